Context: an optimization exercise on an open-source flow, tuned for small area and a short achievable clock period. The choices shown serve that exercise and are no tape-out recipe.
RTL that was checked went through simulation tests only; none was proved equivalent to the original.
Runs are listed by start time; runs that overlapped did not see each other's results, and the first one shown may already differ from the original design.
The series may have gaps, and a smaller design here may also do less where the tests do not look.
No functional check of the RTL was part of runs 2 to 5, 8, 11, 14, 16 to 18, 21, 24, 27 to 29 and 34.
Power and IR drop assume default switching activity.

$ cat flow/design.v
module writebackmultiplexer (vsel, datapath_in, datapath_out, data_in);   
  input vsel;
  input [15:0] datapath_in;
  input[15:0] datapath_out;
  output reg [15:0] data_in;
  always @(*) begin
    case(vsel)
      1'b1: data_in=datapath_in;
      1'b0: data_in=datapath_out; 
    endcase
  end
endmodule
module vDFF1(clk,D,Q);
  input clk;
  input  D;
  output Q;
  reg Q;
  always @(posedge clk)
    Q <= D;
endmodule
module regfile(data_in,writenum,write,readnum,clk,data_out);
input [15:0] data_in;
input [2:0] writenum, readnum;
input write, clk;
output [15:0] data_out;
wire[15:0] R0,R1,R2,R3,R4,R5,R6,R7;
wire [7:0] read_decoder_out;
wire [7:0] write_decoder_out;
wire [7:0] and_gate;
assign and_gate[0]=write_decoder_out[0] & write;
assign and_gate[1]=write_decoder_out[1] & write;
assign and_gate[2]=write_decoder_out[2] & write;
assign and_gate[3]=write_decoder_out[3] & write;
assign and_gate[4]=write_decoder_out[4] & write;
assign and_gate[5]=write_decoder_out[5] & write;
assign and_gate[6]=write_decoder_out[6] & write;
assign and_gate[7]=write_decoder_out[7] & write;
decoder dec1(writenum,write_decoder_out);
decoder dec2(readnum,read_decoder_out);
LoadEnableCircuit r0(clk,data_in,and_gate[0],R0);
LoadEnableCircuit r1(clk,data_in,and_gate[1],R1);
LoadEnableCircuit r2(clk,data_in,and_gate[2],R2);
LoadEnableCircuit r3(clk,data_in,and_gate[3],R3);
LoadEnableCircuit r4(clk,data_in,and_gate[4],R4);
LoadEnableCircuit r5(clk,data_in,and_gate[5],R5);
LoadEnableCircuit r6(clk,data_in,and_gate[6],R6);
LoadEnableCircuit r7(clk,data_in,and_gate[7],R7);
MUX16to8 mu(R0,R1,R2,R3,R4,R5,R6,R7,read_decoder_out,data_out);
endmodule
module LoadEnableCircuit(clk,in_data,and_output,LEC_out);
input clk,and_output;
input [15:0] in_data;
output reg [15:0] LEC_out;
reg [15:0] mux_out;
wire [15:0] df_out;
always @(*) begin
  case(and_output)
    1'b1:begin  mux_out = in_data;
                LEC_out=df_out;
    end
    1'b0:begin mux_out = df_out;
               LEC_out=df_out;
    end
  endcase
end
vDFF16 dq(clk,mux_out,df_out);
endmodule
module vDFF16(clk,D,Q);
  input clk;
  input [15:0] D;
  output [15:0] Q;
  reg [15:0] Q;
  always @(posedge clk)
    Q <= D;
endmodule
module decoder(in,out);
input [2:0] in;
output [7:0] out;
wire [7:0] out= 1 << in;
endmodule
module MUX16to8 (AG0,AG1,AG2,AG3,AG4,AG5,AG6,AG7,num_sel,out_data);
input[15:0] AG0,AG1,AG2,AG3,AG4,AG5,AG6,AG7;
input [7:0] num_sel;
output [15:0] out_data;
reg [15:0] out_data;
always @(*)
begin
case(num_sel)
    8'b00000001:out_data=AG0;
    8'b00000010:out_data=AG1;
    8'b00000100:out_data=AG2;
    8'b00001000:out_data=AG3;
    8'b00010000:out_data=AG4;
    8'b00100000:out_data=AG5;
    8'b01000000:out_data=AG6;
    8'b10000000:out_data=AG7;
	 default:out_data=16'bx;
endcase
end
endmodule
module pipeline_reg(in_data, clk, load, pipeline_out);   
input clk,load;
input [15:0] in_data;
output [15:0] pipeline_out;
reg [15:0] pipeline_out;
reg [15:0] MUX_out;
wire [15:0] DF_out;
vDFF16  DQ(clk,MUX_out,DF_out);
always @(*) begin
  case(load)
    1'b1:begin  MUX_out = in_data;
                pipeline_out=DF_out;
    end
    1'b0:begin MUX_out = DF_out;
             pipeline_out=DF_out;
    end
  endcase
end
endmodule
module shifter(in,shift,sout);
   input [15:0] in;
   input [1:0] shift;
   output reg [15:0] sout;
   always @(*) begin
      case(shift)
         2'b00: sout = in;
         2'b01: sout = in << 1;
         2'b10: sout = in >> 1;
         2'b11: begin
                   sout = in >> 1;
                   sout[15] = in[15];  
                end
      endcase
end
endmodule
module Multiplexer_A (asel, pipeline_out,A_inp,Ain);     
  input asel;
  input [15:0] pipeline_out;
  input [15:0] A_inp;
  output reg [15:0] Ain;
  always @(*) begin
    case(asel)
    1'b1:Ain=A_inp;
    1'b0:Ain=pipeline_out;
    endcase
  end
endmodule
module Multiplexer_B (bsel, sout, B_inp,Bin);
  input bsel;
  input [15:0] sout,B_inp;
  output reg [15:0] Bin;  
  always @(*) begin
    case(bsel)
    1'b0:Bin=sout; 
    1'b1:Bin=B_inp; 
    endcase
  end
endmodule
module ALU(Ain,Bin,ALUop,out,Z);
input [15:0] Ain, Bin;
input [1:0] ALUop;
output reg [15:0] out;
output Z;
reg Z;
always @(*) begin
    case(ALUop) 
        2'b00:
        begin 
            out=Ain+Bin;
                if(out==16'b0000000000000000)
                  Z=1'b1;
                else
                  Z=1'b0;
        end
        2'b01:begin 
            out=Ain-Bin;
                if(out==16'b0000000000000000)begin
                  Z=1'b1;
                end
                else
                  Z=1'b0;
        end 
        2'b10: begin
        out=Ain & Bin;
                if(out==16'b0000000000000000)begin
                  Z=1'b1;
                end
                else
                  Z=1'b0;
        end
        2'b11: begin
        out=~Bin;
                if(out==16'b0000000000000000)begin
                  Z=1'b1;
                end
                else
                  Z=1'b0;
        end
        default:Z=1'b0;
    endcase
end 
endmodule
module status( Z, clk, loads, Z_out); 
  input loads,clk;
  input Z;
  output reg Z_out;
  reg mux_out;
  wire df_out;
  vDFF1 DQ(clk,mux_out,df_out);
always @(*) begin
  case(loads)
    1'b1:begin  mux_out = Z;
                Z_out=df_out;
    end
    1'b0:begin mux_out = df_out;
               Z_out=df_out;
    end
  endcase     
  end
endmodule
module datapath(datapath_in, vsel, writenum, write, readnum, clk, loada, loadb, shift, asel, bsel, ALUop, loadc, loads, datapath_out, Z_out);
  input write, clk, loada, loadb, vsel, asel, bsel, loadc, loads;
  input [1:0] shift, ALUop;
  input [2:0] writenum, readnum;
  input [15:0] datapath_in;
  output [15:0] datapath_out;
  output Z_out;
  wire [15:0] out,data_in, data_out, A_out, in, sout, Ain, Bin;
  wire Z;
  writebackmultiplexer beg(vsel, datapath_in, datapath_out, data_in);
  regfile REGFILE(data_in, writenum, write,readnum, clk, data_out);  
  pipeline_reg A(data_out, clk, loada, A_out);  
  pipeline_reg B(data_out, clk, loadb, in);  
  shifter SHIFT(in,shift,sout);  
  Multiplexer_A mux_A(asel,A_out,16'b0, Ain);
  Multiplexer_B mux_B(bsel, sout,{11'b0,datapath_in[4:0]}, Bin);
  ALU ALU(Ain,Bin,ALUop,out,Z);  
  pipeline_reg C(out, clk, loadc, datapath_out);
  status STATUS(Z, clk, loads, Z_out);  
endmodule
$ cat flow/run.sh
#!/bin/bash
# synth_recipe.tcl (not shown) runs the flow's synth.tcl, then flattens the netlist and writes it again
# the make line also repeats each setting of config.mk as NAME=value (left out here)
make -C /OpenROAD-flow-scripts/flow DESIGN_CONFIG=/design/flow/config.mk WORK_HOME=/design/flow/orfs CLKGATE_MAP_FILE= SYNTH_SCRIPT=/design/flow/synth_recipe.tcl finish
$ cat flow/config.mk
export PLATFORM = sky130hd
export DESIGN_NAME = datapath
export DESIGN_NICKNAME = datapath
export VERILOG_FILES = /design/flow/design.v
export SDC_FILE = /design/flow/constraint.sdc
export NUM_CORES = 4
export LEC_CHECK = 0
export CAP_MARGIN = 20
export CORE_MARGIN = 2
export CORE_UTILIZATION = 40
export SLEW_MARGIN = 20
$ cat flow/constraint.sdc
create_clock -name core_clock -period 5.0 [get_ports {clk}]
set_input_delay 1.0000 -clock core_clock [delete_from_list [all_inputs] [get_ports {clk}]]
set_output_delay 1.0000 -clock core_clock [all_outputs]
set_load 0.01 [all_outputs]
==> results of run 1 <==
-- power by group --
| group | internal (mW) | switching [mW] | total, mW |
|---|---|---|---|
| sequential | 1.74 | 0.0324 | 1.77 |
| combinational | 0.395 | 0.436 | 0.831 |
| clock | 0.895 | 0.559 | 1.45 |
-- metrics by stage --
step	setup TNS, ps	util [%]	hold WS [ps]	power, mW
CTS	0	50.69	604.2	4.051
finish	0	51.53	589.4	4.056
global placement	-3170	47.71	545.8	2.588
global route	0	51.53	638.3	4.212
floorplan	0	-	528.8	2.207
detailed placement	-3369	47.71	581.6	2.596
-- cell type report --
cell class              count  area [um2]  share of cell area (%)
flip-flops and latches    177        5315                   45.70
multi-input cells         475        3745                   32.20
clock inverters            15       230.2                   1.979
well taps                 285       356.6                   3.066
repair buffers            169        1398                   12.02
clock buffers              17       425.4                   3.657
inverters                  43       161.4                   1.388
-- worst max-delay path, stage by stage --
cell and delay (ps):
dlygate4sd2_1 290, inv_2 130, ha_4 180, nor2_1 60, a21oi_1 160, o21ai_2 80, buf_4 150, ha_1 220
fa_2 430, xnor2_2 160, or4_4 500, nor3_4 170, or4b_4 480, or4_4 420, or4_1 400, o311ai_1 260
-- per-layer routing --
metal / routed length, um / global-route usage, % / up-vias
met1: 10520 / 26.88 / 3219
met5: 0 / 0 / -
met4: 484 / 6.684 / 0
met2: 12090 / 35.39 / 178
met3: 972 / 2.702 / 35
li1: - / - / 3077
-- path summary, 6_finish.rpt --
check | from | endpoint | depth (start not counted) | slack (ps)
worst max-delay path | shift[1] | STATUS.DQ.Q$_DFFE_PP_ | 16 | 160
worst min-delay path | REGFILE.r0.dq.Q[4]$_DFFE_PP_ | A.DQ.Q[4]$_DFFE_PP_ | 1 | 590
worst max register to register | B.DQ.Q[1]$_DFFE_PP_ | STATUS.DQ.Q$_DFFE_PP_ | 14 | 870
worst min register to register | REGFILE.r0.dq.Q[4]$_DFFE_PP_ | A.DQ.Q[4]$_DFFE_PP_ | 1 | 590
-- what timing repair did --
action | in CTS | in global routing
setup endpoints to repair | 3 | 3
resized for setup | 6 | 35
pin swaps | 0 | 10
setup buffers | 1 | 2
cloned | 0 | 0
-- logic make-up after synthesis --
| kind of cell | Yosys count | share of synthesized area (%) |
|---|---|---|
| AND/OR/NAND/NOR | 183 | 9.907 |
| flip-flops | 177 | 58.13 |
| AO/OA/AOI/OAI | 175 | 12.75 |
| buffers and inverters | 77 | 3.270 |
| multiplexers | 49 | 7.663 |
| adder cells (fa/ha/maj) | 39 | 5.501 |
| XOR/XNOR | 29 | 2.778 |
-- layout by cell type (no fill, tap or decap), drive strengths merged, types with 3 or more instances in the layout --
| master | n |
|---|---|
| nor3 | 11 |
| o21bai | 8 |
| a22oi | 18 |
| o21ai | 25 |
| clkbuf | 17 |
| mux2i | 16 |
| mux4 | 15 |
| nand2b | 11 |
| a22o | 8 |
| xnor2 | 24 |
| clkdlybuf4s50 | 49 |
| and3 | 3 |
| a221oi | 16 |
| nor4 | 7 |
| nor2b | 25 |
| or3b | 3 |
| a211oi | 4 |
| o21a | 4 |
| xor2 | 5 |
| a31oi | 5 |
| buf | 118 |
| a21oi | 53 |
| inv | 47 |
| clkinv | 6 |
| edfxtp | 177 |
| mux2 | 18 |
| a21o | 4 |
| ha | 37 |
| or4 | 3 |
| or4b | 4 |
| nor2 | 73 |
| nand3 | 8 |
| o211ai | 5 |
| nand2 | 27 |
| o22a | 6 |
| nand4 | 3 |
| bufinv | 5 |
==> impl_results.md, run 1 <==
* Syn. warnings at 11
* Routed Antenna Nets at 0
* Hold Crit Class: flip-flop to flip-flop
* Slack of the critical path at 162.1 ps
* Worst-Skew Late Latency at 430 ps
* Layout Nets at 957
* Die footprint at 24090 um2
* Finished Cell Area at 11630 um2
* WP data required at 5250 ps
* Vias in the first global route at 6729
* Crit path launch type: input pin
* Ranking of synthesized cells by area: edfxtp_1 (58%), ha_1 (5.1%), mux4_2 (3.7%), nor2_1 (3.0%), a21oi_1 (2.9%)
* EDFF count, synth at 177
* DIE WIDTH at 155.2 um
* Post-Syn Nets at 803
* Average wire per standard cell at 20.38 um
* Hold buffer count at cts at 0
* Synth top cells by count: edfxtp_1 (177), nor2_1 (73), a21oi_1 (53)
* Peak supply drop at 0.3087 mV
* Ant diodes at 0
* Maxcap violations at 0
* Vias/cell at 5.511
* Clock buffer depth at 2
* First-pass GRT wire length at 37180 um
* CTS clk-pin slew, worst paths at 70 ps
* Number of remaining DRC errors at 0
* Outcome: timing/DRC/antenna clean
* GRT overflow at 0
* Top_reg_cell synth: edfxtp_1
* CTS tree: done
* Hpwl dp at 17870 um
* Post-synthesis cell area at 9144 um2
* Die height at 155.2 um
* CTS sink cnt at 177
* Cell taking the most area after synthesis: edfxtp_1
* FF+latch count, synth at 177
* Syn Inst Count at 729
* DR vias at 6509
* Total GRT Usage at 20.48%
* Final Max Tran Viols at 0
* Relative slew slack at 29.89%
* Post-synth cell types at 59
* Pwr Density at 348.7 nW/um2
* Critical path type: input pin to flip-flop
* Register area share after synthesis at 58.13%
* Least-Margin Pin Slew at 1048 ps
* Dpl ws at -763.6 ps
* Root Driver: clkbuf_16
* DP Area at 10770 um2
* Synth top area share at 58.13%
* H-tree levels at 4
* Ratio of cells with drive above 1 in the final layout at 25.00%
* Area grow syn2layout at 27.20%
* Num CTS Buffers at 17
* Post-synth ARST share at 0%
* Finished Layout Cells at 1181
* Final setup violation count at 0
* Post-Place Cells at 1147
* Count leader, synth: edfxtp_1
* Core ar. at 22570 um2
* Initial antenna violation count at 0
* Critical Path End Type: flip-flop
* Largest net degree at the start of global routing at 35
* Final number of hold-violating endpoints at 0
* Fin crit share at 96.76%
* WL final at 24070 um
* Clk_skew at 17.06 ps
* I/O Pins at 52
* Pre-Repair DR Iteration Count at 5
* Max Freq at 206.7 MHz
* Initial core utilization at 40.51%
* GP Congestion at 0.9074
* Filler cells at 1960
* Critical Path AT at 5090 ps
* Syn_area_per_cell at 12.54 um2
* Final min period at 4838 ps
* RSZ-0062 raised after global routing: no
* Initial detailed-routing violation count at 382
* Pleak at 4.321 nW
* IO Port Bufs at 51
* Core Rows at 55
* Crit-path max FO at 5
==> inputs of run 2 (changes only) <==
==> flow/design.v (replaced) <==
module datapath(datapath_in, vsel, writenum, write, readnum, clk, loada, loadb, shift, asel, bsel, ALUop, loadc, loads, datapath_out, Z_out);
  input write, clk, loada, loadb, vsel, asel, bsel, loadc, loads;
  input [1:0] shift, ALUop;
  input [2:0] writenum, readnum;
  input [15:0] datapath_in;
  output [15:0] datapath_out;
  output Z_out;
  reg [15:0] R0, R1, R2, R3, R4, R5, R6, R7;
  reg [15:0] A, B, C;
  reg S;
  wire [15:0] wdata = vsel ? datapath_in : C;
  always @(posedge clk) begin
    if (write && writenum == 3'd0) R0 <= wdata;
    if (write && writenum == 3'd1) R1 <= wdata;
    if (write && writenum == 3'd2) R2 <= wdata;
    if (write && writenum == 3'd3) R3 <= wdata;
    if (write && writenum == 3'd4) R4 <= wdata;
    if (write && writenum == 3'd5) R5 <= wdata;
    if (write && writenum == 3'd6) R6 <= wdata;
    if (write && writenum == 3'd7) R7 <= wdata;
  end
  wire [7:0] rsel = 8'b1 << readnum;
  wire [15:0] rdata = ({16{rsel[0]}} & R0) | ({16{rsel[1]}} & R1) |
                      ({16{rsel[2]}} & R2) | ({16{rsel[3]}} & R3) |
                      ({16{rsel[4]}} & R4) | ({16{rsel[5]}} & R5) |
                      ({16{rsel[6]}} & R6) | ({16{rsel[7]}} & R7);
  always @(posedge clk) begin
    if (loada) A <= rdata;
    if (loadb) B <= rdata;
  end
  wire selB = ~bsel & (shift == 2'b00);
  wire selL = ~bsel & (shift == 2'b01);
  wire selR = ~bsel & shift[1];
  wire msb  = shift[0] & B[15];
  wire [15:0] Bin = ({16{selB}} & B) | ({16{selL}} & {B[14:0], 1'b0}) |
                    ({16{selR}} & {msb, B[15:1]}) | ({16{bsel}} & {11'b0, datapath_in[4:0]});
  wire [15:0] Ain = {16{~asel}} & A;
  wire sub = ALUop[0];
  wire [15:0] bx = Bin ^ {16{sub}};
  wire [15:0] p = Ain ^ bx;
  wire [15:0] g = Ain & bx;
  wire [15:0] y = Ain | bx;
  wire [15:0] g1, p1, g2, p2, g3, p3, g4, p4;
  wire [15:0] g0 = {g[15:1], g[0] | (p[0] & sub)};
  wire [15:0] p0 = p;
  genvar i;
  generate
    for (i = 0; i < 16; i = i + 1) begin : pfx
      if (i % 2 == 1) begin : l1
        assign g1[i] = g0[i] | (p0[i] & g0[i-1]);
        assign p1[i] = p0[i] & p0[i-1];
      end else begin : l1n
        assign g1[i] = g0[i];
        assign p1[i] = p0[i];
      end
      if (i % 4 >= 2) begin : l2
        assign g2[i] = g1[i] | (p1[i] & g1[(i/4)*4+1]);
        assign p2[i] = p1[i] & p1[(i/4)*4+1];
      end else begin : l2n
        assign g2[i] = g1[i];
        assign p2[i] = p1[i];
      end
      if (i % 8 >= 4) begin : l3
        assign g3[i] = g2[i] | (p2[i] & g2[(i/8)*8+3]);
        assign p3[i] = p2[i] & p2[(i/8)*8+3];
      end else begin : l3n
        assign g3[i] = g2[i];
        assign p3[i] = p2[i];
      end
      if (i >= 8) begin : l4
        assign g4[i] = g3[i] | (p3[i] & g3[7]);
        assign p4[i] = p3[i] & p3[7];
      end else begin : l4n
        assign g4[i] = g3[i];
        assign p4[i] = p3[i];
      end
    end
  endgenerate
  wire [15:0] carry = {g4[14:0], sub};
  wire [15:0] sum = p ^ carry;
  wire [15:0] alu_out = ALUop[1] ? (ALUop[0] ? ~Bin : (Ain & Bin)) : sum;
  wire [15:0] cz = {y[14:0], sub};
  wire z_arith = &(p ~^ cz);
  wire z_and = ~|(Ain & Bin);
  wire z_not = &Bin;
  wire Z = ALUop[1] ? (ALUop[0] ? z_not : z_and) : z_arith;
  always @(posedge clk) begin
    if (loadc) C <= alu_out;
    if (loads) S <= Z;
  end
  assign datapath_out = C;
  assign Z_out = S;
endmodule
--- a/flow/config.mk
+++ b/flow/config.mk
@@ -7,5 +7,5 @@
 export LEC_CHECK = 0
 export CAP_MARGIN = 20
 export CORE_MARGIN = 2
-export CORE_UTILIZATION = 40
+export CORE_UTILIZATION = 65
 export SLEW_MARGIN = 20
==> run 2 against run 1 <==
  * Still clean
  * Global-route usage up 11 points
  * Clock-buffer cell count is the same
  * Final cell count fell by 21%
  * Clock power fell by 6%
  * Largest power group unchanged
  * Highest routed layer unchanged
==> impl_results.md, run 2 <==
* Syn_area_per_cell at 13.10 um2 (+4.4%)
* Final Max Tran Viols at 0 (unchanged)
* FF+latch count, synth at 177 (unchanged)
* Critical Path End Type: flip-flop
* Root Driver: clkbuf_16
* Clock power frac at 36.3% (+0.4 points)
* Synth top area share at 59.40% (+1.3 points)
* Initial core utilization at 67.03% (+27 points)
* Worst r2r dst: C[15]$_DFFE_PP_
* Slack of the worst reg-to-reg path at 1290 ps (+420 ps)
* Least-Margin Pin Slew at 956.2 ps (-92.11 ps)
* Ratio of cells with drive above 1 in the final layout at 15.74% (-9.3 points)
* Most frequent cells in the layout: edfxtp_1 (177), clkdlybuf4s50_1 (51), nand2_1 (47), mux2_2 (44)
* RSZ-0062 raised after global routing: no
* CTS clk-pin slew, worst paths at 70 ps (about the same)
* DIE WIDTH at 121.3 um (-22%)
* Final number of hold-violating endpoints at 0 (unchanged)
* Switching fraction of total power at 26.81% (+1.5 points)
* Ant diodes at 0 (unchanged)
* Post-synthesis cell area at 8947 um2 (-2.1%)
* GRT overflow at 0 (unchanged)
* Register-to-Register Path Depth at 12 (-2)
* Vias/cell at 6.441 (+17%)
* TNS Setup at 0 ps (unchanged)
* Combinational share of power at 16.8% (-3.7 points)
* Crit path launch type: input pin
* Final min period at 4419 ps (-418.9 ps)
* WL final at 22000 um (-8.6%)
* Max Freq at 226.3 MHz (+9.5%)
* Count leader, synth: edfxtp_1
* Clk_skew at 7.796 ps (-9.264 ps)
* Pwr Density at 365.1 nW/um2 (+4.7%)
* Routed Antenna Nets at 0 (unchanged)
* Core ar. at 13350 um2 (-41%)
* Hold Path Depth at 2 (+1)
* Hold buffer count at cts at 0 (unchanged)
* Internal power at 2.760 mW (-8.9%)
* Post-synth cell types at 55 (-6.8%)
* Vias in the first global route at 5879 (-13%)
* Most common cell after layout, fill and taps aside: edfxtp_1
* Die height at 121.3 um (-22%)
* I/O Pins at 52 (unchanged)
* Hold Crit Class: flip-flop to flip-flop
* Synth top cells by count: edfxtp_1 (177), nand2_1 (47), mux2_2 (44)
* Post-Route Utilization at 77.37% (+26 points)
* Initial antenna violation count at 0 (unchanged)
* Syn. warnings at 1 (-10)
* Core Rows at 42 (-24%)
* WP data required at 5160 ps (-90 ps)
* CTS sink cnt at 177 (unchanged)
* Layout Nets at 811 (-15%)
* H-tree levels at 4 (unchanged)
* Worst-Skew Late Latency at 430 ps (about the same)
* EDFF count, synth at 177 (unchanged)
* Average wire per standard cell at 23.61 um (+16%)
* Crit-path max FO at 17 (+12)
* Critical path type: input pin to flip-flop
* Total power at 3.771 mW (-7.0%)
* Hpwl dp at 15260 um (-15%)
* Pleak at 3.671 nW (-15%)
* Total GRT Usage at 31.71% (+11 points)
* Post-Syn Nets at 751 (-6.5%)
* Critical Path AT at 4580 ps (-510 ps)
* Fin crit share at 88.38% (-8.4 points)
* Sequential Power Share at 47.0% (+3.4 points)
* IO Port Bufs at 51 (unchanged)
* Post-CTS Repair Setup Buffers at 0 (-1)
* Relative slew slack at 36.02% (+6.1 points)
* Register area share after synthesis at 59.40% (+1.3 points)
* Num CTS Buffers at 17 (unchanged)
* Peak supply drop at 0.3584 mV (+16%)
* Maxcap violations at 0 (unchanged)
* Die footprint at 14720 um2 (-39%)
* Number of remaining DRC errors at 0 (unchanged)
* Hold endpoint: A[15]$_DFFE_PP_
* Largest net degree at the start of global routing at 31 (-11%)
* Sw Pwr at 1.011 mW (-1.6%)
* Post-synth ARST share at 0% (unchanged)
* Cell taking the most area after synthesis: edfxtp_1
* GP Congestion at 0.9936 (+9.5%)
* Syn Inst Count at 683 (-6.3%)
* Outcome: timing/DRC/antenna clean
* DR vias at 6003 (-7.8%)
* Ranking of synthesized cells by area: edfxtp_1 (59%), mux2_2 (5.5%), ha_1 (4.1%), xnor2_1 (3.7%), a221oi_1 (2.5%)
* Area grow syn2layout at 15.42%
* Pre-Repair DR Iteration Count at 5 (unchanged)
* Top_reg_cell synth: edfxtp_1
* First-pass GRT wire length at 33400 um (-10%)
* Final setup violation count at 0 (unchanged)
* CTS tree: done
* Post-cts resize count at 0 (-6)
* Hold path start: R6[15]$_DFFE_PP_
* Reg2reg start: B[1]$_DFFE_PP_
* Clock buffer depth at 2 (unchanged)
* Initial detailed-routing violation count at 762 (+99%)
[run 2: worst max-delay path, stage by stage]
cell,delay (ps)
clkdlybuf4s50_1,540
buf_4,280
a211oi_1,250
nor3_1,80
a21oi_1,280
xnor2_1,140
ha_1,370
a211oi_1,360
o211ai_1,230
and4_1,240
o22ai_1,280
xnor2_1,170
a22oi_1,200
o221ai_1,160
[run 2: per-stage QoR]
stage	hold WS, ps	area, um2	worst slack [ps]	std cells
after floorplan	612.8	8947	1178	683
after global placement	676.0	9713	393.7	900
after detailed placement	693.2	9713	208.0	900
after CTS	736.1	10330	651.1	932
after global routing	777.4	10330	417.1	932
final	742.3	10330	581.1	932
[run 2: worst max-delay path by stage]
stage / from / to / depth (start not counted)
after global routing: shift[0] / C[15]$_DFFE_PP_ / 14
final: shift[0] / C[15]$_DFFE_PP_ / 14
after floorplan: shift[0] / C[9]$_DFFE_PP_ / 15
after detailed placement: shift[1] / C[15]$_DFFE_PP_ / 13
after global placement: shift[0] / C[9]$_DFFE_PP_ / 15
after CTS: shift[1] / C[15]$_DFFE_PP_ / 13
[run 2: cells by family after synthesis]
family,Yosys count,synth area share (%)
AO/OA/AOI/OAI,140,10.77
XOR/XNOR,44,4.307
AND/OR/NAND/NOR,155,8.628
adder cells (fa/ha/maj),33,4.950
buffers and inverters,70,3.314
flip-flops,177,59.40
multiplexers,64,8.628
[run 2: power by group through the flow]
stage          clock network [mW]  logic, mW  registers (mW)
2_1_floorplan                   0      0.398            1.80
3_3_place_gp                    0      0.604            1.80
3_5_place_dp                    0      0.618            1.80
4_1_cts                      1.38      0.624            1.77
5_1_grt                      1.43      0.679            1.78
6_report                     1.37      0.632            1.77
[run 2: cell type report]
type / count / area (um2)
Clock buffer: 17 / 425.4
Clock inverter: 15 / 188.9
Fill cell: 824 / 3020
Inverter: 36 / 135.1
Multi-Input combinational cell: 436 / 3352
Tap cell: 176 / 220.2
Timing Repair Buffer: 75 / 690.7
Sequential cell: 177 / 5315
[run 2: metal layers]
metal  up-vias  track usage [%]  part of all wire (%)
li1       2706                -                     -
met1      2911            40.67                    39
met2       324            52.46                    50
met3        62            6.109                   7.3
met4         0            14.87                   3.4
met5         -                0                     0
==> inputs of run 3 (changes only) <==
--- a/flow/config.mk
+++ b/flow/config.mk
@@ -7,5 +7,5 @@
 export LEC_CHECK = 0
 export CAP_MARGIN = 20
 export CORE_MARGIN = 2
-export CORE_UTILIZATION = 65
+export CORE_UTILIZATION = 40
 export SLEW_MARGIN = 20
==> run 3 against run 2 <==
  * Critical path depth fell by 1
  * Sequential share of layout area decreased by 0.63 points
  * Final cell count rose by 11%
  * Critical path type unchanged
  * Highest routed layer unchanged
  * Clock power decreased by 3%
  * Still clean
  * Sequential cell count unchanged
  * Clock-buffer cell count is 1 higher
  * Total power decreased by 1.0%
  * Register-to-register slack improved by 120 ps
  * Largest power group unchanged
  * Sequential power barely moved
  * Largest cell class unchanged
==> impl_results.md, run 3 <==
* Initial core utilization at 40.87% (-26 points)
* Critical path type: input pin to flip-flop
* EDFF count, synth at 177 (unchanged)
* Final min period at 4363 ps (-56.12 ps)
* Post-synthesis cell area at 8947 um2 (unchanged)
* Post-cts resize count at 0 (unchanged)
* Synth top cells by count: edfxtp_1 (177), nand2_1 (47), mux2_2 (44)
* Die height at 153.6 um (+27%)
* Hold Crit Class: flip-flop to flip-flop
* Initial detailed-routing violation count at 624 (-18%)
* DIE WIDTH at 153.6 um (+27%)
* Outcome: timing/DRC/antenna clean
* CTS clk-pin slew, worst paths at 70 ps (about the same)
* Root Driver: clkbuf_16
* GRT overflow at 0 (unchanged)
* Post-synth ARST share at 0% (unchanged)
* IO Port Bufs at 51 (unchanged)
* Post-Route Utilization at 47.77% (-30 points)
* RSZ-0062 raised after global routing: no
* Vias/cell at 5.536 (-14%)
* Number of remaining DRC errors at 0 (unchanged)
* Final setup violation count at 0 (unchanged)
* Pre-Repair DR Iteration Count at 5 (unchanged)
* Max Freq at 229.2 MHz (+1.3%)
* Total GRT Usage at 19.53% (-12 points)
* Average wire per standard cell at 21.79 um (-7.7%)
* WL final at 22640 um (+2.9%)
* Post-Syn Nets at 751 (unchanged)
* Pleak at 3.672 nW (about the same)
* Slack of the critical path at 637.2 ps (+56.12 ps)
* First-pass GRT wire length at 34410 um (+3.0%)
* FF+latch count, synth at 177 (unchanged)
* Syn. warnings at 1 (unchanged)
* Largest net degree at the start of global routing at 30 (-3.2%)
* Core Rows at 54 (+29%)
* Least-Margin Pin Slew at 974.0 ps (+17.82 ps)
* Synth top area share at 59.40% (unchanged)
* Worst-Skew Late Latency at 430 ps (about the same)
* Register area share after synthesis at 59.40% (unchanged)
* Clk_skew at 13.92 ps (+6.121 ps)
* Clock buffer depth at 2 (unchanged)
* Crit-path max FO at 8 (-9)
* GP Congestion at 0.8678 (-13%)
* TNS Setup at 0 ps (unchanged)
* Maxcap violations at 0 (unchanged)
* Ant diodes at 0 (unchanged)
* Critical Path End Type: flip-flop
* Syn_area_per_cell at 13.10 um2 (unchanged)
* Count leader, synth: edfxtp_1
* Layout Nets at 814 (+0.37%)
* Syn Inst Count at 683 (unchanged)
* Pwr Density at 356.9 nW/um2 (-2.3%)
* Post-synth cell types at 55 (unchanged)
* Cell taking the most area after synthesis: edfxtp_1
* Initial antenna violation count at 0 (unchanged)
* Most common cell after layout, fill and taps aside: edfxtp_1
* Critical Path AT at 4510 ps (-70 ps)
* Area grow syn2layout at 16.87%
* Final number of hold-violating endpoints at 0 (unchanged)
* Top_reg_cell synth: edfxtp_1
* Fin crit share at 87.26% (-1.1 points)
* H-tree levels at 4 (unchanged)
* Core ar. at 21890 um2 (+64%)
* CTS sink cnt at 177 (unchanged)
* Num CTS Buffers at 17 (unchanged)
* DR vias at 5752 (-4.2%)
* Dpl ws at 248.4 ps (+40.42 ps)
* WP data required at 5150 ps (about the same)
* Hold WS at 706.4 ps (-35.84 ps)
* Hpwl dp at 16280 um (+6.7%)
* Ranking of synthesized cells by area: edfxtp_1 (59%), mux2_2 (5.5%), ha_1 (4.1%), xnor2_1 (3.7%), a221oi_1 (2.5%)
* Routed Antenna Nets at 0 (unchanged)
* Vias in the first global route at 5771 (-1.8%)
* Most frequent cells in the layout: edfxtp_1 (177), clkdlybuf4s50_1 (51), nand2_1 (47), mux2_2 (44)
* Peak supply drop at 0.3086 mV (-14%)
* I/O Pins at 52 (unchanged)
* Die footprint at 23580 um2 (+60%)
* Crit path launch type: input pin
* Relative slew slack at 34.86% (-1.2 points)
* Post-CTS Repair Setup Buffers at 0 (unchanged)
* Final Max Tran Viols at 0 (unchanged)
* CTS tree: done
* Ratio of cells with drive above 1 in the final layout at 15.81% (+0.070 points)
* Hold buffer count at cts at 0 (unchanged)
run 3: cell counts after synthesis:
Identical to the previous run, type by type.
run 3: cell type report:
type / count / area (um2)
Tap cell: 280 / 350.3
Clock inverter: 14 / 167.7
Sequential cell: 177 / 5315
Timing Repair Buffer: 78 / 713.2
Fill cell: 1959 / 11430
Inverter: 36 / 135.1
Multi-Input combinational cell: 436 / 3346
Clock buffer: 18 / 429.2
run 3: final timing paths:
| check | slack (ps) | endpoint | depth (start not counted) | from |
|---|---|---|---|---|
| worst max-delay path | 640 | C[15]$_DFFE_PP_ | 13 | shift[0] |
| worst min-delay path | 710 | B[4]$_DFFE_PP_ | 2 | R3[4]$_DFFE_PP_ |
| worst max register to register | 1410 | C[15]$_DFFE_PP_ | 13 | B[2]$_DFFE_PP_ |
| worst min register to register | 710 | B[4]$_DFFE_PP_ | 2 | R3[4]$_DFFE_PP_ |
run 3: cell families (layout without fill, tap and decap cells):
family                     Yosys count  in the layout  share of synthesized area (%)
buffers and inverters               70            146                          3.314
adders and majority gates           33             33                          4.950
AOI/OAI and AO/OA                  140            140                          10.77
muxes                               64             64                          8.628
DFF                                177            177                          59.40
and+or+nand+nor                    155            155                          8.628
xor gates and xnor gates            44             44                          4.307
run 3: critical path, stage by stage:
cell,delay [ps]
clkdlybuf4s50_1,680
mux2i_1,230
o21ai_1,70
mux2i_1,280
xnor2_1,190
fa_1,480
a211oi_1,360
o211ai_1,220
and4_1,240
o22ai_1,290
xnor2_1,140
a22oi_1,170
o221ai_1,150
run 3: metrics by stage:
stage / area [um2] / instances / total power, mW
global placement: 9859 / 1007 / 2.427
finish: 10460 / 1039 / 3.732
global route: 10460 / 1039 / 3.881
floorplan: 8947 / 683 / 2.195
CTS: 10460 / 1039 / 3.755
detailed placement: 9859 / 1007 / 2.433
run 3: report_power, final:
group	total, mW	internal (mW)	switching [mW]
registers	1.77	1.74	0.0347
clock network	1.33	0.714	0.616
logic	0.630	0.264	0.366
run 3: routing by layer:
metal,global-route usage [%],vias up,share of wire [%]
li1,-,2695,-
met1,27.05,2865,45
met2,32.28,168,49
met3,2.959,24,4.1
met4,5.374,0,1.4
met5,0,-,0
==> inputs of run 4 (changes only) <==
--- a/flow/config.mk
+++ b/flow/config.mk
@@ -7,5 +7,6 @@
 export LEC_CHECK = 0
 export CAP_MARGIN = 20
 export CORE_MARGIN = 2
-export CORE_UTILIZATION = 40
+export CORE_UTILIZATION = 65
+export SETUP_SLACK_MARGIN = 2.0
 export SLEW_MARGIN = 20
==> run 4 against run 3 <==
  * Cell area rose by 6.4%
  * Critical path type unchanged
  * Die area shrank 38%
  * Wire length grew 3.9%
  * Critical path depth is 1 higher
  * Maximum frequency is 29% higher
  * Total power grew 7.9%
  * Utilization is 36 points higher
==> impl_results.md, run 4 <==
* Reg2reg start: B[2]$_DFFE_PP_
* RSZ-0062 raised after global routing: yes
* Peak supply drop at 0.3589 mV (+16%)
* Critical Path AT at 3560 ps (-950 ps)
* Clk_skew at 13.56 ps (-0.3570 ps)
* Crit-path max FO at 5 (-3)
* Ranking of synthesized cells by area: edfxtp_1 (59%), mux2_2 (5.5%), ha_1 (4.1%), xnor2_1 (3.7%), a221oi_1 (2.5%)
* Initial antenna violation count at 0 (unchanged)
* WP data required at 5180 ps (+30 ps)
* Ratio of cells with drive above 1 in the final layout at 27.47% (+12 points)
* Core Rows at 42 (-22%)
* Register-to-Register Path Depth at 13 (unchanged)
* Crit path depth at 14 (+1)
* Relative slew slack at 33.81% (-1.0 points)
* Final min period at 3386 ps (-976.8 ps)
* I/O Pins at 52 (unchanged)
* Outcome: timing/DRC/antenna clean
* Crit path buffers/inverters at 3 (+2)
* Register area share after synthesis at 59.40% (unchanged)
* FF+latch count, synth at 177 (unchanged)
* Post-synth ARST share at 0% (unchanged)
* Most used cell, CP: a21oi_2
* GP Congestion at 0.9394 (+8.3%)
* Die footprint at 14720 um2 (-38%)
* Post-synth cell types at 55 (unchanged)
* Number of remaining DRC errors at 0 (unchanged)
* Critical Path End Type: flip-flop
* Cell taking the most area after synthesis: edfxtp_1
* GRT overflow at 0 (unchanged)
* Hold path start: R3[4]$_DFFE_PP_
* Slowest-stage cell, CP: fa_2
* Top_reg_cell synth: edfxtp_1
* CTS clk-pin slew, worst paths at 70 ps (about the same)
* Hold Path Depth at 2 (unchanged)
* Crit path launch type: input pin
* Post-Syn Nets at 751 (unchanged)
* Synth top cells by count: edfxtp_1 (177), nand2_1 (47), mux2_2 (44)
* Vias in the first global route at 6251 (+8.3%)
* EDFF count, synth at 177 (unchanged)
* Initial detailed-routing violation count at 761 (+22%)
* Average wire per standard cell at 24.35 um (+12%)
* Count leader, synth: edfxtp_1
* First-pass GRT wire length at 34420 um (about the same)
* Final Max Tran Viols at 0 (unchanged)
* Syn. warnings at 1 (unchanged)
* Slack of the worst reg-to-reg path at 1770 ps (+360 ps)
* H-tree levels at 4 (unchanged)
* IO Port Bufs at 51 (unchanged)
* Most frequent cells in the layout: edfxtp_1 (177), buf_4 (47), nand2_1 (45), mux2_2 (43), clkdlybuf4s50_1 (42)
* Hpwl dp at 15070 um (-7.4%)
* Layout Nets at 845 (+3.8%)
* Clock buffer depth at 2 (unchanged)
* Routed Antenna Nets at 0 (unchanged)
* Root Driver: clkbuf_16
* DR vias at 6300 (+9.5%)
* Num CTS Buffers at 17 (unchanged)
* CP top delay family: adder cells
* Final number of hold-violating endpoints at 0 (unchanged)
* Critical path type: input pin to flip-flop
* Syn_area_per_cell at 13.10 um2 (unchanged)
* Die height at 121.3 um (-21%)
* DIE WIDTH at 121.3 um (-21%)
* Pre-Repair DR Iteration Count at 6 (+1)
* Peak per-stage delay on the critical path at 530 ps (-150 ps)
* Pleak at 4.002 nW (+9.0%)
* Most common cell after layout, fill and taps aside: edfxtp_1
* Total GRT Usage at 32.29% (+13 points)
* Worst path cell trace: buf_12 -> buf_6 -> mux2i_4 -> a21oi_2 -> mux2_4 -> xnor2_4 -> ha_4 -> o211ai_1 -> buf_4 -> o21ai_4 -> a21o_1 -> a21oi_2 -> fa_2 -> mux2i_1
* Post-synthesis cell area at 8947 um2 (unchanged)
* Vias/cell at 6.522 (+18%)
* Worst r2r dst: C[8]$_DFFE_PP_
* Least-Margin Pin Slew at 989.6 ps (+15.57 ps)
* Final setup violation count at 0 (unchanged)
* Core ar. at 13350 um2 (-39%)
* Area grow syn2layout at 24.32%
* Hold endpoint: B[4]$_DFFE_PP_
* TNS Setup at 0 ps (unchanged)
* CTS tree: done
* Worst-Skew Late Latency at 430 ps (about the same)
* Synth top area share at 59.40% (unchanged)
* Max Freq at 295.3 MHz (+29%)
* Fin crit share at 67.72% (-20 points)
* Total power at 4.026 mW (+7.9%)
* Ant diodes at 0 (unchanged)
* Largest net degree at the start of global routing at 31 (+3.3%)
* Hold Crit Class: flip-flop to flip-flop
* Maxcap violations at 0 (unchanged)
* Pwr Density at 362.0 nW/um2 (+1.4%)
* Initial core utilization at 67.03% (+26 points)
* WL final at 23520 um (+3.9%)
* Syn Inst Count at 683 (unchanged)
* CTS sink cnt at 177 (unchanged)
[run 4: final cells by class]
| type | count | area [um2] |
|---|---|---|
| clock inverters | 15 | 227.7 |
| inverters | 36 | 138.9 |
| repair inverters | 1 | 5.005 |
| flip-flops and latches | 177 | 5315 |
| repair buffers | 108 | 1021 |
| well taps | 176 | 220.2 |
| fillers | 687 | 2225 |
| clock buffers | 17 | 425.4 |
| multi-input cells | 436 | 3770 |
[run 4: cells by family (layout without fill, tap and decap cells)]
| logic type | after synthesis | count (layout) | share of synthesized area, % |
|---|---|---|---|
| buffers and inverters | 70 | 177 | 3.314 |
| flip-flops | 177 | 177 | 59.40 |
| XOR/XNOR | 44 | 44 | 4.307 |
| adder cells (fa/ha/maj) | 33 | 33 | 4.950 |
| AND/OR/NAND/NOR | 155 | 155 | 8.628 |
| AO/OA/AOI/OAI | 140 | 140 | 10.77 |
| multiplexers | 64 | 64 | 8.628 |
[run 4: worst max path at each step]
| stage | startpoint | end | slack [ps] |
|---|---|---|---|
| final | shift[0] | C[8]$_DFFE_PP_ | 1610 |
| after global routing | shift[0] | C[15]$_DFFE_PP_ | 1510 |
| after CTS | shift[0] | C[15]$_DFFE_PP_ | 1720 |
| after detailed placement | shift[1] | C[15]$_DFFE_PP_ | 340 |
| after global placement | shift[0] | C[15]$_DFFE_PP_ | 500 |
| after floorplan | shift[0] | C[8]$_DFFE_PP_ | 1420 |
[run 4: metal layers]
metal	track usage [%]	up-vias	share of wire (%)
met5	0	-	0
met4	16.02	0	4.5
met3	4.746	75	6.4
met2	54.07	320	50
met1	41.42	3141	39
li1	-	2764	-
[run 4: worst register-to-register path: stages (launching register included)]
cell and delay (ps):
edfxtp_1 450, nor2b_1 180, a211oi_1 230, nor3_1 80
a21oi_2 210, xnor2_2 180, ha_4 250, a211oi_4 290
buf_4 180, o21ai_4 60, a21o_1 220, a21oi_2 160
fa_2 460, mux2i_1 130
[run 4: report_power, final]
| group | switching [mW] | internal (mW) |
|---|---|---|
| combinational | 0.437 | 0.368 |
| clock | 0.594 | 0.855 |
| sequential | 0.0350 | 1.74 |
| total | 1.07 | 2.96 |
[run 4: timing repair]
action	CTS	global route
gates cloned	2	0
pin swaps	27	26
setup buffers	28	4
endpoints found under the setup margin	30	19
gates resized for setup	65	50
hold buffers	0	0
[run 4: stage by stage]
step	setup slack [ps]	instance area [um2]	std cells	hold WS [ps]	utilization, %
after floorplan	1418	9026	683	612.8	-
after global placement	503.7	9766	900	671.2	73.16
after detailed placement	343.3	9766	900	687.9	73.16
after CTS	1718	10800	962	700.7	80.94
after global routing	1509	11120	966	742.0	83.33
final	1614	11120	966	696.5	83.33
==> inputs of run 5 (changes only) <==
--- a/flow/config.mk
+++ b/flow/config.mk
@@ -8,5 +8,5 @@
 export CAP_MARGIN = 20
 export CORE_MARGIN = 2
 export CORE_UTILIZATION = 65
-export SETUP_SLACK_MARGIN = 2.0
+export SETUP_SLACK_MARGIN = 2.6
 export SLEW_MARGIN = 20
==> run 5 against run 4 <==
  * Still clean on timing, DRC and antenna
  * Hold slack gained 76 ps
  * Largest cell class unchanged
  * Sequential share of layout area shrank 1.6 points
  * Global-route usage grew 5.5 points
  * Critical path type unchanged
  * Critical endpoint is now C[15]$_DFFE_PP_
==> impl_results.md, run 5 <==
* Outcome: timing/DRC/antenna clean
* Crit-path max FO at 5 (unchanged)
* Syn Inst Count at 683 (unchanged)
* Reg2reg start: B[1]$_DFFE_PP_
* Ant diodes at 0 (unchanged)
* Multiplexer area fraction after synthesis at 8.628% (unchanged)
* Vias in the first global route at 6617 (+5.9%)
* CP endpoint: C[15]$_DFFE_PP_
* Hold Crit Class: flip-flop to flip-flop
* Final Max Tran Viols at 0 (unchanged)
* FF+latch count, synth at 177 (unchanged)
* Relative slew slack at 38.29% (+4.5 points)
* DR vias at 6847 (+8.7%)
* CTS tree: done
* Count leader, synth: edfxtp_1
* Core Rows at 42 (unchanged)
* IO Port Bufs at 51 (unchanged)
* Crit path launch type: input pin
* Worst r2r dst: C[15]$_DFFE_PP_
* Post-Syn Nets at 751 (unchanged)
* TNS Setup at 0 ps (unchanged)
* Xor/xnor share of the synthesized area at 4.307% (unchanged)
* Largest net degree at the start of global routing at 30 (-3.2%)
* Synth Area in Compound Gates at 10.77% (unchanged)
* Routed Antenna Nets at 0 (unchanged)
* CTS clk-pin slew, worst paths at 80 ps (about the same)
* Most frequent cells in the layout: edfxtp_1 (177), buf_4 (55), nand2_1 (44), mux2_2 (43), clkdlybuf4s50_1 (33)
* Average wire per standard cell at 29.09 um (+19%)
* Post-synthesis cell area at 8947 um2 (unchanged)
* DIE WIDTH at 121.3 um (unchanged)
* Synth top cells by count: edfxtp_1 (177), nand2_1 (47), mux2_2 (44)
* Number of remaining DRC errors at 0 (unchanged)
* Ranking of synthesized cells by area: edfxtp_1 (59%), mux2_2 (5.5%), ha_1 (4.1%), xnor2_1 (3.7%), a221oi_1 (2.5%)
* Least-Margin Pin Slew at 925.6 ps (-64.01 ps)
* Hold Path Depth at 1 (-1)
* CTS sink cnt at 177 (unchanged)
* Area grow syn2layout at 28.72%
* Register area share after synthesis at 59.40% (unchanged)
* Layout Nets at 862 (+2.0%)
* Top_reg_cell synth: edfxtp_1
* WP data required at 5170 ps (about the same)
* RSZ-0062 raised after global routing: yes
* Peak supply drop at 0.3347 mV (-6.8%)
* Total GRT Usage at 37.80% (+5.5 points)
* WL final at 28600 um (+22%)
* Fin crit share at 65.36% (-2.4 points)
* Final setup violation count at 0 (unchanged)
* I/O Pins at 52 (unchanged)
* Initial core utilization at 67.03% (unchanged)
* Worst-Skew Late Latency at 440 ps (about the same)
* Clk_skew at 12.52 ps (-1.045 ps)
* Core ar. at 13350 um2 (unchanged)
* GP Congestion at 0.9019 (-4.0%)
* Pleak at 4.253 nW (+6.3%)
* Die footprint at 14720 um2 (unchanged)
* Die height at 121.3 um (unchanged)
* Pwr Density at 351.6 nW/um2 (-2.9%)
* Maxcap violations at 0 (unchanged)
* H-tree levels at 4 (unchanged)
* Post-synthesis simple-gate area fraction at 8.628% (unchanged)
* Root Driver: clkbuf_16
* Initial antenna violation count at 0 (unchanged)
* Initial detailed-routing violation count at 1069 (+40%)
* Main combinational cell family by area after synthesis: compound AO/OA/AOI/OAI gates
* Cell taking the most area after synthesis: edfxtp_1
* Post-synth cell types at 55 (unchanged)
* Pre-Repair DR Iteration Count at 8 (+2)
* Hpwl dp at 15440 um (+2.5%)
* GRT overflow at 0 (unchanged)
* Num CTS Buffers at 17 (unchanged)
* Final min period at 3268 ps (-117.8 ps)
* Most common cell after layout, fill and taps aside: edfxtp_1
* Vias/cell at 6.965 (+6.8%)
* Clock buffer depth at 2 (unchanged)
* Register-to-Register Path Depth at 12 (-1)
* Total power at 4.049 mW (+0.57%)
* Syn_area_per_cell at 13.10 um2 (unchanged)
* Syn. warnings at 1 (unchanged)
* Critical Path AT at 3440 ps (-120 ps)
* EDFF count, synth at 177 (unchanged)
* Post-synth ARST share at 0% (unchanged)
* First-pass GRT wire length at 39880 um (+16%)
* Ratio of cells with drive above 1 in the final layout at 31.10% (+3.6 points)
* Synth top area share at 59.40% (unchanged)
* Max Freq at 306.0 MHz (+3.6%)
* Critical Path Source: shift[0]
* Critical path type: input pin to flip-flop
* Slack of the worst reg-to-reg path at 1870 ps (+100 ps)
* Final number of hold-violating endpoints at 0 (unchanged)
* Synth Area in Adders at 4.950% (unchanged)
* Hold buffer count at cts at 0 (unchanged)
* Critical Path End Type: flip-flop
==> run 5: cell count changes in the layout (fill, tap and decap cells not counted), moves of 3 or more <==
cell	before	now
bufbuf_16	0	4
nor2_4	1	4
xnor2_2	13	16
a221oi_2	0	5
buf_12	3	10
clkdlybuf4s50_1	42	33
a221oi_1	26	20
buf_4	47	55
dlygate4sd2_1	3	9
buf_6	8	5
nor2_1	31	27
dlymetal6s2s_1	0	4
==> run 5: cells by family after synthesis <==
family,Yosys count
AOI/OAI and AO/OA,140
buffers and inverters,70
DFF,177
and+or+nand+nor,155
adders and majority gates,33
muxes,64
xor gates and xnor gates,44
==> run 5: power by group <==
part	leakage (nW)	internal (mW)	switching, mW
Clock	0.295	0.723	0.689
Sequential	1.65	1.74	0.0393
Combinational	2.31	0.393	0.469
Total	4.25	2.85	1.20
==> run 5: worst max-delay path: stages <==
cell,delay [ps]
buf_12,100
mux2i_1,220
o21ai_2,80
mux2i_4,210
xnor2_2,110
fa_2,420
a211oi_4,280
o211ai_1,180
and4_1,220
o22ai_2,220
xnor2_2,100
a22oi_1,160
o221ai_1,120
==> run 5: worst min-delay path by stage <==
| stage | from | endpoint |
|---|---|---|
| CTS | R6[15]$_DFFE_PP_ | A[15]$_DFFE_PP_ |
| finish | C[6]$_DFFE_PP_ | R5[6]$_DFFE_PP_ |
| global route | C[7]$_DFFE_PP_ | R6[7]$_DFFE_PP_ |
| global placement | R3[7]$_DFFE_PP_ | A[7]$_DFFE_PP_ |
| detailed placement | R6[15]$_DFFE_PP_ | A[15]$_DFFE_PP_ |
| floorplan | R4[13]$_DFFE_PP_ | A[13]$_DFFE_PP_ |
==> run 5: metrics by stage <==
step	setup slack (ps)	area (um2)	std cells	hold WS (ps)	utilization [%]
global placement	506.6	9744	898	680.7	73.00
global route	1645	11520	983	785.1	86.29
detailed placement	381.5	9744	898	689.9	73.00
floorplan	1418	9046	683	612.8	-
finish	1732	11520	983	772.4	86.29
CTS	1756	11110	963	710.2	83.23
==> run 5: routing by layer <==
metal	routed length (um)	up-vias	global-route usage (%)
met5	0	-	0
met4	1370	0	15.37
met3	2904	113	7.895
met2	14240	587	63.80
met1	10080	3346	47.97
li1	-	2801	-
==> run 5: cell type report <==
class / count / area [um2]
clock buffer: 17 / 425.4
clock inverter: 15 / 183.9
fill: 591 / 1831
inverter: 36 / 166.4
multi-input combinational: 436 / 3855
sequential: 177 / 5315
tap: 176 / 220.2
timing repair buffer: 125 / 1344
timing repair inverter: 1 / 7.507
==> run 5: timing repair <==
item	CTS	global route
gates resized for setup	115	44
pin swaps	31	22
gates cloned	7	0
endpoints found under the setup margin	161	41
buffers inserted	26	20
==> inputs of run 6 (changes only) <==
==> flow/design.v (replaced) <==
module datapath(datapath_in, vsel, writenum, write, readnum, clk, loada, loadb, shift, asel, bsel, ALUop, loadc, loads, datapath_out, Z_out);
  input write, clk, loada, loadb, vsel, asel, bsel, loadc, loads;
  input [1:0] shift, ALUop;
  input [2:0] writenum, readnum;
  input [15:0] datapath_in;
  output [15:0] datapath_out;
  output Z_out;
  reg [15:0] R0, R1, R2, R3, R4, R5, R6, R7;
  reg [15:0] A, B, C;
  reg S;
  wire [15:0] wdata = vsel ? datapath_in : C;
  always @(posedge clk) begin
    if (write && writenum == 3'd0) R0 <= wdata;
    if (write && writenum == 3'd1) R1 <= wdata;
    if (write && writenum == 3'd2) R2 <= wdata;
    if (write && writenum == 3'd3) R3 <= wdata;
    if (write && writenum == 3'd4) R4 <= wdata;
    if (write && writenum == 3'd5) R5 <= wdata;
    if (write && writenum == 3'd6) R6 <= wdata;
    if (write && writenum == 3'd7) R7 <= wdata;
  end
  wire [7:0] rsel = 8'b1 << readnum;
  wire [15:0] rdata;
  genvar i;
  generate
    for (i = 0; i < 16; i = i + 1) begin : rd
      read_bit u(.r({R7[i], R6[i], R5[i], R4[i], R3[i], R2[i], R1[i], R0[i]}), .s(rsel), .q(rdata[i]));
    end
  endgenerate
  always @(posedge clk) begin
    if (loada) A <= rdata;
    if (loadb) B <= rdata;
  end
  wire sel_b = ~bsel & ~shift[1] & ~shift[0];    
  wire sel_l = ~bsel & ~shift[1] & shift[0];     
  wire sel_r = ~bsel & shift[1];                 
  wire sel_s = ~bsel & shift[1] & shift[0];      
  wire sub = ALUop[0];
  wire [15:0] bx;
  operand_bit3 ob0(.s0(sel_b), .d0(B[0]), .s1(sel_r), .d1(B[1]), .s2(bsel), .d2(datapath_in[0]), .inv(sub), .bx(bx[0]));
  generate
    for (i = 1; i < 5; i = i + 1) begin : ob_imm
      operand_bit4 u(.s0(sel_b), .d0(B[i]), .s1(sel_l), .d1(B[i-1]), .s2(sel_r), .d2(B[i+1]),
                     .s3(bsel), .d3(datapath_in[i]), .inv(sub), .bx(bx[i]));
    end
    for (i = 5; i < 15; i = i + 1) begin : ob
      operand_bit3 u(.s0(sel_b), .d0(B[i]), .s1(sel_l), .d1(B[i-1]), .s2(sel_r), .d2(B[i+1]), .inv(sub), .bx(bx[i]));
    end
  endgenerate
  operand_bit3 ob15(.s0(sel_b), .d0(B[15]), .s1(sel_l), .d1(B[14]), .s2(sel_s), .d2(B[15]), .inv(sub), .bx(bx[15]));
  wire [15:0] ain = A & {16{~asel}};
  wire [15:0] p, g, y;
  generate
    for (i = 0; i < 16; i = i + 1) begin : pg
      xor_bit ux(.a(ain[i]), .b(bx[i]), .y(p[i]));
      and_or_bit ua(.a(ain[i]), .b(bx[i]), .g(g[i]), .y(y[i]));
    end
  endgenerate
  wire [15:0] carry;
  prefix16 u_pfx(.p(p), .g(g), .cin(sub), .c(carry));
  wire arith = ~ALUop[1];
  wire pick_not = ALUop[1] & ALUop[0];
  wire pick_and = ALUop[1] & ~ALUop[0];
  wire [15:0] alu_out;
  generate
    for (i = 0; i < 16; i = i + 1) begin : res
      result_bit u(.p(p[i]), .c(carry[i]), .arith(arith), .pick_not(pick_not), .bx(bx[i]),
                   .pick_and(pick_and), .g(g[i]), .out(alu_out[i]));
    end
  endgenerate
  wire Z;
  zero_flag u_z(.op(ALUop), .p(p), .y(y), .g(g), .bx(bx), .z(Z));
  always @(posedge clk) begin
    if (loadc) C <= alu_out;
    if (loads) S <= Z;
  end
  assign datapath_out = C;
  assign Z_out = S;
endmodule
module read_bit(r, s, q);
  input [7:0] r, s;
  output q;
  assign q = |(r & s);
endmodule
module operand_bit3(s0, d0, s1, d1, s2, d2, inv, bx);
  input s0, d0, s1, d1, s2, d2, inv;
  output bx;
  assign bx = ((s0 & d0) | (s1 & d1) | (s2 & d2)) ^ inv;
endmodule
module operand_bit4(s0, d0, s1, d1, s2, d2, s3, d3, inv, bx);
  input s0, d0, s1, d1, s2, d2, s3, d3, inv;
  output bx;
  assign bx = ((s0 & d0) | (s1 & d1) | (s2 & d2) | (s3 & d3)) ^ inv;
endmodule
module xor_bit(a, b, y);
  input a, b;
  output y;
  assign y = a ^ b;
endmodule
module and_or_bit(a, b, g, y);
  input a, b;
  output g, y;
  assign g = a & b;
  assign y = a | b;
endmodule
module prefix16(p, g, cin, c);
  input [15:0] p, g;
  input cin;
  output [15:0] c;
  wire [15:0] g0 = {g[15:1], g[0] | (p[0] & cin)};
  wire [15:0] g1, p1, g2, p2, g3, p3, g4;
  genvar i;
  generate
    for (i = 0; i < 16; i = i + 1) begin : lvl
      if (i % 2 == 1) begin : l1
        assign g1[i] = g0[i] | (p[i] & g0[i-1]);
        assign p1[i] = p[i] & p[i-1];
      end else begin : l1n
        assign g1[i] = g0[i];
        assign p1[i] = p[i];
      end
      if (i % 4 >= 2) begin : l2
        assign g2[i] = g1[i] | (p1[i] & g1[(i/4)*4+1]);
        assign p2[i] = p1[i] & p1[(i/4)*4+1];
      end else begin : l2n
        assign g2[i] = g1[i];
        assign p2[i] = p1[i];
      end
      if (i % 8 >= 4) begin : l3
        assign g3[i] = g2[i] | (p2[i] & g2[(i/8)*8+3]);
        assign p3[i] = p2[i] & p2[(i/8)*8+3];
      end else begin : l3n
        assign g3[i] = g2[i];
        assign p3[i] = p2[i];
      end
      if (i >= 8) begin : l4
        assign g4[i] = g3[i] | (p3[i] & g3[7]);
      end else begin : l4n
        assign g4[i] = g3[i];
      end
    end
  endgenerate
  assign c = {g4[14:0], cin};
endmodule
module result_bit(p, c, arith, pick_not, bx, pick_and, g, out);
  input p, c, arith, pick_not, bx, pick_and, g;
  output out;
  assign out = (arith & (p ^ c)) | (pick_not & bx) | (pick_and & g);
endmodule
module zero_flag(op, p, y, g, bx, z);
  input [1:0] op;
  input [15:0] p, y, g, bx;
  output z;
  wire z_arith = &(p ~^ {y[14:0], op[0]});
  wire z_and = ~|g;
  wire z_not = ~|bx;
  assign z = op[1] ? (op[0] ? z_not : z_and) : z_arith;
endmodule
--- a/flow/config.mk
+++ b/flow/config.mk
@@ -8,5 +8,7 @@
 export CAP_MARGIN = 20
 export CORE_MARGIN = 2
 export CORE_UTILIZATION = 65
-export SETUP_SLACK_MARGIN = 2.6
+export SETUP_SLACK_MARGIN = 2.0
 export SLEW_MARGIN = 20
+export SYNTH_HIERARCHICAL = 1
+export SYNTH_MINIMUM_KEEP_SIZE = 0
==> run 6 against run 5 <==
  * Sequential cell count unchanged
  * Setup slack got worse by 170 ps
  * Global-route usage decreased by 4.6 points
  * Critical path depth decreased by 1
  * Sequential power about the same
  * Hold slack got worse by 180 ps
  * Clock skew decreased by 1.4 ps
  * Register-to-register slack improved by 70 ps
  * Non-clock buffer count increased by 3
  * Via count decreased by 16%
  * Clock-buffer cell count unchanged
  * Cell area decreased by 9.1%
  * Critical endpoint is now C[13]$_DFFE_PP_
  * Largest cell class unchanged
==> impl_results.md, run 6 <==
* Clock buffer depth at 2 (unchanged)
* DR vias at 5759 (-16%)
* Hold buffer count at cts at 0 (unchanged)
* Filler cells at 491 (-17%)
* Syn Inst Count at 541 (-21%)
* Maxcap violations at 0 (unchanged)
* Pwr Density at 371.6 nW/um2 (+5.7%)
* GP Congestion at 0.8884 (-1.5%)
* Most frequent cells in the layout: edfxtp_1 (177), a22oi_1 (80), buf_4 (65), clkdlybuf4s50_1 (44), nand4_1 (22)
* Ant diodes at 0 (unchanged)
* Max Freq at 290.6 MHz (-5.0%)
* Most used cell, CP: xnor2_1
* Core Rows at 40 (-4.8%)
* Hold Path Depth at 2 (+1)
* Worst-Skew Late Latency at 430 ps (about the same)
* WP data required at 5180 ps (about the same)
* Fin crit share at 68.83% (+3.5 points)
* Initial antenna violation count at 0 (unchanged)
* Syn. warnings at 7 (+6)
* Reg2reg start: B[0]$_DFFE_PP_
* CP top delay family: compound AO/OA/AOI/OAI gates
* Layout Nets at 719 (-17%)
* TNS Setup at 0 ps (unchanged)
* Final Max Tran Viols at 0 (unchanged)
* Routed Antenna Nets at 0 (unchanged)
* WL final at 21890 um (-23%)
* Hpwl dp at 12580 um (-19%)
* Pre-Repair DR Iteration Count at 6 (-2)
* RSZ-0062 raised after global routing: yes
* First-pass GRT wire length at 32120 um (-19%)
* Root Driver: clkbuf_16
* Die height at 115.6 um (-4.7%)
* Total GRT Usage at 33.21% (-4.6 points)
* Crit path buffers/inverters at 2 (+1)
* Final min period at 3441 ps (+173.2 ps)
* CTS clk-pin slew, worst paths at 70 ps (about the same)
* CTS sink cnt at 177 (unchanged)
* Critical path type: input pin to flip-flop
* Register-to-Register Path Depth at 10 (-2)
* Final setup violation count at 0 (unchanged)
* Peak per-stage delay on the critical path at 480 ps (+60 ps)
* Reg area at 5315 um2 (unchanged)
* Post-synthesis cell area at 8095 um2 (-9.5%)
* GRT overflow at 0 (unchanged)
* Crit-path max FO at 5 (unchanged)
* Initial detailed-routing violation count at 781 (-27%)
* Crit path depth at 12 (-1)
* CP endpoint: C[13]$_DFFE_PP_
* Pleak at 3.761 nW (-12%)
* Worst path cell trace: buf_12 -> buf_4 -> a222oi_1 -> xnor2_1 -> xor2_1 -> a21o_4 -> nand4_1 -> a21oi_2 -> o2111ai_4 -> a32oi_2 -> xnor2_1 -> o21ai_1
* CTS tree: done
* Average wire per standard cell at 25.31 um (-13%)
* Peak supply drop at 0.3213 mV (-4.0%)
* Critical Path AT at 3620 ps (+180 ps)
* Area of the multi-input gates at 3127 um2 (-19%)
* Outcome: timing/DRC/antenna clean
* Post-Syn Nets at 576 (-23%)
* IO Port Bufs at 51 (unchanged)
* Syn_area_per_cell at 14.96 um2 (+14%)
* DIE WIDTH at 115.6 um (-4.7%)
* Ratio of cells with drive above 1 in the final layout at 29.84% (-1.3 points)
* Area grow syn2layout at 29.26%
* Vias in the first global route at 5752 (-13%)
* Crit path launch type: input pin
* Finished Layout Cells at 865 (-12%)
* Slowest-stage cell, CP: a222oi_1
* I/O Pins at 52 (unchanged)
* Num CTS Buffers at 17 (unchanged)
* Least-Margin Pin Slew at 1013 ps (+87.90 ps)
* Vias/cell at 6.658 (-4.4%)
* Largest net degree at the start of global routing at 18 (-40%)
* Number of remaining DRC errors at 0 (unchanged)
* Hold Crit Class: flip-flop to flip-flop
* Most common cell after layout, fill and taps aside: edfxtp_1
* H-tree levels at 4 (unchanged)
* Critical Path End Type: flip-flop
* Total power at 3.889 mW (-4.0%)
* Initial core utilization at 67.12% (+0.084 points)
* Post-Place Cells at 770 (-14%)
* Critical Path Source: bsel
* Core ar. at 12060 um2 (-9.6%)
* Clk_skew at 11.16 ps (-1.359 ps)
* Worst r2r dst: C[13]$_DFFE_PP_
* Relative slew slack at 32.22% (-6.1 points)
* Post-Route Utilization at 86.75% (+0.47 points)
* Slack of the worst reg-to-reg path at 1940 ps (+70 ps)
* Final number of hold-violating endpoints at 0 (unchanged)
* Die footprint at 13360 um2 (-9.2%)
==> run 6: worst register-to-register path: stages (launching register included) <==
cell,delay [ps]
edfxtp_1,410
a222oi_1,530
xnor2_1,250
xor2_1,330
a21o_4,180
nand4_1,180
a21oi_2,270
o2111ai_4,180
a32oi_2,280
xnor2_1,150
o21ai_1,70
==> run 6: layout make-up <==
cell class / count / share of cell area, %
Timing Repair Buffer: 128 / 11.08
Inverter: 21 / 0.7533
Multi-Input combinational cell: 339 / 29.88
Sequential cell: 177 / 50.80
Clock inverter: 15 / 1.411
Tap cell: 168 / 2.009
Clock buffer: 17 / 4.066
==> run 6: worst min path at each step <==
stage | endpoint | slack, ps | start
after CTS | B[7]$_DFFE_PP_ | 590 | R6[7]$_DFFE_PP_
after global placement | A[4]$_DFFE_PP_ | 560 | R6[4]$_DFFE_PP_
final | B[0]$_DFFE_PP_ | 590 | R6[0]$_DFFE_PP_
after floorplan | A[0]$_DFFE_PP_ | 540 | R6[0]$_DFFE_PP_
after global routing | A[7]$_DFFE_PP_ | 620 | R6[7]$_DFFE_PP_
after detailed placement | B[4]$_DFFE_PP_ | 570 | R6[4]$_DFFE_PP_
==> run 6: per-layer routing <==
metal,global-route usage [%],vias to the layer above,part of all wire [%]
li1,-,2470,-
met1,41.38,2868,37
met2,57.78,355,52
met3,6.538,66,8.3
met4,12.93,0,3.2
met5,0,-,0
==> run 6: stage by stage <==
step | cell area [um2] | hold WS, ps | setup slack, ps
after floorplan | 8207 | 539.3 | 1309
after global placement | 9036 | 559.8 | 375.9
after detailed placement | 9036 | 567.3 | 246.3
after CTS | 10270 | 593.4 | 1834
after global routing | 10460 | 623.9 | 1428
final | 10460 | 592.5 | 1559
==> run 6: where the power goes <==
part           leakage [nW]  internal (mW)  total (mW)  switching [mW]
logic                  1.83          0.378       0.811           0.433
clock network         0.279          0.699        1.29           0.586
registers              1.66           1.75        1.79          0.0427
total                  3.76           2.83        3.89            1.06
==> run 6: timing repair <==
item	in CTS	in global routing
setup endpoints to repair	17	14
setup buffers	48	15
gates resized for setup	73	17
hold endpoints to repair	0	0
pin swaps	61	40
==> inputs of run 7 (changes only) <==
--- a/flow/config.mk
+++ b/flow/config.mk
@@ -8,7 +8,7 @@
 export CAP_MARGIN = 20
 export CORE_MARGIN = 2
 export CORE_UTILIZATION = 65
-export SETUP_SLACK_MARGIN = 2.0
+export SETUP_SLACK_MARGIN = 2.6
 export SLEW_MARGIN = 20
 export SYNTH_HIERARCHICAL = 1
 export SYNTH_MINIMUM_KEEP_SIZE = 0
==> run 7 against run 6 <==
  * Utilization increased by 0.37 points
  * Critical path depth up 3
  * Critical endpoint is now C[10]$_DFFE_PP_
  * Non-clock buffer count decreased by 2
  * Still clean
  * Clock skew decreased by 0.54 ps
  * Synthesized cell count is the same
  * Final cell count shrank 0.23%
  * Global-route usage grew 0.46 points
  * Sequential power about the same
  * Wire length rose by 12%
==> impl_results.md, run 7 <==
* Outcome: timing/DRC/antenna clean
* Layout Nets at 717 (-0.28%)
* H-tree levels at 4 (unchanged)
* Clock power frac at 35.1% (+2.0 points)
* Sw Pwr at 1.129 mW (+6.4%)
* Largest net degree at the start of global routing at 19 (+1)
* Slack of the worst reg-to-reg path at 2100 ps (+160 ps)
* Crit path buffers/inverters at 4 (+2)
* Core ar. at 12060 um2 (unchanged)
* CTS sink cnt at 177 (unchanged)
* WP data required at 5170 ps (about the same)
* Hpwl dp at 12850 um (+2.1%)
* Most frequent cells in the layout: edfxtp_1 (177), a22oi_1 (80), buf_4 (64), clkdlybuf4s50_1 (33), nand4_1 (22)
* Total GRT Usage at 33.68% (+0.46 points)
* WL final at 24430 um (+12%)
* Initial detailed-routing violation count at 955 (+22%)
* Hold buffer count at cts at 0 (unchanged)
* Ratio of cells with drive above 1 in the final layout at 30.94% (+1.1 points)
* Critical Path Source: shift[1]
* Slowest-stage cell, CP: a221oi_2
* Routed Antenna Nets at 0 (unchanged)
* Post-synthesis cell area at 8095 um2 (unchanged)
* Finished Cell Area at 10510 um2 (+0.43%)
* Final number of hold-violating endpoints at 0 (unchanged)
* Pre-Repair DR Iteration Count at 6 (unchanged)
* CTS clk-pin slew, worst paths at 70 ps (about the same)
* Worst r2r dst: C[10]$_DFFE_PP_
* Num CTS Buffers at 17 (unchanged)
* Max Freq at 295.0 MHz (+1.5%)
* Switching fraction of total power at 28.14% (+0.84 points)
* Worst path cell trace: buf_6 -> nor2b_4 -> buf_6 -> a22o_1 -> a221oi_2 -> xnor2_2 -> xor2_1 -> buf_4 -> nand4_1 -> buf_4 -> a21o_1 -> a21oi_2 -> a21o_1 -> xnor2_1 -> o21ai_1
* Core Rows at 40 (unchanged)
* Die height at 115.6 um (unchanged)
* CTS tree: done
* Clk_skew at 10.62 ps (-0.5412 ps)
* Average wire per standard cell at 28.31 um (+12%)
* CP top delay family: compound AO/OA/AOI/OAI gates
* Crit path depth at 15 (+3)
* Hold WS at 595.0 ps (+2.521 ps)
* Final Max Tran Viols at 0 (unchanged)
* Least-Margin Pin Slew at 1072 ps (+58.82 ps)
* First-pass GRT wire length at 32450 um (+1.0%)
* Area grow syn2layout at 29.81%
* Peak per-stage delay on the critical path at 290 ps (-190 ps)
* Worst-Skew Late Latency at 430 ps (about the same)
* Internal power at 2.883 mW (+2.0%)
* GRT overflow at 0 (unchanged)
* Initial core utilization at 67.12% (unchanged)
* Syn Inst Count at 541 (unchanged)
* Final min period at 3390 ps (-51.59 ps)
* Crit path launch type: input pin
* Critical path type: input pin to flip-flop
* Final setup violation count at 0 (unchanged)
* Combinational share of power at 20.2% (-0.6 points)
* Reg2reg start: B[2]$_DFFE_PP_
* Slack of the critical path at 1610 ps (+51.59 ps)
* Critical Path End Type: flip-flop
* Crit-path max FO at 5 (unchanged)
* Die footprint at 13360 um2 (unchanged)
* Maxcap violations at 0 (unchanged)
* DR vias at 5944 (+3.2%)
* Root Driver: clkbuf_16
* Syn. warnings at 7 (unchanged)
* IO Port Bufs at 51 (unchanged)
* Critical Path AT at 3560 ps (-60 ps)
* Ant diodes at 0 (unchanged)
* Vias in the first global route at 5760 (+0.14%)
* Vias/cell at 6.888 (+3.5%)
* Relative slew slack at 28.51% (-3.7 points)
* Register-to-Register Path Depth at 11 (+1)
* Fin crit share at 67.80% (-1.0 points)
* Syn_area_per_cell at 14.96 um2 (unchanged)
* TNS Setup at 0 ps (unchanged)
* GP Congestion at 0.8777 (-1.2%)
* Hold Crit Class: flip-flop to flip-flop
* DP Area at 9074 um2 (+0.42%)
* RSZ-0062 raised after global routing: yes
* Number of remaining DRC errors at 0 (unchanged)
* Clock buffer depth at 2 (unchanged)
* Sequential Power Share at 44.7% (-1.4 points)
* Initial antenna violation count at 0 (unchanged)
* Dpl ws at 332.4 ps (+86.09 ps)
* Pleak at 3.852 nW (+2.4%)
* Most common cell after layout, fill and taps aside: edfxtp_1
* I/O Pins at 52 (unchanged)
* Post-Syn Nets at 576 (unchanged)
* Peak supply drop at 0.3414 mV (+6.3%)
* CP endpoint: C[10]$_DFFE_PP_
* Pwr Density at 381.8 nW/um2 (+2.7%)
* DIE WIDTH at 115.6 um (unchanged)
-- run 7: power by group through the flow --
stage               clock network (mW)  logic (mW)  registers (mW)
floorplan                            0       0.368            1.81
global placement                     0       0.582            1.82
detailed placement                   0       0.594            1.82
CTS                               1.38       0.693            1.79
global route                      1.45       0.851            1.80
finish                            1.41       0.812            1.79
-- run 7: stage by stage --
step                      util, %  instances  power, mW
after floorplan                 -        541      2.180
after global placement      75.23        775      2.397
after detailed placement    75.23        775      2.412
after CTS                   84.35        843      3.859
after global routing        87.13        863      4.103
final                       87.13        863      4.012
-- run 7: cell type report --
class | count | area [um2]
well taps | 168 | 210.2
clock buffers | 17 | 425.4
repair buffers | 126 | 1146
inverters | 21 | 78.83
multi-input cells | 339 | 3143
clock inverters | 15 | 190.2
flip-flops and latches | 177 | 5315
fillers | 461 | 1553
-- run 7: per-layer routing --
layer  routed length, um  up-vias  GRT usage [%]
met2               12240      512          58.25
met4                 706        0          13.33
met5                   0        -              0
li1                    -     2474              -
met3                2720       71          5.596
met1                8761     2887          42.87
-- run 7: worst min path at each step --
stage	from	to	slack, ps	cells past startpoint
2_1_floorplan	R6[0]$_DFFE_PP_	A[0]$_DFFE_PP_	540	2
3_5_place_dp	R6[6]$_DFFE_PP_	A[6]$_DFFE_PP_	580	2
5_1_grt	R6[6]$_DFFE_PP_	B[6]$_DFFE_PP_	620	2
3_3_place_gp	R6[2]$_DFFE_PP_	A[2]$_DFFE_PP_	550	2
4_1_cts	R6[6]$_DFFE_PP_	B[6]$_DFFE_PP_	600	2
6_report	R6[6]$_DFFE_PP_	B[6]$_DFFE_PP_	600	2
-- run 7: timing repair --
| action | CTS | global route |
|---|---|---|
| cloned | 0 | 1 |
| pin swaps | 39 | 46 |
| gates resized for setup | 73 | 37 |
| endpoints found under the setup margin | 244 | 50 |
| setup buffers | 36 | 19 |
-- run 7: worst min-delay path: stages (launching register included) --
cell      delay, ps
edfxtp_1        330
a22oi_1          60
nand4_1          90
==> inputs of run 8 (changes only) <==
--- a/flow/design.v
+++ b/flow/design.v
@@ -36,24 +36,27 @@
   wire sel_r = ~bsel & shift[1];                 
   wire sel_s = ~bsel & shift[1] & shift[0];      
   wire sub = ALUop[0];
-  wire [15:0] bx;
-  operand_bit3 ob0(.s0(sel_b), .d0(B[0]), .s1(sel_r), .d1(B[1]), .s2(bsel), .d2(datapath_in[0]), .inv(sub), .bx(bx[0]));
+  wire [15:0] bn;
+  aoi222 ob0(.a1(sel_b), .a2(B[0]), .b1(sel_r), .b2(B[1]), .c1(bsel), .c2(datapath_in[0]), .y(bn[0]));
   generate
     for (i = 1; i < 5; i = i + 1) begin : ob_imm
-      operand_bit4 u(.s0(sel_b), .d0(B[i]), .s1(sel_l), .d1(B[i-1]), .s2(sel_r), .d2(B[i+1]),
-                     .s3(bsel), .d3(datapath_in[i]), .inv(sub), .bx(bx[i]));
+      wire lo_n, hi_n;
+      aoi22 u0(.a1(sel_b), .a2(B[i]), .b1(sel_l), .b2(B[i-1]), .y(lo_n));
+      aoi22 u1(.a1(sel_r), .a2(B[i+1]), .b1(bsel), .b2(datapath_in[i]), .y(hi_n));
+      and2 u2(.a(lo_n), .b(hi_n), .y(bn[i]));
     end
     for (i = 5; i < 15; i = i + 1) begin : ob
-      operand_bit3 u(.s0(sel_b), .d0(B[i]), .s1(sel_l), .d1(B[i-1]), .s2(sel_r), .d2(B[i+1]), .inv(sub), .bx(bx[i]));
+      aoi222 u(.a1(sel_b), .a2(B[i]), .b1(sel_l), .b2(B[i-1]), .c1(sel_r), .c2(B[i+1]), .y(bn[i]));
     end
   endgenerate
-  operand_bit3 ob15(.s0(sel_b), .d0(B[15]), .s1(sel_l), .d1(B[14]), .s2(sel_s), .d2(B[15]), .inv(sub), .bx(bx[15]));
+  aoi222 ob15(.a1(sel_b), .a2(B[15]), .b1(sel_l), .b2(B[14]), .c1(sel_s), .c2(B[15]), .y(bn[15]));
   wire [15:0] ain = A & {16{~asel}};
+  wire [15:0] ainx = ain ^ {16{sub}};
   wire [15:0] p, g, y;
   generate
     for (i = 0; i < 16; i = i + 1) begin : pg
-      xor_bit ux(.a(ain[i]), .b(bx[i]), .y(p[i]));
-      and_or_bit ua(.a(ain[i]), .b(bx[i]), .g(g[i]), .y(y[i]));
+      xnor2 ux(.a(ainx[i]), .b(bn[i]), .y(p[i]));
+      gen_or_bit ua(.a(ain[i]), .p(p[i]), .g(g[i]), .y(y[i]));
     end
   endgenerate
   wire [15:0] carry;
@@ -64,12 +67,12 @@
   wire [15:0] alu_out;
   generate
     for (i = 0; i < 16; i = i + 1) begin : res
-      result_bit u(.p(p[i]), .c(carry[i]), .arith(arith), .pick_not(pick_not), .bx(bx[i]),
+      result_bit u(.p(p[i]), .c(carry[i]), .arith(arith), .pick_not(pick_not), .bn(bn[i]),
                    .pick_and(pick_and), .g(g[i]), .out(alu_out[i]));
     end
   endgenerate
   wire Z;
-  zero_flag u_z(.op(ALUop), .p(p), .y(y), .g(g), .bx(bx), .z(Z));
+  zero_flag u_z(.op(ALUop), .p(p), .y(y), .g(g), .bn(bn), .z(Z));
   always @(posedge clk) begin
     if (loadc) C <= alu_out;
     if (loads) S <= Z;
@@ -82,26 +85,31 @@
   output q;
   assign q = |(r & s);
 endmodule
-module operand_bit3(s0, d0, s1, d1, s2, d2, inv, bx);
-  input s0, d0, s1, d1, s2, d2, inv;
-  output bx;
-  assign bx = ((s0 & d0) | (s1 & d1) | (s2 & d2)) ^ inv;
+module aoi222(a1, a2, b1, b2, c1, c2, y);
+  input a1, a2, b1, b2, c1, c2;
+  output y;
+  assign y = ~((a1 & a2) | (b1 & b2) | (c1 & c2));
 endmodule
-module operand_bit4(s0, d0, s1, d1, s2, d2, s3, d3, inv, bx);
-  input s0, d0, s1, d1, s2, d2, s3, d3, inv;
-  output bx;
-  assign bx = ((s0 & d0) | (s1 & d1) | (s2 & d2) | (s3 & d3)) ^ inv;
+module aoi22(a1, a2, b1, b2, y);
+  input a1, a2, b1, b2;
+  output y;
+  assign y = ~((a1 & a2) | (b1 & b2));
 endmodule
-module xor_bit(a, b, y);
+module and2(a, b, y);
   input a, b;
   output y;
-  assign y = a ^ b;
+  assign y = a & b;
 endmodule
-module and_or_bit(a, b, g, y);
+module xnor2(a, b, y);
   input a, b;
+  output y;
+  assign y = ~(a ^ b);
+endmodule
+module gen_or_bit(a, p, g, y);
+  input a, p;
   output g, y;
-  assign g = a & b;
-  assign y = a | b;
+  assign g = a & ~p;
+  assign y = a | p;
 endmodule
 module prefix16(p, g, cin, c);
   input [15:0] p, g;
@@ -142,17 +150,17 @@
   endgenerate
   assign c = {g4[14:0], cin};
 endmodule
-module result_bit(p, c, arith, pick_not, bx, pick_and, g, out);
-  input p, c, arith, pick_not, bx, pick_and, g;
+module result_bit(p, c, arith, pick_not, bn, pick_and, g, out);
+  input p, c, arith, pick_not, bn, pick_and, g;
   output out;
-  assign out = (arith & (p ^ c)) | (pick_not & bx) | (pick_and & g);
+  assign out = (arith & (p ^ c)) | (pick_not & bn) | (pick_and & g);
 endmodule
-module zero_flag(op, p, y, g, bx, z);
+module zero_flag(op, p, y, g, bn, z);
   input [1:0] op;
-  input [15:0] p, y, g, bx;
+  input [15:0] p, y, g, bn;
   output z;
   wire z_arith = &(p ~^ {y[14:0], op[0]});
   wire z_and = ~|g;
-  wire z_not = ~|bx;
+  wire z_not = ~|bn;
   assign z = op[1] ? (op[0] ? z_not : z_and) : z_arith;
 endmodule
==> run 8 against run 7 <==
  * Clock power shrank 5%
  * Highest routed layer unchanged
  * Setup slack lost 330 ps
  * Clock skew shrank 0.56 ps
  * Critical path type unchanged
  * Synthesized cell count grew 2.2%
  * Hold slack gained 9.9 ps
  * Maximum frequency shrank 8.9%
  * Die area grew 0.91%
  * Wire length is essentially flat
  * Sequential cell count is the same
==> impl_results.md, run 8 <==
* RSZ-0062 raised after global routing: yes
* Register-to-Register Path Depth at 11 (unchanged)
* DR vias at 6113 (+2.8%)
* Ant diodes at 0 (unchanged)
* Maxcap violations at 0 (unchanged)
* IO Port Bufs at 51 (unchanged)
* Initial detailed-routing violation count at 930 (-2.6%)
* First-pass GRT wire length at 34340 um (+5.8%)
* Slack of the worst reg-to-reg path at 1690 ps (-410 ps)
* Number of remaining DRC errors at 0 (unchanged)
* Crit-path max FO at 5 (unchanged)
* I/O Pins at 52 (unchanged)
* Root Driver: clkbuf_16
* WP data required at 5170 ps (about the same)
* Num CTS Buffers at 17 (unchanged)
* Syn_area_per_cell at 14.78 um2 (-1.2%)
* Largest net degree at the start of global routing at 19 (unchanged)
* Most frequent cells in the layout: edfxtp_1 (177), buf_4 (87), a22oi_1 (80), clkdlybuf4s50_1 (30), xor2_1 (26)
* Syn. warnings at 7 (unchanged)
* Outcome: timing/DRC/antenna clean
* Slowest-stage cell, CP: a222oi_1
* Worst-Skew Late Latency at 440 ps (about the same)
* Initial antenna violation count at 0 (unchanged)
* Average wire per standard cell at 27.34 um (-3.4%)
* Relative slew slack at 33.89% (+5.4 points)
* CP top delay family: compound AO/OA/AOI/OAI gates
* Die footprint at 13490 um2 (+0.91%)
* Post-Syn Nets at 588 (+2.1%)
* Syn Inst Count at 553 (+2.2%)
* Worst r2r dst: C[9]$_DFFE_PP_
* CTS sink cnt at 177 (unchanged)
* Peak supply drop at 0.3565 mV (+4.4%)
* Most common cell after layout, fill and taps aside: edfxtp_1
* DP Area at 9124 um2 (+0.55%)
* Finished Layout Cells at 894 (+3.6%)
* Critical Path End Type: flip-flop
* GRT overflow at 0 (unchanged)
* Crit path buffers/inverters at 4 (unchanged)
* TNS Setup at 0 ps (unchanged)
* Core ar. at 12160 um2 (+0.83%)
* Core Rows at 40 (unchanged)
* CTS tree: done
* Area grow syn2layout at 31.82%
* Crit path launch type: input pin
* Post-synthesis cell area at 8172 um2 (+0.94%)
* Least-Margin Pin Slew at 991.6 ps (-80.67 ps)
* Hold endpoint: B[15]$_DFFE_PP_
* Die height at 116.1 um (+0.45%)
* Final number of hold-violating endpoints at 0 (unchanged)
* Finished Cell Area at 10770 um2 (+2.5%)
* Final min period at 3722 ps (+332.3 ps)
* Hold Path Depth at 2 (unchanged)
* Hold WS at 604.9 ps (+9.902 ps)
* Slack of the critical path at 1278 ps (-332.2 ps)
* Max Freq at 268.7 MHz (-8.9%)
* DIE WIDTH at 116.1 um (+0.45%)
* H-tree levels at 4 (unchanged)
* Final Max Tran Viols at 0 (unchanged)
* Post-Place Cells at 784 (+1.2%)
* Pre-Repair DR Iteration Count at 8 (+2)
* Critical path type: input pin to flip-flop
* Reg2reg start: B[0]$_DFFE_PP_
* Pleak at 3.958 nW (+2.8%)
* Clk_skew at 10.05 ps (-0.5638 ps)
* Pwr Density at 375.1 nW/um2 (-1.8%)
* Total GRT Usage at 35.69% (+2.0 points)
* Layout Nets at 749 (+4.5%)
* Vias/cell at 6.838 (-0.72%)
* WL final at 24440 um (about the same)
* GP Congestion at 0.9125 (+4.0%)
* Routed Antenna Nets at 0 (unchanged)
* Hold Crit Class: flip-flop to flip-flop
* Peak per-stage delay on the critical path at 460 ps (+170 ps)
* Dpl ws at 359.5 ps (+27.04 ps)
* Ratio of cells with drive above 1 in the final layout at 32.64% (+1.7 points)
* CTS clk-pin slew, worst paths at 70 ps (about the same)
* Worst path cell trace: buf_12 -> nor2b_4 -> buf_12 -> a222oi_1 -> xnor2_1 -> nor2b_1 -> a21o_2 -> nand4_1 -> buf_4 -> a21o_1 -> a21oi_2 -> buf_4 -> xnor2_1 -> o21ai_1
* Initial core utilization at 67.19% (+0.075 points)
* Clock buffer depth at 2 (unchanged)
* Hold path start: R6[15]$_DFFE_PP_
* Hpwl dp at 12590 um (-2.0%)
* Critical Path Source: shift[1]
* Critical Path AT at 3890 ps (+330 ps)
* Fin crit share at 74.44% (+6.6 points)
* Vias in the first global route at 6100 (+5.9%)
* Final setup violation count at 0 (unchanged)
## run 8: cell type report
type	instances	area [um2]
sequential	177	5315
multi-input combinational	349	3233
fill	482	1390
timing repair buffer	148	1351
clock buffer	19	432.9
tap	168	210.2
clock inverter	12	150.1
inverter	21	78.83
## run 8: power by group
part	internal, mW	total (mW)	switching (mW)
registers	1.75	1.79	0.0441
logic	0.412	0.912	0.500
clock network	0.747	1.34	0.589
## run 8: routing by layer
| layer | vias to the layer above | part of all wire, % | track usage, % |
|---|---|---|---|
| met5 | - | 0 | 0 |
| met4 | 0 | 5.1 | 17.22 |
| met3 | 127 | 10 | 7.421 |
| met1 | 3000 | 35 | 44.75 |
| li1 | 2538 | - | - |
| met2 | 448 | 49 | 60.04 |
## run 8: how the worst max path moves through the flow
stage / end / depth (start not counted)
2_1_floorplan: C[15]$_DFFE_PP_ / 11
6_report: C[9]$_DFFE_PP_ / 14
3_3_place_gp: C[13]$_DFFE_PP_ / 12
4_1_cts: C[13]$_DFFE_PP_ / 12
5_1_grt: C[10]$_DFFE_PP_ / 14
3_5_place_dp: C[13]$_DFFE_PP_ / 12
## run 8: timing repair
action / in CTS / in global routing
gates cloned: 1 / 0
endpoints found under the setup margin: 104 / 67
buffers inserted: 72 / 6
hold buffers: 0 / 0
pin swaps: 52 / 26
resized for setup: 97 / 27
## run 8: through the flow
step           util, %  total power, mW
6_report         88.57            4.041
5_1_grt          88.57            4.143
4_1_cts          86.99            3.907
3_5_place_dp     75.02            2.438
3_3_place_gp     75.02            2.419
2_1_floorplan        -            2.219
## run 8: worst reg2reg max path: stages (launching register included)
cell and delay (ps):
edfxtp_1 420, a222oi_1 580, xnor2_1 220, nor2b_1 230, a21o_2 150, nand4_1 200
buf_4 220, a21o_1 210, a21oi_2 350, buf_4 230, xnor2_1 130, o21ai_1 100
==> inputs of run 9 (changes only) <==
==> flow/design.v: back to that of run 6 <==
==> flow/flow/run.sh (new file) <==
#!/bin/bash
# Layout flow: the standard flow (standard.sh, unchanged synthesis) with
# smaller port buffers and no dummy clock loads. Each tool's full output
# stays in orfs/logs/; make's own output goes to flow_make.log here.
set -euo pipefail
bash standard.sh \
  "BUFFER_PORTS_ARGS=-buffer_cell sky130_fd_sc_hd__buf_2" \
  "CTS_ARGS=-sink_clustering_enable -repair_clock_nets -dont_use_dummy_load" \
  finish > flow_make.log 2>&1
==> flow/standard.sh (new file) <==
#!/bin/bash
# synth_recipe.tcl (not shown) runs the flow's synth.tcl, then flattens the netlist and writes it again
# the make line also repeats each setting of config.mk as NAME=value (left out here)
make -C /OpenROAD-flow-scripts/flow DESIGN_CONFIG=/design/flow/config.mk WORK_HOME=/design/flow/orfs CLKGATE_MAP_FILE= SYNTH_SCRIPT=/design/flow/synth_recipe.tcl "${@:-finish}"
removed: flow/run.sh
==> run 9 against run 8 <==
  * Global-route usage shrank 2.9 points
  * Synthesized area fell by 0.93%
  * Cell area is 6.5% lower
  * Maximum frequency grew 14%
  * Final cell count down 5.1%
  * Critical path depth fell by 2
  * Clock skew increased by 8.2 ps
  * Largest power group unchanged
==> impl_results.md, run 9 <==
* Outcome: timing/DRC/antenna clean
* Die footprint at 13360 um2 (-0.90%)
* Peak supply drop at 0.3069 mV (-14%)
* Critical Path Source: shift[1]
* Sequential Power Share at 49.2% (+4.8 points)
* Syn. warnings at 7 (unchanged)
* Crit path launch type: input pin
* Final setup violation count at 0 (unchanged)
* Post-Place Cells at 763 (-2.7%)
* RSZ-0062 raised after global routing: yes
* CP endpoint: C[13]$_DFFE_PP_
* Area grow syn2layout at 24.44%
* DR vias at 5670 (-7.2%)
* Internal power at 2.694 mW (-7.4%)
* Sw Pwr at 941.5 uW (-17%)
* Die height at 115.6 um (-0.45%)
* Critical Path End Type: flip-flop
* Least-Margin Pin Slew at 938.5 ps (-53.14 ps)
* Post-synthesis cell area at 8095 um2 (-0.93%)
* Average wire per standard cell at 24.88 um (-9.0%)
* CTS sink cnt at 177 (unchanged)
* Ratio of cells with drive above 1 in the final layout at 35.88% (+3.2 points)
* Relative slew slack at 37.39% (+3.5 points)
* Clock buffer depth at 2 (unchanged)
* Core ar. at 12060 um2 (-0.82%)
* Critical path type: input pin to flip-flop
* IO Port Bufs at 51 (unchanged)
* Clk_skew at 18.25 ps (+8.204 ps)
* Hold WS at 598.1 ps (-6.820 ps)
* Pre-Repair DR Iteration Count at 8 (unchanged)
* H-tree levels at 4 (unchanged)
* GRT overflow at 0 (unchanged)
* Dpl ws at 695.9 ps (+336.4 ps)
* Combinational share of power at 21.7% (-0.9 points)
* TNS Setup at 0 ps (unchanged)
* Register-to-Register Path Depth at 10 (-1)
* Critical Path AT at 3430 ps (-460 ps)
* WL final at 21100 um (-14%)
* Num CTS Buffers at 17 (unchanged)
* Clock power frac at 29.1% (-4.0 points)
* Slack of the critical path at 1741 ps (+463.2 ps)
* Post-Syn Nets at 576 (-2.0%)
* Crit-path max FO at 5 (unchanged)
* Most common cell after layout, fill and taps aside: edfxtp_1
* Finished Layout Cells at 848 (-5.1%)
* Root Driver: clkbuf_16
* Max Freq at 306.9 MHz (+14%)
* Initial detailed-routing violation count at 785 (-16%)
* Slack of the worst reg-to-reg path at 2090 ps (+400 ps)
* Syn Inst Count at 541 (-2.2%)
* Vias in the first global route at 5631 (-7.7%)
* Pleak at 3.685 nW (-6.9%)
* Worst r2r dst: C[13]$_DFFE_PP_
* Routed Antenna Nets at 0 (unchanged)
* Initial antenna violation count at 0 (unchanged)
* Reg2reg start: B[0]$_DFFE_PP_
* Switching fraction of total power at 25.90% (-2.1 points)
* Pwr Density at 360.9 nW/um2 (-3.8%)
* CTS clk-pin slew, worst paths at 60 ps (about the same)
* Filler cells at 569 (+18%)
* Final Max Tran Viols at 0 (unchanged)
* Core Rows at 40 (unchanged)
* Hold Crit Class: flip-flop to flip-flop
* WP data required at 5170 ps (about the same)
* Total GRT Usage at 32.81% (-2.9 points)
* Fin crit share at 65.18% (-9.3 points)
* Vias/cell at 6.686 (-2.2%)
* Worst-Skew Late Latency at 420 ps (-20 ps)
* Largest net degree at the start of global routing at 24 (+5)
* Final min period at 3259 ps (-463.2 ps)
* Ant diodes at 0 (unchanged)
* Final number of hold-violating endpoints at 0 (unchanged)
* Hpwl dp at 12180 um (-3.3%)
* GP Congestion at 0.9201 (+0.83%)
* Initial core utilization at 67.12% (-0.075 points)
* Number of remaining DRC errors at 0 (unchanged)
* Layout Nets at 717 (-4.3%)
* First-pass GRT wire length at 31150 um (-9.3%)
* CTS tree: done
* Maxcap violations at 0 (unchanged)
* DIE WIDTH at 115.6 um (-0.45%)
* I/O Pins at 52 (unchanged)
* Syn_area_per_cell at 14.96 um2 (+1.3%)
* Most frequent cells in the layout: edfxtp_1 (177), a22oi_1 (80), buf_4 (70), buf_2 (47), nand4_1 (22)
run 9: worst min-delay path by stage:
stage | cells past startpoint | end | start
6_report | 2 | B[0]$_DFFE_PP_ | R6[0]$_DFFE_PP_
5_1_grt | 2 | A[4]$_DFFE_PP_ | R2[4]$_DFFE_PP_
4_1_cts | 2 | B[0]$_DFFE_PP_ | R6[0]$_DFFE_PP_
3_5_place_dp | 2 | B[4]$_DFFE_PP_ | R6[4]$_DFFE_PP_
3_3_place_gp | 2 | A[0]$_DFFE_PP_ | R6[0]$_DFFE_PP_
2_1_floorplan | 2 | A[0]$_DFFE_PP_ | R6[0]$_DFFE_PP_
run 9: repair_timing:
action / CTS / global route
pin swaps: 71 / 41
setup endpoints to repair: 17 / 16
gates resized for setup: 52 / 14
hold buffers: 0 / 0
setup buffers: 53 / 15
run 9: routing by layer:
metal	wire [um]	up-vias	part of all wire, %	track usage, %
li1	-	2455	-	-
met4	735	0	3.5	14.38
met2	10820	295	51	55.71
met1	8165	2849	39	40.55
met3	1386	71	6.6	7.741
met5	0	-	0	0
run 9: final cells by class:
class / count / area [um2] / area share, %
Clock buffer: 17 / 425.4 / 4.223
Inverter: 21 / 78.83 / 0.7825
Multi-Input combinational cell: 339 / 3143 / 31.20
Sequential cell: 177 / 5315 / 52.76
Tap cell: 168 / 210.2 / 2.087
Timing Repair Buffer: 126 / 900.9 / 8.943
run 9: metrics by stage:
step | total power [mW] | instance area (um2) | utilization (%)
after detailed placement | 2.358 | 8731 | 72.39
final | 3.635 | 10070 | 83.52
after CTS | 3.558 | 9878 | 81.90
after global placement | 2.342 | 8728 | 72.37
after floorplan | 2.180 | 8238 | -
after global routing | 3.748 | 10070 | 83.52
run 9: worst max-delay path, stage by stage:
cell       delay, ps
buf_6            110
nor2b_4          140
a222oi_1         350
xnor2_1          210
xor2_1           300
a21o_4           190
nand4_1          180
a21oi_2          250
o2111ai_4        190
a32oi_2          290
xnor2_1          140
o21ai_1           70
run 9: power groups by stage:
stage	logic (mW)	clock network, mW	registers (mW)
floorplan	0.368	0	1.81
global placement	0.528	0	1.81
detailed placement	0.542	0	1.82
CTS	0.705	1.07	1.79
global route	0.832	1.12	1.79
finish	0.788	1.06	1.79
==> inputs of run 10 (changes only) <==
==> flow/design.v (replaced) <==
module alu16(a, b, imm, asel, bsel, shift, op, out, z);
  input [15:0] a, b;
  input [4:0] imm;
  input asel, bsel;
  input [1:0] shift, op;
  output [15:0] out;
  output z;
  wire sel_b = ~bsel & ~shift[1] & ~shift[0];    
  wire sel_l = ~bsel & ~shift[1] & shift[0];     
  wire sel_r = ~bsel & shift[1];                 
  wire sel_bs = ~bsel & (shift == 2'b00 || shift == 2'b11);   
  wire sub = op[0];
  wire sub_n = ~op[0];
  wire asel_n = ~asel;
  wire arith_n = op[1];
  wire pick_not_n = ~(op[1] & op[0]);
  wire pick_and_n = ~(op[1] & ~op[0]);
  wire [15:0] bin, ainx, pn, gn;
  wire bt0_0;
  wire bt0_1;
  wire bt0_2;
  wire bt1_0;
  wire bt1_1;
  wire bt1_2;
  wire bt1_3;
  wire bt2_0;
  wire bt2_1;
  wire bt2_2;
  wire bt2_3;
  wire bt3_0;
  wire bt3_1;
  wire bt3_2;
  wire bt3_3;
  wire bt4_0;
  wire bt4_1;
  wire bt4_2;
  wire bt4_3;
  wire bt5_0;
  wire bt5_1;
  wire bt5_2;
  wire bt6_0;
  wire bt6_1;
  wire bt6_2;
  wire bt7_0;
  wire bt7_1;
  wire bt7_2;
  wire bt8_0;
  wire bt8_1;
  wire bt8_2;
  wire bt9_0;
  wire bt9_1;
  wire bt9_2;
  wire bt10_0;
  wire bt10_1;
  wire bt10_2;
  wire bt11_0;
  wire bt11_1;
  wire bt11_2;
  wire bt12_0;
  wire bt12_1;
  wire bt12_2;
  wire bt13_0;
  wire bt13_1;
  wire bt13_2;
  wire bt14_0;
  wire bt14_1;
  wire bt14_2;
  wire bt15_0;
  wire bt15_1;
  wire an_0;
  wire an_1;
  wire an_2;
  wire an_3;
  wire an_4;
  wire an_5;
  wire an_6;
  wire an_7;
  wire an_8;
  wire an_9;
  wire an_10;
  wire an_11;
  wire an_12;
  wire an_13;
  wire an_14;
  wire an_15;
  wire g0n_0;
  wire p0n_0;
  wire g0n_1;
  wire p0n_1;
  wire g0n_2;
  wire p0n_2;
  wire g0n_3;
  wire p0n_3;
  wire g0n_4;
  wire p0n_4;
  wire g0n_5;
  wire p0n_5;
  wire g0n_6;
  wire p0n_6;
  wire g0n_7;
  wire p0n_7;
  wire g0n_8;
  wire p0n_8;
  wire g0n_9;
  wire p0n_9;
  wire g0n_10;
  wire p0n_10;
  wire g0n_11;
  wire p0n_11;
  wire g0n_12;
  wire p0n_12;
  wire g0n_13;
  wire p0n_13;
  wire g0n_14;
  wire p0n_14;
  wire g0n_15;
  wire p0n_15;
  wire g1_1;
  wire g1_3;
  wire pp1_3;
  wire g1_5;
  wire pp1_5;
  wire g1_7;
  wire pp1_7;
  wire g1_9;
  wire pp1_9;
  wire g1_11;
  wire pp1_11;
  wire g1_13;
  wire pp1_13;
  wire g1_15;
  wire pp1_15;
  wire g0n_2_i;
  wire p0n_2_i;
  wire g2_2;
  wire g2_3;
  wire g0n_6_i;
  wire p0n_6_i;
  wire g2_6;
  wire pp2_6;
  wire g2_7;
  wire pp2_7;
  wire g0n_10_i;
  wire p0n_10_i;
  wire g2_10;
  wire pp2_10;
  wire g2_11;
  wire pp2_11;
  wire g0n_14_i;
  wire p0n_14_i;
  wire g2_14;
  wire pp2_14;
  wire g2_15;
  wire pp2_15;
  wire g3_4;
  wire g1_5_i;
  wire pp1_5_i;
  wire g3_5;
  wire g3_6;
  wire g3_7;
  wire g3_12;
  wire pp3_12;
  wire g1_13_i;
  wire pp1_13_i;
  wire g3_13;
  wire pp3_13;
  wire g3_14;
  wire pp3_14;
  wire g3_15;
  wire pp3_15;
  wire g0n_8_i;
  wire p0n_8_i;
  wire g4_8;
  wire g4_9;
  wire g2_10_i;
  wire pp2_10_i;
  wire g4_10;
  wire g2_11_i;
  wire pp2_11_i;
  wire g4_11;
  wire g4_12;
  wire g4_13;
  wire g4_14;
  wire g4_15;
  wire q_0;
  wire sn_0;
  wire tn_0;
  wire q_1;
  wire sn_1;
  wire tn_1;
  wire q_2;
  wire sn_2;
  wire tn_2;
  wire q_3;
  wire sn_3;
  wire tn_3;
  wire q_4;
  wire sn_4;
  wire tn_4;
  wire q_5;
  wire sn_5;
  wire tn_5;
  wire q_6;
  wire sn_6;
  wire tn_6;
  wire q_7;
  wire sn_7;
  wire tn_7;
  wire q_8;
  wire sn_8;
  wire tn_8;
  wire q_9;
  wire sn_9;
  wire tn_9;
  wire q_10;
  wire sn_10;
  wire tn_10;
  wire q_11;
  wire sn_11;
  wire tn_11;
  wire q_12;
  wire sn_12;
  wire tn_12;
  wire q_13;
  wire sn_13;
  wire tn_13;
  wire q_14;
  wire sn_14;
  wire tn_14;
  wire q_15;
  wire sn_15;
  wire tn_15;
  wire k_0;
  wire e_0;
  wire k_1;
  wire e_1;
  wire k_2;
  wire e_2;
  wire k_3;
  wire e_3;
  wire k_4;
  wire e_4;
  wire k_5;
  wire e_5;
  wire k_6;
  wire e_6;
  wire k_7;
  wire e_7;
  wire k_8;
  wire e_8;
  wire k_9;
  wire e_9;
  wire k_10;
  wire e_10;
  wire k_11;
  wire e_11;
  wire k_12;
  wire e_12;
  wire k_13;
  wire e_13;
  wire k_14;
  wire e_14;
  wire k_15;
  wire e_15;
  wire z_arith_n0;
  wire z_arith_n1;
  wire z_arith_n2;
  wire z_arith_n3;
  wire z_arith;
  wire z_logic_n0;
  wire z_logic_n1;
  wire z_logic_n2;
  wire z_logic_n3;
  wire z_logic;
  c_nand2 u1(.a(sel_b), .b(b[0]), .y(bt0_0));
  c_nand2 u2(.a(sel_r), .b(b[1]), .y(bt0_1));
  c_nand2 u3(.a(bsel), .b(imm[0]), .y(bt0_2));
  c_nand3 u4(.a(bt0_0), .b(bt0_1), .c(bt0_2), .y(bin[0]));
  c_nand2 u5(.a(sel_b), .b(b[1]), .y(bt1_0));
  c_nand2 u6(.a(sel_l), .b(b[0]), .y(bt1_1));
  c_nand2 u7(.a(sel_r), .b(b[2]), .y(bt1_2));
  c_nand2 u8(.a(bsel), .b(imm[1]), .y(bt1_3));
  c_nand4 u9(.a(bt1_0), .b(bt1_1), .c(bt1_2), .d(bt1_3), .y(bin[1]));
  c_nand2 u10(.a(sel_b), .b(b[2]), .y(bt2_0));
  c_nand2 u11(.a(sel_l), .b(b[1]), .y(bt2_1));
  c_nand2 u12(.a(sel_r), .b(b[3]), .y(bt2_2));
  c_nand2 u13(.a(bsel), .b(imm[2]), .y(bt2_3));
  c_nand4 u14(.a(bt2_0), .b(bt2_1), .c(bt2_2), .d(bt2_3), .y(bin[2]));
  c_nand2 u15(.a(sel_b), .b(b[3]), .y(bt3_0));
  c_nand2 u16(.a(sel_l), .b(b[2]), .y(bt3_1));
  c_nand2 u17(.a(sel_r), .b(b[4]), .y(bt3_2));
  c_nand2 u18(.a(bsel), .b(imm[3]), .y(bt3_3));
  c_nand4 u19(.a(bt3_0), .b(bt3_1), .c(bt3_2), .d(bt3_3), .y(bin[3]));
  c_nand2 u20(.a(sel_b), .b(b[4]), .y(bt4_0));
  c_nand2 u21(.a(sel_l), .b(b[3]), .y(bt4_1));
  c_nand2 u22(.a(sel_r), .b(b[5]), .y(bt4_2));
  c_nand2 u23(.a(bsel), .b(imm[4]), .y(bt4_3));
  c_nand4 u24(.a(bt4_0), .b(bt4_1), .c(bt4_2), .d(bt4_3), .y(bin[4]));
  c_nand2 u25(.a(sel_b), .b(b[5]), .y(bt5_0));
  c_nand2 u26(.a(sel_l), .b(b[4]), .y(bt5_1));
  c_nand2 u27(.a(sel_r), .b(b[6]), .y(bt5_2));
  c_nand3 u28(.a(bt5_0), .b(bt5_1), .c(bt5_2), .y(bin[5]));
  c_nand2 u29(.a(sel_b), .b(b[6]), .y(bt6_0));
  c_nand2 u30(.a(sel_l), .b(b[5]), .y(bt6_1));
  c_nand2 u31(.a(sel_r), .b(b[7]), .y(bt6_2));
  c_nand3 u32(.a(bt6_0), .b(bt6_1), .c(bt6_2), .y(bin[6]));
  c_nand2 u33(.a(sel_b), .b(b[7]), .y(bt7_0));
  c_nand2 u34(.a(sel_l), .b(b[6]), .y(bt7_1));
  c_nand2 u35(.a(sel_r), .b(b[8]), .y(bt7_2));
  c_nand3 u36(.a(bt7_0), .b(bt7_1), .c(bt7_2), .y(bin[7]));
  c_nand2 u37(.a(sel_b), .b(b[8]), .y(bt8_0));
  c_nand2 u38(.a(sel_l), .b(b[7]), .y(bt8_1));
  c_nand2 u39(.a(sel_r), .b(b[9]), .y(bt8_2));
  c_nand3 u40(.a(bt8_0), .b(bt8_1), .c(bt8_2), .y(bin[8]));
  c_nand2 u41(.a(sel_b), .b(b[9]), .y(bt9_0));
  c_nand2 u42(.a(sel_l), .b(b[8]), .y(bt9_1));
  c_nand2 u43(.a(sel_r), .b(b[10]), .y(bt9_2));
  c_nand3 u44(.a(bt9_0), .b(bt9_1), .c(bt9_2), .y(bin[9]));
  c_nand2 u45(.a(sel_b), .b(b[10]), .y(bt10_0));
  c_nand2 u46(.a(sel_l), .b(b[9]), .y(bt10_1));
  c_nand2 u47(.a(sel_r), .b(b[11]), .y(bt10_2));
  c_nand3 u48(.a(bt10_0), .b(bt10_1), .c(bt10_2), .y(bin[10]));
  c_nand2 u49(.a(sel_b), .b(b[11]), .y(bt11_0));
  c_nand2 u50(.a(sel_l), .b(b[10]), .y(bt11_1));
  c_nand2 u51(.a(sel_r), .b(b[12]), .y(bt11_2));
  c_nand3 u52(.a(bt11_0), .b(bt11_1), .c(bt11_2), .y(bin[11]));
  c_nand2 u53(.a(sel_b), .b(b[12]), .y(bt12_0));
  c_nand2 u54(.a(sel_l), .b(b[11]), .y(bt12_1));
  c_nand2 u55(.a(sel_r), .b(b[13]), .y(bt12_2));
  c_nand3 u56(.a(bt12_0), .b(bt12_1), .c(bt12_2), .y(bin[12]));
  c_nand2 u57(.a(sel_b), .b(b[13]), .y(bt13_0));
  c_nand2 u58(.a(sel_l), .b(b[12]), .y(bt13_1));
  c_nand2 u59(.a(sel_r), .b(b[14]), .y(bt13_2));
  c_nand3 u60(.a(bt13_0), .b(bt13_1), .c(bt13_2), .y(bin[13]));
  c_nand2 u61(.a(sel_b), .b(b[14]), .y(bt14_0));
  c_nand2 u62(.a(sel_l), .b(b[13]), .y(bt14_1));
  c_nand2 u63(.a(sel_r), .b(b[15]), .y(bt14_2));
  c_nand3 u64(.a(bt14_0), .b(bt14_1), .c(bt14_2), .y(bin[14]));
  c_nand2 u65(.a(sel_bs), .b(b[15]), .y(bt15_0));
  c_nand2 u66(.a(sel_l), .b(b[14]), .y(bt15_1));
  c_nand2 u67(.a(bt15_0), .b(bt15_1), .y(bin[15]));
  c_nand2 u68(.a(a[0]), .b(asel_n), .y(an_0));
  c_xnor2 u69(.a(an_0), .b(sub), .y(ainx[0]));
  c_nand2 u70(.a(a[1]), .b(asel_n), .y(an_1));
  c_xnor2 u71(.a(an_1), .b(sub), .y(ainx[1]));
  c_nand2 u72(.a(a[2]), .b(asel_n), .y(an_2));
  c_xnor2 u73(.a(an_2), .b(sub), .y(ainx[2]));
  c_nand2 u74(.a(a[3]), .b(asel_n), .y(an_3));
  c_xnor2 u75(.a(an_3), .b(sub), .y(ainx[3]));
  c_nand2 u76(.a(a[4]), .b(asel_n), .y(an_4));
  c_xnor2 u77(.a(an_4), .b(sub), .y(ainx[4]));
  c_nand2 u78(.a(a[5]), .b(asel_n), .y(an_5));
  c_xnor2 u79(.a(an_5), .b(sub), .y(ainx[5]));
  c_nand2 u80(.a(a[6]), .b(asel_n), .y(an_6));
  c_xnor2 u81(.a(an_6), .b(sub), .y(ainx[6]));
  c_nand2 u82(.a(a[7]), .b(asel_n), .y(an_7));
  c_xnor2 u83(.a(an_7), .b(sub), .y(ainx[7]));
  c_nand2 u84(.a(a[8]), .b(asel_n), .y(an_8));
  c_xnor2 u85(.a(an_8), .b(sub), .y(ainx[8]));
  c_nand2 u86(.a(a[9]), .b(asel_n), .y(an_9));
  c_xnor2 u87(.a(an_9), .b(sub), .y(ainx[9]));
  c_nand2 u88(.a(a[10]), .b(asel_n), .y(an_10));
  c_xnor2 u89(.a(an_10), .b(sub), .y(ainx[10]));
  c_nand2 u90(.a(a[11]), .b(asel_n), .y(an_11));
  c_xnor2 u91(.a(an_11), .b(sub), .y(ainx[11]));
  c_nand2 u92(.a(a[12]), .b(asel_n), .y(an_12));
  c_xnor2 u93(.a(an_12), .b(sub), .y(ainx[12]));
  c_nand2 u94(.a(a[13]), .b(asel_n), .y(an_13));
  c_xnor2 u95(.a(an_13), .b(sub), .y(ainx[13]));
  c_nand2 u96(.a(a[14]), .b(asel_n), .y(an_14));
  c_xnor2 u97(.a(an_14), .b(sub), .y(ainx[14]));
  c_nand2 u98(.a(a[15]), .b(asel_n), .y(an_15));
  c_xnor2 u99(.a(an_15), .b(sub), .y(ainx[15]));
  c_nand2 u100(.a(ainx[0]), .b(bin[0]), .y(g0n_0));
  c_xnor2 u101(.a(ainx[0]), .b(bin[0]), .y(p0n_0));
  assign pn[0] = p0n_0;
  assign gn[0] = g0n_0;
  c_nand2 u102(.a(ainx[1]), .b(bin[1]), .y(g0n_1));
  c_xnor2 u103(.a(ainx[1]), .b(bin[1]), .y(p0n_1));
  assign pn[1] = p0n_1;
  assign gn[1] = g0n_1;
  c_nand2 u104(.a(ainx[2]), .b(bin[2]), .y(g0n_2));
  c_xnor2 u105(.a(ainx[2]), .b(bin[2]), .y(p0n_2));
  assign pn[2] = p0n_2;
  assign gn[2] = g0n_2;
  c_nand2 u106(.a(ainx[3]), .b(bin[3]), .y(g0n_3));
  c_xnor2 u107(.a(ainx[3]), .b(bin[3]), .y(p0n_3));
  assign pn[3] = p0n_3;
  assign gn[3] = g0n_3;
  c_nand2 u108(.a(ainx[4]), .b(bin[4]), .y(g0n_4));
  c_xnor2 u109(.a(ainx[4]), .b(bin[4]), .y(p0n_4));
  assign pn[4] = p0n_4;
  assign gn[4] = g0n_4;
  c_nand2 u110(.a(ainx[5]), .b(bin[5]), .y(g0n_5));
  c_xnor2 u111(.a(ainx[5]), .b(bin[5]), .y(p0n_5));
  assign pn[5] = p0n_5;
  assign gn[5] = g0n_5;
  c_nand2 u112(.a(ainx[6]), .b(bin[6]), .y(g0n_6));
  c_xnor2 u113(.a(ainx[6]), .b(bin[6]), .y(p0n_6));
  assign pn[6] = p0n_6;
  assign gn[6] = g0n_6;
  c_nand2 u114(.a(ainx[7]), .b(bin[7]), .y(g0n_7));
  c_xnor2 u115(.a(ainx[7]), .b(bin[7]), .y(p0n_7));
  assign pn[7] = p0n_7;
  assign gn[7] = g0n_7;
  c_nand2 u116(.a(ainx[8]), .b(bin[8]), .y(g0n_8));
  c_xnor2 u117(.a(ainx[8]), .b(bin[8]), .y(p0n_8));
  assign pn[8] = p0n_8;
  assign gn[8] = g0n_8;
  c_nand2 u118(.a(ainx[9]), .b(bin[9]), .y(g0n_9));
  c_xnor2 u119(.a(ainx[9]), .b(bin[9]), .y(p0n_9));
  assign pn[9] = p0n_9;
  assign gn[9] = g0n_9;
  c_nand2 u120(.a(ainx[10]), .b(bin[10]), .y(g0n_10));
  c_xnor2 u121(.a(ainx[10]), .b(bin[10]), .y(p0n_10));
  assign pn[10] = p0n_10;
  assign gn[10] = g0n_10;
  c_nand2 u122(.a(ainx[11]), .b(bin[11]), .y(g0n_11));
  c_xnor2 u123(.a(ainx[11]), .b(bin[11]), .y(p0n_11));
  assign pn[11] = p0n_11;
  assign gn[11] = g0n_11;
  c_nand2 u124(.a(ainx[12]), .b(bin[12]), .y(g0n_12));
  c_xnor2 u125(.a(ainx[12]), .b(bin[12]), .y(p0n_12));
  assign pn[12] = p0n_12;
  assign gn[12] = g0n_12;
  c_nand2 u126(.a(ainx[13]), .b(bin[13]), .y(g0n_13));
  c_xnor2 u127(.a(ainx[13]), .b(bin[13]), .y(p0n_13));
  assign pn[13] = p0n_13;
  assign gn[13] = g0n_13;
  c_nand2 u128(.a(ainx[14]), .b(bin[14]), .y(g0n_14));
  c_xnor2 u129(.a(ainx[14]), .b(bin[14]), .y(p0n_14));
  assign pn[14] = p0n_14;
  assign gn[14] = g0n_14;
  c_nand2 u130(.a(ainx[15]), .b(bin[15]), .y(g0n_15));
  c_xnor2 u131(.a(ainx[15]), .b(bin[15]), .y(p0n_15));
  assign pn[15] = p0n_15;
  assign gn[15] = g0n_15;
  c_oai21 u132(.a1(p0n_1), .a2(g0n_0), .b1(g0n_1), .y(g1_1));
  c_oai21 u133(.a1(p0n_3), .a2(g0n_2), .b1(g0n_3), .y(g1_3));
  c_nor2 u134(.a(p0n_3), .b(p0n_2), .y(pp1_3));
  c_oai21 u135(.a1(p0n_5), .a2(g0n_4), .b1(g0n_5), .y(g1_5));
  c_nor2 u136(.a(p0n_5), .b(p0n_4), .y(pp1_5));
  c_oai21 u137(.a1(p0n_7), .a2(g0n_6), .b1(g0n_7), .y(g1_7));
  c_nor2 u138(.a(p0n_7), .b(p0n_6), .y(pp1_7));
  c_oai21 u139(.a1(p0n_9), .a2(g0n_8), .b1(g0n_9), .y(g1_9));
  c_nor2 u140(.a(p0n_9), .b(p0n_8), .y(pp1_9));
  c_oai21 u141(.a1(p0n_11), .a2(g0n_10), .b1(g0n_11), .y(g1_11));
  c_nor2 u142(.a(p0n_11), .b(p0n_10), .y(pp1_11));
  c_oai21 u143(.a1(p0n_13), .a2(g0n_12), .b1(g0n_13), .y(g1_13));
  c_nor2 u144(.a(p0n_13), .b(p0n_12), .y(pp1_13));
  c_oai21 u145(.a1(p0n_15), .a2(g0n_14), .b1(g0n_15), .y(g1_15));
  c_nor2 u146(.a(p0n_15), .b(p0n_14), .y(pp1_15));
  c_inv u147(.a(g0n_2), .y(g0n_2_i));
  c_inv u148(.a(p0n_2), .y(p0n_2_i));
  c_aoi21 u149(.a1(p0n_2_i), .a2(g1_1), .b1(g0n_2_i), .y(g2_2));
  c_aoi21 u150(.a1(pp1_3), .a2(g1_1), .b1(g1_3), .y(g2_3));
  c_inv u151(.a(g0n_6), .y(g0n_6_i));
  c_inv u152(.a(p0n_6), .y(p0n_6_i));
  c_aoi21 u153(.a1(p0n_6_i), .a2(g1_5), .b1(g0n_6_i), .y(g2_6));
  c_nand2 u154(.a(p0n_6_i), .b(pp1_5), .y(pp2_6));
  c_aoi21 u155(.a1(pp1_7), .a2(g1_5), .b1(g1_7), .y(g2_7));
  c_nand2 u156(.a(pp1_7), .b(pp1_5), .y(pp2_7));
  c_inv u157(.a(g0n_10), .y(g0n_10_i));
  c_inv u158(.a(p0n_10), .y(p0n_10_i));
  c_aoi21 u159(.a1(p0n_10_i), .a2(g1_9), .b1(g0n_10_i), .y(g2_10));
  c_nand2 u160(.a(p0n_10_i), .b(pp1_9), .y(pp2_10));
  c_aoi21 u161(.a1(pp1_11), .a2(g1_9), .b1(g1_11), .y(g2_11));
  c_nand2 u162(.a(pp1_11), .b(pp1_9), .y(pp2_11));
  c_inv u163(.a(g0n_14), .y(g0n_14_i));
  c_inv u164(.a(p0n_14), .y(p0n_14_i));
  c_aoi21 u165(.a1(p0n_14_i), .a2(g1_13), .b1(g0n_14_i), .y(g2_14));
  c_nand2 u166(.a(p0n_14_i), .b(pp1_13), .y(pp2_14));
  c_aoi21 u167(.a1(pp1_15), .a2(g1_13), .b1(g1_15), .y(g2_15));
  c_nand2 u168(.a(pp1_15), .b(pp1_13), .y(pp2_15));
  c_oai21 u169(.a1(p0n_4), .a2(g2_3), .b1(g0n_4), .y(g3_4));
  c_inv u170(.a(g1_5), .y(g1_5_i));
  c_inv u171(.a(pp1_5), .y(pp1_5_i));
  c_oai21 u172(.a1(pp1_5_i), .a2(g2_3), .b1(g1_5_i), .y(g3_5));
  c_oai21 u173(.a1(pp2_6), .a2(g2_3), .b1(g2_6), .y(g3_6));
  c_oai21 u174(.a1(pp2_7), .a2(g2_3), .b1(g2_7), .y(g3_7));
  c_oai21 u175(.a1(p0n_12), .a2(g2_11), .b1(g0n_12), .y(g3_12));
  c_nor2 u176(.a(p0n_12), .b(pp2_11), .y(pp3_12));
  c_inv u177(.a(g1_13), .y(g1_13_i));
  c_inv u178(.a(pp1_13), .y(pp1_13_i));
  c_oai21 u179(.a1(pp1_13_i), .a2(g2_11), .b1(g1_13_i), .y(g3_13));
  c_nor2 u180(.a(pp1_13_i), .b(pp2_11), .y(pp3_13));
  c_oai21 u181(.a1(pp2_14), .a2(g2_11), .b1(g2_14), .y(g3_14));
  c_nor2 u182(.a(pp2_14), .b(pp2_11), .y(pp3_14));
  c_oai21 u183(.a1(pp2_15), .a2(g2_11), .b1(g2_15), .y(g3_15));
  c_nor2 u184(.a(pp2_15), .b(pp2_11), .y(pp3_15));
  c_inv u185(.a(g0n_8), .y(g0n_8_i));
  c_inv u186(.a(p0n_8), .y(p0n_8_i));
  c_aoi21 u187(.a1(p0n_8_i), .a2(g3_7), .b1(g0n_8_i), .y(g4_8));
  c_aoi21 u188(.a1(pp1_9), .a2(g3_7), .b1(g1_9), .y(g4_9));
  c_inv u189(.a(g2_10), .y(g2_10_i));
  c_inv u190(.a(pp2_10), .y(pp2_10_i));
  c_aoi21 u191(.a1(pp2_10_i), .a2(g3_7), .b1(g2_10_i), .y(g4_10));
  c_inv u192(.a(g2_11), .y(g2_11_i));
  c_inv u193(.a(pp2_11), .y(pp2_11_i));
  c_aoi21 u194(.a1(pp2_11_i), .a2(g3_7), .b1(g2_11_i), .y(g4_11));
  c_aoi21 u195(.a1(pp3_12), .a2(g3_7), .b1(g3_12), .y(g4_12));
  c_aoi21 u196(.a1(pp3_13), .a2(g3_7), .b1(g3_13), .y(g4_13));
  c_aoi21 u197(.a1(pp3_14), .a2(g3_7), .b1(g3_14), .y(g4_14));
  c_aoi21 u198(.a1(pp3_15), .a2(g3_7), .b1(g3_15), .y(g4_15));
  c_xnor2 u199(.a(pn[0]), .b(sub), .y(q_0));
  c_inv u200(.a(q_0), .y(sn_0));
  c_o22a u201(.a1(pick_not_n), .a2(bin[0]), .b1(pick_and_n), .b2(gn[0]), .y(tn_0));
  c_oai21 u202(.a1(sn_0), .a2(arith_n), .b1(tn_0), .y(out[0]));
  c_xnor2 u203(.a(pn[1]), .b(sub), .y(q_1));
  c_xor2 u204(.a(q_1), .b(g0n_0), .y(sn_1));
  c_o22a u205(.a1(pick_not_n), .a2(bin[1]), .b1(pick_and_n), .b2(gn[1]), .y(tn_1));
  c_oai21 u206(.a1(sn_1), .a2(arith_n), .b1(tn_1), .y(out[1]));
  c_xnor2 u207(.a(pn[2]), .b(sub), .y(q_2));
  c_xnor2 u208(.a(q_2), .b(g1_1), .y(sn_2));
  c_o22a u209(.a1(pick_not_n), .a2(bin[2]), .b1(pick_and_n), .b2(gn[2]), .y(tn_2));
  c_oai21 u210(.a1(sn_2), .a2(arith_n), .b1(tn_2), .y(out[2]));
  c_xnor2 u211(.a(pn[3]), .b(sub), .y(q_3));
  c_xor2 u212(.a(q_3), .b(g2_2), .y(sn_3));
  c_o22a u213(.a1(pick_not_n), .a2(bin[3]), .b1(pick_and_n), .b2(gn[3]), .y(tn_3));
  c_oai21 u214(.a1(sn_3), .a2(arith_n), .b1(tn_3), .y(out[3]));
  c_xnor2 u215(.a(pn[4]), .b(sub), .y(q_4));
  c_xor2 u216(.a(q_4), .b(g2_3), .y(sn_4));
  c_o22a u217(.a1(pick_not_n), .a2(bin[4]), .b1(pick_and_n), .b2(gn[4]), .y(tn_4));
  c_oai21 u218(.a1(sn_4), .a2(arith_n), .b1(tn_4), .y(out[4]));
  c_xnor2 u219(.a(pn[5]), .b(sub), .y(q_5));
  c_xnor2 u220(.a(q_5), .b(g3_4), .y(sn_5));
  c_o22a u221(.a1(pick_not_n), .a2(bin[5]), .b1(pick_and_n), .b2(gn[5]), .y(tn_5));
  c_oai21 u222(.a1(sn_5), .a2(arith_n), .b1(tn_5), .y(out[5]));
  c_xnor2 u223(.a(pn[6]), .b(sub), .y(q_6));
  c_xnor2 u224(.a(q_6), .b(g3_5), .y(sn_6));
  c_o22a u225(.a1(pick_not_n), .a2(bin[6]), .b1(pick_and_n), .b2(gn[6]), .y(tn_6));
  c_oai21 u226(.a1(sn_6), .a2(arith_n), .b1(tn_6), .y(out[6]));
  c_xnor2 u227(.a(pn[7]), .b(sub), .y(q_7));
  c_xnor2 u228(.a(q_7), .b(g3_6), .y(sn_7));
  c_o22a u229(.a1(pick_not_n), .a2(bin[7]), .b1(pick_and_n), .b2(gn[7]), .y(tn_7));
  c_oai21 u230(.a1(sn_7), .a2(arith_n), .b1(tn_7), .y(out[7]));
  c_xnor2 u231(.a(pn[8]), .b(sub), .y(q_8));
  c_xnor2 u232(.a(q_8), .b(g3_7), .y(sn_8));
  c_o22a u233(.a1(pick_not_n), .a2(bin[8]), .b1(pick_and_n), .b2(gn[8]), .y(tn_8));
  c_oai21 u234(.a1(sn_8), .a2(arith_n), .b1(tn_8), .y(out[8]));
  c_xnor2 u235(.a(pn[9]), .b(sub), .y(q_9));
  c_xor2 u236(.a(q_9), .b(g4_8), .y(sn_9));
  c_o22a u237(.a1(pick_not_n), .a2(bin[9]), .b1(pick_and_n), .b2(gn[9]), .y(tn_9));
  c_oai21 u238(.a1(sn_9), .a2(arith_n), .b1(tn_9), .y(out[9]));
  c_xnor2 u239(.a(pn[10]), .b(sub), .y(q_10));
  c_xor2 u240(.a(q_10), .b(g4_9), .y(sn_10));
  c_o22a u241(.a1(pick_not_n), .a2(bin[10]), .b1(pick_and_n), .b2(gn[10]), .y(tn_10));
  c_oai21 u242(.a1(sn_10), .a2(arith_n), .b1(tn_10), .y(out[10]));
  c_xnor2 u243(.a(pn[11]), .b(sub), .y(q_11));
  c_xor2 u244(.a(q_11), .b(g4_10), .y(sn_11));
  c_o22a u245(.a1(pick_not_n), .a2(bin[11]), .b1(pick_and_n), .b2(gn[11]), .y(tn_11));
  c_oai21 u246(.a1(sn_11), .a2(arith_n), .b1(tn_11), .y(out[11]));
  c_xnor2 u247(.a(pn[12]), .b(sub), .y(q_12));
  c_xor2 u248(.a(q_12), .b(g4_11), .y(sn_12));
  c_o22a u249(.a1(pick_not_n), .a2(bin[12]), .b1(pick_and_n), .b2(gn[12]), .y(tn_12));
  c_oai21 u250(.a1(sn_12), .a2(arith_n), .b1(tn_12), .y(out[12]));
  c_xnor2 u251(.a(pn[13]), .b(sub), .y(q_13));
  c_xor2 u252(.a(q_13), .b(g4_12), .y(sn_13));
  c_o22a u253(.a1(pick_not_n), .a2(bin[13]), .b1(pick_and_n), .b2(gn[13]), .y(tn_13));
  c_oai21 u254(.a1(sn_13), .a2(arith_n), .b1(tn_13), .y(out[13]));
  c_xnor2 u255(.a(pn[14]), .b(sub), .y(q_14));
  c_xor2 u256(.a(q_14), .b(g4_13), .y(sn_14));
  c_o22a u257(.a1(pick_not_n), .a2(bin[14]), .b1(pick_and_n), .b2(gn[14]), .y(tn_14));
  c_oai21 u258(.a1(sn_14), .a2(arith_n), .b1(tn_14), .y(out[14]));
  c_xnor2 u259(.a(pn[15]), .b(sub), .y(q_15));
  c_xor2 u260(.a(q_15), .b(g4_14), .y(sn_15));
  c_o22a u261(.a1(pick_not_n), .a2(bin[15]), .b1(pick_and_n), .b2(gn[15]), .y(tn_15));
  c_oai21 u262(.a1(sn_15), .a2(arith_n), .b1(tn_15), .y(out[15]));
  assign k_0 = sub;
  c_xor2 u263(.a(pn[0]), .b(k_0), .y(e_0));
  c_nand3 u264(.a(gn[0]), .b(pn[0]), .c(sub_n), .y(k_1));
  c_xor2 u265(.a(pn[1]), .b(k_1), .y(e_1));
  c_nand3 u266(.a(gn[1]), .b(pn[1]), .c(sub_n), .y(k_2));
  c_xor2 u267(.a(pn[2]), .b(k_2), .y(e_2));
  c_nand3 u268(.a(gn[2]), .b(pn[2]), .c(sub_n), .y(k_3));
  c_xor2 u269(.a(pn[3]), .b(k_3), .y(e_3));
  c_nand3 u270(.a(gn[3]), .b(pn[3]), .c(sub_n), .y(k_4));
  c_xor2 u271(.a(pn[4]), .b(k_4), .y(e_4));
  c_nand3 u272(.a(gn[4]), .b(pn[4]), .c(sub_n), .y(k_5));
  c_xor2 u273(.a(pn[5]), .b(k_5), .y(e_5));
  c_nand3 u274(.a(gn[5]), .b(pn[5]), .c(sub_n), .y(k_6));
  c_xor2 u275(.a(pn[6]), .b(k_6), .y(e_6));
  c_nand3 u276(.a(gn[6]), .b(pn[6]), .c(sub_n), .y(k_7));
  c_xor2 u277(.a(pn[7]), .b(k_7), .y(e_7));
  c_nand3 u278(.a(gn[7]), .b(pn[7]), .c(sub_n), .y(k_8));
  c_xor2 u279(.a(pn[8]), .b(k_8), .y(e_8));
  c_nand3 u280(.a(gn[8]), .b(pn[8]), .c(sub_n), .y(k_9));
  c_xor2 u281(.a(pn[9]), .b(k_9), .y(e_9));
  c_nand3 u282(.a(gn[9]), .b(pn[9]), .c(sub_n), .y(k_10));
  c_xor2 u283(.a(pn[10]), .b(k_10), .y(e_10));
  c_nand3 u284(.a(gn[10]), .b(pn[10]), .c(sub_n), .y(k_11));
  c_xor2 u285(.a(pn[11]), .b(k_11), .y(e_11));
  c_nand3 u286(.a(gn[11]), .b(pn[11]), .c(sub_n), .y(k_12));
  c_xor2 u287(.a(pn[12]), .b(k_12), .y(e_12));
  c_nand3 u288(.a(gn[12]), .b(pn[12]), .c(sub_n), .y(k_13));
  c_xor2 u289(.a(pn[13]), .b(k_13), .y(e_13));
  c_nand3 u290(.a(gn[13]), .b(pn[13]), .c(sub_n), .y(k_14));
  c_xor2 u291(.a(pn[14]), .b(k_14), .y(e_14));
  c_nand3 u292(.a(gn[14]), .b(pn[14]), .c(sub_n), .y(k_15));
  c_xor2 u293(.a(pn[15]), .b(k_15), .y(e_15));
  c_nand4 u294(.a(e_0), .b(e_1), .c(e_2), .d(e_3), .y(z_arith_n0));
  c_nand4 u295(.a(e_4), .b(e_5), .c(e_6), .d(e_7), .y(z_arith_n1));
  c_nand4 u296(.a(e_8), .b(e_9), .c(e_10), .d(e_11), .y(z_arith_n2));
  c_nand4 u297(.a(e_12), .b(e_13), .c(e_14), .d(e_15), .y(z_arith_n3));
  c_nor4 u298(.a(z_arith_n0), .b(z_arith_n1), .c(z_arith_n2), .d(z_arith_n3), .y(z_arith));
  c_nand4 u299(.a(tn_0), .b(tn_1), .c(tn_2), .d(tn_3), .y(z_logic_n0));
  c_nand4 u300(.a(tn_4), .b(tn_5), .c(tn_6), .d(tn_7), .y(z_logic_n1));
  c_nand4 u301(.a(tn_8), .b(tn_9), .c(tn_10), .d(tn_11), .y(z_logic_n2));
  c_nand4 u302(.a(tn_12), .b(tn_13), .c(tn_14), .d(tn_15), .y(z_logic_n3));
  c_nor4 u303(.a(z_logic_n0), .b(z_logic_n1), .c(z_logic_n2), .d(z_logic_n3), .y(z_logic));
  c_mux2 u304(.s(op[1]), .a(z_arith), .b(z_logic), .y(z));
endmodule
module datapath(datapath_in, vsel, writenum, write, readnum, clk, loada, loadb, shift, asel, bsel, ALUop, loadc, loads, datapath_out, Z_out);
  input write, clk, loada, loadb, vsel, asel, bsel, loadc, loads;
  input [1:0] shift, ALUop;
  input [2:0] writenum, readnum;
  input [15:0] datapath_in;
  output [15:0] datapath_out;
  output Z_out;
  reg [15:0] R0, R1, R2, R3, R4, R5, R6, R7;
  reg [15:0] A, B, C;
  reg S;
  wire [15:0] wdata = vsel ? datapath_in : C;
  always @(posedge clk) begin
    if (write && writenum == 3'd0) R0 <= wdata;
    if (write && writenum == 3'd1) R1 <= wdata;
    if (write && writenum == 3'd2) R2 <= wdata;
    if (write && writenum == 3'd3) R3 <= wdata;
    if (write && writenum == 3'd4) R4 <= wdata;
    if (write && writenum == 3'd5) R5 <= wdata;
    if (write && writenum == 3'd6) R6 <= wdata;
    if (write && writenum == 3'd7) R7 <= wdata;
  end
  wire [7:0] rsel = 8'b1 << readnum;
  wire [15:0] rdata;
  genvar i;
  generate
    for (i = 0; i < 16; i = i + 1) begin : rd
      read_bit u(.r({R7[i], R6[i], R5[i], R4[i], R3[i], R2[i], R1[i], R0[i]}), .s(rsel), .q(rdata[i]));
    end
  endgenerate
  always @(posedge clk) begin
    if (loada) A <= rdata;
    if (loadb) B <= rdata;
  end
  wire [15:0] alu_out;
  wire Z;
  alu16 u_alu(.a(A), .b(B), .imm(datapath_in[4:0]), .asel(asel), .bsel(bsel), .shift(shift),
              .op(ALUop), .out(alu_out), .z(Z));
  always @(posedge clk) begin
    if (loadc) C <= alu_out;
    if (loads) S <= Z;
  end
  assign datapath_out = C;
  assign Z_out = S;
endmodule
module read_bit(r, s, q);
  input [7:0] r, s;
  output q;
  assign q = |(r & s);
endmodule
module c_inv(a, y);
  input a;
  output y;
  assign y = ~a;
endmodule
module c_nand2(a, b, y);
  input a, b;
  output y;
  assign y = ~(a & b);
endmodule
module c_nand3(a, b, c, y);
  input a, b, c;
  output y;
  assign y = ~(a & b & c);
endmodule
module c_nand4(a, b, c, d, y);
  input a, b, c, d;
  output y;
  assign y = ~(a & b & c & d);
endmodule
module c_nor2(a, b, y);
  input a, b;
  output y;
  assign y = ~(a | b);
endmodule
module c_xor2(a, b, y);
  input a, b;
  output y;
  assign y = a ^ b;
endmodule
module c_xnor2(a, b, y);
  input a, b;
  output y;
  assign y = ~(a ^ b);
endmodule
module c_aoi21(a1, a2, b1, y);
  input a1, a2, b1;
  output y;
  assign y = ~((a1 & a2) | b1);
endmodule
module c_oai21(a1, a2, b1, y);
  input a1, a2, b1;
  output y;
  assign y = ~((a1 | a2) & b1);
endmodule
module c_o22a(a1, a2, b1, b2, y);
  input a1, a2, b1, b2;
  output y;
  assign y = (a1 | a2) & (b1 | b2);
endmodule
module c_nor4(a, b, c, d, y);
  input a, b, c, d;
  output y;
  assign y = ~(a | b | c | d);
endmodule
module c_mux2(s, a, b, y);
  input s, a, b;
  output y;
  assign y = s ? b : a;
endmodule
--- a/flow/config.mk
+++ b/flow/config.mk
@@ -8,7 +8,7 @@
 export CAP_MARGIN = 20
 export CORE_MARGIN = 2
 export CORE_UTILIZATION = 65
-export SETUP_SLACK_MARGIN = 2.6
+export SETUP_SLACK_MARGIN = 3.0
 export SLEW_MARGIN = 20
 export SYNTH_HIERARCHICAL = 1
 export SYNTH_MINIMUM_KEEP_SIZE = 0
==> run 10 against run 9 <==
  * Synthesized area grew 0.31%
  * Sequential share of layout area shrank 1.1 points
  * Clock skew is 1.7 ps higher
  * Critical path depth increased by 1
  * Utilization is 1.4 points higher
  * Maximum frequency increased by 17%
  * Sequential cell count is the same
  * Critical endpoint is now C[8]$_DFFE_PP_
==> impl_results.md, run 10 <==
* Die height at 115.8 um (+0.15%)
* Hold buffer count at cts at 0 (unchanged)
* Vias/cell at 6.469 (-3.3%)
* Clock buffer depth at 2 (unchanged)
* Sequential Power Share at 48.5% (-0.7 points)
* Ant diodes at 0 (unchanged)
* Initial detailed-routing violation count at 571 (-27%)
* Routed Antenna Nets at 0 (unchanged)
* Crit-path max FO at 8 (+3)
* Total power at 3.687 mW (+1.4%)
* GRT overflow at 0 (unchanged)
* Final number of hold-violating endpoints at 0 (unchanged)
* Synth top cells by count: edfxtp_1 (177), nand2_1 (91), a22oi_1 (64)
* Count leader, synth: edfxtp_1
* FF+latch count, synth at 177
* Post-Route Utilization at 84.88% (+1.4 points)
* Switching fraction of total power at 26.42% (+0.52 points)
* Layout Nets at 765 (+6.7%)
* Vias in the first global route at 5656 (+0.44%)
* I/O Pins at 52 (unchanged)
* Sw Pwr at 973.9 uW (+3.4%)
* Post-synth ARST share at 0%
* DP Area at 8931 um2 (+2.3%)
* IO Port Bufs at 51 (unchanged)
* Syn Inst Count at 597 (+10%)
* Clock power frac at 28.7% (-0.4 points)
* Internal power at 2.713 mW (+0.71%)
* Filler cells at 571 (+0.35%)
* First-pass GRT wire length at 29880 um (-4.1%)
* Cell taking the most area after synthesis: edfxtp_1
* Ratio of cells with drive above 1 in the final layout at 35.30% (-0.58 points)
* Final Max Tran Viols at 0 (unchanged)
* Max Freq at 359.3 MHz (+17%)
* Post-synthesis cell area at 8120 um2 (+0.31%)
* Hold Crit Class: flip-flop to flip-flop
* WP data required at 5150 ps (-20 ps)
* Combinational share of power at 22.8% (+1.1 points)
* CTS sink cnt at 177 (unchanged)
* CTS clk-pin slew, worst paths at 60 ps (about the same)
* Crit path launch type: input pin
* Most common cell after layout, fill and taps aside: edfxtp_1
* Outcome: timing/DRC/antenna clean
* Final setup violation count at 0 (unchanged)
* Fin crit share at 55.67% (-9.5 points)
* Average wire per standard cell at 22.96 um (-7.7%)
* DIE WIDTH at 115.8 um (+0.15%)
* Most frequent cells in the layout: edfxtp_1 (177), nand2_1 (81), a22oi_1 (64), buf_4 (57), buf_2 (47)
* Ranking of synthesized cells by area: edfxtp_1 (65%), a22oi_1 (5.9%), xnor2_1 (5.7%), nand2_1 (4.2%), xor2_1 (2.9%)
* GP Congestion at 0.9008 (-2.1%)
* CTS tree: done
* Pwr Density at 358.6 nW/um2 (-0.62%)
* Register area share after synthesis at 65.45%
* Critical Path AT at 2930 ps (-500 ps)
* Finished Layout Cells at 896 (+5.7%)
* Hold path start: R6[0]$_DFFE_PP_
* Root Driver: clkbuf_16
* WL final at 20570 um (-2.5%)
* Core Rows at 40 (unchanged)
* Pre-Repair DR Iteration Count at 7 (-1)
* Worst-Skew Late Latency at 430 ps (about the same)
* TNS Setup at 0 ps (unchanged)
* Num CTS Buffers at 17 (unchanged)
* Initial core utilization at 67.05% (-0.071 points)
* Syn_area_per_cell at 13.60 um2 (-9.1%)
* Die footprint at 13400 um2 (+0.29%)
* Maxcap violations at 0 (unchanged)
* Finished Cell Area at 10280 um2 (+2.0%)
* Reg2reg start: B[4]$_DFFE_PP_
* H-tree levels at 4 (unchanged)
* Core ar. at 12110 um2 (+0.41%)
* Largest net degree at the start of global routing at 28 (+17%)
* Total GRT Usage at 30.78% (-2.0 points)
* Number of remaining DRC errors at 0 (unchanged)
* RSZ-0062 raised after global routing: yes
* Clk_skew at 20.00 ps (+1.747 ps)
* Critical Path Source: shift[1]
* Critical Path End Type: flip-flop
* Peak supply drop at 0.2882 mV (-6.1%)
* Post-Place Cells at 822 (+7.7%)
* Post-Syn Nets at 632 (+9.7%)
* Pleak at 3.711 nW (+0.72%)
* Final min period at 2783 ps (-475.6 ps)
* Area grow syn2layout at 26.60%
* Initial antenna violation count at 0 (unchanged)
* Hpwl dp at 11910 um (-2.2%)
* Top_reg_cell synth: edfxtp_1
* Relative slew slack at 57.81% (+20 points)
* Least-Margin Pin Slew at 631.3 ps (-307.2 ps)
* Synth top area share at 65.45%
* DR vias at 5796 (+2.2%)
* EDFF count, synth at 177
* Post-synth cell types at 27
* Syn. warnings at 7 (unchanged)
* Critical path type: input pin to flip-flop
## run 10: final cells by class
| type | count | area (um2) | area share (%) |
|---|---|---|---|
| Timing Repair inverter | 1 | 7.507 | 0.07303 |
| Inverter | 21 | 86.33 | 0.8398 |
| Clock buffer | 17 | 425.4 | 4.138 |
| Tap cell | 168 | 210.2 | 2.045 |
| Multi-Input combinational cell | 397 | 3418 | 33.25 |
| Timing Repair Buffer | 115 | 817.0 | 7.948 |
| Sequential cell | 177 | 5315 | 51.70 |
## run 10: worst max-delay path, stage by stage
cell and delay, ps:
buf_6 110, nor3b_4 260, buf_6 170, nand2_1 90
nand4_1 230, xnor2_2 160, nor2_2 190, nand2_2 80
o21ai_4 150, buf_12 160, buf_4 120, xnor2_2 100
o21ai_1 80
## run 10: logic make-up after synthesis
logic type             after synthesis  synth area share (%)
multiplexers                        17                 2.866
AND/OR/NAND/NOR                    176                 10.69
AO/OA/AOI/OAI                      124                 11.00
flip-flops                         177                 65.45
XOR/XNOR                            80                 8.629
buffers and inverters               23                 1.356
## run 10: power groups by stage
stage                     combinational, mW  sequential, mW  clock (mW)
after floorplan                       0.434            1.81           0
after global placement                0.591            1.82           0
after detailed placement              0.608            1.82           0
after CTS                             0.736            1.78        1.06
after global routing                  0.890            1.79        1.11
final                                 0.839            1.79        1.06
## run 10: routing by layer
| metal | global-route usage [%] | part of all wire, % |
|---|---|---|
| met1 | 38.47 | 38 |
| met2 | 52.48 | 52 |
| met3 | 5.021 | 6.6 |
| met4 | 15.63 | 3.9 |
| met5 | 0 | 0 |
## run 10: timing repair
action                                 in CTS  in global routing
setup buffers                              32                 24
setup endpoints to repair                  83                 43
endpoints found under the hold margin       0                  0
gates cloned                                1                  0
pin swaps                                  24                 19
gates resized for setup                    68                 24
## run 10: worst paths after layout
check,slack (ps),cells past startpoint,endpoint
worst min register to register,580,2,B[0]$_DFFE_PP_
worst min-delay path,580,2,B[0]$_DFFE_PP_
worst max register to register,2700,10,C[14]$_DFFE_PP_
worst max-delay path,2220,13,C[8]$_DFFE_PP_
## run 10: modules after synthesis, one instance, submodules excluded, a selection
module / copies in the design / flops+latches / cells inside
c_mux2: 1 / 0 / 1
read_bit: 16 / 0 / 5
c_nand4: 12 / 0 / 1
c_nand2: 89 / 0 / 1
c_inv: 19 / 0 / 1
c_oai21: 30 / 0 / 1
## run 10: metrics by stage
step	hold WS (ps)	setup WS [ps]
6_report	583.0	2217
5_1_grt	646.7	2112
4_1_cts	582.4	2355
3_5_place_dp	564.6	1387
3_3_place_gp	560.5	1476
2_1_floorplan	539.3	2035
==> inputs of run 11 (changes only) <==
==> flow/design.v (replaced) <==
module alu16(a, b, imm, asel, bsel, shift, op, out, z);
  input [15:0] a, b;
  input [4:0] imm;
  input asel, bsel;
  input [1:0] shift, op;
  output [15:0] out;
  output z;
  wire sub = op[0];
  wire sub_n = ~op[0];
  wire arith_n = op[1];
  wire arith = ~op[1];
  wire pick_not_n = ~(op[1] & op[0]);
  wire pick_and_n = ~(op[1] & ~op[0]);
  wire [15:0] bin, ainx, pn, gn;
  wire s0_n;
  wire s1_n;
  wire sel_b0;
  wire sel_l0;
  wire sel_r0;
  wire sel_b1;
  wire sel_l1;
  wire sel_r1;
  wire sel_b2;
  wire sel_l2;
  wire sel_r2;
  wire sel_b3;
  wire sel_l3;
  wire sel_r3;
  wire s_x;
  wire sel_bs;
  wire bt0_0;
  wire bt0_1;
  wire bt0_2;
  wire bt1_0;
  wire bt1_1;
  wire bt1_2;
  wire bt1_3;
  wire bt2_0;
  wire bt2_1;
  wire bt2_2;
  wire bt2_3;
  wire bt3_0;
  wire bt3_1;
  wire bt3_2;
  wire bt3_3;
  wire bt4_0;
  wire bt4_1;
  wire bt4_2;
  wire bt4_3;
  wire bt5_0;
  wire bt5_1;
  wire bt5_2;
  wire bt6_0;
  wire bt6_1;
  wire bt6_2;
  wire bt7_0;
  wire bt7_1;
  wire bt7_2;
  wire bt8_0;
  wire bt8_1;
  wire bt8_2;
  wire bt9_0;
  wire bt9_1;
  wire bt9_2;
  wire bt10_0;
  wire bt10_1;
  wire bt10_2;
  wire bt11_0;
  wire bt11_1;
  wire bt11_2;
  wire bt12_0;
  wire bt12_1;
  wire bt12_2;
  wire bt13_0;
  wire bt13_1;
  wire bt13_2;
  wire bt14_0;
  wire bt14_1;
  wire bt14_2;
  wire bt15_0;
  wire bt15_1;
  wire asel_n0;
  wire asel_n1;
  wire an_0;
  wire an_1;
  wire an_2;
  wire an_3;
  wire an_4;
  wire an_5;
  wire an_6;
  wire an_7;
  wire an_8;
  wire an_9;
  wire an_10;
  wire an_11;
  wire an_12;
  wire an_13;
  wire an_14;
  wire an_15;
  wire g0n_0;
  wire p0n_0;
  wire g0n_1;
  wire p0n_1;
  wire g0n_2;
  wire p0n_2;
  wire g0n_3;
  wire p0n_3;
  wire g0n_4;
  wire p0n_4;
  wire g0n_5;
  wire p0n_5;
  wire g0n_6;
  wire p0n_6;
  wire g0n_7;
  wire p0n_7;
  wire g0n_8;
  wire p0n_8;
  wire g0n_9;
  wire p0n_9;
  wire g0n_10;
  wire p0n_10;
  wire g0n_11;
  wire p0n_11;
  wire g0n_12;
  wire p0n_12;
  wire g0n_13;
  wire p0n_13;
  wire g0n_14;
  wire p0n_14;
  wire g0n_15;
  wire p0n_15;
  wire g1_1;
  wire g1_3;
  wire pp1_3;
  wire g1_5;
  wire pp1_5;
  wire g1_7;
  wire pp1_7;
  wire g1_9;
  wire pp1_9;
  wire g1_11;
  wire pp1_11;
  wire g1_13;
  wire pp1_13;
  wire g1_15;
  wire pp1_15;
  wire g0n_2_i;
  wire p0n_2_i;
  wire g2_2;
  wire g2_3;
  wire g0n_6_i;
  wire p0n_6_i;
  wire g2_6;
  wire pp2_6;
  wire g2_7;
  wire pp2_7;
  wire g0n_10_i;
  wire p0n_10_i;
  wire g2_10;
  wire pp2_10;
  wire g2_11;
  wire pp2_11;
  wire g0n_14_i;
  wire p0n_14_i;
  wire g2_14;
  wire pp2_14;
  wire g2_15;
  wire pp2_15;
  wire g3_4;
  wire g1_5_i;
  wire pp1_5_i;
  wire g3_5;
  wire g3_6;
  wire g3_7;
  wire g3_12;
  wire pp3_12;
  wire g1_13_i;
  wire pp1_13_i;
  wire g3_13;
  wire pp3_13;
  wire g3_14;
  wire pp3_14;
  wire g3_15;
  wire pp3_15;
  wire g0n_8_i;
  wire p0n_8_i;
  wire g4_8;
  wire g4_9;
  wire g2_10_i;
  wire pp2_10_i;
  wire g4_10;
  wire g2_11_i;
  wire pp2_11_i;
  wire g4_11;
  wire g4_12;
  wire g4_13;
  wire g4_14;
  wire g4_15;
  wire q_0;
  wire sn_0;
  wire tn_0;
  wire q_1;
  wire sn_1;
  wire tn_1;
  wire q_2;
  wire sn_2;
  wire tn_2;
  wire q_3;
  wire sn_3;
  wire tn_3;
  wire q_4;
  wire sn_4;
  wire tn_4;
  wire q_5;
  wire sn_5;
  wire tn_5;
  wire q_6;
  wire sn_6;
  wire tn_6;
  wire q_7;
  wire sn_7;
  wire tn_7;
  wire q_8;
  wire sn_8;
  wire tn_8;
  wire q_9;
  wire sn_9;
  wire tn_9;
  wire q_10;
  wire sn_10;
  wire tn_10;
  wire q_11;
  wire sn_11;
  wire tn_11;
  wire q_12;
  wire sn_12;
  wire tn_12;
  wire q_13;
  wire sn_13;
  wire tn_13;
  wire q_14;
  wire sn_14;
  wire tn_14;
  wire q_15;
  wire sn_15;
  wire tn_15;
  wire kn_0;
  wire e_0;
  wire kn_1;
  wire e_1;
  wire kn_2;
  wire e_2;
  wire kn_3;
  wire e_3;
  wire kn_4;
  wire e_4;
  wire kn_5;
  wire e_5;
  wire kn_6;
  wire e_6;
  wire kn_7;
  wire e_7;
  wire kn_8;
  wire e_8;
  wire kn_9;
  wire e_9;
  wire kn_10;
  wire e_10;
  wire kn_11;
  wire e_11;
  wire kn_12;
  wire e_12;
  wire kn_13;
  wire e_13;
  wire kn_14;
  wire e_14;
  wire kn_15;
  wire e_15;
  wire za_q0;
  wire za_q1;
  wire za_q2;
  wire za_q3;
  wire za_h0;
  wire za_h1;
  wire za_n;
  wire zl_q0;
  wire zl_q1;
  wire zl_q2;
  wire zl_q3;
  wire zl_h0;
  wire zl_h1;
  wire zl_n;
  c_inv u1(.a(shift[0]), .y(s0_n));
  c_inv u2(.a(shift[1]), .y(s1_n));
  c_nor3 u3(.a(bsel), .b(shift[1]), .c(shift[0]), .y(sel_b0));
  c_nor3 u4(.a(bsel), .b(shift[1]), .c(s0_n), .y(sel_l0));
  c_nor2 u5(.a(bsel), .b(s1_n), .y(sel_r0));
  c_nor3 u6(.a(bsel), .b(shift[1]), .c(shift[0]), .y(sel_b1));
  c_nor3 u7(.a(bsel), .b(shift[1]), .c(s0_n), .y(sel_l1));
  c_nor2 u8(.a(bsel), .b(s1_n), .y(sel_r1));
  c_nor3 u9(.a(bsel), .b(shift[1]), .c(shift[0]), .y(sel_b2));
  c_nor3 u10(.a(bsel), .b(shift[1]), .c(s0_n), .y(sel_l2));
  c_nor2 u11(.a(bsel), .b(s1_n), .y(sel_r2));
  c_nor3 u12(.a(bsel), .b(shift[1]), .c(shift[0]), .y(sel_b3));
  c_nor3 u13(.a(bsel), .b(shift[1]), .c(s0_n), .y(sel_l3));
  c_nor2 u14(.a(bsel), .b(s1_n), .y(sel_r3));
  c_xor2 u15(.a(shift[1]), .b(shift[0]), .y(s_x));
  c_nor2 u16(.a(bsel), .b(s_x), .y(sel_bs));
  c_nand2 u17(.a(sel_b0), .b(b[0]), .y(bt0_0));
  c_nand2 u18(.a(sel_r0), .b(b[1]), .y(bt0_1));
  c_nand2 u19(.a(bsel), .b(imm[0]), .y(bt0_2));
  c_nand3 u20(.a(bt0_0), .b(bt0_1), .c(bt0_2), .y(bin[0]));
  c_nand2 u21(.a(sel_b0), .b(b[1]), .y(bt1_0));
  c_nand2 u22(.a(sel_l0), .b(b[0]), .y(bt1_1));
  c_nand2 u23(.a(sel_r0), .b(b[2]), .y(bt1_2));
  c_nand2 u24(.a(bsel), .b(imm[1]), .y(bt1_3));
  c_nand4 u25(.a(bt1_0), .b(bt1_1), .c(bt1_2), .d(bt1_3), .y(bin[1]));
  c_nand2 u26(.a(sel_b0), .b(b[2]), .y(bt2_0));
  c_nand2 u27(.a(sel_l0), .b(b[1]), .y(bt2_1));
  c_nand2 u28(.a(sel_r0), .b(b[3]), .y(bt2_2));
  c_nand2 u29(.a(bsel), .b(imm[2]), .y(bt2_3));
  c_nand4 u30(.a(bt2_0), .b(bt2_1), .c(bt2_2), .d(bt2_3), .y(bin[2]));
  c_nand2 u31(.a(sel_b0), .b(b[3]), .y(bt3_0));
  c_nand2 u32(.a(sel_l0), .b(b[2]), .y(bt3_1));
  c_nand2 u33(.a(sel_r0), .b(b[4]), .y(bt3_2));
  c_nand2 u34(.a(bsel), .b(imm[3]), .y(bt3_3));
  c_nand4 u35(.a(bt3_0), .b(bt3_1), .c(bt3_2), .d(bt3_3), .y(bin[3]));
  c_nand2 u36(.a(sel_b1), .b(b[4]), .y(bt4_0));
  c_nand2 u37(.a(sel_l1), .b(b[3]), .y(bt4_1));
  c_nand2 u38(.a(sel_r1), .b(b[5]), .y(bt4_2));
  c_nand2 u39(.a(bsel), .b(imm[4]), .y(bt4_3));
  c_nand4 u40(.a(bt4_0), .b(bt4_1), .c(bt4_2), .d(bt4_3), .y(bin[4]));
  c_nand2 u41(.a(sel_b1), .b(b[5]), .y(bt5_0));
  c_nand2 u42(.a(sel_l1), .b(b[4]), .y(bt5_1));
  c_nand2 u43(.a(sel_r1), .b(b[6]), .y(bt5_2));
  c_nand3 u44(.a(bt5_0), .b(bt5_1), .c(bt5_2), .y(bin[5]));
  c_nand2 u45(.a(sel_b1), .b(b[6]), .y(bt6_0));
  c_nand2 u46(.a(sel_l1), .b(b[5]), .y(bt6_1));
  c_nand2 u47(.a(sel_r1), .b(b[7]), .y(bt6_2));
  c_nand3 u48(.a(bt6_0), .b(bt6_1), .c(bt6_2), .y(bin[6]));
  c_nand2 u49(.a(sel_b1), .b(b[7]), .y(bt7_0));
  c_nand2 u50(.a(sel_l1), .b(b[6]), .y(bt7_1));
  c_nand2 u51(.a(sel_r1), .b(b[8]), .y(bt7_2));
  c_nand3 u52(.a(bt7_0), .b(bt7_1), .c(bt7_2), .y(bin[7]));
  c_nand2 u53(.a(sel_b2), .b(b[8]), .y(bt8_0));
  c_nand2 u54(.a(sel_l2), .b(b[7]), .y(bt8_1));
  c_nand2 u55(.a(sel_r2), .b(b[9]), .y(bt8_2));
  c_nand3 u56(.a(bt8_0), .b(bt8_1), .c(bt8_2), .y(bin[8]));
  c_nand2 u57(.a(sel_b2), .b(b[9]), .y(bt9_0));
  c_nand2 u58(.a(sel_l2), .b(b[8]), .y(bt9_1));
  c_nand2 u59(.a(sel_r2), .b(b[10]), .y(bt9_2));
  c_nand3 u60(.a(bt9_0), .b(bt9_1), .c(bt9_2), .y(bin[9]));
  c_nand2 u61(.a(sel_b2), .b(b[10]), .y(bt10_0));
  c_nand2 u62(.a(sel_l2), .b(b[9]), .y(bt10_1));
  c_nand2 u63(.a(sel_r2), .b(b[11]), .y(bt10_2));
  c_nand3 u64(.a(bt10_0), .b(bt10_1), .c(bt10_2), .y(bin[10]));
  c_nand2 u65(.a(sel_b2), .b(b[11]), .y(bt11_0));
  c_nand2 u66(.a(sel_l2), .b(b[10]), .y(bt11_1));
  c_nand2 u67(.a(sel_r2), .b(b[12]), .y(bt11_2));
  c_nand3 u68(.a(bt11_0), .b(bt11_1), .c(bt11_2), .y(bin[11]));
  c_nand2 u69(.a(sel_b3), .b(b[12]), .y(bt12_0));
  c_nand2 u70(.a(sel_l3), .b(b[11]), .y(bt12_1));
  c_nand2 u71(.a(sel_r3), .b(b[13]), .y(bt12_2));
  c_nand3 u72(.a(bt12_0), .b(bt12_1), .c(bt12_2), .y(bin[12]));
  c_nand2 u73(.a(sel_b3), .b(b[13]), .y(bt13_0));
  c_nand2 u74(.a(sel_l3), .b(b[12]), .y(bt13_1));
  c_nand2 u75(.a(sel_r3), .b(b[14]), .y(bt13_2));
  c_nand3 u76(.a(bt13_0), .b(bt13_1), .c(bt13_2), .y(bin[13]));
  c_nand2 u77(.a(sel_b3), .b(b[14]), .y(bt14_0));
  c_nand2 u78(.a(sel_l3), .b(b[13]), .y(bt14_1));
  c_nand2 u79(.a(sel_r3), .b(b[15]), .y(bt14_2));
  c_nand3 u80(.a(bt14_0), .b(bt14_1), .c(bt14_2), .y(bin[14]));
  c_nand2 u81(.a(sel_bs), .b(b[15]), .y(bt15_0));
  c_nand2 u82(.a(sel_l3), .b(b[14]), .y(bt15_1));
  c_nand2 u83(.a(bt15_0), .b(bt15_1), .y(bin[15]));
  c_inv u84(.a(asel), .y(asel_n0));
  c_inv u85(.a(asel), .y(asel_n1));
  c_nand2 u86(.a(a[0]), .b(asel_n0), .y(an_0));
  c_xnor2 u87(.a(an_0), .b(sub), .y(ainx[0]));
  c_nand2 u88(.a(a[1]), .b(asel_n0), .y(an_1));
  c_xnor2 u89(.a(an_1), .b(sub), .y(ainx[1]));
  c_nand2 u90(.a(a[2]), .b(asel_n0), .y(an_2));
  c_xnor2 u91(.a(an_2), .b(sub), .y(ainx[2]));
  c_nand2 u92(.a(a[3]), .b(asel_n0), .y(an_3));
  c_xnor2 u93(.a(an_3), .b(sub), .y(ainx[3]));
  c_nand2 u94(.a(a[4]), .b(asel_n0), .y(an_4));
  c_xnor2 u95(.a(an_4), .b(sub), .y(ainx[4]));
  c_nand2 u96(.a(a[5]), .b(asel_n0), .y(an_5));
  c_xnor2 u97(.a(an_5), .b(sub), .y(ainx[5]));
  c_nand2 u98(.a(a[6]), .b(asel_n0), .y(an_6));
  c_xnor2 u99(.a(an_6), .b(sub), .y(ainx[6]));
  c_nand2 u100(.a(a[7]), .b(asel_n0), .y(an_7));
  c_xnor2 u101(.a(an_7), .b(sub), .y(ainx[7]));
  c_nand2 u102(.a(a[8]), .b(asel_n1), .y(an_8));
  c_xnor2 u103(.a(an_8), .b(sub), .y(ainx[8]));
  c_nand2 u104(.a(a[9]), .b(asel_n1), .y(an_9));
  c_xnor2 u105(.a(an_9), .b(sub), .y(ainx[9]));
  c_nand2 u106(.a(a[10]), .b(asel_n1), .y(an_10));
  c_xnor2 u107(.a(an_10), .b(sub), .y(ainx[10]));
  c_nand2 u108(.a(a[11]), .b(asel_n1), .y(an_11));
  c_xnor2 u109(.a(an_11), .b(sub), .y(ainx[11]));
  c_nand2 u110(.a(a[12]), .b(asel_n1), .y(an_12));
  c_xnor2 u111(.a(an_12), .b(sub), .y(ainx[12]));
  c_nand2 u112(.a(a[13]), .b(asel_n1), .y(an_13));
  c_xnor2 u113(.a(an_13), .b(sub), .y(ainx[13]));
  c_nand2 u114(.a(a[14]), .b(asel_n1), .y(an_14));
  c_xnor2 u115(.a(an_14), .b(sub), .y(ainx[14]));
  c_nand2 u116(.a(a[15]), .b(asel_n1), .y(an_15));
  c_xnor2 u117(.a(an_15), .b(sub), .y(ainx[15]));
  c_nand2 u118(.a(ainx[0]), .b(bin[0]), .y(g0n_0));
  c_xnor2 u119(.a(ainx[0]), .b(bin[0]), .y(p0n_0));
  assign pn[0] = p0n_0;
  assign gn[0] = g0n_0;
  c_nand2 u120(.a(ainx[1]), .b(bin[1]), .y(g0n_1));
  c_xnor2 u121(.a(ainx[1]), .b(bin[1]), .y(p0n_1));
  assign pn[1] = p0n_1;
  assign gn[1] = g0n_1;
  c_nand2 u122(.a(ainx[2]), .b(bin[2]), .y(g0n_2));
  c_xnor2 u123(.a(ainx[2]), .b(bin[2]), .y(p0n_2));
  assign pn[2] = p0n_2;
  assign gn[2] = g0n_2;
  c_nand2 u124(.a(ainx[3]), .b(bin[3]), .y(g0n_3));
  c_xnor2 u125(.a(ainx[3]), .b(bin[3]), .y(p0n_3));
  assign pn[3] = p0n_3;
  assign gn[3] = g0n_3;
  c_nand2 u126(.a(ainx[4]), .b(bin[4]), .y(g0n_4));
  c_xnor2 u127(.a(ainx[4]), .b(bin[4]), .y(p0n_4));
  assign pn[4] = p0n_4;
  assign gn[4] = g0n_4;
  c_nand2 u128(.a(ainx[5]), .b(bin[5]), .y(g0n_5));
  c_xnor2 u129(.a(ainx[5]), .b(bin[5]), .y(p0n_5));
  assign pn[5] = p0n_5;
  assign gn[5] = g0n_5;
  c_nand2 u130(.a(ainx[6]), .b(bin[6]), .y(g0n_6));
  c_xnor2 u131(.a(ainx[6]), .b(bin[6]), .y(p0n_6));
  assign pn[6] = p0n_6;
  assign gn[6] = g0n_6;
  c_nand2 u132(.a(ainx[7]), .b(bin[7]), .y(g0n_7));
  c_xnor2 u133(.a(ainx[7]), .b(bin[7]), .y(p0n_7));
  assign pn[7] = p0n_7;
  assign gn[7] = g0n_7;
  c_nand2 u134(.a(ainx[8]), .b(bin[8]), .y(g0n_8));
  c_xnor2 u135(.a(ainx[8]), .b(bin[8]), .y(p0n_8));
  assign pn[8] = p0n_8;
  assign gn[8] = g0n_8;
  c_nand2 u136(.a(ainx[9]), .b(bin[9]), .y(g0n_9));
  c_xnor2 u137(.a(ainx[9]), .b(bin[9]), .y(p0n_9));
  assign pn[9] = p0n_9;
  assign gn[9] = g0n_9;
  c_nand2 u138(.a(ainx[10]), .b(bin[10]), .y(g0n_10));
  c_xnor2 u139(.a(ainx[10]), .b(bin[10]), .y(p0n_10));
  assign pn[10] = p0n_10;
  assign gn[10] = g0n_10;
  c_nand2 u140(.a(ainx[11]), .b(bin[11]), .y(g0n_11));
  c_xnor2 u141(.a(ainx[11]), .b(bin[11]), .y(p0n_11));
  assign pn[11] = p0n_11;
  assign gn[11] = g0n_11;
  c_nand2 u142(.a(ainx[12]), .b(bin[12]), .y(g0n_12));
  c_xnor2 u143(.a(ainx[12]), .b(bin[12]), .y(p0n_12));
  assign pn[12] = p0n_12;
  assign gn[12] = g0n_12;
  c_nand2 u144(.a(ainx[13]), .b(bin[13]), .y(g0n_13));
  c_xnor2 u145(.a(ainx[13]), .b(bin[13]), .y(p0n_13));
  assign pn[13] = p0n_13;
  assign gn[13] = g0n_13;
  c_nand2 u146(.a(ainx[14]), .b(bin[14]), .y(g0n_14));
  c_xnor2 u147(.a(ainx[14]), .b(bin[14]), .y(p0n_14));
  assign pn[14] = p0n_14;
  assign gn[14] = g0n_14;
  c_nand2 u148(.a(ainx[15]), .b(bin[15]), .y(g0n_15));
  c_xnor2 u149(.a(ainx[15]), .b(bin[15]), .y(p0n_15));
  assign pn[15] = p0n_15;
  assign gn[15] = g0n_15;
  c_oai21 u150(.a1(p0n_1), .a2(g0n_0), .b1(g0n_1), .y(g1_1));
  c_oai21 u151(.a1(p0n_3), .a2(g0n_2), .b1(g0n_3), .y(g1_3));
  c_nor2 u152(.a(p0n_3), .b(p0n_2), .y(pp1_3));
  c_oai21 u153(.a1(p0n_5), .a2(g0n_4), .b1(g0n_5), .y(g1_5));
  c_nor2 u154(.a(p0n_5), .b(p0n_4), .y(pp1_5));
  c_oai21 u155(.a1(p0n_7), .a2(g0n_6), .b1(g0n_7), .y(g1_7));
  c_nor2 u156(.a(p0n_7), .b(p0n_6), .y(pp1_7));
  c_oai21 u157(.a1(p0n_9), .a2(g0n_8), .b1(g0n_9), .y(g1_9));
  c_nor2 u158(.a(p0n_9), .b(p0n_8), .y(pp1_9));
  c_oai21 u159(.a1(p0n_11), .a2(g0n_10), .b1(g0n_11), .y(g1_11));
  c_nor2 u160(.a(p0n_11), .b(p0n_10), .y(pp1_11));
  c_oai21 u161(.a1(p0n_13), .a2(g0n_12), .b1(g0n_13), .y(g1_13));
  c_nor2 u162(.a(p0n_13), .b(p0n_12), .y(pp1_13));
  c_oai21 u163(.a1(p0n_15), .a2(g0n_14), .b1(g0n_15), .y(g1_15));
  c_nor2 u164(.a(p0n_15), .b(p0n_14), .y(pp1_15));
  c_inv u165(.a(g0n_2), .y(g0n_2_i));
  c_inv u166(.a(p0n_2), .y(p0n_2_i));
  c_aoi21 u167(.a1(p0n_2_i), .a2(g1_1), .b1(g0n_2_i), .y(g2_2));
  c_aoi21 u168(.a1(pp1_3), .a2(g1_1), .b1(g1_3), .y(g2_3));
  c_inv u169(.a(g0n_6), .y(g0n_6_i));
  c_inv u170(.a(p0n_6), .y(p0n_6_i));
  c_aoi21 u171(.a1(p0n_6_i), .a2(g1_5), .b1(g0n_6_i), .y(g2_6));
  c_nand2 u172(.a(p0n_6_i), .b(pp1_5), .y(pp2_6));
  c_aoi21 u173(.a1(pp1_7), .a2(g1_5), .b1(g1_7), .y(g2_7));
  c_nand2 u174(.a(pp1_7), .b(pp1_5), .y(pp2_7));
  c_inv u175(.a(g0n_10), .y(g0n_10_i));
  c_inv u176(.a(p0n_10), .y(p0n_10_i));
  c_aoi21 u177(.a1(p0n_10_i), .a2(g1_9), .b1(g0n_10_i), .y(g2_10));
  c_nand2 u178(.a(p0n_10_i), .b(pp1_9), .y(pp2_10));
  c_aoi21 u179(.a1(pp1_11), .a2(g1_9), .b1(g1_11), .y(g2_11));
  c_nand2 u180(.a(pp1_11), .b(pp1_9), .y(pp2_11));
  c_inv u181(.a(g0n_14), .y(g0n_14_i));
  c_inv u182(.a(p0n_14), .y(p0n_14_i));
  c_aoi21 u183(.a1(p0n_14_i), .a2(g1_13), .b1(g0n_14_i), .y(g2_14));
  c_nand2 u184(.a(p0n_14_i), .b(pp1_13), .y(pp2_14));
  c_aoi21 u185(.a1(pp1_15), .a2(g1_13), .b1(g1_15), .y(g2_15));
  c_nand2 u186(.a(pp1_15), .b(pp1_13), .y(pp2_15));
  c_oai21 u187(.a1(p0n_4), .a2(g2_3), .b1(g0n_4), .y(g3_4));
  c_inv u188(.a(g1_5), .y(g1_5_i));
  c_inv u189(.a(pp1_5), .y(pp1_5_i));
  c_oai21 u190(.a1(pp1_5_i), .a2(g2_3), .b1(g1_5_i), .y(g3_5));
  c_oai21 u191(.a1(pp2_6), .a2(g2_3), .b1(g2_6), .y(g3_6));
  c_oai21 u192(.a1(pp2_7), .a2(g2_3), .b1(g2_7), .y(g3_7));
  c_oai21 u193(.a1(p0n_12), .a2(g2_11), .b1(g0n_12), .y(g3_12));
  c_nor2 u194(.a(p0n_12), .b(pp2_11), .y(pp3_12));
  c_inv u195(.a(g1_13), .y(g1_13_i));
  c_inv u196(.a(pp1_13), .y(pp1_13_i));
  c_oai21 u197(.a1(pp1_13_i), .a2(g2_11), .b1(g1_13_i), .y(g3_13));
  c_nor2 u198(.a(pp1_13_i), .b(pp2_11), .y(pp3_13));
  c_oai21 u199(.a1(pp2_14), .a2(g2_11), .b1(g2_14), .y(g3_14));
  c_nor2 u200(.a(pp2_14), .b(pp2_11), .y(pp3_14));
  c_oai21 u201(.a1(pp2_15), .a2(g2_11), .b1(g2_15), .y(g3_15));
  c_nor2 u202(.a(pp2_15), .b(pp2_11), .y(pp3_15));
  c_inv u203(.a(g0n_8), .y(g0n_8_i));
  c_inv u204(.a(p0n_8), .y(p0n_8_i));
  c_aoi21 u205(.a1(p0n_8_i), .a2(g3_7), .b1(g0n_8_i), .y(g4_8));
  c_aoi21 u206(.a1(pp1_9), .a2(g3_7), .b1(g1_9), .y(g4_9));
  c_inv u207(.a(g2_10), .y(g2_10_i));
  c_inv u208(.a(pp2_10), .y(pp2_10_i));
  c_aoi21 u209(.a1(pp2_10_i), .a2(g3_7), .b1(g2_10_i), .y(g4_10));
  c_inv u210(.a(g2_11), .y(g2_11_i));
  c_inv u211(.a(pp2_11), .y(pp2_11_i));
  c_aoi21 u212(.a1(pp2_11_i), .a2(g3_7), .b1(g2_11_i), .y(g4_11));
  c_aoi21 u213(.a1(pp3_12), .a2(g3_7), .b1(g3_12), .y(g4_12));
  c_aoi21 u214(.a1(pp3_13), .a2(g3_7), .b1(g3_13), .y(g4_13));
  c_aoi21 u215(.a1(pp3_14), .a2(g3_7), .b1(g3_14), .y(g4_14));
  c_aoi21 u216(.a1(pp3_15), .a2(g3_7), .b1(g3_15), .y(g4_15));
  c_xnor2 u217(.a(pn[0]), .b(sub), .y(q_0));
  c_inv u218(.a(q_0), .y(sn_0));
  c_o22a u219(.a1(pick_not_n), .a2(bin[0]), .b1(pick_and_n), .b2(gn[0]), .y(tn_0));
  c_oai21 u220(.a1(sn_0), .a2(arith_n), .b1(tn_0), .y(out[0]));
  c_xnor2 u221(.a(pn[1]), .b(sub), .y(q_1));
  c_xor2 u222(.a(q_1), .b(g0n_0), .y(sn_1));
  c_o22a u223(.a1(pick_not_n), .a2(bin[1]), .b1(pick_and_n), .b2(gn[1]), .y(tn_1));
  c_oai21 u224(.a1(sn_1), .a2(arith_n), .b1(tn_1), .y(out[1]));
  c_xnor2 u225(.a(pn[2]), .b(sub), .y(q_2));
  c_xnor2 u226(.a(q_2), .b(g1_1), .y(sn_2));
  c_o22a u227(.a1(pick_not_n), .a2(bin[2]), .b1(pick_and_n), .b2(gn[2]), .y(tn_2));
  c_oai21 u228(.a1(sn_2), .a2(arith_n), .b1(tn_2), .y(out[2]));
  c_xnor2 u229(.a(pn[3]), .b(sub), .y(q_3));
  c_xor2 u230(.a(q_3), .b(g2_2), .y(sn_3));
  c_o22a u231(.a1(pick_not_n), .a2(bin[3]), .b1(pick_and_n), .b2(gn[3]), .y(tn_3));
  c_oai21 u232(.a1(sn_3), .a2(arith_n), .b1(tn_3), .y(out[3]));
  c_xnor2 u233(.a(pn[4]), .b(sub), .y(q_4));
  c_xor2 u234(.a(q_4), .b(g2_3), .y(sn_4));
  c_o22a u235(.a1(pick_not_n), .a2(bin[4]), .b1(pick_and_n), .b2(gn[4]), .y(tn_4));
  c_oai21 u236(.a1(sn_4), .a2(arith_n), .b1(tn_4), .y(out[4]));
  c_xnor2 u237(.a(pn[5]), .b(sub), .y(q_5));
  c_xnor2 u238(.a(q_5), .b(g3_4), .y(sn_5));
  c_o22a u239(.a1(pick_not_n), .a2(bin[5]), .b1(pick_and_n), .b2(gn[5]), .y(tn_5));
  c_oai21 u240(.a1(sn_5), .a2(arith_n), .b1(tn_5), .y(out[5]));
  c_xnor2 u241(.a(pn[6]), .b(sub), .y(q_6));
  c_xnor2 u242(.a(q_6), .b(g3_5), .y(sn_6));
  c_o22a u243(.a1(pick_not_n), .a2(bin[6]), .b1(pick_and_n), .b2(gn[6]), .y(tn_6));
  c_oai21 u244(.a1(sn_6), .a2(arith_n), .b1(tn_6), .y(out[6]));
  c_xnor2 u245(.a(pn[7]), .b(sub), .y(q_7));
  c_xnor2 u246(.a(q_7), .b(g3_6), .y(sn_7));
  c_o22a u247(.a1(pick_not_n), .a2(bin[7]), .b1(pick_and_n), .b2(gn[7]), .y(tn_7));
  c_oai21 u248(.a1(sn_7), .a2(arith_n), .b1(tn_7), .y(out[7]));
  c_xnor2 u249(.a(pn[8]), .b(sub), .y(q_8));
  c_xnor2 u250(.a(q_8), .b(g3_7), .y(sn_8));
  c_o22a u251(.a1(pick_not_n), .a2(bin[8]), .b1(pick_and_n), .b2(gn[8]), .y(tn_8));
  c_oai21 u252(.a1(sn_8), .a2(arith_n), .b1(tn_8), .y(out[8]));
  c_xnor2 u253(.a(pn[9]), .b(sub), .y(q_9));
  c_xor2 u254(.a(q_9), .b(g4_8), .y(sn_9));
  c_o22a u255(.a1(pick_not_n), .a2(bin[9]), .b1(pick_and_n), .b2(gn[9]), .y(tn_9));
  c_oai21 u256(.a1(sn_9), .a2(arith_n), .b1(tn_9), .y(out[9]));
  c_xnor2 u257(.a(pn[10]), .b(sub), .y(q_10));
  c_xor2 u258(.a(q_10), .b(g4_9), .y(sn_10));
  c_o22a u259(.a1(pick_not_n), .a2(bin[10]), .b1(pick_and_n), .b2(gn[10]), .y(tn_10));
  c_oai21 u260(.a1(sn_10), .a2(arith_n), .b1(tn_10), .y(out[10]));
  c_xnor2 u261(.a(pn[11]), .b(sub), .y(q_11));
  c_xor2 u262(.a(q_11), .b(g4_10), .y(sn_11));
  c_o22a u263(.a1(pick_not_n), .a2(bin[11]), .b1(pick_and_n), .b2(gn[11]), .y(tn_11));
  c_oai21 u264(.a1(sn_11), .a2(arith_n), .b1(tn_11), .y(out[11]));
  c_xnor2 u265(.a(pn[12]), .b(sub), .y(q_12));
  c_xor2 u266(.a(q_12), .b(g4_11), .y(sn_12));
  c_o22a u267(.a1(pick_not_n), .a2(bin[12]), .b1(pick_and_n), .b2(gn[12]), .y(tn_12));
  c_oai21 u268(.a1(sn_12), .a2(arith_n), .b1(tn_12), .y(out[12]));
  c_xnor2 u269(.a(pn[13]), .b(sub), .y(q_13));
  c_xor2 u270(.a(q_13), .b(g4_12), .y(sn_13));
  c_o22a u271(.a1(pick_not_n), .a2(bin[13]), .b1(pick_and_n), .b2(gn[13]), .y(tn_13));
  c_oai21 u272(.a1(sn_13), .a2(arith_n), .b1(tn_13), .y(out[13]));
  c_xnor2 u273(.a(pn[14]), .b(sub), .y(q_14));
  c_xor2 u274(.a(q_14), .b(g4_13), .y(sn_14));
  c_o22a u275(.a1(pick_not_n), .a2(bin[14]), .b1(pick_and_n), .b2(gn[14]), .y(tn_14));
  c_oai21 u276(.a1(sn_14), .a2(arith_n), .b1(tn_14), .y(out[14]));
  c_xnor2 u277(.a(pn[15]), .b(sub), .y(q_15));
  c_xor2 u278(.a(q_15), .b(g4_14), .y(sn_15));
  c_o22a u279(.a1(pick_not_n), .a2(bin[15]), .b1(pick_and_n), .b2(gn[15]), .y(tn_15));
  c_oai21 u280(.a1(sn_15), .a2(arith_n), .b1(tn_15), .y(out[15]));
  assign kn_0 = sub_n;
  c_xnor2 u281(.a(pn[0]), .b(kn_0), .y(e_0));
  c_nor3 u282(.a(sub), .b(ainx[0]), .c(bin[0]), .y(kn_1));
  c_xnor2 u283(.a(pn[1]), .b(kn_1), .y(e_1));
  c_nor3 u284(.a(sub), .b(ainx[1]), .c(bin[1]), .y(kn_2));
  c_xnor2 u285(.a(pn[2]), .b(kn_2), .y(e_2));
  c_nor3 u286(.a(sub), .b(ainx[2]), .c(bin[2]), .y(kn_3));
  c_xnor2 u287(.a(pn[3]), .b(kn_3), .y(e_3));
  c_nor3 u288(.a(sub), .b(ainx[3]), .c(bin[3]), .y(kn_4));
  c_xnor2 u289(.a(pn[4]), .b(kn_4), .y(e_4));
  c_nor3 u290(.a(sub), .b(ainx[4]), .c(bin[4]), .y(kn_5));
  c_xnor2 u291(.a(pn[5]), .b(kn_5), .y(e_5));
  c_nor3 u292(.a(sub), .b(ainx[5]), .c(bin[5]), .y(kn_6));
  c_xnor2 u293(.a(pn[6]), .b(kn_6), .y(e_6));
  c_nor3 u294(.a(sub), .b(ainx[6]), .c(bin[6]), .y(kn_7));
  c_xnor2 u295(.a(pn[7]), .b(kn_7), .y(e_7));
  c_nor3 u296(.a(sub), .b(ainx[7]), .c(bin[7]), .y(kn_8));
  c_xnor2 u297(.a(pn[8]), .b(kn_8), .y(e_8));
  c_nor3 u298(.a(sub), .b(ainx[8]), .c(bin[8]), .y(kn_9));
  c_xnor2 u299(.a(pn[9]), .b(kn_9), .y(e_9));
  c_nor3 u300(.a(sub), .b(ainx[9]), .c(bin[9]), .y(kn_10));
  c_xnor2 u301(.a(pn[10]), .b(kn_10), .y(e_10));
  c_nor3 u302(.a(sub), .b(ainx[10]), .c(bin[10]), .y(kn_11));
  c_xnor2 u303(.a(pn[11]), .b(kn_11), .y(e_11));
  c_nor3 u304(.a(sub), .b(ainx[11]), .c(bin[11]), .y(kn_12));
  c_xnor2 u305(.a(pn[12]), .b(kn_12), .y(e_12));
  c_nor3 u306(.a(sub), .b(ainx[12]), .c(bin[12]), .y(kn_13));
  c_xnor2 u307(.a(pn[13]), .b(kn_13), .y(e_13));
  c_nor3 u308(.a(sub), .b(ainx[13]), .c(bin[13]), .y(kn_14));
  c_xnor2 u309(.a(pn[14]), .b(kn_14), .y(e_14));
  c_nor3 u310(.a(sub), .b(ainx[14]), .c(bin[14]), .y(kn_15));
  c_xnor2 u311(.a(pn[15]), .b(kn_15), .y(e_15));
  c_nand4 u312(.a(e_0), .b(e_1), .c(e_2), .d(e_3), .y(za_q0));
  c_nand4 u313(.a(e_4), .b(e_5), .c(e_6), .d(e_7), .y(za_q1));
  c_nand4 u314(.a(e_8), .b(e_9), .c(e_10), .d(e_11), .y(za_q2));
  c_nand4 u315(.a(e_12), .b(e_13), .c(e_14), .d(e_15), .y(za_q3));
  c_nor2 u316(.a(za_q0), .b(za_q1), .y(za_h0));
  c_nor2 u317(.a(za_q2), .b(za_q3), .y(za_h1));
  c_nand3 u318(.a(za_h0), .b(za_h1), .c(arith), .y(za_n));
  c_nand4 u319(.a(tn_0), .b(tn_1), .c(tn_2), .d(tn_3), .y(zl_q0));
  c_nand4 u320(.a(tn_4), .b(tn_5), .c(tn_6), .d(tn_7), .y(zl_q1));
  c_nand4 u321(.a(tn_8), .b(tn_9), .c(tn_10), .d(tn_11), .y(zl_q2));
  c_nand4 u322(.a(tn_12), .b(tn_13), .c(tn_14), .d(tn_15), .y(zl_q3));
  c_nor2 u323(.a(zl_q0), .b(zl_q1), .y(zl_h0));
  c_nor2 u324(.a(zl_q2), .b(zl_q3), .y(zl_h1));
  c_nand3 u325(.a(zl_h0), .b(zl_h1), .c(op[1]), .y(zl_n));
  c_nand2 u326(.a(za_n), .b(zl_n), .y(z));
endmodule
module datapath(datapath_in, vsel, writenum, write, readnum, clk, loada, loadb, shift, asel, bsel, ALUop, loadc, loads, datapath_out, Z_out);
  input write, clk, loada, loadb, vsel, asel, bsel, loadc, loads;
  input [1:0] shift, ALUop;
  input [2:0] writenum, readnum;
  input [15:0] datapath_in;
  output [15:0] datapath_out;
  output Z_out;
  reg [15:0] R0, R1, R2, R3, R4, R5, R6, R7;
  reg [15:0] A, B, C;
  reg S;
  wire [15:0] wdata = vsel ? datapath_in : C;
  always @(posedge clk) begin
    if (write && writenum == 3'd0) R0 <= wdata;
    if (write && writenum == 3'd1) R1 <= wdata;
    if (write && writenum == 3'd2) R2 <= wdata;
    if (write && writenum == 3'd3) R3 <= wdata;
    if (write && writenum == 3'd4) R4 <= wdata;
    if (write && writenum == 3'd5) R5 <= wdata;
    if (write && writenum == 3'd6) R6 <= wdata;
    if (write && writenum == 3'd7) R7 <= wdata;
  end
  wire [7:0] rsel = 8'b1 << readnum;
  wire [15:0] rdata;
  genvar i;
  generate
    for (i = 0; i < 16; i = i + 1) begin : rd
      read_bit u(.r({R7[i], R6[i], R5[i], R4[i], R3[i], R2[i], R1[i], R0[i]}), .s(rsel), .q(rdata[i]));
    end
  endgenerate
  always @(posedge clk) begin
    if (loada) A <= rdata;
    if (loadb) B <= rdata;
  end
  wire [15:0] alu_out;
  wire Z;
  alu16 u_alu(.a(A), .b(B), .imm(datapath_in[4:0]), .asel(asel), .bsel(bsel), .shift(shift),
              .op(ALUop), .out(alu_out), .z(Z));
  always @(posedge clk) begin
    if (loadc) C <= alu_out;
    if (loads) S <= Z;
  end
  assign datapath_out = C;
  assign Z_out = S;
endmodule
module read_bit(r, s, q);
  input [7:0] r, s;
  output q;
  assign q = |(r & s);
endmodule
module c_inv(a, y);
  input a;
  output y;
  assign y = ~a;
endmodule
module c_nand2(a, b, y);
  input a, b;
  output y;
  assign y = ~(a & b);
endmodule
module c_nand3(a, b, c, y);
  input a, b, c;
  output y;
  assign y = ~(a & b & c);
endmodule
module c_nand4(a, b, c, d, y);
  input a, b, c, d;
  output y;
  assign y = ~(a & b & c & d);
endmodule
module c_nor2(a, b, y);
  input a, b;
  output y;
  assign y = ~(a | b);
endmodule
module c_xor2(a, b, y);
  input a, b;
  output y;
  assign y = a ^ b;
endmodule
module c_xnor2(a, b, y);
  input a, b;
  output y;
  assign y = ~(a ^ b);
endmodule
module c_aoi21(a1, a2, b1, y);
  input a1, a2, b1;
  output y;
  assign y = ~((a1 & a2) | b1);
endmodule
module c_oai21(a1, a2, b1, y);
  input a1, a2, b1;
  output y;
  assign y = ~((a1 | a2) & b1);
endmodule
module c_o22a(a1, a2, b1, b2, y);
  input a1, a2, b1, b2;
  output y;
  assign y = (a1 | a2) & (b1 | b2);
endmodule
module c_nor4(a, b, c, d, y);
  input a, b, c, d;
  output y;
  assign y = ~(a | b | c | d);
endmodule
module c_mux2(s, a, b, y);
  input s, a, b;
  output y;
  assign y = s ? b : a;
endmodule
module c_nor3(a, b, c, y);
  input a, b, c;
  output y;
  assign y = ~(a | b | c);
endmodule
--- a/flow/config.mk
+++ b/flow/config.mk
@@ -8,7 +8,7 @@
 export CAP_MARGIN = 20
 export CORE_MARGIN = 2
 export CORE_UTILIZATION = 65
-export SETUP_SLACK_MARGIN = 3.0
+export SETUP_SLACK_MARGIN = 2.6
 export SLEW_MARGIN = 20
 export SYNTH_HIERARCHICAL = 1
 export SYNTH_MINIMUM_KEEP_SIZE = 0
==> run 11 against run 10 <==
  * Sequential power about the same
  * Non-clock buffer count is 14 lower
  * Clock power is essentially flat
  * Critical path depth increased by 1
  * Highest routed layer unchanged
  * Maximum frequency rose by 2.2%
  * Total power shrank 1.0%
==> impl_results.md, run 11 <==
* Clk_skew at 27.42 ps (+7.422 ps)
* Die height at 116.9 um (+0.93%)
* First-pass GRT wire length at 30610 um (+2.4%)
* Initial core utilization at 66.13% (-0.91 points)
* Peak supply drop at 0.2621 mV (-9.0%)
* Most common cell after layout, fill and taps aside: edfxtp_1
* Final min period at 2723 ps (-60.38 ps)
* Layout Nets at 767 (+0.26%)
* Post-Syn Nets at 649 (+2.7%)
* RSZ-0062 raised after global routing: yes
* Crit path launch type: input pin
* Syn Inst Count at 614 (+2.8%)
* Total GRT Usage at 31.05% (+0.28 points)
* Synth top cells by count: edfxtp_1 (177), nand2_1 (91), xnor2_1 (69)
* Average wire per standard cell at 22.77 um (-0.84%)
* Most frequent cells in the layout: edfxtp_1 (177), nand2_1 (85), a22oi_1 (64), buf_2 (47), buf_4 (46)
* Relative slew slack at 34.62% (-23 points)
* DR vias at 5792 (-0.069%)
* DIE WIDTH at 116.9 um (+0.93%)
* Outcome: timing/DRC/antenna clean
* Ratio of cells with drive above 1 in the final layout at 34.25% (-1.1 points)
* Synth top area share at 64.21% (-1.2 points)
* Post-Place Cells at 845 (+2.8%)
* Initial detailed-routing violation count at 543 (-4.9%)
* Vias/cell at 6.421 (-0.73%)
* Least-Margin Pin Slew at 980.0 ps (+348.7 ps)
* CTS clk-pin slew, worst paths at 50 ps (about the same)
* Dpl ws at 1484 ps (+97.37 ps)
* FF+latch count, synth at 177 (unchanged)
* CTS tree: done
* H-tree levels at 4 (unchanged)
* Top_reg_cell synth: edfxtp_1
* Final setup violation count at 0 (unchanged)
* Post-synth cell types at 27 (unchanged)
* Num CTS Buffers at 17 (unchanged)
* Pleak at 3.654 nW (-1.5%)
* Final Max Tran Viols at 0 (unchanged)
* CTS sink cnt at 177 (unchanged)
* Fin crit share at 54.46% (-1.2 points)
* Cell taking the most area after synthesis: edfxtp_1
* Pwr Density at 357.2 nW/um2 (-0.41%)
* Routed Antenna Nets at 0 (unchanged)
* Ranking of synthesized cells by area: edfxtp_1 (64%), xnor2_1 (7.3%), a22oi_1 (5.8%), nand2_1 (4.1%), nor3_2 (2.8%)
* Syn_area_per_cell at 13.48 um2 (-0.88%)
* Slack of the critical path at 2277 ps (+60.38 ps)
* Die footprint at 13650 um2 (+1.9%)
* Ant diodes at 0 (unchanged)
* Root Driver: clkbuf_16
* Core ar. at 12520 um2 (+3.3%)
* Core Rows at 41 (+2.5%)
* Largest net degree at the start of global routing at 21 (-25%)
* Finished Layout Cells at 902 (+0.67%)
* Clock buffer depth at 2 (unchanged)
* Area grow syn2layout at 23.41%
* Syn. warnings at 7 (unchanged)
* Initial antenna violation count at 0 (unchanged)
* I/O Pins at 52 (unchanged)
* Register area share after synthesis at 64.21% (-1.2 points)
* Max Freq at 367.3 MHz (+2.2%)
* EDFF count, synth at 177 (unchanged)
* GP Congestion at 0.9766 (+8.4%)
* Maxcap violations at 0 (unchanged)
* GRT overflow at 0 (unchanged)
* Count leader, synth: edfxtp_1
* Crit-path max FO at 5 (-3)
* Post-synthesis cell area at 8278 um2 (+1.9%)
* Critical path type: input pin to flip-flop
* WL final at 20540 um (-0.18%)
* IO Port Bufs at 51 (unchanged)
* Final number of hold-violating endpoints at 0 (unchanged)
* Post-synth ARST share at 0% (unchanged)
* Hpwl dp at 12290 um (+3.1%)
* Number of remaining DRC errors at 0 (unchanged)
* Critical Path End Type: flip-flop
* WP data required at 5140 ps (about the same)
* Pre-Repair DR Iteration Count at 5 (-2)
* Critical Path AT at 2870 ps (-60 ps)
* Worst-Skew Late Latency at 440 ps (about the same)
* TNS Setup at 0 ps (unchanged)
* Vias in the first global route at 5655 (-0.018%)
* Hold Crit Class: flip-flop to flip-flop
## run 11: metal layers
layer / part of all wire (%) / up-vias / GRT usage, %
met1: 39 / 2872 / 40.88
li1: - / 2583 / -
met4: 2.3 / 0 / 10.51
met2: 52 / 295 / 52.45
met5: 0 / - / 0
met3: 6.9 / 42 / 6.179
## run 11: area by class of cell
cell class                      count  area (um2)
Clock buffer                       17       425.4
Fill cell                         694        2301
Inverter                           25       100.1
Multi-Input combinational cell    410        3465
Sequential cell                   177        5315
Tap cell                          172       215.2
Timing Repair Buffer              101       695.7
## run 11: modules after synthesis, one instance, submodules excluded
module | area [um2] | cells
datapath | 5704 | 211
c_inv | 3.754 | 1
read_bit | 36.28 | 5
c_nand2 | 3.754 | 1
c_nor3 | 10.01 | 1
c_nand3 | 5.005 | 1
c_nor2 | 3.754 | 1
c_nand4 | 6.256 | 1
c_xnor2 | 8.758 | 1
c_aoi21 | 8.758 | 1
alu16 | 17.52 | 4
c_o22a | 8.758 | 1
c_xor2 | 8.758 | 1
c_oai21 | 5.005 | 1
## run 11: path summary, 6_finish.rpt
check | depth (start not counted) | end | slack [ps] | from
setup / recovery | 14 | C[7]$_DFFE_PP_ | 2280 | shift[0]
hold / removal | 2 | B[15]$_DFFE_PP_ | 590 | R6[15]$_DFFE_PP_
setup reg to reg | 10 | C[7]$_DFFE_PP_ | 2770 | B[4]$_DFFE_PP_
hold reg to reg | 2 | B[15]$_DFFE_PP_ | 590 | R6[15]$_DFFE_PP_
## run 11: power breakdown
part | internal (mW) | switching, mW | leakage (nW)
clock network | 0.590 | 0.469 | 0.209
logic | 0.346 | 0.453 | 1.79
registers | 1.75 | 0.0395 | 1.65
total | 2.69 | 0.961 | 3.65
## run 11: worst max-delay path, cell delays in order
cell and delay, ps:
buf_12 110, clkinvlp_4 100, buf_6 110, nor3_4 30
nand2_1 70, nand4_1 170, xnor2_2 330, o21ai_2 130
a21oi_4 180, buf_4 140, buf_6 120, o21ai_2 70
xnor2_1 200, o21ai_1 90
## run 11: cells by family after synthesis
group | synth area share [%]
and+or+nand+nor | 12.39
DFF | 64.21
AOI/OAI and AO/OA | 10.79
xor gates and xnor gates | 8.464
buffers and inverters | 1.511
muxes | 2.630
## run 11: metrics by stage
step | utilization (%) | area [um2] | total power, mW | hold slack [ps]
6_report | 81.62 | 10220 | 3.649 | 591.5
2_1_floorplan | - | 8408 | 2.230 | 539.3
3_3_place_gp | 71.40 | 8937 | 2.396 | 559.3
3_5_place_dp | 71.40 | 8937 | 2.413 | 566.1
5_1_grt | 81.62 | 10220 | 3.766 | 632.7
4_1_cts | 80.12 | 10030 | 3.559 | 591.9
## run 11: what timing repair did
item / in CTS / in global routing
setup buffers: 27 / 13
endpoints found under the setup margin: 17 / 16
resized for setup: 83 / 16
pin swaps: 25 / 22
hold buffers: 0 / 0
==> inputs of run 12 (changes only) <==
==> flow/design.v: back to that of run 10 <==
==> run 12 against run 11 <==
  * Still clean
  * Sequential share of layout area grew 0.87 points
  * Non-clock buffer count shrank 7
  * Setup slack lost 42 ps
  * Cell area shrank 1.7%
  * Final cell count shrank 3.0%
  * Register-to-register slack lost 70 ps
  * Critical path depth shrank 2
  * Critical endpoint is now S$_DFFE_PP_
  * Highest routed layer unchanged
==> impl_results.md, run 12 <==
* WP data required at 5280 ps (+140 ps)
* Total GRT Usage at 31.94% (+0.89 points)
* Peak per-stage delay on the critical path at 310 ps (-20 ps)
* Outcome: timing/DRC/antenna clean
* Hold path start: R6[14]$_DFFE_PP_
* Worst-Skew Late Latency at 440 ps (about the same)
* CTS sink cnt at 177 (unchanged)
* Layout Nets at 744 (-3.0%)
* Critical Path AT at 3050 ps (+180 ps)
* Initial antenna violation count at 0 (unchanged)
* Slowest-stage cell, CP: nor3_4
* Maxcap violations at 0 (unchanged)
* Post-synth ARST share at 0% (unchanged)
* Relative slew slack at 37.16% (+2.5 points)
* Cell taking the most area after synthesis: edfxtp_1
* First-pass GRT wire length at 30840 um (+0.74%)
* FF+latch count, synth at 177 (unchanged)
* Least-Margin Pin Slew at 942.0 ps (-38.04 ps)
* Initial core utilization at 67.05% (+0.91 points)
* EDFF count, synth at 177 (unchanged)
* Count leader, synth: edfxtp_1
* Core Rows at 40 (-2.4%)
* Core ar. at 12110 um2 (-3.2%)
* Area grow syn2layout at 23.73%
* Final Max Tran Viols at 0 (unchanged)
* GRT overflow at 0 (unchanged)
* RSZ-0062 raised after global routing: yes
* Clk_skew at 28.07 ps (+0.6456 ps)
* Register-to-Register Path Depth at 9 (-1)
* Hpwl dp at 12140 um (-1.2%)
* Number of remaining DRC errors at 0 (unchanged)
* Largest net degree at the start of global routing at 24 (+14%)
* Pwr Density at 360.9 nW/um2 (+1.0%)
* Syn Inst Count at 597 (-2.8%)
* Die height at 115.8 um (-0.92%)
* Crit-path max FO at 7 (+2)
* Most frequent cells in the layout: edfxtp_1 (177), nand2_1 (83), a22oi_1 (64), buf_2 (47), buf_4 (38)
* Final setup violation count at 0 (unchanged)
* Crit path launch type: input pin
* Crit path buffers/inverters at 3 (-2)
* Most used cell, CP: nand4_1
* TNS Setup at 0 ps (unchanged)
* Hold endpoint: B[14]$_DFFE_PP_
* CTS tree: done
* Routed Antenna Nets at 0 (unchanged)
* Die footprint at 13400 um2 (-1.8%)
* Syn_area_per_cell at 13.60 um2 (+0.89%)
* Post-synthesis cell area at 8120 um2 (-1.9%)
* DIE WIDTH at 115.8 um (-0.92%)
* Synth top area share at 65.45% (+1.2 points)
* Final number of hold-violating endpoints at 0 (unchanged)
* Average wire per standard cell at 23.01 um (+1.1%)
* Max Freq at 361.7 MHz (-1.5%)
* Ratio of cells with drive above 1 in the final layout at 30.83% (-3.4 points)
* Register area share after synthesis at 65.45% (+1.2 points)
* Dpl ws at 1454 ps (-30.64 ps)
* CP top delay family: simple AND/OR/NAND/NOR gates
* Initial detailed-routing violation count at 487 (-10%)
* Slack of the critical path at 2235 ps (-42.05 ps)
* Post-Syn Nets at 632 (-2.6%)
* Pleak at 3.580 nW (-2.0%)
* Worst path cell trace: buf_6 -> nor3_4 -> buf_12 -> nand2_2 -> nand4_1 -> xnor2_2 -> buf_4 -> nand3_2 -> xor2_1 -> nand4_1 -> nor4_2 -> mux2_4
* Clock buffer depth at 2 (unchanged)
* Top_reg_cell synth: edfxtp_1
* Critical path type: input pin to flip-flop
* Synth top cells by count: edfxtp_1 (177), nand2_1 (91), a22oi_1 (64)
* Most common cell after layout, fill and taps aside: edfxtp_1
* GP Congestion at 0.8759 (-10%)
* Reg2reg start: B[2]$_DFFE_PP_
* CTS clk-pin slew, worst paths at 60 ps (about the same)
* Vias/cell at 6.451 (+0.47%)
* Fin crit share at 55.30% (+0.84 points)
* Critical Path End Type: flip-flop
* Num CTS Buffers at 17 (unchanged)
* Ant diodes at 0 (unchanged)
* Post-synth cell types at 27 (unchanged)
* Slack of the worst reg-to-reg path at 2700 ps (-70 ps)
* Root Driver: clkbuf_16
* I/O Pins at 52 (unchanged)
* Filler cells at 618 (-11%)
* Pre-Repair DR Iteration Count at 5 (unchanged)
* Hold Path Depth at 2 (unchanged)
* Worst r2r dst: S$_DFFE_PP_
* Hold Crit Class: flip-flop to flip-flop
* Area of the multi-input gates at 3312 um2 (-4.4%)
* Syn. warnings at 7 (unchanged)
* Vias in the first global route at 5650 (-0.088%)
* Final min period at 2765 ps (+42.05 ps)
* Reg area at 5315 um2 (unchanged)
* WL final at 20140 um (-2.0%)
* Peak supply drop at 0.3352 mV (+28%)
* Ranking of synthesized cells by area: edfxtp_1 (65%), a22oi_1 (5.9%), xnor2_1 (5.7%), nand2_1 (4.2%), xor2_1 (2.9%)
* DR vias at 5645 (-2.5%)
* IO Port Bufs at 51 (unchanged)
* H-tree levels at 4 (unchanged)
[run 12: changes by cell type after synthesis, sizes merged, moves of 2 or more]
| cell | previous run | this run |
|---|---|---|
| inv | 25 | 21 |
| nand3 | 13 | 26 |
| nor2 | 18 | 10 |
| nor3 | 24 | 2 |
| nor4 | 0 | 2 |
| xnor2 | 69 | 53 |
| xor2 | 11 | 27 |
[run 12: final cells by class]
| class | count | share of cell area, % |
|---|---|---|
| inverters | 21 | 0.8593 |
| multi-input cells | 397 | 32.96 |
| repair buffers | 94 | 6.874 |
| well taps | 168 | 2.092 |
| flip-flops and latches | 177 | 52.90 |
| repair inverters | 1 | 0.07472 |
| clock buffers | 17 | 4.234 |
[run 12: layer usage]
| metal | vias up | share of wire (%) | track usage, % |
|---|---|---|---|
| met3 | 70 | 6.9 | 7.584 |
| met4 | 0 | 4.1 | 15.08 |
| met1 | 2785 | 40 | 41.18 |
| met2 | 272 | 49 | 51.89 |
| met5 | - | 0 | 0 |
| li1 | 2518 | - | - |
[run 12: timing repair]
item	CTS	global route
setup buffers	33	1
endpoints found under the hold margin	0	0
setup endpoints to repair	17	16
hold buffers	0	0
pin swaps	33	11
gates cloned	2	0
gates resized for setup	58	6
[run 12: worst max-delay path by stage]
stage	startpoint	end	slack, ps	depth (start not counted)
floorplan	bsel	C[12]$_DFFE_PP_	2030	10
detailed placement	bsel	C[10]$_DFFE_PP_	1450	11
CTS	bsel	C[13]$_DFFE_PP_	2340	13
global route	shift[0]	S$_DFFE_PP_	2170	12
finish	shift[0]	S$_DFFE_PP_	2240	12
global placement	ALUop[0]	S$_DFFE_PP_	1490	7
[run 12: per-stage QoR]
| step | total power, mW | instance area (um2) | util (%) | instances | hold slack (ps) |
|---|---|---|---|---|---|
| 6_report | 3.626 | 10050 | 82.95 | 875 | 570.9 |
| 2_1_floorplan | 2.248 | 8417 | - | 597 | 539.3 |
| 3_3_place_gp | 2.407 | 8926 | 73.70 | 822 | 565.3 |
| 4_1_cts | 3.584 | 10010 | 82.61 | 874 | 576.6 |
| 5_1_grt | 3.730 | 10050 | 82.95 | 875 | 601.2 |
| 3_5_place_dp | 2.427 | 8926 | 73.70 | 822 | 568.4 |
[run 12: Yosys stat by module, one instance, submodules excluded, a selection]
module / times used / cell area, um2 / cells inside / flip-flops and latches
alu16: 1 / 46.29 / 9 / 0
c_aoi21: 14 / 8.758 / 1 / 0
c_inv: 19 / 3.754 / 1 / 0
c_nand2: 89 / 3.754 / 1 / 0
c_nor2: 9 / 3.754 / 1 / 0
c_nor4: 2 / 12.51 / 1 / 0
c_oai21: 30 / 5.005 / 1 / 0
c_xnor2: 53 / 8.758 / 1 / 0
datapath: 1 / 5704 / 211 / 177
[run 12: cell families (layout without fill, tap and decap cells)]
logic type                Yosys count  in the layout  synth area share (%)
AOI/OAI and AO/OA                 124            124                 11.00
DFF                               177            177                 65.45
and+or+nand+nor                   176            176                 10.69
xor gates and xnor gates           80             80                 8.629
buffers and inverters              23            133                 1.356
muxes                              17             17                 2.866
[run 12: worst reg2reg max path: cells and delay by family, from the launching register on]
| family | cells | cell delay [ps] |
|---|---|---|
| and+or+nand+nor | 5 | 910 |
| xor gates and xnor gates | 2 | 460 |
| DFF | 1 | 430 |
| buffers and inverters | 1 | 180 |
| muxes | 1 | 180 |
[run 12: power breakdown]
part | leakage [nW] | switching [mW] | total, mW | internal, mW
Clock | 0.209 | 0.474 | 1.06 | 0.590
Sequential | 1.65 | 0.0398 | 1.79 | 1.75
Combinational | 1.72 | 0.444 | 0.770 | 0.326
==> inputs of run 13 (changes only) <==
--- a/flow/config.mk
+++ b/flow/config.mk
@@ -8,6 +8,7 @@
 export CAP_MARGIN = 20
 export CORE_MARGIN = 2
 export CORE_UTILIZATION = 65
+export CTS_BUF_LIST = sky130_fd_sc_hd__clkbuf_4
 export SETUP_SLACK_MARGIN = 2.6
 export SLEW_MARGIN = 20
 export SYNTH_HIERARCHICAL = 1
==> run 13 against run 12 <==
  * Maximum frequency did not move
  * Utilization stayed put
  * Via count is the same
  * Register-to-register slack barely moved
  * Total power unchanged
  * Synthesized area unchanged
  * Sequential share of layout area stayed put
  * Setup slack is the same
  * Combinational power barely moved
  * Non-clock buffer count stayed put
  * Clock skew unchanged
  * Synthesized cell count stayed put
==> impl_results.md, run 13 <==
* CTS sink cnt at 177 (unchanged)
* Clk_skew at 28.07 ps (unchanged)
* Average wire per standard cell at 23.01 um (unchanged)
* Crit path launch type: input pin
* GP Congestion at 0.8759 (unchanged)
* CTS clk-pin slew, worst paths at 60 ps (about the same)
* Root Driver: clkbuf_16
* Layout Nets at 744 (unchanged)
* Final number of hold-violating endpoints at 0 (unchanged)
* Outcome: timing/DRC/antenna clean
* CTS tree: done
* Fin crit share at 55.30% (unchanged)
* Most frequent cells in the layout: edfxtp_1 (177), nand2_1 (83), a22oi_1 (64), buf_2 (47), buf_4 (38)
* Hold buffer count at cts at 0 (unchanged)
* Area grow syn2layout at 23.73% (unchanged)
* DIE WIDTH at 115.8 um (unchanged)
* Critical Path Source: shift[0]
* Vias in the first global route at 5650 (unchanged)
* Slack of the critical path at 2235 ps (unchanged)
* H-tree levels at 4 (unchanged)
* Hpwl dp at 12140 um (unchanged)
* Syn Inst Count at 597 (unchanged)
* RSZ-0062 raised after global routing: yes
* Slowest-stage cell, CP: nor3_4
* Post-synthesis cell area at 8120 um2 (unchanged)
* WP data required at 5280 ps (about the same)
* Die footprint at 13400 um2 (unchanged)
* Crit path buffers/inverters at 3 (unchanged)
* CP top delay family: simple AND/OR/NAND/NOR gates
* Met3 GRT Util at 7.584% (unchanged)
* Peak per-stage delay on the critical path at 310 ps (about the same)
* Reg2reg start: B[2]$_DFFE_PP_
* EDFF count, synth at 177 (unchanged)
* Maxcap violations at 0 (unchanged)
* Relative slew slack at 37.16% (unchanged)
* Total GRT Usage at 31.94% (unchanged)
* Max Freq at 361.7 MHz (unchanged)
* DR vias at 5645 (unchanged)
* Pleak at 3.580 nW (unchanged)
* Number of remaining DRC errors at 0 (unchanged)
* Top_reg_cell synth: edfxtp_1
* Initial antenna violation count at 0 (unchanged)
* Post-synth ARST share at 0% (unchanged)
* Cell taking the most area after synthesis: edfxtp_1
* GR met2 Demand/Resource at 51.89% (unchanged)
* TNS Setup at 0 ps (unchanged)
* Post-synth cell types at 27 (unchanged)
* Hold Crit Class: flip-flop to flip-flop
* Critical path type: input pin to flip-flop
* FF+latch count, synth at 177 (unchanged)
* Hold path start: R6[14]$_DFFE_PP_
* Filler cells at 618 (unchanged)
* Core ar. at 12110 um2 (unchanged)
* Die height at 115.8 um (unchanged)
* Vias/cell at 6.451 (unchanged)
* Ratio of cells with drive above 1 in the final layout at 30.83% (unchanged)
* Critical Path AT at 3050 ps (about the same)
* Most used cell, CP: nand4_1
* GRT overflow at 0 (unchanged)
* Post-Syn Nets at 632 (unchanged)
* Num CTS Buffers at 17 (unchanged)
* Total power at 3.626 mW (unchanged)
* Worst path cell trace: buf_6 -> nor3_4 -> buf_12 -> nand2_2 -> nand4_1 -> xnor2_2 -> buf_4 -> nand3_2 -> xor2_1 -> nand4_1 -> nor4_2 -> mux2_4
* Crit-path max FO at 7 (unchanged)
* Pre-Repair DR Iteration Count at 5 (unchanged)
* Final Max Tran Viols at 0 (unchanged)
* Peak supply drop at 0.3352 mV (unchanged)
* Ant diodes at 0 (unchanged)
* Final min period at 2765 ps (unchanged)
* Critical Path End Type: flip-flop
* Synth top cells by count: edfxtp_1 (177), nand2_1 (91), a22oi_1 (64)
* IO Port Bufs at 51 (unchanged)
* Worst-Skew Late Latency at 440 ps (about the same)
* Syn. warnings at 7 (unchanged)
* I/O Pins at 52 (unchanged)
* Synth top area share at 65.45% (unchanged)
* Routed Antenna Nets at 0 (unchanged)
* Dpl ws at 1454 ps (unchanged)
* GR peak layer: met2
* Least-Margin Pin Slew at 942.0 ps (unchanged)
* Final setup violation count at 0 (unchanged)
* WL final at 20140 um (unchanged)
* Initial detailed-routing violation count at 487 (unchanged)
* Count leader, synth: edfxtp_1
* Initial core utilization at 67.05% (unchanged)
* Core Rows at 40 (unchanged)
* Clock buffer depth at 2 (unchanged)
* Most common cell after layout, fill and taps aside: edfxtp_1
* Syn_area_per_cell at 13.60 um2 (unchanged)
* First-pass GRT wire length at 30840 um (unchanged)
* Met1 Usage GRT at 41.18% (unchanged)
* Pwr Density at 360.9 nW/um2 (unchanged)
* Ranking of synthesized cells by area: edfxtp_1 (65%), a22oi_1 (5.9%), xnor2_1 (5.7%), nand2_1 (4.2%), xor2_1 (2.9%)
* Register area share after synthesis at 65.45% (unchanged)
* Largest net degree at the start of global routing at 24 (unchanged)
-- run 13: stage by stage --
stage / hold WS [ps] / cell area [um2] / instances / util (%)
floorplan: 539.3 / 8417 / 597 / -
finish: 570.9 / 10050 / 875 / 82.95
global route: 601.2 / 10050 / 875 / 82.95
CTS: 576.6 / 10010 / 874 / 82.61
detailed placement: 568.4 / 8926 / 822 / 73.70
global placement: 565.3 / 8926 / 822 / 73.70
-- run 13: Yosys stat by module, one instance, submodules excluded, a selection --
module | copies in the design | cell area, um2 | flip-flops and latches | cells
c_o22a | 16 | 8.758 | 0 | 1
c_nor4 | 2 | 12.51 | 0 | 1
c_aoi21 | 14 | 8.758 | 0 | 1
alu16 | 1 | 46.29 | 0 | 9
c_mux2 | 1 | 15.01 | 0 | 1
c_nand2 | 89 | 3.754 | 0 | 1
c_nor2 | 9 | 3.754 | 0 | 1
-- run 13: area by class of cell --
class	instances	area, um2	area share (%)
timing repair buffer	94	690.7	6.874
timing repair inverter	1	7.507	0.07472
inverter	21	86.33	0.8593
tap	168	210.2	2.092
multi-input combinational	397	3312	32.96
clock buffer	17	425.4	4.234
sequential	177	5315	52.90
-- run 13: repair_timing --
| action | CTS | global route |
|---|---|---|
| endpoints found under the setup margin | 17 | 16 |
| resized for setup | 58 | 6 |
| pin swaps | 33 | 11 |
| gates cloned | 2 | 0 |
| setup buffers | 33 | 1 |
-- run 13: path summary, 6_finish.rpt --
path,end,cells after the start,slack (ps)
min reg2reg,B[14]$_DFFE_PP_,2,570
max,S$_DFFE_PP_,12,2240
max reg2reg,S$_DFFE_PP_,9,2700
min,B[14]$_DFFE_PP_,2,570
-- run 13: logic make-up after synthesis --
family | count (synthesis) | synth area share (%)
buf+inv | 23 | 1.356
compound gates | 124 | 11.00
mux | 17 | 2.866
simple gates | 176 | 10.69
xor+xnor | 80 | 8.629
flops | 177 | 65.45
-- run 13: worst min-delay path, cell delays in order (launching register included) --
cell,delay [ps]
edfxtp_1,320
a22oi_1,60
nand4_1,90
-- run 13: power by group --
part	total [mW]	internal, mW	switching [mW]	leakage (nW)
registers	1.79	1.75	0.0398	1.65
logic	0.770	0.326	0.444	1.72
clock network	1.06	0.590	0.474	0.209
total	3.63	2.67	0.958	3.58
-- run 13: layer usage --
| metal | vias up | routed length, um |
|---|---|---|
| li1 | 2518 | - |
| met4 | 0 | 817 |
| met1 | 2785 | 7963 |
| met3 | 70 | 1396 |
| met2 | 272 | 9959 |
| met5 | - | 0 |
==> inputs of run 14 (changes only) <==
--- a/flow/design.v
+++ b/flow/design.v
@@ -13,6 +13,7 @@
   wire sub_n = ~op[0];
   wire asel_n = ~asel;
   wire arith_n = op[1];
+  wire arith = ~op[1];
   wire pick_not_n = ~(op[1] & op[0]);
   wire pick_and_n = ~(op[1] & ~op[0]);
   wire [15:0] bin, ainx, pn, gn;
@@ -230,48 +231,52 @@
   wire q_15;
   wire sn_15;
   wire tn_15;
-  wire k_0;
+  wire kn_0;
   wire e_0;
-  wire k_1;
+  wire kn_1;
   wire e_1;
-  wire k_2;
+  wire kn_2;
   wire e_2;
-  wire k_3;
+  wire kn_3;
   wire e_3;
-  wire k_4;
+  wire kn_4;
   wire e_4;
-  wire k_5;
+  wire kn_5;
   wire e_5;
-  wire k_6;
+  wire kn_6;
   wire e_6;
-  wire k_7;
+  wire kn_7;
   wire e_7;
-  wire k_8;
+  wire kn_8;
   wire e_8;
-  wire k_9;
+  wire kn_9;
   wire e_9;
-  wire k_10;
+  wire kn_10;
   wire e_10;
-  wire k_11;
+  wire kn_11;
   wire e_11;
-  wire k_12;
+  wire kn_12;
   wire e_12;
-  wire k_13;
+  wire kn_13;
   wire e_13;
-  wire k_14;
+  wire kn_14;
   wire e_14;
-  wire k_15;
+  wire kn_15;
   wire e_15;
-  wire z_arith_n0;
-  wire z_arith_n1;
-  wire z_arith_n2;
-  wire z_arith_n3;
-  wire z_arith;
-  wire z_logic_n0;
-  wire z_logic_n1;
-  wire z_logic_n2;
-  wire z_logic_n3;
-  wire z_logic;
+  wire za_q0;
+  wire za_q1;
+  wire za_q2;
+  wire za_q3;
+  wire za_h0;
+  wire za_h1;
+  wire za_n;
+  wire zl_q0;
+  wire zl_q1;
+  wire zl_q2;
+  wire zl_q3;
+  wire zl_h0;
+  wire zl_h1;
+  wire zl_n;
   c_nand2 u1(.a(sel_b), .b(b[0]), .y(bt0_0));
   c_nand2 u2(.a(sel_r), .b(b[1]), .y(bt0_1));
   c_nand2 u3(.a(bsel), .b(imm[0]), .y(bt0_2));
@@ -566,49 +571,53 @@
   c_xor2 u260(.a(q_15), .b(g4_14), .y(sn_15));
   c_o22a u261(.a1(pick_not_n), .a2(bin[15]), .b1(pick_and_n), .b2(gn[15]), .y(tn_15));
   c_oai21 u262(.a1(sn_15), .a2(arith_n), .b1(tn_15), .y(out[15]));
-  assign k_0 = sub;
-  c_xor2 u263(.a(pn[0]), .b(k_0), .y(e_0));
-  c_nand3 u264(.a(gn[0]), .b(pn[0]), .c(sub_n), .y(k_1));
-  c_xor2 u265(.a(pn[1]), .b(k_1), .y(e_1));
-  c_nand3 u266(.a(gn[1]), .b(pn[1]), .c(sub_n), .y(k_2));
-  c_xor2 u267(.a(pn[2]), .b(k_2), .y(e_2));
-  c_nand3 u268(.a(gn[2]), .b(pn[2]), .c(sub_n), .y(k_3));
-  c_xor2 u269(.a(pn[3]), .b(k_3), .y(e_3));
-  c_nand3 u270(.a(gn[3]), .b(pn[3]), .c(sub_n), .y(k_4));
-  c_xor2 u271(.a(pn[4]), .b(k_4), .y(e_4));
-  c_nand3 u272(.a(gn[4]), .b(pn[4]), .c(sub_n), .y(k_5));
-  c_xor2 u273(.a(pn[5]), .b(k_5), .y(e_5));
-  c_nand3 u274(.a(gn[5]), .b(pn[5]), .c(sub_n), .y(k_6));
-  c_xor2 u275(.a(pn[6]), .b(k_6), .y(e_6));
-  c_nand3 u276(.a(gn[6]), .b(pn[6]), .c(sub_n), .y(k_7));
-  c_xor2 u277(.a(pn[7]), .b(k_7), .y(e_7));
-  c_nand3 u278(.a(gn[7]), .b(pn[7]), .c(sub_n), .y(k_8));
-  c_xor2 u279(.a(pn[8]), .b(k_8), .y(e_8));
-  c_nand3 u280(.a(gn[8]), .b(pn[8]), .c(sub_n), .y(k_9));
-  c_xor2 u281(.a(pn[9]), .b(k_9), .y(e_9));
-  c_nand3 u282(.a(gn[9]), .b(pn[9]), .c(sub_n), .y(k_10));
-  c_xor2 u283(.a(pn[10]), .b(k_10), .y(e_10));
-  c_nand3 u284(.a(gn[10]), .b(pn[10]), .c(sub_n), .y(k_11));
-  c_xor2 u285(.a(pn[11]), .b(k_11), .y(e_11));
-  c_nand3 u286(.a(gn[11]), .b(pn[11]), .c(sub_n), .y(k_12));
-  c_xor2 u287(.a(pn[12]), .b(k_12), .y(e_12));
-  c_nand3 u288(.a(gn[12]), .b(pn[12]), .c(sub_n), .y(k_13));
-  c_xor2 u289(.a(pn[13]), .b(k_13), .y(e_13));
-  c_nand3 u290(.a(gn[13]), .b(pn[13]), .c(sub_n), .y(k_14));
-  c_xor2 u291(.a(pn[14]), .b(k_14), .y(e_14));
-  c_nand3 u292(.a(gn[14]), .b(pn[14]), .c(sub_n), .y(k_15));
-  c_xor2 u293(.a(pn[15]), .b(k_15), .y(e_15));
-  c_nand4 u294(.a(e_0), .b(e_1), .c(e_2), .d(e_3), .y(z_arith_n0));
-  c_nand4 u295(.a(e_4), .b(e_5), .c(e_6), .d(e_7), .y(z_arith_n1));
-  c_nand4 u296(.a(e_8), .b(e_9), .c(e_10), .d(e_11), .y(z_arith_n2));
-  c_nand4 u297(.a(e_12), .b(e_13), .c(e_14), .d(e_15), .y(z_arith_n3));
-  c_nor4 u298(.a(z_arith_n0), .b(z_arith_n1), .c(z_arith_n2), .d(z_arith_n3), .y(z_arith));
-  c_nand4 u299(.a(tn_0), .b(tn_1), .c(tn_2), .d(tn_3), .y(z_logic_n0));
-  c_nand4 u300(.a(tn_4), .b(tn_5), .c(tn_6), .d(tn_7), .y(z_logic_n1));
-  c_nand4 u301(.a(tn_8), .b(tn_9), .c(tn_10), .d(tn_11), .y(z_logic_n2));
-  c_nand4 u302(.a(tn_12), .b(tn_13), .c(tn_14), .d(tn_15), .y(z_logic_n3));
-  c_nor4 u303(.a(z_logic_n0), .b(z_logic_n1), .c(z_logic_n2), .d(z_logic_n3), .y(z_logic));
-  c_mux2 u304(.s(op[1]), .a(z_arith), .b(z_logic), .y(z));
+  assign kn_0 = sub_n;
+  c_xnor2 u263(.a(pn[0]), .b(kn_0), .y(e_0));
+  c_nor3 u264(.a(sub), .b(ainx[0]), .c(bin[0]), .y(kn_1));
+  c_xnor2 u265(.a(pn[1]), .b(kn_1), .y(e_1));
+  c_nor3 u266(.a(sub), .b(ainx[1]), .c(bin[1]), .y(kn_2));
+  c_xnor2 u267(.a(pn[2]), .b(kn_2), .y(e_2));
+  c_nor3 u268(.a(sub), .b(ainx[2]), .c(bin[2]), .y(kn_3));
+  c_xnor2 u269(.a(pn[3]), .b(kn_3), .y(e_3));
+  c_nor3 u270(.a(sub), .b(ainx[3]), .c(bin[3]), .y(kn_4));
+  c_xnor2 u271(.a(pn[4]), .b(kn_4), .y(e_4));
+  c_nor3 u272(.a(sub), .b(ainx[4]), .c(bin[4]), .y(kn_5));
+  c_xnor2 u273(.a(pn[5]), .b(kn_5), .y(e_5));
+  c_nor3 u274(.a(sub), .b(ainx[5]), .c(bin[5]), .y(kn_6));
+  c_xnor2 u275(.a(pn[6]), .b(kn_6), .y(e_6));
+  c_nor3 u276(.a(sub), .b(ainx[6]), .c(bin[6]), .y(kn_7));
+  c_xnor2 u277(.a(pn[7]), .b(kn_7), .y(e_7));
+  c_nor3 u278(.a(sub), .b(ainx[7]), .c(bin[7]), .y(kn_8));
+  c_xnor2 u279(.a(pn[8]), .b(kn_8), .y(e_8));
+  c_nor3 u280(.a(sub), .b(ainx[8]), .c(bin[8]), .y(kn_9));
+  c_xnor2 u281(.a(pn[9]), .b(kn_9), .y(e_9));
+  c_nor3 u282(.a(sub), .b(ainx[9]), .c(bin[9]), .y(kn_10));
+  c_xnor2 u283(.a(pn[10]), .b(kn_10), .y(e_10));
+  c_nor3 u284(.a(sub), .b(ainx[10]), .c(bin[10]), .y(kn_11));
+  c_xnor2 u285(.a(pn[11]), .b(kn_11), .y(e_11));
+  c_nor3 u286(.a(sub), .b(ainx[11]), .c(bin[11]), .y(kn_12));
+  c_xnor2 u287(.a(pn[12]), .b(kn_12), .y(e_12));
+  c_nor3 u288(.a(sub), .b(ainx[12]), .c(bin[12]), .y(kn_13));
+  c_xnor2 u289(.a(pn[13]), .b(kn_13), .y(e_13));
+  c_nor3 u290(.a(sub), .b(ainx[13]), .c(bin[13]), .y(kn_14));
+  c_xnor2 u291(.a(pn[14]), .b(kn_14), .y(e_14));
+  c_nor3 u292(.a(sub), .b(ainx[14]), .c(bin[14]), .y(kn_15));
+  c_xnor2 u293(.a(pn[15]), .b(kn_15), .y(e_15));
+  c_nand4 u294(.a(e_0), .b(e_1), .c(e_2), .d(e_3), .y(za_q0));
+  c_nand4 u295(.a(e_4), .b(e_5), .c(e_6), .d(e_7), .y(za_q1));
+  c_nand4 u296(.a(e_8), .b(e_9), .c(e_10), .d(e_11), .y(za_q2));
+  c_nand4 u297(.a(e_12), .b(e_13), .c(e_14), .d(e_15), .y(za_q3));
+  c_nor2 u298(.a(za_q0), .b(za_q1), .y(za_h0));
+  c_nor2 u299(.a(za_q2), .b(za_q3), .y(za_h1));
+  c_nand3 u300(.a(za_h0), .b(za_h1), .c(arith), .y(za_n));
+  c_nand4 u301(.a(tn_0), .b(tn_1), .c(tn_2), .d(tn_3), .y(zl_q0));
+  c_nand4 u302(.a(tn_4), .b(tn_5), .c(tn_6), .d(tn_7), .y(zl_q1));
+  c_nand4 u303(.a(tn_8), .b(tn_9), .c(tn_10), .d(tn_11), .y(zl_q2));
+  c_nand4 u304(.a(tn_12), .b(tn_13), .c(tn_14), .d(tn_15), .y(zl_q3));
+  c_nor2 u305(.a(zl_q0), .b(zl_q1), .y(zl_h0));
+  c_nor2 u306(.a(zl_q2), .b(zl_q3), .y(zl_h1));
+  c_nand3 u307(.a(zl_h0), .b(zl_h1), .c(op[1]), .y(zl_n));
+  c_nand2 u308(.a(za_n), .b(zl_n), .y(z));
 endmodule
 module datapath(datapath_in, vsel, writenum, write, readnum, clk, loada, loadb, shift, asel, bsel, ALUop, loadc, loads, datapath_out, Z_out);
   input write, clk, loada, loadb, vsel, asel, bsel, loadc, loads;
@@ -714,8 +723,8 @@
   output y;
   assign y = ~(a | b | c | d);
 endmodule
-module c_mux2(s, a, b, y);
-  input s, a, b;
+module c_nor3(a, b, c, y);
+  input a, b, c;
   output y;
-  assign y = s ? b : a;
+  assign y = ~(a | b | c);
 endmodule
--- a/flow/config.mk
+++ b/flow/config.mk
@@ -8,7 +8,6 @@
 export CAP_MARGIN = 20
 export CORE_MARGIN = 2
 export CORE_UTILIZATION = 65
-export CTS_BUF_LIST = sky130_fd_sc_hd__clkbuf_4
 export SETUP_SLACK_MARGIN = 2.6
 export SLEW_MARGIN = 20
 export SYNTH_HIERARCHICAL = 1
==> run 14 against run 13 <==
  * Still clean
  * Final cell count grew 2.6%
  * Synthesized area grew 0.83%
  * Synthesized cell count grew 0.84%
  * Total power grew 0.96%
  * First-iteration DRC count grew 70%
  * Sequential power is essentially flat
  * Clock power is essentially flat
  * Sequential cell count is the same
  * Utilization grew 0.96 points
  * Hold slack gained 1.3 ps
  * Critical path type unchanged
  * Largest cell class unchanged
==> impl_results.md, run 14 <==
* Post-Route Utilization at 83.91% (+0.96 points)
* Register-to-Register Path Depth at 10 (+1)
* Critical Path End Type: flip-flop
* CTS clk-pin slew, worst paths at 60 ps (about the same)
* Total GRT Usage at 31.03% (-0.91 points)
* Most common cell after layout, fill and taps aside: edfxtp_1
* Total power at 3.661 mW (+0.96%)
* Clk_skew at 26.32 ps (-1.747 ps)
* Fin crit share at 57.39% (+2.1 points)
* CTS sink cnt at 177 (unchanged)
* Worst r2r dst: C[10]$_DFFE_PP_
* Root Driver: clkbuf_16
* Register area share after synthesis at 64.91% (-0.54 points)
* Multiplexer area fraction after synthesis at 2.659% (-0.21 points)
* EDFF count, synth at 177 (unchanged)
* Peak per-stage delay on the critical path at 340 ps (+30 ps)
* Outcome: timing/DRC/antenna clean
* DR vias at 5769 (+2.2%)
* Ratio of cells with drive above 1 in the final layout at 35.21% (+4.4 points)
* Critical Path Source: shift[0]
* Die footprint at 13510 um2 (+0.81%)
* Max Freq at 348.5 MHz (-3.6%)
* GRT overflow at 0 (unchanged)
* Post-synth cell types at 27 (unchanged)
* Vias in the first global route at 5619 (-0.55%)
* Met1 Wirelength at 8062 um (+1.2%)
* Crit path launch type: input pin
* Finished Layout Cells at 898 (+2.6%)
* Ant diodes at 0 (unchanged)
* GP Congestion at 0.8798 (+0.45%)
* TNS Setup at 0 ps (unchanged)
* Post-synthesis cell area at 8188 um2 (+0.83%)
* DIE WIDTH at 116.2 um (+0.40%)
* Xor/xnor share of the synthesized area at 8.557% (-0.071 points)
* Vias/cell at 6.424 (-0.42%)
* Pwr Density at 358.7 nW/um2 (-0.60%)
* Reg2reg start: B[2]$_DFFE_PP_
* Average wire per standard cell at 23.05 um (+0.14%)
* Layout Nets at 767 (+3.1%)
* Relative slew slack at 36.81% (-0.34 points)
* Pre-Repair DR Iteration Count at 6 (+1)
* H-tree levels at 4 (unchanged)
* Post-synthesis simple-gate area fraction at 11.57% (+0.87 points)
* Num CTS Buffers at 17 (unchanged)
* I/O Pins at 52 (unchanged)
* Hold Crit Class: flip-flop to flip-flop
* Largest net degree at the start of global routing at 30 (+25%)
* Syn. warnings at 7 (unchanged)
* Crit-path max FO at 8 (+1)
* Area grow syn2layout at 24.63%
* Final number of hold-violating endpoints at 0 (unchanged)
* Syn_area_per_cell at 13.60 um2 (about the same)
* Critical Path AT at 3010 ps (-40 ps)
* Most frequent cells in the layout: edfxtp_1 (177), nand2_1 (83), a22oi_1 (64), buf_4 (54), buf_2 (48)
* Core ar. at 12160 um2 (+0.41%)
* Slowest-stage cell, CP: xnor2_2
* Critical path type: input pin to flip-flop
* Clock buffer depth at 2 (unchanged)
* Peak supply drop at 0.3188 mV (-4.9%)
* Post-Place Cells at 830 (+0.97%)
* Met3 wire len at 1616 um (+16%)
* CTS tree: done
* Top_reg_cell synth: edfxtp_1
* Initial core utilization at 67.33% (+0.28 points)
* Maxcap violations at 0 (unchanged)
* Synth Area in Adders at 0% (unchanged)
* First-pass GRT wire length at 30300 um (-1.7%)
* Synth top area share at 64.91% (-0.54 points)
* IO Port Bufs at 51 (unchanged)
* Filler cells at 613 (-0.81%)
* Final min period at 2870 ps (+104.7 ps)
* CP endpoint: C[10]$_DFFE_PP_
* Initial detailed-routing violation count at 826 (+70%)
* Main combinational cell family by area after synthesis: simple AND/OR/NAND/NOR gates
* Synth top cells by count: edfxtp_1 (177), nand2_1 (92), xnor2_1 (69)
* WL final at 20700 um (+2.8%)
* DR WL met2 at 10470 um (+5.2%)
* Finished Cell Area at 10200 um2 (+1.6%)
* Hpwl dp at 12200 um (+0.50%)
* Synth Area in Compound Gates at 10.91% (-0.091 points)
* Initial antenna violation count at 0 (unchanged)
* Hold buffer count at cts at 0 (unchanged)
* Worst-Skew Late Latency at 430 ps (about the same)
* Count leader, synth: edfxtp_1
* Least-Margin Pin Slew at 947.1 ps (+5.159 ps)
* Final Max Tran Viols at 0 (unchanged)
* RSZ-0062 raised after global routing: yes
* Post-synth ARST share at 0% (unchanged)
* Ranking of synthesized cells by area: edfxtp_1 (65%), xnor2_1 (7.4%), a22oi_1 (5.9%), nand2_1 (4.2%), nand4_1 (2.1%)
* WP data required at 5140 ps (-140 ps)
* Pleak at 3.686 nW (+3.0%)
* DP Area at 8935 um2 (about the same)
* Die height at 116.2 um (+0.40%)
* Routed Antenna Nets at 0 (unchanged)
* FF+latch count, synth at 177 (unchanged)
* Worst path cell trace: buf_8 -> nor3b_4 -> buf_6 -> nand2_2 -> nand4_1 -> xnor2_2 -> o21ai_2 -> a21oi_4 -> o21ai_4 -> buf_12 -> a21oi_2 -> xor2_1 -> o21ai_1
* Highest metal layer with signal wires: met4
* Final setup violation count at 0 (unchanged)
* Number of remaining DRC errors at 0 (unchanged)
* Core Rows at 40 (unchanged)
* Post-Syn Nets at 637 (+0.79%)
* Cell taking the most area after synthesis: edfxtp_1
* Slack of the worst reg-to-reg path at 2640 ps (-60 ps)
* Syn Inst Count at 602 (+0.84%)
[run 14: changes by cell type after synthesis]
cell     delta
inv_1       +1
nand3_1    -13
nor2_1      +4
nand2_1     +1
nor3_2     +15
xor2_1     -16
nor4_2      -2
xnor2_1    +16
mux2_4      -1
[run 14: power by group]
group          internal [mW]  switching, mW
clock                  0.589          0.459
sequential              1.75         0.0386
combinational          0.358          0.463
total                   2.70          0.960
[run 14: worst min path at each step]
| stage | startpoint | to | slack, ps | cells after the start |
|---|---|---|---|---|
| 2_1_floorplan | R6[0]$_DFFE_PP_ | A[0]$_DFFE_PP_ | 540 | 2 |
| 3_3_place_gp | R6[7]$_DFFE_PP_ | A[7]$_DFFE_PP_ | 560 | 2 |
| 3_5_place_dp | R6[9]$_DFFE_PP_ | A[9]$_DFFE_PP_ | 580 | 2 |
| 4_1_cts | R6[7]$_DFFE_PP_ | A[7]$_DFFE_PP_ | 570 | 2 |
| 5_1_grt | R6[3]$_DFFE_PP_ | B[3]$_DFFE_PP_ | 630 | 2 |
| 6_report | R6[7]$_DFFE_PP_ | A[7]$_DFFE_PP_ | 570 | 2 |
[run 14: worst max-delay path, delay by kind of cell]
family,cells,cell delay (ps)
simple gates,3,480
compound gates,5,610
xor+xnor,2,530
buf+inv,3,390
[run 14: layout make-up]
type                            instances  area (um2)  area share, %
Clock buffer                           17       425.4          4.169
Inverter                               22       86.33         0.8460
Multi-Input combinational cell        401        3359          32.92
Sequential cell                       177        5315          52.08
Tap cell                              168       210.2          2.060
Timing Repair Buffer                  112       800.8          7.847
Timing Repair inverter                  1       7.507        0.07357
[run 14: stage by stage]
step	hold WS, ps	worst slack (ps)
global placement	556.4	1462
global route	630.5	2094
detailed placement	577.8	1376
finish	572.2	2130
CTS	574.0	2308
floorplan	539.3	2005
[run 14: modules after synthesis (local to each module, per instance), a selection]
module    area (um2)  cells inside
alu16          50.05            10
c_aoi21        8.758             1
c_inv          3.754             1
c_nand2        3.754             1
c_nor3         10.01             1
c_xnor2        8.758             1
c_xor2         8.758             1
datapath        5704           211
read_bit       36.28             5
[run 14: kinds of logic (layout without fill, tap and decap cells)]
family          Yosys count  after routing
compound gates          124            124
xor+xnor                 80             80
buf+inv                  24            152
simple gates            181            181
mux                      16             16
flops                   177            177
[run 14: routing by layer]
metal,up-vias,GRT usage [%]
met5,-,0
li1,2565,-
met1,2828,41.35
met3,51,5.916
met4,0,11.19
met2,325,51.71
[run 14: repair_timing]
action | in CTS | in global routing
setup buffers | 39 | 10
pin swaps | 29 | 15
gates resized for setup | 55 | 31
endpoints found under the setup margin | 17 | 15
cloned | 1 | 1
==> inputs of run 15 (changes only) <==
==> flow/design.v: back to that of run 10 <==
--- a/flow/flow/run.sh
+++ b/flow/flow/run.sh
@@ -5,5 +5,5 @@
 set -euo pipefail
 bash standard.sh \
   "BUFFER_PORTS_ARGS=-buffer_cell sky130_fd_sc_hd__buf_2" \
-  "CTS_ARGS=-sink_clustering_enable -repair_clock_nets -dont_use_dummy_load" \
+  "CTS_ARGS=-sink_clustering_enable -repair_clock_nets -dont_use_dummy_load -buf_list sky130_fd_sc_hd__clkbuf_8" \
   finish > flow_make.log 2>&1
==> run 15 against run 14 <==
  * Critical path depth did not move
  * Register-to-register slack improved by 50 ps
  * Die area fell by 0.80%
  * Utilization fell by 2.5 points
==> impl_results.md, run 15 <==
* Most common cell after layout, fill and taps aside: edfxtp_1
* Cell taking the most area after synthesis: edfxtp_1
* Syn Inst Count at 597 (-0.83%)
* Core Rows at 40 (unchanged)
* Die height at 115.8 um (-0.40%)
* Max Freq at 364.9 MHz (+4.7%)
* Final Max Tran Viols at 0 (unchanged)
* Post-synth cell types at 27 (unchanged)
* Pleak at 3.500 nW (-5.0%)
* Core ar. at 12110 um2 (-0.41%)
* Largest net degree at the start of global routing at 24 (-20%)
* CTS sink cnt at 177 (unchanged)
* Most frequent cells in the layout: edfxtp_1 (177), nand2_1 (82), a22oi_1 (64), buf_2 (46), buf_4 (37)
* Initial antenna violation count at 0 (unchanged)
* Hold path start: R6[14]$_DFFE_PP_
* Hold endpoint: A[14]$_DFFE_PP_
* Synth top area share at 65.45% (+0.54 points)
* Critical Path AT at 2920 ps (-90 ps)
* WP data required at 5180 ps (+40 ps)
* FF+latch count, synth at 177 (unchanged)
* DIE WIDTH at 115.8 um (-0.40%)
* Slack of the worst reg-to-reg path at 2690 ps (+50 ps)
* DR vias at 5581 (-3.3%)
* Maxcap violations at 0 (unchanged)
* Post-Syn Nets at 632 (-0.78%)
* Vias in the first global route at 5439 (-3.2%)
* Peak supply drop at 0.2933 mV (-8.0%)
* First-pass GRT wire length at 29450 um (-2.8%)
* Worst r2r dst: C[10]$_DFFE_PP_
* IO Port Bufs at 51 (unchanged)
* EDFF count, synth at 177 (unchanged)
* Outcome: timing/DRC/antenna clean
* Vias/cell at 6.386 (-0.60%)
* Count leader, synth: edfxtp_1
* CTS tree: done
* RSZ-0062 raised after global routing: yes
* Reg2reg start: B[2]$_DFFE_PP_
* I/O Pins at 52 (unchanged)
* Routed Antenna Nets at 0 (unchanged)
* Syn_area_per_cell at 13.60 um2 (about the same)
* Fin crit share at 54.81% (-2.6 points)
* Filler cells at 672 (+9.6%)
* DP Area at 8926 um2 (about the same)
* H-tree levels at 4 (unchanged)
* TNS Setup at 0 ps (unchanged)
* Clock buffer depth at 2 (unchanged)
* Least-Margin Pin Slew at 956.5 ps (+9.363 ps)
* Worst-Skew Late Latency at 470 ps (+40 ps)
* WL final at 19440 um (-6.1%)
* Total GRT Usage at 30.60% (-0.43 points)
* Root Driver: clkbuf_8
* Post-synth ARST share at 0% (unchanged)
* Hold buffer count at cts at 0 (unchanged)
* Initial detailed-routing violation count at 529 (-36%)
* CTS clk-pin slew, worst paths at 80 ps (+20 ps)
* Average wire per standard cell at 22.24 um (-3.5%)
* Number of remaining DRC errors at 0 (unchanged)
* Layout Nets at 743 (-3.1%)
* Num CTS Buffers at 17 (unchanged)
* Crit path launch type: input pin
* Initial core utilization at 67.05% (-0.28 points)
* Relative slew slack at 36.19% (-0.62 points)
* Critical Path End Type: flip-flop
* Final setup violation count at 0 (unchanged)
* Hold Path Depth at 2 (unchanged)
* Hold Crit Class: flip-flop to flip-flop
* Ratio of cells with drive above 1 in the final layout at 30.74% (-4.5 points)
* Register area share after synthesis at 65.45% (+0.54 points)
* Hpwl dp at 12140 um (-0.49%)
* Post-synthesis cell area at 8120 um2 (-0.83%)
* Area grow syn2layout at 21.45%
* Final min period at 2741 ps (-128.9 ps)
* GRT overflow at 0 (unchanged)
* Pwr Density at 331.6 nW/um2 (-7.5%)
* Ant diodes at 0 (unchanged)
* GP Congestion at 0.8759 (-0.44%)
* Crit-path max FO at 8 (unchanged)
* Synth top cells by count: edfxtp_1 (177), nand2_1 (91), a22oi_1 (64)
* Clk_skew at 43.98 ps (+17.66 ps)
* Syn. warnings at 7 (unchanged)
* Critical path type: input pin to flip-flop
* Top_reg_cell synth: edfxtp_1
* Ranking of synthesized cells by area: edfxtp_1 (65%), a22oi_1 (5.9%), xnor2_1 (5.7%), nand2_1 (4.2%), xor2_1 (2.9%)
* Die footprint at 13400 um2 (-0.80%)
* Final number of hold-violating endpoints at 0 (unchanged)
* Pre-Repair DR Iteration Count at 5 (-1)
* Register-to-Register Path Depth at 10 (unchanged)
* Finished Cell Area at 9862 um2 (-3.4%)
## run 15: worst max path at each step
stage              from               to  slack (ps)  cells past startpoint
6_report       shift[0]  C[10]$_DFFE_PP_        2260                     13
5_1_grt        shift[0]  C[14]$_DFFE_PP_        2210                     13
4_1_cts        shift[1]  C[14]$_DFFE_PP_        2390                     13
3_5_place_dp       bsel  C[10]$_DFFE_PP_        1450                     11
3_3_place_gp   ALUop[0]      S$_DFFE_PP_        1490                      7
2_1_floorplan      bsel  C[12]$_DFFE_PP_        2030                     10
## run 15: cell families after synthesis
group	after synthesis	share of synthesized area (%)
compound gates	124	11.00
xor+xnor	80	8.629
buf+inv	23	1.356
flops	177	65.45
mux	17	2.866
simple gates	176	10.69
## run 15: layout make-up
type	count	area (um2)	area share (%)
clock buffers	17	234.0	2.372
repair buffers	93	693.2	7.029
repair inverters	1	7.507	0.07612
multi-input cells	397	3316	33.62
inverters	21	86.33	0.8754
flip-flops and latches	177	5315	53.89
well taps	168	210.2	2.131
## run 15: metrics by stage
stage	total power, mW	setup slack, ps	hold WS, ps	instances	utilization [%]
floorplan	2.248	2035	539.3	597	-
global placement	2.407	1491	565.3	822	73.70
detailed placement	2.427	1454	568.4	822	73.70
CTS	3.233	2390	576.7	871	80.74
global route	3.379	2211	611.6	874	81.43
finish	3.271	2259	569.1	874	81.43
## run 15: worst max-delay path, stage by stage
cell     delay [ps]
buf_8           100
nor3_4          310
buf_12          170
nand2_4          50
nand4_1         220
xnor2_2         170
nor2_2           80
a21oi_4         190
o21ai_4          70
buf_12          150
a21oi_4         120
xor2_1          180
o21ai_1          80
## run 15: metal layers
metal / part of all wire [%] / GRT usage (%) / vias to the layer above
met1: 40 / 39.99 / 2737
li1: - / - / 2507
met2: 50 / 49.90 / 273
met3: 6.5 / 5.962 / 64
met5: 0 / 0 / -
met4: 3.7 / 14.84 / 0
## run 15: Yosys stat by module, one instance, submodules excluded, excerpt
module | copies in the design | area, um2 | cells inside
c_o22a | 16 | 8.758 | 1
c_nand2 | 89 | 3.754 | 1
c_xnor2 | 53 | 8.758 | 1
c_nor2 | 9 | 3.754 | 1
c_nand3 | 26 | 5.005 | 1
c_mux2 | 1 | 15.01 | 1
datapath | 1 | 5704 | 211
alu16 | 1 | 46.29 | 9
c_oai21 | 30 | 5.005 | 1
c_xor2 | 26 | 8.758 | 1
## run 15: what timing repair did
item / 4_1_cts / 5_1_grt
cloned: 2 / 0
setup buffers: 30 / 3
pin swaps: 33 / 15
resized for setup: 57 / 11
setup endpoints to repair: 17 / 16
## run 15: power breakdown
group	switching (mW)	internal, mW	total [mW]	leakage (nW)
sequential	0.0388	1.75	1.79	1.65
clock	0.420	0.300	0.721	0.122
combinational	0.436	0.326	0.761	1.72
total	0.895	2.38	3.27	3.50
==> inputs of run 16 (changes only) <==
--- a/flow/design.v
+++ b/flow/design.v
@@ -1,10 +1,13 @@
-module alu16(a, b, imm, asel, bsel, shift, op, out, z);
+module alu16(a, b, imm, asel, bsel, shift, op, loadc, loads, c_q, s_q, d_c, d_s);
   input [15:0] a, b;
   input [4:0] imm;
   input asel, bsel;
   input [1:0] shift, op;
-  output [15:0] out;
-  output z;
+  input loadc, loads;
+  input [15:0] c_q;   
+  input s_q;          
+  output [15:0] d_c;  
+  output d_s;         
   wire sel_b = ~bsel & ~shift[1] & ~shift[0];    
   wire sel_l = ~bsel & ~shift[1] & shift[0];     
   wire sel_r = ~bsel & shift[1];                 
@@ -12,9 +15,14 @@
   wire sub = op[0];
   wire sub_n = ~op[0];
   wire asel_n = ~asel;
-  wire arith_n = op[1];
-  wire pick_not_n = ~(op[1] & op[0]);
-  wire pick_and_n = ~(op[1] & ~op[0]);
+  wire loadc_n = ~loadc;
+  wire loads_n = ~loads;
+  wire ld_arith_n = ~(loadc & ~op[1]);
+  wire ld_not_n = ~(loadc & op[1] & op[0]);
+  wire ld_and_n = ~(loadc & op[1] & ~op[0]);
+  wire ld_arith = loads & ~op[1];
+  wire ld_not = loads & op[1] & op[0];
+  wire ld_and = loads & op[1] & ~op[0];
   wire [15:0] bin, ainx, pn, gn;
   wire bt0_0;
   wire bt0_1;
@@ -184,52 +192,68 @@
   wire g4_15;
   wire q_0;
   wire sn_0;
-  wire tn_0;
+  wire v_0;
+  wire u_0;
   wire q_1;
   wire sn_1;
-  wire tn_1;
+  wire v_1;
+  wire u_1;
   wire q_2;
   wire sn_2;
-  wire tn_2;
+  wire v_2;
+  wire u_2;
   wire q_3;
   wire sn_3;
-  wire tn_3;
+  wire v_3;
+  wire u_3;
   wire q_4;
   wire sn_4;
-  wire tn_4;
+  wire v_4;
+  wire u_4;
   wire q_5;
   wire sn_5;
-  wire tn_5;
+  wire v_5;
+  wire u_5;
   wire q_6;
   wire sn_6;
-  wire tn_6;
+  wire v_6;
+  wire u_6;
   wire q_7;
   wire sn_7;
-  wire tn_7;
+  wire v_7;
+  wire u_7;
   wire q_8;
   wire sn_8;
-  wire tn_8;
+  wire v_8;
+  wire u_8;
   wire q_9;
   wire sn_9;
-  wire tn_9;
+  wire v_9;
+  wire u_9;
   wire q_10;
   wire sn_10;
-  wire tn_10;
+  wire v_10;
+  wire u_10;
   wire q_11;
   wire sn_11;
-  wire tn_11;
+  wire v_11;
+  wire u_11;
   wire q_12;
   wire sn_12;
-  wire tn_12;
+  wire v_12;
+  wire u_12;
   wire q_13;
   wire sn_13;
-  wire tn_13;
+  wire v_13;
+  wire u_13;
   wire q_14;
   wire sn_14;
-  wire tn_14;
+  wire v_14;
+  wire u_14;
   wire q_15;
   wire sn_15;
-  wire tn_15;
+  wire v_15;
+  wire u_15;
   wire k_0;
   wire e_0;
   wire k_1;
@@ -262,16 +286,28 @@
   wire e_14;
   wire k_15;
   wire e_15;
-  wire z_arith_n0;
-  wire z_arith_n1;
-  wire z_arith_n2;
-  wire z_arith_n3;
-  wire z_arith;
-  wire z_logic_n0;
-  wire z_logic_n1;
-  wire z_logic_n2;
-  wire z_logic_n3;
-  wire z_logic;
+  wire za_q0;
+  wire za_q1;
+  wire za_q2;
+  wire za_q3;
+  wire za_h0;
+  wire za_h1;
+  wire za_n;
+  wire zand_q0;
+  wire zand_q1;
+  wire zand_q2;
+  wire zand_q3;
+  wire zand_h0;
+  wire zand_h1;
+  wire zand_n;
+  wire znot_q0;
+  wire znot_q1;
+  wire znot_q2;
+  wire znot_q3;
+  wire znot_h0;
+  wire znot_h1;
+  wire znot_n;
+  wire hold_n;
   c_nand2 u1(.a(sel_b), .b(b[0]), .y(bt0_0));
   c_nand2 u2(.a(sel_r), .b(b[1]), .y(bt0_1));
   c_nand2 u3(.a(bsel), .b(imm[0]), .y(bt0_2));
@@ -504,111 +540,139 @@
   c_aoi21 u198(.a1(pp3_15), .a2(g3_7), .b1(g3_15), .y(g4_15));
   c_xnor2 u199(.a(pn[0]), .b(sub), .y(q_0));
   c_inv u200(.a(q_0), .y(sn_0));
-  c_o22a u201(.a1(pick_not_n), .a2(bin[0]), .b1(pick_and_n), .b2(gn[0]), .y(tn_0));
-  c_oai21 u202(.a1(sn_0), .a2(arith_n), .b1(tn_0), .y(out[0]));
-  c_xnor2 u203(.a(pn[1]), .b(sub), .y(q_1));
-  c_xor2 u204(.a(q_1), .b(g0n_0), .y(sn_1));
-  c_o22a u205(.a1(pick_not_n), .a2(bin[1]), .b1(pick_and_n), .b2(gn[1]), .y(tn_1));
-  c_oai21 u206(.a1(sn_1), .a2(arith_n), .b1(tn_1), .y(out[1]));
-  c_xnor2 u207(.a(pn[2]), .b(sub), .y(q_2));
-  c_xnor2 u208(.a(q_2), .b(g1_1), .y(sn_2));
-  c_o22a u209(.a1(pick_not_n), .a2(bin[2]), .b1(pick_and_n), .b2(gn[2]), .y(tn_2));
-  c_oai21 u210(.a1(sn_2), .a2(arith_n), .b1(tn_2), .y(out[2]));
-  c_xnor2 u211(.a(pn[3]), .b(sub), .y(q_3));
-  c_xor2 u212(.a(q_3), .b(g2_2), .y(sn_3));
-  c_o22a u213(.a1(pick_not_n), .a2(bin[3]), .b1(pick_and_n), .b2(gn[3]), .y(tn_3));
-  c_oai21 u214(.a1(sn_3), .a2(arith_n), .b1(tn_3), .y(out[3]));
-  c_xnor2 u215(.a(pn[4]), .b(sub), .y(q_4));
-  c_xor2 u216(.a(q_4), .b(g2_3), .y(sn_4));
-  c_o22a u217(.a1(pick_not_n), .a2(bin[4]), .b1(pick_and_n), .b2(gn[4]), .y(tn_4));
-  c_oai21 u218(.a1(sn_4), .a2(arith_n), .b1(tn_4), .y(out[4]));
-  c_xnor2 u219(.a(pn[5]), .b(sub), .y(q_5));
-  c_xnor2 u220(.a(q_5), .b(g3_4), .y(sn_5));
-  c_o22a u221(.a1(pick_not_n), .a2(bin[5]), .b1(pick_and_n), .b2(gn[5]), .y(tn_5));
-  c_oai21 u222(.a1(sn_5), .a2(arith_n), .b1(tn_5), .y(out[5]));
-  c_xnor2 u223(.a(pn[6]), .b(sub), .y(q_6));
-  c_xnor2 u224(.a(q_6), .b(g3_5), .y(sn_6));
-  c_o22a u225(.a1(pick_not_n), .a2(bin[6]), .b1(pick_and_n), .b2(gn[6]), .y(tn_6));
-  c_oai21 u226(.a1(sn_6), .a2(arith_n), .b1(tn_6), .y(out[6]));
-  c_xnor2 u227(.a(pn[7]), .b(sub), .y(q_7));
-  c_xnor2 u228(.a(q_7), .b(g3_6), .y(sn_7));
-  c_o22a u229(.a1(pick_not_n), .a2(bin[7]), .b1(pick_and_n), .b2(gn[7]), .y(tn_7));
-  c_oai21 u230(.a1(sn_7), .a2(arith_n), .b1(tn_7), .y(out[7]));
-  c_xnor2 u231(.a(pn[8]), .b(sub), .y(q_8));
-  c_xnor2 u232(.a(q_8), .b(g3_7), .y(sn_8));
-  c_o22a u233(.a1(pick_not_n), .a2(bin[8]), .b1(pick_and_n), .b2(gn[8]), .y(tn_8));
-  c_oai21 u234(.a1(sn_8), .a2(arith_n), .b1(tn_8), .y(out[8]));
-  c_xnor2 u235(.a(pn[9]), .b(sub), .y(q_9));
-  c_xor2 u236(.a(q_9), .b(g4_8), .y(sn_9));
-  c_o22a u237(.a1(pick_not_n), .a2(bin[9]), .b1(pick_and_n), .b2(gn[9]), .y(tn_9));
-  c_oai21 u238(.a1(sn_9), .a2(arith_n), .b1(tn_9), .y(out[9]));
-  c_xnor2 u239(.a(pn[10]), .b(sub), .y(q_10));
-  c_xor2 u240(.a(q_10), .b(g4_9), .y(sn_10));
-  c_o22a u241(.a1(pick_not_n), .a2(bin[10]), .b1(pick_and_n), .b2(gn[10]), .y(tn_10));
-  c_oai21 u242(.a1(sn_10), .a2(arith_n), .b1(tn_10), .y(out[10]));
-  c_xnor2 u243(.a(pn[11]), .b(sub), .y(q_11));
-  c_xor2 u244(.a(q_11), .b(g4_10), .y(sn_11));
-  c_o22a u245(.a1(pick_not_n), .a2(bin[11]), .b1(pick_and_n), .b2(gn[11]), .y(tn_11));
-  c_oai21 u246(.a1(sn_11), .a2(arith_n), .b1(tn_11), .y(out[11]));
-  c_xnor2 u247(.a(pn[12]), .b(sub), .y(q_12));
-  c_xor2 u248(.a(q_12), .b(g4_11), .y(sn_12));
-  c_o22a u249(.a1(pick_not_n), .a2(bin[12]), .b1(pick_and_n), .b2(gn[12]), .y(tn_12));
-  c_oai21 u250(.a1(sn_12), .a2(arith_n), .b1(tn_12), .y(out[12]));
-  c_xnor2 u251(.a(pn[13]), .b(sub), .y(q_13));
-  c_xor2 u252(.a(q_13), .b(g4_12), .y(sn_13));
-  c_o22a u253(.a1(pick_not_n), .a2(bin[13]), .b1(pick_and_n), .b2(gn[13]), .y(tn_13));
-  c_oai21 u254(.a1(sn_13), .a2(arith_n), .b1(tn_13), .y(out[13]));
-  c_xnor2 u255(.a(pn[14]), .b(sub), .y(q_14));
-  c_xor2 u256(.a(q_14), .b(g4_13), .y(sn_14));
-  c_o22a u257(.a1(pick_not_n), .a2(bin[14]), .b1(pick_and_n), .b2(gn[14]), .y(tn_14));
-  c_oai21 u258(.a1(sn_14), .a2(arith_n), .b1(tn_14), .y(out[14]));
-  c_xnor2 u259(.a(pn[15]), .b(sub), .y(q_15));
-  c_xor2 u260(.a(q_15), .b(g4_14), .y(sn_15));
-  c_o22a u261(.a1(pick_not_n), .a2(bin[15]), .b1(pick_and_n), .b2(gn[15]), .y(tn_15));
-  c_oai21 u262(.a1(sn_15), .a2(arith_n), .b1(tn_15), .y(out[15]));
+  c_o22a u201(.a1(ld_not_n), .a2(bin[0]), .b1(ld_and_n), .b2(gn[0]), .y(v_0));
+  c_nand2 u202(.a(loadc_n), .b(c_q[0]), .y(u_0));
+  c_o211ai u203(.a1(sn_0), .a2(ld_arith_n), .b1(u_0), .c1(v_0), .y(d_c[0]));
+  c_xnor2 u204(.a(pn[1]), .b(sub), .y(q_1));
+  c_xor2 u205(.a(q_1), .b(g0n_0), .y(sn_1));
+  c_o22a u206(.a1(ld_not_n), .a2(bin[1]), .b1(ld_and_n), .b2(gn[1]), .y(v_1));
+  c_nand2 u207(.a(loadc_n), .b(c_q[1]), .y(u_1));
+  c_o211ai u208(.a1(sn_1), .a2(ld_arith_n), .b1(u_1), .c1(v_1), .y(d_c[1]));
+  c_xnor2 u209(.a(pn[2]), .b(sub), .y(q_2));
+  c_xnor2 u210(.a(q_2), .b(g1_1), .y(sn_2));
+  c_o22a u211(.a1(ld_not_n), .a2(bin[2]), .b1(ld_and_n), .b2(gn[2]), .y(v_2));
+  c_nand2 u212(.a(loadc_n), .b(c_q[2]), .y(u_2));
+  c_o211ai u213(.a1(sn_2), .a2(ld_arith_n), .b1(u_2), .c1(v_2), .y(d_c[2]));
+  c_xnor2 u214(.a(pn[3]), .b(sub), .y(q_3));
+  c_xor2 u215(.a(q_3), .b(g2_2), .y(sn_3));
+  c_o22a u216(.a1(ld_not_n), .a2(bin[3]), .b1(ld_and_n), .b2(gn[3]), .y(v_3));
+  c_nand2 u217(.a(loadc_n), .b(c_q[3]), .y(u_3));
+  c_o211ai u218(.a1(sn_3), .a2(ld_arith_n), .b1(u_3), .c1(v_3), .y(d_c[3]));
+  c_xnor2 u219(.a(pn[4]), .b(sub), .y(q_4));
+  c_xor2 u220(.a(q_4), .b(g2_3), .y(sn_4));
+  c_o22a u221(.a1(ld_not_n), .a2(bin[4]), .b1(ld_and_n), .b2(gn[4]), .y(v_4));
+  c_nand2 u222(.a(loadc_n), .b(c_q[4]), .y(u_4));
+  c_o211ai u223(.a1(sn_4), .a2(ld_arith_n), .b1(u_4), .c1(v_4), .y(d_c[4]));
+  c_xnor2 u224(.a(pn[5]), .b(sub), .y(q_5));
+  c_xnor2 u225(.a(q_5), .b(g3_4), .y(sn_5));
+  c_o22a u226(.a1(ld_not_n), .a2(bin[5]), .b1(ld_and_n), .b2(gn[5]), .y(v_5));
+  c_nand2 u227(.a(loadc_n), .b(c_q[5]), .y(u_5));
+  c_o211ai u228(.a1(sn_5), .a2(ld_arith_n), .b1(u_5), .c1(v_5), .y(d_c[5]));
+  c_xnor2 u229(.a(pn[6]), .b(sub), .y(q_6));
+  c_xnor2 u230(.a(q_6), .b(g3_5), .y(sn_6));
+  c_o22a u231(.a1(ld_not_n), .a2(bin[6]), .b1(ld_and_n), .b2(gn[6]), .y(v_6));
+  c_nand2 u232(.a(loadc_n), .b(c_q[6]), .y(u_6));
+  c_o211ai u233(.a1(sn_6), .a2(ld_arith_n), .b1(u_6), .c1(v_6), .y(d_c[6]));
+  c_xnor2 u234(.a(pn[7]), .b(sub), .y(q_7));
+  c_xnor2 u235(.a(q_7), .b(g3_6), .y(sn_7));
+  c_o22a u236(.a1(ld_not_n), .a2(bin[7]), .b1(ld_and_n), .b2(gn[7]), .y(v_7));
+  c_nand2 u237(.a(loadc_n), .b(c_q[7]), .y(u_7));
+  c_o211ai u238(.a1(sn_7), .a2(ld_arith_n), .b1(u_7), .c1(v_7), .y(d_c[7]));
+  c_xnor2 u239(.a(pn[8]), .b(sub), .y(q_8));
+  c_xnor2 u240(.a(q_8), .b(g3_7), .y(sn_8));
+  c_o22a u241(.a1(ld_not_n), .a2(bin[8]), .b1(ld_and_n), .b2(gn[8]), .y(v_8));
+  c_nand2 u242(.a(loadc_n), .b(c_q[8]), .y(u_8));
+  c_o211ai u243(.a1(sn_8), .a2(ld_arith_n), .b1(u_8), .c1(v_8), .y(d_c[8]));
+  c_xnor2 u244(.a(pn[9]), .b(sub), .y(q_9));
+  c_xor2 u245(.a(q_9), .b(g4_8), .y(sn_9));
+  c_o22a u246(.a1(ld_not_n), .a2(bin[9]), .b1(ld_and_n), .b2(gn[9]), .y(v_9));
+  c_nand2 u247(.a(loadc_n), .b(c_q[9]), .y(u_9));
+  c_o211ai u248(.a1(sn_9), .a2(ld_arith_n), .b1(u_9), .c1(v_9), .y(d_c[9]));
+  c_xnor2 u249(.a(pn[10]), .b(sub), .y(q_10));
+  c_xor2 u250(.a(q_10), .b(g4_9), .y(sn_10));
+  c_o22a u251(.a1(ld_not_n), .a2(bin[10]), .b1(ld_and_n), .b2(gn[10]), .y(v_10));
+  c_nand2 u252(.a(loadc_n), .b(c_q[10]), .y(u_10));
+  c_o211ai u253(.a1(sn_10), .a2(ld_arith_n), .b1(u_10), .c1(v_10), .y(d_c[10]));
+  c_xnor2 u254(.a(pn[11]), .b(sub), .y(q_11));
+  c_xor2 u255(.a(q_11), .b(g4_10), .y(sn_11));
+  c_o22a u256(.a1(ld_not_n), .a2(bin[11]), .b1(ld_and_n), .b2(gn[11]), .y(v_11));
+  c_nand2 u257(.a(loadc_n), .b(c_q[11]), .y(u_11));
+  c_o211ai u258(.a1(sn_11), .a2(ld_arith_n), .b1(u_11), .c1(v_11), .y(d_c[11]));
+  c_xnor2 u259(.a(pn[12]), .b(sub), .y(q_12));
+  c_xor2 u260(.a(q_12), .b(g4_11), .y(sn_12));
+  c_o22a u261(.a1(ld_not_n), .a2(bin[12]), .b1(ld_and_n), .b2(gn[12]), .y(v_12));
+  c_nand2 u262(.a(loadc_n), .b(c_q[12]), .y(u_12));
+  c_o211ai u263(.a1(sn_12), .a2(ld_arith_n), .b1(u_12), .c1(v_12), .y(d_c[12]));
+  c_xnor2 u264(.a(pn[13]), .b(sub), .y(q_13));
+  c_xor2 u265(.a(q_13), .b(g4_12), .y(sn_13));
+  c_o22a u266(.a1(ld_not_n), .a2(bin[13]), .b1(ld_and_n), .b2(gn[13]), .y(v_13));
+  c_nand2 u267(.a(loadc_n), .b(c_q[13]), .y(u_13));
+  c_o211ai u268(.a1(sn_13), .a2(ld_arith_n), .b1(u_13), .c1(v_13), .y(d_c[13]));
+  c_xnor2 u269(.a(pn[14]), .b(sub), .y(q_14));
+  c_xor2 u270(.a(q_14), .b(g4_13), .y(sn_14));
+  c_o22a u271(.a1(ld_not_n), .a2(bin[14]), .b1(ld_and_n), .b2(gn[14]), .y(v_14));
+  c_nand2 u272(.a(loadc_n), .b(c_q[14]), .y(u_14));
+  c_o211ai u273(.a1(sn_14), .a2(ld_arith_n), .b1(u_14), .c1(v_14), .y(d_c[14]));
+  c_xnor2 u274(.a(pn[15]), .b(sub), .y(q_15));
+  c_xor2 u275(.a(q_15), .b(g4_14), .y(sn_15));
+  c_o22a u276(.a1(ld_not_n), .a2(bin[15]), .b1(ld_and_n), .b2(gn[15]), .y(v_15));
+  c_nand2 u277(.a(loadc_n), .b(c_q[15]), .y(u_15));
+  c_o211ai u278(.a1(sn_15), .a2(ld_arith_n), .b1(u_15), .c1(v_15), .y(d_c[15]));
   assign k_0 = sub;
-  c_xor2 u263(.a(pn[0]), .b(k_0), .y(e_0));
-  c_nand3 u264(.a(gn[0]), .b(pn[0]), .c(sub_n), .y(k_1));
-  c_xor2 u265(.a(pn[1]), .b(k_1), .y(e_1));
-  c_nand3 u266(.a(gn[1]), .b(pn[1]), .c(sub_n), .y(k_2));
-  c_xor2 u267(.a(pn[2]), .b(k_2), .y(e_2));
-  c_nand3 u268(.a(gn[2]), .b(pn[2]), .c(sub_n), .y(k_3));
-  c_xor2 u269(.a(pn[3]), .b(k_3), .y(e_3));
-  c_nand3 u270(.a(gn[3]), .b(pn[3]), .c(sub_n), .y(k_4));
-  c_xor2 u271(.a(pn[4]), .b(k_4), .y(e_4));
-  c_nand3 u272(.a(gn[4]), .b(pn[4]), .c(sub_n), .y(k_5));
-  c_xor2 u273(.a(pn[5]), .b(k_5), .y(e_5));
-  c_nand3 u274(.a(gn[5]), .b(pn[5]), .c(sub_n), .y(k_6));
-  c_xor2 u275(.a(pn[6]), .b(k_6), .y(e_6));
-  c_nand3 u276(.a(gn[6]), .b(pn[6]), .c(sub_n), .y(k_7));
-  c_xor2 u277(.a(pn[7]), .b(k_7), .y(e_7));
-  c_nand3 u278(.a(gn[7]), .b(pn[7]), .c(sub_n), .y(k_8));
-  c_xor2 u279(.a(pn[8]), .b(k_8), .y(e_8));
-  c_nand3 u280(.a(gn[8]), .b(pn[8]), .c(sub_n), .y(k_9));
-  c_xor2 u281(.a(pn[9]), .b(k_9), .y(e_9));
-  c_nand3 u282(.a(gn[9]), .b(pn[9]), .c(sub_n), .y(k_10));
-  c_xor2 u283(.a(pn[10]), .b(k_10), .y(e_10));
-  c_nand3 u284(.a(gn[10]), .b(pn[10]), .c(sub_n), .y(k_11));
-  c_xor2 u285(.a(pn[11]), .b(k_11), .y(e_11));
-  c_nand3 u286(.a(gn[11]), .b(pn[11]), .c(sub_n), .y(k_12));
-  c_xor2 u287(.a(pn[12]), .b(k_12), .y(e_12));
-  c_nand3 u288(.a(gn[12]), .b(pn[12]), .c(sub_n), .y(k_13));
-  c_xor2 u289(.a(pn[13]), .b(k_13), .y(e_13));
-  c_nand3 u290(.a(gn[13]), .b(pn[13]), .c(sub_n), .y(k_14));
-  c_xor2 u291(.a(pn[14]), .b(k_14), .y(e_14));
-  c_nand3 u292(.a(gn[14]), .b(pn[14]), .c(sub_n), .y(k_15));
-  c_xor2 u293(.a(pn[15]), .b(k_15), .y(e_15));
-  c_nand4 u294(.a(e_0), .b(e_1), .c(e_2), .d(e_3), .y(z_arith_n0));
-  c_nand4 u295(.a(e_4), .b(e_5), .c(e_6), .d(e_7), .y(z_arith_n1));
-  c_nand4 u296(.a(e_8), .b(e_9), .c(e_10), .d(e_11), .y(z_arith_n2));
-  c_nand4 u297(.a(e_12), .b(e_13), .c(e_14), .d(e_15), .y(z_arith_n3));
-  c_nor4 u298(.a(z_arith_n0), .b(z_arith_n1), .c(z_arith_n2), .d(z_arith_n3), .y(z_arith));
-  c_nand4 u299(.a(tn_0), .b(tn_1), .c(tn_2), .d(tn_3), .y(z_logic_n0));
-  c_nand4 u300(.a(tn_4), .b(tn_5), .c(tn_6), .d(tn_7), .y(z_logic_n1));
-  c_nand4 u301(.a(tn_8), .b(tn_9), .c(tn_10), .d(tn_11), .y(z_logic_n2));
-  c_nand4 u302(.a(tn_12), .b(tn_13), .c(tn_14), .d(tn_15), .y(z_logic_n3));
-  c_nor4 u303(.a(z_logic_n0), .b(z_logic_n1), .c(z_logic_n2), .d(z_logic_n3), .y(z_logic));
-  c_mux2 u304(.s(op[1]), .a(z_arith), .b(z_logic), .y(z));
+  c_xor2 u279(.a(pn[0]), .b(k_0), .y(e_0));
+  c_nand3 u280(.a(gn[0]), .b(pn[0]), .c(sub_n), .y(k_1));
+  c_xor2 u281(.a(pn[1]), .b(k_1), .y(e_1));
+  c_nand3 u282(.a(gn[1]), .b(pn[1]), .c(sub_n), .y(k_2));
+  c_xor2 u283(.a(pn[2]), .b(k_2), .y(e_2));
+  c_nand3 u284(.a(gn[2]), .b(pn[2]), .c(sub_n), .y(k_3));
+  c_xor2 u285(.a(pn[3]), .b(k_3), .y(e_3));
+  c_nand3 u286(.a(gn[3]), .b(pn[3]), .c(sub_n), .y(k_4));
+  c_xor2 u287(.a(pn[4]), .b(k_4), .y(e_4));
+  c_nand3 u288(.a(gn[4]), .b(pn[4]), .c(sub_n), .y(k_5));
+  c_xor2 u289(.a(pn[5]), .b(k_5), .y(e_5));
+  c_nand3 u290(.a(gn[5]), .b(pn[5]), .c(sub_n), .y(k_6));
+  c_xor2 u291(.a(pn[6]), .b(k_6), .y(e_6));
+  c_nand3 u292(.a(gn[6]), .b(pn[6]), .c(sub_n), .y(k_7));
+  c_xor2 u293(.a(pn[7]), .b(k_7), .y(e_7));
+  c_nand3 u294(.a(gn[7]), .b(pn[7]), .c(sub_n), .y(k_8));
+  c_xor2 u295(.a(pn[8]), .b(k_8), .y(e_8));
+  c_nand3 u296(.a(gn[8]), .b(pn[8]), .c(sub_n), .y(k_9));
+  c_xor2 u297(.a(pn[9]), .b(k_9), .y(e_9));
+  c_nand3 u298(.a(gn[9]), .b(pn[9]), .c(sub_n), .y(k_10));
+  c_xor2 u299(.a(pn[10]), .b(k_10), .y(e_10));
+  c_nand3 u300(.a(gn[10]), .b(pn[10]), .c(sub_n), .y(k_11));
+  c_xor2 u301(.a(pn[11]), .b(k_11), .y(e_11));
+  c_nand3 u302(.a(gn[11]), .b(pn[11]), .c(sub_n), .y(k_12));
+  c_xor2 u303(.a(pn[12]), .b(k_12), .y(e_12));
+  c_nand3 u304(.a(gn[12]), .b(pn[12]), .c(sub_n), .y(k_13));
+  c_xor2 u305(.a(pn[13]), .b(k_13), .y(e_13));
+  c_nand3 u306(.a(gn[13]), .b(pn[13]), .c(sub_n), .y(k_14));
+  c_xor2 u307(.a(pn[14]), .b(k_14), .y(e_14));
+  c_nand3 u308(.a(gn[14]), .b(pn[14]), .c(sub_n), .y(k_15));
+  c_xor2 u309(.a(pn[15]), .b(k_15), .y(e_15));
+  c_nand4 u310(.a(e_0), .b(e_1), .c(e_2), .d(e_3), .y(za_q0));
+  c_nand4 u311(.a(e_4), .b(e_5), .c(e_6), .d(e_7), .y(za_q1));
+  c_nand4 u312(.a(e_8), .b(e_9), .c(e_10), .d(e_11), .y(za_q2));
+  c_nand4 u313(.a(e_12), .b(e_13), .c(e_14), .d(e_15), .y(za_q3));
+  c_nor2 u314(.a(za_q0), .b(za_q1), .y(za_h0));
+  c_nor2 u315(.a(za_q2), .b(za_q3), .y(za_h1));
+  c_nand3 u316(.a(za_h0), .b(za_h1), .c(ld_arith), .y(za_n));
+  c_nand4 u317(.a(gn[0]), .b(gn[1]), .c(gn[2]), .d(gn[3]), .y(zand_q0));
+  c_nand4 u318(.a(gn[4]), .b(gn[5]), .c(gn[6]), .d(gn[7]), .y(zand_q1));
+  c_nand4 u319(.a(gn[8]), .b(gn[9]), .c(gn[10]), .d(gn[11]), .y(zand_q2));
+  c_nand4 u320(.a(gn[12]), .b(gn[13]), .c(gn[14]), .d(gn[15]), .y(zand_q3));
+  c_nor2 u321(.a(zand_q0), .b(zand_q1), .y(zand_h0));
+  c_nor2 u322(.a(zand_q2), .b(zand_q3), .y(zand_h1));
+  c_nand3 u323(.a(zand_h0), .b(zand_h1), .c(ld_and), .y(zand_n));
+  c_nand4 u324(.a(bin[0]), .b(bin[1]), .c(bin[2]), .d(bin[3]), .y(znot_q0));
+  c_nand4 u325(.a(bin[4]), .b(bin[5]), .c(bin[6]), .d(bin[7]), .y(znot_q1));
+  c_nand4 u326(.a(bin[8]), .b(bin[9]), .c(bin[10]), .d(bin[11]), .y(znot_q2));
+  c_nand4 u327(.a(bin[12]), .b(bin[13]), .c(bin[14]), .d(bin[15]), .y(znot_q3));
+  c_nor2 u328(.a(znot_q0), .b(znot_q1), .y(znot_h0));
+  c_nor2 u329(.a(znot_q2), .b(znot_q3), .y(znot_h1));
+  c_nand3 u330(.a(znot_h0), .b(znot_h1), .c(ld_not), .y(znot_n));
+  c_nand2 u331(.a(loads_n), .b(s_q), .y(hold_n));
+  c_nand4 u332(.a(za_n), .b(zand_n), .c(znot_n), .d(hold_n), .y(d_s));
 endmodule
 module datapath(datapath_in, vsel, writenum, write, readnum, clk, loada, loadb, shift, asel, bsel, ALUop, loadc, loads, datapath_out, Z_out);
   input write, clk, loada, loadb, vsel, asel, bsel, loadc, loads;
@@ -643,13 +707,14 @@
     if (loada) A <= rdata;
     if (loadb) B <= rdata;
   end
-  wire [15:0] alu_out;
-  wire Z;
+  wire [15:0] c_next;
+  wire s_next;
   alu16 u_alu(.a(A), .b(B), .imm(datapath_in[4:0]), .asel(asel), .bsel(bsel), .shift(shift),
-              .op(ALUop), .out(alu_out), .z(Z));
+              .op(ALUop), .loadc(loadc), .loads(loads), .c_q(C), .s_q(S),
+              .d_c(c_next), .d_s(s_next));
   always @(posedge clk) begin
-    if (loadc) C <= alu_out;
-    if (loads) S <= Z;
+    C <= c_next;
+    S <= s_next;
   end
   assign datapath_out = C;
   assign Z_out = S;
@@ -714,8 +779,8 @@
   output y;
   assign y = ~(a | b | c | d);
 endmodule
-module c_mux2(s, a, b, y);
-  input s, a, b;
+module c_o211ai(a1, a2, b1, c1, y);
+  input a1, a2, b1, c1;
   output y;
-  assign y = s ? b : a;
+  assign y = ~((a1 | a2) & b1 & c1);
 endmodule
--- a/flow/flow/run.sh
+++ b/flow/flow/run.sh
@@ -5,5 +5,5 @@
 set -euo pipefail
 bash standard.sh \
   "BUFFER_PORTS_ARGS=-buffer_cell sky130_fd_sc_hd__buf_2" \
-  "CTS_ARGS=-sink_clustering_enable -repair_clock_nets -dont_use_dummy_load -buf_list sky130_fd_sc_hd__clkbuf_8" \
+  "CTS_ARGS=-sink_clustering_enable -repair_clock_nets -dont_use_dummy_load" \
   finish > flow_make.log 2>&1
==> run 16 against run 15 <==
  * Still clean
  * Utilization rose by 3.8 points
  * First-iteration DRC count rose by 57%
  * Clock skew fell by 29 ps
  * Sequential power barely moved
  * Register-to-register slack got worse by 40 ps
  * Non-clock buffer count rose by 31
  * Setup slack got worse by 71 ps
  * Die area rose by 0.89%
  * Combinational power rose by 31%
  * Final cell count rose by 8.0%
  * Total power rose by 18%
  * Critical path type unchanged
  * Largest power group unchanged
  * Highest routed layer unchanged
==> impl_results.md, run 16 <==
* Finished Cell Area at 10620 um2 (+7.7%)
* Pwr Density at 364.8 nW/um2 (+10%)
* Initial antenna violation count at 1 (+1)
* Outcome: timing/DRC/antenna clean
* Crit-path max FO at 8 (unchanged)
* DR vias at 6381 (+14%)
* Post-synth ARST share at 0% (unchanged)
* Hpwl dp at 11980 um (-1.3%)
* Die footprint at 13520 um2 (+0.89%)
* Crit path launch type: input pin
* Final min period at 2811 ps (+70.67 ps)
* Syn. warnings at 7 (unchanged)
* Ranking of synthesized cells by area: edfxtp_1 (59%), a22oi_1 (5.9%), xnor2_1 (5.7%), nand2_1 (4.9%), dfxtp_1 (4.2%)
* CTS clk-pin slew, worst paths at 60 ps (-20 ps)
* Syn_area_per_cell at 12.99 um2 (-4.5%)
* Hold Crit Class: flip-flop to flip-flop
* Area of the multi-input gates at 3805 um2 (+15%)
* Slack of the worst reg-to-reg path at 2650 ps (-40 ps)
* Ratio of cells with drive above 1 in the final layout at 37.82% (+7.1 points)
* Critical Path End Type: flip-flop
* Final number of hold-violating endpoints at 0 (unchanged)
* Top_reg_cell synth: edfxtp_1
* Pre-Repair DR Iteration Count at 5 (unchanged)
* Reg area at 5145 um2 (-3.2%)
* Layout Nets at 809 (+8.9%)
* Critical path type: input pin to flip-flop
* Initial core utilization at 65.74% (-1.3 points)
* CP endpoint: S$_DFF_P_
* Total GRT Usage at 31.89% (+1.3 points)
* Clock buffer depth at 2 (unchanged)
* Die height at 116.3 um (+0.44%)
* Num CTS Buffers at 17 (unchanged)
* Initial detailed-routing violation count at 833 (+57%)
* Synth top area share at 58.63% (-6.8 points)
* Core Rows at 41 (+2.5%)
* IO Port Bufs at 51 (unchanged)
* Register-to-Register Path Depth at 10 (unchanged)
* GP Congestion at 0.8922 (+1.9%)
* DIE WIDTH at 116.3 um (+0.44%)
* Final setup violation count at 0 (unchanged)
* First-pass GRT wire length at 31400 um (+6.6%)
* Synth top cells by count: edfxtp_1 (160), nand2_1 (106), a22oi_1 (64)
* FF+latch count, synth at 177 (unchanged)
* WL final at 23570 um (+21%)
* GRT overflow at 0 (unchanged)
* Ant diodes at 0 (unchanged)
* Filler cells at 558 (-17%)
* Post-synth cell types at 29 (+7.4%)
* Number of remaining DRC errors at 0 (unchanged)
* I/O Pins at 52 (unchanged)
* Final Max Tran Viols at 0 (unchanged)
* Worst-Skew Late Latency at 420 ps (-50 ps)
* Worst r2r dst: C[9]$_DFF_P_
* Cell taking the most area after synthesis: edfxtp_1
* CTS tree: done
* Root Driver: clkbuf_16
* Critical Path AT at 3160 ps (+240 ps)
* Least-Margin Pin Slew at 1134 ps (+177.9 ps)
* Maxcap violations at 0 (unchanged)
* Core ar. at 12470 um2 (+2.9%)
* Pleak at 3.940 nW (+13%)
* Peak supply drop at 0.2433 mV (-17%)
* Register area share after synthesis at 62.78% (-2.7 points)
* EDFF count, synth at 160 (-9.6%)
* Max Freq at 355.7 MHz (-2.5%)
* DP Area at 8922 um2 (about the same)
* Syn Inst Count at 631 (+5.7%)
* CTS sink cnt at 177 (unchanged)
* RSZ-0062 raised after global routing: yes
* Clk_skew at 14.54 ps (-29.44 ps)
* TNS Setup at 0 ps (unchanged)
* Count leader, synth: edfxtp_1
* Fin crit share at 56.23% (+1.4 points)
* H-tree levels at 4 (unchanged)
* WP data required at 5350 ps (+170 ps)
* Area grow syn2layout at 29.63%
* Hold WS at 524.4 ps (-44.73 ps)
* Relative slew slack at 24.37% (-12 points)
* Post-Route Utilization at 85.23% (+3.8 points)
* Most common cell after layout, fill and taps aside: edfxtp_1
* Post-synthesis cell area at 8195 um2 (+0.92%)
* Routed Antenna Nets at 0 (unchanged)
* Largest net degree at the start of global routing at 20 (-17%)
* Most frequent cells in the layout: edfxtp_1 (160), nand2_1 (82), a22oi_1 (64), buf_4 (61), buf_2 (46)
* Post-Syn Nets at 666 (+5.4%)
* Vias in the first global route at 5981 (+10%)
* Reg2reg start: B[4]$_DFFE_PP_
* Critical Path Source: asel
* Average wire per standard cell at 24.96 um (+12%)
* Hold buffer count at cts at 0 (unchanged)
* Vias/cell at 6.760 (+5.9%)
## run 16: metal layers
metal	wire, um	track usage (%)
met1	8598	40.37
met2	11570	53.22
met4	1149	16.67
met5	0	0
met3	2250	5.501
## run 16: what timing repair did
| action | 4_1_cts | 5_1_grt |
|---|---|---|
| setup endpoints to repair | 17 | 17 |
| gates cloned | 2 | 0 |
| pin swaps | 35 | 40 |
| setup buffers | 45 | 20 |
| resized for setup | 82 | 57 |
## run 16: how the worst min path moves through the flow
| stage | start | to | cells after the start |
|---|---|---|---|
| after floorplan | S$_DFF_P_ | S$_DFF_P_ | 2 |
| after global placement | S$_DFF_P_ | S$_DFF_P_ | 2 |
| after detailed placement | S$_DFF_P_ | S$_DFF_P_ | 2 |
| after CTS | S$_DFF_P_ | S$_DFF_P_ | 2 |
| after global routing | S$_DFF_P_ | S$_DFF_P_ | 2 |
| final | C[10]$_DFF_P_ | C[10]$_DFF_P_ | 2 |
## run 16: cell type report
type	instances	area share (%)
well taps	172	2.026
inverters	23	0.8833
repair buffers	124	8.774
clock buffers	17	4.004
flip-flops and latches	177	48.43
repair inverters	1	0.07066
multi-input cells	430	35.81
## run 16: logic make-up after synthesis
logic type | after synthesis | share of synthesized area [%]
DFF | 177 | 62.78
buffers and inverters | 25 | 1.435
muxes | 16 | 2.656
xor gates and xnor gates | 80 | 8.550
AOI/OAI and AO/OA | 124 | 12.37
and+or+nand+nor | 209 | 12.21
## run 16: critical path, cell delays in order
cell	delay [ps]
buf_4	140
clkinvlp_4	230
nand2_1	190
xnor2_2	110
xnor2_1	450
nand3_1	190
xor2_1	190
nand4_1	150
nor2_2	280
nand3_1	150
nand4_1	90
## run 16: per-module statistics from Yosys, one instance, submodules excluded
module | copies in the design | cells inside
c_inv | 19 | 1
c_nand3 | 29 | 1
c_o22a | 16 | 1
alu16 | 1 | 15
c_nand4 | 17 | 1
c_oai21 | 14 | 1
c_xnor2 | 53 | 1
c_nand2 | 106 | 1
c_o211ai | 16 | 1
datapath | 1 | 211
read_bit | 16 | 5
c_nor2 | 15 | 1
c_xor2 | 26 | 1
c_aoi21 | 14 | 1
## run 16: power breakdown
part / switching, mW / internal, mW / total (mW)
logic: 0.572 / 0.423 / 0.995
clock network: 0.472 / 0.591 / 1.06
registers: 0.0656 / 1.75 / 1.82
## run 16: per-stage QoR
stage	total power, mW	cells	worst slack [ps]
final	3.875	944	2189
after global routing	3.996	944	2114
after CTS	3.688	924	2413
after detailed placement	2.502	860	1445
after global placement	2.477	860	1627
after floorplan	2.303	631	2077
==> inputs of run 17 (changes only) <==
==> flow/flow/run.sh (replaced) <==
#!/bin/bash
# Layout flow: the standard flow (standard.sh, unchanged synthesis) with
# smaller port buffers, smaller clock buffers and no dummy clock loads. Each tool's full output
# stays in orfs/logs/; make's own output goes to flow_make.log here.
set -euo pipefail
bash standard.sh \
  "BUFFER_PORTS_ARGS=-buffer_cell sky130_fd_sc_hd__buf_2" \
  "CTS_ARGS=-sink_clustering_enable -repair_clock_nets -dont_use_dummy_load -buf_list sky130_fd_sc_hd__clkbuf_8" \
  finish > flow_make.log 2>&1
==> run 17 against run 16 <==
  * Die area unchanged
  * Hold slack worse by 24 ps
  * Clock power down 33%
  * Wire length down 16%
  * Critical path type unchanged
  * Critical endpoint is now C[10]$_DFF_P_
==> impl_results.md, run 17 <==
* GP Congestion at 0.8922 (unchanged)
* Combinational share of power at 25.6% (about the same)
* DIE WIDTH at 116.3 um (unchanged)
* DR WL met2 at 10130 um (-12%)
* Synth top area share at 58.63% (unchanged)
* FF+latch count, synth at 177 (unchanged)
* Average wire per standard cell at 21.17 um (-15%)
* Ratio of cells with drive above 1 in the final layout at 32.89% (-4.9 points)
* Top_reg_cell synth: edfxtp_1
* Post-synthesis cell area at 8195 um2 (unchanged)
* Max Freq at 363.3 MHz (+2.1%)
* Finished Layout Cells at 932 (-1.3%)
* Post-Syn Nets at 666 (unchanged)
* Core ar. at 12470 um2 (unchanged)
* Crit-path max FO at 8 (unchanged)
* WL final at 19730 um (-16%)
* Clock buffer depth at 2 (unchanged)
* Most common cell after layout, fill and taps aside: edfxtp_1
* CTS tree: done
* Count leader, synth: edfxtp_1
* Pleak at 3.675 nW (-6.7%)
* Syn Inst Count at 631 (unchanged)
* Root Driver: clkbuf_8
* Vias/cell at 6.265 (-7.3%)
* I/O Pins at 52 (unchanged)
* Post-synth ARST share at 0% (unchanged)
* Ranking of synthesized cells by area: edfxtp_1 (59%), a22oi_1 (5.9%), xnor2_1 (5.7%), nand2_1 (4.9%), dfxtp_1 (4.2%)
* CTS sink cnt at 177 (unchanged)
* Outcome: timing/DRC/antenna clean
* Layout Nets at 797 (-1.5%)
* Initial core utilization at 65.74% (unchanged)
* Final setup violation count at 0 (unchanged)
* Area grow syn2layout at 21.97%
* Final min period at 2753 ps (-58.63 ps)
* Total GRT Usage at 30.31% (-1.6 points)
* Die height at 116.3 um (unchanged)
* Ant diodes at 0 (unchanged)
* Clock power frac at 21.0% (-6.4 points)
* Cell taking the most area after synthesis: edfxtp_1
* Vias in the first global route at 5653 (-5.5%)
* Most frequent cells in the layout: edfxtp_1 (160), nand2_1 (96), a22oi_1 (64), buf_4 (52), buf_2 (47)
* Post-synth cell types at 29 (unchanged)
* Post-Place Cells at 860 (unchanged)
* IO Port Bufs at 51 (unchanged)
* WP data required at 5270 ps (-80 ps)
* Final Max Tran Viols at 0 (unchanged)
* Fin crit share at 55.05% (-1.2 points)
* Critical path type: input pin to flip-flop
* Critical Path AT at 3020 ps (-140 ps)
* EDFF count, synth at 160 (unchanged)
* Sequential Power Share at 53.4% (+6.5 points)
* Number of remaining DRC errors at 0 (unchanged)
* Core Rows at 41 (unchanged)
* Maxcap violations at 0 (unchanged)
* Highest metal layer with signal wires: met4
* Met3 wire len at 1360 um (-40%)
* Relative slew slack at 29.45% (+5.1 points)
* Syn_area_per_cell at 12.99 um2 (unchanged)
* Syn. warnings at 7 (unchanged)
* RSZ-0062 raised after global routing: yes
* Sw Pwr at 956.5 uW (-14%)
* Initial antenna violation count at 0 (-1)
* H-tree levels at 4 (unchanged)
* Least-Margin Pin Slew at 1058 ps (-76.17 ps)
* CTS clk-pin slew, worst paths at 60 ps (about the same)
* Initial detailed-routing violation count at 607 (-27%)
* Pwr Density at 338.7 nW/um2 (-7.2%)
* First-pass GRT wire length at 29990 um (-4.5%)
* DR vias at 5839 (-8.5%)
* Final number of hold-violating endpoints at 0 (unchanged)
* Die footprint at 13520 um2 (unchanged)
* Switching fraction of total power at 28.25% (-0.38 points)
* Worst-Skew Late Latency at 440 ps (+20 ps)
* Crit path launch type: input pin
* Pre-Repair DR Iteration Count at 5 (unchanged)
* Clk_skew at 28.51 ps (+13.97 ps)
* Internal power at 2.429 mW (-12%)
* Hpwl dp at 11980 um (unchanged)
* Peak supply drop at 0.2902 mV (+19%)
* Register area share after synthesis at 62.78% (unchanged)
* Synth top cells by count: edfxtp_1 (160), nand2_1 (106), a22oi_1 (64)
* Met1 Wirelength at 7828 um (-9.0%)
* Hold Crit Class: flip-flop to flip-flop
* Routed Antenna Nets at 0 (unchanged)
* Critical Path End Type: flip-flop
* GRT overflow at 0 (unchanged)
* TNS Setup at 0 ps (unchanged)
* Largest net degree at the start of global routing at 20 (unchanged)
* Num CTS Buffers at 17 (unchanged)
==> run 17: metrics by stage <==
stage	total power [mW]	cell area [um2]	worst slack (ps)	hold slack, ps	util (%)
after detailed placement	2.502	8922	1445	469.6	71.57
final	3.385	9996	2247	500.5	80.19
after global routing	3.523	9996	2257	527.5	80.19
after CTS	3.315	9748	2377	483.5	78.20
after floorplan	2.303	8408	2077	511.1	-
after global placement	2.477	8922	1627	461.1	71.57
==> run 17: layout make-up <==
type / count / area (um2)
Fill cell: 700 / 2470
Timing Repair Buffer: 113 / 813.3
Sequential cell: 177 / 5145
Clock buffer: 17 / 234.0
Timing Repair inverter: 1 / 7.507
Inverter: 23 / 93.84
Tap cell: 172 / 215.2
Multi-Input combinational cell: 429 / 3487
==> run 17: modules after synthesis (local to each module, per instance), excerpt <==
module / cell area (um2) / cells / times used
c_nand3: 5.005 / 1 / 29
read_bit: 36.28 / 5 / 16
c_xnor2: 8.758 / 1 / 53
c_xor2: 8.758 / 1 / 26
c_nand4: 6.256 / 1 / 17
c_o211ai: 12.51 / 1 / 16
c_aoi21: 8.758 / 1 / 14
==> run 17: path summary, 6_finish.rpt <==
check / slack [ps] / to / startpoint / depth (start not counted)
setup reg to reg: 2740 / C[10]$_DFF_P_ / B[4]$_DFFE_PP_ / 10
hold reg to reg: 500 / S$_DFF_P_ / S$_DFF_P_ / 2
setup / recovery: 2250 / C[10]$_DFF_P_ / shift[0] / 13
hold / removal: 500 / S$_DFF_P_ / S$_DFF_P_ / 2
==> run 17: kinds of logic (layout without fill, tap and decap cells) <==
group	count (synthesis)	in the layout	share of synthesized area, %
and+or+nand+nor	209	209	12.21
buffers and inverters	25	154	1.435
AOI/OAI and AO/OA	124	124	12.37
muxes	16	16	2.656
xor gates and xnor gates	80	80	8.550
DFF	177	177	62.78
==> run 17: what timing repair did <==
item / 4_1_cts / 5_1_grt
cloned: 0 / 1
resized for setup: 50 / 27
pin swaps: 37 / 15
hold buffers: 0 / 0
setup buffers: 42 / 12
setup endpoints to repair: 17 / 17
endpoints found under the hold margin: 0 / 0
==> run 17: power by group through the flow <==
stage / clock (mW) / sequential (mW) / combinational, mW
global route: 0.781 / 1.81 / 0.927
global placement: 0 / 1.83 / 0.646
CTS: 0.721 / 1.80 / 0.791
floorplan: 0 / 1.83 / 0.472
finish: 0.711 / 1.81 / 0.867
detailed placement: 0 / 1.83 / 0.668
==> run 17: worst max-delay path, stage by stage <==
cell and delay, ps:
buf_8 100, nor3b_4 140, buf_6 130, nand2_2 50
nand4_1 270, xnor2_2 360, o21ai_2 110, a21oi_4 200
o21ai_4 80, buf_12 150, a21oi_4 150, xor2_2 180
o211ai_2 90
==> run 17: routing by layer <==
layer	vias to the layer above	GRT usage [%]
met5	-	0
met4	0	11.59
met3	42	4.307
met2	277	51.16
met1	2859	40.37
li1	2661	-
==> run 18: too many edits to list; what changed since run 17 <==
flow/design.v: 786 -> 775 lines; modules unchanged: 14
  alu16: edited, 676 -> 660 lines, shown in part
  c_aoi22: new, 5 lines
==> module alu16 as of run 18, first 62 of 660 lines <==
module alu16(a, b, imm, asel, bsel, shift, op, loadc, loads, c_q, s_q, d_c, d_s);
  input [15:0] a, b;
  input [4:0] imm;
  input asel, bsel;
  input [1:0] shift, op;
  input loadc, loads;
  input [15:0] c_q;   
  input s_q;          
  output [15:0] d_c;  
  output d_s;         
  wire sel_b = ~bsel & ~shift[1] & ~shift[0];    
  wire sel_l = ~bsel & ~shift[1] & shift[0];     
  wire sel_r = ~bsel & shift[1];                 
  wire sel_bs = ~bsel & (shift == 2'b00 || shift == 2'b11);   
  wire sub = op[0];
  wire sub_n = ~op[0];
  wire asel_n = ~asel;
  wire loadc_n = ~loadc;
  wire loads_n = ~loads;
  wire ld_arith_n = ~(loadc & ~op[1]);
  wire ld_not_n = ~(loadc & op[1] & op[0]);
  wire ld_and_n = ~(loadc & op[1] & ~op[0]);
  wire ld_arith = loads & ~op[1];
  wire ld_not = loads & op[1] & op[0];
  wire ld_and = loads & op[1] & ~op[0];
  wire [15:0] bin, ainx, pn, gn;
  wire bt0_0;
  wire bt0_1;
  wire bt0_2;
  wire bt1_0;
  wire bt1_1;
  wire bt2_0;
  wire bt2_1;
  wire bt3_0;
  wire bt3_1;
  wire bt4_0;
  wire bt4_1;
  wire bt5_0;
  wire bt5_1;
  wire bt5_2;
  wire bt6_0;
  wire bt6_1;
  wire bt6_2;
  wire bt7_0;
  wire bt7_1;
  wire bt7_2;
  wire bt8_0;
  wire bt8_1;
  wire bt8_2;
  wire bt9_0;
  wire bt9_1;
  wire bt9_2;
  wire bt10_0;
  wire bt10_1;
  wire bt10_2;
  wire bt11_0;
  wire bt11_1;
  wire bt11_2;
  wire bt12_0;
  wire bt12_1;
  wire bt12_2;
  wire bt13_0;
==> module c_aoi22 as of run 18 <==
module c_aoi22(a1, a2, b1, b2, y);
  input a1, a2, b1, b2;
  output y;
  assign y = ~((a1 & a2) | (b1 & b2));
endmodule
==> run 18 against run 17 <==
  * Setup slack gained 140 ps
  * Cell area grew 1.8%
  * Clock-buffer cell count is the same
  * Die area rose by 0.35%
  * Via count up 0.21%
  * Sequential power is essentially flat
  * Sequential share of layout area down 0.89 points
  * Critical path type unchanged
==> impl_results.md, run 18 <==
* Root Driver: clkbuf_8
* Maxcap violations at 0 (unchanged)
* Hpwl dp at 12190 um (+1.8%)
* Pwr Density at 336.9 nW/um2 (-0.52%)
* Clock power frac at 21.1% (about the same)
* Critical Path Source: shift[1]
* WL final at 20560 um (+4.2%)
* CTS tree: done
* Sequential Power Share at 52.8% (-0.6 points)
* Finished Layout Cells at 916 (-1.7%)
* Reg2reg start: B[4]$_DFFE_PP_
* I/O Pins at 52 (unchanged)
* Post-synthesis cell area at 8225 um2 (+0.37%)
* Hold path start: S$_DFF_P_
* Combinational share of power at 26.1% (+0.5 points)
* Clock buffer depth at 2 (unchanged)
* Vias in the first global route at 5575 (-1.4%)
* Final min period at 2615 ps (-138.0 ps)
* Syn Inst Count at 623 (-1.3%)
* Worst path cell trace: buf_12 -> nor2b_4 -> buf_6 -> a22oi_2 -> nand2_2 -> xnor2_4 -> nor2_2 -> nand2_1 -> o21ai_4 -> buf_12 -> a21oi_4 -> xor2_2 -> o211ai_2
* Hold Crit Class: flip-flop to flip-flop
* Post-synth ARST share at 0% (unchanged)
* TNS Setup at 0 ps (unchanged)
* H-tree levels at 4 (unchanged)
* DIE WIDTH at 116.5 um (+0.18%)
* Cell taking the most area after synthesis: edfxtp_1
* Core ar. at 12470 um2 (unchanged)
* Most common cell after layout, fill and taps aside: edfxtp_1
* Worst-Skew Late Latency at 460 ps (+20 ps)
* Register area share after synthesis at 62.55% (-0.23 points)
* Die footprint at 13570 um2 (+0.35%)
* Most frequent cells in the layout: edfxtp_1 (160), nand2_1 (79), a22oi_1 (64), buf_4 (49), buf_2 (46)
* Filler cells at 687 (-1.9%)
* Max Freq at 382.4 MHz (+5.3%)
* DR vias at 5851 (+0.21%)
* CTS clk-pin slew, worst paths at 60 ps (about the same)
* Least-Margin Pin Slew at 1079 ps (+20.59 ps)
* Top_reg_cell synth: edfxtp_1
* Critical Path End Type: flip-flop
* RSZ-0062 raised after global routing: yes
* WP data required at 5280 ps (about the same)
* CTS sink cnt at 177 (unchanged)
* Initial detailed-routing violation count at 537 (-12%)
* Initial core utilization at 65.98% (+0.24 points)
* Switching fraction of total power at 29.00% (+0.75 points)
* Initial antenna violation count at 0 (unchanged)
* Layout Nets at 781 (-2.0%)
* Slowest-stage cell, CP: xnor2_4
* Outcome: timing/DRC/antenna clean
* Internal power at 2.433 mW (+0.17%)
* Pleak at 3.691 nW (+0.45%)
* Final Max Tran Viols at 0 (unchanged)
* Final setup violation count at 0 (unchanged)
* Fin crit share at 52.29% (-2.8 points)
* Die height at 116.5 um (+0.18%)
* Synth top area share at 58.41% (-0.21 points)
* GP Congestion at 0.8881 (-0.46%)
* Crit path launch type: input pin
* Synth Area in Adders at 0% (unchanged)
* Syn_area_per_cell at 13.20 um2 (+1.7%)
* Count leader, synth: edfxtp_1
* Average wire per standard cell at 22.45 um (+6.0%)
* EDFF count, synth at 160 (unchanged)
* IO Port Bufs at 51 (unchanged)
* Vias/cell at 6.388 (+2.0%)
* Ratio of cells with drive above 1 in the final layout at 34.81% (+1.9 points)
* Xor/xnor share of the synthesized area at 8.518% (-0.031 points)
* Peak per-stage delay on the critical path at 210 ps (-150 ps)
* Ranking of synthesized cells by area: edfxtp_1 (58%), a22oi_1 (5.8%), xnor2_1 (5.6%), nand2_1 (4.3%), dfxtp_1 (4.1%)
* Multiplexer area fraction after synthesis at 2.647% (-0.0097 points)
* FF+latch count, synth at 177 (unchanged)
* Routed Antenna Nets at 0 (unchanged)
* Total GRT Usage at 30.54% (+0.23 points)
* Post-Place Cells at 852 (-0.93%)
* Syn. warnings at 7 (unchanged)
* Total power at 3.427 mW (+1.2%)
* Ant diodes at 0 (unchanged)
* Relative slew slack at 28.08% (-1.4 points)
* Clk_skew at 30.84 ps (+2.330 ps)
* Core Rows at 41 (unchanged)
* Post-synthesis simple-gate area fraction at 11.32% (-0.90 points)
* Peak supply drop at 0.3389 mV (+17%)
* Largest net degree at the start of global routing at 28 (+40%)
* Number of remaining DRC errors at 0 (unchanged)
* Post-synth cell types at 30 (+3.4%)
* Critical path type: input pin to flip-flop
* Num CTS Buffers at 17 (unchanged)
* Sw Pwr at 993.8 uW (+3.9%)
* Critical Path AT at 2890 ps (-130 ps)
* GRT overflow at 0 (unchanged)
* Area grow syn2layout at 23.65%
* Main combinational cell family by area after synthesis: compound AO/OA/AOI/OAI gates
* First-pass GRT wire length at 29840 um (-0.51%)
* Pre-Repair DR Iteration Count at 8 (+3)
* Crit-path max FO at 8 (unchanged)
* Synth Area in Compound Gates at 13.54% (+1.2 points)
* Final number of hold-violating endpoints at 0 (unchanged)
* Hold WS at 496.7 ps (-3.855 ps)
* Synth top cells by count: edfxtp_1 (160), nand2_1 (94), a22oi_1 (64)
* Most used cell, CP: buf_12
* Post-Syn Nets at 658 (-1.2%)
## run 18: cell count changes in the layout (fill, tap and decap cells not counted), moves of 4 or more
cell / before / now
o21ai_1: 9 / 5
xnor2_4: 4 / 16
xnor2_2: 20 / 10
a22oi_2: 0 / 8
nand4_1: 33 / 29
nand2_1: 96 / 79
## run 18: layout make-up
cell class / instances / area [um2] / area share (%)
Clock buffer: 17 / 234.0 / 2.300
Inverter: 23 / 90.09 / 0.8857
Multi-Input combinational cell: 421 / 3747 / 36.84
Sequential cell: 177 / 5145 / 50.58
Tap cell: 172 / 215.2 / 2.116
Timing Repair Buffer: 105 / 732.0 / 7.196
Timing Repair inverter: 1 / 7.507 / 0.07381
## run 18: worst max-delay path, delay by kind of cell
family	cells	cell delay [ps]
AO/OA/AOI/OAI	4	510
buffers and inverters	3	400
AND/OR/NAND/NOR	4	570
XOR/XNOR	2	400
## run 18: kinds of logic (layout without fill, tap and decap cells)
logic type,after synthesis,count (layout)
muxes,16,16
AOI/OAI and AO/OA,132,132
DFF,177,177
xor gates and xnor gates,80,80
buffers and inverters,25,146
and+or+nand+nor,193,193
## run 18: routing by layer
metal	vias to the layer above	share of wire, %	wire length [um]	GRT usage [%]
met1	2857	39	7989	39.73
met5	-	0	0	0
li1	2636	-	-	-
met2	292	50	10310	51.71
met4	0	3.1	646	10.32
met3	66	7.9	1621	6.435
## run 18: through the flow
step,area (um2),util [%],worst slack (ps)
detailed placement,9046,72.57,1529
floorplan,8532,-,2087
CTS,9857,79.07,2475
global placement,9046,72.57,1643
finish,10170,81.59,2385
global route,10170,81.59,2347
## run 18: repair_timing
item | in CTS | in global routing
gates resized for setup | 59 | 32
setup buffers | 29 | 17
gates cloned | 1 | 0
pin swaps | 28 | 16
endpoints found under the setup margin | 17 | 17
hold buffers | 0 | 0
## run 18: power groups by stage
stage | logic (mW) | clock network, mW | registers, mW
after floorplan | 0.489 | 0 | 1.83
after global placement | 0.667 | 0 | 1.83
after detailed placement | 0.686 | 0 | 1.84
after CTS | 0.796 | 0.730 | 1.81
after global routing | 0.949 | 0.785 | 1.82
final | 0.894 | 0.723 | 1.81
## run 18: final timing paths
| kind | cells after the start | slack (ps) | endpoint |
|---|---|---|---|
| setup reg to reg | 10 | 2830 | C[10]$_DFF_P_ |
| hold reg to reg | 2 | 500 | S$_DFF_P_ |
| setup / recovery | 13 | 2390 | C[10]$_DFF_P_ |
| hold / removal | 2 | 500 | S$_DFF_P_ |
## run 18: per-module statistics from Yosys (local to each module, per instance), a selection
module,times used,cells
alu16,1,15
c_aoi21,14,1
c_inv,19,1
c_nand2,94,1
c_nand3,29,1
c_nand4,13,1
c_nor2,15,1
c_o211ai,16,1
c_o22a,16,1
c_oai21,14,1
c_xnor2,53,1
c_xor2,26,1
datapath,1,211
read_bit,16,5
==> inputs of run 19 (changes only) <==
==> flow/design.v: back to that of run 10 <==
--- a/flow/flow/run.sh
+++ b/flow/flow/run.sh
@@ -1,6 +1,6 @@
 #!/bin/bash
 # Layout flow: the standard flow (standard.sh, unchanged synthesis) with
-# smaller port buffers, smaller clock buffers and no dummy clock loads. Each tool's full output
+# smaller port buffers and no dummy clock loads. Each tool's full output
 # stays in orfs/logs/; make's own output goes to flow_make.log here.
 set -euo pipefail
 bash standard.sh \
--- a/flow/config.mk
+++ b/flow/config.mk
@@ -8,7 +8,7 @@
 export CAP_MARGIN = 20
 export CORE_MARGIN = 2
 export CORE_UTILIZATION = 65
-export SETUP_SLACK_MARGIN = 2.6
+export SETUP_SLACK_MARGIN = 2.3
 export SLEW_MARGIN = 20
 export SYNTH_HIERARCHICAL = 1
 export SYNTH_MINIMUM_KEEP_SIZE = 0
==> run 19 against run 18 <==
  * Die area shrank 1.2%
  * Highest routed layer unchanged
  * Sequential power is essentially flat
  * Combinational power shrank 16%
  * Clock skew grew 2.4 ps
  * Critical path depth is the same
  * Global-route usage shrank 1.8 points
  * Synthesized area shrank 1.3%
  * Utilization shrank 0.52 points
  * Clock-buffer cell count is the same
  * Final cell count shrank 5.0%
  * First-iteration DRC count grew 2.2%
  * Setup slack lost 110 ps
==> impl_results.md, run 19 <==
* Outcome: timing/DRC/antenna clean
* Core Rows at 40 (-2.4%)
* Final setup violation count at 0 (unchanged)
* Critical path type: input pin to flip-flop
* Relative slew slack at 37.17% (+9.1 points)
* Syn. warnings at 7 (unchanged)
* Finished Layout Cells at 870 (-5.0%)
* Synth top cells by count: edfxtp_1 (177), nand2_1 (91), a22oi_1 (64)
* Initial detailed-routing violation count at 549 (+2.2%)
* Root Driver: clkbuf_8
* Pre-Repair DR Iteration Count at 5 (-3)
* Fin crit share at 54.59% (+2.3 points)
* Pleak at 3.520 nW (-4.6%)
* Worst-Skew Late Latency at 460 ps (about the same)
* Least-Margin Pin Slew at 941.7 ps (-137.2 ps)
* FF+latch count, synth at 177 (unchanged)
* Vias in the first global route at 5190 (-6.9%)
* WL final at 18930 um (-8.0%)
* Hpwl dp at 11830 um (-3.0%)
* Combinational share of power at 23.1% (-3.0 points)
* Vias/cell at 6.267 (-1.9%)
* Sequential Power Share at 55.1% (+2.3 points)
* Register area share after synthesis at 65.45% (+2.9 points)
* Clock buffer depth at 2 (unchanged)
* Clock power frac at 21.7% (+0.6 points)
* CTS sink cnt at 177 (unchanged)
* Number of remaining DRC errors at 0 (unchanged)
* Hold Crit Class: flip-flop to flip-flop
* Largest net degree at the start of global routing at 28 (unchanged)
* Num CTS Buffers at 17 (unchanged)
* EDFF count, synth at 177 (+11%)
* Most frequent cells in the layout: edfxtp_1 (177), nand2_1 (80), a22oi_1 (64), buf_2 (46), buf_4 (33)
* Post-synth cell types at 27 (-10%)
* Die footprint at 13400 um2 (-1.2%)
* Final min period at 2730 ps (+114.8 ps)
* Post-Syn Nets at 632 (-4.0%)
* Layout Nets at 739 (-5.4%)
* Crit-path max FO at 8 (unchanged)
* Post-Place Cells at 822 (-3.5%)
* Routed Antenna Nets at 0 (unchanged)
* First-pass GRT wire length at 27720 um (-7.1%)
* Post-synthesis cell area at 8120 um2 (-1.3%)
* Area grow syn2layout at 20.92%
* Count leader, synth: edfxtp_1
* Critical Path End Type: flip-flop
* Synth top area share at 65.45% (+7.0 points)
* Met3 wire len at 1280 um (-21%)
* Ratio of cells with drive above 1 in the final layout at 31.34% (-3.5 points)
* Pwr Density at 330.0 nW/um2 (-2.0%)
* Cell taking the most area after synthesis: edfxtp_1
* CTS tree: done
* Max Freq at 366.4 MHz (-4.2%)
* Ranking of synthesized cells by area: edfxtp_1 (65%), a22oi_1 (5.9%), xnor2_1 (5.7%), nand2_1 (4.2%), xor2_1 (2.9%)
* Total GRT Usage at 28.74% (-1.8 points)
* Sw Pwr at 874.1 uW (-12%)
* Syn Inst Count at 597 (-4.2%)
* Critical Path AT at 2900 ps (about the same)
* Switching fraction of total power at 26.97% (-2.0 points)
* DR WL met2 at 9794 um (-5.0%)
* H-tree levels at 4 (unchanged)
* TNS Setup at 0 ps (unchanged)
* Peak supply drop at 0.2600 mV (-23%)
* Die height at 115.8 um (-0.62%)
* Ant diodes at 0 (unchanged)
* Final Max Tran Viols at 0 (unchanged)
* Top_reg_cell synth: edfxtp_1
* IO Port Bufs at 51 (unchanged)
* GP Congestion at 0.9373 (+5.5%)
* Internal power at 2.367 mW (-2.7%)
* CTS clk-pin slew, worst paths at 80 ps (+20 ps)
* Highest metal layer with signal wires: met4
* DIE WIDTH at 115.8 um (-0.62%)
* Most common cell after layout, fill and taps aside: edfxtp_1
* Post-synth ARST share at 0% (unchanged)
* Initial antenna violation count at 0 (unchanged)
* Final number of hold-violating endpoints at 0 (unchanged)
* DR vias at 5452 (-6.8%)
* WP data required at 5170 ps (-110 ps)
* Average wire per standard cell at 21.75 um (-3.1%)
* Core ar. at 12110 um2 (-2.8%)
* Syn_area_per_cell at 13.60 um2 (+3.0%)
* Maxcap violations at 0 (unchanged)
* Initial core utilization at 67.05% (+1.1 points)
* Clk_skew at 33.26 ps (+2.424 ps)
* RSZ-0062 raised after global routing: yes
* GRT overflow at 0 (unchanged)
* I/O Pins at 52 (unchanged)
* Met1 Wirelength at 7497 um (-6.2%)
* Crit path launch type: input pin
run 19: cell types whose count changed after synthesis, moves of 2 or more:
cell	delta
nand2_1	-3
inv_1	-2
dfxtp_1	-17
nor4_2	+2
o211ai_2	-16
nor2_1	-7
and3_1	-2
nand3_1	-5
edfxtp_1	+17
o21ai_1	+16
a22oi_2	-8
run 19: worst paths after layout:
kind / from / endpoint / slack [ps] / depth (start not counted)
min reg2reg: R4[15]$_DFFE_PP_ / B[15]$_DFFE_PP_ / 580 / 2
max reg2reg: B[4]$_DFFE_PP_ / C[15]$_DFFE_PP_ / 2680 / 10
max: bsel / C[15]$_DFFE_PP_ / 2270 / 13
min: R4[15]$_DFFE_PP_ / B[15]$_DFFE_PP_ / 580 / 2
run 19: modules after synthesis (local to each module, per instance), a selection:
module	copies in the design	cells	area [um2]
c_mux2	1	1	15.01
c_nor2	9	1	3.754
c_xor2	26	1	8.758
c_nand4	12	1	6.256
c_inv	19	1	3.754
c_aoi21	14	1	8.758
c_oai21	30	1	5.005
c_nand2	89	1	3.754
c_xnor2	53	1	8.758
c_nor4	2	1	12.51
alu16	1	9	46.29
read_bit	16	5	36.28
c_o22a	16	1	8.758
c_nand3	26	1	5.005
run 19: area by class of cell:
cell class	instances	area [um2]
Sequential cell	177	5315
Inverter	21	82.58
Tap cell	168	210.2
Timing Repair inverter	1	7.507
Clock buffer	17	234.0
Timing Repair Buffer	89	611.8
Multi-Input combinational cell	397	3358
Fill cell	682	2292
run 19: cells by family after synthesis:
kind of cell	Yosys count	synth area share, %
compound gates	124	11.00
mux	17	2.866
flops	177	65.45
xor+xnor	80	8.629
buf+inv	23	1.356
simple gates	176	10.69
run 19: critical path: stages:
cell and delay (ps):
buf_12 120, nor3b_4 300, buf_6 180, nand2_2 80, nand3_4 120, xnor2_4 160, nor2_4 70, a21oi_2 190
o21ai_4 90, buf_12 150, a21oi_2 160, xor2_1 180, o21ai_1 90
run 19: power by group through the flow:
stage                     Sequential [mW]  Clock (mW)  Combinational [mW]
after global placement               1.81           0               0.593
after CTS                            1.78       0.710               0.665
after detailed placement             1.81           0               0.607
after floorplan                      1.81           0               0.429
after global routing                 1.79       0.767               0.803
final                                1.79       0.704               0.750
run 19: per-stage QoR:
step                worst slack [ps]  power (mW)  hold WS, ps  utilization (%)  cell area [um2]
floorplan                       2001       2.243        539.3                -             8359
global placement                1500       2.407        556.9            73.48             8900
detailed placement              1444       2.422        573.2            73.48             8900
CTS                             2297       3.159        571.2            77.74             9415
global route                    2220       3.362        618.2            81.07             9819
finish                          2270       3.241        579.3            81.07             9819
run 19: routing by layer:
layer	global-route usage, %	up-vias
li1	-	2503
met1	38.61	2671
met2	47.13	250
met3	5.649	28
met4	11.19	0
met5	0	-
run 19: repair_timing:
item | in CTS | in global routing
setup buffers | 14 | 16
gates resized for setup | 25 | 58
hold buffers | 0 | 0
cloned | 0 | 1
pin swaps | 14 | 38
setup endpoints to repair | 12 | 12
==> inputs of run 20 (changes only) <==
--- a/flow/config.mk
+++ b/flow/config.mk
@@ -8,7 +8,7 @@
 export CAP_MARGIN = 20
 export CORE_MARGIN = 2
 export CORE_UTILIZATION = 65
-export SETUP_SLACK_MARGIN = 2.3
+export SETUP_SLACK_MARGIN = 2.1
 export SLEW_MARGIN = 20
 export SYNTH_HIERARCHICAL = 1
 export SYNTH_MINIMUM_KEEP_SIZE = 0
==> run 20 against run 19 <==
  * Still clean
  * Hold slack better by 21 ps
  * Register-to-register slack worse by 20 ps
  * Wire length is 2.0% lower
  * Final cell count is 0.69% lower
  * Die area stayed put
  * Critical path depth stayed put
==> impl_results.md, run 20 <==
* Relative slew slack at 39.83% (+2.7 points)
* Layout Nets at 733 (-0.81%)
* Crit path depth at 13 (unchanged)
* H-tree levels at 4 (unchanged)
* Final number of hold-violating endpoints at 0 (unchanged)
* Hold Crit Class: flip-flop to flip-flop
* Final setup violation count at 0 (unchanged)
* Worst path cell trace: buf_4 -> nor3b_4 -> buf_6 -> nand2_1 -> nand4_1 -> xnor2_2 -> nor2_2 -> a21oi_4 -> o21ai_4 -> buf_12 -> a21oi_2 -> xor2_1 -> o21ai_1
* Initial core utilization at 67.05% (unchanged)
* Critical path type: input pin to flip-flop
* Fin crit share at 57.62% (+3.0 points)
* Reg2reg start: B[3]$_DFFE_PP_
* Largest net degree at the start of global routing at 30 (+7.1%)
* Post-synth cell types at 27 (unchanged)
* Num CTS Buffers at 17 (unchanged)
* IO Port Bufs at 51 (unchanged)
* Syn Inst Count at 597 (unchanged)
* Syn_area_per_cell at 13.60 um2 (unchanged)
* Synth top cells by count: edfxtp_1 (177), nand2_1 (91), a22oi_1 (64)
* Vias in the first global route at 5308 (+2.3%)
* TNS Setup at 0 ps (unchanged)
* CTS clk-pin slew, worst paths at 90 ps (about the same)
* Most common cell after layout, fill and taps aside: edfxtp_1
* Die footprint at 13400 um2 (unchanged)
* DP Area at 8738 um2 (-1.8%)
* Critical Path End Type: flip-flop
* Ranking of synthesized cells by area: edfxtp_1 (65%), a22oi_1 (5.9%), xnor2_1 (5.7%), nand2_1 (4.2%), xor2_1 (2.9%)
* Average wire per standard cell at 21.48 um (-1.3%)
* First-pass GRT wire length at 28140 um (+1.5%)
* Post-synth ARST share at 0% (unchanged)
* Ant diodes at 0 (unchanged)
* Worst r2r dst: C[11]$_DFFE_PP_
* WP data required at 5170 ps (about the same)
* I/O Pins at 52 (unchanged)
* Top_reg_cell synth: edfxtp_1
* Ratio of cells with drive above 1 in the final layout at 25.14% (-6.2 points)
* Number of remaining DRC errors at 0 (unchanged)
* Worst-Skew Late Latency at 450 ps (about the same)
* Crit path buffers/inverters at 3 (unchanged)
* Core ar. at 12110 um2 (unchanged)
* Pre-Repair DR Iteration Count at 5 (unchanged)
* Crit-path max FO at 8 (unchanged)
* Outcome: timing/DRC/antenna clean
* Peak per-stage delay on the critical path at 390 ps (+90 ps)
* Vias/cell at 6.383 (+1.9%)
* Total GRT Usage at 28.52% (-0.22 points)
* CP endpoint: C[11]$_DFFE_PP_
* Max Freq at 347.1 MHz (-5.3%)
* Least-Margin Pin Slew at 901.9 ps (-39.74 ps)
* Cell taking the most area after synthesis: edfxtp_1
* Core Rows at 40 (unchanged)
* Finished Cell Area at 9434 um2 (-3.9%)
* DIE WIDTH at 115.8 um (unchanged)
* Die height at 115.8 um (unchanged)
* Slack of the worst reg-to-reg path at 2660 ps (-20 ps)
* WL final at 18560 um (-2.0%)
* Peak supply drop at 0.4154 mV (+60%)
* Final min period at 2881 ps (+151.3 ps)
* Hpwl dp at 11910 um (+0.65%)
* Final Max Tran Viols at 0 (unchanged)
* Root Driver: clkbuf_8
* Maxcap violations at 0 (unchanged)
* Finished Layout Cells at 864 (-0.69%)
* Syn. warnings at 7 (unchanged)
* Post-Syn Nets at 632 (unchanged)
* Register-to-Register Path Depth at 10 (unchanged)
* Post-Place Cells at 822 (unchanged)
* Initial antenna violation count at 0 (unchanged)
* Register area share after synthesis at 65.45% (unchanged)
* Synth top area share at 65.45% (unchanged)
* CP top delay family: XOR/XNOR gates
* CTS tree: done
* Post-synthesis cell area at 8120 um2 (unchanged)
* Critical Path Source: shift[0]
* Critical Path AT at 3050 ps (+150 ps)
* Area grow syn2layout at 16.18%
* GP Congestion at 0.9360 (-0.14%)
* Routed Antenna Nets at 0 (unchanged)
* Crit path launch type: input pin
* Count leader, synth: edfxtp_1
* FF+latch count, synth at 177 (unchanged)
* RSZ-0062 raised after global routing: no
* DR vias at 5515 (+1.2%)
* Clock buffer depth at 2 (unchanged)
* Most frequent cells in the layout: edfxtp_1 (177), nand2_1 (90), a22oi_1 (64), buf_2 (47), xnor2_1 (39)
* Pwr Density at 337.8 nW/um2 (+2.4%)
* EDFF count, synth at 177 (unchanged)
* Pleak at 3.314 nW (-5.9%)
* Initial detailed-routing violation count at 729 (+33%)
* CTS sink cnt at 177 (unchanged)
* Hold buffer count at cts at 0 (unchanged)
* GRT overflow at 0 (unchanged)
* Clk_skew at 29.68 ps (-3.583 ps)
* Slowest-stage cell, CP: xnor2_2
run 20: cell counts after synthesis:
No cell type changed its count.
run 20: worst min path at each step:
stage                           startpoint         endpoint  slack [ps]  depth (start not counted)
after floorplan            R6[0]$_DFFE_PP_   A[0]$_DFFE_PP_         540                          2
after global placement     R6[3]$_DFFE_PP_   A[3]$_DFFE_PP_         560                          2
after detailed placement   R6[2]$_DFFE_PP_   B[2]$_DFFE_PP_         570                          2
after CTS                  R6[7]$_DFFE_PP_   B[7]$_DFFE_PP_         600                          2
after global routing      R6[15]$_DFFE_PP_  B[15]$_DFFE_PP_         650                          2
final                      R6[7]$_DFFE_PP_   B[7]$_DFFE_PP_         600                          2
run 20: cell type report:
| type | count | area [um2] |
|---|---|---|
| Clock buffer | 17 | 234.0 |
| Inverter | 21 | 82.58 |
| Sequential cell | 177 | 5315 |
| Timing Repair Buffer | 83 | 541.8 |
| Multi-Input combinational cell | 398 | 3050 |
| Fill cell | 747 | 2678 |
| Tap cell | 168 | 210.2 |
run 20: layer usage:
layer  vias up  track usage, %  wire length (um)
met2       259           47.17              9371
met5         -               0                 0
met1      2719           38.14              7632
met3        45           6.224              1082
li1       2492               -                 -
met4         0           9.603               469
run 20: power breakdown:
part           switching, mW  total [mW]  internal (mW)
logic                  0.406       0.686          0.279
registers             0.0373        1.79           1.75
clock network          0.413       0.714          0.301
total                  0.857        3.19           2.33
run 20: Yosys stat by module, one instance, submodules excluded, excerpt:
module | flip-flops and latches | cells | area (um2)
c_o22a | 0 | 1 | 8.758
read_bit | 0 | 5 | 36.28
c_oai21 | 0 | 1 | 5.005
c_aoi21 | 0 | 1 | 8.758
c_nand2 | 0 | 1 | 3.754
c_nand3 | 0 | 1 | 5.005
c_xor2 | 0 | 1 | 8.758
c_nor4 | 0 | 1 | 12.51
c_inv | 0 | 1 | 3.754
datapath | 177 | 211 | 5704
c_nand4 | 0 | 1 | 6.256
c_mux2 | 0 | 1 | 15.01
c_nor2 | 0 | 1 | 3.754
run 20: worst register-to-register path, delay by kind of cell, from the launching register on:
kind / cells / cell delay [ps]
XOR/XNOR: 2 / 570
AND/OR/NAND/NOR: 3 / 370
AO/OA/AOI/OAI: 4 / 580
buffers and inverters: 1 / 150
flip-flops: 1 / 420
run 20: logic make-up (layout without fill, tap and decap cells):
| logic type | count (synthesis) | in the layout | share of synthesized area [%] |
|---|---|---|---|
| buffers and inverters | 23 | 121 | 1.356 |
| XOR/XNOR | 80 | 80 | 8.629 |
| flip-flops | 177 | 177 | 65.45 |
| AO/OA/AOI/OAI | 124 | 124 | 11.00 |
| AND/OR/NAND/NOR | 176 | 177 | 10.69 |
| multiplexers | 17 | 17 | 2.866 |
run 20: through the flow:
stage	hold slack [ps]	setup slack [ps]	utilization [%]	power [mW]
2_1_floorplan	539.3	2015	-	2.215
3_3_place_gp	560.8	1473	72.15	2.371
3_5_place_dp	572.0	1353	72.15	2.392
4_1_cts	597.6	2097	75.36	3.105
5_1_grt	653.0	2056	77.89	3.301
6_report	600.7	2119	77.89	3.187
run 20: what timing repair did:
item	4_1_cts	5_1_grt
endpoints found under the setup margin	12	9
setup buffers	8	16
cloned	0	1
pin swaps	5	18
resized for setup	12	33
==> inputs of run 21 (changes only) <==
==> flow/design.v: back to that of run 18 <==
--- a/flow/flow/run.sh
+++ b/flow/flow/run.sh
@@ -1,6 +1,6 @@
 #!/bin/bash
 # Layout flow: the standard flow (standard.sh, unchanged synthesis) with
-# smaller port buffers and no dummy clock loads. Each tool's full output
+# smaller port buffers, smaller clock buffers and no dummy clock loads. Each tool's full output
 # stays in orfs/logs/; make's own output goes to flow_make.log here.
 set -euo pipefail
 bash standard.sh \
--- a/flow/config.mk
+++ b/flow/config.mk
@@ -8,7 +8,7 @@
 export CAP_MARGIN = 20
 export CORE_MARGIN = 2
 export CORE_UTILIZATION = 65
-export SETUP_SLACK_MARGIN = 2.1
+export SETUP_SLACK_MARGIN = 2.3
 export SLEW_MARGIN = 20
 export SYNTH_HIERARCHICAL = 1
 export SYNTH_MINIMUM_KEEP_SIZE = 0
==> run 21 against run 20 <==
  * Still clean on timing, DRC and antenna
  * Register-to-register slack improved by 220 ps
  * Final cell count rose by 3.9%
  * Global-route usage rose by 0.075 points
  * Synthesized cell count rose by 4.4%
  * Die area rose by 1.2%
  * Via count rose by 2.9%
  * Synthesized area rose by 1.3%
  * Sequential power barely moved
  * Wire length rose by 2.4%
  * Cell area rose by 3.1%
  * Critical path type unchanged
  * Largest cell class unchanged
==> impl_results.md, run 21 <==
* Register area share after synthesis at 62.55% (-2.9 points)
* EDFF count, synth at 160 (-9.6%)
* Peak supply drop at 0.2954 mV (-29%)
* Finished Cell Area at 9731 um2 (+3.1%)
* Initial antenna violation count at 0 (unchanged)
* Synth top cells by count: edfxtp_1 (160), nand2_1 (94), a22oi_1 (64)
* Hold WS at 495.6 ps (-105.1 ps)
* Slack of the critical path at 2307 ps (+187.7 ps)
* Fin crit share at 53.86% (-3.8 points)
* Vias/cell at 6.317 (-1.0%)
* Crit path launch type: input pin
* Core Rows at 41 (+2.5%)
* Initial detailed-routing violation count at 626 (-14%)
* Crit-path max FO at 8 (unchanged)
* Final Max Tran Viols at 0 (unchanged)
* I/O Pins at 52 (unchanged)
* Register-to-Register Path Depth at 10 (unchanged)
* Hold buffer count at cts at 0 (unchanged)
* Pleak at 3.507 nW (+5.8%)
* RSZ-0062 raised after global routing: no
* Syn Inst Count at 623 (+4.4%)
* Pre-Repair DR Iteration Count at 5 (unchanged)
* DR vias at 5673 (+2.9%)
* Largest net degree at the start of global routing at 31 (+3.3%)
* Most frequent cells in the layout: edfxtp_1 (160), nand2_1 (87), a22oi_1 (64), buf_2 (48)
* Average wire per standard cell at 21.16 um (-1.5%)
* Dpl ws at 1499 ps (+146.3 ps)
* Pwr Density at 341.2 nW/um2 (+1.0%)
* Ant diodes at 0 (unchanged)
* Total power at 3.320 mW (+4.2%)
* Met1 Usage GRT at 37.87% (-0.27 points)
* Finished Layout Cells at 898 (+3.9%)
* Post-synth cell types at 30 (+11%)
* Count leader, synth: edfxtp_1
* Outcome: timing/DRC/antenna clean
* Post-synthesis cell area at 8225 um2 (+1.3%)
* First-pass GRT wire length at 28280 um (+0.52%)
* Post-Route Utilization at 78.06% (+0.17 points)
* WP data required at 5290 ps (+120 ps)
* Core ar. at 12470 um2 (+2.9%)
* WL final at 19010 um (+2.4%)
* Critical path type: input pin to flip-flop
* GR peak layer: met2
* Final setup violation count at 0 (unchanged)
* Routed Antenna Nets at 0 (unchanged)
* CTS clk-pin slew, worst paths at 80 ps (about the same)
* Clock buffer depth at 2 (unchanged)
* Total GRT Usage at 28.60% (+0.075 points)
* Filler cells at 783 (+4.8%)
* Hold Path Depth at 2 (unchanged)
* Number of remaining DRC errors at 0 (unchanged)
* Hold path start: C[15]$_DFF_P_
* Clk_skew at 31.24 ps (+1.558 ps)
* Root Driver: clkbuf_8
* Ratio of cells with drive above 1 in the final layout at 30.30% (+5.2 points)
* Max Freq at 371.3 MHz (+7.0%)
* Top_reg_cell synth: edfxtp_1
* Area grow syn2layout at 18.30%
* Maxcap violations at 0 (unchanged)
* Syn. warnings at 7 (unchanged)
* GRT overflow at 0 (unchanged)
* Met3 GRT Util at 5.189% (-1.0 points)
* Slack of the worst reg-to-reg path at 2880 ps (+220 ps)
* DP Area at 8966 um2 (+2.6%)
* Hold Crit Class: flip-flop to flip-flop
* GR met2 Demand/Resource at 48.80% (+1.6 points)
* Post-Syn Nets at 658 (+4.1%)
* Synth top area share at 58.41% (-7.0 points)
* Critical Path AT at 2980 ps (-70 ps)
* Most common cell after layout, fill and taps aside: edfxtp_1
* Critical Path End Type: flip-flop
* Hold endpoint: C[15]$_DFF_P_
* GP Congestion at 0.8674 (-7.3%)
* Die height at 116.5 um (+0.62%)
* Vias in the first global route at 5395 (+1.6%)
* Die footprint at 13570 um2 (+1.2%)
* Initial core utilization at 65.98% (-1.1 points)
* CTS sink cnt at 177 (unchanged)
* TNS Setup at 0 ps (unchanged)
* FF+latch count, synth at 177 (unchanged)
* Least-Margin Pin Slew at 1053 ps (+151.2 ps)
* Layout Nets at 763 (+4.1%)
* Post-Place Cells at 852 (+3.6%)
* Syn_area_per_cell at 13.20 um2 (-2.9%)
* Post-synth ARST share at 0% (unchanged)
* Worst r2r dst: C[11]$_DFF_P_
* Relative slew slack at 29.79% (-10 points)
* Worst-Skew Late Latency at 450 ps (about the same)
* Cell taking the most area after synthesis: edfxtp_1
* DIE WIDTH at 116.5 um (+0.62%)
* Num CTS Buffers at 17 (unchanged)
* Hpwl dp at 12310 um (+3.4%)
* H-tree levels at 4 (unchanged)
* Reg2reg start: B[3]$_DFFE_PP_
* Ranking of synthesized cells by area: edfxtp_1 (58%), a22oi_1 (5.8%), xnor2_1 (5.6%), nand2_1 (4.3%), dfxtp_1 (4.1%)
* Final min period at 2693 ps (-187.7 ps)
* IO Port Bufs at 51 (unchanged)
* Final number of hold-violating endpoints at 0 (unchanged)
* CTS tree: done
==> run 21: changes by cell type after synthesis, moves of 5 or more <==
| cell | change |
|---|---|
| dfxtp_1 | +17 |
| edfxtp_1 | -17 |
| o211ai_2 | +16 |
| o21ai_1 | -16 |
| a22oi_2 | +8 |
| nor2_1 | +7 |
| nand3_1 | +5 |
==> run 21: how the worst max path moves through the flow <==
stage,to,startpoint,depth (start not counted),slack (ps)
after floorplan,C[10]$_DFF_P_,shift[0],10,2070
after global placement,C[10]$_DFF_P_,ALUop[0],9,1550
after detailed placement,C[11]$_DFF_P_,shift[1],11,1500
after CTS,C[15]$_DFF_P_,shift[1],12,2300
after global routing,C[10]$_DFF_P_,shift[1],13,2240
final,C[15]$_DFF_P_,shift[1],13,2310
==> run 21: layout make-up <==
class | count | area (um2) | area share [%]
clock buffers | 17 | 234.0 | 2.405
inverters | 23 | 90.09 | 0.9258
multi-input cells | 421 | 3462 | 35.58
flip-flops and latches | 177 | 5145 | 52.87
well taps | 172 | 215.2 | 2.212
repair buffers | 87 | 576.8 | 5.928
repair inverters | 1 | 7.507 | 0.07715
==> run 21: modules after synthesis, one instance, submodules excluded, excerpt <==
module / cells inside / cell area (um2) / copies in the design / flops+latches
c_xnor2: 1 / 8.758 / 53 / 0
c_nand3: 1 / 5.005 / 29 / 0
c_o211ai: 1 / 12.51 / 16 / 0
c_inv: 1 / 3.754 / 19 / 0
c_nand4: 1 / 6.256 / 13 / 0
c_oai21: 1 / 5.005 / 14 / 0
c_nand2: 1 / 3.754 / 94 / 0
c_xor2: 1 / 8.758 / 26 / 0
c_o22a: 1 / 8.758 / 16 / 0
datapath: 211 / 5534 / 1 / 177
c_aoi22: 1 / 12.51 / 8 / 0
==> run 21: power breakdown <==
part	switching, mW	total, mW	internal [mW]
sequential	0.0587	1.81	1.75
combinational	0.460	0.797	0.337
clock	0.414	0.715	0.301
==> run 21: cells by family after synthesis <==
family / count (synthesis) / synth area share, %
simple gates: 193 / 11.32
flops: 177 / 62.55
compound gates: 132 / 13.54
xor+xnor: 80 / 8.519
buf+inv: 25 / 1.430
mux: 16 / 2.647
==> run 21: critical path: stages <==
cell and delay [ps]:
clkbuf_4 160, nor2b_4 150, buf_4 160, buf_4 140
nand2_1 70, nand3_1 270, xnor2_4 250, nor2_1 170
nand2_1 100, nor2_1 150, a21oi_2 80, xor2_1 180
o211ai_2 80
==> run 21: what timing repair did <==
action / 4_1_cts / 5_1_grt
setup endpoints to repair: 17 / 17
pin swaps: 7 / 15
buffers inserted: 13 / 15
gates resized for setup: 13 / 35
gates cloned: 0 / 1
==> run 21: layer usage <==
metal / vias to the layer above / share of wire (%)
li1: 2600 / -
met1: 2778 / 40
met2: 275 / 51
met3: 20 / 7.4
met4: 0 / 1.1
met5: - / 0
--- run 22: outline of the changes from run 21 ---
flow/design.v: 775 -> 800 lines; modules unchanged: 15
  alu16: edited, 660 -> 680 lines, shown in part
  c_nor3: new, 5 lines
==> module alu16, changes in run 22, first 45 of 735 lines <==
@@ -8,10 +8,6 @@
   input s_q;          
   output [15:0] d_c;  
   output d_s;         
-  wire sel_b = ~bsel & ~shift[1] & ~shift[0];    
-  wire sel_l = ~bsel & ~shift[1] & shift[0];     
-  wire sel_r = ~bsel & shift[1];                 
-  wire sel_bs = ~bsel & (shift == 2'b00 || shift == 2'b11);   
   wire sub = op[0];
   wire sub_n = ~op[0];
   wire asel_n = ~asel;
@@ -24,6 +20,16 @@
   wire ld_not = loads & op[1] & op[0];
   wire ld_and = loads & op[1] & ~op[0];
   wire [15:0] bin, ainx, pn, gn;
+  wire s0_n;
+  wire s1_n;
+  wire sel_b0;
+  wire sel_l0;
+  wire sel_r0;
+  wire sel_b1;
+  wire sel_l1;
+  wire sel_r1;
+  wire s_x;
+  wire sel_bs;
   wire bt0_0;
   wire bt0_1;
   wire bt0_2;
@@ -182,6 +188,8 @@
   wire g4_13;
   wire g4_14;
   wire g4_15;
+  wire g3_7_b;
+  wire g2_3_b;
   wire q_0;
   wire sn_0;
   wire v_0;
@@ -300,361 +308,373 @@
   wire znot_h1;
   wire znot_n;
   wire hold_n;
-  c_nand2 u1(.a(sel_b), .b(b[0]), .y(bt0_0));
-  c_nand2 u2(.a(sel_r), .b(b[1]), .y(bt0_1));
-  c_nand2 u3(.a(bsel), .b(imm[0]), .y(bt0_2));
-  c_nand3 u4(.a(bt0_0), .b(bt0_1), .c(bt0_2), .y(bin[0]));
==> module c_nor3 as of run 22 <==
module c_nor3(a, b, c, y);
  input a, b, c;
  output y;
  assign y = ~(a | b | c);
endmodule
--- a/flow/config.mk
+++ b/flow/config.mk
@@ -8,7 +8,7 @@
 export CAP_MARGIN = 20
 export CORE_MARGIN = 2
 export CORE_UTILIZATION = 65
-export SETUP_SLACK_MARGIN = 2.3
+export SETUP_SLACK_MARGIN = 2.6
 export SLEW_MARGIN = 20
 export SYNTH_HIERARCHICAL = 1
 export SYNTH_MINIMUM_KEEP_SIZE = 0
==> run 22 against run 21 <==
  * Still clean
  * Synthesized area is 0.70% higher
  * Combinational power is 15% higher
  * Die area is 0.68% higher
  * Clock-buffer cell count stayed put
  * First-iteration DRC count is 22% lower
  * Sequential power hardly changed
  * Clock skew is 13 ps higher
  * Wire length is 8.7% higher
  * Maximum frequency is 7.1% higher
  * Critical path type unchanged
==> impl_results.md, run 22 <==
* Post-synth ARST share at 0% (unchanged)
* Number of remaining DRC errors at 0 (unchanged)
* Critical Path AT at 2880 ps (-100 ps)
* Largest net degree at the start of global routing at 24 (-23%)
* Core ar. at 12520 um2 (+0.41%)
* Area grow syn2layout at 25.20%
* Worst-Skew Late Latency at 450 ps (about the same)
* Num CTS Buffers at 17 (unchanged)
* Initial core utilization at 66.17% (+0.19 points)
* DR vias at 5893 (+3.9%)
* RSZ-0062 raised after global routing: yes
* Highest metal layer with signal wires: met4
* Clk_skew at 44.48 ps (+13.24 ps)
* Relative slew slack at 26.94% (-2.8 points)
* Post-Syn Nets at 665 (+1.1%)
* First-pass GRT wire length at 30570 um (+8.1%)
* Outcome: timing/DRC/antenna clean
* CTS clk-pin slew, worst paths at 90 ps (about the same)
* Ratio of cells with drive above 1 in the final layout at 37.70% (+7.4 points)
* Critical Path End Type: flip-flop
* Met1 Wirelength at 8161 um (+7.2%)
* Vias in the first global route at 5749 (+6.6%)
* Initial antenna violation count at 0 (unchanged)
* CTS sink cnt at 177 (unchanged)
* Ant diodes at 0 (unchanged)
* Worst path cell trace: buf_12 -> nor3_4 -> buf_12 -> nand2_1 -> nand3_4 -> xnor2_2 -> buf_4 -> nand3_1 -> xor2_1 -> nand4_1 -> nor2_2 -> nand3_1 -> nand4_1
* DIE WIDTH at 116.9 um (+0.34%)
* Critical path type: input pin to flip-flop
* Pre-Repair DR Iteration Count at 5 (unchanged)
* EDFF count, synth at 160 (unchanged)
* Final min period at 2516 ps (-177.4 ps)
* Crit path buffers/inverters at 3 (unchanged)
* Crit-path max FO at 7 (-1)
* Dpl ws at 1696 ps (+197.5 ps)
* Die footprint at 13660 um2 (+0.68%)
* H-tree levels at 4 (unchanged)
* Final Max Tran Viols at 0 (unchanged)
* Peak per-stage delay on the critical path at 240 ps (-30 ps)
* WL final at 20650 um (+8.7%)
* Root Driver: clkbuf_8
* I/O Pins at 52 (unchanged)
* Pleak at 3.797 nW (+8.3%)
* Cell taking the most area after synthesis: edfxtp_1
* Register area share after synthesis at 62.11% (-0.43 points)
* Final number of hold-violating endpoints at 0 (unchanged)
* Total GRT Usage at 30.89% (+2.3 points)
* Core Rows at 41 (unchanged)
* Hpwl dp at 12680 um (+3.0%)
* Synth top area share at 58.01% (-0.41 points)
* Die height at 116.9 um (+0.34%)
* Crit path launch type: input pin
* Routed Antenna Nets at 0 (unchanged)
* GRT overflow at 0 (unchanged)
* Pwr Density at 333.3 nW/um2 (-2.3%)
* TNS Setup at 0 ps (unchanged)
* Slack of the critical path at 2484 ps (+177.4 ps)
* Syn Inst Count at 630 (+1.1%)
* Syn_area_per_cell at 13.15 um2 (-0.42%)
* Top_reg_cell synth: edfxtp_1
* Filler cells at 703 (-10%)
* Count leader, synth: edfxtp_1
* Vias/cell at 6.350 (+0.52%)
* Peak supply drop at 0.3876 mV (+31%)
* CTS tree: done
* Post-synth cell types at 32 (+6.7%)
* Slowest-stage cell, CP: nor3_4
* Met3 wire len at 1298 um (-7.5%)
* WP data required at 5360 ps (+70 ps)
* Max Freq at 397.5 MHz (+7.1%)
* Syn. warnings at 7 (unchanged)
* Most common cell after layout, fill and taps aside: edfxtp_1
* CP top delay family: simple AND/OR/NAND/NOR gates
* Clock buffer depth at 2 (unchanged)
* GP Congestion at 0.8697 (+0.27%)
* Synth top cells by count: edfxtp_1 (160), nand2_1 (94), a22oi_1 (64)
* Maxcap violations at 0 (unchanged)
* Least-Margin Pin Slew at 1096 ps (+42.71 ps)
* Most frequent cells in the layout: edfxtp_1 (160), nand2_1 (71), a22oi_1 (64), buf_4 (53), buf_2 (46)
* FF+latch count, synth at 177 (unchanged)
* Layout Nets at 793 (+3.9%)
* Final setup violation count at 0 (unchanged)
* Hold Crit Class: flip-flop to flip-flop
* Hold buffer count at cts at 0 (unchanged)
* IO Port Bufs at 51 (unchanged)
* Average wire per standard cell at 22.26 um (+5.2%)
* Fin crit share at 50.31% (-3.5 points)
* DR WL met2 at 10750 um (+10%)
* Ranking of synthesized cells by area: edfxtp_1 (58%), a22oi_1 (5.8%), xnor2_1 (5.6%), nand2_1 (4.3%), dfxtp_1 (4.1%)
* Initial detailed-routing violation count at 488 (-22%)
* Post-synthesis cell area at 8283 um2 (+0.70%)
run 22: what timing repair did:
item	4_1_cts	5_1_grt
setup endpoints to repair	17	17
pin swaps	35	45
cloned	2	0
buffers inserted	32	18
resized for setup	78	41
hold endpoints to repair	0	0
run 22: cell families (layout without fill, tap and decap cells):
kind of cell | after synthesis | count (layout) | synth area share (%)
AOI/OAI and AO/OA | 134 | 134 | 13.61
xor gates and xnor gates | 80 | 80 | 8.459
buffers and inverters | 27 | 153 | 1.511
DFF | 177 | 177 | 62.11
muxes | 16 | 16 | 2.628
and+or+nand+nor | 196 | 196 | 11.68
run 22: Yosys stat by module (local to each module, per instance), a selection:
module	times used	cells	flops+latches	area, um2
c_aoi22	8	1	0	12.51
c_inv	21	1	0	3.754
c_nand2	94	1	0	3.754
c_nand3	29	1	0	5.005
c_nand4	13	1	0	6.256
c_o22a	16	1	0	8.758
c_oai21	15	1	0	5.005
c_xor2	27	1	0	8.758
datapath	1	211	177	5534
run 22: final cells by class:
type	count	area, um2	share of cell area [%]
Sequential cell	177	5145	49.61
Multi-Input combinational cell	426	3825	36.88
Timing Repair Buffer	110	840.8	8.108
Clock buffer	17	234.0	2.256
Tap cell	172	215.2	2.075
Inverter	25	105.1	1.014
Timing Repair inverter	1	5.005	0.04826
run 22: tightest hold or removal path, cell delays in order, from the launching register on:
cell and delay, ps:
dfxtp_1 350, nand2_1 70, o211ai_2 60
run 22: path summary, 6_finish.rpt:
| path | startpoint | slack [ps] | cells past startpoint | endpoint |
|---|---|---|---|---|
| min reg2reg | C[15]$_DFF_P_ | 510 | 2 | C[15]$_DFF_P_ |
| min | C[15]$_DFF_P_ | 510 | 2 | C[15]$_DFF_P_ |
| max | shift[1] | 2480 | 13 | S$_DFF_P_ |
| max reg2reg | B[8]$_DFFE_PP_ | 2940 | 9 | S$_DFF_P_ |
run 22: through the flow:
| stage | cell area [um2] | utilization [%] | total power, mW | hold WS (ps) | std cells |
|---|---|---|---|---|---|
| 2_1_floorplan | 8538 | - | 2.317 | 510.7 | 630 |
| 3_3_place_gp | 9052 | 72.32 | 2.502 | 465.8 | 859 |
| 3_5_place_dp | 9052 | 72.32 | 2.525 | 473.7 | 859 |
| 4_1_cts | 10020 | 80.03 | 3.366 | 489.7 | 910 |
| 5_1_grt | 10370 | 82.85 | 3.578 | 524.1 | 928 |
| 6_report | 10370 | 82.85 | 3.456 | 505.4 | 928 |
run 22: metal layers:
metal | global-route usage (%) | vias to the layer above
met4 | 10.82 | 0
met5 | 0 | -
li1 | - | 2680
met3 | 6.025 | 48
met2 | 52.25 | 276
met1 | 40.45 | 2889
run 22: power breakdown:
group	leakage (nW)	total [mW]	internal, mW	switching, mW
clock	0.122	0.729	0.301	0.428
combinational	2.04	0.916	0.400	0.515
sequential	1.63	1.81	1.75	0.0620
total	3.80	3.46	2.45	1.01
==> inputs of run 23 (changes only) <==
--- a/flow/config.mk
+++ b/flow/config.mk
@@ -8,7 +8,7 @@
 export CAP_MARGIN = 20
 export CORE_MARGIN = 2
 export CORE_UTILIZATION = 65
-export SETUP_SLACK_MARGIN = 2.6
+export SETUP_SLACK_MARGIN = 2.3
 export SLEW_MARGIN = 20
 export SYNTH_HIERARCHICAL = 1
 export SYNTH_MINIMUM_KEEP_SIZE = 0
==> run 23 against run 22 <==
  * Largest cell class unchanged
  * Still clean
  * Combinational power decreased by 13%
  * Sequential share of layout area up 3.0 points
  * Final cell count down 3.1%
  * Clock-buffer cell count unchanged
  * Non-clock buffer count decreased by 29
==> impl_results.md, run 23 <==
* CTS clk-pin slew, worst paths at 60 ps (-30 ps)
* Final min period at 2674 ps (+157.8 ps)
* Initial detailed-routing violation count at 661 (+35%)
* Clock power frac at 21.5% (+0.4 points)
* Cell taking the most area after synthesis: edfxtp_1
* Internal power at 2.373 mW (-3.2%)
* Critical path type: input pin to flip-flop
* Post-synth ARST share at 0% (unchanged)
* WL final at 19090 um (-7.5%)
* Filler cells at 805 (+15%)
* DP Area at 9036 um2 (-0.18%)
* Core ar. at 12520 um2 (unchanged)
* Critical Path End Type: flip-flop
* Synth top cells by count: edfxtp_1 (160), nand2_1 (94), a22oi_1 (64)
* Peak supply drop at 0.3074 mV (-21%)
* Clk_skew at 30.81 ps (-13.67 ps)
* Pwr Density at 338.6 nW/um2 (+1.6%)
* DIE WIDTH at 116.9 um (unchanged)
* Post-synth cell types at 32 (unchanged)
* Register area share after synthesis at 62.11% (unchanged)
* Final Max Tran Viols at 0 (unchanged)
* Post-synthesis cell area at 8283 um2 (unchanged)
* Finished Cell Area at 9782 um2 (-5.7%)
* H-tree levels at 4 (unchanged)
* Fin crit share at 53.47% (+3.2 points)
* Worst r2r dst: C[8]$_DFF_P_
* Combinational share of power at 24.0% (-2.5 points)
* Num CTS Buffers at 17 (unchanged)
* Worst-Skew Late Latency at 440 ps (about the same)
* Maxcap violations at 0 (unchanged)
* Outcome: timing/DRC/antenna clean
* Area grow syn2layout at 18.10%
* Die height at 116.9 um (unchanged)
* CTS tree: done
* Total GRT Usage at 28.12% (-2.8 points)
* Pre-Repair DR Iteration Count at 5 (unchanged)
* Vias/cell at 6.394 (+0.69%)
* First-pass GRT wire length at 27920 um (-8.6%)
* Hold Path Depth at 2 (unchanged)
* Critical Path AT at 2940 ps (+60 ps)
* Number of remaining DRC errors at 0 (unchanged)
* Ratio of cells with drive above 1 in the final layout at 30.40% (-7.3 points)
* Vias in the first global route at 5314 (-7.6%)
* Root Driver: clkbuf_8
* Core Rows at 41 (unchanged)
* Layout Nets at 764 (-3.7%)
* Slack of the worst reg-to-reg path at 2810 ps (-130 ps)
* Hold endpoint: C[15]$_DFF_P_
* IO Port Bufs at 51 (unchanged)
* WP data required at 5270 ps (-90 ps)
* Sw Pwr at 939.0 uW (-6.6%)
* Most frequent cells in the layout: edfxtp_1 (160), nand2_1 (84), a22oi_1 (64), buf_2 (47), xnor2_1 (32)
* Ant diodes at 0 (unchanged)
* Finished Layout Cells at 899 (-3.1%)
* Switching fraction of total power at 28.35% (-0.74 points)
* Syn_area_per_cell at 13.15 um2 (unchanged)
* Pleak at 3.497 nW (-7.9%)
* Syn. warnings at 7 (unchanged)
* Final setup violation count at 0 (unchanged)
* Count leader, synth: edfxtp_1
* Hold Crit Class: flip-flop to flip-flop
* EDFF count, synth at 160 (unchanged)
* I/O Pins at 52 (unchanged)
* Reg2reg start: B[4]$_DFFE_PP_
* Post-Syn Nets at 665 (unchanged)
* Crit path launch type: input pin
* Post-Place Cells at 859 (unchanged)
* GRT overflow at 0 (unchanged)
* Initial core utilization at 66.17% (unchanged)
* Max Freq at 374.0 MHz (-5.9%)
* Register-to-Register Path Depth at 9 (unchanged)
* Average wire per standard cell at 21.24 um (-4.6%)
* TNS Setup at 0 ps (unchanged)
* Largest net degree at the start of global routing at 28 (+17%)
* Syn Inst Count at 630 (unchanged)
* Hpwl dp at 12200 um (-3.8%)
* Routed Antenna Nets at 0 (unchanged)
* RSZ-0062 raised after global routing: no
* Sequential Power Share at 54.5% (+2.1 points)
* CTS sink cnt at 177 (unchanged)
* Clock buffer depth at 2 (unchanged)
* Initial antenna violation count at 0 (unchanged)
* GP Congestion at 0.8678 (-0.22%)
* FF+latch count, synth at 177 (unchanged)
* Relative slew slack at 26.93% (about the same)
* Critical Path Source: shift[0]
* Hold path start: C[15]$_DFF_P_
* Ranking of synthesized cells by area: edfxtp_1 (58%), a22oi_1 (5.8%), xnor2_1 (5.6%), nand2_1 (4.3%), dfxtp_1 (4.1%)
* Final number of hold-violating endpoints at 0 (unchanged)
* Top_reg_cell synth: edfxtp_1
* DR vias at 5748 (-2.5%)
* Crit-path max FO at 7 (unchanged)
* Synth top area share at 58.01% (unchanged)
* Least-Margin Pin Slew at 1096 ps (+0.2163 ps)
* Die footprint at 13660 um2 (unchanged)
* Most common cell after layout, fill and taps aside: edfxtp_1
run 23: power by group through the flow:
stage / sequential, mW / clock (mW) / combinational [mW]
finish: 1.81 / 0.711 / 0.795
global route: 1.81 / 0.768 / 0.857
CTS: 1.80 / 0.718 / 0.708
detailed placement: 1.83 / 0 / 0.682
global placement: 1.83 / 0 / 0.661
floorplan: 1.83 / 0 / 0.482
run 23: cells by family (layout without fill, tap and decap cells):
| kind of cell | Yosys count | count (layout) | synth area share (%) |
|---|---|---|---|
| simple gates | 196 | 196 | 11.68 |
| flops | 177 | 177 | 62.11 |
| compound gates | 134 | 134 | 13.61 |
| xor+xnor | 80 | 80 | 8.459 |
| buf+inv | 27 | 124 | 1.511 |
| mux | 16 | 16 | 2.628 |
run 23: worst max-delay path by stage:
stage | end | cells after the start
floorplan | C[10]$_DFF_P_ | 10
global placement | C[15]$_DFF_P_ | 9
detailed placement | C[13]$_DFF_P_ | 9
CTS | C[12]$_DFF_P_ | 12
global route | C[9]$_DFF_P_ | 13
finish | C[8]$_DFF_P_ | 13
run 23: per-module statistics from Yosys (local to each module, per instance), excerpt:
module / cells inside / area, um2
c_xor2: 1 / 8.758
c_nand4: 1 / 6.256
c_oai21: 1 / 5.005
c_inv: 1 / 3.754
c_o22a: 1 / 8.758
read_bit: 5 / 36.28
c_nor2: 1 / 3.754
datapath: 211 / 5534
c_nand3: 1 / 5.005
c_nor3: 1 / 10.01
run 23: stage by stage:
| step | utilization [%] | hold slack (ps) | total power, mW | setup WS [ps] |
|---|---|---|---|---|
| 2_1_floorplan | - | 510.7 | 2.314 | 2267 |
| 3_3_place_gp | 72.19 | 465.3 | 2.495 | 1724 |
| 3_5_place_dp | 72.19 | 477.9 | 2.516 | 1632 |
| 4_1_cts | 75.15 | 491.0 | 3.229 | 2302 |
| 5_1_grt | 78.15 | 520.1 | 3.439 | 2254 |
| 6_report | 78.15 | 496.9 | 3.312 | 2326 |
run 23: worst max-delay path: stages:
cell,delay [ps]
buf_4,150
inv_4,80
nor3_4,50
buf_12,130
a22oi_2,150
nand2_2,140
xnor2_4,310
o21ai_4,120
a21oi_4,190
o21ai_4,120
buf_4,160
xnor2_1,220
o211ai_2,90
run 23: cell type report:
cell class	count	area, um2	area share, %
flip-flops and latches	177	5145	52.60
clock buffers	17	234.0	2.392
multi-input cells	426	3565	36.44
repair inverters	1	5.005	0.05116
inverters	25	100.1	1.023
well taps	172	215.2	2.200
repair buffers	81	518.0	5.295
run 23: layer usage:
layer	vias up	GRT usage, %	share of wire [%]
met4	0	10.12	2.2
li1	2608	-	-
met3	32	5.098	6.3
met1	2859	37.80	41
met5	-	0	0
met2	249	46.67	51
run 23: timing repair:
item / in CTS / in global routing
hold buffers: 0 / 0
setup endpoints to repair: 11 / 11
setup buffers: 7 / 15
cloned: 0 / 1
gates resized for setup: 14 / 45
pin swaps: 8 / 16
==> run 24: too many edits to list; what changed since run 23 <==
flow/design.v: 800 -> 832 lines; modules unchanged: 16
  alu16: edited, 680 -> 712 lines, not shown
--- a/flow/config.mk
+++ b/flow/config.mk
@@ -8,7 +8,7 @@
 export CAP_MARGIN = 20
 export CORE_MARGIN = 2
 export CORE_UTILIZATION = 65
-export SETUP_SLACK_MARGIN = 2.3
+export SETUP_SLACK_MARGIN = 2.6
 export SLEW_MARGIN = 20
 export SYNTH_HIERARCHICAL = 1
 export SYNTH_MINIMUM_KEEP_SIZE = 0
==> run 24 against run 23 <==
  * Still clean
  * Wire length up 8.0%
  * First-iteration DRC count up 8.6%
  * Total power up 2.4%
  * Hold slack better by 1.7 ps
  * Largest power group unchanged
==> impl_results.md, run 24 <==
* Peak supply drop at 0.3072 mV (about the same)
* Area of the multi-input gates at 3816 um2 (+7.1%)
* RSZ-0062 raised after global routing: yes
* Crit path buffers/inverters at 2 (-2)
* EDFF count, synth at 160 (unchanged)
* Register-to-Register Path Depth at 9 (unchanged)
* Critical Path End Type: flip-flop
* Num CTS Buffers at 17 (unchanged)
* Most frequent cells in the layout: edfxtp_1 (160), nand2_1 (72), a22oi_1 (64), buf_2 (46), xnor2_1 (43)
* Core ar. at 12620 um2 (+0.82%)
* Number of remaining DRC errors at 0 (unchanged)
* Syn. warnings at 7 (unchanged)
* Final number of hold-violating endpoints at 0 (unchanged)
* Post-synth cell types at 32 (unchanged)
* Top_reg_cell synth: edfxtp_1
* Ranking of synthesized cells by area: edfxtp_1 (57%), xnor2_1 (7.0%), a22oi_1 (5.7%), nand2_1 (4.2%), dfxtp_1 (4.0%)
* Area grow syn2layout at 20.62%
* Hold buffer count at cts at 0 (unchanged)
* Synth top area share at 57.16% (-0.85 points)
* Syn_area_per_cell at 13.05 um2 (-0.73%)
* Critical Path AT at 2850 ps (-90 ps)
* Critical path type: input pin to flip-flop
* Initial detailed-routing violation count at 718 (+8.6%)
* CTS tree: done
* Total GRT Usage at 29.09% (+0.96 points)
* Root Driver: clkbuf_8
* Filler cells at 714 (-11%)
* Post-Place Cells at 873 (+1.6%)
* Most used cell, CP: nand2_2
* Synth top cells by count: edfxtp_1 (160), nand2_1 (94), xnor2_1 (67)
* Pleak at 3.634 nW (+3.9%)
* WP data required at 5280 ps (about the same)
* Routed Antenna Nets at 0 (unchanged)
* Largest net degree at the start of global routing at 26 (-7.1%)
* Reg area at 5145 um2 (unchanged)
* Hold Crit Class: flip-flop to flip-flop
* IO Port Bufs at 51 (unchanged)
* Most common cell after layout, fill and taps aside: edfxtp_1
* Die footprint at 13860 um2 (+1.4%)
* Pwr Density at 334.7 nW/um2 (-1.2%)
* DP Area at 9105 um2 (+0.76%)
* FF+latch count, synth at 177 (unchanged)
* Worst r2r dst: C[12]$_DFF_P_
* Post-synth ARST share at 0% (unchanged)
* Cell taking the most area after synthesis: edfxtp_1
* Count leader, synth: edfxtp_1
* DIE WIDTH at 117.7 um (+0.71%)
* Hpwl dp at 12460 um (+2.1%)
* Final Max Tran Viols at 0 (unchanged)
* Slack of the worst reg-to-reg path at 2880 ps (+70 ps)
* Initial antenna violation count at 0 (unchanged)
* Finished Cell Area at 10140 um2 (+3.6%)
* GRT overflow at 0 (unchanged)
* Final min period at 2576 ps (-97.81 ps)
* Outcome: timing/DRC/antenna clean
* Die height at 117.7 um (+0.71%)
* H-tree levels at 4 (unchanged)
* CTS sink cnt at 177 (unchanged)
* Post-synthesis cell area at 8406 um2 (+1.5%)
* CP endpoint: C[12]$_DFF_P_
* Core Rows at 41 (unchanged)
* Average wire per standard cell at 22.53 um (+6.1%)
* DR vias at 5950 (+3.5%)
* Crit path launch type: input pin
* Pre-Repair DR Iteration Count at 5 (unchanged)
* Crit path depth at 12 (-1)
* Worst path cell trace: buf_12 -> inv_8 -> nor2_4 -> a22oi_2 -> nand2_2 -> xnor2_2 -> nor2_2 -> nand2_2 -> o21ai_4 -> a21oi_2 -> xor2_1 -> o211ai_2
* Reg2reg start: B[5]$_DFFE_PP_
* Clock buffer depth at 2 (unchanged)
* Layout Nets at 780 (+2.1%)
* I/O Pins at 52 (unchanged)
* Least-Margin Pin Slew at 1152 ps (+56.17 ps)
* Initial core utilization at 66.61% (+0.43 points)
* Maxcap violations at 0 (unchanged)
* Ant diodes at 0 (unchanged)
* TNS Setup at 0 ps (unchanged)
* Vias in the first global route at 5717 (+7.6%)
* Ratio of cells with drive above 1 in the final layout at 32.97% (+2.6 points)
* Max Freq at 388.2 MHz (+3.8%)
* Relative slew slack at 23.18% (-3.7 points)
* Syn Inst Count at 644 (+2.2%)
* First-pass GRT wire length at 30570 um (+9.5%)
* Post-Syn Nets at 679 (+2.1%)
* CTS clk-pin slew, worst paths at 70 ps (about the same)
* Peak per-stage delay on the critical path at 290 ps (-20 ps)
* Fin crit share at 51.52% (-2.0 points)
* Worst-Skew Late Latency at 450 ps (about the same)
* Final setup violation count at 0 (unchanged)
* Register area share after synthesis at 61.21% (-0.91 points)
* Critical Path Source: shift[1]
* GP Congestion at 0.9469 (+9.1%)
* Vias/cell at 6.503 (+1.7%)
* Crit-path max FO at 8 (+1)
* Slowest-stage cell, CP: o21ai_4
* WL final at 20610 um (+8.0%)
* Clk_skew at 34.20 ps (+3.392 ps)
* CP top delay family: simple AND/OR/NAND/NOR gates
* Finished Layout Cells at 915 (+1.8%)
[run 24: power by group]
part | switching (mW) | internal, mW | leakage (nW)
Clock | 0.412 | 0.301 | 0.122
Sequential | 0.0638 | 1.75 | 1.63
Combinational | 0.516 | 0.351 | 1.88
Total | 0.992 | 2.40 | 3.63
[run 24: worst min-delay path, delay by kind of cell, from the launching register on]
kind | cells | cell delay (ps)
DFF | 1 | 330
and+or+nand+nor | 2 | 140
[run 24: modules after synthesis, one instance, submodules excluded]
module	cells inside	times used	flip-flops and latches	area [um2]
c_aoi21	1	15	0	8.758
c_nand3	1	29	0	5.005
c_oai21	1	15	0	5.005
c_nand2	1	94	0	3.754
c_inv	1	21	0	3.754
read_bit	5	16	0	36.28
c_xor2	1	27	0	8.758
c_nor2	1	18	0	3.754
c_o211ai	1	16	0	12.51
c_xnor2	1	67	0	8.758
c_nor3	1	4	0	10.01
c_aoi22	1	8	0	12.51
datapath	211	1	177	5534
c_o22a	1	16	0	8.758
alu16	10	1	0	55.05
c_nand4	1	13	0	6.256
[run 24: final cells by class]
| cell class | count | area share [%] |
|---|---|---|
| clock buffer | 17 | 2.308 |
| inverter | 25 | 1.086 |
| multi-input combinational | 440 | 37.64 |
| sequential | 177 | 50.75 |
| tap | 172 | 2.123 |
| timing repair buffer | 83 | 6.022 |
| timing repair inverter | 1 | 0.07405 |
[run 24: metrics by stage]
step	setup slack [ps]	power (mW)	hold slack (ps)	utilization (%)
global route	2309	3.510	532.1	80.34
detailed placement	1683	2.535	479.4	72.15
CTS	2544	3.311	495.8	78.45
global placement	1750	2.514	456.2	72.15
floorplan	2303	2.329	510.7	-
finish	2424	3.393	498.7	80.34
[run 24: how the worst min path moves through the flow]
| stage | start | to | slack [ps] | cells after the start |
|---|---|---|---|---|
| 2_1_floorplan | S$_DFF_P_ | S$_DFF_P_ | 510 | 2 |
| 3_3_place_gp | S$_DFF_P_ | S$_DFF_P_ | 460 | 2 |
| 3_5_place_dp | S$_DFF_P_ | S$_DFF_P_ | 480 | 2 |
| 4_1_cts | S$_DFF_P_ | S$_DFF_P_ | 500 | 2 |
| 5_1_grt | S$_DFF_P_ | S$_DFF_P_ | 530 | 2 |
| 6_report | S$_DFF_P_ | S$_DFF_P_ | 500 | 2 |
[run 24: metal layers]
| layer | global-route usage (%) | wire (um) | vias to the layer above | part of all wire (%) |
|---|---|---|---|---|
| li1 | - | - | 2651 | - |
| met1 | 37.47 | 7858 | 2911 | 38 |
| met2 | 50.51 | 10490 | 323 | 51 |
| met3 | 5.039 | 1619 | 65 | 7.9 |
| met4 | 9.262 | 642 | 0 | 3.1 |
| met5 | 0 | 0 | - | 0 |
[run 24: logic make-up after synthesis]
| family | synth area share [%] |
|---|---|
| compound gates | 13.41 |
| xor+xnor | 9.795 |
| buf+inv | 1.489 |
| flops | 61.21 |
| mux | 2.590 |
| simple gates | 11.51 |
[run 24: timing repair]
item	4_1_cts	5_1_grt
resized for setup	80	27
pin swaps	29	21
setup buffers	14	10
setup endpoints to repair	17	15
gates cloned	1	0
==> inputs of run 25 (changes only) <==
==> flow/design.v: back to that of run 22 <==
--- a/flow/config.mk
+++ b/flow/config.mk
@@ -7,8 +7,8 @@
 export LEC_CHECK = 0
 export CAP_MARGIN = 20
 export CORE_MARGIN = 2
-export CORE_UTILIZATION = 65
-export SETUP_SLACK_MARGIN = 2.6
+export CORE_UTILIZATION = 75
+export SETUP_SLACK_MARGIN = 2.3
 export SLEW_MARGIN = 20
 export SYNTH_HIERARCHICAL = 1
 export SYNTH_MINIMUM_KEEP_SIZE = 0
==> run 25 against run 24 <==
  * Still clean on timing, DRC and antenna
  * Synthesized cell count shrank 2.2%
  * Wire length grew 15%
  * Utilization rose by 10 points
  * Cell area decreased by 3.9%
  * Clock skew is 1.0 ps lower
  * Critical endpoint is now C[9]$_DFF_P_
  * Largest cell class unchanged
  * Largest power group unchanged
  * Highest routed layer unchanged
==> impl_results.md, run 25 <==
* Outcome: timing/DRC/antenna clean
* Most used cell, CP: buf_4
* RSZ-0062 raised after global routing: yes
* Initial core utilization at 76.74% (+10 points)
* Worst-Skew Late Latency at 460 ps (about the same)
* Critical Path AT at 3170 ps (+320 ps)
* Syn_area_per_cell at 13.15 um2 (+0.73%)
* Least-Margin Pin Slew at 1140 ps (-11.80 ps)
* CTS tree: done
* FF+latch count, synth at 177 (unchanged)
* Critical Path End Type: flip-flop
* Crit path launch type: input pin
* Initial detailed-routing violation count at 963 (+34%)
* Worst path cell trace: buf_2 -> clkinvlp_4 -> buf_4 -> nand2_1 -> xnor2_2 -> xnor2_4 -> nor2_2 -> buf_4 -> a21oi_4 -> o21ai_4 -> a21oi_2 -> xor2_1 -> o211ai_2
* Ant diodes at 0 (unchanged)
* Max Freq at 348.0 MHz (-10%)
* Top_reg_cell synth: edfxtp_1
* Final setup violation count at 0 (unchanged)
* Die height at 109.1 um (-7.3%)
* Initial antenna violation count at 0 (unchanged)
* Register area share after synthesis at 62.11% (+0.91 points)
* Most common cell after layout, fill and taps aside: edfxtp_1
* First-pass GRT wire length at 30860 um (+0.95%)
* CTS clk-pin slew, worst paths at 70 ps (about the same)
* IO Port Bufs at 51 (unchanged)
* Maxcap violations at 0 (unchanged)
* Peak per-stage delay on the critical path at 360 ps (+70 ps)
* Post-Place Cells at 827 (-5.3%)
* Synth top cells by count: edfxtp_1 (160), nand2_1 (94), a22oi_1 (64)
* Post-synthesis cell area at 8283 um2 (-1.5%)
* Count leader, synth: edfxtp_1
* Ranking of synthesized cells by area: edfxtp_1 (58%), a22oi_1 (5.8%), xnor2_1 (5.6%), nand2_1 (4.3%), dfxtp_1 (4.1%)
* Critical path type: input pin to flip-flop
* Slowest-stage cell, CP: xnor2_2
* Ratio of cells with drive above 1 in the final layout at 30.29% (-2.7 points)
* Num CTS Buffers at 17 (unchanged)
* Slack of the critical path at 2127 ps (-297.6 ps)
* Clk_skew at 33.18 ps (-1.022 ps)
* WP data required at 5300 ps (+20 ps)
* WL final at 23720 um (+15%)
* Synth top area share at 58.01% (+0.85 points)
* DR vias at 6378 (+7.2%)
* Syn Inst Count at 630 (-2.2%)
* Total power at 3.413 mW (+0.57%)
* Largest net degree at the start of global routing at 28 (+7.7%)
* Syn. warnings at 7 (unchanged)
* CTS sink cnt at 177 (unchanged)
* Post-synth ARST share at 0% (unchanged)
* Total GRT Usage at 36.54% (+7.5 points)
* Final min period at 2873 ps (+297.6 ps)
* Crit path buffers/inverters at 4 (+2)
* Vias/cell at 7.390 (+14%)
* Most frequent cells in the layout: edfxtp_1 (160), nand2_1 (82), a22oi_1 (64), buf_2 (47), xnor2_1 (32)
* Final number of hold-violating endpoints at 0 (unchanged)
* Pre-Repair DR Iteration Count at 8 (+3)
* Number of remaining DRC errors at 0 (unchanged)
* TNS Setup at 0 ps (unchanged)
* H-tree levels at 4 (unchanged)
* Routed Antenna Nets at 0 (unchanged)
* Pwr Density at 350.1 nW/um2 (+4.6%)
* Layout Nets at 760 (-2.6%)
* Area grow syn2layout at 17.67%
* Fin crit share at 57.47% (+6.0 points)
* Hold Crit Class: flip-flop to flip-flop
* Core Rows at 38 (-7.3%)
* Finished Layout Cells at 863 (-5.7%)
* GP Congestion at 0.9336 (-1.4%)
* Root Driver: clkbuf_8
* Peak supply drop at 0.4413 mV (+44%)
* Hold buffer count at cts at 0 (unchanged)
* Relative slew slack at 23.97% (+0.79 points)
* Post-synth cell types at 32 (unchanged)
* Average wire per standard cell at 27.49 um (+22%)
* GRT overflow at 0 (unchanged)
* Die footprint at 11900 um2 (-14%)
* DIE WIDTH at 109.1 um (-7.3%)
* Dpl ws at 1652 ps (-30.84 ps)
* Cell taking the most area after synthesis: edfxtp_1
* Core ar. at 10790 um2 (-14%)
* Vias in the first global route at 5847 (+2.3%)
* EDFF count, synth at 160 (unchanged)
* Post-Route Utilization at 90.31% (+10 points)
* Post-Syn Nets at 665 (-2.1%)
* CP top delay family: XOR/XNOR gates
* Pleak at 3.487 nW (-4.0%)
* Crit-path max FO at 10 (+2)
* I/O Pins at 52 (unchanged)
* Hpwl dp at 13040 um (+4.7%)
* Final Max Tran Viols at 0 (unchanged)
* Clock buffer depth at 2 (unchanged)
run 25: cell types whose count changed in the layout (fill, tap and decap cells not counted), sizes merged:
cell,previous run,this run
clkinvlp,2,1
buf,83,77
clkbuf,17,18
xnor2,67,53
run 25: kinds of logic (layout without fill, tap and decap cells):
kind of cell | count (synthesis) | count (layout) | synth area share, %
XOR/XNOR | 80 | 80 | 8.459
AND/OR/NAND/NOR | 196 | 196 | 11.68
multiplexers | 16 | 16 | 2.628
buffers and inverters | 27 | 120 | 1.511
AO/OA/AOI/OAI | 134 | 134 | 13.61
flip-flops | 177 | 177 | 62.11
run 25: power by group:
part / switching, mW / leakage, nW / internal (mW)
clock: 0.449 / 0.122 / 0.301
combinational: 0.516 / 1.73 / 0.328
sequential: 0.0693 / 1.63 / 1.75
total: 1.03 / 3.49 / 2.38
run 25: Yosys stat by module (local to each module, per instance), a selection:
module    copies in the design  cell area (um2)  cells inside  flops+latches
c_xnor2                     53            8.758             1              0
c_aoi22                      8            12.51             1              0
c_o22a                      16            8.758             1              0
c_o211ai                    16            12.51             1              0
c_xor2                      27            8.758             1              0
alu16                        1            55.05            10              0
c_nand3                     29            5.005             1              0
c_inv                       21            3.754             1              0
c_aoi21                     15            8.758             1              0
c_nand2                     94            3.754             1              0
c_nor3                       4            10.01             1              0
c_oai21                     15            5.005             1              0
read_bit                    16            36.28             5              0
datapath                     1             5534           211            177
run 25: cell type report:
| class | count | area [um2] |
|---|---|---|
| Timing Repair Buffer | 78 | 516.7 |
| Clock buffer | 17 | 234.0 |
| Fill cell | 411 | 1046 |
| Multi-Input combinational cell | 426 | 3576 |
| Sequential cell | 177 | 5145 |
| Inverter | 25 | 100.1 |
| Tap cell | 140 | 175.2 |
run 25: per-stage QoR:
stage	hold WS (ps)	area [um2]
floorplan	510.7	8491
global placement	463.7	8996
detailed placement	475.6	8996
CTS	489.0	9360
global route	547.1	9747
finish	537.9	9747
run 25: final timing paths:
check	start	endpoint	slack, ps	depth (start not counted)
setup / recovery	asel	C[9]$_DFF_P_	2130	13
hold / removal	C[15]$_DFF_P_	C[15]$_DFF_P_	540	2
setup reg to reg	B[8]$_DFFE_PP_	C[9]$_DFF_P_	2670	10
hold reg to reg	C[15]$_DFF_P_	C[15]$_DFF_P_	540	2
run 25: timing repair:
item | in CTS | in global routing
setup endpoints to repair | 9 | 10
buffers inserted | 3 | 16
pin swaps | 8 | 21
gates cloned | 0 | 0
resized for setup | 16 | 43
run 25: worst min-delay path, delay by kind of cell (launching register included):
| kind | cells | cell delay [ps] |
|---|---|---|
| compound gates | 1 | 70 |
| simple gates | 1 | 90 |
| flops | 1 | 330 |
run 25: per-layer routing:
layer  vias to the layer above  routed length, um  global-route usage (%)
met2                       554              11720                   60.69
met5                         -                  0                       0
met4                         0               1378                   16.12
met1                      3079               7931                   46.17
met3                       143               2693                   8.488
li1                       2602                  -                       -
==> inputs of run 26 (changes only) <==
--- a/flow/flow/run.sh
+++ b/flow/flow/run.sh
@@ -5,5 +5,5 @@
 set -euo pipefail
 bash standard.sh \
   "BUFFER_PORTS_ARGS=-buffer_cell sky130_fd_sc_hd__buf_2" \
-  "CTS_ARGS=-sink_clustering_enable -repair_clock_nets -dont_use_dummy_load -buf_list sky130_fd_sc_hd__clkbuf_8" \
+  "CTS_ARGS=-sink_clustering_enable -repair_clock_nets -dont_use_dummy_load -buf_list sky130_fd_sc_hd__clkbuf_8 -sink_clustering_size 30 -sink_clustering_max_diameter 100" \
   finish > flow_make.log 2>&1
--- a/flow/config.mk
+++ b/flow/config.mk
@@ -7,7 +7,7 @@
 export LEC_CHECK = 0
 export CAP_MARGIN = 20
 export CORE_MARGIN = 2
-export CORE_UTILIZATION = 75
+export CORE_UTILIZATION = 65
 export SETUP_SLACK_MARGIN = 2.3
 export SLEW_MARGIN = 20
 export SYNTH_HIERARCHICAL = 1
==> run 26 against run 25 <==
  * Still clean on timing, DRC and antenna
  * Sequential cell count did not move
  * Die area is 15% higher
  * Sequential power about the same
  * Clock-buffer cell count unchanged
  * Critical path depth did not move
  * Sequential share of layout area shrank 0.19 points
  * Clock skew is 2.4 ps lower
  * Synthesized area stayed put
  * Clock power fell by 5.2%
  * Cell area grew 0.36%
  * Largest cell class unchanged
==> impl_results.md, run 26 <==
* H-tree levels at 4 (unchanged)
* GRT overflow at 0 (unchanged)
* Hold buffer count at cts at 0 (unchanged)
* Largest net degree at the start of global routing at 28 (unchanged)
* Synth top area share at 58.01% (unchanged)
* Worst-Skew Late Latency at 440 ps (-20 ps)
* Number of remaining DRC errors at 0 (unchanged)
* Clk_skew at 30.81 ps (-2.371 ps)
* Outcome: timing/DRC/antenna clean
* Met3 GRT Util at 5.098% (-3.4 points)
* IO Port Bufs at 51 (unchanged)
* Initial detailed-routing violation count at 661 (-31%)
* Final number of hold-violating endpoints at 0 (unchanged)
* Critical Path End Type: flip-flop
* Final Max Tran Viols at 0 (unchanged)
* Post-synth cell types at 32 (unchanged)
* EDFF count, synth at 160 (unchanged)
* FF+latch count, synth at 177 (unchanged)
* Post-synthesis simple-gate area fraction at 11.68% (unchanged)
* Post-synth ARST share at 0% (unchanged)
* Clock buffer depth at 2 (unchanged)
* Synth Area in Compound Gates at 13.61% (unchanged)
* Filler cells at 805 (+96%)
* Average wire per standard cell at 21.24 um (-23%)
* Sequential Power Share at 54.5% (+1.2 points)
* Die footprint at 13660 um2 (+15%)
* Layout Nets at 764 (+0.53%)
* Relative slew slack at 26.93% (+3.0 points)
* Pleak at 3.497 nW (+0.27%)
* GR peak layer: met2
* Cell taking the most area after synthesis: edfxtp_1
* Initial core utilization at 66.17% (-11 points)
* Pre-Repair DR Iteration Count at 5 (-3)
* Synth Area in Adders at 0% (unchanged)
* DIE WIDTH at 116.9 um (+7.1%)
* Post-Syn Nets at 665 (unchanged)
* GP Congestion at 0.8678 (-7.0%)
* Count leader, synth: edfxtp_1
* Slowest-stage cell, CP: xnor2_4
* Post-synthesis cell area at 8283 um2 (unchanged)
* Reg area at 5145 um2 (unchanged)
* Final min period at 2674 ps (-199.8 ps)
* Num CTS Buffers at 17 (unchanged)
* CTS tree: done
* Area grow syn2layout at 18.10%
* Peak supply drop at 0.3074 mV (-30%)
* CTS clk-pin slew, worst paths at 60 ps (about the same)
* Least-Margin Pin Slew at 1096 ps (-44.37 ps)
* Pwr Density at 338.6 nW/um2 (-3.3%)
* Syn_area_per_cell at 13.15 um2 (unchanged)
* Main combinational cell family by area after synthesis: compound AO/OA/AOI/OAI gates
* RSZ-0062 raised after global routing: no
* Vias/cell at 6.394 (-13%)
* Ant diodes at 0 (unchanged)
* Switching fraction of total power at 28.35% (-2.0 points)
* Max Freq at 374.0 MHz (+7.5%)
* Hpwl dp at 12200 um (-6.4%)
* Critical Path AT at 2940 ps (-230 ps)
* CP top delay family: compound AO/OA/AOI/OAI gates
* Initial antenna violation count at 0 (unchanged)
* Met1 Usage GRT at 37.80% (-8.4 points)
* Fin crit share at 53.47% (-4.0 points)
* Final setup violation count at 0 (unchanged)
* Critical path type: input pin to flip-flop
* Synth top cells by count: edfxtp_1 (160), nand2_1 (94), a22oi_1 (64)
* WL final at 19090 um (-20%)
* Internal power at 2.373 mW (-0.21%)
* Total power at 3.312 mW (-2.9%)
* Ranking of synthesized cells by area: edfxtp_1 (58%), a22oi_1 (5.8%), xnor2_1 (5.6%), nand2_1 (4.3%), dfxtp_1 (4.1%)
* Xor/xnor share of the synthesized area at 8.459% (unchanged)
* Ratio of cells with drive above 1 in the final layout at 30.40% (+0.11 points)
* Crit path buffers/inverters at 4 (unchanged)
* WP data required at 5270 ps (-30 ps)
* Crit-path max FO at 7 (-3)
* I/O Pins at 52 (unchanged)
* CTS sink cnt at 177 (unchanged)
* Most common cell after layout, fill and taps aside: edfxtp_1
* Most frequent cells in the layout: edfxtp_1 (160), nand2_1 (84), a22oi_1 (64), buf_2 (47), xnor2_1 (32)
* Clock power frac at 21.5% (-0.5 points)
* Peak per-stage delay on the critical path at 310 ps (-50 ps)
* TNS Setup at 0 ps (unchanged)
* Maxcap violations at 0 (unchanged)
* Top_reg_cell synth: edfxtp_1
* Root Driver: clkbuf_8
* Total GRT Usage at 28.12% (-8.4 points)
* First-pass GRT wire length at 27920 um (-9.5%)
* Core Rows at 41 (+7.9%)
* Worst path cell trace: buf_4 -> inv_4 -> nor3_4 -> buf_12 -> a22oi_2 -> nand2_2 -> xnor2_4 -> o21ai_4 -> a21oi_4 -> o21ai_4 -> buf_4 -> xnor2_1 -> o211ai_2
* Core ar. at 12520 um2 (+16%)
* Vias in the first global route at 5314 (-9.1%)
* Post-Route Utilization at 78.15% (-12 points)
* Die height at 116.9 um (+7.1%)
* Crit path launch type: input pin
* DR vias at 5748 (-9.9%)
* Combinational share of power at 24.0% (-0.7 points)
* Register area share after synthesis at 62.11% (unchanged)
* Hold Crit Class: flip-flop to flip-flop
* Multiplexer area fraction after synthesis at 2.628% (unchanged)
* Area of the multi-input gates at 3565 um2 (-0.31%)
* Syn. warnings at 7 (unchanged)
* Syn Inst Count at 630 (unchanged)
* Sw Pwr at 939.0 uW (-9.2%)
* GR met2 Demand/Resource at 46.67% (-14 points)
* Routed Antenna Nets at 0 (unchanged)
-- run 26: cell counts after synthesis --
Identical to the previous run, type by type.
-- run 26: area by class of cell --
type	count	area share [%]
Sequential cell	177	52.60
Timing Repair Buffer	81	5.295
Tap cell	172	2.200
Multi-Input combinational cell	426	36.44
Timing Repair inverter	1	0.05116
Inverter	25	1.023
Clock buffer	17	2.392
-- run 26: routing by layer --
layer	wire [um]	vias to the layer above
met5	0	-
met4	416	0
met3	1200	32
met2	9658	249
met1	7819	2859
li1	-	2608
-- run 26: power by group through the flow --
stage                     sequential [mW]  clock [mW]  combinational, mW
after floorplan                      1.83           0              0.482
after global placement               1.83           0              0.661
after detailed placement             1.83           0              0.682
after CTS                            1.80       0.718              0.708
after global routing                 1.81       0.768              0.857
final                                1.81       0.711              0.795
-- run 26: tightest hold or removal path: cells and delay by family, from the launching register on --
family	cells	cell delay, ps
compound gates	1	50
simple gates	1	70
flops	1	340
-- run 26: logic make-up after synthesis --
kind of cell / Yosys count
AOI/OAI and AO/OA: 134
and+or+nand+nor: 196
buffers and inverters: 27
xor gates and xnor gates: 80
DFF: 177
muxes: 16
-- run 26: metrics by stage --
stage / hold WS (ps) / std cells / worst slack, ps / area (um2)
floorplan: 510.7 / 630 / 2267 / 8491
global placement: 465.3 / 859 / 1724 / 9036
detailed placement: 477.9 / 859 / 1632 / 9036
CTS: 491.0 / 883 / 2302 / 9407
global route: 520.1 / 899 / 2254 / 9782
finish: 496.9 / 899 / 2326 / 9782
-- run 26: repair_timing --
item | CTS | global route
setup buffers | 7 | 15
pin swaps | 8 | 16
resized for setup | 14 | 45
gates cloned | 0 | 1
endpoints found under the setup margin | 11 | 11
-- run 26: final timing paths --
check                  from             to  slack (ps)  cells past startpoint
max reg2reg  B[4]$_DFFE_PP_   C[8]$_DFF_P_        2810                      9
max                shift[0]   C[8]$_DFF_P_        2330                     13
min           C[15]$_DFF_P_  C[15]$_DFF_P_         500                      2
min reg2reg   C[15]$_DFF_P_  C[15]$_DFF_P_         500                      2
-- run 26: per-module statistics from Yosys, one instance, submodules excluded, excerpt --
module | flops+latches | copies in the design | cell area [um2] | cells inside
c_nand4 | 0 | 13 | 6.256 | 1
c_o22a | 0 | 16 | 8.758 | 1
c_nand3 | 0 | 29 | 5.005 | 1
c_oai21 | 0 | 15 | 5.005 | 1
c_inv | 0 | 21 | 3.754 | 1
c_nor3 | 0 | 4 | 10.01 | 1
alu16 | 0 | 1 | 55.05 | 10
datapath | 177 | 1 | 5534 | 211
c_nand2 | 0 | 94 | 3.754 | 1
read_bit | 0 | 16 | 36.28 | 5
c_xor2 | 0 | 27 | 8.758 | 1
c_nor2 | 0 | 18 | 3.754 | 1
c_o211ai | 0 | 16 | 12.51 | 1
c_xnor2 | 0 | 53 | 8.758 | 1
==> inputs of run 27 (changes only) <==
--- a/flow/design.v
+++ b/flow/design.v
@@ -16,6 +16,7 @@
   wire ld_arith_n = ~(loadc & ~op[1]);
   wire ld_not_n = ~(loadc & op[1] & op[0]);
   wire ld_and_n = ~(loadc & op[1] & ~op[0]);
+  wire ld_arith_c = loadc & ~op[1];
   wire ld_arith = loads & ~op[1];
   wire ld_not = loads & op[1] & op[0];
   wire ld_and = loads & op[1] & ~op[0];
@@ -191,69 +192,98 @@
   wire g3_7_b;
   wire g2_3_b;
   wire q_0;
-  wire sn_0;
-  wire v_0;
-  wire u_0;
+  wire nu_0;
+  wire nv_0;
   wire q_1;
-  wire sn_1;
-  wire v_1;
-  wire u_1;
+  wire nu_1;
+  wire nv_1;
+  wire qn_1;
+  wire x0n_1;
+  wire x1n_1;
   wire q_2;
-  wire sn_2;
-  wire v_2;
-  wire u_2;
+  wire nu_2;
+  wire nv_2;
+  wire qn_2;
+  wire x0n_2;
+  wire x1n_2;
   wire q_3;
-  wire sn_3;
-  wire v_3;
-  wire u_3;
+  wire nu_3;
+  wire nv_3;
+  wire qn_3;
+  wire x0n_3;
+  wire x1n_3;
   wire q_4;
-  wire sn_4;
-  wire v_4;
-  wire u_4;
+  wire nu_4;
+  wire nv_4;
+  wire qn_4;
+  wire x0n_4;
+  wire x1n_4;
   wire q_5;
-  wire sn_5;
-  wire v_5;
-  wire u_5;
+  wire nu_5;
+  wire nv_5;
+  wire qn_5;
+  wire x0n_5;
+  wire x1n_5;
   wire q_6;
-  wire sn_6;
-  wire v_6;
-  wire u_6;
+  wire nu_6;
+  wire nv_6;
+  wire qn_6;
+  wire x0n_6;
+  wire x1n_6;
   wire q_7;
-  wire sn_7;
-  wire v_7;
-  wire u_7;
+  wire nu_7;
+  wire nv_7;
+  wire qn_7;
+  wire x0n_7;
+  wire x1n_7;
   wire q_8;
-  wire sn_8;
-  wire v_8;
-  wire u_8;
+  wire nu_8;
+  wire nv_8;
+  wire qn_8;
+  wire x0n_8;
+  wire x1n_8;
   wire q_9;
-  wire sn_9;
-  wire v_9;
-  wire u_9;
+  wire nu_9;
+  wire nv_9;
+  wire qn_9;
+  wire x0n_9;
+  wire x1n_9;
   wire q_10;
-  wire sn_10;
-  wire v_10;
-  wire u_10;
+  wire nu_10;
+  wire nv_10;
+  wire qn_10;
+  wire x0n_10;
+  wire x1n_10;
   wire q_11;
-  wire sn_11;
-  wire v_11;
-  wire u_11;
+  wire nu_11;
+  wire nv_11;
+  wire qn_11;
+  wire x0n_11;
+  wire x1n_11;
   wire q_12;
-  wire sn_12;
-  wire v_12;
-  wire u_12;
+  wire nu_12;
+  wire nv_12;
+  wire qn_12;
+  wire x0n_12;
+  wire x1n_12;
   wire q_13;
-  wire sn_13;
-  wire v_13;
-  wire u_13;
+  wire nu_13;
+  wire nv_13;
+  wire qn_13;
+  wire x0n_13;
+  wire x1n_13;
   wire q_14;
-  wire sn_14;
-  wire v_14;
-  wire u_14;
+  wire nu_14;
+  wire nv_14;
+  wire qn_14;
+  wire x0n_14;
+  wire x1n_14;
   wire q_15;
-  wire sn_15;
-  wire v_15;
-  wire u_15;
+  wire nu_15;
+  wire nv_15;
+  wire qn_15;
+  wire x0n_15;
+  wire x1n_15;
   wire k_0;
   wire e_0;
   wire k_1;
@@ -543,140 +573,169 @@
   c_oai21 u201(.a1(pp2_7), .a2(g2_3), .b1(g2_7), .y(g3_7_b));
   c_aoi21 u202(.a1(pp1_3), .a2(g1_1), .b1(g1_3), .y(g2_3_b));
   c_xnor2 u203(.a(pn[0]), .b(sub), .y(q_0));
-  c_inv u204(.a(q_0), .y(sn_0));
-  c_o22a u205(.a1(ld_not_n), .a2(bin[0]), .b1(ld_and_n), .b2(gn[0]), .y(v_0));
-  c_nand2 u206(.a(loadc_n), .b(c_q[0]), .y(u_0));
-  c_o211ai u207(.a1(sn_0), .a2(ld_arith_n), .b1(u_0), .c1(v_0), .y(d_c[0]));
-  c_xnor2 u208(.a(pn[1]), .b(sub), .y(q_1));
-  c_xor2 u209(.a(q_1), .b(g0n_0), .y(sn_1));
-  c_o22a u210(.a1(ld_not_n), .a2(bin[1]), .b1(ld_and_n), .b2(gn[1]), .y(v_1));
-  c_nand2 u211(.a(loadc_n), .b(c_q[1]), .y(u_1));
-  c_o211ai u212(.a1(sn_1), .a2(ld_arith_n), .b1(u_1), .c1(v_1), .y(d_c[1]));
-  c_xnor2 u213(.a(pn[2]), .b(sub), .y(q_2));
-  c_xnor2 u214(.a(q_2), .b(g1_1), .y(sn_2));
-  c_o22a u215(.a1(ld_not_n), .a2(bin[2]), .b1(ld_and_n), .b2(gn[2]), .y(v_2));
-  c_nand2 u216(.a(loadc_n), .b(c_q[2]), .y(u_2));
-  c_o211ai u217(.a1(sn_2), .a2(ld_arith_n), .b1(u_2), .c1(v_2), .y(d_c[2]));
-  c_xnor2 u218(.a(pn[3]), .b(sub), .y(q_3));
-  c_xor2 u219(.a(q_3), .b(g2_2), .y(sn_3));
-  c_o22a u220(.a1(ld_not_n), .a2(bin[3]), .b1(ld_and_n), .b2(gn[3]), .y(v_3));
-  c_nand2 u221(.a(loadc_n), .b(c_q[3]), .y(u_3));
-  c_o211ai u222(.a1(sn_3), .a2(ld_arith_n), .b1(u_3), .c1(v_3), .y(d_c[3]));
-  c_xnor2 u223(.a(pn[4]), .b(sub), .y(q_4));
-  c_xor2 u224(.a(q_4), .b(g2_3), .y(sn_4));
-  c_o22a u225(.a1(ld_not_n), .a2(bin[4]), .b1(ld_and_n), .b2(gn[4]), .y(v_4));
-  c_nand2 u226(.a(loadc_n), .b(c_q[4]), .y(u_4));
-  c_o211ai u227(.a1(sn_4), .a2(ld_arith_n), .b1(u_4), .c1(v_4), .y(d_c[4]));
-  c_xnor2 u228(.a(pn[5]), .b(sub), .y(q_5));
-  c_xnor2 u229(.a(q_5), .b(g3_4), .y(sn_5));
-  c_o22a u230(.a1(ld_not_n), .a2(bin[5]), .b1(ld_and_n), .b2(gn[5]), .y(v_5));
-  c_nand2 u231(.a(loadc_n), .b(c_q[5]), .y(u_5));
-  c_o211ai u232(.a1(sn_5), .a2(ld_arith_n), .b1(u_5), .c1(v_5), .y(d_c[5]));
-  c_xnor2 u233(.a(pn[6]), .b(sub), .y(q_6));
-  c_xnor2 u234(.a(q_6), .b(g3_5), .y(sn_6));
-  c_o22a u235(.a1(ld_not_n), .a2(bin[6]), .b1(ld_and_n), .b2(gn[6]), .y(v_6));
-  c_nand2 u236(.a(loadc_n), .b(c_q[6]), .y(u_6));
-  c_o211ai u237(.a1(sn_6), .a2(ld_arith_n), .b1(u_6), .c1(v_6), .y(d_c[6]));
-  c_xnor2 u238(.a(pn[7]), .b(sub), .y(q_7));
-  c_xnor2 u239(.a(q_7), .b(g3_6), .y(sn_7));
-  c_o22a u240(.a1(ld_not_n), .a2(bin[7]), .b1(ld_and_n), .b2(gn[7]), .y(v_7));
-  c_nand2 u241(.a(loadc_n), .b(c_q[7]), .y(u_7));
-  c_o211ai u242(.a1(sn_7), .a2(ld_arith_n), .b1(u_7), .c1(v_7), .y(d_c[7]));
-  c_xnor2 u243(.a(pn[8]), .b(sub), .y(q_8));
-  c_xnor2 u244(.a(q_8), .b(g3_7), .y(sn_8));
-  c_o22a u245(.a1(ld_not_n), .a2(bin[8]), .b1(ld_and_n), .b2(gn[8]), .y(v_8));
-  c_nand2 u246(.a(loadc_n), .b(c_q[8]), .y(u_8));
-  c_o211ai u247(.a1(sn_8), .a2(ld_arith_n), .b1(u_8), .c1(v_8), .y(d_c[8]));
-  c_xnor2 u248(.a(pn[9]), .b(sub), .y(q_9));
-  c_xor2 u249(.a(q_9), .b(g4_8), .y(sn_9));
-  c_o22a u250(.a1(ld_not_n), .a2(bin[9]), .b1(ld_and_n), .b2(gn[9]), .y(v_9));
-  c_nand2 u251(.a(loadc_n), .b(c_q[9]), .y(u_9));
-  c_o211ai u252(.a1(sn_9), .a2(ld_arith_n), .b1(u_9), .c1(v_9), .y(d_c[9]));
-  c_xnor2 u253(.a(pn[10]), .b(sub), .y(q_10));
-  c_xor2 u254(.a(q_10), .b(g4_9), .y(sn_10));
-  c_o22a u255(.a1(ld_not_n), .a2(bin[10]), .b1(ld_and_n), .b2(gn[10]), .y(v_10));
-  c_nand2 u256(.a(loadc_n), .b(c_q[10]), .y(u_10));
-  c_o211ai u257(.a1(sn_10), .a2(ld_arith_n), .b1(u_10), .c1(v_10), .y(d_c[10]));
-  c_xnor2 u258(.a(pn[11]), .b(sub), .y(q_11));
-  c_xor2 u259(.a(q_11), .b(g4_10), .y(sn_11));
-  c_o22a u260(.a1(ld_not_n), .a2(bin[11]), .b1(ld_and_n), .b2(gn[11]), .y(v_11));
-  c_nand2 u261(.a(loadc_n), .b(c_q[11]), .y(u_11));
-  c_o211ai u262(.a1(sn_11), .a2(ld_arith_n), .b1(u_11), .c1(v_11), .y(d_c[11]));
-  c_xnor2 u263(.a(pn[12]), .b(sub), .y(q_12));
-  c_xor2 u264(.a(q_12), .b(g4_11), .y(sn_12));
-  c_o22a u265(.a1(ld_not_n), .a2(bin[12]), .b1(ld_and_n), .b2(gn[12]), .y(v_12));
-  c_nand2 u266(.a(loadc_n), .b(c_q[12]), .y(u_12));
-  c_o211ai u267(.a1(sn_12), .a2(ld_arith_n), .b1(u_12), .c1(v_12), .y(d_c[12]));
-  c_xnor2 u268(.a(pn[13]), .b(sub), .y(q_13));
-  c_xor2 u269(.a(q_13), .b(g4_12), .y(sn_13));
-  c_o22a u270(.a1(ld_not_n), .a2(bin[13]), .b1(ld_and_n), .b2(gn[13]), .y(v_13));
-  c_nand2 u271(.a(loadc_n), .b(c_q[13]), .y(u_13));
-  c_o211ai u272(.a1(sn_13), .a2(ld_arith_n), .b1(u_13), .c1(v_13), .y(d_c[13]));
-  c_xnor2 u273(.a(pn[14]), .b(sub), .y(q_14));
-  c_xor2 u274(.a(q_14), .b(g4_13), .y(sn_14));
-  c_o22a u275(.a1(ld_not_n), .a2(bin[14]), .b1(ld_and_n), .b2(gn[14]), .y(v_14));
-  c_nand2 u276(.a(loadc_n), .b(c_q[14]), .y(u_14));
-  c_o211ai u277(.a1(sn_14), .a2(ld_arith_n), .b1(u_14), .c1(v_14), .y(d_c[14]));
-  c_xnor2 u278(.a(pn[15]), .b(sub), .y(q_15));
-  c_xor2 u279(.a(q_15), .b(g4_14), .y(sn_15));
-  c_o22a u280(.a1(ld_not_n), .a2(bin[15]), .b1(ld_and_n), .b2(gn[15]), .y(v_15));
-  c_nand2 u281(.a(loadc_n), .b(c_q[15]), .y(u_15));
-  c_o211ai u282(.a1(sn_15), .a2(ld_arith_n), .b1(u_15), .c1(v_15), .y(d_c[15]));
+  c_and2 u204(.a(loadc_n), .b(c_q[0]), .y(nu_0));
+  c_o22ai u205(.a1(ld_not_n), .a2(bin[0]), .b1(ld_and_n), .b2(gn[0]), .y(nv_0));
+  c_a211o u206(.a1(ld_arith_c), .a2(q_0), .b1(nu_0), .c1(nv_0), .y(d_c[0]));
+  c_xnor2 u207(.a(pn[1]), .b(sub), .y(q_1));
+  c_and2 u208(.a(loadc_n), .b(c_q[1]), .y(nu_1));
+  c_o22ai u209(.a1(ld_not_n), .a2(bin[1]), .b1(ld_and_n), .b2(gn[1]), .y(nv_1));
+  c_inv u210(.a(q_1), .y(qn_1));
+  c_a211oi u211(.a1(ld_arith_c), .a2(q_1), .b1(nu_1), .c1(nv_1), .y(x0n_1));
+  c_a211oi u212(.a1(ld_arith_c), .a2(qn_1), .b1(nu_1), .c1(nv_1), .y(x1n_1));
+  c_mux2i u213(.s(g0n_0), .a0(x1n_1), .a1(x0n_1), .y(d_c[1]));
+  c_xnor2 u214(.a(pn[2]), .b(sub), .y(q_2));
+  c_and2 u215(.a(loadc_n), .b(c_q[2]), .y(nu_2));
+  c_o22ai u216(.a1(ld_not_n), .a2(bin[2]), .b1(ld_and_n), .b2(gn[2]), .y(nv_2));
+  c_inv u217(.a(q_2), .y(qn_2));
+  c_a211oi u218(.a1(ld_arith_c), .a2(q_2), .b1(nu_2), .c1(nv_2), .y(x0n_2));
+  c_a211oi u219(.a1(ld_arith_c), .a2(qn_2), .b1(nu_2), .c1(nv_2), .y(x1n_2));
+  c_mux2i u220(.s(g1_1), .a0(x0n_2), .a1(x1n_2), .y(d_c[2]));
+  c_xnor2 u221(.a(pn[3]), .b(sub), .y(q_3));
+  c_and2 u222(.a(loadc_n), .b(c_q[3]), .y(nu_3));
+  c_o22ai u223(.a1(ld_not_n), .a2(bin[3]), .b1(ld_and_n), .b2(gn[3]), .y(nv_3));
+  c_inv u224(.a(q_3), .y(qn_3));
+  c_a211oi u225(.a1(ld_arith_c), .a2(q_3), .b1(nu_3), .c1(nv_3), .y(x0n_3));
+  c_a211oi u226(.a1(ld_arith_c), .a2(qn_3), .b1(nu_3), .c1(nv_3), .y(x1n_3));
+  c_mux2i u227(.s(g2_2), .a0(x1n_3), .a1(x0n_3), .y(d_c[3]));
+  c_xnor2 u228(.a(pn[4]), .b(sub), .y(q_4));
+  c_and2 u229(.a(loadc_n), .b(c_q[4]), .y(nu_4));
+  c_o22ai u230(.a1(ld_not_n), .a2(bin[4]), .b1(ld_and_n), .b2(gn[4]), .y(nv_4));
+  c_inv u231(.a(q_4), .y(qn_4));
+  c_a211oi u232(.a1(ld_arith_c), .a2(q_4), .b1(nu_4), .c1(nv_4), .y(x0n_4));
+  c_a211oi u233(.a1(ld_arith_c), .a2(qn_4), .b1(nu_4), .c1(nv_4), .y(x1n_4));
+  c_mux2i u234(.s(g2_3), .a0(x1n_4), .a1(x0n_4), .y(d_c[4]));
+  c_xnor2 u235(.a(pn[5]), .b(sub), .y(q_5));
+  c_and2 u236(.a(loadc_n), .b(c_q[5]), .y(nu_5));
+  c_o22ai u237(.a1(ld_not_n), .a2(bin[5]), .b1(ld_and_n), .b2(gn[5]), .y(nv_5));
+  c_inv u238(.a(q_5), .y(qn_5));
+  c_a211oi u239(.a1(ld_arith_c), .a2(q_5), .b1(nu_5), .c1(nv_5), .y(x0n_5));
+  c_a211oi u240(.a1(ld_arith_c), .a2(qn_5), .b1(nu_5), .c1(nv_5), .y(x1n_5));
+  c_mux2i u241(.s(g3_4), .a0(x0n_5), .a1(x1n_5), .y(d_c[5]));
+  c_xnor2 u242(.a(pn[6]), .b(sub), .y(q_6));
+  c_and2 u243(.a(loadc_n), .b(c_q[6]), .y(nu_6));
+  c_o22ai u244(.a1(ld_not_n), .a2(bin[6]), .b1(ld_and_n), .b2(gn[6]), .y(nv_6));
+  c_inv u245(.a(q_6), .y(qn_6));
+  c_a211oi u246(.a1(ld_arith_c), .a2(q_6), .b1(nu_6), .c1(nv_6), .y(x0n_6));
+  c_a211oi u247(.a1(ld_arith_c), .a2(qn_6), .b1(nu_6), .c1(nv_6), .y(x1n_6));
+  c_mux2i u248(.s(g3_5), .a0(x0n_6), .a1(x1n_6), .y(d_c[6]));
+  c_xnor2 u249(.a(pn[7]), .b(sub), .y(q_7));
+  c_and2 u250(.a(loadc_n), .b(c_q[7]), .y(nu_7));
+  c_o22ai u251(.a1(ld_not_n), .a2(bin[7]), .b1(ld_and_n), .b2(gn[7]), .y(nv_7));
+  c_inv u252(.a(q_7), .y(qn_7));
+  c_a211oi u253(.a1(ld_arith_c), .a2(q_7), .b1(nu_7), .c1(nv_7), .y(x0n_7));
+  c_a211oi u254(.a1(ld_arith_c), .a2(qn_7), .b1(nu_7), .c1(nv_7), .y(x1n_7));
+  c_mux2i u255(.s(g3_6), .a0(x0n_7), .a1(x1n_7), .y(d_c[7]));
+  c_xnor2 u256(.a(pn[8]), .b(sub), .y(q_8));
+  c_and2 u257(.a(loadc_n), .b(c_q[8]), .y(nu_8));
+  c_o22ai u258(.a1(ld_not_n), .a2(bin[8]), .b1(ld_and_n), .b2(gn[8]), .y(nv_8));
+  c_inv u259(.a(q_8), .y(qn_8));
+  c_a211oi u260(.a1(ld_arith_c), .a2(q_8), .b1(nu_8), .c1(nv_8), .y(x0n_8));
+  c_a211oi u261(.a1(ld_arith_c), .a2(qn_8), .b1(nu_8), .c1(nv_8), .y(x1n_8));
+  c_mux2i u262(.s(g3_7), .a0(x0n_8), .a1(x1n_8), .y(d_c[8]));
+  c_xnor2 u263(.a(pn[9]), .b(sub), .y(q_9));
+  c_and2 u264(.a(loadc_n), .b(c_q[9]), .y(nu_9));
+  c_o22ai u265(.a1(ld_not_n), .a2(bin[9]), .b1(ld_and_n), .b2(gn[9]), .y(nv_9));
+  c_inv u266(.a(q_9), .y(qn_9));
+  c_a211oi u267(.a1(ld_arith_c), .a2(q_9), .b1(nu_9), .c1(nv_9), .y(x0n_9));
+  c_a211oi u268(.a1(ld_arith_c), .a2(qn_9), .b1(nu_9), .c1(nv_9), .y(x1n_9));
+  c_mux2i u269(.s(g4_8), .a0(x1n_9), .a1(x0n_9), .y(d_c[9]));
+  c_xnor2 u270(.a(pn[10]), .b(sub), .y(q_10));
+  c_and2 u271(.a(loadc_n), .b(c_q[10]), .y(nu_10));
+  c_o22ai u272(.a1(ld_not_n), .a2(bin[10]), .b1(ld_and_n), .b2(gn[10]), .y(nv_10));
+  c_inv u273(.a(q_10), .y(qn_10));
+  c_a211oi u274(.a1(ld_arith_c), .a2(q_10), .b1(nu_10), .c1(nv_10), .y(x0n_10));
+  c_a211oi u275(.a1(ld_arith_c), .a2(qn_10), .b1(nu_10), .c1(nv_10), .y(x1n_10));
+  c_mux2i u276(.s(g4_9), .a0(x1n_10), .a1(x0n_10), .y(d_c[10]));
+  c_xnor2 u277(.a(pn[11]), .b(sub), .y(q_11));
+  c_and2 u278(.a(loadc_n), .b(c_q[11]), .y(nu_11));
+  c_o22ai u279(.a1(ld_not_n), .a2(bin[11]), .b1(ld_and_n), .b2(gn[11]), .y(nv_11));
+  c_inv u280(.a(q_11), .y(qn_11));
+  c_a211oi u281(.a1(ld_arith_c), .a2(q_11), .b1(nu_11), .c1(nv_11), .y(x0n_11));
+  c_a211oi u282(.a1(ld_arith_c), .a2(qn_11), .b1(nu_11), .c1(nv_11), .y(x1n_11));
+  c_mux2i u283(.s(g4_10), .a0(x1n_11), .a1(x0n_11), .y(d_c[11]));
+  c_xnor2 u284(.a(pn[12]), .b(sub), .y(q_12));
+  c_and2 u285(.a(loadc_n), .b(c_q[12]), .y(nu_12));
+  c_o22ai u286(.a1(ld_not_n), .a2(bin[12]), .b1(ld_and_n), .b2(gn[12]), .y(nv_12));
+  c_inv u287(.a(q_12), .y(qn_12));
+  c_a211oi u288(.a1(ld_arith_c), .a2(q_12), .b1(nu_12), .c1(nv_12), .y(x0n_12));
+  c_a211oi u289(.a1(ld_arith_c), .a2(qn_12), .b1(nu_12), .c1(nv_12), .y(x1n_12));
+  c_mux2i u290(.s(g4_11), .a0(x1n_12), .a1(x0n_12), .y(d_c[12]));
+  c_xnor2 u291(.a(pn[13]), .b(sub), .y(q_13));
+  c_and2 u292(.a(loadc_n), .b(c_q[13]), .y(nu_13));
+  c_o22ai u293(.a1(ld_not_n), .a2(bin[13]), .b1(ld_and_n), .b2(gn[13]), .y(nv_13));
+  c_inv u294(.a(q_13), .y(qn_13));
+  c_a211oi u295(.a1(ld_arith_c), .a2(q_13), .b1(nu_13), .c1(nv_13), .y(x0n_13));
+  c_a211oi u296(.a1(ld_arith_c), .a2(qn_13), .b1(nu_13), .c1(nv_13), .y(x1n_13));
+  c_mux2i u297(.s(g4_12), .a0(x1n_13), .a1(x0n_13), .y(d_c[13]));
+  c_xnor2 u298(.a(pn[14]), .b(sub), .y(q_14));
+  c_and2 u299(.a(loadc_n), .b(c_q[14]), .y(nu_14));
+  c_o22ai u300(.a1(ld_not_n), .a2(bin[14]), .b1(ld_and_n), .b2(gn[14]), .y(nv_14));
+  c_inv u301(.a(q_14), .y(qn_14));
+  c_a211oi u302(.a1(ld_arith_c), .a2(q_14), .b1(nu_14), .c1(nv_14), .y(x0n_14));
+  c_a211oi u303(.a1(ld_arith_c), .a2(qn_14), .b1(nu_14), .c1(nv_14), .y(x1n_14));
+  c_mux2i u304(.s(g4_13), .a0(x1n_14), .a1(x0n_14), .y(d_c[14]));
+  c_xnor2 u305(.a(pn[15]), .b(sub), .y(q_15));
+  c_and2 u306(.a(loadc_n), .b(c_q[15]), .y(nu_15));
+  c_o22ai u307(.a1(ld_not_n), .a2(bin[15]), .b1(ld_and_n), .b2(gn[15]), .y(nv_15));
+  c_inv u308(.a(q_15), .y(qn_15));
+  c_a211oi u309(.a1(ld_arith_c), .a2(q_15), .b1(nu_15), .c1(nv_15), .y(x0n_15));
+  c_a211oi u310(.a1(ld_arith_c), .a2(qn_15), .b1(nu_15), .c1(nv_15), .y(x1n_15));
+  c_mux2i u311(.s(g4_14), .a0(x1n_15), .a1(x0n_15), .y(d_c[15]));
   assign k_0 = sub;
-  c_xor2 u283(.a(pn[0]), .b(k_0), .y(e_0));
-  c_nand3 u284(.a(gn[0]), .b(pn[0]), .c(sub_n), .y(k_1));
-  c_xor2 u285(.a(pn[1]), .b(k_1), .y(e_1));
-  c_nand3 u286(.a(gn[1]), .b(pn[1]), .c(sub_n), .y(k_2));
-  c_xor2 u287(.a(pn[2]), .b(k_2), .y(e_2));
-  c_nand3 u288(.a(gn[2]), .b(pn[2]), .c(sub_n), .y(k_3));
-  c_xor2 u289(.a(pn[3]), .b(k_3), .y(e_3));
-  c_nand3 u290(.a(gn[3]), .b(pn[3]), .c(sub_n), .y(k_4));
-  c_xor2 u291(.a(pn[4]), .b(k_4), .y(e_4));
-  c_nand3 u292(.a(gn[4]), .b(pn[4]), .c(sub_n), .y(k_5));
-  c_xor2 u293(.a(pn[5]), .b(k_5), .y(e_5));
-  c_nand3 u294(.a(gn[5]), .b(pn[5]), .c(sub_n), .y(k_6));
-  c_xor2 u295(.a(pn[6]), .b(k_6), .y(e_6));
-  c_nand3 u296(.a(gn[6]), .b(pn[6]), .c(sub_n), .y(k_7));
-  c_xor2 u297(.a(pn[7]), .b(k_7), .y(e_7));
-  c_nand3 u298(.a(gn[7]), .b(pn[7]), .c(sub_n), .y(k_8));
-  c_xor2 u299(.a(pn[8]), .b(k_8), .y(e_8));
-  c_nand3 u300(.a(gn[8]), .b(pn[8]), .c(sub_n), .y(k_9));
-  c_xor2 u301(.a(pn[9]), .b(k_9), .y(e_9));
-  c_nand3 u302(.a(gn[9]), .b(pn[9]), .c(sub_n), .y(k_10));
-  c_xor2 u303(.a(pn[10]), .b(k_10), .y(e_10));
-  c_nand3 u304(.a(gn[10]), .b(pn[10]), .c(sub_n), .y(k_11));
-  c_xor2 u305(.a(pn[11]), .b(k_11), .y(e_11));
-  c_nand3 u306(.a(gn[11]), .b(pn[11]), .c(sub_n), .y(k_12));
-  c_xor2 u307(.a(pn[12]), .b(k_12), .y(e_12));
-  c_nand3 u308(.a(gn[12]), .b(pn[12]), .c(sub_n), .y(k_13));
-  c_xor2 u309(.a(pn[13]), .b(k_13), .y(e_13));
-  c_nand3 u310(.a(gn[13]), .b(pn[13]), .c(sub_n), .y(k_14));
-  c_xor2 u311(.a(pn[14]), .b(k_14), .y(e_14));
-  c_nand3 u312(.a(gn[14]), .b(pn[14]), .c(sub_n), .y(k_15));
-  c_xor2 u313(.a(pn[15]), .b(k_15), .y(e_15));
-  c_nand4 u314(.a(e_0), .b(e_1), .c(e_2), .d(e_3), .y(za_q0));
-  c_nand4 u315(.a(e_4), .b(e_5), .c(e_6), .d(e_7), .y(za_q1));
-  c_nand4 u316(.a(e_8), .b(e_9), .c(e_10), .d(e_11), .y(za_q2));
-  c_nand4 u317(.a(e_12), .b(e_13), .c(e_14), .d(e_15), .y(za_q3));
-  c_nor2 u318(.a(za_q0), .b(za_q1), .y(za_h0));
-  c_nor2 u319(.a(za_q2), .b(za_q3), .y(za_h1));
-  c_nand3 u320(.a(za_h0), .b(za_h1), .c(ld_arith), .y(za_n));
-  c_nand4 u321(.a(gn[0]), .b(gn[1]), .c(gn[2]), .d(gn[3]), .y(zand_q0));
-  c_nand4 u322(.a(gn[4]), .b(gn[5]), .c(gn[6]), .d(gn[7]), .y(zand_q1));
-  c_nand4 u323(.a(gn[8]), .b(gn[9]), .c(gn[10]), .d(gn[11]), .y(zand_q2));
-  c_nand4 u324(.a(gn[12]), .b(gn[13]), .c(gn[14]), .d(gn[15]), .y(zand_q3));
-  c_nor2 u325(.a(zand_q0), .b(zand_q1), .y(zand_h0));
-  c_nor2 u326(.a(zand_q2), .b(zand_q3), .y(zand_h1));
-  c_nand3 u327(.a(zand_h0), .b(zand_h1), .c(ld_and), .y(zand_n));
-  c_nand4 u328(.a(bin[0]), .b(bin[1]), .c(bin[2]), .d(bin[3]), .y(znot_q0));
-  c_nand4 u329(.a(bin[4]), .b(bin[5]), .c(bin[6]), .d(bin[7]), .y(znot_q1));
-  c_nand4 u330(.a(bin[8]), .b(bin[9]), .c(bin[10]), .d(bin[11]), .y(znot_q2));
-  c_nand4 u331(.a(bin[12]), .b(bin[13]), .c(bin[14]), .d(bin[15]), .y(znot_q3));
-  c_nor2 u332(.a(znot_q0), .b(znot_q1), .y(znot_h0));
-  c_nor2 u333(.a(znot_q2), .b(znot_q3), .y(znot_h1));
-  c_nand3 u334(.a(znot_h0), .b(znot_h1), .c(ld_not), .y(znot_n));
-  c_nand2 u335(.a(loads_n), .b(s_q), .y(hold_n));
-  c_nand4 u336(.a(za_n), .b(zand_n), .c(znot_n), .d(hold_n), .y(d_s));
+  c_xor2 u312(.a(pn[0]), .b(k_0), .y(e_0));
+  c_nand3 u313(.a(gn[0]), .b(pn[0]), .c(sub_n), .y(k_1));
+  c_xor2 u314(.a(pn[1]), .b(k_1), .y(e_1));
+  c_nand3 u315(.a(gn[1]), .b(pn[1]), .c(sub_n), .y(k_2));
+  c_xor2 u316(.a(pn[2]), .b(k_2), .y(e_2));
+  c_nand3 u317(.a(gn[2]), .b(pn[2]), .c(sub_n), .y(k_3));
+  c_xor2 u318(.a(pn[3]), .b(k_3), .y(e_3));
+  c_nand3 u319(.a(gn[3]), .b(pn[3]), .c(sub_n), .y(k_4));
+  c_xor2 u320(.a(pn[4]), .b(k_4), .y(e_4));
+  c_nand3 u321(.a(gn[4]), .b(pn[4]), .c(sub_n), .y(k_5));
+  c_xor2 u322(.a(pn[5]), .b(k_5), .y(e_5));
+  c_nand3 u323(.a(gn[5]), .b(pn[5]), .c(sub_n), .y(k_6));
+  c_xor2 u324(.a(pn[6]), .b(k_6), .y(e_6));
+  c_nand3 u325(.a(gn[6]), .b(pn[6]), .c(sub_n), .y(k_7));
+  c_xor2 u326(.a(pn[7]), .b(k_7), .y(e_7));
+  c_nand3 u327(.a(gn[7]), .b(pn[7]), .c(sub_n), .y(k_8));
+  c_xor2 u328(.a(pn[8]), .b(k_8), .y(e_8));
+  c_nand3 u329(.a(gn[8]), .b(pn[8]), .c(sub_n), .y(k_9));
+  c_xor2 u330(.a(pn[9]), .b(k_9), .y(e_9));
+  c_nand3 u331(.a(gn[9]), .b(pn[9]), .c(sub_n), .y(k_10));
+  c_xor2 u332(.a(pn[10]), .b(k_10), .y(e_10));
+  c_nand3 u333(.a(gn[10]), .b(pn[10]), .c(sub_n), .y(k_11));
+  c_xor2 u334(.a(pn[11]), .b(k_11), .y(e_11));
+  c_nand3 u335(.a(gn[11]), .b(pn[11]), .c(sub_n), .y(k_12));
+  c_xor2 u336(.a(pn[12]), .b(k_12), .y(e_12));
+  c_nand3 u337(.a(gn[12]), .b(pn[12]), .c(sub_n), .y(k_13));
+  c_xor2 u338(.a(pn[13]), .b(k_13), .y(e_13));
+  c_nand3 u339(.a(gn[13]), .b(pn[13]), .c(sub_n), .y(k_14));
+  c_xor2 u340(.a(pn[14]), .b(k_14), .y(e_14));
+  c_nand3 u341(.a(gn[14]), .b(pn[14]), .c(sub_n), .y(k_15));
+  c_xor2 u342(.a(pn[15]), .b(k_15), .y(e_15));
+  c_nand4 u343(.a(e_0), .b(e_1), .c(e_2), .d(e_3), .y(za_q0));
+  c_nand4 u344(.a(e_4), .b(e_5), .c(e_6), .d(e_7), .y(za_q1));
+  c_nand4 u345(.a(e_8), .b(e_9), .c(e_10), .d(e_11), .y(za_q2));
+  c_nand4 u346(.a(e_12), .b(e_13), .c(e_14), .d(e_15), .y(za_q3));
+  c_nor2 u347(.a(za_q0), .b(za_q1), .y(za_h0));
+  c_nor2 u348(.a(za_q2), .b(za_q3), .y(za_h1));
+  c_nand3 u349(.a(za_h0), .b(za_h1), .c(ld_arith), .y(za_n));
+  c_nand4 u350(.a(gn[0]), .b(gn[1]), .c(gn[2]), .d(gn[3]), .y(zand_q0));
+  c_nand4 u351(.a(gn[4]), .b(gn[5]), .c(gn[6]), .d(gn[7]), .y(zand_q1));
+  c_nand4 u352(.a(gn[8]), .b(gn[9]), .c(gn[10]), .d(gn[11]), .y(zand_q2));
+  c_nand4 u353(.a(gn[12]), .b(gn[13]), .c(gn[14]), .d(gn[15]), .y(zand_q3));
+  c_nor2 u354(.a(zand_q0), .b(zand_q1), .y(zand_h0));
+  c_nor2 u355(.a(zand_q2), .b(zand_q3), .y(zand_h1));
+  c_nand3 u356(.a(zand_h0), .b(zand_h1), .c(ld_and), .y(zand_n));
+  c_nand4 u357(.a(bin[0]), .b(bin[1]), .c(bin[2]), .d(bin[3]), .y(znot_q0));
+  c_nand4 u358(.a(bin[4]), .b(bin[5]), .c(bin[6]), .d(bin[7]), .y(znot_q1));
+  c_nand4 u359(.a(bin[8]), .b(bin[9]), .c(bin[10]), .d(bin[11]), .y(znot_q2));
+  c_nand4 u360(.a(bin[12]), .b(bin[13]), .c(bin[14]), .d(bin[15]), .y(znot_q3));
+  c_nor2 u361(.a(znot_q0), .b(znot_q1), .y(znot_h0));
+  c_nor2 u362(.a(znot_q2), .b(znot_q3), .y(znot_h1));
+  c_nand3 u363(.a(znot_h0), .b(znot_h1), .c(ld_not), .y(znot_n));
+  c_nand2 u364(.a(loads_n), .b(s_q), .y(hold_n));
+  c_nand4 u365(.a(za_n), .b(zand_n), .c(znot_n), .d(hold_n), .y(d_s));
 endmodule
 module datapath(datapath_in, vsel, writenum, write, readnum, clk, loada, loadb, shift, asel, bsel, ALUop, loadc, loads, datapath_out, Z_out);
   input write, clk, loada, loadb, vsel, asel, bsel, loadc, loads;
@@ -798,3 +857,28 @@
   output y;
   assign y = ~(a | b | c);
 endmodule
+module c_and2(a, b, y);
+  input a, b;
+  output y;
+  assign y = a & b;
+endmodule
+module c_o22ai(a1, a2, b1, b2, y);
+  input a1, a2, b1, b2;
+  output y;
+  assign y = ~((a1 | a2) & (b1 | b2));
+endmodule
+module c_a211o(a1, a2, b1, c1, y);
+  input a1, a2, b1, c1;
+  output y;
+  assign y = (a1 & a2) | b1 | c1;
+endmodule
+module c_a211oi(a1, a2, b1, c1, y);
+  input a1, a2, b1, c1;
+  output y;
+  assign y = ~((a1 & a2) | b1 | c1);
+endmodule
+module c_mux2i(s, a0, a1, y);
+  input s, a0, a1;
+  output y;
+  assign y = ~(s ? a1 : a0);
+endmodule
--- a/flow/flow/run.sh
+++ b/flow/flow/run.sh
@@ -5,5 +5,5 @@
 set -euo pipefail
 bash standard.sh \
   "BUFFER_PORTS_ARGS=-buffer_cell sky130_fd_sc_hd__buf_2" \
-  "CTS_ARGS=-sink_clustering_enable -repair_clock_nets -dont_use_dummy_load -buf_list sky130_fd_sc_hd__clkbuf_8 -sink_clustering_size 30 -sink_clustering_max_diameter 100" \
+  "CTS_ARGS=-sink_clustering_enable -repair_clock_nets -dont_use_dummy_load -buf_list sky130_fd_sc_hd__clkbuf_8" \
   finish > flow_make.log 2>&1
==> run 27 against run 26 <==
  * Critical endpoint is now C[9]$_DFF_P_
  * Clock-buffer cell count stayed put
  * Sequential power grew 2%
  * Still clean on timing, DRC and antenna
  * Clock power is 1% higher
  * Final cell count grew 1.7%
==> impl_results.md, run 27 <==
* Worst-Skew Late Latency at 440 ps (about the same)
* Final min period at 2670 ps (-3.560 ps)
* Max Freq at 374.5 MHz (+0.13%)
* Filler cells at 844 (+4.8%)
* Ratio of cells with drive above 1 in the final layout at 27.49% (-2.9 points)
* DR vias at 5848 (+1.7%)
* DIE WIDTH at 118.6 um (+1.5%)
* CTS tree: done
* Relative slew slack at 37.77% (+11 points)
* Pwr Density at 348.8 nW/um2 (+3.0%)
* GP Congestion at 0.8806 (+1.5%)
* Peak supply drop at 0.2481 mV (-19%)
* FF+latch count, synth at 177 (unchanged)
* Critical path type: input pin to flip-flop
* Final Max Tran Viols at 0 (unchanged)
* Area grow syn2layout at 14.32%
* Post-Route Utilization at 76.72% (-1.4 points)
* Synth top area share at 56.27% (-1.7 points)
* Critical Path End Type: flip-flop
* Die footprint at 14070 um2 (+3.0%)
* Pleak at 3.506 nW (+0.28%)
* Post-synth ARST share at 0% (unchanged)
* Routed Antenna Nets at 0 (unchanged)
* Ant diodes at 0 (unchanged)
* Slack of the critical path at 2330 ps (+3.560 ps)
* Count leader, synth: edfxtp_1
* Crit path launch type: input pin
* Core Rows at 41 (unchanged)
* Num CTS Buffers at 17 (unchanged)
* Die height at 118.6 um (+1.5%)
* Most frequent cells in the layout: edfxtp_1 (160), nand2_1 (74), a22oi_1 (64), buf_2 (48), inv_1 (38)
* Most common cell after layout, fill and taps aside: edfxtp_1
* CP top delay family: compound AO/OA/AOI/OAI gates
* Initial core utilization at 67.11% (+0.94 points)
* Clock buffer depth at 2 (unchanged)
* WP data required at 5310 ps (+40 ps)
* GRT overflow at 0 (unchanged)
* Final number of hold-violating endpoints at 0 (unchanged)
* Dpl ws at 1445 ps (-186.8 ps)
* Clk_skew at 22.06 ps (-8.749 ps)
* Worst path cell trace: buf_2 -> inv_1 -> nor3_4 -> buf_12 -> a22oi_2 -> nand2_1 -> xnor2_2 -> nor2_2 -> a21oi_2 -> o21ai_4 -> a21oi_2 -> mux2i_1
* Largest net degree at the start of global routing at 39 (+39%)
* Crit-path max FO at 7 (unchanged)
* Critical Path AT at 2980 ps (+40 ps)
* Root Driver: clkbuf_8
* Initial detailed-routing violation count at 687 (+3.9%)
* Hpwl dp at 12320 um (+0.95%)
* Syn_area_per_cell at 12.96 um2 (-1.5%)
* Layout Nets at 779 (+2.0%)
* WL final at 19110 um (about the same)
* Core ar. at 12720 um2 (+1.6%)
* Post-Syn Nets at 694 (+4.4%)
* Least-Margin Pin Slew at 932.7 ps (-163.4 ps)
* Average wire per standard cell at 20.90 um (-1.6%)
* RSZ-0062 raised after global routing: yes
* Total GRT Usage at 27.51% (-0.61 points)
* Ranking of synthesized cells by area: edfxtp_1 (56%), a22oi_1 (5.6%), xnor2_1 (4.9%), a211oi_2 (4.4%), dfxtp_1 (4.0%)
* Post-synth cell types at 34 (+6.3%)
* EDFF count, synth at 160 (unchanged)
* Slowest-stage cell, CP: o21ai_4
* Synth top cells by count: edfxtp_1 (160), nand2_1 (78), a22oi_1 (64)
* Pre-Repair DR Iteration Count at 5 (unchanged)
* Hold WS at 482.9 ps (-13.98 ps)
* Hold Crit Class: flip-flop to flip-flop
* IO Port Bufs at 51 (unchanged)
* First-pass GRT wire length at 29370 um (+5.2%)
* Vias in the first global route at 5655 (+6.4%)
* I/O Pins at 52 (unchanged)
* Post-synthesis cell area at 8538 um2 (+3.1%)
* Maxcap violations at 0 (unchanged)
* Final setup violation count at 0 (unchanged)
* Syn. warnings at 7 (unchanged)
* Peak per-stage delay on the critical path at 280 ps (-30 ps)
* Vias/cell at 6.398 (about the same)
* H-tree levels at 4 (unchanged)
* Most used cell, CP: a21oi_2
* Initial antenna violation count at 0 (unchanged)
* Crit path buffers/inverters at 3 (-1)
* Number of remaining DRC errors at 0 (unchanged)
* Syn Inst Count at 659 (+4.6%)
* Top_reg_cell synth: edfxtp_1
* Fin crit share at 53.40% (-0.071 points)
* Outcome: timing/DRC/antenna clean
* Cell taking the most area after synthesis: edfxtp_1
* TNS Setup at 0 ps (unchanged)
* Hold buffer count at cts at 0 (unchanged)
* Register area share after synthesis at 60.26% (-1.9 points)
* CTS sink cnt at 177 (unchanged)
* CTS clk-pin slew, worst paths at 70 ps (about the same)
run 27: cell types whose count changed after synthesis, moves of 5 or more:
cell      previous run  this run
a211oi_2             0        30
and2_1               0        16
inv_1               25        39
mux2i_1              0        15
nand2_1             94        78
o211ai_2            16         0
o22a_1              16         0
o22ai_1              0        16
xnor2_1             53        48
xor2_1              27        17
run 27: repair_timing:
item                                   4_1_cts  5_1_grt
setup endpoints to repair                   17       13
resized for setup                            6       37
pin swaps                                    1       17
cloned                                       0        0
buffers inserted                             0        9
endpoints found under the hold margin        0        0
run 27: per-module statistics from Yosys, one instance, submodules excluded, a selection:
module	copies in the design	flip-flops and latches	cells	cell area [um2]
c_aoi22	8	0	1	12.51
c_nor3	4	0	1	10.01
c_mux2i	15	0	1	10.01
c_xnor2	48	0	1	8.758
c_xor2	17	0	1	8.758
c_a211o	1	0	1	8.758
c_and2	16	0	1	6.256
c_nand4	13	0	1	6.256
c_o22ai	16	0	1	6.256
c_oai21	15	0	1	5.005
c_nand3	29	0	1	5.005
c_inv	35	0	1	3.754
c_nand2	78	0	1	3.754
c_nor2	18	0	1	3.754
run 27: final cells by class:
cell class / count / area [um2] / area share (%)
Clock buffer: 17 / 234.0 / 2.397
Inverter: 39 / 150.1 / 1.538
Multi-Input combinational cell: 441 / 3581 / 36.69
Sequential cell: 177 / 5145 / 52.71
Tap cell: 172 / 215.2 / 2.205
Timing Repair Buffer: 68 / 435.4 / 4.461
run 27: tightest hold or removal path, cell delays in order, from the launching register on:
cell     delay, ps
dfxtp_1        330
nand2_1         50
nand4_1         80
run 27: metal layers:
layer  GRT usage (%)  vias to the layer above  wire length (um)
li1                -                     2708                 -
met1           37.10                     2848              7950
met2           45.37                      253              9513
met3           5.019                       39              1244
met4           9.301                        0               397
met5               0                        -                 0
run 27: final timing paths:
| path | end | cells after the start | slack [ps] | startpoint |
|---|---|---|---|---|
| worst max-delay path | C[9]$_DFF_P_ | 12 | 2330 | shift[0] |
| worst min-delay path | S$_DFF_P_ | 2 | 480 | S$_DFF_P_ |
| worst max register to register | C[9]$_DFF_P_ | 8 | 2940 | B[2]$_DFFE_PP_ |
| worst min register to register | S$_DFF_P_ | 2 | 480 | S$_DFF_P_ |
run 27: where the power goes:
part	total (mW)	internal [mW]	leakage, nW	switching [mW]
Sequential	1.85	1.78	1.63	0.0712
Combinational	0.837	0.337	1.75	0.500
Clock	0.718	0.301	0.122	0.417
run 27: through the flow:
step                      instance area, um2  std cells  power, mW
after CTS                               9422        904      3.329
after detailed placement                9155        887      2.627
final                                   9761        914      3.404
after global placement                  9155        887      2.596
after floorplan                         8612        659      2.394
after global routing                    9761        914      3.544
run 27: kinds of logic (layout without fill, tap and decap cells):
logic type	Yosys count	count (layout)	share of synthesized area (%)
AO/OA/AOI/OAI	149	149	14.89
AND/OR/NAND/NOR	196	196	11.80
multiplexers	31	31	4.308
flip-flops	177	177	60.26
buffers and inverters	41	124	2.081
XOR/XNOR	65	65	6.668
## Run 28: large edit since run 27, in outline
flow/design.v: 884 -> 890 lines; modules unchanged: 21
  alu16: edited, 739 -> 735 lines, shown in part
  c_nor3b: new, 5 lines
  c_nor2b: new, 5 lines
==> module alu16 as of run 28, first 34 of 735 lines <==
module alu16(a, b, imm, asel, bsel, shift, op, loadc, loads, c_q, s_q, d_c, d_s);
  input [15:0] a, b;
  input [4:0] imm;
  input asel, bsel;
  input [1:0] shift, op;
  input loadc, loads;
  input [15:0] c_q;   
  input s_q;          
  output [15:0] d_c;  
  output d_s;         
  wire sub = op[0];
  wire sub_n = ~op[0];
  wire asel_n = ~asel;
  wire loadc_n = ~loadc;
  wire loads_n = ~loads;
  wire ld_arith_n = ~(loadc & ~op[1]);
  wire ld_not_n = ~(loadc & op[1] & op[0]);
  wire ld_and_n = ~(loadc & op[1] & ~op[0]);
  wire ld_arith_c = loadc & ~op[1];
  wire ld_arith = loads & ~op[1];
  wire ld_not = loads & op[1] & op[0];
  wire ld_and = loads & op[1] & ~op[0];
  wire [15:0] bin, ainx, pn, gn;
  wire sel_b0;
  wire sel_l0;
  wire sel_r0;
  wire sel_b1;
  wire sel_l1;
  wire sel_r1;
  wire s_x;
  wire sel_bs;
  wire bt0_0;
  wire bt0_1;
  wire bt0_2;
==> module c_nor3b as of run 28 <==
module c_nor3b(a, b, c_n, y);
  input a, b, c_n;
  output y;
  assign y = ~(a | b | ~c_n);
endmodule
==> module c_nor2b as of run 28 <==
module c_nor2b(a, b_n, y);
  input a, b_n;
  output y;
  assign y = ~(a | ~b_n);
endmodule
--- a/flow/flow/run.sh
+++ b/flow/flow/run.sh
@@ -4,6 +4,6 @@
 # stays in orfs/logs/; make's own output goes to flow_make.log here.
 set -euo pipefail
 bash standard.sh \
-  "BUFFER_PORTS_ARGS=-buffer_cell sky130_fd_sc_hd__buf_2" \
+  "BUFFER_PORTS_ARGS=-buffer_cell sky130_fd_sc_hd__buf_1" \
   "CTS_ARGS=-sink_clustering_enable -repair_clock_nets -dont_use_dummy_load -buf_list sky130_fd_sc_hd__clkbuf_8" \
   finish > flow_make.log 2>&1
==> run 28 against run 27 <==
  * Sequential share of layout area shrank 0.44 points
  * Combinational power grew 2.6%
  * Global-route usage grew 0.59 points
  * Total power grew 0.47%
  * Final cell count grew 1.1%
  * Setup slack gained 30 ps
  * Sequential cell count is the same
  * Register-to-register slack gained 20 ps
  * Synthesized area grew 0.21%
  * Wire length grew 1.8%
  * Clock-buffer cell count is the same
  * Critical endpoint unchanged
==> impl_results.md, run 28 <==
* Initial detailed-routing violation count at 603 (-12%)
* Pleak at 3.456 nW (-1.4%)
* Initial antenna violation count at 0 (unchanged)
* Post-synth ARST share at 0% (unchanged)
* Reg area at 5145 um2 (unchanged)
* Num CTS Buffers at 17 (unchanged)
* Worst path cell trace: buf_4 -> buf_8 -> nor3_4 -> buf_4 -> a22oi_2 -> nand2_2 -> xnor2_4 -> o21ai_4 -> a21oi_4 -> o21ai_4 -> a21oi_2 -> mux2i_1
* Syn. warnings at 7 (unchanged)
* I/O Pins at 52 (unchanged)
* Total power at 3.420 mW (+0.47%)
* Final setup violation count at 0 (unchanged)
* Layout Nets at 789 (+1.3%)
* Filler cells at 840 (-0.47%)
* Synth Area in Compound Gates at 14.86% (-0.030 points)
* Core Rows at 41 (unchanged)
* Maxcap violations at 0 (unchanged)
* Top_reg_cell synth: edfxtp_1
* Critical path type: input pin to flip-flop
* Count leader, synth: edfxtp_1
* CTS sink cnt at 177 (unchanged)
* Post-synthesis cell area at 8556 um2 (+0.21%)
* Worst-Skew Late Latency at 450 ps (about the same)
* Critical Path End Type: flip-flop
* Ranking of synthesized cells by area: edfxtp_1 (56%), a22oi_1 (5.6%), xnor2_1 (4.9%), a211oi_2 (4.4%), dfxtp_1 (4.0%)
* CTS clk-pin slew, worst paths at 60 ps (about the same)
* Clock buffer depth at 2 (unchanged)
* Pwr Density at 347.5 nW/um2 (-0.36%)
* Final number of hold-violating endpoints at 0 (unchanged)
* EDFF count, synth at 160 (unchanged)
* IO Port Bufs at 51 (unchanged)
* Routed Antenna Nets at 0 (unchanged)
* First-pass GRT wire length at 29990 um (+2.1%)
* Final Max Tran Viols at 0 (unchanged)
* TNS Setup at 0 ps (unchanged)
* Post-synth cell types at 36 (+5.9%)
* Average wire per standard cell at 21.06 um (+0.75%)
* GP Congestion at 0.8467 (-3.8%)
* Total GRT Usage at 28.10% (+0.59 points)
* Crit path depth at 12 (unchanged)
* Hpwl dp at 12660 um (+2.8%)
* Ratio of cells with drive above 1 in the final layout at 23.67% (-3.8 points)
* Area of the multi-input gates at 3675 um2 (+2.6%)
* H-tree levels at 4 (unchanged)
* Area grow syn2layout at 15.03%
* Peak supply drop at 0.2794 mV (+13%)
* Peak per-stage delay on the critical path at 310 ps (+30 ps)
* Pre-Repair DR Iteration Count at 5 (unchanged)
* Post-Route Utilization at 77.36% (+0.64 points)
* DIE WIDTH at 118.7 um (+0.10%)
* WP data required at 5320 ps (about the same)
* Multiplexer area fraction after synthesis at 4.300% (-0.0088 points)
* CP top delay family: compound AO/OA/AOI/OAI gates
* Hold Path Depth at 2 (unchanged)
* Clk_skew at 30.79 ps (+8.726 ps)
* Post-Syn Nets at 692 (-0.29%)
* Register area share after synthesis at 60.13% (-0.12 points)
* Cell taking the most area after synthesis: edfxtp_1
* Most common cell after layout, fill and taps aside: edfxtp_1
* Max Freq at 378.8 MHz (+1.2%)
* Number of remaining DRC errors at 0 (unchanged)
* Vias/cell at 6.319 (-1.2%)
* Largest net degree at the start of global routing at 32 (-18%)
* Crit path launch type: input pin
* Most frequent cells in the layout: edfxtp_1 (160), nand2_1 (70), a22oi_1 (64), buf_1 (47), inv_1 (36)
* Final min period at 2640 ps (-30.43 ps)
* Fin crit share at 52.79% (-0.61 points)
* Critical Path AT at 2960 ps (-20 ps)
* Die height at 118.7 um (+0.10%)
* Xor/xnor share of the synthesized area at 6.654% (-0.014 points)
* Synth top area share at 56.16% (-0.12 points)
* Post-Place Cells at 888 (+0.11%)
* FF+latch count, synth at 177 (unchanged)
* Hold Crit Class: flip-flop to flip-flop
* Least-Margin Pin Slew at 1085 ps (+152.0 ps)
* Syn Inst Count at 657 (-0.30%)
* Crit path buffers/inverters at 3 (unchanged)
* Slowest-stage cell, CP: o21ai_4
* Initial core utilization at 67.25% (+0.14 points)
* Outcome: timing/DRC/antenna clean
* WL final at 19460 um (+1.8%)
* RSZ-0062 raised after global routing: no
* Die footprint at 14100 um2 (+0.20%)
* Root Driver: clkbuf_8
* Synth Area in Adders at 0% (unchanged)
* Crit-path max FO at 7 (unchanged)
* Relative slew slack at 27.53% (-10 points)
* Core ar. at 12720 um2 (unchanged)
* Finished Layout Cells at 924 (+1.1%)
* DR vias at 5839 (-0.15%)
* Syn_area_per_cell at 13.02 um2 (+0.51%)
* CTS tree: done
* Register-to-Register Path Depth at 8 (unchanged)
* Vias in the first global route at 5814 (+2.8%)
* Synth top cells by count: edfxtp_1 (160), nand2_1 (78), a22oi_1 (64)
* Ant diodes at 0 (unchanged)
* Post-synthesis simple-gate area fraction at 12.06% (+0.27 points)
* GRT overflow at 0 (unchanged)
* Main combinational cell family by area after synthesis: compound AO/OA/AOI/OAI gates
==> run 28: layer usage <==
metal / track usage (%) / part of all wire, % / vias to the layer above
li1: - / - / 2725
met1: 35.60 / 41 / 2865
met2: 48.46 / 51 / 212
met3: 5.405 / 5.8 / 37
met4: 9.821 / 2.0 / 0
met5: 0 / 0 / -
==> run 28: stage by stage <==
step	cell area (um2)	worst slack, ps	hold slack (ps)
finish	9842	2360	512.4
global route	9842	2269	544.7
CTS	9567	2277	505.6
detailed placement	9130	1434	491.4
global placement	9130	1581	472.2
floorplan	8627	2312	510.7
==> run 28: where the power goes <==
part | internal, mW | total, mW | switching (mW) | leakage (nW)
logic | 0.343 | 0.859 | 0.516 | 1.70
registers | 1.78 | 1.84 | 0.0667 | 1.63
clock network | 0.300 | 0.716 | 0.416 | 0.122
total | 2.42 | 3.42 | 0.999 | 3.46
==> run 28: worst register-to-register path, stage by stage, from the launching register on <==
cell      delay [ps]
edfxtp_1         320
nand2_1           70
xnor2_1          420
xnor2_4          180
o21ai_4          290
a21oi_4          110
o21ai_4          320
a21oi_2          110
mux2i_1          120
==> run 28: worst paths after layout <==
| path | from | slack [ps] | endpoint |
|---|---|---|---|
| hold / removal | S$_DFF_P_ | 510 | S$_DFF_P_ |
| setup / recovery | bsel | 2360 | C[9]$_DFF_P_ |
| setup reg to reg | A[1]$_DFFE_PP_ | 2960 | C[9]$_DFF_P_ |
| hold reg to reg | S$_DFF_P_ | 510 | S$_DFF_P_ |
==> run 28: timing repair <==
item | CTS | global route
hold buffers | 0 | 0
gates resized for setup | 22 | 40
endpoints found under the setup margin | 16 | 9
setup buffers | 11 | 8
gates cloned | 0 | 0
pin swaps | 7 | 14
==> run 28: final cells by class <==
type	instances	area share [%]
Clock buffer	17	2.377
Inverter	37	1.449
Multi-Input combinational cell	441	37.34
Sequential cell	177	52.28
Tap cell	172	2.187
Timing Repair Buffer	80	4.373
==> run 28: cells by family after synthesis <==
group,after synthesis
xor gates and xnor gates,65
muxes,31
buffers and inverters,39
and+or+nand+nor,196
AOI/OAI and AO/OA,149
DFF,177
==> run 28: modules after synthesis, one instance, submodules excluded, a selection <==
module	cell area (um2)	flops+latches	cells
alu16	55.05	0	10
read_bit	36.28	0	5
c_aoi21	8.758	0	1
c_nor3	10.01	0	1
c_oai21	5.005	0	1
c_nor3b	12.51	0	1
c_nor2	3.754	0	1
c_nand4	6.256	0	1
c_mux2i	10.01	0	1
c_a211oi	12.51	0	1
c_inv	3.754	0	1
==> inputs of run 29 (changes only) <==
==> flow/design.v: back to that of run 27 <==
==> run 29 against run 28 <==
  * Combinational power fell by 4.2%
  * First-iteration DRC count rose by 8.6%
  * Clock-buffer cell count did not move
  * Global-route usage fell by 0.37 points
  * Wire length fell by 3.0%
  * Sequential power barely moved
  * Synthesized cell count rose by 0.30%
  * Setup slack got worse by 28 ps
  * Cell area fell by 1.3%
  * Clock skew rose by 9.0 ps
  * Sequential share of layout area rose by 0.69 points
  * Via count fell by 0.60%
  * Largest cell class unchanged
==> impl_results.md, run 29 <==
* Cell taking the most area after synthesis: edfxtp_1
* Die height at 118.6 um (-0.10%)
* Post-Place Cells at 889 (+0.11%)
* Most frequent cells in the layout: edfxtp_1 (160), nand2_1 (72), a22oi_1 (64), buf_1 (47), inv_1 (37)
* Critical path type: input pin to flip-flop
* Sequential Power Share at 54.6% (+0.7 points)
* WL final at 18880 um (-3.0%)
* Peak supply drop at 0.2763 mV (-1.1%)
* Internal power at 2.402 mW (-0.82%)
* Syn Inst Count at 659 (+0.30%)
* Switching fraction of total power at 29.08% (-0.12 points)
* Count leader, synth: edfxtp_1
* Layout Nets at 783 (-0.76%)
* Least-Margin Pin Slew at 941.0 ps (-143.7 ps)
* Critical Path Source: bsel
* Initial antenna violation count at 0 (unchanged)
* Ant diodes at 0 (unchanged)
* CTS clk-pin slew, worst paths at 70 ps (about the same)
* CTS sink cnt at 177 (unchanged)
* TNS Setup at 0 ps (unchanged)
* Crit-path max FO at 12 (+5)
* Total GRT Usage at 27.74% (-0.37 points)
* Initial core utilization at 67.11% (-0.14 points)
* Fin crit share at 53.36% (+0.57 points)
* Hpwl dp at 12470 um (-1.5%)
* IO Port Bufs at 51 (unchanged)
* RSZ-0062 raised after global routing: yes
* Crit path launch type: input pin
* Syn_area_per_cell at 12.96 um2 (-0.51%)
* DIE WIDTH at 118.6 um (-0.10%)
* Worst r2r dst: S$_DFF_P_
* Relative slew slack at 37.22% (+9.7 points)
* Slack of the critical path at 2332 ps (-28.44 ps)
* Filler cells at 854 (+1.7%)
* Clk_skew at 39.83 ps (+9.047 ps)
* Register area share after synthesis at 60.26% (+0.12 points)
* Dpl ws at 1402 ps (-32.50 ps)
* Top_reg_cell synth: edfxtp_1
* Core ar. at 12720 um2 (unchanged)
* First-pass GRT wire length at 29750 um (-0.81%)
* Vias in the first global route at 5721 (-1.6%)
* Vias/cell at 6.322 (about the same)
* Hold Path Depth at 2 (unchanged)
* WP data required at 5320 ps (about the same)
* Highest metal layer with signal wires: met4
* Most common cell after layout, fill and taps aside: edfxtp_1
* Register-to-Register Path Depth at 9 (+1)
* Post-Syn Nets at 694 (+0.29%)
* FF+latch count, synth at 177 (unchanged)
* Maxcap violations at 0 (unchanged)
* H-tree levels at 4 (unchanged)
* Max Freq at 374.8 MHz (-1.1%)
* EDFF count, synth at 160 (unchanged)
* Average wire per standard cell at 20.57 um (-2.3%)
* Num CTS Buffers at 17 (unchanged)
* Outcome: timing/DRC/antenna clean
* Final Max Tran Viols at 0 (unchanged)
* Initial detailed-routing violation count at 655 (+8.6%)
* Post-Route Utilization at 76.36% (-1.0 points)
* Post-synthesis cell area at 8538 um2 (-0.20%)
* Pre-Repair DR Iteration Count at 5 (unchanged)
* Pwr Density at 348.6 nW/um2 (+0.31%)
* Combinational share of power at 24.3% (-0.8 points)
* Worst-Skew Late Latency at 450 ps (about the same)
* Sw Pwr at 984.7 uW (-1.4%)
* Hold buffer count at cts at 0 (unchanged)
* Routed Antenna Nets at 0 (unchanged)
* I/O Pins at 52 (unchanged)
* Reg2reg start: B[4]$_DFFE_PP_
* Critical Path AT at 2990 ps (+30 ps)
* Synth top area share at 56.27% (+0.12 points)
* Ratio of cells with drive above 1 in the final layout at 21.05% (-2.6 points)
* Hold endpoint: S$_DFF_P_
* Post-synth cell types at 34 (-5.6%)
* GRT overflow at 0 (unchanged)
* Final number of hold-violating endpoints at 0 (unchanged)
* Hold Crit Class: flip-flop to flip-flop
* Synth top cells by count: edfxtp_1 (160), nand2_1 (78), a22oi_1 (64)
* Slack of the worst reg-to-reg path at 2940 ps (-20 ps)
* Total power at 3.386 mW (-0.99%)
* Largest net degree at the start of global routing at 32 (unchanged)
* Area grow syn2layout at 13.77%
* Met1 Wirelength at 7822 um (-2.2%)
* Core Rows at 41 (unchanged)
* Finished Layout Cells at 918 (-0.65%)
* Hold path start: S$_DFF_P_
* DR WL met2 at 9461 um (-4.7%)
* Post-synth ARST share at 0% (unchanged)
* Number of remaining DRC errors at 0 (unchanged)
* DR vias at 5804 (-0.60%)
* Die footprint at 14070 um2 (-0.20%)
* Critical Path End Type: flip-flop
* Ranking of synthesized cells by area: edfxtp_1 (56%), a22oi_1 (5.6%), xnor2_1 (4.9%), a211oi_2 (4.4%), dfxtp_1 (4.0%)
* CTS tree: done
* Syn. warnings at 7 (unchanged)
* Clock power frac at 21.1% (+0.2 points)
* Clock buffer depth at 2 (unchanged)
* Final min period at 2668 ps (+28.44 ps)
* Final setup violation count at 0 (unchanged)
* GP Congestion at 0.8582 (+1.4%)
* Met3 wire len at 1187 um (+4.5%)
* Pleak at 3.359 nW (-2.8%)
* Root Driver: clkbuf_8
[run 29: modules after synthesis, one instance, submodules excluded, a selection]
module    copies in the design  flip-flops and latches
c_oai21                     15                       0
c_nand4                     13                       0
c_xor2                      17                       0
c_and2                      16                       0
c_mux2i                     15                       0
c_aoi21                     15                       0
c_a211oi                    30                       0
c_aoi22                      8                       0
c_xnor2                     48                       0
c_nand2                     78                       0
alu16                        1                       0
c_nor2                      18                       0
[run 29: metrics by stage]
stage	area (um2)	hold WS, ps
6_report	9714	508.2
3_5_place_dp	9107	481.5
3_3_place_gp	9107	464.9
5_1_grt	9714	558.2
4_1_cts	9442	495.4
2_1_floorplan	8612	510.7
[run 29: area by class of cell]
class / instances / area [um2] / area share (%)
clock buffer: 17 / 234.0 / 2.409
inverter: 39 / 150.1 / 1.546
multi-input combinational: 441 / 3570 / 36.75
sequential: 177 / 5145 / 52.96
tap: 172 / 215.2 / 2.215
timing repair buffer: 72 / 400.4 / 4.122
[run 29: how the worst max path moves through the flow]
stage | to | slack, ps | cells after the start
2_1_floorplan | C[10]$_DFF_P_ | 2310 | 9
3_3_place_gp | C[15]$_DFF_P_ | 1480 | 10
3_5_place_dp | C[12]$_DFF_P_ | 1400 | 10
4_1_cts | C[12]$_DFF_P_ | 2300 | 10
6_report | C[12]$_DFF_P_ | 2330 | 11
5_1_grt | S$_DFF_P_ | 2240 | 13
[run 29: layer usage]
layer	GRT usage, %	vias to the layer above
met5	0	-
met4	8.333	0
met3	5.261	34
met2	46.34	240
met1	37.20	2826
li1	-	2704
[run 29: repair_timing]
item / 4_1_cts / 5_1_grt
setup endpoints to repair: 16 / 12
pin swaps: 1 / 9
setup buffers: 2 / 9
resized for setup: 16 / 30
[run 29: kinds of logic (layout without fill, tap and decap cells)]
family	after synthesis	after routing	synth area share, %
AO/OA/AOI/OAI	149	149	14.89
XOR/XNOR	65	65	6.668
buffers and inverters	41	128	2.081
flip-flops	177	177	60.26
multiplexers	31	31	4.308
AND/OR/NAND/NOR	196	196	11.80
[run 29: critical path, cell delays in order]
cell and delay, ps:
buf_4 190, nor3_4 280, buf_4 200, nand2_1 60, nand3_1 210, nand2_2 170
o21ai_4 260, a21oi_4 100, o21ai_4 280, a21oi_2 100, mux2i_1 130
[run 29: power by group through the flow]
| stage | Combinational, mW | Clock, mW | Sequential, mW |
|---|---|---|---|
| 2_1_floorplan | 0.523 | 0 | 1.87 |
| 6_report | 0.823 | 0.715 | 1.85 |
| 5_1_grt | 0.891 | 0.773 | 1.86 |
| 4_1_cts | 0.755 | 0.720 | 1.85 |
| 3_3_place_gp | 0.708 | 0 | 1.88 |
| 3_5_place_dp | 0.736 | 0 | 1.88 |
==> inputs of run 30 (changes only) <==
==> flow/design.v: back to that of run 22 <==
==> run 30 against run 29 <==
  * Still clean on timing, DRC and antenna
  * Synthesized area shrank 3.0%
  * Clock skew decreased by 8.7 ps
  * Hold slack worse by 13 ps
  * Register-to-register slack got worse by 70 ps
  * Maximum frequency grew 1.0%
  * Critical path depth is 2 higher
  * Clock-buffer cell count stayed put
  * Total power down 2.7%
  * Cell area shrank 0.89%
  * Utilization up 0.56 points
  * First-iteration DRC count down 9.9%
  * Critical path type unchanged
  * Largest cell class unchanged
  * Highest routed layer unchanged
==> impl_results.md, run 30 <==
* Main combinational cell family by area after synthesis: compound AO/OA/AOI/OAI gates
* Die footprint at 13660 um2 (-2.9%)
* Root Driver: clkbuf_8
* Switching fraction of total power at 28.77% (-0.31 points)
* TNS Setup at 0 ps (unchanged)
* IO Port Bufs at 51 (unchanged)
* Critical Path Source: shift[0]
* First-pass GRT wire length at 28180 um (-5.3%)
* Total GRT Usage at 28.61% (+0.87 points)
* GP Congestion at 0.8736 (+1.8%)
* Reg2reg start: B[1]$_DFFE_PP_
* Critical Path End Type: flip-flop
* Xor/xnor share of the synthesized area at 8.459% (+1.8 points)
* Post-synth ARST share at 0% (unchanged)
* Clock power frac at 22.1% (+1.0 points)
* Crit path launch type: input pin
* Initial antenna violation count at 0 (unchanged)
* Hold buffer count at cts at 0 (unchanged)
* Worst path cell trace: clkbuf_4 -> inv_4 -> nor3_4 -> buf_12 -> a22oi_2 -> nand2_2 -> xnor2_4 -> o21ai_4 -> a21oi_2 -> o21ai_4 -> a21oi_2 -> xor2_1 -> o211ai_2
* Die height at 116.9 um (-1.5%)
* Pwr Density at 342.1 nW/um2 (-1.9%)
* Ranking of synthesized cells by area: edfxtp_1 (58%), a22oi_1 (5.8%), xnor2_1 (5.6%), nand2_1 (4.3%), dfxtp_1 (4.1%)
* DR vias at 5627 (-3.0%)
* Vias/cell at 6.344 (+0.34%)
* Least-Margin Pin Slew at 997.6 ps (+56.62 ps)
* Syn Inst Count at 630 (-4.4%)
* Average wire per standard cell at 21.29 um (+3.5%)
* Total power at 3.294 mW (-2.7%)
* Ratio of cells with drive above 1 in the final layout at 22.66% (+1.6 points)
* Initial detailed-routing violation count at 590 (-9.9%)
* Hold Crit Class: flip-flop to flip-flop
* Largest net degree at the start of global routing at 29 (-9.4%)
* GRT overflow at 0 (unchanged)
* Fin crit share at 52.82% (-0.54 points)
* Dpl ws at 1386 ps (-15.88 ps)
* Top_reg_cell synth: edfxtp_1
* Multiplexer area fraction after synthesis at 2.628% (-1.7 points)
* Register area share after synthesis at 62.11% (+1.9 points)
* Initial core utilization at 66.17% (-0.94 points)
* Num CTS Buffers at 17 (unchanged)
* Combinational share of power at 23.0% (-1.3 points)
* Cell taking the most area after synthesis: edfxtp_1
* Pleak at 3.301 nW (-1.7%)
* Relative slew slack at 33.44% (-3.8 points)
* Post-synth cell types at 32 (-5.9%)
* WP data required at 5300 ps (-20 ps)
* Worst-Skew Late Latency at 450 ps (about the same)
* EDFF count, synth at 160 (unchanged)
* Slack of the critical path at 2359 ps (+26.99 ps)
* Most frequent cells in the layout: edfxtp_1 (160), nand2_1 (86), a22oi_1 (64), buf_1 (46), xnor2_1 (33)
* WL final at 18890 um (about the same)
* Sequential Power Share at 54.9% (+0.3 points)
* Max Freq at 378.6 MHz (+1.0%)
* Area grow syn2layout at 16.24%
* Post-synthesis simple-gate area fraction at 11.68% (-0.12 points)
* Core Rows at 41 (unchanged)
* Final Max Tran Viols at 0 (unchanged)
* Most common cell after layout, fill and taps aside: edfxtp_1
* Final setup violation count at 0 (unchanged)
* Post-Syn Nets at 665 (-4.2%)
* H-tree levels at 4 (unchanged)
* Peak per-stage delay on the critical path at 320 ps (+40 ps)
* CTS clk-pin slew, worst paths at 70 ps (about the same)
* Vias in the first global route at 5318 (-7.0%)
* Routed Antenna Nets at 0 (unchanged)
* Pre-Repair DR Iteration Count at 5 (unchanged)
* Hold path start: C[15]$_DFF_P_
* RSZ-0062 raised after global routing: no
* Syn. warnings at 7 (unchanged)
* Number of remaining DRC errors at 0 (unchanged)
* Crit-path max FO at 7 (-5)
* Layout Nets at 752 (-4.0%)
* Core ar. at 12520 um2 (-1.6%)
* Final min period at 2641 ps (-26.99 ps)
* I/O Pins at 52 (unchanged)
* Hpwl dp at 12210 um (-2.1%)
* Critical Path AT at 2940 ps (-50 ps)
* Internal power at 2.346 mW (-2.3%)
* DIE WIDTH at 116.9 um (-1.5%)
* Sw Pwr at 947.7 uW (-3.8%)
* Critical path type: input pin to flip-flop
* Peak supply drop at 0.2536 mV (-8.2%)
* CTS tree: done
* CTS sink cnt at 177 (unchanged)
* Outcome: timing/DRC/antenna clean
* Post-synthesis cell area at 8283 um2 (-3.0%)
* Clk_skew at 31.13 ps (-8.703 ps)
* Maxcap violations at 0 (unchanged)
* Final number of hold-violating endpoints at 0 (unchanged)
* Synth Area in Adders at 0% (unchanged)
* Synth top area share at 58.01% (+1.7 points)
* Count leader, synth: edfxtp_1
* Synth Area in Compound Gates at 13.61% (-1.3 points)
* Clock buffer depth at 2 (unchanged)
* FF+latch count, synth at 177 (unchanged)
* Syn_area_per_cell at 13.15 um2 (+1.5%)
* Ant diodes at 0 (unchanged)
* Synth top cells by count: edfxtp_1 (160), nand2_1 (94), a22oi_1 (64)
* Slowest-stage cell, CP: xnor2_4
-- run 30: cell count changes after synthesis, sizes merged, moves of 10 or more --
cell,delta
and2,-16
a211oi,-30
mux2i,-15
o22a,+16
inv,-14
nand2,+16
o22ai,-16
xor2,+10
o211ai,+16
-- run 30: routing by layer --
layer  routed length, um  GRT usage [%]  vias up
li1                    -              -     2580
met1                7593          38.49     2771
met2                9623          47.71      238
met3                1224          5.819       38
met4                 445          8.784        0
met5                   0              0        -
-- run 30: metrics by stage --
stage,hold WS [ps],cell area (um2),utilization [%],std cells
after floorplan,510.7,8491,-,630
after global placement,472.6,8989,71.81,861
after detailed placement,474.7,8989,71.81,861
after CTS,495.6,9374,74.89,882
after global routing,522.5,9628,76.92,887
final,495.4,9628,76.92,887
-- run 30: final timing paths --
kind	end	slack (ps)	depth (start not counted)
worst min register to register	C[15]$_DFF_P_	500	2
worst max register to register	C[10]$_DFF_P_	2870	9
worst min-delay path	C[15]$_DFF_P_	500	2
worst max-delay path	C[10]$_DFF_P_	2360	13
-- run 30: layout make-up --
type | instances | area [um2]
fillers | 832 | 2889
flip-flops and latches | 177 | 5145
clock buffers | 17 | 234.0
repair inverters | 1 | 7.507
multi-input cells | 426 | 3563
repair buffers | 69 | 362.8
well taps | 172 | 215.2
inverters | 25 | 100.1
-- run 30: power groups by stage --
stage | combinational (mW) | sequential (mW) | clock, mW
final | 0.758 | 1.81 | 0.728
after global routing | 0.819 | 1.82 | 0.786
after CTS | 0.701 | 1.81 | 0.734
after detailed placement | 0.672 | 1.84 | 0
after global placement | 0.652 | 1.84 | 0
after floorplan | 0.482 | 1.83 | 0
-- run 30: timing repair --
item	4_1_cts	5_1_grt
resized for setup	21	39
endpoints found under the setup margin	16	9
buffers inserted	4	4
pin swaps	7	11
cloned	0	1
-- run 30: Yosys stat by module, one instance, submodules excluded, a selection --
module	copies in the design	cells inside	flip-flops and latches
c_inv	21	1	0
c_nor2	18	1	0
c_xor2	27	1	0
c_nand2	94	1	0
c_o211ai	16	1	0
c_nor3	4	1	0
alu16	1	10	0
read_bit	16	5	0
-- run 30: cells by family after synthesis --
group                     Yosys count
and+or+nand+nor                   196
muxes                              16
AOI/OAI and AO/OA                 134
xor gates and xnor gates           80
DFF                               177
buffers and inverters              27
-- run 30: critical path, delay by kind of cell --
kind | cells | cell delay, ps
buffers and inverters | 3 | 400
AND/OR/NAND/NOR | 2 | 190
XOR/XNOR | 2 | 510
AO/OA/AOI/OAI | 6 | 830
==> inputs of run 31 (changes only) <==
--- a/flow/config.mk
+++ b/flow/config.mk
@@ -8,7 +8,7 @@
 export CAP_MARGIN = 20
 export CORE_MARGIN = 2
 export CORE_UTILIZATION = 65
-export SETUP_SLACK_MARGIN = 2.3
+export SETUP_SLACK_MARGIN = 2.45
 export SLEW_MARGIN = 20
 export SYNTH_HIERARCHICAL = 1
 export SYNTH_MINIMUM_KEEP_SIZE = 0
==> run 31 against run 30 <==
  * Synthesized area did not move
  * Largest cell class unchanged
  * Maximum frequency rose by 3.5%
  * Sequential share of layout area fell by 2.2 points
  * Wire length rose by 6.0%
  * Total power rose by 2.6%
  * Clock skew barely moved
  * Non-clock buffer count rose by 21
  * Critical endpoint is now C[9]$_DFF_P_
  * Sequential cell count did not move
==> impl_results.md, run 31 <==
* Outcome: timing/DRC/antenna clean
* Area grow syn2layout at 21.15%
* WL final at 20010 um (+6.0%)
* Sequential Power Share at 53.6% (-1.3 points)
* Hold buffer count at cts at 0 (unchanged)
* FF+latch count, synth at 177 (unchanged)
* Critical path type: input pin to flip-flop
* Crit path launch type: input pin
* Final setup violation count at 0 (unchanged)
* Most common cell after layout, fill and taps aside: edfxtp_1
* Num CTS Buffers at 17 (unchanged)
* Die footprint at 13660 um2 (unchanged)
* Die height at 116.9 um (unchanged)
* Core Rows at 41 (unchanged)
* Post-synth cell types at 32 (unchanged)
* Total GRT Usage at 28.52% (-0.092 points)
* Clock power frac at 21.6% (-0.5 points)
* Initial antenna violation count at 0 (unchanged)
* Synth top area share at 58.01% (unchanged)
* Core ar. at 12520 um2 (unchanged)
* Max Freq at 392.1 MHz (+3.5%)
* Least-Margin Pin Slew at 1086 ps (+88.08 ps)
* Count leader, synth: edfxtp_1
* Vias/cell at 6.366 (+0.34%)
* Register area share after synthesis at 62.11% (unchanged)
* Clock buffer depth at 2 (unchanged)
* CTS sink cnt at 177 (unchanged)
* Synth top cells by count: edfxtp_1 (160), nand2_1 (94), a22oi_1 (64)
* Routed Antenna Nets at 0 (unchanged)
* Worst-Skew Late Latency at 460 ps (about the same)
* Final Max Tran Viols at 0 (unchanged)
* Post-Syn Nets at 665 (unchanged)
* Ratio of cells with drive above 1 in the final layout at 27.04% (+4.4 points)
* Filler cells at 752 (-9.6%)
* GP Congestion at 0.8545 (-2.2%)
* Final number of hold-violating endpoints at 0 (unchanged)
* Hpwl dp at 12090 um (-0.97%)
* Vias in the first global route at 5309 (-0.17%)
* Hold WS at 498.9 ps (+3.469 ps)
* Initial core utilization at 66.17% (unchanged)
* Pwr Density at 336.8 nW/um2 (-1.6%)
* Switching fraction of total power at 29.20% (+0.43 points)
* Syn. warnings at 7 (unchanged)
* Syn Inst Count at 630 (unchanged)
* I/O Pins at 52 (unchanged)
* Hold Crit Class: flip-flop to flip-flop
* Post-Place Cells at 860 (-0.12%)
* H-tree levels at 4 (unchanged)
* Initial detailed-routing violation count at 593 (+0.51%)
* Dpl ws at 1240 ps (-146.5 ps)
* First-pass GRT wire length at 28200 um (about the same)
* Ant diodes at 0 (unchanged)
* Critical Path End Type: flip-flop
* Root Driver: clkbuf_8
* Fin crit share at 51.01% (-1.8 points)
* Maxcap violations at 0 (unchanged)
* CTS clk-pin slew, worst paths at 80 ps (about the same)
* Ranking of synthesized cells by area: edfxtp_1 (58%), a22oi_1 (5.8%), xnor2_1 (5.6%), nand2_1 (4.3%), dfxtp_1 (4.1%)
* Number of remaining DRC errors at 0 (unchanged)
* Syn_area_per_cell at 13.15 um2 (unchanged)
* Average wire per standard cell at 22.04 um (+3.5%)
* IO Port Bufs at 51 (unchanged)
* Final min period at 2551 ps (-90.43 ps)
* Combinational share of power at 24.8% (+1.8 points)
* WP data required at 5300 ps (about the same)
* Pre-Repair DR Iteration Count at 5 (unchanged)
* Relative slew slack at 27.62% (-5.8 points)
* Largest net degree at the start of global routing at 24 (-17%)
* Crit-path max FO at 8 (+1)
* DIE WIDTH at 116.9 um (unchanged)
* Finished Layout Cells at 908 (+2.4%)
* TNS Setup at 0 ps (unchanged)
* Critical Path AT at 2850 ps (-90 ps)
* GRT overflow at 0 (unchanged)
* Cell taking the most area after synthesis: edfxtp_1
* Internal power at 2.393 mW (+2.0%)
* EDFF count, synth at 160 (unchanged)
* RSZ-0062 raised after global routing: yes
* DR vias at 5780 (+2.7%)
* Post-synthesis cell area at 8283 um2 (unchanged)
* CTS tree: done
* Top_reg_cell synth: edfxtp_1
* Most frequent cells in the layout: edfxtp_1 (160), nand2_1 (75), a22oi_1 (64), buf_1 (46), buf_4 (35)
* Post-synth ARST share at 0% (unchanged)
* Clk_skew at 31.15 ps (+0.02310 ps)
* Pleak at 3.502 nW (+6.1%)
* Sw Pwr at 987.1 uW (+4.2%)
* Peak supply drop at 0.3590 mV (+42%)
* Slack of the critical path at 2449 ps (+90.43 ps)
* Layout Nets at 773 (+2.8%)
[run 31: cells by family (layout without fill, tap and decap cells)]
| logic type | after synthesis | count (layout) | share of synthesized area (%) |
|---|---|---|---|
| flops | 177 | 177 | 62.11 |
| simple gates | 196 | 196 | 11.68 |
| xor+xnor | 80 | 80 | 8.459 |
| compound gates | 134 | 134 | 13.61 |
| mux | 16 | 16 | 2.628 |
| buf+inv | 27 | 133 | 1.511 |
[run 31: path summary, 6_finish.rpt]
kind / cells past startpoint / to / startpoint / slack, ps
setup / recovery: 11 / C[9]$_DFF_P_ / asel / 2450
hold / removal: 2 / C[15]$_DFF_P_ / C[15]$_DFF_P_ / 500
setup reg to reg: 9 / C[15]$_DFF_P_ / B[4]$_DFFE_PP_ / 2860
hold reg to reg: 2 / C[15]$_DFF_P_ / C[15]$_DFF_P_ / 500
[run 31: metal layers]
metal | vias up | routed length [um] | global-route usage (%)
li1 | 2632 | - | -
met1 | 2809 | 7931 | 38.08
met2 | 288 | 10040 | 47.28
met3 | 51 | 1456 | 5.510
met4 | 0 | 586 | 10.35
met5 | - | 0 | 0
[run 31: final cells by class]
type / instances / area [um2] / share of cell area, %
tap: 172 / 215.2 / 2.145
timing repair inverter: 1 / 7.507 / 0.07481
timing repair buffer: 90 / 593.1 / 5.910
inverter: 25 / 107.6 / 1.072
multi-input combinational: 426 / 3732 / 37.19
sequential: 177 / 5145 / 51.27
clock buffer: 17 / 234.0 / 2.332
[run 31: power groups by stage]
stage	clock [mW]	sequential, mW	combinational (mW)
floorplan	0	1.83	0.482
global placement	0	1.83	0.656
detailed placement	0	1.84	0.671
CTS	0.734	1.81	0.712
global route	0.774	1.82	0.896
finish	0.731	1.81	0.838
[run 31: repair_timing]
| item | 4_1_cts | 5_1_grt |
|---|---|---|
| gates resized for setup | 35 | 73 |
| endpoints found under the setup margin | 17 | 17 |
| buffers inserted | 8 | 21 |
| cloned | 1 | 1 |
| pin swaps | 11 | 30 |
[run 31: critical path: stages]
cell and delay (ps):
buf_6 110, clkinvlp_4 220, nand2_4 170, xnor2_4 110, xnor2_4 300, o21ai_4 120
a21oi_4 230, o21ai_4 140, a21oi_2 170, xor2_1 190, o211ai_2 90
[run 31: per-stage QoR]
step,power (mW),cell area (um2),utilization (%)
2_1_floorplan,2.314,8491,-
3_3_place_gp,2.490,8981,71.75
3_5_place_dp,2.508,8981,71.75
4_1_cts,3.252,9432,75.35
5_1_grt,3.490,10030,80.17
6_report,3.380,10030,80.17
[run 31: Yosys stat by module, one instance, submodules excluded, a selection]
module   cells inside  times used
c_xor2              1          27
c_inv               1          21
c_o22a              1          16
alu16              10           1
c_aoi21             1          15
c_oai21             1          15
c_nor3              1           4
==> inputs of run 32 (changes only) <==
--- a/flow/config.mk
+++ b/flow/config.mk
@@ -8,7 +8,8 @@
 export CAP_MARGIN = 20
 export CORE_MARGIN = 2
 export CORE_UTILIZATION = 65
-export SETUP_SLACK_MARGIN = 2.45
+export GPL_TIMING_DRIVEN = 0
+export SETUP_SLACK_MARGIN = 2.3
 export SLEW_MARGIN = 20
 export SYNTH_HIERARCHICAL = 1
 export SYNTH_MINIMUM_KEEP_SIZE = 0
==> run 32 against run 31 <==
  * Final cell count is 0.88% lower
  * Critical path type unchanged
  * Register-to-register slack improved by 30 ps
  * Setup slack worse by 88 ps
  * Combinational power fell by 5.5%
==> impl_results.md, run 32 <==
* I/O Pins at 52 (unchanged)
* Average wire per standard cell at 20.84 um (-5.5%)
* Final setup violation count at 0 (unchanged)
* Largest net degree at the start of global routing at 27 (+13%)
* Clk_skew at 34.74 ps (+3.585 ps)
* Peak supply drop at 0.3027 mV (-16%)
* Hold buffer count at cts at 0 (unchanged)
* DP Area at 9047 um2 (+0.74%)
* Initial detailed-routing violation count at 461 (-22%)
* Max Freq at 379.0 MHz (-3.3%)
* Dpl ws at 1208 ps (-31.31 ps)
* Root Driver: clkbuf_8
* Count leader, synth: edfxtp_1
* Slack of the critical path at 2362 ps (-87.63 ps)
* Ant diodes at 0 (unchanged)
* Ranking of synthesized cells by area: edfxtp_1 (58%), a22oi_1 (5.8%), xnor2_1 (5.6%), nand2_1 (4.3%), dfxtp_1 (4.1%)
* CTS sink cnt at 177 (unchanged)
* Number of remaining DRC errors at 0 (unchanged)
* Ratio of cells with drive above 1 in the final layout at 24.04% (-3.0 points)
* Routed Antenna Nets at 0 (unchanged)
* Initial antenna violation count at 0 (unchanged)
* Crit path launch type: input pin
* Total power at 3.305 mW (-2.2%)
* IO Port Bufs at 50 (-2.0%)
* Most frequent cells in the layout: edfxtp_1 (160), nand2_1 (85), a22oi_1 (64), buf_1 (45), xnor2_1 (34)
* Worst-Skew Late Latency at 460 ps (about the same)
* TNS Setup at 0 ps (unchanged)
* Core ar. at 12520 um2 (unchanged)
* Pre-Repair DR Iteration Count at 5 (unchanged)
* Final number of hold-violating endpoints at 0 (unchanged)
* Cell taking the most area after synthesis: edfxtp_1
* Relative slew slack at 29.26% (+1.6 points)
* Most common cell after layout, fill and taps aside: edfxtp_1
* Critical Path End Type: flip-flop
* Outcome: timing/DRC/antenna clean
* RSZ-0062 raised after global routing: yes
* Final Max Tran Viols at 0 (unchanged)
* CTS tree: done
* Pleak at 3.366 nW (-3.9%)
* Vias in the first global route at 5387 (+1.5%)
* Least-Margin Pin Slew at 1061 ps (-24.53 ps)
* Final min period at 2638 ps (+87.63 ps)
* Layout Nets at 765 (-1.0%)
* Post-Syn Nets at 665 (unchanged)
* DR vias at 5641 (-2.4%)
* Area grow syn2layout at 17.60%
* Post-synth ARST share at 0% (unchanged)
* Die height at 116.9 um (unchanged)
* FF+latch count, synth at 177 (unchanged)
* Hold WS at 502.6 ps (+3.733 ps)
* Post-synthesis cell area at 8283 um2 (unchanged)
* Hold Crit Class: flip-flop to flip-flop
* H-tree levels at 4 (unchanged)
* Crit-path max FO at 8 (unchanged)
* CTS clk-pin slew, worst paths at 70 ps (about the same)
* Total GRT Usage at 28.09% (-0.42 points)
* Die footprint at 13660 um2 (unchanged)
* GRT overflow at 0 (unchanged)
* First-pass GRT wire length at 27850 um (-1.2%)
* Num CTS Buffers at 17 (unchanged)
* DIE WIDTH at 116.9 um (unchanged)
* Synth top area share at 58.01% (unchanged)
* Pwr Density at 339.3 nW/um2 (+0.75%)
* Register area share after synthesis at 62.11% (unchanged)
* EDFF count, synth at 160 (unchanged)
* Initial core utilization at 66.17% (unchanged)
* Critical Path AT at 2930 ps (+80 ps)
* Synth top cells by count: edfxtp_1 (160), nand2_1 (94), a22oi_1 (64)
* Top_reg_cell synth: edfxtp_1
* Fin crit share at 52.76% (+1.8 points)
* Maxcap violations at 0 (unchanged)
* Critical path type: input pin to flip-flop
* Core Rows at 41 (unchanged)
* Syn_area_per_cell at 13.15 um2 (unchanged)
* GP Congestion at 0.8917 (+4.4%)
* Syn Inst Count at 630 (unchanged)
* Clock buffer depth at 2 (unchanged)
* WL final at 18750 um (-6.3%)
* WP data required at 5290 ps (about the same)
* Finished Cell Area at 9741 um2 (-2.9%)
* Post-synth cell types at 32 (unchanged)
* Hpwl dp at 12600 um (+4.2%)
* Syn. warnings at 7 (unchanged)
* Vias/cell at 6.268 (-1.5%)
-- run 32: critical path, stage by stage --
cell and delay [ps]:
clkbuf_4 180, inv_4 60, nor3_4 330, nand2_1 110, nand3_1 190, xnor2_1 260, inv_1 140, a21oi_2 150
o21ai_1 80, a21oi_2 140, xor2_1 190, o211ai_2 80
-- run 32: area by class of cell --
| class | count | area [um2] |
|---|---|---|
| flip-flops and latches | 177 | 5145 |
| repair inverters | 1 | 7.507 |
| fillers | 794 | 2776 |
| inverters | 25 | 100.1 |
| well taps | 172 | 215.2 |
| clock buffers | 17 | 234.0 |
| multi-input cells | 426 | 3535 |
| plain buffers | 2 | 31.28 |
| repair buffers | 80 | 473.0 |
-- run 32: logic make-up (layout without fill, tap and decap cells) --
| group | after synthesis | after routing | share of synthesized area [%] |
|---|---|---|---|
| buffers and inverters | 27 | 125 | 1.511 |
| AND/OR/NAND/NOR | 196 | 196 | 11.68 |
| multiplexers | 16 | 16 | 2.628 |
| AO/OA/AOI/OAI | 134 | 134 | 13.61 |
| flip-flops | 177 | 177 | 62.11 |
| XOR/XNOR | 80 | 80 | 8.459 |
-- run 32: worst paths after layout --
check | start | to | slack (ps) | cells after the start
min reg2reg | C[10]$_DFF_P_ | C[10]$_DFF_P_ | 500 | 2
min | C[10]$_DFF_P_ | C[10]$_DFF_P_ | 500 | 2
max | shift[0] | C[15]$_DFF_P_ | 2360 | 12
max reg2reg | B[4]$_DFFE_PP_ | S$_DFF_P_ | 2890 | 10
-- run 32: metrics by stage --
| step | instances | util (%) |
|---|---|---|
| finish | 900 | 77.82 |
| global route | 900 | 77.82 |
| CTS | 886 | 75.68 |
| detailed placement | 863 | 72.28 |
| global placement | 852 | 71.05 |
| floorplan | 630 | - |
-- run 32: Yosys stat by module, one instance, submodules excluded, a selection --
module	times used	area (um2)	flops+latches
c_nand2	94	3.754	0
c_nand4	13	6.256	0
c_o22a	16	8.758	0
c_oai21	15	5.005	0
c_xnor2	53	8.758	0
c_xor2	27	8.758	0
datapath	1	5534	177
read_bit	16	36.28	0
-- run 32: power breakdown --
part	switching [mW]	internal, mW
sequential	0.0567	1.75
combinational	0.470	0.322
clock	0.407	0.300
-- run 32: what timing repair did --
item | in CTS | in global routing
pin swaps | 9 | 11
resized for setup | 27 | 33
endpoints found under the setup margin | 15 | 9
setup buffers | 6 | 13
gates cloned | 0 | 1
-- run 32: per-layer routing --
metal	vias to the layer above	routed length [um]	track usage (%)
met5	-	0	0
met4	0	401	13.41
met3	36	1235	5.510
met2	231	9593	46.51
met1	2759	7524	36.08
li1	2615	-	-
==> inputs of run 33 (changes only) <==
--- a/flow/config.mk
+++ b/flow/config.mk
@@ -8,7 +8,7 @@
 export CAP_MARGIN = 20
 export CORE_MARGIN = 2
 export CORE_UTILIZATION = 65
-export GPL_TIMING_DRIVEN = 0
+export GPL_ROUTABILITY_DRIVEN = 0
 export SETUP_SLACK_MARGIN = 2.3
 export SLEW_MARGIN = 20
 export SYNTH_HIERARCHICAL = 1
==> run 33 against run 32 <==
  * Clock power increased by 2%
  * Clock-buffer cell count unchanged
  * Wire length increased by 3.1%
  * Non-clock buffer count increased by 4
  * Global-route usage increased by 1.5 points
  * Sequential cell count unchanged
  * Via count increased by 0.74%
  * Hold slack got worse by 7.9 ps
  * Register-to-register slack got worse by 60 ps
  * Clock skew decreased by 7.0 ps
  * Sequential power about the same
  * Sequential share of layout area decreased by 0.29 points
==> impl_results.md, run 33 <==
* IO Port Bufs at 51 (+2.0%)
* Clock buffer depth at 2 (unchanged)
* Die footprint at 13660 um2 (unchanged)
* Initial detailed-routing violation count at 565 (+23%)
* Total GRT Usage at 29.59% (+1.5 points)
* Pleak at 3.406 nW (+1.2%)
* RSZ-0062 raised after global routing: yes
* Post-synth cell types at 32 (unchanged)
* Ant diodes at 0 (unchanged)
* Multiplexer area fraction after synthesis at 2.628% (unchanged)
* Critical Path AT at 2950 ps (+20 ps)
* H-tree levels at 4 (unchanged)
* Outcome: timing/DRC/antenna clean
* Max Freq at 375.3 MHz (-1.0%)
* Dpl ws at 1405 ps (+196.6 ps)
* Fin crit share at 53.30% (+0.53 points)
* Top_reg_cell synth: edfxtp_1
* Worst-Skew Late Latency at 450 ps (about the same)
* Synth Area in Compound Gates at 13.61% (unchanged)
* Critical path type: input pin to flip-flop
* Final min period at 2665 ps (+26.55 ps)
* WL final at 19330 um (+3.1%)
* Most common cell after layout, fill and taps aside: edfxtp_1
* DIE WIDTH at 116.9 um (unchanged)
* Syn_area_per_cell at 13.15 um2 (unchanged)
* EDFF count, synth at 160 (unchanged)
* Initial core utilization at 66.17% (unchanged)
* FF+latch count, synth at 177 (unchanged)
* Final Max Tran Viols at 0 (unchanged)
* Routed Antenna Nets at 0 (unchanged)
* Cell taking the most area after synthesis: edfxtp_1
* CTS tree: done
* Pwr Density at 339.7 nW/um2 (+0.11%)
* Finished Cell Area at 9794 um2 (+0.55%)
* Peak supply drop at 0.2897 mV (-4.3%)
* I/O Pins at 52 (unchanged)
* WP data required at 5290 ps (about the same)
* Number of remaining DRC errors at 0 (unchanged)
* Num CTS Buffers at 17 (unchanged)
* Least-Margin Pin Slew at 1031 ps (-30.15 ps)
* CTS clk-pin slew, worst paths at 70 ps (about the same)
* Hpwl dp at 12240 um (-2.8%)
* Post-synthesis simple-gate area fraction at 11.68% (unchanged)
* Area grow syn2layout at 18.25%
* Peak per-stage delay on the critical path at 260 ps (-70 ps)
* TNS Setup at 0 ps (unchanged)
* Final number of hold-violating endpoints at 0 (unchanged)
* Final setup violation count at 0 (unchanged)
* Root Driver: clkbuf_8
* Largest net degree at the start of global routing at 32 (+19%)
* Core Rows at 41 (unchanged)
* Synth top cells by count: edfxtp_1 (160), nand2_1 (94), a22oi_1 (64)
* Vias/cell at 6.287 (+0.30%)
* DP Area at 8989 um2 (-0.65%)
* Slack of the critical path at 2335 ps (-26.55 ps)
* Register area share after synthesis at 62.11% (unchanged)
* Synth Area in Adders at 0% (unchanged)
* Count leader, synth: edfxtp_1
* Most frequent cells in the layout: edfxtp_1 (160), nand2_1 (83), a22oi_1 (64), buf_1 (46)
* Worst path cell trace: buf_12 -> clkinvlp_4 -> nor2_4 -> buf_4 -> a22oi_2 -> nand2_2 -> xnor2_4 -> o21ai_4 -> a21oi_4 -> o21ai_4 -> buf_4 -> xnor2_1 -> o211ai_2
* Relative slew slack at 31.27% (+2.0 points)
* Core ar. at 12520 um2 (unchanged)
* Xor/xnor share of the synthesized area at 8.459% (unchanged)
* Slack of the worst reg-to-reg path at 2830 ps (-60 ps)
* Pre-Repair DR Iteration Count at 5 (unchanged)
* DR vias at 5683 (+0.74%)
* Initial antenna violation count at 0 (unchanged)
* Average wire per standard cell at 21.39 um (+2.6%)
* Crit path launch type: input pin
* CTS sink cnt at 177 (unchanged)
* Layout Nets at 769 (+0.52%)
* Syn. warnings at 7 (unchanged)
* Main combinational cell family by area after synthesis: compound AO/OA/AOI/OAI gates
* Slowest-stage cell, CP: o21ai_4
* Ratio of cells with drive above 1 in the final layout at 24.73% (+0.69 points)
* Crit-path max FO at 6 (-2)
* Post-synth ARST share at 0% (unchanged)
* Hold Crit Class: flip-flop to flip-flop
* Post-synthesis cell area at 8283 um2 (unchanged)
* Clk_skew at 27.71 ps (-7.033 ps)
* Die height at 116.9 um (unchanged)
* Maxcap violations at 0 (unchanged)
* Critical Path End Type: flip-flop
* Synth top area share at 58.01% (unchanged)
* First-pass GRT wire length at 29170 um (+4.7%)
* Ranking of synthesized cells by area: edfxtp_1 (58%), a22oi_1 (5.8%), xnor2_1 (5.6%), nand2_1 (4.3%), dfxtp_1 (4.1%)
* Syn Inst Count at 630 (unchanged)
* Post-Syn Nets at 665 (unchanged)
* GRT overflow at 0 (unchanged)
* Post-Route Utilization at 78.25% (+0.43 points)
* Vias in the first global route at 5460 (+1.4%)
## run 33: per-module statistics from Yosys (local to each module, per instance), a selection
| module | flip-flops and latches | copies in the design | cell area (um2) |
|---|---|---|---|
| c_o211ai | 0 | 16 | 12.51 |
| read_bit | 0 | 16 | 36.28 |
| c_nor3 | 0 | 4 | 10.01 |
| c_xnor2 | 0 | 53 | 8.758 |
| c_oai21 | 0 | 15 | 5.005 |
| c_nand4 | 0 | 13 | 6.256 |
| c_aoi22 | 0 | 8 | 12.51 |
| alu16 | 0 | 1 | 55.05 |
## run 33: final cells by class
class	count	area [um2]
well taps	172	215.2
repair inverters	1	7.507
flip-flops and latches	177	5145
fillers	787	2723
repair buffers	86	519.2
clock buffers	17	234.0
inverters	25	101.3
multi-input cells	426	3572
## run 33: where the power goes
group	leakage (nW)	total (mW)	internal [mW]	switching, mW
Clock	0.122	0.723	0.301	0.423
Combinational	1.65	0.794	0.322	0.472
Sequential	1.63	1.81	1.75	0.0602
Total	3.41	3.33	2.37	0.955
## run 33: final timing paths
path | start | end | cells after the start
worst min-delay path | C[8]$_DFF_P_ | C[8]$_DFF_P_ | 2
worst min register to register | C[8]$_DFF_P_ | C[8]$_DFF_P_ | 2
worst max-delay path | shift[1] | C[8]$_DFF_P_ | 13
worst max register to register | B[8]$_DFFE_PP_ | C[8]$_DFF_P_ | 10
## run 33: what timing repair did
item / CTS / global route
pin swaps: 11 / 23
setup endpoints to repair: 13 / 10
gates resized for setup: 32 / 36
setup buffers: 5 / 20
hold buffers: 0 / 0
cloned: 0 / 1
## run 33: logic make-up after synthesis
| family | Yosys count |
|---|---|
| compound gates | 134 |
| simple gates | 196 |
| mux | 16 |
| xor+xnor | 80 |
| flops | 177 |
| buf+inv | 27 |
## run 33: worst max-delay path: cells and delay by family
family	cells	cell delay, ps
AO/OA/AOI/OAI	5	860
buffers and inverters	4	550
XOR/XNOR	2	320
AND/OR/NAND/NOR	2	210
## run 33: per-layer routing
layer / global-route usage (%) / routed length, um / vias up
li1: - / - / 2612
met1: 40.64 / 7934 / 2782
met2: 47.17 / 9597 / 246
met3: 5.767 / 1318 / 43
met4: 12.08 / 484 / 0
met5: 0 / 0 / -
## run 33: stage by stage
step	total power [mW]	instances	hold slack, ps
after floorplan	2.314	630	510.7
after global placement	2.488	861	469.8
after detailed placement	2.509	861	474.3
after CTS	3.248	883	496.3
after global routing	3.472	904	529.7
final	3.327	904	494.7
## Run 34: large edit since run 33, in outline
flow/design.v: 800 -> 812 lines; modules unchanged: 16
  alu16: edited, 680 -> 692 lines, not shown
--- a/flow/config.mk
+++ b/flow/config.mk
@@ -8,7 +8,6 @@
 export CAP_MARGIN = 20
 export CORE_MARGIN = 2
 export CORE_UTILIZATION = 65
-export GPL_ROUTABILITY_DRIVEN = 0
 export SETUP_SLACK_MARGIN = 2.3
 export SLEW_MARGIN = 20
 export SYNTH_HIERARCHICAL = 1
==> run 34 against run 33 <==
  * Still clean on timing, DRC and antenna
  * Non-clock buffer count down 8
  * First-iteration DRC count down 0.88%
  * Global-route usage down 1.3 points
  * Combinational power down 2.8%
  * Critical path depth down 4
  * Die area up 0.56%
  * Register-to-register slack better by 20 ps
  * Sequential share of layout area up 0.18 points
  * Clock-buffer cell count unchanged
==> impl_results.md, run 34 <==
* Outcome: timing/DRC/antenna clean
* FF+latch count, synth at 177 (unchanged)
* Root Driver: clkbuf_8
* Peak per-stage delay on the critical path at 400 ps (+140 ps)
* Post-Syn Nets at 671 (+0.90%)
* Critical Path AT at 3030 ps (+80 ps)
* Syn Inst Count at 636 (+0.95%)
* Max Freq at 376.3 MHz (+0.28%)
* Clk_skew at 37.67 ps (+9.961 ps)
* Combinational share of power at 23.5% (-0.4 points)
* Hold buffer count at cts at 0 (unchanged)
* Ranking of synthesized cells by area: edfxtp_1 (58%), a22oi_1 (5.8%), xnor2_1 (5.6%), nand2_1 (4.2%), dfxtp_1 (4.1%)
* Num CTS Buffers at 17 (unchanged)
* Largest net degree at the start of global routing at 22 (-31%)
* Relative slew slack at 32.01% (+0.74 points)
* H-tree levels at 4 (unchanged)
* Initial antenna violation count at 0 (unchanged)
* Critical Path End Type: flip-flop
* Die height at 117.2 um (+0.28%)
* Clock power frac at 21.7% (about the same)
* DR vias at 5727 (+0.77%)
* Pwr Density at 337.3 nW/um2 (-0.71%)
* Reg area at 5145 um2 (unchanged)
* WP data required at 5370 ps (+80 ps)
* Switching fraction of total power at 28.43% (-0.27 points)
* Least-Margin Pin Slew at 1020 ps (-11.14 ps)
* Final Max Tran Viols at 0 (unchanged)
* Worst path cell trace: clkbuf_4 -> buf_4 -> inv_1 -> nand3_1 -> xor2_1 -> nand4_1 -> nor2_1 -> nand3_1 -> nand4_1
* Ratio of cells with drive above 1 in the final layout at 23.46% (-1.3 points)
* Crit path buffers/inverters at 3 (-1)
* Syn_area_per_cell at 13.10 um2 (-0.37%)
* Core ar. at 12570 um2 (+0.41%)
* Crit path launch type: input pin
* DIE WIDTH at 117.2 um (+0.28%)
* Core Rows at 41 (unchanged)
* Routed Antenna Nets at 0 (unchanged)
* Crit-path max FO at 21 (+15)
* Most frequent cells in the layout: edfxtp_1 (160), nand2_1 (87), a22oi_1 (64), buf_1 (47), xnor2_1 (31)
* Hpwl dp at 12400 um (+1.3%)
* Post-synth cell types at 32 (unchanged)
* Cell taking the most area after synthesis: edfxtp_1
* Post-synthesis cell area at 8330 um2 (+0.57%)
* GP Congestion at 0.9167
* Sequential Power Share at 54.9% (+0.5 points)
* First-pass GRT wire length at 28060 um (-3.8%)
* GRT overflow at 0 (unchanged)
* Final min period at 2657 ps (-7.340 ps)
* CTS sink cnt at 177 (unchanged)
* EDFF count, synth at 160 (unchanged)
* Internal power at 2.357 mW (-0.67%)
* Finished Cell Area at 9762 um2 (-0.33%)
* Average wire per standard cell at 21.10 um (-1.3%)
* Vias in the first global route at 5441 (-0.35%)
* Layout Nets at 766 (-0.39%)
* RSZ-0062 raised after global routing: yes
* Most common cell after layout, fill and taps aside: edfxtp_1
* IO Port Bufs at 51 (unchanged)
* Count leader, synth: edfxtp_1
* Final number of hold-violating endpoints at 0 (unchanged)
* Top_reg_cell synth: edfxtp_1
* Final setup violation count at 0 (unchanged)
* Post-synth ARST share at 0% (unchanged)
* Filler cells at 792 (+0.64%)
* Fin crit share at 53.15% (-0.15 points)
* Die footprint at 13740 um2 (+0.56%)
* Slack of the worst reg-to-reg path at 2850 ps (+20 ps)
* Critical path type: input pin to flip-flop
* Pre-Repair DR Iteration Count at 6 (+1)
* Sw Pwr at 936.1 uW (-2.0%)
* Slowest-stage cell, CP: buf_4
* Register area share after synthesis at 61.76% (-0.35 points)
* CP top delay family: buffers and inverters
* WL final at 19010 um (-1.7%)
* Hold Crit Class: flip-flop to flip-flop
* DP Area at 8987 um2 (about the same)
* Peak supply drop at 0.2774 mV (-4.2%)
* Pleak at 3.366 nW (-1.2%)
* Clock buffer depth at 2 (unchanged)
* Vias/cell at 6.356 (+1.1%)
* Maxcap violations at 0 (unchanged)
* Area grow syn2layout at 17.18%
* CTS clk-pin slew, worst paths at 60 ps (about the same)
* Area of the multi-input gates at 3583 um2 (+0.32%)
* Ant diodes at 0 (unchanged)
* CTS tree: done
* Initial detailed-routing violation count at 560 (-0.88%)
* Number of remaining DRC errors at 0 (unchanged)
* Synth top area share at 57.67% (-0.33 points)
* Synth top cells by count: edfxtp_1 (160), nand2_1 (94), a22oi_1 (64)
* Initial core utilization at 66.28% (+0.11 points)
* Syn. warnings at 7 (unchanged)
* I/O Pins at 52 (unchanged)
* TNS Setup at 0 ps (unchanged)
* Total GRT Usage at 28.25% (-1.3 points)
* Worst-Skew Late Latency at 450 ps (about the same)
-- run 34: worst min-delay path: cells and delay by family (launching register included) --
kind | cells | cell delay (ps)
compound gates | 1 | 50
flops | 1 | 350
simple gates | 1 | 70
-- run 34: layer usage --
metal,track usage (%),vias up,part of all wire [%]
li1,-,2629,-
met1,37.03,2771,40
met2,47.55,274,51
met3,4.686,53,6.2
met4,11.22,0,2.7
met5,0,-,0
-- run 34: power groups by stage --
stage                     logic, mW  clock network, mW  registers [mW]
after floorplan               0.476                  0            1.83
after global placement        0.648                  0            1.83
after detailed placement      0.665                  0            1.84
after CTS                     0.700              0.723            1.80
after global routing          0.839              0.766            1.81
final                         0.772              0.714            1.81
-- run 34: logic make-up after synthesis --
group,synth area share (%)
xor+xnor,8.411
buf+inv,1.502
compound gates,13.53
mux,2.613
flops,61.76
simple gates,12.18
-- run 34: path summary, 6_finish.rpt --
| kind | start | endpoint | cells past startpoint |
|---|---|---|---|
| worst min register to register | C[7]$_DFF_P_ | C[7]$_DFF_P_ | 2 |
| worst min-delay path | C[7]$_DFF_P_ | C[7]$_DFF_P_ | 2 |
| worst max-delay path | ALUop[0] | S$_DFF_P_ | 9 |
| worst max register to register | B[1]$_DFFE_PP_ | C[11]$_DFF_P_ | 9 |
-- run 34: area by class of cell --
cell class | instances | share of cell area, %
Multi-Input combinational cell | 432 | 36.71
Timing Repair Buffer | 78 | 4.947
Clock buffer | 17 | 2.397
Tap cell | 172 | 2.205
Sequential cell | 177 | 52.70
Inverter | 25 | 1.038
-- run 34: per-module statistics from Yosys (local to each module, per instance), a selection --
module / copies in the design / cell area (um2)
c_xnor2: 53 / 8.758
c_inv: 21 / 3.754
c_o211ai: 16 / 12.51
c_aoi21: 15 / 8.758
c_nor2: 20 / 3.754
c_nand4: 13 / 6.256
read_bit: 16 / 36.28
c_o22a: 16 / 8.758
-- run 34: timing repair --
item,in CTS,in global routing
setup buffers,6,10
setup endpoints to repair,16,9
resized for setup,33,39
pin swaps,13,15
endpoints found under the hold margin,0,0
cloned,0,1
-- run 34: metrics by stage --
stage | util (%) | power, mW | worst slack, ps | hold slack, ps | cells
5_1_grt | 77.67 | 3.419 | 2244 | 527.8 | 901
4_1_cts | 74.75 | 3.228 | 2301 | 502.8 | 890
3_3_place_gp | 71.51 | 2.481 | 1269 | 466.5 | 867
6_report | 77.67 | 3.293 | 2343 | 496.4 | 901
2_1_floorplan | - | 2.308 | 2297 | 510.7 | 636
3_5_place_dp | 71.51 | 2.503 | 1157 | 485.8 | 867
==> inputs of run 35 (changes only) <==
==> flow/design.v: back to that of run 22 <==
--- a/flow/config.mk
+++ b/flow/config.mk
@@ -8,7 +8,7 @@
 export CAP_MARGIN = 20
 export CORE_MARGIN = 2
 export CORE_UTILIZATION = 65
-export SETUP_SLACK_MARGIN = 2.3
+export SETUP_SLACK_MARGIN = 2.2
 export SLEW_MARGIN = 20
 export SYNTH_HIERARCHICAL = 1
 export SYNTH_MINIMUM_KEEP_SIZE = 0
==> run 35 against run 34 <==
  * Die area decreased by 0.55%
  * Combinational power down 6.0%
  * Final cell count decreased by 1.8%
  * Still clean on timing, DRC and antenna
  * Synthesized cell count fell by 0.94%
  * Wire length is 0.30% lower
  * Critical path depth increased by 3
  * Maximum frequency is 3.7% lower
  * Hold slack worse by 1.7 ps
  * Critical path type unchanged
  * Register-to-register slack got worse by 30 ps
==> impl_results.md, run 35 <==
* FF+latch count, synth at 177 (unchanged)
* Worst-Skew Late Latency at 450 ps (about the same)
* DR WL met2 at 9508 um (-2.1%)
* TNS Setup at 0 ps (unchanged)
* Initial core utilization at 66.17% (-0.11 points)
* Fin crit share at 55.20% (+2.1 points)
* Critical Path AT at 3060 ps (+30 ps)
* Average wire per standard cell at 21.42 um (+1.5%)
* CTS sink cnt at 177 (unchanged)
* Core ar. at 12520 um2 (-0.41%)
* Crit-path max FO at 8 (-62%)
* Reg area at 5145 um2 (unchanged)
* Clock power frac at 22.2% (+0.5 points)
* Initial antenna violation count at 0 (unchanged)
* Switching fraction of total power at 28.47% (+0.043 points)
* Highest metal layer with signal wires: met4
* Reg2reg start: B[7]$_DFFE_PP_
* Post-synthesis cell area at 8283 um2 (-0.57%)
* Root Driver: clkbuf_8
* Layout Nets at 750 (-2.1%)
* Filler cells at 813 (+2.7%)
* Peak per-stage delay on the critical path at 360 ps (-40 ps)
* Critical path type: input pin to flip-flop
* Dpl ws at 1194 ps (+37.01 ps)
* Area grow syn2layout at 14.00%
* Met3 wire len at 1516 um (+28%)
* Pleak at 3.234 nW (-3.9%)
* Total GRT Usage at 28.84% (+0.60 points)
* Final setup violation count at 0 (unchanged)
* Ranking of synthesized cells by area: edfxtp_1 (58%), a22oi_1 (5.8%), xnor2_1 (5.6%), nand2_1 (4.3%), dfxtp_1 (4.1%)
* DIE WIDTH at 116.9 um (-0.28%)
* Syn Inst Count at 630 (-0.94%)
* Maxcap violations at 0 (unchanged)
* Vias/cell at 6.362 (about the same)
* Vias in the first global route at 5240 (-3.7%)
* Clock buffer depth at 2 (unchanged)
* RSZ-0062 raised after global routing: no
* Largest net degree at the start of global routing at 23 (+4.5%)
* Hold buffer count at cts at 0 (unchanged)
* Clk_skew at 28.60 ps (-9.065 ps)
* Crit path launch type: input pin
* Top_reg_cell synth: edfxtp_1
* Final min period at 2760 ps (+102.8 ps)
* Initial detailed-routing violation count at 696 (+24%)
* I/O Pins at 52 (unchanged)
* Syn_area_per_cell at 13.15 um2 (+0.38%)
* Critical Path End Type: flip-flop
* Hold path start: S$_DFF_P_
* CP top delay family: XOR/XNOR gates
* Ratio of cells with drive above 1 in the final layout at 20.90% (-2.6 points)
* Final number of hold-violating endpoints at 0 (unchanged)
* Peak supply drop at 0.3395 mV (+22%)
* Worst path cell trace: clkbuf_4 -> inv_1 -> nor2_4 -> nand2_1 -> nand3_2 -> xnor2_2 -> nor2_2 -> a21oi_4 -> o21ai_4 -> a21oi_2 -> xor2_1 -> o211ai_2
* Final Max Tran Viols at 0 (unchanged)
* Ant diodes at 0 (unchanged)
* Syn. warnings at 7 (unchanged)
* H-tree levels at 4 (unchanged)
* Pwr Density at 344.7 nW/um2 (+2.2%)
* CTS tree: done
* WP data required at 5300 ps (-70 ps)
* Finished Cell Area at 9443 um2 (-3.3%)
* Number of remaining DRC errors at 0 (unchanged)
* Critical Path Source: shift[1]
* Slowest-stage cell, CP: xnor2_2
* Synth top cells by count: edfxtp_1 (160), nand2_1 (94), a22oi_1 (64)
* First-pass GRT wire length at 28500 um (+1.6%)
* DP Area at 8860 um2 (-1.4%)
* Met1 Wirelength at 7599 um (about the same)
* Post-Syn Nets at 665 (-0.89%)
* Sw Pwr at 926.7 uW (-1.0%)
* EDFF count, synth at 160 (unchanged)
* Synth top area share at 58.01% (+0.33 points)
* WL final at 18960 um (-0.30%)
* Die footprint at 13660 um2 (-0.55%)
* Area of the multi-input gates at 3378 um2 (-5.7%)
* Post-synth cell types at 32 (unchanged)
* Most frequent cells in the layout: edfxtp_1 (160), nand2_1 (86), a22oi_1 (64), buf_1 (47), xnor2_1 (38)
* Most common cell after layout, fill and taps aside: edfxtp_1
* Die height at 116.9 um (-0.28%)
* Outcome: timing/DRC/antenna clean
* Register area share after synthesis at 62.11% (+0.35 points)
* Pre-Repair DR Iteration Count at 5 (-1)
* GP Congestion at 0.8901 (-2.9%)
* Cell taking the most area after synthesis: edfxtp_1
* Combinational share of power at 22.3% (-1.2 points)
* Relative slew slack at 29.62% (-2.4 points)
* Max Freq at 362.3 MHz (-3.7%)
* Num CTS Buffers at 17 (unchanged)
* Core Rows at 41 (unchanged)
* Hpwl dp at 12240 um (-1.3%)
* IO Port Bufs at 51 (unchanged)
* CTS clk-pin slew, worst paths at 70 ps (about the same)
* Hold WS at 494.7 ps (-1.719 ps)
* Internal power at 2.328 mW (-1.2%)
* Routed Antenna Nets at 0 (unchanged)
* GRT overflow at 0 (unchanged)
* Crit path buffers/inverters at 2 (-1)
* DR vias at 5630 (-1.7%)
* Least-Margin Pin Slew at 1056 ps (+35.83 ps)
* Count leader, synth: edfxtp_1
* Hold Crit Class: flip-flop to flip-flop
* Sequential Power Share at 55.5% (+0.6 points)
* Slack of the critical path at 2240 ps (-102.8 ps)
* Post-synth ARST share at 0% (unchanged)
[run 35: timing repair]
item / CTS / global route
resized for setup: 19 / 33
setup buffers: 5 / 3
pin swaps: 8 / 8
endpoints found under the setup margin: 14 / 9
[run 35: area by class of cell]
class | instances | area share (%)
Sequential cell | 177 | 54.49
Multi-Input combinational cell | 426 | 35.78
Timing Repair Buffer | 68 | 3.949
Clock buffer | 17 | 2.478
Tap cell | 172 | 2.279
Inverter | 25 | 1.034
[run 35: power by group through the flow]
stage	sequential, mW	clock (mW)	combinational [mW]
finish	1.81	0.722	0.726
global placement	1.83	0	0.631
CTS	1.80	0.728	0.683
floorplan	1.83	0	0.461
global route	1.82	0.782	0.785
detailed placement	1.84	0	0.651
[run 35: per-module statistics from Yosys, one instance, submodules excluded, a selection]
module / cells inside / copies in the design / flip-flops and latches / area [um2]
c_nor2: 1 / 18 / 0 / 3.754
c_inv: 1 / 21 / 0 / 3.754
c_o211ai: 1 / 16 / 0 / 12.51
read_bit: 5 / 16 / 0 / 36.28
c_nand4: 1 / 13 / 0 / 6.256
alu16: 10 / 1 / 0 / 55.05
c_aoi21: 1 / 15 / 0 / 8.758
c_nor3: 1 / 4 / 0 / 10.01
c_nand2: 1 / 94 / 0 / 3.754
c_oai21: 1 / 15 / 0 / 5.005
c_aoi22: 1 / 8 / 0 / 12.51
[run 35: cell families after synthesis]
kind of cell | synth area share [%]
AOI/OAI and AO/OA | 13.61
xor gates and xnor gates | 8.459
buffers and inverters | 1.511
DFF | 62.11
muxes | 2.628
and+or+nand+nor | 11.68
[run 35: per-layer routing]
metal	global-route usage, %	up-vias
met4	9.098	0
met3	6.437	36
met5	0	-
met1	39.61	2735
met2	46.74	279
li1	-	2580
[run 35: final timing paths]
check	end	slack, ps	cells past startpoint
max	C[13]$_DFF_P_	2240	12
max reg2reg	C[13]$_DFF_P_	2820	9
min	S$_DFF_P_	490	2
min reg2reg	S$_DFF_P_	490	2
[run 35: through the flow]
step,power [mW],util (%),std cells
3_3_place_gp,2.465,70.78,860
3_5_place_dp,2.487,70.78,860
4_1_cts,3.215,73.91,882
6_report,3.255,75.44,885
2_1_floorplan,2.294,-,630
5_1_grt,3.382,75.44,885
[run 35: worst register-to-register path: cells and delay by family, from the launching register on]
family | cells | cell delay, ps
xor+xnor | 2 | 600
flops | 1 | 450
simple gates | 3 | 390
compound gates | 4 | 600
==> inputs of run 36 (changes only) <==
--- a/flow/config.mk
+++ b/flow/config.mk
@@ -7,8 +7,9 @@
 export LEC_CHECK = 0
 export CAP_MARGIN = 20
 export CORE_MARGIN = 2
-export CORE_UTILIZATION = 65
-export SETUP_SLACK_MARGIN = 2.2
+export CORE_UTILIZATION = 60
+export PLACE_DENSITY = 0.7
+export SETUP_SLACK_MARGIN = 2.3
 export SLEW_MARGIN = 20
 export SYNTH_HIERARCHICAL = 1
 export SYNTH_MINIMUM_KEEP_SIZE = 0
==> run 36 against run 35 <==
  * Clock-buffer cell count is the same
  * Non-clock buffer count increased by 10
  * Final cell count grew 1.6%
  * Synthesized cell count did not move
  * Global-route usage decreased by 1.7 points
  * Clock power shrank 0.6%
  * Clock skew is 1.8 ps higher
  * Register-to-register slack better by 50 ps
  * Combinational power is 7.3% higher
  * Sequential cell count unchanged
  * Maximum frequency increased by 4.7%
  * Critical path type unchanged
  * Largest power group unchanged
==> impl_results.md, run 36 <==
* Outcome: timing/DRC/antenna clean
* Number of remaining DRC errors at 0 (unchanged)
* Core Rows at 42 (+2.4%)
* Crit-path max FO at 5 (-3)
* Final setup violation count at 0 (unchanged)
* First-pass GRT wire length at 29390 um (+3.1%)
* Clk_skew at 30.44 ps (+1.842 ps)
* Synth top cells by count: edfxtp_1 (160), nand2_1 (94), a22oi_1 (64)
* Most common cell after layout, fill and taps aside: edfxtp_1
* Final Max Tran Viols at 0 (unchanged)
* Initial antenna violation count at 0 (unchanged)
* Syn_area_per_cell at 13.15 um2 (unchanged)
* Top_reg_cell synth: edfxtp_1
* Vias in the first global route at 5445 (+3.9%)
* Register area share after synthesis at 62.11% (unchanged)
* Synth top area share at 58.01% (unchanged)
* Post-synthesis cell area at 8283 um2 (unchanged)
* Syn Inst Count at 630 (unchanged)
* Crit path launch type: input pin
* TNS Setup at 0 ps (unchanged)
* Hold buffer count at cts at 0 (unchanged)
* Fin crit share at 52.73% (-2.5 points)
* CTS tree: done
* Ratio of cells with drive above 1 in the final layout at 23.51% (+2.6 points)
* WL final at 19150 um (+1.0%)
* Critical Path Source: shift[0]
* Initial core utilization at 62.05% (-4.1 points)
* Critical Path End Type: flip-flop
* Ant diodes at 0 (unchanged)
* Hold Crit Class: flip-flop to flip-flop
* DR vias at 5559 (-1.3%)
* Hold WS at 513.5 ps (+18.78 ps)
* Cell taking the most area after synthesis: edfxtp_1
* I/O Pins at 52 (unchanged)
* RSZ-0062 raised after global routing: no
* Hpwl dp at 12750 um (+4.2%)
* Critical Path AT at 2920 ps (-140 ps)
* Total power at 3.308 mW (+1.6%)
* Worst path cell trace: buf_4 -> inv_4 -> nor3_4 -> buf_4 -> a22oi_2 -> nand2_2 -> xnor2_4 -> o21ai_4 -> a21oi_4 -> o21ai_4 -> a21oi_2 -> xor2_1 -> o211ai_2
* Pre-Repair DR Iteration Count at 5 (unchanged)
* Post-synth cell types at 32 (unchanged)
* Pleak at 3.361 nW (+3.9%)
* Layout Nets at 760 (+1.3%)
* Root Driver: clkbuf_8
* CTS sink cnt at 177 (unchanged)
* Initial detailed-routing violation count at 542 (-22%)
* Slowest-stage cell, CP: o21ai_4
* IO Port Bufs at 51 (unchanged)
* Critical path type: input pin to flip-flop
* Finished Cell Area at 9738 um2 (+3.1%)
* FF+latch count, synth at 177 (unchanged)
* Core ar. at 13350 um2 (+6.6%)
* Register-to-Register Path Depth at 9 (unchanged)
* Least-Margin Pin Slew at 1078 ps (+22.52 ps)
* Largest net degree at the start of global routing at 33 (+43%)
* Syn. warnings at 7 (unchanged)
* Final number of hold-violating endpoints at 0 (unchanged)
* Relative slew slack at 28.12% (-1.5 points)
* Num CTS Buffers at 17 (unchanged)
* GP Congestion at 0.9085 (+2.1%)
* DIE WIDTH at 121.5 um (+3.9%)
* Vias/cell at 6.184 (-2.8%)
* Ranking of synthesized cells by area: edfxtp_1 (58%), a22oi_1 (5.8%), xnor2_1 (5.6%), nand2_1 (4.3%), dfxtp_1 (4.1%)
* Routed Antenna Nets at 0 (unchanged)
* Worst-Skew Late Latency at 440 ps (about the same)
* Reg2reg start: B[3]$_DFFE_PP_
* Post-synth ARST share at 0% (unchanged)
* CP endpoint: C[9]$_DFF_P_
* Maxcap violations at 0 (unchanged)
* Die height at 121.5 um (+3.9%)
* Total GRT Usage at 27.15% (-1.7 points)
* Count leader, synth: edfxtp_1
* WP data required at 5280 ps (-20 ps)
* Most frequent cells in the layout: edfxtp_1 (160), nand2_1 (85), a22oi_1 (64), buf_1 (47), xnor2_1 (30)
* GRT overflow at 0 (unchanged)
* Pwr Density at 339.6 nW/um2 (-1.5%)
* Area grow syn2layout at 17.57%
* Post-Syn Nets at 665 (unchanged)
* Die footprint at 14760 um2 (+8.0%)
* EDFF count, synth at 160 (unchanged)
* Worst r2r dst: C[6]$_DFF_P_
* Final min period at 2637 ps (-123.5 ps)
* Slack of the worst reg-to-reg path at 2870 ps (+50 ps)
* Peak per-stage delay on the critical path at 270 ps (-90 ps)
* Average wire per standard cell at 21.30 um (-0.54%)
* DP Area at 8994 um2 (+1.5%)
* Clock buffer depth at 2 (unchanged)
* CTS clk-pin slew, worst paths at 70 ps (about the same)
* Peak supply drop at 0.2696 mV (-21%)
* Max Freq at 379.3 MHz (+4.7%)
* H-tree levels at 4 (unchanged)
[run 36: cell counts after synthesis]
No cell type changed its count.
[run 36: worst min path at each step]
stage / startpoint / endpoint / slack, ps / cells after the start
after detailed placement: S$_DFF_P_ / S$_DFF_P_ / 480 / 2
after global placement: S$_DFF_P_ / S$_DFF_P_ / 470 / 2
after floorplan: S$_DFF_P_ / S$_DFF_P_ / 510 / 2
final: S$_DFF_P_ / S$_DFF_P_ / 510 / 2
after CTS: S$_DFF_P_ / S$_DFF_P_ / 500 / 2
after global routing: C[10]$_DFF_P_ / C[10]$_DFF_P_ / 540 / 2
[run 36: power by group]
group          internal, mW  total, mW  leakage (nW)  switching, mW
combinational         0.311      0.779          1.61          0.469
clock                 0.301      0.718         0.122          0.417
sequential             1.75       1.81          1.63         0.0605
total                  2.36       3.31          3.36          0.946
[run 36: modules after synthesis (local to each module, per instance), excerpt]
| module | cells inside | cell area [um2] | flops+latches | times used |
|---|---|---|---|---|
| c_nand2 | 1 | 3.754 | 0 | 94 |
| c_oai21 | 1 | 5.005 | 0 | 15 |
| datapath | 211 | 5534 | 177 | 1 |
| c_inv | 1 | 3.754 | 0 | 21 |
| read_bit | 5 | 36.28 | 0 | 16 |
| alu16 | 10 | 55.05 | 0 | 1 |
| c_xor2 | 1 | 8.758 | 0 | 27 |
| c_nand4 | 1 | 6.256 | 0 | 13 |
[run 36: cells by family (layout without fill, tap and decap cells)]
logic type	count (synthesis)	after routing	synth area share, %
flops	177	177	62.11
mux	16	16	2.628
xor+xnor	80	80	8.459
compound gates	134	134	13.61
simple gates	196	196	11.68
buf+inv	27	120	1.511
[run 36: per-stage QoR]
step / std cells / worst slack [ps] / utilization [%]
2_1_floorplan: 630 / 2267 / -
3_3_place_gp: 865 / 1448 / 67.38
3_5_place_dp: 865 / 1399 / 67.38
4_1_cts: 891 / 2335 / 70.49
5_1_grt: 899 / 2253 / 72.96
6_report: 899 / 2363 / 72.96
[run 36: layer usage]
metal  track usage [%]  vias to the layer above  part of all wire (%)
met5                 0                        -                     0
met4             7.830                        0                   1.6
met3             5.686                       25                   6.1
met2             45.44                      193                    50
met1             36.16                     2741                    42
li1                  -                     2600                     -
[run 36: what timing repair did]
action                     in CTS  in global routing
setup buffers                   9                  8
hold endpoints to repair        0                  0
resized for setup              23                 41
pin swaps                      10                 19
setup endpoints to repair      17                  9
[run 36: worst max-delay path: cells and delay by family]
kind	cells	cell delay (ps)
XOR/XNOR	2	370
buffers and inverters	3	380
AO/OA/AOI/OAI	6	960
AND/OR/NAND/NOR	2	190
[run 36: final cells by class]
cell class                      instances  area (um2)
Tap cell                              176       220.2
Clock buffer                           17       234.0
Multi-Input combinational cell        426        3620
Fill cell                             915        3610
Timing Repair Buffer                   78       419.2
Inverter                               25       100.1
Sequential cell                       177        5145
==> inputs of run 37 (changes only) <==
--- a/flow/config.mk
+++ b/flow/config.mk
@@ -7,8 +7,7 @@
 export LEC_CHECK = 0
 export CAP_MARGIN = 20
 export CORE_MARGIN = 2
-export CORE_UTILIZATION = 60
-export PLACE_DENSITY = 0.7
+export CORE_UTILIZATION = 55
 export SETUP_SLACK_MARGIN = 2.3
 export SLEW_MARGIN = 20
 export SYNTH_HIERARCHICAL = 1
==> run 37 against run 36 <==
  * Via count rose by 0.45%
  * Clock skew down 0.95 ps
  * Hold slack worse by 16 ps
  * Critical path depth is 1 higher
  * Total power rose by 1.0%
  * Utilization shrank 5.3 points
  * Maximum frequency is essentially flat
  * Setup slack got worse by 1.8 ps
  * Non-clock buffer count rose by 9
  * Critical path type unchanged
  * Highest routed layer unchanged
  * Cell area grew 1.7%
==> impl_results.md, run 37 <==
* Outcome: timing/DRC/antenna clean
* Slowest-stage cell, CP: o21ai_4
* Filler cells at 1059 (+16%)
* Fin crit share at 52.77% (about the same)
* EDFF count, synth at 160 (unchanged)
* Finished Cell Area at 9908 um2 (+1.7%)
* Ranking of synthesized cells by area: edfxtp_1 (58%), a22oi_1 (5.8%), xnor2_1 (5.6%), nand2_1 (4.3%), dfxtp_1 (4.1%)
* Root Driver: clkbuf_8
* IO Port Bufs at 51 (unchanged)
* Pwr Density at 337.2 nW/um2 (-0.72%)
* Die height at 126.7 um (+4.3%)
* Hold Crit Class: flip-flop to flip-flop
* Pleak at 3.440 nW (+2.4%)
* Post-synth ARST share at 0% (unchanged)
* Number of remaining DRC errors at 0 (unchanged)
* Syn_area_per_cell at 13.15 um2 (unchanged)
* Peak supply drop at 0.2696 mV (about the same)
* Core ar. at 14640 um2 (+9.7%)
* CTS sink cnt at 177 (unchanged)
* Register area share after synthesis at 62.11% (unchanged)
* Relative slew slack at 29.86% (+1.7 points)
* WL final at 19880 um (+3.8%)
* Post-Route Utilization at 67.66% (-5.3 points)
* Area grow syn2layout at 19.62%
* Maxcap violations at 0 (unchanged)
* Critical Path AT at 2910 ps (about the same)
* Critical path type: input pin to flip-flop
* Hold buffer count at cts at 0 (unchanged)
* TNS Setup at 0 ps (unchanged)
* Crit path launch type: input pin
* Num CTS Buffers at 17 (unchanged)
* Pre-Repair DR Iteration Count at 5 (unchanged)
* Multiplexer area fraction after synthesis at 2.628% (unchanged)
* Final Max Tran Viols at 0 (unchanged)
* Max Freq at 379.0 MHz (about the same)
* Die footprint at 16060 um2 (+8.8%)
* Post-Place Cells at 873 (+0.92%)
* Hpwl dp at 13040 um (+2.3%)
* Hold endpoint: C[15]$_DFF_P_
* Syn Inst Count at 630 (unchanged)
* DP Area at 9004 um2 (+0.11%)
* Top_reg_cell synth: edfxtp_1
* Synth Area in Compound Gates at 13.61% (unchanged)
* Vias in the first global route at 5635 (+3.5%)
* Syn. warnings at 7 (unchanged)
* Most common cell after layout, fill and taps aside: edfxtp_1
* DR vias at 5584 (+0.45%)
* Synth Area in Adders at 0% (unchanged)
* Clk_skew at 29.49 ps (-0.9547 ps)
* Synth top cells by count: edfxtp_1 (160), nand2_1 (94), a22oi_1 (64)
* Worst-Skew Late Latency at 430 ps (about the same)
* Peak per-stage delay on the critical path at 280 ps (about the same)
* Crit-path max FO at 6 (+1)
* Hold WS at 497.5 ps (-16.00 ps)
* Clock buffer depth at 2 (unchanged)
* First-pass GRT wire length at 30080 um (+2.3%)
* Average wire per standard cell at 21.70 um (+1.9%)
* Hold Path Depth at 2 (unchanged)
* I/O Pins at 52 (unchanged)
* Largest net degree at the start of global routing at 29 (-12%)
* Least-Margin Pin Slew at 1052 ps (-26.19 ps)
* Cell taking the most area after synthesis: edfxtp_1
* Initial detailed-routing violation count at 443 (-18%)
* H-tree levels at 4 (unchanged)
* CTS tree: done
* Critical Path End Type: flip-flop
* GRT overflow at 0 (unchanged)
* FF+latch count, synth at 177 (unchanged)
* Initial core utilization at 56.56% (-5.5 points)
* Finished Layout Cells at 916 (+1.9%)
* Layout Nets at 769 (+1.2%)
* GP Congestion at 0.9124 (+0.43%)
* WP data required at 5270 ps (about the same)
* Vias/cell at 6.096 (-1.4%)
* Core Rows at 44 (+4.8%)
* Final number of hold-violating endpoints at 0 (unchanged)
* Worst r2r dst: C[15]$_DFF_P_
* Synth top area share at 58.01% (unchanged)
* Xor/xnor share of the synthesized area at 8.459% (unchanged)
* Ratio of cells with drive above 1 in the final layout at 25.00% (+1.5 points)
* Register-to-Register Path Depth at 10 (+1)
* Count leader, synth: edfxtp_1
* Worst path cell trace: buf_6 -> inv_2 -> nor2_4 -> buf_6 -> nand2_1 -> nand3_4 -> xnor2_4 -> buf_12 -> nor2_4 -> nand2_4 -> o21ai_4 -> a21oi_2 -> xor2_1 -> o211ai_2
* Final min period at 2638 ps (+1.800 ps)
* Final setup violation count at 0 (unchanged)
* Total GRT Usage at 25.05% (-2.1 points)
* Slack of the worst reg-to-reg path at 2810 ps (-60 ps)
* Main combinational cell family by area after synthesis: compound AO/OA/AOI/OAI gates
* Reg2reg start: B[1]$_DFFE_PP_
* Routed Antenna Nets at 0 (unchanged)
* DIE WIDTH at 126.7 um (+4.3%)
* CTS clk-pin slew, worst paths at 70 ps (about the same)
* RSZ-0062 raised after global routing: no
* Critical Path Source: shift[1]
* Hold path start: C[15]$_DFF_P_
* Post-Syn Nets at 665 (unchanged)
* Post-synthesis cell area at 8283 um2 (unchanged)
* Ant diodes at 0 (unchanged)
* Initial antenna violation count at 0 (unchanged)
* Post-synth cell types at 32 (unchanged)
* Post-synthesis simple-gate area fraction at 11.68% (unchanged)
* Most frequent cells in the layout: edfxtp_1 (160), nand2_1 (83), a22oi_1 (64), buf_1 (46)
## run 37: stage by stage
step	total power [mW]	setup slack, ps
2_1_floorplan	2.314	2267
3_3_place_gp	2.498	1473
3_5_place_dp	2.518	1402
4_1_cts	3.256	2307
5_1_grt	3.498	2281
6_report	3.341	2362
## run 37: critical path: cells and delay by family
kind	cells	cell delay, ps
compound gates	3	480
xor+xnor	2	310
simple gates	5	600
buf+inv	4	490
## run 37: Yosys stat by module, one instance, submodules excluded, excerpt
module	flops+latches	area, um2	copies in the design
read_bit	0	36.28	16
c_xor2	0	8.758	27
c_aoi21	0	8.758	15
c_nand4	0	6.256	13
c_oai21	0	5.005	15
c_nand2	0	3.754	94
## run 37: worst max-delay path by stage
stage	endpoint	slack (ps)	depth (start not counted)
after detailed placement	C[14]$_DFF_P_	1400	12
after global placement	C[13]$_DFF_P_	1470	12
final	C[9]$_DFF_P_	2360	14
after floorplan	C[10]$_DFF_P_	2270	10
after CTS	C[10]$_DFF_P_	2310	13
after global routing	C[9]$_DFF_P_	2280	13
## run 37: cell families after synthesis
group	Yosys count
AND/OR/NAND/NOR	196
buffers and inverters	27
XOR/XNOR	80
flip-flops	177
multiplexers	16
AO/OA/AOI/OAI	134
## run 37: timing repair
item | 4_1_cts | 5_1_grt
resized for setup | 23 | 57
endpoints found under the setup margin | 17 | 10
pin swaps | 8 | 28
buffers inserted | 10 | 16
## run 37: power by group
part           switching (mW)  leakage, nW  total [mW]  internal [mW]
Sequential             0.0621         1.63        1.81           1.75
Combinational           0.480         1.69       0.814          0.335
Clock                   0.414        0.122       0.715          0.301
## run 37: final cells by class
cell class	instances	area, um2	share of cell area (%)
repair buffers	87	539.3	5.443
flip-flops and latches	177	5145	51.93
well taps	184	230.2	2.324
clock buffers	17	234.0	2.361
inverters	25	105.1	1.061
multi-input cells	426	3655	36.89
## run 37: per-layer routing
layer | GRT usage [%] | wire [um] | part of all wire (%) | vias up
met3 | 4.892 | 991 | 5.0 | 26
met2 | 43.62 | 10150 | 51 | 154
met1 | 32.16 | 8424 | 42 | 2780
met5 | 0 | 0 | 0 | -
met4 | 7.369 | 308 | 1.5 | 0
li1 | - | - | - | 2624

[re-timing with driven ports]
The results above use ideal ports. As a check the final layouts listed here were re-extracted and re-timed, cells and wires unchanged. Step 1 sets driving cells, clkbuf_16 on the clock port and buf_2 on the other inputs (assumed; they add their load-dependent delay and slew). Step 2 adds t to the input delays and takes it off the output delays; t is the mean of the earliest and latest rising clock arrival at the registers after step 1. Input paths then give back, and output paths get back, about the clock's delay inside the block. Slacks: ideal ports / drivers / drivers and shift; pairs: ideal ports / drivers.
| run | t (ns) | slack for setup (ns) | hold WS [ns] | pins driven straight from the clock port |
|---|---|---|---|---|
| run 1 | 0.462 | 0.162 / 0.183 / -0.279 | 0.589 / 0.589 / 0.589 | 1 |
| run 2 | 0.472 | 0.581 / 0.598 / 0.126 | 0.742 / 0.742 / 0.742 | 1 |
| run 3 | 0.464 | 0.637 / 0.622 / 0.159 | 0.706 / 0.706 / 0.706 | 1 |
| run 4 | 0.467 | 1.614 / 1.495 / 1.028 | 0.697 / 0.697 / 0.697 | 1 |
| run 5 | 0.478 | 1.732 / 1.617 / 1.139 | 0.772 / 0.772 / 0.772 | 1 |
| run 6 | 0.468 | 1.559 / 1.533 / 1.065 | 0.593 / 0.593 / 0.593 | 1 |
| run 7 | 0.468 | 1.610 / 1.603 / 1.135 | 0.595 / 0.595 / 0.595 | 1 |
| run 8 | 0.469 | 1.278 / 1.268 / 0.799 | 0.605 / 0.605 / 0.605 | 1 |
| run 9 | 0.457 | 1.741 / 1.735 / 1.278 | 0.598 / 0.598 / 0.598 | 1 |
| run 10 | 0.463 | 2.217 / 2.205 / 1.743 | 0.583 / 0.583 / 0.583 | 1 |
| run 11 | 0.469 | 2.277 / 2.268 / 1.799 | 0.591 / 0.591 / 0.591 | 1 |
| run 12 | 0.470 | 2.235 / 2.233 / 1.763 | 0.571 / 0.571 / 0.571 | 1 |
| run 13 | 0.470 | 2.235 / 2.233 / 1.763 | 0.571 / 0.571 / 0.571 | 1 |
| run 14 | 0.458 | 2.130 / 2.128 / 1.670 | 0.572 / 0.572 / 0.572 | 1 |
| run 15 | 0.489 | 2.259 / 2.248 / 1.760 | 0.569 / 0.569 / 0.569 | 1 |
| run 16 | 0.454 | 2.189 / 2.201 / 1.747 | 0.524 / 0.524 / 0.524 | 1 |
| run 17 | 0.466 | 2.247 / 2.244 / 1.778 | 0.501 / 0.501 / 0.501 | 1 |
| run 18 | 0.481 | 2.385 / 2.354 / 1.873 | 0.497 / 0.497 / 0.497 | 1 |
| run 19 | 0.478 | 2.270 / 2.257 / 1.779 | 0.579 / 0.579 / 0.579 | 1 |
| run 20 | 0.468 | 2.119 / 2.123 / 1.655 | 0.601 / 0.601 / 0.601 | 1 |
| run 21 | 0.458 | 2.307 / 2.318 / 1.860 | 0.496 / 0.496 / 0.496 | 1 |
| run 22 | 0.471 | 2.484 / 2.471 / 2.000 | 0.505 / 0.505 / 0.505 | 1 |
| run 23 | 0.467 | 2.326 / 2.311 / 1.845 | 0.497 / 0.497 / 0.497 | 1 |
| run 24 | 0.468 | 2.424 / 2.377 / 1.909 | 0.499 / 0.499 / 0.499 | 1 |
| run 25 | 0.481 | 2.127 / 2.143 / 1.663 | 0.538 / 0.538 / 0.538 | 1 |
| run 26 | 0.467 | 2.326 / 2.311 / 1.845 | 0.497 / 0.497 / 0.497 | 1 |
| run 27 | 0.467 | 2.330 / 2.344 / 1.877 | 0.483 / 0.483 / 0.483 | 1 |
| run 28 | 0.475 | 2.360 / 2.373 / 1.898 | 0.512 / 0.512 / 0.512 | 1 |
| run 29 | 0.466 | 2.332 / 2.344 / 1.878 | 0.508 / 0.508 / 0.508 | 1 |
| run 30 | 0.474 | 2.359 / 2.371 / 1.898 | 0.495 / 0.495 / 0.495 | 1 |
| run 31 | 0.477 | 2.449 / 2.396 / 1.919 | 0.499 / 0.499 / 0.499 | 1 |
| run 32 | 0.482 | 2.362 / 2.354 / 1.872 | 0.503 / 0.503 / 0.503 | 1 |
| run 33 | 0.478 | 2.335 / 2.284 / 1.806 | 0.495 / 0.495 / 0.495 | 1 |
| run 34 | 0.474 | 2.343 / 2.309 / 1.835 | 0.496 / 0.496 / 0.496 | 1 |
| run 35 | 0.475 | 2.240 / 2.224 / 1.750 | 0.495 / 0.495 / 0.495 | 1 |
| run 36 | 0.463 | 2.363 / 2.353 / 1.890 | 0.513 / 0.513 / 0.513 | 1 |
| run 37 | 0.460 | 2.362 / 2.327 / 1.867 | 0.497 / 0.497 / 0.497 | 1 |
With both steps, setup timing fails in run 1, where it was met with ideal ports. For run 5, which loses most, drivers alone change the setup slack by -0.115 ns; drivers and shift together by -0.593 ns.
